Source: an optimization exercise on an open RTL-to-GDS flow (aim: small area, a short achievable clock period and few clock cycles). Production flows keep margins and buffers that such runs may drop.
RTL that was checked went through simulation tests only; none was proved equivalent to the original.
Order is by start time. A run may have started before the one above it ended, and the first run may already hold edits.
The series may have gaps, and a smaller design here may also do less where the tests do not look.
Function not checked in runs 2 to 11, 13, 15, 16, 18 to 22, 26, 27, 29, 34, 46, 47, 50 and 51: the RTL went through the layout flow alone.
No activity file was given, so power comes from the tool's default toggle rates.

===== design/flow/config.mk =====
export PLATFORM = sky130hd
export DESIGN_NAME = simple_cpu
export DESIGN_NICKNAME = simple_cpu
export VERILOG_FILES = /design/flow/design.v
export SDC_FILE = /design/flow/constraint.sdc
export NUM_CORES = 8
export LEC_CHECK = 0
export CAP_MARGIN = 20
export CORE_MARGIN = 2
export CORE_UTILIZATION = 40
export SLEW_MARGIN = 20

===== design/flow/constraint.sdc =====
create_clock -name core_clock -period 10.0 [get_ports {clk}]
set_input_delay 2.0000 -clock core_clock [delete_from_list [all_inputs] [get_ports {clk}]]
set_output_delay 2.0000 -clock core_clock [all_outputs]
set_load 0.01 [all_outputs]

===== design/flow/design.v =====
module register_file (
  input         clk,
  input  [4:0]  raddr1,
  input  [4:0]  raddr2,
  input  [4:0]  waddr,
  input  [31:0] wdata,
  input         wen,
  output [31:0] rdata1,
  output [31:0] rdata2
);
  reg [31:0] regs [1:31];
  always @(posedge clk) begin
    if (wen && waddr != 5'd0) regs[waddr] <= wdata;
  end
  assign rdata1 = (raddr1 == 5'd0) ? 32'd0 : regs[raddr1];
  assign rdata2 = (raddr2 == 5'd0) ? 32'd0 : regs[raddr2];
endmodule
module simple_cpu
#(parameter DATA_WIDTH = 32)(
  input clk,
  input rstn,
  output [DATA_WIDTH-1:0] imem_addr,
  input  [DATA_WIDTH-1:0] imem_rdata,
  output [DATA_WIDTH-1:0] dmem_addr,
  output [DATA_WIDTH-1:0] dmem_wdata,
  output [3:0]            dmem_wstrb,
  output                  dmem_re,
  input  [DATA_WIDTH-1:0] dmem_rdata
);
reg [31:0] ir;       
reg [31:0] pc;       
wire [31:0] next_pc;
always @(posedge clk) begin
  if (!rstn) begin
    ir <= 32'd0;
    pc <= 32'hFFFF_FFFC;    
  end else begin
    ir <= imem_rdata;
    pc <= next_pc;
  end
end
assign imem_addr = next_pc;
wire [6:0] opcode = ir[6:0];
wire [4:0] rd     = ir[11:7];
wire [2:0] funct3 = ir[14:12];
wire [4:0] rs1    = ir[19:15];
wire [4:0] rs2    = ir[24:20];
wire       f7b5   = ir[30];
wire is_op     = (opcode == 7'b0110011);
wire is_opimm  = (opcode == 7'b0010011);
wire is_load   = (opcode == 7'b0000011);
wire is_store  = (opcode == 7'b0100011);
wire is_branch = (opcode == 7'b1100011);
wire is_jalr   = (opcode == 7'b1100111);
wire is_jal    = (opcode == 7'b1101111);
wire is_lui    = (opcode == 7'b0110111);
wire is_auipc  = (opcode == 7'b0010111);
wire [31:0] imm_i = {{20{ir[31]}}, ir[31:20]};
wire [31:0] imm_s = {{20{ir[31]}}, ir[31:25], ir[11:7]};
wire [31:0] imm_b = {{20{ir[31]}}, ir[7], ir[30:25], ir[11:8], 1'b0};
wire [31:0] imm_j = {{12{ir[31]}}, ir[19:12], ir[20], ir[30:21], 1'b0};
wire [31:0] imm_u = {ir[31:12], 12'b0};
wire [31:0] rv1, rv2;
wire [31:0] wb_data;
wire        wb_en = is_op | is_opimm | is_load | is_jalr | is_jal | is_lui | is_auipc;
register_file m_rf (
  .clk(clk),
  .raddr1(rs1), .raddr2(rs2),
  .waddr(rd), .wdata(wb_data), .wen(wb_en & rstn),
  .rdata1(rv1), .rdata2(rv2)
);
wire [31:0] pc_plus4 = pc + 32'd4;
wire [31:0] pc_imm   = pc + (is_jal ? imm_j : imm_b);
wire [31:0] agu      = rv1 + (is_store ? imm_s : imm_i);    
wire        br_eq  = (rv1 == rv2);
wire [32:0] br_sub = {1'b0, rv1} - {1'b0, rv2};
wire        br_ltu = br_sub[32];
wire        br_lt  = (rv1[31] ^ rv2[31]) ? rv1[31] : br_sub[32];
reg br_cond;
always @(*) begin
  case (funct3)
    3'b000:  br_cond = br_eq;
    3'b001:  br_cond = !br_eq;
    3'b100:  br_cond = br_lt;
    3'b101:  br_cond = !br_lt;
    3'b110:  br_cond = br_ltu;
    3'b111:  br_cond = !br_ltu;
    default: br_cond = 1'b0;
  endcase
end
wire take_imm = is_jal | (is_branch & br_cond);
assign next_pc = is_jalr ? agu : (take_imm ? pc_imm : pc_plus4);
wire [31:0] op_a = is_lui ? 32'd0 : (is_auipc ? pc : rv1);
wire [31:0] op_b = is_op ? rv2 : (is_lui | is_auipc) ? imm_u : imm_i;
wire        sub     = is_op & f7b5;
wire [32:0] sum     = {1'b0, op_a} + {1'b0, sub ? ~op_b : op_b} + {32'd0, sub};
wire [32:0] cmp     = {1'b0, op_a} - {1'b0, op_b};
wire        lt_u    = cmp[32];
wire        lt_s    = (op_a[31] ^ op_b[31]) ? op_a[31] : cmp[32];
wire [4:0]  shamt   = op_b[4:0];
wire [31:0] sra_out = $signed(op_a) >>> shamt;
reg [31:0] alu_out;
always @(*) begin
  if (is_lui | is_auipc) alu_out = sum[31:0];
  else if (is_op & f7b5 & (funct3 != 3'b000) & (funct3 != 3'b101)) alu_out = 32'd0;
  else begin
    case (funct3)
      3'b000: alu_out = sum[31:0];
      3'b001: alu_out = op_a << shamt;
      3'b010: alu_out = {31'd0, lt_s};
      3'b011: alu_out = {31'd0, lt_u};
      3'b100: alu_out = op_a ^ op_b;
      3'b101: alu_out = f7b5 ? sra_out : (op_a >> shamt);
      3'b110: alu_out = op_a | op_b;
      default: alu_out = op_a & op_b;
    endcase
  end
end
assign dmem_addr = agu;
assign dmem_re   = is_load;
reg [31:0] st_data;
reg [3:0]  st_strb;
always @(*) begin
  st_data = rv2;
  st_strb = 4'b0000;
  case (funct3[1:0])
    2'b00: begin st_data = {4{rv2[7:0]}};  st_strb = 4'b0001 << agu[1:0]; end
    2'b01: begin st_data = {2{rv2[15:0]}}; st_strb = agu[1] ? 4'b1100 : 4'b0011; end
    2'b10: begin st_data = rv2;            st_strb = 4'b1111; end
    default: ;
  endcase
end
assign dmem_wdata = st_data;
assign dmem_wstrb = (is_store & rstn) ? st_strb : 4'b0000;
wire [7:0]  ld_byte = agu[1] ? (agu[0] ? dmem_rdata[31:24] : dmem_rdata[23:16])
                             : (agu[0] ? dmem_rdata[15:8]  : dmem_rdata[7:0]);
wire [15:0] ld_half = agu[1] ? dmem_rdata[31:16] : dmem_rdata[15:0];
reg  [31:0] ld_data;
always @(*) begin
  case (funct3[1:0])
    2'b00:   ld_data = {{24{ld_byte[7]  & ~funct3[2]}}, ld_byte};
    2'b01:   ld_data = {{16{ld_half[15] & ~funct3[2]}}, ld_half};
    2'b10:   ld_data = dmem_rdata;
    default: ld_data = 32'd0;
  endcase
end
assign wb_data = is_load ? ld_data : (is_jal | is_jalr) ? pc_plus4 : alu_out;
endmodule

===== design/flow/run.sh =====
#!/bin/bash
# synth_recipe.tcl (not shown) runs the flow's synth.tcl, then flattens the netlist and writes it again
# the make line also repeats each setting of config.mk as NAME=value (left out here)
make -C /OpenROAD-flow-scripts/flow DESIGN_CONFIG=/design/flow/config.mk WORK_HOME=/design/flow/orfs CLKGATE_MAP_FILE= SYNTH_SCRIPT=/design/flow/synth_recipe.tcl finish

==> run summary, run 1 <==
Max Clock Skew 0.05411 ns; Initial Util 40.37%; reg2reg setup slack 1.92 ns; min-delay src pc[0]; Rel. slew slack 12.00%; grt ovf 0; status no timing/DRC/antenna violations; Cells after Synth 4739; fin worst setup slack 0.1855 ns; register area share after synthesis 49.10%; DRC 0; hold endpoint pc[0]; critical-path cell list or3b_2 > buf_4 > buf_4 > o221ai_1 > a211oi_1 > a31oi_1 > and2_1 > ha_1 > nand4_1 > or3_1 > nor3_1 > nand2_1 > nor4_1 > a21oi_1 > o21ai_0 > a41oi_1 > nand2_1 > buf_4 > mux2_2 > o21ai_0 > clkdlybuf4s50_1; Internal 8913 uW; Most used DFF post-synth edfxtp_1; Worst-path clk slew 0.06 ns; first-pass iteration count of the detailed router 8; pwr dens 184.2 mW/mm^2; Synth cell types 101; WL/cell 37.92 um; Pleak 0.02481 uW; vias in the first global route 46750; DRT iter0 DRCs 7283; Post-synth ARST share 0%; crit path capture type output pin; final hold vios 0; final worst-path cycle share 98.14%; DP Worst Slack 0.5644 ns; RR Endpoint m_rf.regs[21][28]; Setup CP Type register to output pin; CTS tree built; Arr. time, crit path 7.81 ns; power share of the sequential group 39.6%; Yosys reg bits 1056; Die Footprint 0.1614 sq mm; utilization after layout 46.26%; worst slew pin tran 1.306 ns; Cell Area, Synth 0.06328 sq mm; maxcap violations 0; Worst Path Max Fanout 24; routability cong. 1.113; Max stage delay cell, worst path or3b_2; Worst R2R Path Depth 21; sw frac 33.27%; power share of the clock group 31.7%; DIE HEIGHT 401.7 um; worst vdd ir 163.8 uV; Combinational Power Share 28.7%; CTS sink cnt 1056; Post-synth EDFFs 992; worst hold path depth 3; worst reg2reg startpoint ir[20]; final net count 5246; initial antenna violation count 9; CP required 8.00 ns; Routed Antenna Nets 0; layout cells sized above 1 22.84%; final setup fails 0; Fmax 101.9 MHz; GRT Resource Usage Total 32.66%; placed inst area 0.06856 sq mm; first-pass GRT wire length 370.4 mm; Worst-Skew Late Latency 0.77 ns; clk buf depth 3; synthesized net count 5029; clk root buf clkbuf_16; syn_area_per_cell 13.35 sq um; Hold-fix buffers, CTS 0; Largest stage delay, worst path 0.76 ns; Tmin final 9.814 ns; H-Tree Depth 3; worst min-delay path category register to register; FILL cells 13770; Port Buf Inserts 166; post-DP HPWL 188.1 mm; CP dominant cell by count buf_4; Die X 401.7 um; DR vias/cell 6.806; total core area 0.1568 sq mm; CP Launch Type register; total wire length 269.7 mm; Area growth syn-to-layout 14.60%; CTS buffer count 109; Final Non-Filler Cells 7114; I/O Pins 167; Max Slew Vio Count 0; Via Count 48420; most frequent cells in the layout edfxtp_1, mux4_2, a21oi_1; setup_tns 0 ns; design area 0.07252 sq mm; row cnt 145; dpl cells 6890; largest net degree at the start of global routing 62; Ys Warns 2; RSZ-0062 raised after global routing false; switching pwr 4444 uW; commonest non-fill, non-tap cell in the layout edfxtp_1
sequential cells by signal, summed over array words and instances, names as in the netlist:
| signal | flops |
|---|---|
| ir | 32 |
| pc | 32 |
| m_rf.regs | 992 |
cells by family (layout without fill, tap and decap cells):
group / after synthesis / in the layout / synth area share (%)
other: 0 / 7 / 0
multiplexers: 826 / 826 / 22.63
flip-flops: 1056 / 1056 / 49.10
AO/OA/AOI/OAI: 1180 / 1180 / 12.46
XOR/XNOR: 127 / 127 / 1.770
buffers and inverters: 466 / 776 / 3.306
AND/OR/NAND/NOR: 860 / 860 / 6.264
adder cells (fa/ha/maj): 224 / 224 / 4.465
power groups by stage:
stage / sequential [uW] / combinational [uW] / clock, uW
floorplan: 5290 / 2090 / 0
global route: 5290 / 3990 / 4440
global placement: 5390 / 3670 / 0
finish: 5300 / 3830 / 4230
CTS: 5290 / 3700 / 4280
detailed placement: 5390 / 3670 / 0
metrics by stage:
step                      power (uW)  hold WS [ns]
after floorplan                 7377        0.4838
after global placement          9058        0.6607
after detailed placement        9060        0.6653
after CTS                      13270        0.6746
after global routing           13720        0.7290
final                          13360        0.6856
worst max-delay path, delay by kind of cell, from the launching register on:
family | cells | cell delay (ns)
adder cells (fa/ha/maj) | 1 | 0.17
buffers and inverters | 4 | 1.51
flip-flops | 1 | 0.62
multiplexers | 1 | 0.40
AO/OA/AOI/OAI | 7 | 1.74
AND/OR/NAND/NOR | 8 | 2.58
final cells by class:
class | count | area (sq um) | area share (%)
Antenna cell | 7 | 17.52 | 0.02416
Clock buffer | 131 | 2838 | 3.913
Clock inverter | 73 | 879.6 | 1.213
Inverter | 126 | 474.2 | 0.6539
Multi-Input combinational cell | 3217 | 30600 | 42.20
Sequential cell | 1056 | 31100 | 42.89
Tap cell | 2058 | 2575 | 3.551
Timing Repair Buffer | 446 | 4028 | 5.554
what timing repair did:
action                     in CTS  in global routing
gates resized for setup         1                  3
setup endpoints to repair       7                 22
buffers inserted                8                  4
worst max path at each step:
stage,from,to,depth (start not counted)
after global placement,ir[18],imem_addr[28],20
after CTS,ir[20],imem_addr[28],20
after floorplan,ir[20],imem_addr[17],26
after detailed placement,ir[18],imem_addr[28],21
final,ir[16],imem_addr[29],21
after global routing,ir[16],imem_addr[28],21
routing by layer:
| layer | part of all wire, % | global-route usage (%) | wire (um) | vias to the layer above |
|---|---|---|---|---|
| li1 | - | - | - | 19520 |
| met1 | 36 | 41.31 | 97210 | 24550 |
| met5 | 0.016 | 0 | 44 | - |
| met3 | 11 | 7.245 | 30420 | 817 |
| met2 | 44 | 50.25 | 120000 | 3529 |
| met4 | 8.2 | 22.22 | 22070 | 6 |
cell usage after synthesis, types with 37 or more instances:
master	instances	area, sq um
a21o_1	74	555.5
ha_1	221	2765
edfxtp_1	992	29790
a221oi_1	48	420.4
and2_1	58	362.9
o21ai_0	178	890.9
mux2i_1	255	2552
dfxtp_1	64	1281
nand2_1	254	953.4
o211ai_1	45	337.8
mux2_2	98	1104
a211oi_1	62	465.5
a31oi_1	38	237.7
a21oi_1	322	1612
clkbuf_1	182	683.2
a22o_1	37	324.1
nor2_1	295	1107
a22oi_1	83	623.1
xnor2_1	92	805.8
buf_2	80	400.4
nor3_1	43	215.2
inv_1	117	439.2
o221ai_1	48	420.4
mux4_2	466	10500
nand3_1	54	270.3
Testbench counts, summed over its fixed seeds: cycles 1,946,880.
==> run 2: changes to the inputs <==
==> design/flow/design.v (replaced) <==
module register_file (
  input         clk,
  input  [4:0]  raddr1,
  input  [4:0]  raddr2,
  input  [4:0]  waddr,
  input  [31:0] wdata,
  input         wen,
  output [31:0] rdata1,
  output [31:0] rdata2
);
  reg [31:0] regs [1:31];
  always @(posedge clk) begin
    if (wen) regs[waddr] <= wdata;
  end
  assign rdata1 = (raddr1 == 5'd0) ? 32'd0 : regs[raddr1];
  assign rdata2 = (raddr2 == 5'd0) ? 32'd0 : regs[raddr2];
endmodule
module simple_cpu
#(parameter DATA_WIDTH = 32)(
  input clk,
  input rstn,
  output [DATA_WIDTH-1:0] imem_addr,
  input  [DATA_WIDTH-1:0] imem_rdata,
  output [DATA_WIDTH-1:0] dmem_addr,
  output [DATA_WIDTH-1:0] dmem_wdata,
  output [3:0]            dmem_wstrb,
  output                  dmem_re,
  input  [DATA_WIDTH-1:0] dmem_rdata
);
wire [31:0] f_inst = imem_rdata;
wire [6:0]  f_op   = f_inst[6:0];
wire [4:0]  f_rd   = f_inst[11:7];
wire [4:0]  f_rs1  = f_inst[19:15];
wire [4:0]  f_rs2  = f_inst[24:20];
wire f_is_op     = (f_op == 7'b0110011);
wire f_is_opimm  = (f_op == 7'b0010011);
wire f_is_load   = (f_op == 7'b0000011);
wire f_is_store  = (f_op == 7'b0100011);
wire f_is_branch = (f_op == 7'b1100011);
wire f_is_jalr   = (f_op == 7'b1100111);
wire f_is_jal    = (f_op == 7'b1101111);
wire f_is_lui    = (f_op == 7'b0110111);
wire f_is_auipc  = (f_op == 7'b0010111);
wire f_wr = (f_is_op | f_is_opimm | f_is_load | f_is_jalr | f_is_jal | f_is_lui | f_is_auipc)
            & (f_rd != 5'd0);
reg [31:0] f_imm;
always @(*) begin
  if (f_is_store)
    f_imm = {{20{f_inst[31]}}, f_inst[31:25], f_inst[11:7]};
  else if (f_is_branch)
    f_imm = {{20{f_inst[31]}}, f_inst[7], f_inst[30:25], f_inst[11:8], 1'b0};
  else if (f_is_jal)
    f_imm = {{12{f_inst[31]}}, f_inst[19:12], f_inst[20], f_inst[30:21], 1'b0};
  else if (f_is_lui | f_is_auipc)
    f_imm = {f_inst[31:12], 12'b0};
  else
    f_imm = {{20{f_inst[31]}}, f_inst[31:20]};
end
reg [31:0] pc;           
reg [31:0] imm;
reg [31:0] rv1, rv2;
reg [4:0]  rd;
reg [2:0]  funct3;
reg        f7b5;
reg        is_op, is_opimm, is_load, is_store, is_branch, is_jalr, is_jal, is_lui, is_auipc;
reg        wr;           
wire [31:0] wb_data;
wire [31:0] next_pc;
wire [31:0] rf_rd1, rf_rd2;
register_file m_rf (
  .clk(clk),
  .raddr1(f_rs1), .raddr2(f_rs2),
  .waddr(rd), .wdata(wb_data), .wen(wr),
  .rdata1(rf_rd1), .rdata2(rf_rd2)
);
wire [31:0] f_rv1 = (wr && rd == f_rs1) ? wb_data : rf_rd1;
wire [31:0] f_rv2 = (wr && rd == f_rs2) ? wb_data : rf_rd2;
always @(posedge clk) begin
  if (!rstn) begin
    pc        <= 32'hFFFF_FFFC;
    is_op     <= 1'b0;
    is_opimm  <= 1'b0;
    is_load   <= 1'b0;
    is_store  <= 1'b0;
    is_branch <= 1'b0;
    is_jalr   <= 1'b0;
    is_jal    <= 1'b0;
    is_lui    <= 1'b0;
    is_auipc  <= 1'b0;
    wr        <= 1'b0;
  end else begin
    pc        <= next_pc;
    is_op     <= f_is_op;
    is_opimm  <= f_is_opimm;
    is_load   <= f_is_load;
    is_store  <= f_is_store;
    is_branch <= f_is_branch;
    is_jalr   <= f_is_jalr;
    is_jal    <= f_is_jal;
    is_lui    <= f_is_lui;
    is_auipc  <= f_is_auipc;
    wr        <= f_wr;
  end
  imm    <= f_imm;
  rd     <= f_rd;
  funct3 <= f_inst[14:12];
  f7b5   <= f_inst[30];
  rv1    <= f_rv1;
  rv2    <= f_rv2;
end
assign imem_addr = next_pc;
wire [31:0] pc_plus4 = pc + 32'd4;
wire [31:0] pc_imm   = pc + imm;          
wire [31:0] agu      = rv1 + imm;         
wire        br_eq  = (rv1 == rv2);
wire [32:0] br_sub = {1'b0, rv1} - {1'b0, rv2};
wire        br_ltu = br_sub[32];
wire        br_lt  = (rv1[31] ^ rv2[31]) ? rv1[31] : br_sub[32];
reg br_cond;
always @(*) begin
  case (funct3)
    3'b000:  br_cond = br_eq;
    3'b001:  br_cond = !br_eq;
    3'b100:  br_cond = br_lt;
    3'b101:  br_cond = !br_lt;
    3'b110:  br_cond = br_ltu;
    3'b111:  br_cond = !br_ltu;
    default: br_cond = 1'b0;
  endcase
end
wire take_imm = is_jal | (is_branch & br_cond);
assign next_pc = is_jalr ? agu : (take_imm ? pc_imm : pc_plus4);
wire [31:0] op_b = is_op ? rv2 : imm;
wire        sub     = is_op & f7b5;
wire [31:0] sum     = rv1 + (sub ? ~op_b : op_b) + {31'd0, sub};
wire [32:0] cmp     = {1'b0, rv1} - {1'b0, op_b};
wire        lt_u    = cmp[32];
wire        lt_s    = (rv1[31] ^ op_b[31]) ? rv1[31] : cmp[32];
wire [4:0]  shamt   = op_b[4:0];
wire [31:0] sra_out = $signed(rv1) >>> shamt;
reg [31:0] alu_out;
always @(*) begin
  if (is_op & f7b5 & (funct3 != 3'b000) & (funct3 != 3'b101)) alu_out = 32'd0;
  else begin
    case (funct3)
      3'b000: alu_out = sum;
      3'b001: alu_out = rv1 << shamt;
      3'b010: alu_out = {31'd0, lt_s};
      3'b011: alu_out = {31'd0, lt_u};
      3'b100: alu_out = rv1 ^ op_b;
      3'b101: alu_out = f7b5 ? sra_out : (rv1 >> shamt);
      3'b110: alu_out = rv1 | op_b;
      default: alu_out = rv1 & op_b;
    endcase
  end
end
assign dmem_addr = agu;
assign dmem_re   = is_load;
reg [31:0] st_data;
reg [3:0]  st_strb;
always @(*) begin
  st_data = rv2;
  st_strb = 4'b0000;
  case (funct3[1:0])
    2'b00: begin st_data = {4{rv2[7:0]}};  st_strb = 4'b0001 << agu[1:0]; end
    2'b01: begin st_data = {2{rv2[15:0]}}; st_strb = agu[1] ? 4'b1100 : 4'b0011; end
    2'b10: begin st_data = rv2;            st_strb = 4'b1111; end
    default: ;
  endcase
end
assign dmem_wdata = st_data;
assign dmem_wstrb = is_store ? st_strb : 4'b0000;
wire [7:0]  ld_byte = agu[1] ? (agu[0] ? dmem_rdata[31:24] : dmem_rdata[23:16])
                             : (agu[0] ? dmem_rdata[15:8]  : dmem_rdata[7:0]);
wire [15:0] ld_half = agu[1] ? dmem_rdata[31:16] : dmem_rdata[15:0];
reg  [31:0] ld_data;
always @(*) begin
  case (funct3[1:0])
    2'b00:   ld_data = {{24{ld_byte[7]  & ~funct3[2]}}, ld_byte};
    2'b01:   ld_data = {{16{ld_half[15] & ~funct3[2]}}, ld_half};
    2'b10:   ld_data = dmem_rdata;
    default: ld_data = 32'd0;
  endcase
end
assign wb_data = is_load             ? ld_data  :
                 (is_jal | is_jalr)  ? pc_plus4 :
                 is_lui              ? imm      :
                 is_auipc            ? pc_imm   : alu_out;
endmodule
--- a/design/flow/config.mk
+++ b/design/flow/config.mk
@@ -8,4 +8,5 @@
 export CAP_MARGIN = 20
 export CORE_MARGIN = 2
 export CORE_UTILIZATION = 40
+export SETUP_SLACK_MARGIN = 5
 export SLEW_MARGIN = 20
==> run summary, run 2 <==
layout cells sized above 1 30.69% (+7.9 points); Worst-Skew Late Latency 0.79 ns (+0.02 ns); RSZ-0062 raised after global routing true; reg2reg setup slack 5.00 ns (+3.08 ns); Synth area leader edfxtp_1; final net count 5725 (+9.1%); Largest stage delay, worst path 0.48 ns (-0.28 ns); vias in the first global route 50590 (+8.2%); Worst-path clk slew 0.06 ns (about the same); maxcap violations 0 (unchanged); worst reg2reg startpoint rv2[1]; worst vdd ir 163.0 uV (-0.52%); WL/cell 38.04 um (+0.33%); CTS buffer count 120 (+10%); DR vias/cell 6.794 (-0.19%); Synth cell types 95 (-5.9%); Worst setup startpoint rv2[8]; CTS sink cnt 1138 (+7.8%); Initial Util 40.24% (-0.13 points); Ys Warns 2 (unchanged); status no timing/DRC/antenna violations; FILL cells 14690 (+6.7%); row cnt 151 (+4.1%); Synth top cells by count edfxtp_1, mux4_2, nor2_1, a21oi_1, mux2i_1; total power 14820 uW (+11%); DRC 0 (unchanged); Worst R2R Path Depth 13 (-38%); setup_tns 0 ns (unchanged); Max stage delay cell, worst path or3_4; register area share after synthesis 47.96% (-1.1 points); Pleak 0.02816 uW (+13%); placed inst area 0.07273 sq mm (+6.1%); Cells after Synth 5126 (+8.2%); post-DP HPWL 191.8 mm (+2.0%); Cell Area, Synth 0.06820 sq mm (+7.8%); Max Slew Vio Count 0 (unchanged); CTS tree built; Worst Path Max Fanout 6 (-75%); final setup fails 0 (unchanged); largest net degree at the start of global routing 129 (+110%); syn_area_per_cell 13.31 sq um (-0.36%); GRT Resource Usage Total 33.33% (+0.67 points); final worst-path cycle share 62.11% (-36 points); Die X 416.9 um (+3.8%); critical path buffer and inverter count 3 (-1); pwr dens 181.7 mW/mm^2 (-1.3%); first-pass GRT wire length 406.5 mm (+9.8%); worst min-delay path category register to register; Hold-fix buffers, CTS 0 (unchanged); grt ovf 0 (unchanged); clk root buf clkbuf_16; routability cong. 1.068 (-4.0%); worst hold path depth 2 (-1); Reg with most FFs m_rf.regs; Via Count 52690 (+8.8%); Setup CP Type register to output pin; Routed Antenna Nets 0 (unchanged); initial antenna violation count 7 (-2); hold endpoint pc[2]; ranking of synthesized cells by area edfxtp_1, mux4_2, mux2i_1, dfxtp_1, ha_1; Rel. slew slack 24.35% (+12 points); CP Launch Type register; clk buf depth 3 (unchanged); Arr. time, crit path 4.21 ns (-3.60 ns); max reg flops 992 (unchanged); min-delay src pc[2]; synthesized net count 5417 (+7.7%); CP required 8.00 ns (about the same); Max Clock Skew 0.08788 ns (+0.03377 ns); total core area 0.1695 sq mm (+8.1%); DRT iter0 DRCs 7735 (+6.2%); DIE HEIGHT 416.9 um (+3.8%); Die Footprint 0.1738 sq mm (+7.7%); most frequent cells in the layout edfxtp_1, mux4_2, nor2_1; H-Tree Depth 3 (unchanged); final hold vios 0 (unchanged); Yosys reg bits 1138 (+7.8%); Post-synth EDFFs 992 (unchanged); RR Endpoint m_rf.regs[29][15]; total wire length 295.0 mm (+9.4%); worst slew pin tran 1.125 ns (-0.1811 ns); area share of the largest cell type after synthesis 43.68% (-3.4 points); Tmin final 6.211 ns (-3.604 ns); Port Buf Inserts 166 (unchanged); most frequent cell after synthesis edfxtp_1; I/O Pins 167 (unchanged); design area 0.08156 sq mm (+12%); Most used DFF post-synth edfxtp_1; commonest non-fill, non-tap cell in the layout edfxtp_1; Top Family by Delay on Critical Path simple AND/OR/NAND/NOR gates; Fmax 161.0 MHz (+58%); first-pass iteration count of the detailed router 6 (-2); Post-synth ARST share 0% (unchanged); Area growth syn-to-layout 19.59%; crit path capture type output pin; critical-path cell list inv_4 > ha_4 > nand4_1 > or3_4 > nor4_4 > mux2i_2 > nand2_2 > o41a_4 > buf_12 > and2_4 > a22o_1 > a21o_1 > buf_2
## run 2: cell count changes in the layout (fill, tap and decap cells not counted), moves of 45 or more
cell	before	now
o22ai_1	18	63
a22oi_1	82	15
nor2_1	261	319
mux4_2	466	606
clkdlybuf4s50_1	165	94
mux2_2	98	14
buf_6	1	79
## run 2: cells by family after synthesis
group / count (synthesis) / share of synthesized area [%]
flip-flops: 1138 / 47.96
AO/OA/AOI/OAI: 1122 / 10.83
AND/OR/NAND/NOR: 1017 / 6.907
multiplexers: 939 / 25.05
buffers and inverters: 547 / 3.315
adder cells (fa/ha/maj): 225 / 4.161
XOR/XNOR: 138 / 1.772
## run 2: layer usage
layer | GRT usage, % | share of wire [%] | vias to the layer above | wire length, um
met3 | 8.787 | 11 | 867 | 33080
met5 | 0 | 0.015 | - | 43
met1 | 41.68 | 36 | 27030 | 105400
met4 | 20.58 | 7.8 | 6 | 23040
li1 | - | - | 21190 | -
met2 | 51.72 | 45 | 3593 | 133400
## run 2: stage by stage
step	setup slack (ns)	hold slack (ns)	utilization (%)	instances
final	3.789	0.7349	48.13	7755
after floorplan	4.992	0.6338	-	5126
after global placement	3.208	0.7626	42.91	7295
after detailed placement	3.212	0.7745	42.92	7295
after CTS	3.814	0.7316	47.47	7702
after global routing	3.751	0.7568	48.13	7754
## run 2: where the power goes
group          leakage, uW  switching [uW]  internal [uW]
Combinational       0.0161            2890           1890
Clock              0.00187            1970           2490
Sequential          0.0102             151           5420
## run 2: tightest hold or removal path: stages, from the launching register on
cell and delay, ns:
dfxtp_2 0.39, mux2i_4 0.18, or2_2 0.13
## run 2: layout make-up
class                   instances  area (sq um)  area share, %
diodes                          1         2.502       0.003068
clock buffers                 159          3199          3.923
clock inverters                65         696.9         0.8545
inverters                     172         703.2         0.8621
multi-input cells            3444         35750          43.83
flip-flops and latches       1138         32920          40.36
well taps                    2218          2775          3.403
repair buffers                549          5449          6.681
repair inverters                9         67.56        0.08284
## run 2: worst max path at each step
stage / cells after the start / slack [ns] / to
6_report: 13 / 3.79 / imem_addr[23]
4_1_cts: 13 / 3.81 / imem_addr[23]
2_1_floorplan: 12 / 4.99 / imem_addr[20]
3_3_place_gp: 11 / 3.21 / imem_addr[28]
3_5_place_dp: 11 / 3.21 / imem_addr[28]
5_1_grt: 13 / 3.75 / imem_addr[23]
## run 2: what timing repair did
action	CTS	global route
endpoints found under the setup margin	973	870
setup buffers	165	47
resized for setup	751	165
pin swaps	103	68
gates cloned	18	2
==> run 3: changes to the inputs <==
--- a/design/flow/config.mk
+++ b/design/flow/config.mk
@@ -8,5 +8,5 @@
 export CAP_MARGIN = 20
 export CORE_MARGIN = 2
 export CORE_UTILIZATION = 40
-export SETUP_SLACK_MARGIN = 5
+export SETUP_SLACK_MARGIN = 3
 export SLEW_MARGIN = 20
==> run summary, run 3 <==
max reg flops 992 (unchanged); most frequent cell after synthesis edfxtp_1; most frequent cells in the layout edfxtp_1, mux4_2, a21oi_1; Routed Antenna Nets 0 (unchanged); area share of the largest cell type after synthesis 43.68% (unchanged); Reg with most FFs m_rf.regs; vias in the first global route 49410 (-2.3%); Synth top cells by count edfxtp_1, mux4_2, nor2_1, a21oi_1, mux2i_1; Rel. slew slack 19.50% (-4.9 points); synthesized net count 5417 (unchanged); row cnt 151 (unchanged); clk root buf clkbuf_16; Via Count 51040 (-3.1%); dpl cells 7309 (+0.19%); CP required 8.00 ns (about the same); Max Clock Skew 0.08175 ns (-0.006123 ns); status no timing/DRC/antenna violations; setup_tns 0 ns (unchanged); Pleak 0.02653 uW (-5.8%); DIE HEIGHT 416.9 um (unchanged); Arr. time, crit path 5.02 ns (+0.81 ns); CTS tree built; Yosys reg bits 1138 (unchanged); first-pass GRT wire length 402.9 mm (-0.89%); Setup CP Type register to output pin; FILL cells 15000 (+2.1%); Hold-fix buffers, CTS 0 (unchanged); Post-synth EDFFs 992 (unchanged); Max Slew Vio Count 0 (unchanged); Ys Warns 2 (unchanged); Post-synth ARST share 0% (unchanged); Tmin final 7.019 ns (+0.8086 ns); commonest non-fill, non-tap cell in the layout edfxtp_1; CTS buffer count 121 (+0.83%); maxcap violations 0 (unchanged); CP Launch Type register; design area 0.07713 sq mm (-5.4%); DRT iter0 DRCs 7402 (-4.3%); Synth cell types 95 (unchanged); first-pass iteration count of the detailed router 6 (unchanged); post-DP HPWL 200.5 mm (+4.6%); ranking of synthesized cells by area edfxtp_1, mux4_2, mux2i_1, dfxtp_1, ha_1; final setup fails 0 (unchanged); clk buf depth 3 (unchanged); WL/cell 38.91 um (+2.3%); Synth area leader edfxtp_1; worst slew pin tran 1.203 ns (+0.07800 ns); GRT Resource Usage Total 33.21% (-0.12 points); Worst-Skew Late Latency 0.80 ns (about the same); Most used DFF post-synth edfxtp_1; worst vdd ir 154.3 uV (-5.3%); worst min-delay path category register to register; RSZ-0062 raised after global routing true; crit path capture type output pin; Worst Path Max Fanout 6 (unchanged); Final Non-Filler Cells 7550 (-2.6%); grt ovf 0 (unchanged); layout cells sized above 1 21.54% (-9.2 points); total core area 0.1695 sq mm (unchanged); register area share after synthesis 47.96% (unchanged); I/O Pins 167 (unchanged); Cells after Synth 5126 (unchanged); multi-input logic area 0.03378 sq mm (-5.5%); total wire length 293.8 mm (-0.42%); Seq. cell area 0.03274 sq mm (-0.52%); largest net degree at the start of global routing 82 (-36%); pwr dens 185.4 mW/mm^2 (+2.0%); Area growth syn-to-layout 13.09%; Die X 416.9 um (unchanged); final hold vios 0 (unchanged); final net count 5510 (-3.8%); final worst-path cycle share 70.19% (+8.1 points); placed inst area 0.07277 sq mm (about the same); routability cong. 1.058 (-0.91%); H-Tree Depth 3 (unchanged); Die Footprint 0.1738 sq mm (unchanged); CTS sink cnt 1138 (unchanged); Worst-path clk slew 0.07 ns (about the same); Port Buf Inserts 166 (unchanged); DP Worst Slack 3.147 ns (-0.06496 ns); syn_area_per_cell 13.31 sq um (unchanged); worst reg2reg startpoint is_op; fin worst setup slack 2.981 ns (-0.8086 ns); min-delay src wr; DRC 0 (unchanged); initial antenna violation count 10 (+3); Initial Util 40.24% (unchanged); DR vias/cell 6.761 (-0.49%); utilization after layout 45.51% (-2.6 points); Worst setup startpoint imm[14]; Cell Area, Synth 0.06820 sq mm (unchanged); Fmax 142.5 MHz (-12%)
-- run 3: cell count changes in the layout (fill, tap and decap cells not counted), moves of 24 or more --
cell,delta
dfxtp_4,-44
dfxtp_1,+49
buf_2,-24
buf_6,-77
ha_1,+38
clkdlybuf4s50_1,+62
buf_4,-101
ha_4,-36
buf_12,-41
-- run 3: cells by family after synthesis --
family | synth area share (%)
XOR/XNOR | 1.772
AND/OR/NAND/NOR | 6.907
AO/OA/AOI/OAI | 10.83
multiplexers | 25.05
adder cells (fa/ha/maj) | 4.161
flip-flops | 47.96
buffers and inverters | 3.315
-- run 3: per-layer routing --
| layer | GRT usage (%) | routed length (um) | part of all wire, % | vias to the layer above |
|---|---|---|---|---|
| met5 | 0 | 14 | 0.0048 | - |
| met4 | 20.07 | 21620 | 7.4 | 2 |
| met3 | 6.551 | 27350 | 9.3 | 704 |
| met2 | 52.18 | 134700 | 46 | 3232 |
| met1 | 42.61 | 110100 | 37 | 26370 |
| li1 | - | - | - | 20740 |
-- run 3: path summary, 6_finish.rpt --
check / endpoint / slack (ns) / depth (start not counted)
max reg2reg: m_rf.regs[5][26] / 3.76 / 10
min: rv1[23] / 0.75 / 2
max: imem_addr[17] / 2.98 / 10
min reg2reg: rv1[23] / 0.75 / 2
-- run 3: where the power goes --
part	total [uW]	internal [uW]	switching, uW
Clock	4700	2660	2040
Combinational	4000	1420	2580
Sequential	5600	5420	180
Total	14300	9500	4800
-- run 3: through the flow --
step	hold slack (ns)	power, uW
after floorplan	0.6338	7808
after global placement	0.7161	9530
after detailed placement	0.7320	9527
after CTS	0.7194	14210
after global routing	0.7609	14660
final	0.7527	14300
-- run 3: timing repair --
item,in CTS,in global routing
endpoints found under the setup margin,31,34
pin swaps,1,1
gates cloned,1,0
hold endpoints to repair,0,0
setup buffers,4,0
resized for setup,26,26
-- run 3: layout make-up --
cell class,instances,share of cell area (%)
Timing Repair Buffer,344,3.984
Tap cell,2218,3.598
Clock buffer,143,4.072
Clock inverter,86,1.228
Inverter,172,0.8436
Antenna cell,7,0.02271
Sequential cell,1138,42.45
Multi-Input combinational cell,3442,43.80
-- run 3: critical path, stage by stage, from the launching register on --
cell and delay, ns:
dfxtp_1 1.00, ha_1 0.41, inv_1 0.06, nor2_1 0.22
nand4_1 0.19, o21ai_1 0.73, a21boi_0 0.24, xnor2_1 0.43
a21oi_1 0.16, nor2_1 0.26, clkdlybuf4s50_1 0.58
==> run 4: changes to the inputs <==
--- a/design/flow/design.v
+++ b/design/flow/design.v
@@ -1,3 +1,37 @@
+module ks_adder #(
+  parameter W = 32
+)(
+  input  [W-1:0] a,
+  input  [W-1:0] b,
+  input          cin,
+  output [W-1:0] sum,
+  output         cout
+);
+  localparam L = $clog2(W);
+  wire [W-1:0] p0 = a ^ b;
+  wire [W-1:0] g0 = a & b;
+  wire [W-1:0] gl [0:L];
+  wire [W-1:0] pl [0:L];
+  assign gl[0] = {g0[W-1:1], g0[0] | (p0[0] & cin)};
+  assign pl[0] = p0;
+  genvar l, i;
+  generate
+    for (l = 0; l < L; l = l + 1) begin : lvl
+      for (i = 0; i < W; i = i + 1) begin : bit_
+        if (i >= (1 << l)) begin : node
+          assign gl[l+1][i] = gl[l][i] | (pl[l][i] & gl[l][i - (1 << l)]);
+          assign pl[l+1][i] = pl[l][i] & pl[l][i - (1 << l)];
+        end else begin : pass
+          assign gl[l+1][i] = gl[l][i];
+          assign pl[l+1][i] = pl[l][i];
+        end
+      end
+    end
+  endgenerate
+  wire [W:0] c = {gl[L], cin};
+  assign sum  = p0 ^ c[W-1:0];
+  assign cout = c[W];
+endmodule
 module register_file (
   input         clk,
   input  [4:0]  raddr1,
@@ -5,15 +39,22 @@
   input  [4:0]  waddr,
   input  [31:0] wdata,
   input         wen,
-  output [31:0] rdata1,
-  output [31:0] rdata2
+  output reg [31:0] rdata1,
+  output reg [31:0] rdata2
 );
   reg [31:0] regs [1:31];
   always @(posedge clk) begin
     if (wen) regs[waddr] <= wdata;
   end
-  assign rdata1 = (raddr1 == 5'd0) ? 32'd0 : regs[raddr1];
-  assign rdata2 = (raddr2 == 5'd0) ? 32'd0 : regs[raddr2];
+  integer i;
+  always @(*) begin
+    rdata1 = 32'd0;
+    rdata2 = 32'd0;
+    for (i = 1; i < 32; i = i + 1) begin
+      rdata1 = rdata1 | ({32{raddr1 == i}} & regs[i]);
+      rdata2 = rdata2 | ({32{raddr2 == i}} & regs[i]);
+    end
+  end
 endmodule
 module simple_cpu
 #(parameter DATA_WIDTH = 32)(
@@ -43,6 +84,14 @@
 wire f_is_auipc  = (f_op == 7'b0010111);
 wire f_wr = (f_is_op | f_is_opimm | f_is_load | f_is_jalr | f_is_jal | f_is_lui | f_is_auipc)
             & (f_rd != 5'd0);
+wire [2:0] f_f3 = f_inst[14:12];
+wire f_tk_always = f_is_jal | f_is_jalr;
+wire f_tk_eq  = f_is_branch & (f_f3 == 3'b000);
+wire f_tk_ne  = f_is_branch & (f_f3 == 3'b001);
+wire f_tk_lt  = f_is_branch & (f_f3 == 3'b100);
+wire f_tk_ge  = f_is_branch & (f_f3 == 3'b101);
+wire f_tk_ltu = f_is_branch & (f_f3 == 3'b110);
+wire f_tk_geu = f_is_branch & (f_f3 == 3'b111);
 reg [31:0] f_imm;
 always @(*) begin
   if (f_is_store)
@@ -64,6 +113,7 @@
 reg        f7b5;
 reg        is_op, is_opimm, is_load, is_store, is_branch, is_jalr, is_jal, is_lui, is_auipc;
 reg        wr;           
+reg        tk_always, tk_eq, tk_ne, tk_lt, tk_ge, tk_ltu, tk_geu;
 wire [31:0] wb_data;
 wire [31:0] next_pc;
 wire [31:0] rf_rd1, rf_rd2;
@@ -88,6 +138,13 @@
     is_lui    <= 1'b0;
     is_auipc  <= 1'b0;
     wr        <= 1'b0;
+    tk_always <= 1'b0;
+    tk_eq     <= 1'b0;
+    tk_ne     <= 1'b0;
+    tk_lt     <= 1'b0;
+    tk_ge     <= 1'b0;
+    tk_ltu    <= 1'b0;
+    tk_geu    <= 1'b0;
   end else begin
     pc        <= next_pc;
     is_op     <= f_is_op;
@@ -100,6 +157,13 @@
     is_lui    <= f_is_lui;
     is_auipc  <= f_is_auipc;
     wr        <= f_wr;
+    tk_always <= f_tk_always;
+    tk_eq     <= f_tk_eq;
+    tk_ne     <= f_tk_ne;
+    tk_lt     <= f_tk_lt;
+    tk_ge     <= f_tk_ge;
+    tk_ltu    <= f_tk_ltu;
+    tk_geu    <= f_tk_geu;
   end
   imm    <= f_imm;
   rd     <= f_rd;
@@ -111,44 +175,47 @@
 assign imem_addr = next_pc;
 wire [31:0] pc_plus4 = pc + 32'd4;
 wire [31:0] pc_imm   = pc + imm;          
-wire [31:0] agu      = rv1 + imm;         
-wire        br_eq  = (rv1 == rv2);
-wire [32:0] br_sub = {1'b0, rv1} - {1'b0, rv2};
-wire        br_ltu = br_sub[32];
-wire        br_lt  = (rv1[31] ^ rv2[31]) ? rv1[31] : br_sub[32];
-reg br_cond;
-always @(*) begin
-  case (funct3)
-    3'b000:  br_cond = br_eq;
-    3'b001:  br_cond = !br_eq;
-    3'b100:  br_cond = br_lt;
-    3'b101:  br_cond = !br_lt;
-    3'b110:  br_cond = br_ltu;
-    3'b111:  br_cond = !br_ltu;
-    default: br_cond = 1'b0;
-  endcase
-end
-wire take_imm = is_jal | (is_branch & br_cond);
-assign next_pc = is_jalr ? agu : (take_imm ? pc_imm : pc_plus4);
+wire [31:0] agu;                          
+wire        agu_co;
+ks_adder #(.W(32)) m_agu (.a(rv1), .b(imm), .cin(1'b0), .sum(agu), .cout(agu_co));
+wire [31:0] br_diff;
+wire        br_co;
+ks_adder #(.W(32)) m_cmp (.a(rv1), .b(~rv2), .cin(1'b1), .sum(br_diff), .cout(br_co));
+wire br_eq  = (rv1 == rv2);
+wire br_ltu = ~br_co;
+wire br_lt  = (rv1[31] ^ rv2[31]) ? rv1[31] : br_ltu;
+wire take = tk_always | (tk_eq & br_eq) | (tk_ne & ~br_eq) | (tk_lt & br_lt) |
+            (tk_ge & ~br_lt) | (tk_ltu & br_ltu) | (tk_geu & ~br_ltu);
+wire [31:0] target = is_jalr ? agu : pc_imm;
+assign next_pc = take ? target : pc_plus4;
 wire [31:0] op_b = is_op ? rv2 : imm;
-wire        sub     = is_op & f7b5;
-wire [31:0] sum     = rv1 + (sub ? ~op_b : op_b) + {31'd0, sub};
-wire [32:0] cmp     = {1'b0, rv1} - {1'b0, op_b};
-wire        lt_u    = cmp[32];
-wire        lt_s    = (rv1[31] ^ op_b[31]) ? rv1[31] : cmp[32];
+wire        sub     = (is_op & f7b5 & (funct3 == 3'b000)) | (funct3[2:1] == 2'b01);
+wire [32:0] sum     = {1'b0, rv1} + {1'b0, op_b ^ {32{sub}}} + {32'd0, sub};
+wire        lt_u    = ~sum[32];
+wire        lt_s    = (rv1[31] ^ op_b[31]) ? rv1[31] : sum[31];
 wire [4:0]  shamt   = op_b[4:0];
-wire [31:0] sra_out = $signed(rv1) >>> shamt;
+wire        sh_left = (funct3 == 3'b001);
+reg  [31:0] sh_in, sh_out;
+integer k;
+always @(*) begin
+  for (k = 0; k < 32; k = k + 1) sh_in[k] = sh_left ? rv1[31-k] : rv1[k];
+end
+wire [63:0] sh_ext = {{32{f7b5 & rv1[31] & ~sh_left}}, sh_in};
+wire [31:0] sh_r   = sh_ext >> shamt;
+always @(*) begin
+  for (k = 0; k < 32; k = k + 1) sh_out[k] = sh_left ? sh_r[31-k] : sh_r[k];
+end
 reg [31:0] alu_out;
 always @(*) begin
   if (is_op & f7b5 & (funct3 != 3'b000) & (funct3 != 3'b101)) alu_out = 32'd0;
   else begin
     case (funct3)
-      3'b000: alu_out = sum;
-      3'b001: alu_out = rv1 << shamt;
+      3'b000: alu_out = sum[31:0];
+      3'b001: alu_out = sh_out;
       3'b010: alu_out = {31'd0, lt_s};
       3'b011: alu_out = {31'd0, lt_u};
       3'b100: alu_out = rv1 ^ op_b;
-      3'b101: alu_out = f7b5 ? sra_out : (rv1 >> shamt);
+      3'b101: alu_out = sh_out;
       3'b110: alu_out = rv1 | op_b;
       default: alu_out = rv1 & op_b;
     endcase
--- a/design/flow/config.mk
+++ b/design/flow/config.mk
@@ -8,5 +8,5 @@
 export CAP_MARGIN = 20
 export CORE_MARGIN = 2
 export CORE_UTILIZATION = 40
-export SETUP_SLACK_MARGIN = 3
+export SETUP_SLACK_MARGIN = 5
 export SLEW_MARGIN = 20
==> run summary, run 4 <==
status no timing/DRC/antenna violations; register area share after synthesis 53.59% (+5.6 points); Ys Warns 3 (+1); Synth cell types 96 (+1.1%); GRT Resource Usage Total 44.30% (+11 points); Max stage delay cell, worst path dfxtp_2; Die Footprint 0.1563 sq mm (-10%); first-pass GRT wire length 476.7 mm (+18%); multi-input logic area 0.02931 sq mm (-13%); Die X 395.4 um (-5.2%); worst min-delay path category register to register; worst vdd ir 164.9 uV (+6.9%); Via Count 60100 (+18%); CTS sink cnt 1144 (+0.53%); Area growth syn-to-layout 20.75%; Yosys reg bits 1144 (+0.53%); Worst-path clk slew 0.06 ns (about the same); I/O Pins 167 (unchanged); DP Worst Slack 2.920 ns (-0.2273 ns); FILL cells 13830 (-7.9%); CP Launch Type register; vias in the first global route 55920 (+13%); Rel. slew slack 12.70% (-6.8 points); H-Tree Depth 3 (unchanged); Max Clock Skew 0.07699 ns (-0.004768 ns); Largest stage delay, worst path 0.57 ns (-0.43 ns); Pleak 0.02544 uW (-4.1%); largest net degree at the start of global routing 45 (-45%); DRT iter0 DRCs 12310 (+66%); critical path buffer and inverter count 4 (+2); XOR/XNOR share of the synthesized area 2.059% (+0.29 points); fin worst setup slack 3.796 ns (+0.8152 ns); DIE HEIGHT 395.4 um (-5.2%); Worst Path Max Fanout 7 (+1); utilization after layout 48.65% (+3.1 points); Initial Util 40.29% (+0.041 points); post-synthesis mux area share 2.377% (-23 points); maxcap violations 0 (unchanged); Most used DFF post-synth edfxtp_1; final net count 6112 (+11%); Max Slew Vio Count 0 (unchanged); row cnt 143 (-5.3%); Simple-Gate Fraction of Synth Area 11.90% (+5.0 points); Cells after Synth 5571 (+8.7%); Seq. cell area 0.03296 sq mm (+0.65%); final hold vios 0 (unchanged); ranking of synthesized cells by area edfxtp_1, a22oi_1, dfxtp_1, ha_1, nand2_1; Port Buf Inserts 166 (unchanged); CTS buffer count 116 (-4.1%); pwr dens 198.0 mW/mm^2 (+6.8%); WL/cell 45.26 um (+16%); most frequent cells in the layout edfxtp_1, a22oi_1, nand2_1; hold_ws 0.6258 ns (-0.1269 ns); total wire length 361.3 mm (+23%); Arr. time, crit path 4.20 ns (-0.82 ns); Setup CP Type register to output pin; total power 14650 uW (+2.4%); final worst-path cycle share 62.04% (-8.2 points); CP required 8.00 ns (about the same); DR vias/cell 7.527 (+11%); Tmin final 6.204 ns (-0.8152 ns); initial antenna violation count 20 (+10); layout cells sized above 1 18.90% (-2.6 points); clk buf depth 3 (unchanged); Top Family by Delay on Critical Path compound AO/OA/AOI/OAI gates; RSZ-0062 raised after global routing true; critical-path cell list ha_1 > and4_1 > a221oi_4 > nor2_4 > o41ai_4 > mux2i_4 > buf_6 > nand3_4 > buf_8 > buf_12 > mux2i_4 > buf_2; first-pass iteration count of the detailed router 14 (+8); largest family of logic cells by synthesized area compound AO/OA/AOI/OAI gates; synthesized net count 5830 (+7.6%); area share of the largest cell type after synthesis 48.62% (+4.9 points); most frequent cell after synthesis edfxtp_1; crit path capture type output pin; Post-synth ARST share 0% (unchanged); Post-synth EDFFs 992 (unchanged); Fmax 161.2 MHz (+13%); commonest non-fill, non-tap cell in the layout edfxtp_1; CTS tree built; Synth Area in Adders 3.978% (-0.18 points); final setup fails 0 (unchanged); Synth area leader edfxtp_1; Routed Antenna Nets 0 (unchanged); Cell Area, Synth 0.06127 sq mm (-10%); setup_tns 0 ns (unchanged); clk root buf clkbuf_16; routability cong. 1.095 (+3.5%); syn_area_per_cell 11.00 sq um (-17%); post-DP HPWL 218.6 mm (+9.0%); Worst-Skew Late Latency 0.81 ns (about the same); total core area 0.1521 sq mm (-10%); Synth top cells by count edfxtp_1, a22oi_1, nand2_1, nor2_1, clkbuf_1; DRC 0 (unchanged); Synth Area in Compound Gates 22.72% (+12 points); Reg with most FFs m_rf.regs; worst slew pin tran 1.296 ns (+0.09268 ns); max reg flops 992 (unchanged); CP dominant cell by count mux2i_4; grt ovf 0 (unchanged)
[run 4: cell count changes after synthesis, moves of 45 or more]
cell / change
nand2_1: +197
a21oi_1: -89
nand4_1: +85
nand3_1: +69
clkbuf_1: +62
a222oi_1: +62
nor2_1: -48
buf_2: -45
mux2i_1: -202
mux4_2: -601
a22oi_1: +839
[run 4: power by group]
group          internal [uW]  switching [uW]  leakage (uW)
clock network           2400            1970       0.00179
registers               5480             230        0.0103
logic                   1580            2990        0.0134
[run 4: cell type report]
cell class                 count  share of cell area [%]
antenna                        7                 0.02368
clock buffer                 148                   4.086
clock inverter                64                  0.9403
inverter                     148                  0.8050
multi-input combinational   3906                   39.62
sequential                  1144                   44.55
tap                         2030                   3.433
timing repair buffer         526                   6.437
timing repair inverter        11                  0.1082
[run 4: worst min-delay path, cell delays in order (launching register included)]
cell      delay, ns
edfxtp_1       0.35
a222oi_1       0.09
a22oi_1        0.13
[run 4: final timing paths]
kind	from	depth (start not counted)	slack, ns	to
worst max-delay path	rv1[15]	12	3.80	imem_addr[23]
worst min-delay path	m_rf.regs[24][13]	2	0.63	rv1[13]
worst max register to register	is_op	13	4.77	rv2[7]
worst min register to register	m_rf.regs[24][13]	2	0.63	rv1[13]
[run 4: per-stage QoR]
stage,cells,instance area (sq um)
finish,7984,73980
global route,7978,73970
CTS,7916,72770
detailed placement,7582,66360
global placement,7580,66320
floorplan,5571,61350
[run 4: cell families (layout without fill, tap and decap cells)]
family	after synthesis	after routing
xor+xnor	144	144
flops	1144	1144
fa+ha+maj	193	193
mux	135	135
simple gates	1490	1493
other cells	0	7
buf+inv	527	897
compound gates	1938	1941
[run 4: timing repair]
item | 4_1_cts | 5_1_grt
pin swaps | 80 | 66
resized for setup | 616 | 181
buffers inserted | 111 | 50
hold buffers | 0 | 0
gates cloned | 11 | 9
setup endpoints to repair | 1061 | 834
[run 4: metal layers]
layer	wire (um)	up-vias	part of all wire, %	track usage, %
met5	428	-	0.12	0.4002
met4	38150	28	11	35.06
met3	58880	1986	16	18.55
met2	145200	6473	40	63.43
met1	118700	28840	33	52.14
li1	-	22770	-	-
==> run 5: changes to the inputs <==
--- a/design/flow/config.mk
+++ b/design/flow/config.mk
@@ -8,5 +8,5 @@
 export CAP_MARGIN = 20
 export CORE_MARGIN = 2
 export CORE_UTILIZATION = 40
-export SETUP_SLACK_MARGIN = 5
+export SETUP_SLACK_MARGIN = 4
 export SLEW_MARGIN = 20
==> run summary, run 5 <==
status no timing/DRC/antenna violations; total wire length 359.1 mm (-0.61%); Worst R2R Path Depth 11 (-2); Tmin final 6.222 ns (+0.01764 ns); global routing usage on met3 16.86% (-1.7 points); clk buf depth 3 (unchanged); worst vdd ir 164.8 uV (about the same); fin worst setup slack 3.778 ns (-0.01764 ns); Routed Antenna Nets 0 (unchanged); Synth Area in Adders 3.978% (unchanged); sw frac 34.62% (-0.79 points); Cells after Synth 5571 (unchanged); FILL cells 13780 (-0.37%); largest family of logic cells by synthesized area compound AO/OA/AOI/OAI gates; DIE HEIGHT 395.4 um (unchanged); GR met1 Demand/Resource 53.06% (+0.92 points); final hold vios 0 (unchanged); ranking of synthesized cells by area edfxtp_1, a22oi_1, dfxtp_1, ha_1, nand2_1; critical-path cell list inv_1 > ha_2 > a21o_1 > a221o_1 > a221oi_4 > nor2_4 > o41ai_4 > mux2i_2 > buf_4 > nand3_4 > buf_12 > buf_16 > buf_8 > mux2i_4 > buf_2; Area growth syn-to-layout 17.95%; Worst-path clk slew 0.07 ns (about the same); commonest non-fill, non-tap cell in the layout edfxtp_1; Max stage delay cell, worst path a221oi_4; Synth cell types 96 (unchanged); WL/cell 45.52 um (+0.58%); GRT Resource Usage Total 44.20% (-0.10 points); DP Worst Slack 2.703 ns (-0.2170 ns); row cnt 143 (unchanged); XOR/XNOR share of the synthesized area 2.059% (unchanged); max reg flops 992 (unchanged); clk root buf clkbuf_16; Worst-Skew Late Latency 0.83 ns (+0.02 ns); worst min-delay path category register to register; reg2reg setup slack 4.03 ns (-0.74 ns); Yosys reg bits 1144 (unchanged); Largest stage delay, worst path 0.46 ns (-0.11 ns); CP required 8.00 ns (about the same); power share of the clock group 32.9% (+3.1 points); final net count 5997 (-1.9%); Max Slew Vio Count 0 (unchanged); RSZ-0062 raised after global routing true; Internal 9705 uW (+2.6%); final setup fails 0 (unchanged); maxcap violations 0 (unchanged); vias in the first global route 54760 (-2.1%); RR Endpoint m_rf.regs[20][21]; Arr. time, crit path 4.22 ns (+0.02 ns); Ys Warns 3 (unchanged); synthesized net count 5830 (unchanged); first-pass iteration count of the detailed router 12 (-2); routability cong. 1.078 (-1.6%); most frequent cells in the layout edfxtp_1, a22oi_1, nand2_1; post-synthesis mux area share 2.377% (unchanged); worst slew pin tran 1.313 ns (+0.01710 ns); largest net degree at the start of global routing 59 (+31%); met2 Track Usage GR 63.21% (-0.22 points); Rel. slew slack 12.26% (-0.43 points); total core area 0.1521 sq mm (unchanged); Combinational Power Share 28.6% (-2.6 points); Max Clock Skew 0.09469 ns (+0.01771 ns); Worst setup startpoint rv2[8]; area share of the largest cell type after synthesis 48.62% (unchanged); Hold-fix buffers, CTS 0 (unchanged); dpl cells 7578 (-0.053%); Die Footprint 0.1563 sq mm (unchanged); initial antenna violation count 18 (-10%); CTS buffer count 118 (+1.7%); Most used DFF post-synth edfxtp_1; layout cells sized above 1 14.81% (-4.1 points); CTS tree built; Initial Util 40.29% (unchanged); Reg with most FFs m_rf.regs; DR vias/cell 7.534 (about the same); Synth area leader edfxtp_1; Simple-Gate Fraction of Synth Area 11.90% (unchanged); power share of the sequential group 38.5% (-0.5 points); Final Non-Filler Cells 7889 (-1.2%); min-delay src m_rf.regs[29][6]; syn_area_per_cell 11.00 sq um (unchanged); Setup CP Type register to output pin; CTS sink cnt 1144 (unchanged); switching pwr 5139 uW (-0.94%); register area share after synthesis 53.59% (unchanged); crit path capture type output pin; first-pass GRT wire length 474.3 mm (-0.50%); Die X 395.4 um (unchanged); Post-synth ARST share 0% (unchanged); final worst-path cycle share 62.22% (+0.18 points); Port Buf Inserts 166 (unchanged); Synth Area in Compound Gates 22.72% (unchanged); Via Count 59430 (-1.1%); grt ovf 0 (unchanged); Most Crowded Layer GR met2; pwr dens 205.4 mW/mm^2 (+3.7%); Post-synth EDFFs 992 (unchanged); CP Launch Type register; DRC 0 (unchanged); Fmax 160.7 MHz (-0.28%); Worst Path Max Fanout 4 (-3); end of the critical path imem_addr[10]; worst reg2reg startpoint funct3[1]; total power 14840 uW (+1.3%); DRT iter0 DRCs 12160 (-1.2%); most frequent cell after synthesis edfxtp_1; post-DP HPWL 222.6 mm (+1.8%); worst hold path depth 2 (unchanged); Synth top cells by count edfxtp_1, a22oi_1, nand2_1, nor2_1, clkbuf_1; Pleak 0.02478 uW (-2.6%); H-Tree Depth 3 (unchanged); setup_tns 0 ns (unchanged); Cell Area, Synth 0.06127 sq mm (unchanged); I/O Pins 167 (unchanged); hold endpoint rv1[6]
[run 5: power by group through the flow]
| stage | Sequential (uW) | Combinational [uW] | Clock [uW] |
|---|---|---|---|
| 4_1_cts | 5700 | 3880 | 4870 |
| 2_1_floorplan | 5680 | 2050 | 0 |
| 5_1_grt | 5710 | 4360 | 5040 |
| 6_report | 5710 | 4250 | 4890 |
| 3_5_place_dp | 5800 | 3770 | 0 |
| 3_3_place_gp | 5800 | 3810 | 0 |
[run 5: logic make-up (layout without fill, tap and decap cells)]
logic type | after synthesis | count (layout)
AO/OA/AOI/OAI | 1938 | 1938
AND/OR/NAND/NOR | 1490 | 1491
flip-flops | 1144 | 1144
buffers and inverters | 527 | 796
adder cells (fa/ha/maj) | 193 | 193
XOR/XNOR | 144 | 144
multiplexers | 135 | 135
other | 0 | 18
[run 5: timing repair]
action / CTS / global route
gates cloned: 3 / 2
resized for setup: 318 / 105
buffers inserted: 44 / 18
pin swaps: 23 / 23
endpoints found under the setup margin: 501 / 450
[run 5: stage by stage]
| stage | util, % | hold WS [ns] | cell area (sq um) |
|---|---|---|---|
| floorplan | - | 0.5435 | 61270 |
| global placement | 43.58 | 0.6420 | 66270 |
| global route | 47.49 | 0.6653 | 72220 |
| detailed placement | 43.59 | 0.6433 | 66290 |
| finish | 47.52 | 0.6467 | 72270 |
| CTS | 47.03 | 0.6552 | 71530 |
[run 5: metal layers]
| metal | wire (um) | part of all wire (%) | up-vias |
|---|---|---|---|
| met5 | 252 | 0.070 | - |
| met4 | 37090 | 10 | 16 |
| met3 | 55320 | 15 | 1923 |
| met2 | 145800 | 41 | 6256 |
| met1 | 120600 | 34 | 28680 |
| li1 | - | - | 22560 |
[run 5: critical path, delay by kind of cell, from the launching register on]
| family | cells | cell delay, ns |
|---|---|---|
| buf+inv | 6 | 0.82 |
| simple gates | 2 | 0.16 |
| compound gates | 4 | 1.41 |
| flops | 1 | 0.35 |
| fa+ha+maj | 1 | 0.17 |
| mux | 2 | 0.49 |
[run 5: area by class of cell]
cell class,instances,area (sq um),share of cell area (%)
repair buffers,422,3739,5.173
flip-flops and latches,1144,32940,45.58
clock inverters,79,1162,1.608
clock buffers,144,3100,4.290
multi-input cells,3901,28150,38.95
inverters,148,570.5,0.7895
diodes,18,45.04,0.06233
repair inverters,3,22.52,0.03116
well taps,2030,2540,3.515
==> run 6: changes to the inputs <==
--- a/design/flow/config.mk
+++ b/design/flow/config.mk
@@ -7,6 +7,6 @@
 export LEC_CHECK = 0
 export CAP_MARGIN = 20
 export CORE_MARGIN = 2
-export CORE_UTILIZATION = 40
+export CORE_UTILIZATION = 50
 export SETUP_SLACK_MARGIN = 4
 export SLEW_MARGIN = 20
==> run summary, run 6 <==
status no timing/DRC/antenna violations; Final Non-Filler Cells 7471 (-5.3%); Hold-fix buffers, CTS 0 (unchanged); Largest stage delay, worst path 1.04 ns (+0.58 ns); CTS tree built; end of the critical path m_rf.regs[26][31]; final hold vios 0 (unchanged); dpl cells 7173 (-5.3%); Tmin final 6.162 ns (-0.05962 ns); Cells after Synth 5571 (unchanged); DP Worst Slack 2.925 ns (+0.2228 ns); total power 14160 uW (-4.6%); clk buf depth 3 (unchanged); utilization after layout 58.37% (+11 points); placed inst area 0.06576 sq mm (-0.80%); GRT Resource Usage Total 53.33% (+9.1 points); setup_tns 0 ns (unchanged); Port Buf Inserts 166 (unchanged); I/O Pins 167 (unchanged); Max Slew Vio Count 0 (unchanged); Area growth syn-to-layout 15.96%; pwr dens 199.3 mW/mm^2 (-3.0%); grt ovf 0 (unchanged); initial antenna violation count 29 (+11); worst min-delay path category register to register; crit path capture type register; hold_ws 0.6542 ns (+0.007521 ns); Cell Area, Synth 0.06127 sq mm (unchanged); layout cells sized above 1 14.29% (-0.52 points); Max stage delay cell, worst path a211oi_1; WL met3 57.99 mm (+4.8%); DIE HEIGHT 354.1 um (-10%); routability cong. 1.113 (+3.3%); row cnt 128 (-10%); Routed Antenna Nets 0 (unchanged); CTS buffer count 117 (-0.85%); CP required 10.28 ns (+2.28 ns); Post-synth ARST share 0% (unchanged); uppermost layer routed met5; critical-path cell list buf_4 > or3b_2 > a211oi_1 > nor2_1 > a221oi_2 > nand2_1 > o2111ai_1 > nor2_1 > nor3_2 > nand3_2; CP dominant cell by count nor2_1; H-Tree Depth 3 (unchanged); Rel. slew slack 7.965% (-4.3 points); Worst-Skew Late Latency 0.81 ns (-0.02 ns); Via Count 59870 (+0.74%); most frequent cell after synthesis edfxtp_1; Most used DFF post-synth edfxtp_1; most frequent cells in the layout edfxtp_1, a22oi_1, nand2_1; vias in the first global route 54660 (-0.18%); max reg flops 992 (unchanged); Synth cell types 96 (unchanged); largest net degree at the start of global routing 49 (-17%); DR vias/cell 8.014 (+6.4%); Worst setup startpoint funct3[0]; ranking of synthesized cells by area edfxtp_1, a22oi_1, dfxtp_1, ha_1, nand2_1; synthesized net count 5830 (unchanged); syn_area_per_cell 11.00 sq um (unchanged); total wire length 345.6 mm (-3.8%); Fmax 162.3 MHz (+0.97%); final net count 5989 (-0.13%); maxcap violations 0 (unchanged); Worst-path clk slew 0.07 ns (about the same); design area 0.07104 sq mm (-1.7%); Setup CP Type register to register; Initial Util 50.34% (+10 points); Die Footprint 0.1254 sq mm (-20%); Yosys reg bits 1144 (unchanged); total core area 0.1217 sq mm (-20%); reg2reg setup slack 3.84 ns (-0.19 ns); RSZ-0062 raised after global routing true; Max Clock Skew 0.1041 ns (+0.009428 ns); DRT iter0 DRCs 12830 (+5.5%); Synth area leader edfxtp_1; worst slew pin tran 1.366 ns (+0.05318 ns); DRC 0 (unchanged); final setup fails 0 (unchanged); metal2 WL 138.1 mm (-5.3%); worst reg2reg startpoint funct3[0]; Pleak 0.02447 uW (-1.2%); CTS sink cnt 1144 (unchanged); fin worst setup slack 3.838 ns (+0.05962 ns); routed metal-1 wire length 109.7 mm (-9.1%); Ys Warns 3 (unchanged); Worst Path Max Fanout 31 (+27); first-pass iteration count of the detailed router 14 (+2); register area share after synthesis 53.59% (unchanged); Post-synth EDFFs 992 (unchanged); commonest non-fill, non-tap cell in the layout edfxtp_1; WL/cell 46.26 um (+1.6%); post-DP HPWL 211.6 mm (-5.0%); Reg with most FFs m_rf.regs; final worst-path cycle share 61.62% (-0.60 points); CP Launch Type register; Die X 354.1 um (-10%); Synth top cells by count edfxtp_1, a22oi_1, nand2_1, nor2_1, clkbuf_1; Worst R2R Path Depth 10 (-1); worst vdd ir 209.0 uV (+27%); first-pass GRT wire length 459.4 mm (-3.1%); clk root buf clkbuf_16; Arr. time, crit path 6.44 ns (+2.22 ns); area share of the largest cell type after synthesis 48.62% (unchanged); RR Endpoint m_rf.regs[26][31]
run 6: cell count changes in the layout (fill, tap and decap cells not counted), moves of 4 or more:
cell       before  now
o21ai_1        16   12
buf_4         228  223
ha_4           11    7
bufinv_16      23   11
o21ai_0       170  179
dfxtp_4        18    9
clkinv_2       18   23
mux2i_1        85   89
ha_2            5    9
clkbuf_8        5    1
buf_2          21   33
buf_6          21    3
dfxtp_2        30   42
clkinv_1       22   28
run 6: cell type report:
class,instances,area (sq um)
Fill cell,10190,50670
Antenna cell,17,42.54
Inverter,148,570.5
Multi-Input combinational cell,3902,27990
Timing Repair Buffer,413,3622
Clock buffer,141,3028
Sequential cell,1144,32920
Timing Repair inverter,4,27.53
Clock inverter,77,808.3
Tap cell,1625,2033
run 6: logic make-up after synthesis:
family	Yosys count	share of synthesized area (%)
flip-flops	1144	53.59
buffers and inverters	527	3.380
AND/OR/NAND/NOR	1490	11.90
AO/OA/AOI/OAI	1938	22.72
adder cells (fa/ha/maj)	193	3.978
XOR/XNOR	144	2.059
multiplexers	135	2.377
run 6: layer usage:
layer	global-route usage [%]	vias up
met5	0.2642	-
met4	44.65	38
met3	23.94	2111
met2	75.21	6715
met1	61.98	28470
li1	-	22530
run 6: how the worst min path moves through the flow:
stage / slack (ns) / cells after the start / start / endpoint
after global placement: 0.60 / 2 / m_rf.regs[1][6] / rv1[6]
after detailed placement: 0.64 / 2 / m_rf.regs[24][13] / rv1[13]
final: 0.65 / 2 / m_rf.regs[29][6] / rv1[6]
after floorplan: 0.54 / 2 / m_rf.regs[26][28] / rv2[28]
after global routing: 0.73 / 2 / pc[0] / pc[0]
after CTS: 0.66 / 2 / m_rf.regs[29][6] / rv1[6]
run 6: repair_timing:
action | 4_1_cts | 5_1_grt
gates cloned | 5 | 4
gates resized for setup | 266 | 88
endpoints found under the setup margin | 424 | 467
setup buffers | 38 | 10
pin swaps | 21 | 14
run 6: power by group:
| part | internal, uW | leakage, uW | total (uW) | switching [uW] |
|---|---|---|---|---|
| Clock | 2450 | 0.00185 | 4460 | 2010 |
| Sequential | 5480 | 0.0103 | 5700 | 219 |
| Combinational | 1310 | 0.0124 | 4000 | 2690 |
| Total | 9240 | 0.0245 | 14200 | 4920 |
run 6: worst max-delay path: cells and delay by family, from the launching register on:
family / cells / cell delay [ns]
simple gates: 6 / 2.78
flops: 1 / 0.31
buf+inv: 1 / 0.32
compound gates: 3 / 2.19
==> run 7: changes to the inputs <==
--- a/design/flow/design.v
+++ b/design/flow/design.v
@@ -32,6 +32,33 @@
   assign sum  = p0 ^ c[W-1:0];
   assign cout = c[W];
 endmodule
+module lt_tree #(
+  parameter W = 32           
+)(
+  input  [W-1:0] lt_bit,     
+  input  [W-1:0] eq_bit,     
+  output         lt
+);
+  localparam L = $clog2(W);
+  wire [W-1:0] g [0:L];
+  wire [W-1:0] p [0:L];
+  assign g[0] = lt_bit;
+  assign p[0] = eq_bit;
+  genvar l, i;
+  generate
+    for (l = 0; l < L; l = l + 1) begin : lvl
+      for (i = 0; i < (W >> (l + 1)); i = i + 1) begin : node
+        assign g[l+1][i] = g[l][2*i+1] | (p[l][2*i+1] & g[l][2*i]);
+        assign p[l+1][i] = p[l][2*i+1] & p[l][2*i];
+      end
+      for (i = (W >> (l + 1)); i < W; i = i + 1) begin : unused
+        assign g[l+1][i] = 1'b0;
+        assign p[l+1][i] = 1'b0;
+      end
+    end
+  endgenerate
+  assign lt = g[L][0];
+endmodule
 module register_file (
   input         clk,
   input  [4:0]  raddr1,
@@ -108,6 +135,9 @@
 reg [31:0] pc;           
 reg [31:0] imm;
 reg [31:0] rv1, rv2;
+reg [31:0] c_eq;         
+reg [31:0] c_lt;         
+reg        c_ltu31;      
 reg [4:0]  rd;
 reg [2:0]  funct3;
 reg        f7b5;
@@ -117,14 +147,26 @@
 wire [31:0] wb_data;
 wire [31:0] next_pc;
 wire [31:0] rf_rd1, rf_rd2;
+reg  [31:0] w_data;
+reg  [4:0]  w_rd;
+reg         w_wr;
+always @(posedge clk) begin
+  w_data <= wb_data;
+  w_rd   <= rd;
+  w_wr   <= wr & rstn;
+end
 register_file m_rf (
   .clk(clk),
   .raddr1(f_rs1), .raddr2(f_rs2),
-  .waddr(rd), .wdata(wb_data), .wen(wr),
+  .waddr(w_rd), .wdata(w_data), .wen(w_wr),
   .rdata1(rf_rd1), .rdata2(rf_rd2)
 );
-wire [31:0] f_rv1 = (wr && rd == f_rs1) ? wb_data : rf_rd1;
-wire [31:0] f_rv2 = (wr && rd == f_rs2) ? wb_data : rf_rd2;
+wire x_hit1 = wr & (rd == f_rs1);
+wire x_hit2 = wr & (rd == f_rs2);
+wire w_hit1 = w_wr & (w_rd == f_rs1);
+wire w_hit2 = w_wr & (w_rd == f_rs2);
+wire [31:0] f_rv1 = x_hit1 ? wb_data : w_hit1 ? w_data : rf_rd1;
+wire [31:0] f_rv2 = x_hit2 ? wb_data : w_hit2 ? w_data : rf_rd2;
 always @(posedge clk) begin
   if (!rstn) begin
     pc        <= 32'hFFFF_FFFC;
@@ -171,6 +213,9 @@
   f7b5   <= f_inst[30];
   rv1    <= f_rv1;
   rv2    <= f_rv2;
+  c_eq    <= ~(f_rv1 ^ f_rv2);
+  c_lt    <= {f_rv1[31] & ~f_rv2[31], ~f_rv1[30:0] & f_rv2[30:0]};
+  c_ltu31 <= ~f_rv1[31] & f_rv2[31];
 end
 assign imem_addr = next_pc;
 wire [31:0] pc_plus4 = pc + 32'd4;
@@ -178,12 +223,11 @@
 wire [31:0] agu;                          
 wire        agu_co;
 ks_adder #(.W(32)) m_agu (.a(rv1), .b(imm), .cin(1'b0), .sum(agu), .cout(agu_co));
-wire [31:0] br_diff;
-wire        br_co;
-ks_adder #(.W(32)) m_cmp (.a(rv1), .b(~rv2), .cin(1'b1), .sum(br_diff), .cout(br_co));
-wire br_eq  = (rv1 == rv2);
-wire br_ltu = ~br_co;
-wire br_lt  = (rv1[31] ^ rv2[31]) ? rv1[31] : br_ltu;
+wire lt_low;
+lt_tree #(.W(32)) m_lt (.lt_bit({c_lt[30:0], 1'b0}), .eq_bit({c_eq[30:0], 1'b1}), .lt(lt_low));
+wire br_eq  = &c_eq;
+wire br_lt  = c_lt[31] | (c_eq[31] & lt_low);
+wire br_ltu = c_ltu31  | (c_eq[31] & lt_low);
 wire take = tk_always | (tk_eq & br_eq) | (tk_ne & ~br_eq) | (tk_lt & br_lt) |
             (tk_ge & ~br_lt) | (tk_ltu & br_ltu) | (tk_geu & ~br_ltu);
 wire [31:0] target = is_jalr ? agu : pc_imm;
--- a/design/flow/config.mk
+++ b/design/flow/config.mk
@@ -7,6 +7,6 @@
 export LEC_CHECK = 0
 export CAP_MARGIN = 20
 export CORE_MARGIN = 2
-export CORE_UTILIZATION = 50
+export CORE_UTILIZATION = 40
 export SETUP_SLACK_MARGIN = 4
 export SLEW_MARGIN = 20
==> run summary, run 7 <==
status no timing/DRC/antenna violations; WL/cell 42.89 um (-7.3%); most frequent cells in the layout edfxtp_1, a22oi_1, nand2_1; Area growth syn-to-layout 17.74%; CTS tree built; worst slew pin tran 1.274 ns (-0.09172 ns); register area share after synthesis 54.81% (+1.2 points); WL met3 55.68 mm (-4.0%); Max Slew Vio Count 0 (unchanged); largest net degree at the start of global routing 86 (+76%); total core area 0.1582 sq mm (+30%); final setup fails 0 (unchanged); clk buf depth 3 (unchanged); DR vias/cell 7.402 (-7.6%); Reg with most FFs m_rf.regs; synthesized net count 5925 (+1.6%); GRT Resource Usage Total 41.18% (-12 points); grt ovf 0 (unchanged); Final Non-Filler Cells 8059 (+7.9%); Max Clock Skew 0.03307 ns (-0.07105 ns); fin worst setup slack 3.891 ns (+0.05263 ns); Worst-path clk slew 0.06 ns (about the same); Synth Area in Compound Gates 21.99% (-0.73 points); area share of the largest cell type after synthesis 46.79% (-1.8 points); worst min-delay path category register to register; first-pass iteration count of the detailed router 13 (-1); Synth Area in Adders 3.848% (-0.13 points); pwr dens 208.9 mW/mm^2 (+4.8%); total power 15660 uW (+11%); RSZ-0062 raised after global routing true; routed metal-1 wire length 115.1 mm (+4.9%); Tmin final 6.109 ns (-0.05263 ns); final net count 6118 (+2.2%); Rel. slew slack 14.84% (+6.9 points); DP Worst Slack 3.359 ns (+0.4339 ns); Synth area leader edfxtp_1; Top Family by Delay on Critical Path compound AO/OA/AOI/OAI gates; uppermost layer routed met5; Routed Antenna Nets 0 (unchanged); Initial Util 40.24% (-10 points); CP dominant cell by count buf_4; largest family of logic cells by synthesized area compound AO/OA/AOI/OAI gates; Worst Path Max Fanout 38 (+23%); CP required 10.67 ns (+0.39 ns); DRT iter0 DRCs 12630 (-1.6%); Post-synth EDFFs 992 (unchanged); Die Footprint 0.1624 sq mm (+30%); H-Tree Depth 4 (+1); clk root buf clkbuf_16; Arr. time, crit path 6.78 ns (+0.34 ns); Pleak 0.02636 uW (+7.7%); Fmax 163.7 MHz (+0.86%); metal2 WL 139.2 mm (+0.80%); Port Buf Inserts 166 (unchanged); Ys Warns 4 (+1); post-synthesis mux area share 3.433% (+1.1 points); CTS buffer count 133 (+14%); first-pass GRT wire length 463.4 mm (+0.87%); I/O Pins 167 (unchanged); worst vdd ir 177.8 uV (-15%); Via Count 59660 (-0.36%); CP Launch Type register; dpl cells 7725 (+7.7%); Yosys reg bits 1247 (+9.0%); Hold-fix buffers, CTS 0 (unchanged); XOR/XNOR share of the synthesized area 2.146% (+0.088 points); routability cong. 1.117 (+0.33%); most frequent cell after synthesis edfxtp_1; Post-synth ARST share 0% (unchanged); Cells after Synth 5665 (+1.7%); Cell Area, Synth 0.06366 sq mm (+3.9%); final hold vios 0 (unchanged); Largest stage delay, worst path 0.56 ns (-0.48 ns); Simple-Gate Fraction of Synth Area 10.56% (-1.3 points); final worst-path cycle share 61.09% (-0.53 points); Synth cell types 98 (+2.1%); multi-input logic area 0.02847 sq mm (+1.7%); Setup CP Type register to register; layout cells sized above 1 14.85% (+0.56 points); Synth top cells by count edfxtp_1, a22oi_1, nand2_1, nor2_1, clkbuf_1; initial antenna violation count 25 (-14%); setup_tns 0 ns (unchanged); row cnt 146 (+14%); post-DP HPWL 214.1 mm (+1.2%); DIE HEIGHT 402.9 um (+14%); ranking of synthesized cells by area edfxtp_1, a22oi_1, dfxtp_1, ha_1, nand2_1; CTS sink cnt 1247 (+9.0%); Die X 402.9 um (+14%); Seq. cell area 0.03501 sq mm (+6.4%); critical-path cell list buf_4 > mux2i_4 > buf_4 > inv_4 > a211oi_1 > nor2_1 > a21oi_1 > a221oi_1 > buf_4 > o2111ai_1 > nand4_1 > a221o_1 > a31oi_2 > o21ai_0 > ha_1; max reg flops 992 (unchanged); Max stage delay cell, worst path a211oi_1; syn_area_per_cell 11.24 sq um (+2.2%); Worst-Skew Late Latency 0.79 ns (-0.02 ns); critical path buffer and inverter count 4 (+3); vias in the first global route 55640 (+1.8%); crit path capture type register; total wire length 345.6 mm (about the same); Most used DFF post-synth edfxtp_1; FILL cells 14380 (+41%); DRC 0 (unchanged); commonest non-fill, non-tap cell in the layout edfxtp_1; maxcap violations 0 (unchanged)
-- run 7: final timing paths --
path,startpoint,end,slack (ns),depth (start not counted)
max,is_op,c_eq[21],3.89,15
min,rd[0],w_rd[0],0.42,0
max reg2reg,is_op,c_eq[21],3.89,15
min reg2reg,rd[0],w_rd[0],0.42,0
-- run 7: where the power goes --
| part | internal, uW | total (uW) | switching (uW) | leakage [uW] |
|---|---|---|---|---|
| registers | 5990 | 6450 | 461 | 0.0111 |
| logic | 1530 | 4080 | 2560 | 0.0131 |
| clock network | 2900 | 5130 | 2230 | 0.00215 |
-- run 7: cell type report --
cell class	count	area share (%)
antenna	21	0.07011
clock buffer	172	4.816
clock inverter	71	1.130
inverter	130	0.6543
multi-input combinational	3902	37.98
sequential	1247	46.71
tap	2072	3.459
timing repair buffer	444	5.181
-- run 7: through the flow --
| stage | hold slack (ns) | instance area, sq um | utilization [%] |
|---|---|---|---|
| 2_1_floorplan | 0.3730 | 63660 | - |
| 3_3_place_gp | 0.4055 | 68820 | 43.50 |
| 3_5_place_dp | 0.4006 | 68820 | 43.51 |
| 4_1_cts | 0.4223 | 74220 | 46.92 |
| 5_1_grt | 0.4353 | 74910 | 47.35 |
| 6_report | 0.4226 | 74960 | 47.38 |
-- run 7: kinds of logic after synthesis --
kind of cell,Yosys count
AOI/OAI and AO/OA,1937
xor gates and xnor gates,156
adders and majority gates,194
buffers and inverters,518
DFF,1247
muxes,201
and+or+nand+nor,1412
-- run 7: repair_timing --
action | CTS | global route
setup buffers | 38 | 29
cloned | 2 | 0
pin swaps | 37 | 53
gates resized for setup | 212 | 119
setup endpoints to repair | 56 | 67
-- run 7: routing by layer --
metal  global-route usage, %  vias up
met2                   58.79     6205
met5                  0.2379        -
met1                   48.40    28610
met4                   31.34       37
met3                   18.38     1970
li1                        -    22830
==> run 8: changes to the inputs <==
==> design/flow/flow/run.sh (new file) <==
#!/bin/bash
# Own layout flow: the standard flow (standard.sh, standard synthesis and
# the standard floorplan, power grid, placement, CTS and routing), except that
# the ports are buffered with buf_2 cells instead of the slow delay cell that
# buffer_ports picks by default.
set -euo pipefail
export BUFFER_PORTS_ARGS="-buffer_cell sky130_fd_sc_hd__buf_2"
bash standard.sh > standard_flow.log 2>&1
==> design/flow/standard.sh (new file) <==
#!/bin/bash
# synth_recipe.tcl (not shown) runs the flow's synth.tcl, then flattens the netlist and writes it again
# the make line also repeats each setting of config.mk as NAME=value (left out here)
make -C /OpenROAD-flow-scripts/flow DESIGN_CONFIG=/design/flow/config.mk WORK_HOME=/design/flow/orfs CLKGATE_MAP_FILE= SYNTH_SCRIPT=/design/flow/synth_recipe.tcl "${@:-finish}"
removed: design/flow/run.sh
==> run summary, run 8 <==
metal2 WL 143.1 mm (+2.8%); syn_area_per_cell 11.24 sq um (unchanged); RSZ-0062 raised after global routing true; Internal 10320 uW (-0.94%); Worst Path Max Fanout 3 (-92%); pwr dens 210.7 mW/mm^2 (+0.89%); Routed Antenna Nets 0 (unchanged); first-pass GRT wire length 463.8 mm (about the same); DIE HEIGHT 402.9 um (unchanged); area share of the largest cell type after synthesis 46.79% (unchanged); switching pwr 5245 uW (about the same); I/O Pins 167 (unchanged); clk root buf clkbuf_16; total wire length 347.2 mm (+0.46%); Worst-path clk slew 0.08 ns (+0.02 ns); total core area 0.1582 sq mm (unchanged); register area share after synthesis 54.81% (unchanged); synthesized net count 5925 (unchanged); power share of the sequential group 41.5% (+0.3 points); layout cells sized above 1 16.79% (+1.9 points); crit path capture type output pin; sw frac 33.71% (+0.22 points); Reg with most FFs m_rf.regs; Max stage delay cell, worst path fa_2; status no timing/DRC/antenna violations; FILL cells 14410 (+0.19%); CTS tree built; routed metal-1 wire length 116.3 mm (+1.0%); Max Clock Skew 0.05924 ns (+0.02617 ns); initial antenna violation count 29 (+16%); Ys Warns 4 (unchanged); maxcap violations 0 (unchanged); H-Tree Depth 4 (unchanged); clk buf depth 3 (unchanged); Cells after Synth 5665 (unchanged); largest net degree at the start of global routing 82 (-4.7%); Combinational Power Share 24.6% (-1.5 points); most frequent cell after synthesis edfxtp_1; Die Footprint 0.1624 sq mm (unchanged); DR vias/cell 7.339 (-0.85%); Area growth syn-to-layout 15.99%; Arr. time, crit path 4.08 ns (-2.70 ns); power share of the clock group 33.9% (+1.2 points); post-DP HPWL 218.4 mm (+2.0%); utilization after layout 46.68% (-0.70 points); CTS sink cnt 1247 (unchanged); final worst-path cycle share 60.77% (-0.32 points); Setup CP Type register to output pin; Die X 402.9 um (unchanged); Post-synth ARST share 0% (unchanged); worst vdd ir 195.6 uV (+10%); WL/cell 43.19 um (+0.70%); Pleak 0.02620 uW (-0.62%); CP required 8.00 ns (-2.67 ns); Most used DFF post-synth edfxtp_1; Tmin final 6.077 ns (-0.03208 ns); GRT Resource Usage Total 41.33% (+0.15 points); Cell Area, Synth 0.06366 sq mm (unchanged); CP Launch Type register; Initial Util 40.24% (unchanged); grt ovf 0 (unchanged); Synth cell types 98 (unchanged); Largest stage delay, worst path 0.39 ns (-0.17 ns); Post-synth EDFFs 992 (unchanged); ranking of synthesized cells by area edfxtp_1, a22oi_1, dfxtp_1, ha_1, nand2_1; Yosys reg bits 1247 (unchanged); final setup fails 0 (unchanged); critical-path cell list ha_4 > fa_2 > a211oi_4 > o21ai_2 > a211o_4 > a21oi_4 > o21ai_4 > a21bo_4 > a311oi_4 > xnor2_2 > a21o_1 > o21a_1 > buf_2; final net count 6104 (-0.23%); Rel. slew slack 21.95% (+7.1 points); DRC 0 (unchanged); commonest non-fill, non-tap cell in the layout edfxtp_1; routability cong. 1.045 (-6.5%); uppermost layer routed met5; worst slew pin tran 1.168 ns (-0.1063 ns); first-pass iteration count of the detailed router 14 (+1); Synth area leader edfxtp_1; vias in the first global route 54950 (-1.2%); final hold vios 0 (unchanged); Port Buf Inserts 166 (unchanged); setup_tns 0 ns (unchanged); CTS buffer count 134 (+0.75%); Synth top cells by count edfxtp_1, a22oi_1, nand2_1, nor2_1, clkbuf_1; Top Family by Delay on Critical Path compound AO/OA/AOI/OAI gates; WL met3 52.62 mm (-5.5%); row cnt 146 (unchanged); Via Count 59010 (-1.1%); Worst-Skew Late Latency 0.81 ns (+0.02 ns); DRT iter0 DRCs 11330 (-10%); max reg flops 992 (unchanged); Max Slew Vio Count 0 (unchanged); most frequent cells in the layout edfxtp_1, a22oi_1, nand2_1; Fmax 164.5 MHz (+0.53%); worst min-delay path category register to register; critical path buffer and inverter count 1 (-3)
-- run 8: worst paths after layout --
kind	to	slack, ns	cells past startpoint	start
worst min-delay path	w_rd[1]	0.41	0	rd[1]
worst max register to register	c_eq[15]	3.95	16	is_op
worst max-delay path	imem_addr[30]	3.92	13	imm[0]
worst min register to register	w_rd[1]	0.41	0	rd[1]
-- run 8: final cells by class --
class                           count  area [sq um]  share of cell area [%]
Antenna cell                       13         32.53                 0.04405
Clock buffer                      178          3746                   5.073
Clock inverter                     69         919.6                   1.245
Inverter                          130         488.0                  0.6608
Multi-Input combinational cell   3901         28210                   38.21
Sequential cell                  1247         34980                   47.37
Tap cell                         2072          2592                   3.511
Timing Repair Buffer              430          2872                   3.889
-- run 8: metal layers --
metal	vias to the layer above	global-route usage, %
met2	6006	60.18
met5	-	0.4460
met1	28310	49.09
met3	1871	16.00
li1	22780	-
met4	34	31.58
-- run 8: cell families (layout without fill, tap and decap cells) --
| group | after synthesis | after routing | synth area share, % |
|---|---|---|---|
| other | 0 | 13 | 0 |
| DFF | 1247 | 1247 | 54.81 |
| muxes | 201 | 201 | 3.433 |
| adders and majority gates | 194 | 194 | 3.848 |
| AOI/OAI and AO/OA | 1937 | 1937 | 21.99 |
| and+or+nand+nor | 1412 | 1413 | 10.56 |
| xor gates and xnor gates | 156 | 156 | 2.146 |
| buffers and inverters | 518 | 807 | 3.217 |
-- run 8: repair_timing --
action                     in CTS  in global routing
setup endpoints to repair      51                 47
cloned                          1                  0
buffers inserted               43                 16
hold buffers                    0                  0
pin swaps                      32                 33
gates resized for setup       103                 71
-- run 8: power groups by stage --
stage	Combinational [uW]	Clock, uW	Sequential (uW)
3_5_place_dp	3370	0	6540
5_1_grt	3950	5480	6470
3_3_place_gp	3390	0	6530
6_report	3820	5280	6460
2_1_floorplan	1930	0	6320
4_1_cts	3530	5270	6430
-- run 8: per-stage QoR --
step / cells / worst slack (ns) / total power [uW] / cell area [sq um] / hold slack, ns
2_1_floorplan: 5665 / 4.749 / 8248 / 63660 / 0.3730
3_3_place_gp: 7720 / 3.479 / 9928 / 67920 / 0.4002
3_5_place_dp: 7720 / 3.510 / 9907 / 67920 / 0.3954
4_1_cts: 8011 / 3.914 / 15230 / 73350 / 0.4095
5_1_grt: 8027 / 3.860 / 15900 / 73810 / 0.4235
6_report: 8040 / 3.923 / 15560 / 73840 / 0.4128
==> run 9: changes to the inputs <==
==> design/flow/design.v: back to that of run 4 <==
==> design/flow/run.sh (new file) <==
#!/bin/bash
# synth_recipe.tcl (not shown) runs the flow's synth.tcl, then flattens the netlist and writes it again
# the make line also repeats each setting of config.mk as NAME=value (left out here)
make -C /OpenROAD-flow-scripts/flow DESIGN_CONFIG=/design/flow/config.mk WORK_HOME=/design/flow/orfs CLKGATE_MAP_FILE= SYNTH_SCRIPT=/design/flow/synth_recipe.tcl finish
--- a/design/flow/config.mk
+++ b/design/flow/config.mk
@@ -8,5 +8,6 @@
 export CAP_MARGIN = 20
 export CORE_MARGIN = 2
 export CORE_UTILIZATION = 40
+export CTS_BUF_LIST = sky130_fd_sc_hd__clkbuf_8
 export SETUP_SLACK_MARGIN = 4
 export SLEW_MARGIN = 20
removed: design/flow/flow/run.sh
removed: design/flow/standard.sh
==> run summary, run 9 <==
status no timing/DRC/antenna violations; Post-synth EDFFs 992 (unchanged); clk buf depth 3 (unchanged); CTS sink cnt 1144 (-8.3%); end of the critical path imem_addr[1]; min-delay src m_rf.regs[24][13]; worst slew pin tran 1.301 ns (+0.1327 ns); total power 14030 uW (-9.9%); maxcap violations 0 (unchanged); Synth Area in Adders 3.978% (+0.13 points); max reg flops 992 (unchanged); global routing usage on met3 17.21% (+1.2 points); Via Count 59920 (+1.5%); most frequent cells in the layout edfxtp_1, a22oi_1, nand2_1; RR Endpoint m_rf.regs[11][31]; clk root buf clkbuf_8; I/O Pins 167 (unchanged); register area share after synthesis 53.59% (-1.2 points); Synth Area in Compound Gates 22.72% (+0.73 points); Cells after Synth 5571 (-1.7%); Area growth syn-to-layout 16.81%; critical-path cell list ha_4 > a21o_1 > a221o_1 > a221oi_4 > nor2_4 > o41ai_4 > mux2i_2 > buf_4 > nand3_4 > buf_12 > buf_6 > mux2_4 > buf_6; vias in the first global route 55380 (+0.78%); first-pass iteration count of the detailed router 12 (-2); Synth cell types 96 (-2.0%); post-synthesis mux area share 2.377% (-1.1 points); Most Crowded Layer GR met2; grt ovf 0 (unchanged); layout cells sized above 1 15.74% (-1.1 points); DR vias/cell 7.493 (+2.1%); CTS buffer count 186 (+39%); largest net degree at the start of global routing 59 (-28%); utilization after layout 47.06% (+0.38 points); pwr dens 196.0 mW/mm^2 (-7.0%); ranking of synthesized cells by area edfxtp_1, a22oi_1, dfxtp_1, ha_1, nand2_1; DRT iter0 DRCs 11490 (+1.5%); final hold vios 0 (unchanged); DIE HEIGHT 395.4 um (-1.9%); RSZ-0062 raised after global routing true; Tmin final 6.380 ns (+0.3022 ns); Pleak 0.02477 uW (-5.4%); Post-synth ARST share 0% (unchanged); DRC 0 (unchanged); Simple-Gate Fraction of Synth Area 11.90% (+1.3 points); fin worst setup slack 3.621 ns (-0.3022 ns); worst vdd ir 154.3 uV (-21%); Worst Path Max Fanout 5 (+2); Setup CP Type register to output pin; area share of the largest cell type after synthesis 48.62% (+1.8 points); routability cong. 1.078 (+3.2%); largest family of logic cells by synthesized area compound AO/OA/AOI/OAI gates; CTS tree built; first-pass GRT wire length 477.5 mm (+2.9%); hold_ws 0.6413 ns (+0.2285 ns); GRT Resource Usage Total 44.54% (+3.2 points); Max Slew Vio Count 0 (unchanged); FILL cells 13980 (-3.0%); post-DP HPWL 222.6 mm (+1.9%); CP dominant cell by count buf_6; XOR/XNOR share of the synthesized area 2.059% (-0.088 points); met2 Track Usage GR 63.88% (+3.7 points); Worst R2R Path Depth 10 (-6); final net count 6063 (-0.67%); Yosys reg bits 1144 (-8.3%); crit path capture type output pin; Fmax 156.8 MHz (-4.7%); final worst-path cycle share 63.80% (+3.0 points); row cnt 143 (-2.1%); Worst setup startpoint rv1[9]; commonest non-fill, non-tap cell in the layout edfxtp_1; Ys Warns 3 (-1); Routed Antenna Nets 0 (unchanged); reg2reg setup slack 4.01 ns (+0.06 ns); Largest stage delay, worst path 0.46 ns (+0.07 ns); total core area 0.1521 sq mm (-3.9%); Rel. slew slack 13.07% (-8.9 points); Reg with most FFs m_rf.regs; syn_area_per_cell 11.00 sq um (-2.1%); Max stage delay cell, worst path a221oi_4; Cell Area, Synth 0.06127 sq mm (-3.8%); Arr. time, crit path 4.38 ns (+0.30 ns); Die X 395.4 um (-1.9%); Synth top cells by count edfxtp_1, a22oi_1, nand2_1, nor2_1, clkbuf_1; Port Buf Inserts 166 (unchanged); synthesized net count 5830 (-1.6%); setup_tns 0 ns (unchanged); CP Launch Type register; WL/cell 45.20 um (+4.7%); Most used DFF post-synth edfxtp_1; Initial Util 40.29% (+0.042 points); worst reg2reg startpoint funct3[1]; Synth area leader edfxtp_1; DP Worst Slack 2.703 ns (-0.8074 ns); worst min-delay path category register to register; CP required 8.00 ns (about the same); total wire length 361.4 mm (+4.1%); initial antenna violation count 20 (-31%); H-Tree Depth 4 (unchanged); final setup fails 0 (unchanged); Worst-path clk slew 0.06 ns (-0.02 ns); Worst-Skew Late Latency 1.01 ns (+0.20 ns); most frequent cell after synthesis edfxtp_1; Max Clock Skew 0.09690 ns (+0.03766 ns); Die Footprint 0.1563 sq mm (-3.7%); GR met1 Demand/Resource 53.03% (+3.9 points)
run 9: cell count changes in the layout (fill, tap and decap cells not counted), sizes merged, moves of 30 or more:
cell | before | now
clkdlybuf4s50 | 0 | 122
mux2i | 153 | 109
inv | 134 | 199
a22o | 63 | 33
a21oi | 216 | 251
clkinv | 44 | 83
dfxtp | 255 | 152
buf | 430 | 288
run 9: critical path, delay by kind of cell (launching register included):
kind / cells / cell delay, ns
compound gates: 4 / 1.37
fa+ha+maj: 1 / 0.24
buf+inv: 4 / 0.61
flops: 1 / 0.36
mux: 2 / 0.62
simple gates: 2 / 0.20
run 9: where the power goes:
group | leakage [uW] | internal, uW | switching [uW]
Sequential | 0.0103 | 5480 | 226
Clock | 0.00202 | 1980 | 2110
Combinational | 0.0125 | 1370 | 2850
Total | 0.0248 | 8840 | 5190
run 9: how the worst min path moves through the flow:
| stage | depth (start not counted) | endpoint | slack [ns] |
|---|---|---|---|
| CTS | 2 | rv1[13] | 0.66 |
| floorplan | 2 | rv2[28] | 0.54 |
| detailed placement | 2 | rv1[6] | 0.64 |
| finish | 2 | rv1[13] | 0.64 |
| global route | 2 | rv1[6] | 0.68 |
| global placement | 2 | rv1[13] | 0.64 |
run 9: cell families after synthesis:
kind of cell    Yosys count
buf+inv                 527
xor+xnor                144
mux                     135
flops                  1144
fa+ha+maj               193
simple gates           1490
compound gates         1938
run 9: stage by stage:
stage,cell area [sq um],instances
4_1_cts,70980,7965
2_1_floorplan,61270,5571
6_report,71570,7996
5_1_grt,71540,7984
3_3_place_gp,66270,7577
3_5_place_dp,66290,7578
run 9: layout make-up:
cell class	instances	area (sq um)	area share, %
flip-flops and latches	1144	32940	46.03
multi-input cells	3901	28180	39.38
repair buffers	419	3696	5.164
clock buffers	189	2601	3.635
well taps	2030	2540	3.549
clock inverters	148	969.7	1.355
inverters	148	574.3	0.8024
diodes	13	32.53	0.04545
repair inverters	4	30.03	0.04196
run 9: per-layer routing:
metal  part of all wire, %  vias up  wire [um]
met3                    15     1983      55430
li1                      -    22690          -
met1                    34    28810     121500
met4                    11       20      38110
met5                 0.080        -        290
met2                    40     6417     146100
run 9: what timing repair did:
| action | in CTS | in global routing |
|---|---|---|
| gates resized for setup | 362 | 89 |
| setup endpoints to repair | 522 | 545 |
| setup buffers | 46 | 12 |
| hold buffers | 0 | 0 |
| gates cloned | 4 | 2 |
| pin swaps | 30 | 23 |
==> run 10: changes to the inputs <==
==> design/flow/flow/run.sh (new file) <==
#!/bin/bash
# Own layout flow: the standard flow (standard.sh, standard synthesis and
# the standard floorplan, power grid, placement, CTS and routing), except that
# the ports are buffered with buf_2 cells instead of the slow delay cell that
# buffer_ports picks by default.
set -euo pipefail
export BUFFER_PORTS_ARGS="-buffer_cell sky130_fd_sc_hd__buf_2"
bash standard.sh > standard_flow.log 2>&1
==> design/flow/standard.sh (new file) <==
#!/bin/bash
# synth_recipe.tcl (not shown) runs the flow's synth.tcl, then flattens the netlist and writes it again
# the make line also repeats each setting of config.mk as NAME=value (left out here)
make -C /OpenROAD-flow-scripts/flow DESIGN_CONFIG=/design/flow/config.mk WORK_HOME=/design/flow/orfs CLKGATE_MAP_FILE= SYNTH_SCRIPT=/design/flow/synth_recipe.tcl "${@:-finish}"
==> design/flow/config.mk (replaced) <==
export PLATFORM = sky130hd
export DESIGN_NAME = simple_cpu
export DESIGN_NICKNAME = simple_cpu
export VERILOG_FILES = /design/flow/design.v
export SDC_FILE = /design/flow/constraint.sdc
export NUM_CORES = 8
export LEC_CHECK = 0
export CAP_MARGIN = 40
export CORE_MARGIN = 2
export CORE_UTILIZATION = 40
export SETUP_SLACK_MARGIN = 5
export SLEW_MARGIN = 60
removed: design/flow/run.sh
==> run summary, run 10 <==
power share of the clock group 31.4% (+2.2 points); DRC 0 (unchanged); Fmax 161.6 MHz (+3.1%); DRT iter0 DRCs 12130 (+5.6%); setup_tns 0 ns (unchanged); Synth area leader edfxtp_1; final setup fails 0 (unchanged); clk buf depth 3 (unchanged); clk root buf clkbuf_16; Post-synth ARST share 0% (unchanged); crit path capture type output pin; Die Footprint 0.1563 sq mm (unchanged); CTS tree built; Max stage delay cell, worst path a221oi_4; worst min-delay path category register to register; first-pass GRT wire length 477.3 mm (about the same); maxcap violations 0 (unchanged); Top Family by Delay on Critical Path compound AO/OA/AOI/OAI gates; grt ovf 0 (unchanged); FILL cells 13620 (-2.6%); power share of the sequential group 39.0% (-1.7 points); Cell Area, Synth 0.06127 sq mm (unchanged); Synth cell types 96 (unchanged); critical path buffer and inverter count 4 (unchanged); Cells after Synth 5571 (unchanged); Combinational Power Share 29.5% (-0.6 points); post-DP HPWL 226.9 mm (+1.9%); GRT Resource Usage Total 44.27% (-0.26 points); worst slew pin tran 0.7391 ns (-0.5617 ns); final worst-path cycle share 61.88% (-1.9 points); Worst-Skew Late Latency 0.81 ns (-0.20 ns); Port Buf Inserts 166 (unchanged); final hold vios 0 (unchanged); worst vdd ir 171.6 uV (+11%); CP required 8.00 ns (about the same); Max Slew Vio Count 0 (unchanged); placed inst area 0.06717 sq mm (+1.3%); total wire length 359.5 mm (-0.53%); reg2reg setup slack 5.06 ns (+1.05 ns); worst hold path depth 2 (unchanged); CP Launch Type register; syn_area_per_cell 11.00 sq um (unchanged); largest net degree at the start of global routing 44 (-25%); Hold-fix buffers, CTS 0 (unchanged); Pleak 0.02564 uW (+3.5%); Worst Path Max Fanout 6 (+1); most frequent cell after synthesis edfxtp_1; CTS buffer count 119 (-36%); Rel. slew slack 50.61% (+38 points); Routed Antenna Nets 0 (unchanged); CTS sink cnt 1144 (unchanged); Die X 395.4 um (unchanged); worst reg2reg startpoint imm[2]; pwr dens 198.7 mW/mm^2 (+1.4%); Via Count 60000 (+0.14%); DR vias/cell 7.516 (+0.30%); commonest non-fill, non-tap cell in the layout edfxtp_1; row cnt 143 (unchanged); total power 14710 uW (+4.9%); total core area 0.1521 sq mm (unchanged); area share of the largest cell type after synthesis 48.62% (unchanged); RR Endpoint m_rf.regs[7][8]; Setup CP Type register to output pin; ranking of synthesized cells by area edfxtp_1, a22oi_1, dfxtp_1, ha_1, nand2_1; WL/cell 45.03 um (-0.37%); sw frac 35.49% (-1.5 points); Largest stage delay, worst path 0.44 ns (-0.02 ns); Initial Util 40.29% (unchanged); register area share after synthesis 53.59% (unchanged); final net count 6098 (+0.58%); Tmin final 6.188 ns (-0.1917 ns); Worst path depth 14 (+1); RSZ-0062 raised after global routing true; status no timing/DRC/antenna violations; Internal 9489 uW (+7.4%); Worst R2R Path Depth 17 (+7); critical-path cell list inv_4 > ha_4 > a21o_1 > a221o_1 > a221oi_4 > nor2_2 > o41ai_2 > mux2i_2 > buf_4 > and3_4 > buf_12 > a211o_1 > o21ai_2 > buf_2; layout cells sized above 1 21.74% (+6.0 points); synthesized net count 5830 (unchanged); Worst setup startpoint rv2[9]; max reg flops 992 (unchanged); routability cong. 1.070 (-0.69%); end of the critical path imem_addr[31]; Max Clock Skew 0.08980 ns (-0.007105 ns); Ys Warns 3 (unchanged); I/O Pins 167 (unchanged); most frequent cells in the layout edfxtp_1, a22oi_1, nand2_1; vias in the first global route 55640 (+0.47%); Synth top cells by count edfxtp_1, a22oi_1, nand2_1, nor2_1, clkbuf_1; Worst-path clk slew 0.07 ns (about the same); Arr. time, crit path 4.19 ns (-0.19 ns); initial antenna violation count 22 (+10%); Post-synth EDFFs 992 (unchanged); Most used DFF post-synth edfxtp_1; Area growth syn-to-layout 20.82%; design area 0.07402 sq mm (+3.4%); switching pwr 5220 uW (+0.63%); DIE HEIGHT 395.4 um (unchanged); first-pass iteration count of the detailed router 11 (-1); Yosys reg bits 1144 (unchanged); H-Tree Depth 3 (-1); Reg with most FFs m_rf.regs
==> run 10: per-stage QoR <==
| step | hold slack, ns | worst slack, ns | util [%] | cells |
|---|---|---|---|---|
| after CTS | 0.6290 | 3.799 | 47.97 | 7933 |
| after detailed placement | 0.6211 | 3.857 | 44.16 | 7642 |
| after global routing | 0.6714 | 3.729 | 48.65 | 7972 |
| after floorplan | 0.5435 | 5.001 | - | 5571 |
| after global placement | 0.6093 | 3.267 | 43.09 | 7588 |
| final | 0.6332 | 3.812 | 48.67 | 7983 |
==> run 10: area by class of cell <==
| type | instances | area, sq um | area share, % |
|---|---|---|---|
| Antenna cell | 11 | 27.53 | 0.03719 |
| Clock buffer | 138 | 3132 | 4.231 |
| Sequential cell | 1144 | 32990 | 44.56 |
| Inverter | 148 | 573.1 | 0.7742 |
| Timing Repair Buffer | 525 | 4498 | 6.077 |
| Multi-Input combinational cell | 3901 | 29350 | 39.65 |
| Tap cell | 2030 | 2540 | 3.431 |
| Clock inverter | 86 | 917.1 | 1.239 |
==> run 10: cell families after synthesis <==
| family | after synthesis | synth area share [%] |
|---|---|---|
| DFF | 1144 | 53.59 |
| buffers and inverters | 527 | 3.380 |
| muxes | 135 | 2.377 |
| xor gates and xnor gates | 144 | 2.059 |
| AOI/OAI and AO/OA | 1938 | 22.72 |
| adders and majority gates | 193 | 3.978 |
| and+or+nand+nor | 1490 | 11.90 |
==> run 10: how the worst min path moves through the flow <==
stage	start	end	slack, ns
floorplan	m_rf.regs[26][28]	rv2[28]	0.54
global placement	m_rf.regs[6][13]	rv1[13]	0.61
detailed placement	m_rf.regs[24][13]	rv1[13]	0.62
CTS	m_rf.regs[6][13]	rv1[13]	0.63
global route	m_rf.regs[6][13]	rv1[13]	0.67
finish	m_rf.regs[6][13]	rv1[13]	0.63
==> run 10: power groups by stage <==
stage	sequential, uW	combinational (uW)	clock (uW)
6_report	5740	4340	4630
2_1_floorplan	5680	2050	0
4_1_cts	5720	4000	4630
3_3_place_gp	5840	3550	0
5_1_grt	5730	4470	4820
3_5_place_dp	5840	3650	0
==> run 10: per-layer routing <==
layer  wire [um]  vias up  GRT usage (%)
met5         416        -         0.3387
met4       37150       34          34.13
met1      120200    29100          52.81
li1            -    22750              -
met2      146000     6198          63.84
met3       55690     1923          17.41
==> run 10: what timing repair did <==
item | CTS | global route
gates cloned | 0 | 3
buffers inserted | 67 | 24
pin swaps | 55 | 37
resized for setup | 265 | 100
endpoints found under the setup margin | 777 | 682
==> run 11: changes to the inputs <==
==> design/flow/design.v: back to that of run 7 <==
--- a/design/flow/config.mk
+++ b/design/flow/config.mk
@@ -5,8 +5,8 @@
 export SDC_FILE = /design/flow/constraint.sdc
 export NUM_CORES = 8
 export LEC_CHECK = 0
-export CAP_MARGIN = 40
+export CAP_MARGIN = 20
 export CORE_MARGIN = 2
 export CORE_UTILIZATION = 40
 export SETUP_SLACK_MARGIN = 5
-export SLEW_MARGIN = 60
+export SLEW_MARGIN = 20
==> run summary, run 11 <==
Die Footprint 0.1624 sq mm (+3.9%); Via Count 59630 (-0.61%); worst vdd ir 205.4 uV (+20%); Port Buf Inserts 166 (unchanged); CP Launch Type register; commonest non-fill, non-tap cell in the layout edfxtp_1; synthesized net count 5925 (+1.6%); setup_tns 0 ns (unchanged); max reg flops 992 (unchanged); total core area 0.1582 sq mm (+4.0%); Yosys reg bits 1247 (+9.0%); metal2 WL 137.9 mm (-5.6%); worst reg2reg startpoint is_op; end of the critical path imem_addr[30]; Tmin final 6.069 ns (-0.1186 ns); RR Endpoint c_eq[4]; Initial Util 40.24% (-0.042 points); CTS tree built; grt ovf 0 (unchanged); Reg with most FFs m_rf.regs; WL met3 52.89 mm (-5.0%); most frequent cells in the layout edfxtp_1, a22oi_1, nand2_1; first-pass GRT wire length 452.3 mm (-5.2%); post-DP HPWL 203.9 mm (-10%); I/O Pins 167 (unchanged); Die X 402.9 um (+1.9%); routability cong. 1.063 (-0.71%); maxcap violations 0 (unchanged); Worst Path Max Fanout 3 (-3); Pleak 0.02679 uW (+4.5%); vias in the first global route 54620 (-1.8%); Synth area leader edfxtp_1; clk root buf clkbuf_16; register area share after synthesis 54.81% (+1.2 points); RSZ-0062 raised after global routing true; largest family of logic cells by synthesized area compound AO/OA/AOI/OAI gates; total wire length 339.1 mm (-5.7%); largest net degree at the start of global routing 69 (+57%); layout cells sized above 1 20.10% (-1.6 points); Final Non-Filler Cells 8113 (+1.6%); dpl cells 7700 (+0.76%); first-pass iteration count of the detailed router 13 (+2); Simple-Gate Fraction of Synth Area 10.56% (-1.3 points); most frequent cell after synthesis edfxtp_1; crit path capture type output pin; DP Worst Slack 3.523 ns (-0.3334 ns); CTS buffer count 132 (+11%); post-synthesis mux area share 3.433% (+1.1 points); DRT iter0 DRCs 11460 (-5.6%); Rel. slew slack 16.17% (-34 points); syn_area_per_cell 11.24 sq um (+2.2%); final hold vios 0 (unchanged); worst slew pin tran 1.244 ns (+0.5052 ns); Synth Area in Compound Gates 21.99% (-0.73 points); ranking of synthesized cells by area edfxtp_1, a22oi_1, dfxtp_1, ha_1, nand2_1; pwr dens 209.0 mW/mm^2 (+5.2%); H-Tree Depth 4 (+1); FILL cells 14260 (+4.7%); row cnt 146 (+2.1%); Post-synth ARST share 0% (unchanged); Most used DFF post-synth edfxtp_1; status no timing/DRC/antenna violations; Max Slew Vio Count 0 (unchanged); Ys Warns 4 (+1); Cells after Synth 5665 (+1.7%); DR vias/cell 7.350 (-2.2%); worst min-delay path category register to register; Worst-path clk slew 0.06 ns (about the same); final net count 6178 (+1.3%); reg2reg setup slack 4.97 ns (-0.09 ns); Synth Area in Adders 3.848% (-0.13 points); Max Clock Skew 0.05513 ns (-0.03467 ns); initial antenna violation count 19 (-14%); fin worst setup slack 3.931 ns (+0.1186 ns); CP required 8.00 ns (about the same); DIE HEIGHT 402.9 um (+1.9%); Hold-fix buffers, CTS 0 (unchanged); Worst R2R Path Depth 16 (-1); Setup CP Type register to output pin; Area growth syn-to-layout 18.86%; Worst setup startpoint imm[0]; Post-synth EDFFs 992 (unchanged); final worst-path cycle share 60.69% (-1.2 points); CTS sink cnt 1247 (+9.0%); clk buf depth 3 (unchanged); routed metal-1 wire length 113.9 mm (-5.2%); Fmax 164.8 MHz (+2.0%); DRC 0 (unchanged); area share of the largest cell type after synthesis 46.79% (-1.8 points); Routed Antenna Nets 0 (unchanged); GRT Resource Usage Total 40.11% (-4.2 points); Worst-Skew Late Latency 0.81 ns (about the same); final setup fails 0 (unchanged); uppermost layer routed met5; XOR/XNOR share of the synthesized area 2.146% (+0.088 points); Cell Area, Synth 0.06366 sq mm (+3.9%); Synth cell types 98 (+2.1%); Synth top cells by count edfxtp_1, a22oi_1, nand2_1, nor2_1, clkbuf_1; Arr. time, crit path 4.07 ns (-0.12 ns); WL/cell 41.79 um (-7.2%)
run 11: metrics by stage:
| step | util (%) | hold WS [ns] | total power, uW | cell area, sq um |
|---|---|---|---|---|
| global placement | 42.82 | 0.3972 | 9858 | 67740 |
| floorplan | - | 0.3730 | 8251 | 63680 |
| global route | 47.81 | 0.4176 | 16160 | 75630 |
| finish | 47.83 | 0.4143 | 15820 | 75670 |
| detailed placement | 42.82 | 0.3876 | 9846 | 67740 |
| CTS | 47.01 | 0.4070 | 15300 | 74360 |
run 11: layer usage:
metal / track usage [%] / vias to the layer above
met5: 0.7731 / -
met4: 30.41 / 24
met3: 15.30 / 1884
met2: 57.75 / 6218
met1: 48.43 / 28580
li1: - / 22920
run 11: layout make-up:
cell class,instances,area [sq um],share of cell area [%]
Antenna cell,16,40.04,0.05291
Timing Repair Buffer,502,3741,4.944
Clock inverter,64,808.3,1.068
Tap cell,2072,2592,3.426
Clock buffer,177,3603,4.762
Multi-Input combinational cell,3905,29340,38.77
Inverter,130,488.0,0.6449
Sequential cell,1247,35060,46.33
run 11: worst min-delay path by stage:
stage	from	end	slack, ns	cells after the start
6_report	rd[1]	w_rd[1]	0.41	0
5_1_grt	rd[4]	w_rd[4]	0.42	0
4_1_cts	rd[1]	w_rd[1]	0.41	0
3_5_place_dp	rd[1]	w_rd[1]	0.39	0
3_3_place_gp	rd[1]	w_rd[1]	0.40	0
2_1_floorplan	rd[1]	w_rd[1]	0.37	0
run 11: report_power, final:
| group | switching [uW] | internal (uW) |
|---|---|---|
| Combinational | 2670 | 1630 |
| Clock | 2230 | 2820 |
| Sequential | 478 | 5990 |
run 11: repair_timing:
action / 4_1_cts / 5_1_grt
cloned: 3 / 3
pin swaps: 83 / 88
setup endpoints to repair: 144 / 118
gates resized for setup: 322 / 151
buffers inserted: 91 / 57
run 11: logic make-up after synthesis:
group           Yosys count
fa+ha+maj               194
compound gates         1937
simple gates           1412
mux                     201
xor+xnor                156
flops                  1247
buf+inv                 518
run 11: critical path, cell delays in order, from the launching register on:
cell and delay [ns]:
dfxtp_4 0.39, ha_4 0.18, fa_2 0.37, a211oi_4 0.24, o21ai_2 0.12, a211o_4 0.42, a21oi_4 0.19, o21ai_2 0.08
a21bo_2 0.23, a311oi_2 0.32, xnor2_2 0.17, a21o_1 0.23, o21a_1 0.22, buf_2 0.14
--- run 12: outline of the changes from run 11 ---
design/flow/design.v: 300 -> 263 lines; modules unchanged: 2
  simple_cpu: edited, 215 -> 205 lines, not shown
  removed: lt_tree
removed: design/flow/flow/run.sh
removed: design/flow/standard.sh
==> design/flow/run.sh (new file) <==
#!/bin/bash
# synth_recipe.tcl (not shown) runs the flow's synth.tcl, then flattens the netlist and writes it again
# the make line also repeats each setting of config.mk as NAME=value (left out here)
make -C /OpenROAD-flow-scripts/flow DESIGN_CONFIG=/design/flow/config.mk WORK_HOME=/design/flow/orfs CLKGATE_MAP_FILE= SYNTH_SCRIPT=/design/flow/synth_recipe.tcl finish
--- a/design/flow/config.mk
+++ b/design/flow/config.mk
@@ -8,5 +8,5 @@
 export CAP_MARGIN = 20
 export CORE_MARGIN = 2
 export CORE_UTILIZATION = 40
-export SETUP_SLACK_MARGIN = 5
+export SETUP_SLACK_MARGIN = 4
 export SLEW_MARGIN = 20
==> run summary, run 12 <==
uppermost layer routed met5; routed metal-1 wire length 108.5 mm (-4.8%); DRC 0 (unchanged); Synth cell types 91 (-7.1%); Ys Warns 3 (-1); post-synthesis mux area share 4.163% (+0.73 points); first-pass GRT wire length 445.9 mm (-1.4%); H-Tree Depth 3 (-1); Rel. slew slack 16.64% (+0.47 points); GRT Resource Usage Total 42.16% (+2.0 points); Area growth syn-to-layout 17.81%; I/O Pins 167 (unchanged); Hold-fix buffers, CTS 0 (unchanged); total core area 0.1501 sq mm (-5.1%); Combinational Power Share 30.5% (+3.3 points); largest family of logic cells by synthesized area compound AO/OA/AOI/OAI gates; Port Buf Inserts 166 (unchanged); syn_area_per_cell 11.69 sq um (+4.0%); worst slew pin tran 1.241 ns (-0.003421 ns); WL/cell 44.76 um (+7.1%); power share of the sequential group 37.8% (-3.1 points); ranking of synthesized cells by area edfxtp_1, a22oi_1, dfxtp_1, a221oi_1, ha_1; crit path capture type register; final setup fails 0 (unchanged); Synth area leader edfxtp_1; DR vias/cell 7.586 (+3.2%); Most used DFF post-synth edfxtp_1; Synth Area in Compound Gates 22.25% (+0.26 points); Max Slew Vio Count 0 (unchanged); grt ovf 0 (unchanged); maxcap violations 0 (unchanged); Worst Path Max Fanout 51 (+48); XOR/XNOR share of the synthesized area 1.980% (-0.17 points); Initial Util 40.36% (+0.11 points); Post-synth ARST share 0% (unchanged); CTS buffer count 117 (-11%); post-DP HPWL 207.0 mm (+1.5%); switching pwr 5208 uW (-3.2%); Seq. cell area 0.03324 sq mm (-5.2%); Reg with most FFs m_rf.regs; setup_tns 0 ns (unchanged); Worst-path clk slew 0.06 ns (about the same); worst vdd ir 152.8 uV (-26%); Max Clock Skew 0.07545 ns (+0.02032 ns); layout cells sized above 1 16.70% (-3.4 points); status no timing/DRC/antenna violations; power share of the clock group 31.7% (-0.2 points); clk buf depth 3 (unchanged); WL met3 53.00 mm (+0.21%); routability cong. 1.096 (+3.2%); worst min-delay path category register to register; Die X 393.2 um (-2.4%); Internal 9643 uW (-7.6%); area share of the largest cell type after synthesis 49.16% (+2.4 points); final hold vios 0 (unchanged); FILL cells 13440 (-5.7%); most frequent cell after synthesis edfxtp_1; first-pass iteration count of the detailed router 12 (-1); Arr. time, crit path 6.56 ns (+2.49 ns); commonest non-fill, non-tap cell in the layout edfxtp_1; row cnt 142 (-2.7%); CTS tree built; clk root buf clkbuf_16; Worst-Skew Late Latency 0.79 ns (-0.02 ns); CP Launch Type register; largest net degree at the start of global routing 57 (-17%); dpl cells 7191 (-6.6%); pwr dens 208.1 mW/mm^2 (-0.47%); most frequent cells in the layout edfxtp_1, a22oi_1, nand2_1; register area share after synthesis 54.48% (-0.32 points); synthesized net count 5441 (-8.2%); Synth top cells by count edfxtp_1, a22oi_1, clkbuf_1, nand2_1, a221oi_1; initial antenna violation count 15 (-4); Die Footprint 0.1546 sq mm (-4.8%); Cell Area, Synth 0.06059 sq mm (-4.8%); total wire length 334.7 mm (-1.3%); Final Non-Filler Cells 7477 (-7.8%); Post-synth EDFFs 992 (unchanged); Via Count 56720 (-4.9%); Pleak 0.02444 uW (-8.8%); metal2 WL 135.6 mm (-1.7%); final worst-path cycle share 62.13% (+1.4 points); final net count 5614 (-9.1%); Simple-Gate Fraction of Synth Area 9.768% (-0.79 points); CTS sink cnt 1153 (-7.5%); sw frac 35.07% (+1.1 points); Fmax 161.0 MHz (-2.3%); DIE HEIGHT 393.2 um (-2.4%); RSZ-0062 raised after global routing true; Synth Area in Adders 4.023% (+0.17 points); DRT iter0 DRCs 11860 (+3.5%); utilization after layout 47.54% (-0.29 points); Tmin final 6.213 ns (+0.1433 ns); Routed Antenna Nets 0 (unchanged); multi-input logic area 0.02735 sq mm (-6.8%); Setup CP Type register to register; vias in the first global route 52670 (-3.6%); max reg flops 992 (unchanged); CP required 10.35 ns (+2.35 ns); Yosys reg bits 1153 (-7.5%); Cells after Synth 5182 (-8.5%)
[run 12: changes by cell type after synthesis, sizes merged, moves of 36 or more]
cell,previous run,this run
a221oi,73,277
a22o,63,254
a22oi,825,448
buf,104,68
dfxtp,255,161
nand2,469,301
nand3,141,182
nor2,332,248
o21ai,212,142
[run 12: area by class of cell]
type	count	share of cell area, %
sequential	1153	46.57
multi-input combinational	3515	38.31
timing repair buffer	425	5.126
clock buffer	138	4.212
tap	2016	3.534
clock inverter	82	1.467
inverter	142	0.7555
antenna	5	0.01753
timing repair inverter	1	0.01052
[run 12: path summary, 6_finish.rpt]
kind	slack, ns	cells after the start	start	endpoint
max	3.79	10	sh_l	m_rf.regs[28][2]
min	0.62	2	m_rf.regs[4][23]	xb[23]
max reg2reg	3.79	10	sh_l	m_rf.regs[28][2]
min reg2reg	0.62	2	m_rf.regs[4][23]	xb[23]
[run 12: what timing repair did]
item                                    CTS  global route
cloned                                    3             3
buffers inserted                         40            14
pin swaps                                35            15
endpoints found under the setup margin  117           290
gates resized for setup                 376            82
[run 12: worst max-delay path: stages, from the launching register on]
cell,delay (ns)
dfxtp_2,0.31
buf_4,0.60
mux2i_1,1.00
mux2i_1,0.50
mux2i_1,0.56
a21oi_1,0.14
a21oi_1,0.73
or4b_1,0.31
a41oi_1,0.12
a21oi_1,0.76
inv_1,0.67
[run 12: stage by stage]
step	total power, uW	worst slack (ns)	hold slack (ns)	area (sq um)
2_1_floorplan	7630	4.825	0.5332	60590
3_3_place_gp	9560	3.420	0.6173	65630
3_5_place_dp	9530	3.547	0.5985	65640
4_1_cts	14430	3.944	0.6170	70890
5_1_grt	15130	3.830	0.6795	71370
6_report	14850	3.787	0.6249	71380
[run 12: logic make-up after synthesis]
kind of cell | after synthesis
xor gates and xnor gates | 137
buffers and inverters | 514
and+or+nand+nor | 1193
muxes | 216
DFF | 1153
adders and majority gates | 193
AOI/OAI and AO/OA | 1776
[run 12: power by group through the flow]
stage	registers [uW]	clock network (uW)	logic, uW
2_1_floorplan	5530	0	2100
3_3_place_gp	5700	0	3870
3_5_place_dp	5690	0	3840
4_1_cts	5590	4690	4150
5_1_grt	5610	4880	4640
6_report	5620	4710	4530
[run 12: layer usage]
metal,global-route usage [%],up-vias
met2,60.49,5983
met4,35.11,22
met1,49.57,27360
met3,16.41,1952
met5,0.9569,-
li1,-,21400
Testbench counts for the RTL of run 12, summed over its fixed seeds: cycles 1,946,880.
==> run 13: changes to the inputs <==
--- a/design/flow/design.v
+++ b/design/flow/design.v
@@ -86,13 +86,6 @@
 wire f_is_auipc  = (f_op == 7'b0010111);
 wire f_wr = (f_is_op | f_is_opimm | f_is_load | f_is_jalr | f_is_jal | f_is_lui | f_is_auipc)
             & (f_rd != 5'd0);
-wire f_tk_always = f_is_jal | f_is_jalr;
-wire f_tk_eq  = f_is_branch & (f_f3 == 3'b000);
-wire f_tk_ne  = f_is_branch & (f_f3 == 3'b001);
-wire f_tk_lt  = f_is_branch & (f_f3 == 3'b100);
-wire f_tk_ge  = f_is_branch & (f_f3 == 3'b101);
-wire f_tk_ltu = f_is_branch & (f_f3 == 3'b110);
-wire f_tk_geu = f_is_branch & (f_f3 == 3'b111);
 wire f_alu    = f_is_opimm | (f_is_op & (~f_f7b5 | f_f3 == 3'b000 | f_f3 == 3'b101));
 wire f_r_add  = f_alu & (f_f3 == 3'b000);
 wire f_r_sh   = f_alu & (f_f3 == 3'b001 | f_f3 == 3'b101);
@@ -117,19 +110,20 @@
   else
     f_imm = {{20{f_inst[31]}}, f_inst[31:20]};
 end
-reg [31:0] pc;           
 reg [31:0] imm;
 reg [31:0] rv1, rv2;     
-reg [31:0] xa, xb;       
+reg [31:0] agu;          
+reg [31:0] tgt;          
+reg [31:0] pc4;          
+reg        take;         
 reg [4:0]  rd;
 reg [2:0]  funct3;
 reg        wr;           
 reg        is_op, is_load, is_store, is_jalr;
-reg        tk_always, tk_eq, tk_ne, tk_lt, tk_ge, tk_ltu, tk_geu;
 reg        r_add, r_sh, r_slt, r_sltu, r_xor, r_or, r_and, r_link, r_lui, r_auipc;
 reg        sub, sh_l, sh_a;
 wire [31:0] wb_data;
-wire [31:0] next_pc;
+wire [31:0] next_pc;     
 wire [31:0] rf_rd1, rf_rd2;
 register_file m_rf (
   .clk(clk),
@@ -139,36 +133,48 @@
 );
 wire [31:0] f_rv1 = (wr && rd == f_rs1) ? wb_data : rf_rd1;
 wire [31:0] f_rv2 = (wr && rd == f_rs2) ? wb_data : rf_rd2;
+wire [31:0] f_agu, f_tgt, f_diff;
+wire        f_agu_co, f_tgt_co, f_cmp_co;
+ks_adder #(.W(32)) m_agu (.a(f_rv1),   .b(f_imm), .cin(1'b0), .sum(f_agu), .cout(f_agu_co));
+ks_adder #(.W(32)) m_tgt (.a(next_pc), .b(f_imm), .cin(1'b0), .sum(f_tgt), .cout(f_tgt_co));
+ks_adder #(.W(32)) m_cmp (.a(f_rv1),   .b(~f_rv2), .cin(1'b1), .sum(f_diff), .cout(f_cmp_co));
+wire [31:0] f_pc4 = next_pc + 32'd4;
+wire f_eq  = (f_rv1 == f_rv2);
+wire f_ltu = ~f_cmp_co;
+wire f_lt  = (f_rv1[31] ^ f_rv2[31]) ? f_rv1[31] : f_ltu;
+reg f_cond;
+always @(*) begin
+  case (f_f3)
+    3'b000:  f_cond = f_eq;
+    3'b001:  f_cond = !f_eq;
+    3'b100:  f_cond = f_lt;
+    3'b101:  f_cond = !f_lt;
+    3'b110:  f_cond = f_ltu;
+    3'b111:  f_cond = !f_ltu;
+    default: f_cond = 1'b0;
+  endcase
+end
+wire f_take = f_is_jal | f_is_jalr | (f_is_branch & f_cond);
 always @(posedge clk) begin
   if (!rstn) begin
-    pc        <= 32'hFFFF_FFFC;
+    pc4       <= 32'd0;
+    take      <= 1'b0;
     wr        <= 1'b0;
     is_op     <= 1'b0;
     is_load   <= 1'b0;
     is_store  <= 1'b0;
     is_jalr   <= 1'b0;
-    tk_always <= 1'b0;
-    tk_eq     <= 1'b0;
-    tk_ne     <= 1'b0;
-    tk_lt     <= 1'b0;
-    tk_ge     <= 1'b0;
-    tk_ltu    <= 1'b0;
-    tk_geu    <= 1'b0;
   end else begin
-    pc        <= next_pc;
+    pc4       <= f_pc4;
+    take      <= f_take;
     wr        <= f_wr;
     is_op     <= f_is_op;
     is_load   <= f_is_load;
     is_store  <= f_is_store;
     is_jalr   <= f_is_jalr;
-    tk_always <= f_tk_always;
-    tk_eq     <= f_tk_eq;
-    tk_ne     <= f_tk_ne;
-    tk_lt     <= f_tk_lt;
-    tk_ge     <= f_tk_ge;
-    tk_ltu    <= f_tk_ltu;
-    tk_geu    <= f_tk_geu;
   end
+  agu     <= f_agu;
+  tgt     <= f_tgt;
   r_add   <= f_r_add;
   r_sh    <= f_r_sh;
   r_slt   <= f_r_slt;
@@ -187,25 +193,9 @@
   funct3  <= f_f3;
   rv1     <= f_rv1;
   rv2     <= f_rv2;
-  xa      <= f_rv1;
-  xb      <= f_rv2;
-end
+end
+assign next_pc   = take ? (is_jalr ? agu : tgt) : pc4;
 assign imem_addr = next_pc;
-wire [31:0] pc_plus4 = pc + 32'd4;
-wire [31:0] pc_imm   = pc + imm;          
-wire [31:0] agu;                          
-wire        agu_co;
-ks_adder #(.W(32)) m_agu (.a(xa), .b(imm), .cin(1'b0), .sum(agu), .cout(agu_co));
-wire [31:0] br_diff;
-wire        br_co;
-ks_adder #(.W(32)) m_cmp (.a(xa), .b(~xb), .cin(1'b1), .sum(br_diff), .cout(br_co));
-wire br_eq  = (xa == xb);
-wire br_ltu = ~br_co;
-wire br_lt  = (xa[31] ^ xb[31]) ? xa[31] : br_ltu;
-wire take = tk_always | (tk_eq & br_eq) | (tk_ne & ~br_eq) | (tk_lt & br_lt) |
-            (tk_ge & ~br_lt) | (tk_ltu & br_ltu) | (tk_geu & ~br_ltu);
-wire [31:0] target = is_jalr ? agu : pc_imm;
-assign next_pc = take ? target : pc_plus4;
 wire [31:0] op_b = is_op ? rv2 : imm;
 wire [32:0] sum  = {1'b0, rv1} + {1'b0, op_b ^ {32{sub}}} + {32'd0, sub};
 wire        lt_u = ~sum[32];
@@ -228,9 +218,9 @@
                     | ({32{r_xor}}   & (rv1 ^ op_b))
                     | ({32{r_or}}    & (rv1 | op_b))
                     | ({32{r_and}}   & (rv1 & op_b))
-                    | ({32{r_link}}  & pc_plus4)
+                    | ({32{r_link}}  & pc4)
                     | ({32{r_lui}}   & imm)
-                    | ({32{r_auipc}} & pc_imm);
+                    | ({32{r_auipc}} & tgt);
 assign dmem_addr = agu;
 assign dmem_re   = is_load;
 reg [31:0] st_data;
==> design/flow/flow/run.sh (new file) <==
#!/bin/bash
# Own layout flow: the standard flow (standard.sh, standard synthesis and
# the standard floorplan, power grid, placement, CTS and routing), except that
# the ports are buffered with buf_2 cells instead of the slow delay cell that
# buffer_ports picks by default.
set -euo pipefail
export BUFFER_PORTS_ARGS="-buffer_cell sky130_fd_sc_hd__buf_2"
bash standard.sh > standard_flow.log 2>&1
==> design/flow/standard.sh (new file) <==
#!/bin/bash
# synth_recipe.tcl (not shown) runs the flow's synth.tcl, then flattens the netlist and writes it again
# the make line also repeats each setting of config.mk as NAME=value (left out here)
make -C /OpenROAD-flow-scripts/flow DESIGN_CONFIG=/design/flow/config.mk WORK_HOME=/design/flow/orfs CLKGATE_MAP_FILE= SYNTH_SCRIPT=/design/flow/synth_recipe.tcl "${@:-finish}"
--- a/design/flow/config.mk
+++ b/design/flow/config.mk
@@ -8,5 +8,5 @@
 export CAP_MARGIN = 20
 export CORE_MARGIN = 2
 export CORE_UTILIZATION = 40
-export SETUP_SLACK_MARGIN = 4
+export SETUP_SLACK_MARGIN = 5
 export SLEW_MARGIN = 20
removed: design/flow/run.sh
==> run summary, run 13 <==
status no timing/DRC/antenna violations; RR Endpoint agu[31]; Pleak 0.02625 uW (+7.4%); Max stage delay cell, worst path nor3_2; Reg with most FFs m_rf.regs; switching pwr 3758 uW (-28%); final net count 5705 (+1.6%); CTS buffer count 133 (+14%); Post-synth EDFFs 992 (unchanged); Port Buf Inserts 166 (unchanged); RSZ-0062 raised after global routing true; vias in the first global route 51940 (-1.4%); grt ovf 0 (unchanged); Most used DFF post-synth edfxtp_1; GRT Resource Usage Total 41.94% (-0.22 points); Die X 391.6 um (-0.39%); Die Footprint 0.1534 sq mm (-0.79%); hold endpoint rv2[22]; CP Launch Type input port; area share of the largest cell type after synthesis 49.56% (+0.39 points); WL met3 56.35 mm (+6.3%); Post-synth ARST share 0% (unchanged); Synth top cells by count edfxtp_1, a22oi_1, a221oi_1, nor2_1, clkbuf_1; Worst-Skew Late Latency 0.82 ns (+0.03 ns); DIE HEIGHT 391.6 um (-0.39%); Combinational Power Share 16.9% (-14 points); register area share after synthesis 56.85% (+2.4 points); Hold-fix buffers, CTS 0 (unchanged); placed inst area 0.06489 sq mm (-1.1%); post-DP HPWL 198.7 mm (-4.0%); critical-path cell list buf_2 > or2_4 > nor2_4 > buf_4 > a22o_1 > a221oi_1 > nand4_1 > nor3_2 > nand2_1 > o21ai_0 > ha_1 > nand4_1 > nor4_1 > inv_1 > or3_4 > nor2_1 > o31ai_1 > nor4b_4 > xor2_1 > o211ai_1 > a311oi_1; sw frac 29.23% (-5.8 points); routability cong. 1.050 (-4.2%); pwr dens 172.8 mW/mm^2 (-17%); syn_area_per_cell 12.11 sq um (+3.5%); final hold vios 0 (unchanged); total power 12860 uW (-13%); total wire length 331.7 mm (-0.87%); WL/cell 43.76 um (-2.2%); commonest non-fill, non-tap cell in the layout edfxtp_1; row cnt 142 (unchanged); maxcap violations 0 (unchanged); DRT iter0 DRCs 11210 (-5.4%); Max Clock Skew 0.05744 ns (-0.01801 ns); Worst-path clk slew 0.06 ns (about the same); power share of the sequential group 45.1% (+7.3 points); synthesized net count 5224 (-4.0%); Synth cell types 85 (-6.6%); Routed Antenna Nets 0 (unchanged); Cell Area, Synth 0.06011 sq mm (-0.80%); worst vdd ir 136.5 uV (-11%); layout cells sized above 1 25.16% (+8.5 points); Max Slew Vio Count 0 (unchanged); CP required 10.72 ns (+0.37 ns); Largest stage delay, worst path 0.46 ns (-0.54 ns); global routing usage on met3 19.90% (+3.5 points); Synth area leader edfxtp_1; routed metal-1 wire length 108.1 mm (-0.38%); Worst Path Max Fanout 32 (-37%); Internal 9098 uW (-5.6%); Yosys reg bits 1211 (+5.0%); CTS tree built; DRC 0 (unchanged); min-delay src m_rf.regs[21][22]; reg2reg setup slack 3.88 ns (+0.09 ns); Cells after Synth 4965 (-4.2%); ranking of synthesized cells by area edfxtp_1, dfxtp_1, a22oi_1, a221oi_1, ha_1; clk buf depth 3 (unchanged); DR vias/cell 7.459 (-1.7%); Most Crowded Layer GR met2; Initial Util 40.18% (-0.18 points); setup_tns 0 ns (unchanged); first-pass GRT wire length 439.2 mm (-1.5%); worst min-delay path category register to register; design area 0.07439 sq mm (+4.2%); fin worst setup slack 3.751 ns (-0.03603 ns); Ys Warns 3 (unchanged); most frequent cell after synthesis edfxtp_1; CP dominant cell by count nand4_1; GR met1 Demand/Resource 49.08% (-0.50 points); most frequent cells in the layout edfxtp_1, buf_4, a22oi_1; final setup fails 0 (unchanged); worst hold path depth 3 (+1); I/O Pins 167 (unchanged); H-Tree Depth 4 (+1); DP Worst Slack 1.933 ns (-1.613 ns); Rel. slew slack 11.60% (-5.0 points); worst slew pin tran 1.316 ns (+0.07498 ns); final worst-path cycle share 62.49% (+0.36 points); Top Family by Delay on Critical Path simple AND/OR/NAND/NOR gates; Arr. time, crit path 6.97 ns (+0.41 ns); Fmax 160.0 MHz (-0.58%); total core area 0.1496 sq mm (-0.36%); crit path capture type register; first-pass iteration count of the detailed router 12 (unchanged); initial antenna violation count 31 (+16); worst reg2reg startpoint is_op; Worst R2R Path Depth 23 (+13); uppermost layer routed met5; met2 Track Usage GR 59.21% (-1.3 points); metal2 WL 133.0 mm (-1.9%); clk root buf clkbuf_16; Tmin final 6.249 ns (+0.03603 ns); CTS sink cnt 1211 (+5.0%); Via Count 56540 (-0.32%); FILL cells 13130 (-2.4%); Area growth syn-to-layout 23.77%; critical path buffer and inverter count 3 (+1); largest net degree at the start of global routing 59 (+3.5%); Setup CP Type input port to register; power share of the clock group 38.0% (+6.3 points); max reg flops 992 (unchanged)
run 13: cell count changes after synthesis, sizes merged, moves of 21 or more:
cell,before,now
nand2,301,221
clkbuf,304,272
o21a,26,67
nand3,182,153
a21oi,205,179
or2,30,9
a22oi,448,403
nor2,248,283
mux2,28,57
o21ai,142,167
dfxtp,161,219
run 13: metrics by stage:
| step | util (%) | hold slack [ns] | cells |
|---|---|---|---|
| 2_1_floorplan | - | 0.5735 | 4965 |
| 3_3_place_gp | 43.37 | 0.6331 | 6999 |
| 3_5_place_dp | 43.38 | 0.6290 | 7000 |
| 4_1_cts | 48.57 | 0.6405 | 7459 |
| 5_1_grt | 49.71 | 0.7019 | 7570 |
| 6_report | 49.73 | 0.6324 | 7580 |
run 13: area by class of cell:
cell class	count	area (sq um)	share of cell area, %
Timing Repair inverter	3	18.77	0.02523
Multi-Input combinational cell	3291	27420	36.86
Clock inverter	64	641.9	0.8628
Inverter	136	551.8	0.7417
Sequential cell	1211	34190	45.96
Timing Repair Buffer	670	5404	7.264
Clock buffer	170	3590	4.825
Tap cell	2016	2522	3.391
Antenna cell	19	47.55	0.06391
run 13: how the worst max path moves through the flow:
stage	from	endpoint	slack [ns]	cells past startpoint
after floorplan	is_op	agu[28]	3.90	30
after global placement	imem_rdata[16]	agu[31]	1.63	22
after detailed placement	imem_rdata[16]	agu[31]	1.93	20
after CTS	is_op	take	3.97	21
after global routing	is_op	agu[30]	3.69	28
final	imem_rdata[23]	take	3.75	21
run 13: tightest hold or removal path: stages, from the launching register on:
cell	delay, ns
edfxtp_1	0.36
nand2_1	0.06
nand2_1	0.07
o22a_1	0.14
run 13: cells by family after synthesis:
| group | share of synthesized area (%) |
|---|---|
| buf+inv | 3.100 |
| mux | 4.392 |
| compound gates | 21.27 |
| xor+xnor | 2.113 |
| simple gates | 8.214 |
| fa+ha+maj | 4.055 |
| flops | 56.85 |
run 13: what timing repair did:
action / 4_1_cts / 5_1_grt
endpoints found under the hold margin: 0 / 0
gates cloned: 21 / 2
pin swaps: 118 / 110
setup endpoints to repair: 478 / 54
gates resized for setup: 318 / 155
setup buffers: 204 / 95
run 13: power groups by stage:
stage	Sequential [uW]	Clock, uW	Combinational [uW]
3_5_place_dp	5870	0	1760
6_report	5800	4890	2170
2_1_floorplan	5730	0	1090
5_1_grt	5780	5090	2260
3_3_place_gp	5880	0	1760
4_1_cts	5770	4880	1970
==> run 14: changes to the inputs <==
==> design/flow/design.v: back to that of run 12 <==
==> run summary, run 14 <==
Max Clock Skew 0.09864 ns (+0.04120 ns); Non-CTS inverters 154 (+11%); Worst-Skew Late Latency 0.79 ns (-0.03 ns); maxcap violations 0 (unchanged); DIE HEIGHT 393.2 um (+0.40%); end of the critical path imem_addr[31]; register area share after synthesis 54.48% (-2.4 points); Tmin final 6.150 ns (-0.09820 ns); initial antenna violation count 14 (-55%); Hold-fix buffers, CTS 0 (unchanged); fin worst setup slack 3.850 ns (+0.09820 ns); Routed Antenna Nets 0 (unchanged); H-Tree Depth 3 (-1); RR Endpoint m_rf.regs[1][29]; CP Launch Type register; Reg with most FFs m_rf.regs; routability cong. 1.074 (+2.2%); Die X 393.2 um (+0.40%); CTS sink cnt 1153 (-4.8%); CTS buffer count 115 (-14%); Setup CP Type register to output pin; Post-synth EDFFs 992 (unchanged); syn_area_per_cell 11.69 sq um (-3.4%); final net count 5666 (-0.68%); Die Footprint 0.1546 sq mm (+0.79%); vias in the first global route 52730 (+1.5%); status no timing/DRC/antenna violations; worst min-delay path category register to register; Seq cells 1153 (-4.8%); Worst Path Max Fanout 5 (-84%); final setup fails 0 (unchanged); Via Count 56760 (+0.40%); Final non-clock buffer share 4.940% (-2.3 points); first-pass GRT wire length 444.5 mm (+1.2%); I/O Pins 167 (unchanged); synthesized net count 5441 (+4.2%); final hold vios 0 (unchanged); crit path capture type output pin; WL/cell 44.34 um (+1.3%); Largest stage delay, worst path 0.57 ns (+0.11 ns); setup_tns 0 ns (unchanged); worst slew pin tran 1.244 ns (-0.07190 ns); Clock buf/inv share 5.512% (-0.18 points); area share of the largest cell type after synthesis 49.16% (-0.39 points); max reg flops 992 (unchanged); row cnt 142 (unchanged); worst vdd ir 150.8 uV (+10%); first-pass iteration count of the detailed router 11 (-1); fraction of area in multi-input gates 38.86% (+2.0 points); Worst-path clk slew 0.06 ns (about the same); Synth area leader edfxtp_1; Synth top cells by count edfxtp_1, a22oi_1, clkbuf_1, nand2_1, a221oi_1; total wire length 334.0 mm (+0.69%); largest net degree at the start of global routing 57 (-3.4%); DP Worst Slack 3.382 ns (+1.449 ns); Largest cell class sequential cells; grt ovf 0 (unchanged); worst reg2reg startpoint is_op; Seq. cell area 0.03325 sq mm (-2.8%); Fmax 162.6 MHz (+1.6%); Worst setup startpoint xb[22]; total core area 0.1501 sq mm (+0.36%); Area growth syn-to-layout 18.73%; Cell Area, Synth 0.06059 sq mm (+0.80%); ranking of synthesized cells by area edfxtp_1, a22oi_1, dfxtp_1, a221oi_1, ha_1; most frequent cell after synthesis edfxtp_1; Rel. slew slack 17.07% (+5.5 points); clkbuf count 151 (-11%); post-DP HPWL 204.1 mm (+2.7%); Worst R2R Path Depth 13 (-43%); Most used DFF post-synth edfxtp_1; Port Buf Inserts 166 (unchanged); layout cells sized above 1 21.28% (-3.9 points); Synth cell types 91 (+7.1%); Yosys reg bits 1153 (-4.8%); clk buf depth 3 (unchanged); Arr. time, crit path 4.15 ns (-2.82 ns); Post-synth ARST share 0% (unchanged); GRT Resource Usage Total 42.01% (+0.071 points); commonest non-fill, non-tap cell in the layout edfxtp_1; bufs w/o clock 467 (-30%); FILL cells 13370 (+1.9%); tap cells 2016 (unchanged); Seq/total area 46.22% (+0.26 points); final worst-path cycle share 61.50% (-0.98 points); critical-path cell list inv_1 > ha_1 > nand4_1 > or4_4 > o31a_1 > a2111o_1 > and4b_2 > nor2_4 > buf_12 > bufbuf_16 > o211ai_1 > o21ai_2 > buf_2; CP required 8.00 ns (-2.72 ns); pwr dens 205.4 mW/mm^2 (+19%); RSZ-0062 raised after global routing true; DRC 0 (unchanged); # diodes 9 (-10); Initial Util 40.36% (+0.18 points); Max stage delay cell, worst path or4_4; CTS tree built; clk root buf clkbuf_16; hold_ws 0.6049 ns (-0.02752 ns); #MultiIn Comb 3516 (+6.8%); DR vias/cell 7.535 (+1.0%); Max Slew Vio Count 0 (unchanged); reg2reg setup slack 5.07 ns (+1.19 ns); multi-input logic area 0.02796 sq mm (+1.9%); most frequent cells in the layout edfxtp_1, a22oi_1, nand2_1; Cells after Synth 5182 (+4.4%); Pleak 0.02481 uW (-5.5%); Ys Warns 3 (unchanged); DRT iter0 DRCs 11530 (+2.8%)
run 14: cell count changes in the layout (fill, tap and decap cells not counted), sizes merged, moves of 25 or more:
cell    previous run  this run
buf              659       466
nand2            221       301
dfxtp            219       161
a22oi            403       448
o21a              68        26
nor2             288       248
mux2              57        28
nand3            153       182
clkbuf           178       151
o21ai            167       142
run 14: logic make-up after synthesis:
logic type / count (synthesis) / synth area share, %
muxes: 216 / 4.163
AOI/OAI and AO/OA: 1776 / 22.25
xor gates and xnor gates: 137 / 1.980
buffers and inverters: 514 / 3.329
DFF: 1153 / 54.48
and+or+nand+nor: 1193 / 9.768
adders and majority gates: 193 / 4.023
run 14: layer usage:
layer	vias up	global-route usage [%]	routed length [um]
met2	6053	59.69	133700
met4	16	33.11	34970
met1	27330	50.33	110000
met5	-	0.1276	216
li1	21500	-	-
met3	1859	16.95	55130
run 14: report_power, final:
| part | leakage (uW) | total [uW] | switching (uW) | internal [uW] |
|---|---|---|---|---|
| registers | 0.0106 | 5630 | 301 | 5330 |
| logic | 0.0123 | 4580 | 2870 | 1710 |
| clock network | 0.00191 | 4570 | 1990 | 2580 |
run 14: worst max-delay path: cells and delay by family (launching register included):
kind / cells / cell delay [ns]
buffers and inverters: 4 / 0.65
AOI/OAI and AO/OA: 4 / 0.87
and+or+nand+nor: 4 / 1.12
DFF: 1 / 0.40
adders and majority gates: 1 / 0.31
run 14: worst min-delay path by stage:
stage / depth (start not counted) / slack (ns) / start / end
4_1_cts: 2 / 0.61 / m_rf.regs[5][23] / xa[23]
3_5_place_dp: 2 / 0.59 / m_rf.regs[25][30] / xa[30]
2_1_floorplan: 2 / 0.54 / m_rf.regs[3][6] / xa[6]
6_report: 2 / 0.60 / m_rf.regs[5][23] / xa[23]
5_1_grt: 2 / 0.63 / m_rf.regs[14][31] / xb[31]
3_3_place_gp: 2 / 0.58 / m_rf.regs[25][30] / xa[30]
run 14: repair_timing:
item / 4_1_cts / 5_1_grt
buffers inserted: 89 / 21
pin swaps: 55 / 40
endpoints found under the setup margin: 1045 / 499
gates cloned: 14 / 5
gates resized for setup: 393 / 103
run 14: stage by stage:
step | utilization (%) | cells | cell area [sq um] | power [uW]
5_1_grt | 47.90 | 7524 | 71920 | 15080
2_1_floorplan | - | 5182 | 60650 | 7637
6_report | 47.92 | 7533 | 71940 | 14770
3_3_place_gp | 43.09 | 7176 | 64690 | 9252
3_5_place_dp | 43.10 | 7176 | 64710 | 9237
4_1_cts | 47.47 | 7497 | 71270 | 14370
Testbench counts for the RTL of run 14, summed over its fixed seeds: cycles 1,946,880.
==> run 15: changes to the inputs <==
--- a/design/flow/design.v
+++ b/design/flow/design.v
@@ -31,6 +31,33 @@
   wire [W:0] c = {gl[L], cin};
   assign sum  = p0 ^ c[W-1:0];
   assign cout = c[W];
+endmodule
+module lt_tree #(
+  parameter W = 32           
+)(
+  input  [W-1:0] lt_bit,     
+  input  [W-1:0] eq_bit,     
+  output         lt
+);
+  localparam L = $clog2(W);
+  wire [W-1:0] g [0:L];
+  wire [W-1:0] p [0:L];
+  assign g[0] = lt_bit;
+  assign p[0] = eq_bit;
+  genvar l, i;
+  generate
+    for (l = 0; l < L; l = l + 1) begin : lvl
+      for (i = 0; i < (W >> (l + 1)); i = i + 1) begin : node
+        assign g[l+1][i] = g[l][2*i+1] | (p[l][2*i+1] & g[l][2*i]);
+        assign p[l+1][i] = p[l][2*i+1] & p[l][2*i];
+      end
+      for (i = (W >> (l + 1)); i < W; i = i + 1) begin : unused
+        assign g[l+1][i] = 1'b0;
+        assign p[l+1][i] = 1'b0;
+      end
+    end
+  endgenerate
+  assign lt = g[L][0];
 endmodule
 module register_file (
   input         clk,
@@ -120,7 +147,10 @@
 reg [31:0] pc;           
 reg [31:0] imm;
 reg [31:0] rv1, rv2;     
-reg [31:0] xa, xb;       
+reg [31:0] xa;           
+reg [31:0] c_eq;         
+reg [31:0] c_lt;         
+reg        c_ltu31;      
 reg [4:0]  rd;
 reg [2:0]  funct3;
 reg        wr;           
@@ -188,7 +218,9 @@
   rv1     <= f_rv1;
   rv2     <= f_rv2;
   xa      <= f_rv1;
-  xb      <= f_rv2;
+  c_eq    <= ~(f_rv1 ^ f_rv2);
+  c_lt    <= {f_rv1[31] & ~f_rv2[31], ~f_rv1[30:0] & f_rv2[30:0]};
+  c_ltu31 <= ~f_rv1[31] & f_rv2[31];
 end
 assign imem_addr = next_pc;
 wire [31:0] pc_plus4 = pc + 32'd4;
@@ -196,12 +228,11 @@
 wire [31:0] agu;                          
 wire        agu_co;
 ks_adder #(.W(32)) m_agu (.a(xa), .b(imm), .cin(1'b0), .sum(agu), .cout(agu_co));
-wire [31:0] br_diff;
-wire        br_co;
-ks_adder #(.W(32)) m_cmp (.a(xa), .b(~xb), .cin(1'b1), .sum(br_diff), .cout(br_co));
-wire br_eq  = (xa == xb);
-wire br_ltu = ~br_co;
-wire br_lt  = (xa[31] ^ xb[31]) ? xa[31] : br_ltu;
+wire lt_low;
+lt_tree #(.W(32)) m_lt (.lt_bit({c_lt[30:0], 1'b0}), .eq_bit({c_eq[30:0], 1'b1}), .lt(lt_low));
+wire br_eq  = &c_eq;
+wire br_lt  = c_lt[31] | (c_eq[31] & lt_low);
+wire br_ltu = c_ltu31  | (c_eq[31] & lt_low);
 wire take = tk_always | (tk_eq & br_eq) | (tk_ne & ~br_eq) | (tk_lt & br_lt) |
             (tk_ge & ~br_lt) | (tk_ltu & br_ltu) | (tk_geu & ~br_ltu);
 wire [31:0] target = is_jalr ? agu : pc_imm;
==> run summary, run 15 <==
worst hold path depth 2 (unchanged); Post-synth ARST share 0% (unchanged); Yosys reg bits 1218 (+5.6%); largest net degree at the start of global routing 53 (-7.0%); CP required 10.69 ns (+2.69 ns); first-pass GRT wire length 460.0 mm (+3.5%); row cnt 144 (+1.4%); syn_area_per_cell 11.92 sq um (+2.0%); CTS tree built; Worst-path clk slew 0.07 ns (about the same); DP Worst Slack 3.430 ns (+0.04828 ns); I/O Pins 167 (unchanged); ranking of synthesized cells by area edfxtp_1, dfxtp_1, a221oi_1, a22oi_1, a22o_1; fin worst setup slack 4.091 ns (+0.2415 ns); Die Footprint 0.1581 sq mm (+2.2%); Max Clock Skew 0.05874 ns (-0.03990 ns); Pleak 0.02615 uW (+5.4%); Largest stage delay, worst path 0.52 ns (-0.05 ns); RSZ-0062 raised after global routing true; Worst Path Max Fanout 4 (-1); first-pass iteration count of the detailed router 12 (+1); total wire length 348.5 mm (+4.3%); Via Count 58370 (+2.8%); Synth cell types 93 (+2.2%); Synth top cells by count edfxtp_1, a22oi_1, a221oi_1, clkbuf_1, a22o_1; WL/cell 45.15 um (+1.8%); Area growth syn-to-layout 21.90%; Port Buf Inserts 166 (unchanged); Synth area leader edfxtp_1; CP Launch Type register; Die X 397.6 um (+1.1%); pwr dens 204.5 mW/mm^2 (-0.40%); commonest non-fill, non-tap cell in the layout edfxtp_1; worst vdd ir 205.4 uV (+36%); post-DP HPWL 210.0 mm (+2.9%); vias in the first global route 54380 (+3.1%); Initial Util 40.27% (-0.087 points); register area share after synthesis 55.38% (+0.89 points); max reg flops 992 (unchanged); met2 Track Usage GR 61.69% (+2.0 points); Reg with most FFs m_rf.regs; Routed Antenna Nets 0 (unchanged); DRC 0 (unchanged); Worst R2R Path Depth 34 (+21); crit path capture type register; maxcap violations 0 (unchanged); GR met1 Demand/Resource 48.51% (-1.8 points); routability cong. 1.085 (+1.0%); most frequent cells in the layout edfxtp_1, a22oi_1, buf_4; GRT Resource Usage Total 42.45% (+0.43 points); final net count 5808 (+2.5%); initial antenna violation count 21 (+7); Most Crowded Layer GR met2; Post-synth EDFFs 992 (unchanged); DRT iter0 DRCs 11760 (+2.0%); worst min-delay path category register to register; Fmax 169.2 MHz (+4.1%); status no timing/DRC/antenna violations; CTS sink cnt 1218 (+5.6%); DR vias/cell 7.564 (+0.38%); Most used DFF post-synth edfxtp_1; clk buf depth 3 (unchanged); final setup fails 0 (unchanged); setup_tns 0 ns (unchanged); CTS buffer count 131 (+14%); Max Slew Vio Count 0 (unchanged); Rel. slew slack 12.24% (-4.8 points); grt ovf 0 (unchanged); Max stage delay cell, worst path dfxtp_2; total core area 0.1539 sq mm (+2.5%); layout cells sized above 1 24.35% (+3.1 points); H-Tree Depth 4 (+1); synthesized net count 5458 (+0.31%); worst slew pin tran 1.312 ns (+0.06830 ns); area share of the largest cell type after synthesis 48.07% (-1.1 points); Cell Area, Synth 0.06196 sq mm (+2.3%); clk root buf clkbuf_16; most frequent cell after synthesis edfxtp_1; Worst-Skew Late Latency 0.82 ns (+0.03 ns); CP dominant cell by count buf_4; Cells after Synth 5198 (+0.31%); Tmin final 5.909 ns (-0.2415 ns); DIE HEIGHT 397.6 um (+1.1%); final worst-path cycle share 59.09% (-2.4 points); Ys Warns 4 (+1); final hold vios 0 (unchanged); Setup CP Type register to register; Arr. time, crit path 6.60 ns (+2.45 ns); global routing usage on met3 17.71% (+0.75 points)
run 15: cell types whose count changed in the layout (fill, tap and decap cells not counted), moves of 38 or more:
cell / previous run / this run
a22oi_1: 444 / 358
dfxtp_1: 75 / 156
buf_4: 268 / 336
a221oi_1: 272 / 325
nand2_1: 296 / 257
a22o_1: 253 / 291
run 15: metrics by stage:
stage / hold slack, ns / power, uW / utilization, % / std cells / area [sq um]
3_5_place_dp: 0.6387 / 9313 / 43.08 / 7244 / 66290
4_1_cts: 0.5930 / 14870 / 47.93 / 7612 / 73750
5_1_grt: 0.6593 / 15730 / 49.06 / 7701 / 75490
3_3_place_gp: 0.6330 / 9339 / 43.07 / 7241 / 66260
6_report: 0.6419 / 15450 / 49.09 / 7717 / 75530
2_1_floorplan: 0.5396 / 7758 / - / 5198 / 62010
run 15: metal layers:
metal  wire length (um)  vias to the layer above
met2             142900                     6045
met4              39260                       23
met3              53900                     2105
met5                298                        -
li1                   -                    21970
met1             112100                    28230
run 15: logic make-up (layout without fill, tap and decap cells):
logic type	after synthesis	in the layout	share of synthesized area (%)
fa+ha+maj	194	194	3.954
flops	1218	1218	55.38
xor+xnor	133	133	1.880
mux	220	220	4.184
compound gates	1815	1817	22.51
simple gates	1147	1150	9.113
buf+inv	471	923	2.986
other cells	0	18	0
run 15: where the power goes:
group          internal, uW  switching, uW
registers              5630            265
logic                  1610           2760
clock network          2940           2250
run 15: what timing repair did:
item / CTS / global route
setup endpoints to repair: 767 / 428
pin swaps: 86 / 85
resized for setup: 430 / 204
hold buffers: 0 / 0
cloned: 8 / 4
buffers inserted: 120 / 82
run 15: worst max-delay path: cells and delay by family (launching register included):
| family | cells | cell delay, ns |
|---|---|---|
| buf+inv | 24 | 3.07 |
| compound gates | 5 | 1.14 |
| simple gates | 3 | 0.55 |
| flops | 1 | 0.52 |
| fa+ha+maj | 1 | 0.38 |
| xor+xnor | 1 | 0.16 |
run 15: cell type report:
cell class / count / area [sq um]
inverters: 104 / 416.7
multi-input cells: 3514 / 28950
flip-flops and latches: 1218 / 34460
fillers: 13500 / 78330
repair inverters: 5 / 37.54
well taps: 2044 / 2557
clock inverters: 83 / 1074
diodes: 18 / 45.04
clock buffers: 157 / 3470
repair buffers: 574 / 4518
run 15: path summary, 6_finish.rpt:
kind	from	to	slack (ns)
hold reg to reg	pc[0]	pc[0]	0.64
setup reg to reg	imm[17]	pc[28]	4.09
setup / recovery	imm[17]	pc[28]	4.09
hold / removal	pc[0]	pc[0]	0.64
==> run 16: changes to the inputs <==
--- a/design/flow/design.v
+++ b/design/flow/design.v
@@ -113,7 +113,6 @@
 wire f_is_auipc  = (f_op == 7'b0010111);
 wire f_wr = (f_is_op | f_is_opimm | f_is_load | f_is_jalr | f_is_jal | f_is_lui | f_is_auipc)
             & (f_rd != 5'd0);
-wire f_tk_always = f_is_jal | f_is_jalr;
 wire f_tk_eq  = f_is_branch & (f_f3 == 3'b000);
 wire f_tk_ne  = f_is_branch & (f_f3 == 3'b001);
 wire f_tk_lt  = f_is_branch & (f_f3 == 3'b100);
@@ -144,10 +143,11 @@
   else
     f_imm = {{20{f_inst[31]}}, f_inst[31:20]};
 end
-reg [31:0] pc;           
 reg [31:0] imm;
 reg [31:0] rv1, rv2;     
-reg [31:0] xa;           
+reg [31:0] agu;          
+reg [31:0] tgt;          
+reg [31:0] pc4;          
 reg [31:0] c_eq;         
 reg [31:0] c_lt;         
 reg        c_ltu31;      
@@ -159,7 +159,7 @@
 reg        r_add, r_sh, r_slt, r_sltu, r_xor, r_or, r_and, r_link, r_lui, r_auipc;
 reg        sub, sh_l, sh_a;
 wire [31:0] wb_data;
-wire [31:0] next_pc;
+wire [31:0] next_pc;     
 wire [31:0] rf_rd1, rf_rd2;
 register_file m_rf (
   .clk(clk),
@@ -167,11 +167,17 @@
   .waddr(rd), .wdata(wb_data), .wen(wr),
   .rdata1(rf_rd1), .rdata2(rf_rd2)
 );
-wire [31:0] f_rv1 = (wr && rd == f_rs1) ? wb_data : rf_rd1;
-wire [31:0] f_rv2 = (wr && rd == f_rs2) ? wb_data : rf_rd2;
+wire f_hit1 = wr & (rd == f_rs1);
+wire f_hit2 = wr & (rd == f_rs2);
+wire [31:0] f_rv1 = f_hit1 ? wb_data : rf_rd1;
+wire [31:0] f_rv2 = f_hit2 ? wb_data : rf_rd2;
+wire f_stall = (f_is_load | f_is_store | f_is_jalr) & f_hit1;
+wire [31:0] f_agu = rf_rd1 + f_imm;       
+wire [31:0] f_tgt = next_pc + f_imm;
+wire [31:0] f_pc4 = next_pc + 32'd4;
 always @(posedge clk) begin
   if (!rstn) begin
-    pc        <= 32'hFFFF_FFFC;
+    pc4       <= 32'd0;
     wr        <= 1'b0;
     is_op     <= 1'b0;
     is_load   <= 1'b0;
@@ -184,31 +190,67 @@
     tk_ge     <= 1'b0;
     tk_ltu    <= 1'b0;
     tk_geu    <= 1'b0;
+    r_add     <= 1'b0;
+    r_sh      <= 1'b0;
+    r_slt     <= 1'b0;
+    r_sltu    <= 1'b0;
+    r_xor     <= 1'b0;
+    r_or      <= 1'b0;
+    r_and     <= 1'b0;
+    r_link    <= 1'b0;
+    r_lui     <= 1'b0;
+    r_auipc   <= 1'b0;
+  end else if (f_stall) begin
+    pc4       <= next_pc;
+    wr        <= 1'b0;
+    is_op     <= 1'b0;
+    is_load   <= 1'b0;
+    is_store  <= 1'b0;
+    is_jalr   <= 1'b0;
+    tk_always <= 1'b0;
+    tk_eq     <= 1'b0;
+    tk_ne     <= 1'b0;
+    tk_lt     <= 1'b0;
+    tk_ge     <= 1'b0;
+    tk_ltu    <= 1'b0;
+    tk_geu    <= 1'b0;
+    r_add     <= 1'b0;
+    r_sh      <= 1'b0;
+    r_slt     <= 1'b0;
+    r_sltu    <= 1'b0;
+    r_xor     <= 1'b0;
+    r_or      <= 1'b0;
+    r_and     <= 1'b0;
+    r_link    <= 1'b0;
+    r_lui     <= 1'b0;
+    r_auipc   <= 1'b0;
   end else begin
-    pc        <= next_pc;
+    pc4       <= f_pc4;
     wr        <= f_wr;
     is_op     <= f_is_op;
     is_load   <= f_is_load;
     is_store  <= f_is_store;
     is_jalr   <= f_is_jalr;
-    tk_always <= f_tk_always;
+    tk_always <= f_is_jal | f_is_jalr;
     tk_eq     <= f_tk_eq;
     tk_ne     <= f_tk_ne;
     tk_lt     <= f_tk_lt;
     tk_ge     <= f_tk_ge;
     tk_ltu    <= f_tk_ltu;
     tk_geu    <= f_tk_geu;
+    r_add     <= f_r_add;
+    r_sh      <= f_r_sh;
+    r_slt     <= f_r_slt;
+    r_sltu    <= f_r_sltu;
+    r_xor     <= f_r_xor;
+    r_or      <= f_r_or;
+    r_and     <= f_r_and;
+    r_link    <= f_is_jal | f_is_jalr;
+    r_lui     <= f_is_lui;
+    r_auipc   <= f_is_auipc;
   end
-  r_add   <= f_r_add;
-  r_sh    <= f_r_sh;
-  r_slt   <= f_r_slt;
-  r_sltu  <= f_r_sltu;
-  r_xor   <= f_r_xor;
-  r_or    <= f_r_or;
-  r_and   <= f_r_and;
-  r_link  <= f_is_jal | f_is_jalr;
-  r_lui   <= f_is_lui;
-  r_auipc <= f_is_auipc;
+  agu     <= f_agu;
+  tgt     <= f_tgt;
   sub     <= f_sub;
   sh_l    <= f_sh_l;
   sh_a    <= f_sh_a;
@@ -217,17 +259,10 @@
   funct3  <= f_f3;
   rv1     <= f_rv1;
   rv2     <= f_rv2;
-  xa      <= f_rv1;
   c_eq    <= ~(f_rv1 ^ f_rv2);
   c_lt    <= {f_rv1[31] & ~f_rv2[31], ~f_rv1[30:0] & f_rv2[30:0]};
   c_ltu31 <= ~f_rv1[31] & f_rv2[31];
 end
-assign imem_addr = next_pc;
-wire [31:0] pc_plus4 = pc + 32'd4;
-wire [31:0] pc_imm   = pc + imm;          
-wire [31:0] agu;                          
-wire        agu_co;
-ks_adder #(.W(32)) m_agu (.a(xa), .b(imm), .cin(1'b0), .sum(agu), .cout(agu_co));
 wire lt_low;
 lt_tree #(.W(32)) m_lt (.lt_bit({c_lt[30:0], 1'b0}), .eq_bit({c_eq[30:0], 1'b1}), .lt(lt_low));
 wire br_eq  = &c_eq;
@@ -235,8 +270,9 @@
 wire br_ltu = c_ltu31  | (c_eq[31] & lt_low);
 wire take = tk_always | (tk_eq & br_eq) | (tk_ne & ~br_eq) | (tk_lt & br_lt) |
             (tk_ge & ~br_lt) | (tk_ltu & br_ltu) | (tk_geu & ~br_ltu);
-wire [31:0] target = is_jalr ? agu : pc_imm;
-assign next_pc = take ? target : pc_plus4;
+wire [31:0] target = is_jalr ? agu : tgt;
+assign next_pc   = take ? target : pc4;
+assign imem_addr = next_pc;
 wire [31:0] op_b = is_op ? rv2 : imm;
 wire [32:0] sum  = {1'b0, rv1} + {1'b0, op_b ^ {32{sub}}} + {32'd0, sub};
 wire        lt_u = ~sum[32];
@@ -259,9 +295,9 @@
                     | ({32{r_xor}}   & (rv1 ^ op_b))
                     | ({32{r_or}}    & (rv1 | op_b))
                     | ({32{r_and}}   & (rv1 & op_b))
-                    | ({32{r_link}}  & pc_plus4)
+                    | ({32{r_link}}  & pc4)
                     | ({32{r_lui}}   & imm)
-                    | ({32{r_auipc}} & pc_imm);
+                    | ({32{r_auipc}} & tgt);
 assign dmem_addr = agu;
 assign dmem_re   = is_load;
 reg [31:0] st_data;
==> run summary, run 16 <==
routability cong. 1.060 (-2.3%); DRT iter0 DRCs 12880 (+9.6%); FILL cells 13520 (+0.13%); hold_ws 0.7384 ns (+0.09648 ns); switching pwr 4845 uW (-8.1%); commonest non-fill, non-tap cell in the layout edfxtp_1; power share of the clock group 34.0% (+0.5 points); final hold vios 0 (unchanged); worst slew pin tran 1.190 ns (-0.1226 ns); Combinational Power Share 24.1% (-4.2 points); first-pass GRT wire length 452.4 mm (-1.6%); Internal 10450 uW (+2.7%); most frequent cell after synthesis edfxtp_1; Pleak 0.02698 uW (+3.2%); final setup fails 0 (unchanged); total power 15290 uW (-1.0%); Synth top cells by count edfxtp_1, a22oi_1, nand2_1, dfxtp_1, nor2_1; register area share after synthesis 56.50% (+1.1 points); final worst-path cycle share 54.59% (-4.5 points); Final Non-Filler Cells 7953 (+3.1%); status no timing/DRC/antenna violations; maxcap violations 0 (unchanged); first-pass iteration count of the detailed router 13 (+1); DP Worst Slack 2.932 ns (-0.4985 ns); clk root buf clkbuf_16; Most used DFF post-synth edfxtp_1; Die X 400.7 um (+0.79%); total wire length 340.5 mm (-2.3%); pwr dens 197.4 mW/mm^2 (-3.5%); Initial Util 40.31% (about the same); crit path capture type output pin; syn_area_per_cell 11.81 sq um (-0.94%); fin worst setup slack 4.541 ns (+0.4496 ns); Arr. time, crit path 3.46 ns (-3.14 ns); CP Launch Type register; Ys Warns 3 (-1); vias in the first global route 54600 (+0.40%); Setup CP Type register to output pin; placed inst area 0.06789 sq mm (+2.4%); sw frac 31.68% (-2.4 points); Worst-Skew Late Latency 0.81 ns (about the same); Max stage delay cell, worst path dfxtp_4; Synth cell types 97 (+4.3%); Die Footprint 0.1606 sq mm (+1.6%); row cnt 145 (+0.69%); Top Family by Delay on Critical Path simple AND/OR/NAND/NOR gates; power share of the sequential group 41.9% (+3.8 points); Largest stage delay, worst path 0.37 ns (-0.15 ns); Max Clock Skew 0.06134 ns (+0.002602 ns); design area 0.07749 sq mm (+2.6%); GRT Resource Usage Total 40.61% (-1.8 points); Routed Antenna Nets 0 (unchanged); dpl cells 7418 (+2.4%); RSZ-0062 raised after global routing true; Reg with most FFs m_rf.regs; Seq. cell area 0.03559 sq mm (+3.3%); critical path buffer and inverter count 6 (-75%); ranking of synthesized cells by area edfxtp_1, a22oi_1, dfxtp_1, ha_1, nand2_1; Tmin final 5.459 ns (-0.4496 ns); CTS sink cnt 1281 (+5.2%); Max Slew Vio Count 0 (unchanged); worst min-delay path category register to register; max reg flops 992 (unchanged); area share of the largest cell type after synthesis 47.31% (-0.76 points); CP dominant cell by count buf_6; final net count 6037 (+3.9%); Via Count 58970 (+1.0%); Post-synth ARST share 0% (unchanged); initial antenna violation count 22 (+4.8%); Synth area leader edfxtp_1; WL/cell 42.81 um (-5.2%); grt ovf 0 (unchanged); Cell Area, Synth 0.06296 sq mm (+1.6%); largest net degree at the start of global routing 55 (+3.8%); DIE HEIGHT 400.7 um (+0.79%); total core area 0.1562 sq mm (+1.5%); Yosys reg bits 1281 (+5.2%); CP required 8.00 ns (-2.69 ns); CTS buffer count 135 (+3.1%); worst vdd ir 188.2 uV (-8.4%); most frequent cells in the layout edfxtp_1, a22oi_1, buf_4; Port Buf Inserts 166 (unchanged); Fmax 183.2 MHz (+8.2%); Area growth syn-to-layout 23.07%; critical-path cell list and4_4 > and2_4 > nand4_1 > buf_6 > mux2i_4 > buf_6 > nor4_4 > buf_6 > nor2_4 > buf_4 > buf_16 > a31oi_4 > buf_6; post-DP HPWL 207.1 mm (-1.4%); Worst-path clk slew 0.06 ns (about the same); Worst Path Max Fanout 7 (+3); Post-synth EDFFs 992 (unchanged); Rel. slew slack 20.03% (+7.8 points); DRC 0 (unchanged); H-Tree Depth 4 (unchanged); CTS tree built; setup_tns 0 ns (unchanged); Hold-fix buffers, CTS 0 (unchanged); layout cells sized above 1 23.36% (-0.99 points); utilization after layout 49.61% (+0.52 points); synthesized net count 5592 (+2.5%); I/O Pins 167 (unchanged); DR vias/cell 7.414 (-2.0%); multi-input logic area 0.02825 sq mm (-2.4%); clk buf depth 3 (unchanged); Cells after Synth 5332 (+2.6%)
[run 16: cells by family after synthesis]
group / after synthesis / share of synthesized area [%]
and+or+nand+nor: 1255 / 9.940
adders and majority gates: 194 / 3.891
muxes: 213 / 4.191
buffers and inverters: 474 / 2.951
DFF: 1281 / 56.50
AOI/OAI and AO/OA: 1794 / 20.84
xor gates and xnor gates: 121 / 1.683
[run 16: path summary, 6_finish.rpt]
path / depth (start not counted) / slack, ns / to / startpoint
setup reg to reg: 23 / 4.92 / tgt[29] / c_lt[21]
setup / recovery: 13 / 4.54 / imem_addr[14] / c_eq[14]
hold / removal: 3 / 0.74 / rv2[13] / m_rf.regs[30][13]
hold reg to reg: 3 / 0.74 / rv2[13] / m_rf.regs[30][13]
[run 16: layout make-up]
cell class	count	area share, %
antenna	9	0.02906
clock buffer	174	4.629
clock inverter	72	1.201
inverter	125	0.6346
multi-input combinational	3578	36.46
sequential	1281	45.93
tap	2058	3.323
timing repair buffer	652	7.754
timing repair inverter	4	0.03875
[run 16: repair_timing]
| action | in CTS | in global routing |
|---|---|---|
| gates cloned | 17 | 5 |
| setup buffers | 174 | 84 |
| pin swaps | 97 | 93 |
| setup endpoints to repair | 713 | 331 |
| resized for setup | 328 | 224 |
[run 16: worst reg2reg max path, stage by stage (launching register included)]
cell and delay (ns):
dfxtp_2 0.33, a211oi_2 0.21, o21ai_1 0.11, o221a_1 0.25, o31a_1 0.37, or4_4 0.57, buf_12 0.17, nand2_8 0.09
buf_12 0.17, nor2_4 0.05, a21oi_4 0.14, inv_2 0.07, buf_4 0.13, buf_6 0.11, ha_4 0.22, a21o_1 0.20
a221o_1 0.35, o21ba_4 0.22, nor3_4 0.25, nor4b_2 0.10, o21ai_2 0.28, a21oi_4 0.13, a2111o_1 0.39, o2111ai_1 0.09
[run 16: power by group through the flow]
stage          combinational [uW]  sequential [uW]  clock [uW]
3_5_place_dp                 2700             6460           0
6_report                     3680             6410        5200
4_1_cts                      3290             6360        5190
3_3_place_gp                 2680             6460           0
5_1_grt                      3840             6380        5400
2_1_floorplan                1760             6210           0
[run 16: per-layer routing]
metal	global-route usage [%]	up-vias	share of wire [%]
met3	17.81	2098	16
met1	47.05	28070	32
met5	1.695	-	0.19
met2	59.10	6458	41
li1	-	22320	-
met4	30.47	22	11
==> run 17: changes to the inputs <==
==> design/flow/design.v: back to that of run 12 <==
==> design/flow/flow/run.sh (replaced) <==
#!/bin/bash
# Own layout flow: the standard flow (standard.sh) with two changes:
# the ports are buffered with buf_2 cells instead of the slow delay cell that
# buffer_ports picks by default, and CTS inserts no dummy loads.
set -euo pipefail
export BUFFER_PORTS_ARGS="-buffer_cell sky130_fd_sc_hd__buf_2"
export CTS_ARGS="-sink_clustering_enable -repair_clock_nets -dont_use_dummy_load"
bash standard.sh > standard_flow.log 2>&1
==> run summary, run 17 <==
Reg with most FFs m_rf.regs; Initial Util 40.36% (+0.050 points); Cells after Synth 5182 (-2.8%); WL/cell 44.88 um (+4.8%); Setup CP Type register to output pin; H-Tree Depth 3 (-1); Synth Area in Adders 4.023% (+0.13 points); most frequent cell after synthesis edfxtp_1; initial antenna violation count 19 (-14%); Tmin final 6.162 ns (+0.7029 ns); min-delay src m_rf.regs[5][23]; first-pass GRT wire length 444.3 mm (-1.8%); worst vdd ir 145.2 uV (-23%); DR vias/cell 7.659 (+3.3%); Worst-Skew Late Latency 0.79 ns (-0.02 ns); Max Slew Vio Count 0 (unchanged); Internal 9053 uW (-13%); pwr dens 196.9 mW/mm^2 (-0.26%); Routed Antenna Nets 0 (unchanged); Clock group 3730 uW (-28%); total wire length 334.2 mm (-1.9%); P_comb 4620 uW (+26%); final setup fails 0 (unchanged); Synth area leader edfxtp_1; hold endpoint xa[23]; Rel. slew slack 14.43% (-5.6 points); Ys Warns 3 (unchanged); Synth cell types 91 (-6.2%); total core area 0.1501 sq mm (-3.9%); reg2reg setup slack 5.00 ns (+0.08 ns); Combinational Power Share 33.0% (+8.9 points); row cnt 142 (-2.1%); clk buf depth 3 (unchanged); DRT iter0 DRCs 12010 (-6.8%); Port Buf Inserts 166 (unchanged); Hold-fix buffers, CTS 0 (unchanged); Fmax 162.3 MHz (-11%); Pleak 0.02440 uW (-9.6%); dpl cells 7176 (-3.3%); maxcap violations 0 (unchanged); top power group sequential cells; crit path capture type output pin; Arr. time, crit path 4.16 ns (+0.70 ns); Worst-path clk slew 0.06 ns (about the same); worst reg2reg startpoint is_op; syn_area_per_cell 11.69 sq um (-0.98%); RR Endpoint m_rf.regs[18][5]; area share of the largest cell type after synthesis 49.16% (+1.9 points); CP Launch Type register; RSZ-0062 raised after global routing true; commonest non-fill, non-tap cell in the layout edfxtp_1; CP required 8.00 ns (about the same); grt ovf 0 (unchanged); DRC 0 (unchanged); power share of the clock group 26.7% (-7.3 points); Via Count 57030 (-3.3%); CTS tree built; Cell Area, Synth 0.06059 sq mm (-3.8%); Max Clock Skew 0.1526 ns (+0.09127 ns); Synth top cells by count edfxtp_1, a22oi_1, clkbuf_1, nand2_1, a221oi_1; vias in the first global route 52560 (-3.7%); Simple-Gate Fraction of Synth Area 9.768% (-0.17 points); most frequent cells in the layout edfxtp_1, a22oi_1, nand2_1; Die X 393.2 um (-1.9%); CTS buffer count 115 (-15%); worst slew pin tran 1.275 ns (+0.08535 ns); routed metal-1 wire length 109.8 mm (+0.12%); Sequential Power 5630 uW (-12%); layout cells sized above 1 20.65% (-2.7 points); CTS sink cnt 1153 (-10%); Worst Path Max Fanout 5 (-2); Post-synth ARST share 0% (unchanged); status no timing/DRC/antenna violations; synthesized net count 5441 (-2.7%); metal2 WL 134.6 mm (-3.0%); max reg flops 992 (unchanged); ranking of synthesized cells by area edfxtp_1, a22oi_1, dfxtp_1, a221oi_1, ha_1; power share of the sequential group 40.3% (-1.6 points); final worst-path cycle share 61.62% (+7.0 points); setup_tns 0 ns (unchanged); largest net degree at the start of global routing 57 (+3.6%); Area growth syn-to-layout 17.17%; worst min-delay path category register to register; switching pwr 4923 uW (+1.6%); uppermost layer routed met5; final hold vios 0 (unchanged); largest family of logic cells by synthesized area compound AO/OA/AOI/OAI gates; Worst R2R Path Depth 14 (-39%); post-DP HPWL 204.1 mm (-1.5%); Post-synth EDFFs 992 (unchanged); Most used DFF post-synth edfxtp_1; routability cong. 1.074 (+1.3%); WL met3 55.19 mm (-0.35%); sw frac 35.22% (+3.5 points); final net count 5681 (-5.9%); GRT Resource Usage Total 42.01% (+1.4 points); Synth Area in Compound Gates 22.25% (+1.4 points); XOR/XNOR share of the synthesized area 1.980% (+0.30 points); Die Footprint 0.1546 sq mm (-3.7%); register area share after synthesis 54.48% (-2.0 points); Yosys reg bits 1153 (-10%); I/O Pins 167 (unchanged); utilization after layout 47.29% (-2.3 points); first-pass iteration count of the detailed router 12 (-1); post-synthesis mux area share 4.163% (-0.028 points); DIE HEIGHT 393.2 um (-1.9%); Final Non-Filler Cells 7446 (-6.4%); clk root buf clkbuf_16; worst hold path depth 2 (-1)
-- run 17: cell count changes in the layout (fill, tap and decap cells not counted), sizes merged, moves of 63 or more --
cell,before,now
a221oi,66,277
dfxtp,289,161
nand3,106,182
clkbuf,179,116
a22o,50,254
buf,641,479
a22oi,858,448
-- run 17: area by class of cell --
type	instances	area (sq um)
tap	2016	2522
timing repair inverter	13	85.08
inverter	142	576.8
sequential	1153	33250
clock buffer	115	2878
multi-input combinational	3516	27970
timing repair buffer	481	3676
fill	13440	79140
antenna	10	25.02
-- run 17: what timing repair did --
action | in CTS | in global routing
buffers inserted | 89 | 35
setup endpoints to repair | 1002 | 552
pin swaps | 57 | 47
resized for setup | 390 | 102
hold endpoints to repair | 0 | 0
cloned | 14 | 6
-- run 17: worst max-delay path by stage --
stage,startpoint,end,slack [ns],depth (start not counted)
finish,xb[21],imem_addr[31],3.84,13
global route,xb[21],imem_addr[31],3.85,13
CTS,xb[26],imem_addr[30],3.96,13
detailed placement,is_op,m_rf.regs[14][30],3.38,15
global placement,dmem_rdata[31],m_rf.regs[14][30],3.35,9
floorplan,xa[30],imem_addr[30],5.00,10
-- run 17: kinds of logic (layout without fill, tap and decap cells) --
group                      after synthesis  in the layout
DFF                                   1153           1153
AOI/OAI and AO/OA                     1776           1777
muxes                                  216            216
and+or+nand+nor                       1193           1193
xor gates and xnor gates               137            137
adders and majority gates              193            193
buffers and inverters                  514            751
other                                    0             10
-- run 17: per-stage QoR --
stage                     hold slack, ns  instance area (sq um)  setup WS [ns]  total power (uW)
after global placement            0.5846                  64690          3.348              9252
final                             0.6043                  70990          3.838             13980
after global routing              0.6046                  70970          3.854             14260
after floorplan                   0.5435                  60650          5.001              7637
after CTS                         0.5857                  70210          3.955             13530
after detailed placement          0.5897                  64710          3.382              9237
-- run 17: routing by layer --
layer / vias to the layer above / global-route usage (%)
li1: 21440 / -
met2: 6236 / 60.18
met5: - / 0.1276
met3: 1894 / 16.64
met4: 20 / 32.02
met1: 27440 / 50.52
-- run 17: critical path, stage by stage, from the launching register on --
cell and delay, ns:
dfxtp_4 0.39, inv_1 0.09, ha_4 0.28, nand4_1 0.18, or4_4 0.58, o31a_1 0.30, a2111o_1 0.32, and4b_2 0.33
nor2_4 0.05, buf_12 0.15, bufbuf_16 0.28, o211ai_1 0.14, o21ai_2 0.15, buf_2 0.18
Testbench counts for the RTL of run 17, summed over its fixed seeds: cycles 1,946,880.
--- run 18: outline of the changes from run 17 ---
design/flow/design.v: 263 -> 344 lines; modules unchanged: 2
  lt_tree: new, 27 lines, not shown
  simple_cpu: edited, 205 -> 259 lines, shown in part
==> module simple_cpu, changes in run 18, first 30 of 207 lines <==
@@ -28,7 +28,6 @@
 wire f_is_auipc  = (f_op == 7'b0010111);
 wire f_wr = (f_is_op | f_is_opimm | f_is_load | f_is_jalr | f_is_jal | f_is_lui | f_is_auipc)
             & (f_rd != 5'd0);
-wire f_tk_always = f_is_jal | f_is_jalr;
 wire f_tk_eq  = f_is_branch & (f_f3 == 3'b000);
 wire f_tk_ne  = f_is_branch & (f_f3 == 3'b001);
 wire f_tk_lt  = f_is_branch & (f_f3 == 3'b100);
@@ -59,10 +58,16 @@
   else
     f_imm = {{20{f_inst[31]}}, f_inst[31:20]};
 end
-reg [31:0] pc;           
-reg [31:0] imm;
-reg [31:0] rv1, rv2;     
-reg [31:0] xa, xb;       
+reg [31:0] rv1;          
+reg [31:0] rv2;          
+reg [31:0] agu;          
+reg [31:0] tgt;          
+reg [31:0] pc4;          
+reg [7:0]  c_eq;         
+reg [7:0]  c_lt;         
+reg        c_eq31;       
+reg        c_lts31;      
+reg        c_ltu31;      
 reg [4:0]  rd;
 reg [2:0]  funct3;
 reg        wr;           
@@ -71,7 +76,7 @@
==> design/flow/flow/run.sh (replaced) <==
#!/bin/bash
# Own layout flow: the standard flow (standard.sh, standard synthesis and
# the standard floorplan, power grid, placement, CTS and routing), except that
# the ports are buffered with buf_2 cells instead of the slow delay cell that
# buffer_ports picks by default.
set -euo pipefail
export BUFFER_PORTS_ARGS="-buffer_cell sky130_fd_sc_hd__buf_2"
bash standard.sh > standard_flow.log 2>&1
==> run summary, run 18 <==
Reg with most FFs m_rf.regs; Tmin final 5.357 ns (-0.8056 ns); clk root buf clkbuf_16; Via Count 58840 (+3.2%); DR vias/cell 7.417 (-3.2%); final net count 6028 (+6.1%); total wire length 344.5 mm (+3.1%); Synth area leader edfxtp_1; P_comb 2110 uW (-54%); row cnt 144 (+1.4%); switching pwr 3787 uW (-23%); GRT Resource Usage Total 41.96% (-0.051 points); worst min-delay path category register to register; power share of the sequential group 44.8% (+4.5 points); CP Launch Type input port; Die Footprint 0.1584 sq mm (+2.5%); layout cells sized above 1 22.94% (+2.3 points); Max Slew Vio Count 0 (unchanged); CP required 10.70 ns (+2.70 ns); register area share after synthesis 54.73% (+0.25 points); first-pass iteration count of the detailed router 17 (+5); crit path capture type register; Post-synth EDFFs 992 (unchanged); syn_area_per_cell 11.54 sq um (-1.3%); FILL cells 13480 (+0.31%); total core area 0.1540 sq mm (+2.6%); largest net degree at the start of global routing 62 (+8.8%); Max Clock Skew 0.05484 ns (-0.09778 ns); synthesized net count 5642 (+3.7%); max reg flops 992 (unchanged); Worst setup startpoint imem_rdata[19]; most frequent cells in the layout edfxtp_1, a22oi_1, nand2_1; final worst-path cycle share 53.57% (-8.1 points); Setup CP Type input port to register; grt ovf 0 (unchanged); Die X 398.0 um (+1.2%); Worst Path Max Fanout 32 (+27); status no timing/DRC/antenna violations; Rel. slew slack 23.32% (+8.9 points); final hold vios 0 (unchanged); area share of the largest cell type after synthesis 47.96% (-1.2 points); Worst-path clk slew 0.06 ns (about the same); ranking of synthesized cells by area edfxtp_1, a22oi_1, dfxtp_1, ha_1, nand2_1; Hold-fix buffers, CTS 0 (unchanged); power share of the clock group 38.8% (+12 points); CTS tree built; vias in the first global route 54360 (+3.4%); DRT iter0 DRCs 11470 (-4.5%); Area growth syn-to-layout 22.18%; worst vdd ir 233.4 uV (+61%); worst reg2reg startpoint c_lt[4]; CTS buffer count 131 (+14%); Cell Area, Synth 0.06211 sq mm (+2.5%); H-Tree Depth 4 (+1); maxcap violations 0 (unchanged); I/O Pins 167 (unchanged); Synth top cells by count edfxtp_1, a22oi_1, nand2_1, nor2_1, clkbuf_1; most frequent cell after synthesis edfxtp_1; Clock group 4990 uW (+34%); commonest non-fill, non-tap cell in the layout edfxtp_1; DRC 0 (unchanged); setup_tns 0 ns (unchanged); Post-synth ARST share 0% (unchanged); routability cong. 1.032 (-3.9%); Pleak 0.02759 uW (+13%); Port Buf Inserts 166 (unchanged); top power group sequential cells; Arr. time, crit path 6.05 ns (+1.89 ns); first-pass GRT wire length 456.1 mm (+2.6%); dpl cells 7408 (+3.2%); Yosys reg bits 1202 (+4.2%); worst slew pin tran 1.143 ns (-0.1316 ns); Ys Warns 4 (+1); Routed Antenna Nets 0 (unchanged); final setup fails 0 (unchanged); initial antenna violation count 18 (-1); clk buf depth 3 (unchanged); post-DP HPWL 204.7 mm (+0.30%); Synth cell types 93 (+2.2%); Cells after Synth 5382 (+3.9%); DIE HEIGHT 398.0 um (+1.2%); Fmax 186.7 MHz (+15%); min-delay src pc4[1]; Worst R2R Path Depth 23 (+9); pwr dens 169.7 mW/mm^2 (-14%); sw frac 29.41% (-5.8 points); Internal 9089 uW (+0.39%); Worst-Skew Late Latency 0.83 ns (+0.04 ns); Sequential Power 5770 uW (+2%); RSZ-0062 raised after global routing true; worst hold path depth 2 (unchanged); Combinational Power Share 16.4% (-17 points); Initial Util 40.32% (-0.042 points); Final Non-Filler Cells 7932 (+6.5%); WL/cell 43.44 um (-3.2%); Most used DFF post-synth edfxtp_1; CTS sink cnt 1202 (+4.2%)
run 18: cell types whose count changed after synthesis, sizes merged, moves of 30 or more:
cell    change
a221oi    -161
a22o      -155
a22oi     +272
and3       +30
dfxtp      +49
mux2       +41
mux2i      -80
mux4       +30
nand2     +102
nand4      -30
nor2       +63
o21ai      +41
run 18: worst paths after layout:
| kind | to | slack (ns) |
|---|---|---|
| setup / recovery | agu[26] | 4.64 |
| hold / removal | pc4[1] | 0.73 |
| setup reg to reg | tgt[24] | 5.00 |
| hold reg to reg | pc4[1] | 0.73 |
run 18: layout make-up:
cell class              count  area, sq um  share of cell area, %
inverters                 140        531.8                 0.7008
flip-flops and latches   1202        34010                  44.82
repair buffers            617         5833                  7.687
clock inverters            75        825.8                  1.088
well taps                2044         2557                  3.370
diodes                     16        40.04                0.05276
repair inverters            1        7.507               0.009893
clock buffers             162         3520                  4.638
multi-input cells        3675        28550                  37.63
run 18: kinds of logic after synthesis:
logic type               synth area share [%]
AO/OA/AOI/OAI                           20.45
XOR/XNOR                                1.833
adder cells (fa/ha/maj)                 3.945
buffers and inverters                   3.231
flip-flops                              54.73
multiplexers                            4.613
AND/OR/NAND/NOR                         11.19
run 18: metrics by stage:
stage	util [%]	worst slack (ns)	power, uW	instance area (sq um)	hold WS [ns]
4_1_cts	48.17	4.770	12660	74200	0.7605
3_5_place_dp	43.17	2.730	7655	66500	0.7493
2_1_floorplan	-	4.359	6839	62660	0.6035
3_3_place_gp	43.17	2.734	7649	66500	0.7493
6_report	49.26	4.644	12880	75880	0.7341
5_1_grt	49.23	4.683	13150	75840	0.7242
run 18: critical path, stage by stage:
cell and delay (ns):
buf_12 0.11, nand3b_1 0.22, buf_6 0.16, nor2_4 0.03, buf_8 0.21, a22oi_1 0.30
nand4_1 0.13, or3_4 0.48, ha_4 0.23, inv_2 0.06, fa_2 0.23, nor2b_4 0.05
o2111ai_2 0.18, nand3_2 0.13, a311oi_4 0.30, o221ai_2 0.19, a311oi_2 0.35, o21ba_2 0.21
nor3_1 0.05, a311o_1 0.27
run 18: what timing repair did:
item | in CTS | in global routing
setup buffers | 181 | 68
resized for setup | 324 | 213
pin swaps | 90 | 79
endpoints found under the setup margin | 168 | 136
gates cloned | 13 | 9
run 18: routing by layer:
layer  vias to the layer above  routed length, um  track usage [%]
met1                     28360             113100            49.54
li1                      22230                  -                -
met5                         -                461            1.059
met4                        18              36290            32.42
met3                      1959              55570            18.11
met2                      6267             139100            59.77
==> run 19: changes to the inputs <==
==> design/flow/flow/run.sh (replaced) <==
#!/bin/bash
# Own layout flow: the standard flow (standard.sh) with two changes:
# the ports are buffered with buf_2 cells instead of the slow delay cell that
# buffer_ports picks by default, and CTS inserts no dummy loads and may use
# clkbuf_8 as well as clkbuf_16.
set -euo pipefail
export BUFFER_PORTS_ARGS="-buffer_cell sky130_fd_sc_hd__buf_2"
export CTS_ARGS="-sink_clustering_enable -repair_clock_nets -dont_use_dummy_load -buf_list {sky130_fd_sc_hd__clkbuf_8 sky130_fd_sc_hd__clkbuf_16}"
bash standard.sh > standard_flow.log 2>&1
==> run summary, run 19 <==
status no timing/DRC/antenna violations; Pleak 0.02732 uW (-0.97%); final setup fails 0 (unchanged); syn_area_per_cell 11.54 sq um (unchanged); Yosys reg bits 1202 (unchanged); Post-synth ARST share 0% (unchanged); layout cells sized above 1 22.61% (-0.33 points); H-Tree Depth 4 (unchanged); grt ovf 0 (unchanged); Cells after Synth 5382 (unchanged); DR vias/cell 7.528 (+1.5%); ranking of synthesized cells by area edfxtp_1, a22oi_1, dfxtp_1, ha_1, nand2_1; clk buf depth 3 (unchanged); CP required 10.64 ns (-0.06 ns); DRT iter0 DRCs 11660 (+1.7%); most frequent cells in the layout edfxtp_1, a22oi_1, nand2_1; crit path capture type register; Worst-path clk slew 0.06 ns (about the same); CTS buffer count 131 (unchanged); Most used DFF post-synth edfxtp_1; worst vdd ir 189.6 uV (-19%); Ys Warns 4 (unchanged); final net count 6057 (+0.48%); Initial Util 40.32% (unchanged); placed inst area 0.06650 sq mm (unchanged); WL/cell 44.04 um (+1.4%); Hold-fix buffers, CTS 0 (unchanged); Fmax 186.0 MHz (-0.34%); register area share after synthesis 54.73% (unchanged); design area 0.07524 sq mm (-0.85%); Final Non-Filler Cells 7868 (-0.81%); CTS sink cnt 1202 (unchanged); Reg with most FFs m_rf.regs; max reg flops 992 (unchanged); Synth cell types 93 (unchanged); area share of the largest cell type after synthesis 47.96% (unchanged); initial antenna violation count 17 (-1); Worst Path Max Fanout 8 (-75%); Die X 398.0 um (unchanged); DRC 0 (unchanged); Arr. time, crit path 6.02 ns (-0.03 ns); Max Slew Vio Count 0 (unchanged); maxcap violations 0 (unchanged); CP Launch Type input port; total wire length 346.5 mm (+0.58%); Die Footprint 0.1584 sq mm (unchanged); I/O Pins 167 (unchanged); Via Count 59230 (+0.68%); largest net degree at the start of global routing 62 (unchanged); Setup CP Type input port to register; FILL cells 13530 (+0.36%); Synth top cells by count edfxtp_1, a22oi_1, nand2_1, nor2_1, clkbuf_1; Rel. slew slack 20.81% (-2.5 points); clk root buf clkbuf_16; Synth area leader edfxtp_1; vias in the first global route 54060 (-0.56%); final hold vios 0 (unchanged); first-pass iteration count of the detailed router 14 (-3); worst slew pin tran 1.188 ns (+0.04446 ns); most frequent cell after synthesis edfxtp_1; Worst-Skew Late Latency 0.83 ns (about the same); routability cong. 1.032 (unchanged); dpl cells 7408 (unchanged); DIE HEIGHT 398.0 um (unchanged); setup_tns 0 ns (unchanged); GRT Resource Usage Total 42.16% (+0.21 points); Routed Antenna Nets 0 (unchanged); pwr dens 161.1 mW/mm^2 (-5.1%); CTS tree built; total core area 0.1540 sq mm (unchanged); Port Buf Inserts 166 (unchanged); synthesized net count 5642 (unchanged); worst min-delay path category register to register; first-pass GRT wire length 457.3 mm (+0.27%); Max Clock Skew 0.1122 ns (+0.05732 ns); Cell Area, Synth 0.06211 sq mm (unchanged); Post-synth EDFFs 992 (unchanged); final worst-path cycle share 53.75% (+0.18 points); post-DP HPWL 204.7 mm (unchanged); RSZ-0062 raised after global routing true; row cnt 144 (unchanged); commonest non-fill, non-tap cell in the layout edfxtp_1; Tmin final 5.375 ns (+0.01849 ns); Area growth syn-to-layout 21.15%
-- run 19: worst paths after layout --
check        slack [ns]      end  depth (start not counted)      startpoint
min                0.78   pc4[3]                          4          pc4[3]
max reg2reg        5.03  c_eq[7]                         13          rv2[2]
min reg2reg        0.78   pc4[3]                          4          pc4[3]
max                4.63  agu[30]                         21  imem_rdata[19]
-- run 19: repair_timing --
action / CTS / global route
buffers inserted: 169 / 105
gates cloned: 16 / 10
endpoints found under the hold margin: 0 / 0
pin swaps: 88 / 93
resized for setup: 321 / 234
endpoints found under the setup margin: 173 / 136
-- run 19: worst max-delay path, stage by stage --
cell	delay, ns
buf_12	0.09
nand3b_1	0.17
buf_12	0.15
buf_12	0.10
nor2_4	0.08
buf_12	0.17
a222oi_1	0.32
nand4_1	0.15
or3_4	0.51
ha_4	0.23
inv_2	0.07
fa_2	0.22
nor2b_2	0.06
o2111ai_2	0.18
nand3_2	0.13
a311oi_4	0.30
o221ai_2	0.19
a311oi_2	0.34
o21ai_1	0.14
mux2i_1	0.20
o2111ai_1	0.16
-- run 19: cells by family after synthesis --
group,synth area share (%)
flip-flops,54.73
AND/OR/NAND/NOR,11.19
XOR/XNOR,1.833
buffers and inverters,3.231
AO/OA/AOI/OAI,20.45
multiplexers,4.613
adder cells (fa/ha/maj),3.945
-- run 19: area by class of cell --
class	count	area, sq um	area share [%]
Clock buffer	131	3278	4.357
Multi-Input combinational cell	3675	28590	38.01
Sequential cell	1202	34010	45.21
Antenna cell	29	72.57	0.09645
Tap cell	2044	2557	3.399
Timing Repair inverter	1	7.507	0.009978
Timing Repair Buffer	646	6181	8.215
Inverter	140	534.3	0.7101
-- run 19: metrics by stage --
step                      hold slack [ns]  total power, uW  utilization (%)  setup WS, ns
final                              0.7816            12120            48.84         4.625
after global routing               0.8078            12360            48.80         4.629
after CTS                          0.7355            11880            47.47         4.718
after detailed placement           0.7493             7655            43.17         2.730
after global placement             0.7493             7649            43.17         2.734
after floorplan                    0.6035             6839                -         4.359
-- run 19: power by group --
part           internal [uW]  total, uW  switching (uW)
combinational            828       2140            1310
clock                   2290       4200            1910
sequential              5490       5780             291
-- run 19: layer usage --
metal	routed length (um)	up-vias	global-route usage, %
li1	-	22190	-
met1	113100	28490	49.58
met2	138300	6462	59.77
met3	56960	2080	18.63
met4	37840	16	33.02
met5	317	-	1.029
==> run 20: changes to the inputs <==
==> design/flow/flow/run.sh (replaced) <==
#!/bin/bash
# Own layout flow: the standard flow (standard.sh) with two changes:
# the ports are buffered with buf_2 cells instead of the slow delay cell that
# buffer_ports picks by default, and CTS inserts no dummy loads.
set -euo pipefail
export BUFFER_PORTS_ARGS="-buffer_cell sky130_fd_sc_hd__buf_2"
export CTS_ARGS="-sink_clustering_enable -repair_clock_nets -dont_use_dummy_load"
bash standard.sh > standard_flow.log 2>&1
==> run summary, run 20 <==
Yosys reg bits 1202 (unchanged); clk root buf clkbuf_16; hold endpoint pc4[3]; CTS sink cnt 1202 (unchanged); final hold vios 0 (unchanged); DR vias/cell 7.528 (unchanged); Reg with most FFs m_rf.regs; first-pass iteration count of the detailed router 14 (unchanged); most frequent cell after synthesis edfxtp_1; Largest stage delay, worst path 0.51 ns (about the same); CP dominant cell by count buf_12; utilization after layout 48.84% (unchanged); grt ovf 0 (unchanged); I/O Pins 167 (unchanged); Ys Warns 4 (unchanged); Synth area leader edfxtp_1; total power 12120 uW (unchanged); worst vdd ir 189.6 uV (unchanged); Port Buf Inserts 166 (unchanged); Worst Path Max Fanout 8 (unchanged); most frequent cells in the layout edfxtp_1, a22oi_1, nand2_1; Die X 398.0 um (unchanged); final setup fails 0 (unchanged); worst hold path depth 4 (unchanged); DRC 0 (unchanged); reg2reg setup slack 5.03 ns (about the same); setup_tns 0 ns (unchanged); Routed Antenna Nets 0 (unchanged); Worst-path clk slew 0.06 ns (about the same); Max Slew Vio Count 0 (unchanged); post-DP HPWL 204.7 mm (unchanged); synthesized net count 5642 (unchanged); Fmax 186.0 MHz (unchanged); register area share after synthesis 54.73% (unchanged); CTS buffer count 131 (unchanged); status no timing/DRC/antenna violations; area share of the largest cell type after synthesis 47.96% (unchanged); DRT iter0 DRCs 11660 (unchanged); Worst R2R Path Depth 13 (unchanged); worst min-delay path category register to register; commonest non-fill, non-tap cell in the layout edfxtp_1; Pleak 0.02732 uW (unchanged); H-Tree Depth 4 (unchanged); initial antenna violation count 17 (unchanged); WL/cell 44.04 um (unchanged); Worst-Skew Late Latency 0.83 ns (about the same); Most used DFF post-synth edfxtp_1; Synth top cells by count edfxtp_1, a22oi_1, nand2_1, nor2_1, clkbuf_1; CP Launch Type input port; ranking of synthesized cells by area edfxtp_1, a22oi_1, dfxtp_1, ha_1, nand2_1; Final Non-Filler Cells 7868 (unchanged); Max stage delay cell, worst path or3_4; Die Footprint 0.1584 sq mm (unchanged); Setup CP Type input port to register; min-delay src pc4[3]; CTS tree built; Post-synth EDFFs 992 (unchanged); CP required 10.64 ns (about the same); RSZ-0062 raised after global routing true; Synth cell types 93 (unchanged); total wire length 346.5 mm (unchanged); max reg flops 992 (unchanged); total core area 0.1540 sq mm (unchanged); vias in the first global route 54060 (unchanged); Cells after Synth 5382 (unchanged); DIE HEIGHT 398.0 um (unchanged); final worst-path cycle share 53.75% (unchanged); Area growth syn-to-layout 21.15% (unchanged); pwr dens 161.1 mW/mm^2 (unchanged); Cell Area, Synth 0.06211 sq mm (unchanged); Max Clock Skew 0.1122 ns (unchanged); worst slew pin tran 1.188 ns (unchanged); syn_area_per_cell 11.54 sq um (unchanged); Arr. time, crit path 6.02 ns (about the same); Initial Util 40.32% (unchanged); final net count 6057 (unchanged); GRT Resource Usage Total 42.16% (unchanged); worst reg2reg startpoint rv2[2]; layout cells sized above 1 22.61% (unchanged); row cnt 144 (unchanged); critical-path cell list buf_12 > nand3b_1 > buf_12 > buf_12 > nor2_4 > buf_12 > a222oi_1 > nand4_1 > or3_4 > ha_4 > inv_2 > fa_2 > nor2b_2 > o2111ai_2 > nand3_2 > a311oi_4 > o221ai_2 > a311oi_2 > o21ai_1 > mux2i_1 > o2111ai_1; Post-synth ARST share 0% (unchanged); Tmin final 5.375 ns (unchanged); Rel. slew slack 20.81% (unchanged); Via Count 59230 (unchanged); maxcap violations 0 (unchanged); RR Endpoint c_eq[7]; DP Worst Slack 2.730 ns (unchanged); largest net degree at the start of global routing 62 (unchanged); dpl cells 7408 (unchanged); crit path capture type register; routability cong. 1.032 (unchanged); clk buf depth 3 (unchanged); fin worst setup slack 4.625 ns (unchanged); first-pass GRT wire length 457.3 mm (unchanged)
[run 20: cell counts after synthesis]
Identical to the previous run, type by type.
[run 20: final cells by class]
cell class	count	area, sq um
Multi-Input combinational cell	3675	28590
Inverter	140	534.3
Sequential cell	1202	34010
Timing Repair inverter	1	7.507
Clock buffer	131	3278
Fill cell	13530	78810
Tap cell	2044	2557
Timing Repair Buffer	646	6181
Antenna cell	29	72.57
[run 20: cells by family (layout without fill, tap and decap cells)]
group / after synthesis / count (layout) / share of synthesized area [%]
AOI/OAI and AO/OA: 1733 / 1733 / 20.45
and+or+nand+nor: 1411 / 1411 / 11.19
DFF: 1202 / 1202 / 54.73
buffers and inverters: 505 / 918 / 3.231
muxes: 207 / 207 / 4.613
adders and majority gates: 194 / 194 / 3.945
xor gates and xnor gates: 130 / 130 / 1.833
other: 0 / 29 / 0
[run 20: how the worst max path moves through the flow]
stage / startpoint / end / slack (ns) / cells after the start
after floorplan: imem_rdata[17] / agu[26] / 4.36 / 20
after detailed placement: imem_rdata[15] / agu[26] / 2.73 / 18
after CTS: imem_rdata[15] / agu[26] / 4.72 / 20
after global routing: imem_rdata[19] / agu[29] / 4.63 / 19
after global placement: imem_rdata[15] / agu[26] / 2.73 / 18
final: imem_rdata[19] / agu[30] / 4.63 / 21
[run 20: power breakdown]
part | switching [uW] | internal, uW
combinational | 1310 | 828
clock | 1910 | 2290
sequential | 291 | 5490
total | 3510 | 8610
[run 20: layer usage]
| layer | share of wire [%] | up-vias | routed length (um) | track usage (%) |
|---|---|---|---|---|
| met4 | 11 | 16 | 37840 | 33.02 |
| met5 | 0.091 | - | 317 | 1.029 |
| met3 | 16 | 2080 | 56960 | 18.63 |
| met2 | 40 | 6462 | 138300 | 59.77 |
| met1 | 33 | 28490 | 113100 | 49.58 |
| li1 | - | 22190 | - | - |
[run 20: stage by stage]
stage               hold WS (ns)  instance area [sq um]
floorplan                 0.6035                  62660
global placement          0.7493                  66500
detailed placement        0.7493                  66500
CTS                       0.7355                  73130
global route              0.8078                  75170
finish                    0.7816                  75240
[run 20: timing repair]
item                       in CTS  in global routing
cloned                         16                 10
pin swaps                      88                 93
setup endpoints to repair     173                136
buffers inserted              169                105
gates resized for setup       321                234
hold buffers                    0                  0
[run 20: worst max-delay path, delay by kind of cell]
family	cells	cell delay [ns]
multiplexers	1	0.20
buffers and inverters	5	0.58
AO/OA/AOI/OAI	7	1.63
adder cells (fa/ha/maj)	2	0.45
AND/OR/NAND/NOR	6	1.10
==> run 21: changes to the inputs <==
--- a/design/flow/design.v
+++ b/design/flow/design.v
@@ -185,7 +185,14 @@
     assign f_geq[gi] = &f_beq[4*gi +: 4];
   end
 endgenerate
-wire [31:0] f_agu = rf_rd1 + f_imm;       
+wire [12:0] f_agu_lo  = {1'b0, rf_rd1[11:0]} + {1'b0, f_imm[11:0]};
+wire [19:0] f_hi_inc  = rf_rd1[31:12] + 20'd1;
+wire [19:0] f_hi_dec  = rf_rd1[31:12] - 20'd1;
+wire        f_agu_c   = f_agu_lo[12];
+wire        f_agu_s   = f_imm[11];
+wire [19:0] f_agu_hi  = (f_agu_c & ~f_agu_s) ? f_hi_inc :
+                        (~f_agu_c & f_agu_s) ? f_hi_dec : rf_rd1[31:12];
+wire [31:0] f_agu     = {f_agu_hi, f_agu_lo[11:0]};    
 wire [31:0] f_tgt = next_pc + f_imm;
 wire [31:0] f_pc4 = next_pc + 32'd4;
 always @(posedge clk) begin
==> run summary, run 21 <==
most frequent cells in the layout edfxtp_1, a22oi_1, nand2_1; final net count 6003 (-0.89%); WL/cell 44.22 um (+0.40%); Most used DFF post-synth edfxtp_1; routability cong. 1.024 (-0.78%); Synth cell types 106 (+14%); DR vias/cell 7.457 (-0.95%); Post-synth ARST share 0% (unchanged); Area growth syn-to-layout 20.58%; final setup fails 0 (unchanged); Post-synth EDFFs 992 (unchanged); XOR/XNOR share of the synthesized area 2.056% (+0.22 points); Simple-Gate Fraction of Synth Area 12.07% (+0.87 points); dpl cells 7352 (-0.76%); placed inst area 0.06569 sq mm (-1.2%); DRC 0 (unchanged); Synth area leader edfxtp_1; Port Buf Inserts 166 (unchanged); Worst-Skew Late Latency 0.81 ns (-0.02 ns); design area 0.07396 sq mm (-1.7%); Pleak 0.02785 uW (+1.9%); ranking of synthesized cells by area edfxtp_1, a22oi_1, dfxtp_1, ha_1, nand2_1; Tmin final 6.097 ns (+0.7225 ns); Worst setup startpoint imem_rdata[18]; DIE HEIGHT 395.6 um (-0.61%); synthesized net count 5575 (-1.2%); final hold vios 0 (unchanged); GRT Resource Usage Total 42.19% (about the same); maxcap violations 0 (unchanged); Cell Area, Synth 0.06134 sq mm (-1.2%); routed metal-1 wire length 115.0 mm (+1.6%); Worst-path clk slew 0.06 ns (about the same); Max Clock Skew 0.09753 ns (-0.01463 ns); Synth Area in Compound Gates 19.11% (-1.3 points); crit path capture type register; setup_tns 0 ns (unchanged); WL met3 55.15 mm (-3.2%); worst reg2reg startpoint c_eq[3]; Most Crowded Layer GR met2; CTS sink cnt 1202 (unchanged); worst vdd ir 184.2 uV (-2.8%); clk root buf clkbuf_16; Cells after Synth 5332 (-0.93%); Via Count 58170 (-1.8%); row cnt 143 (-0.69%); largest net degree at the start of global routing 54 (-13%); multi-input logic area 0.02756 sq mm (-3.6%); Max Slew Vio Count 0 (unchanged); Yosys reg bits 1202 (unchanged); RSZ-0062 raised after global routing true; clk buf depth 3 (unchanged); uppermost layer routed met5; vias in the first global route 53280 (-1.4%); initial antenna violation count 18 (+1); Ys Warns 4 (unchanged); CP Launch Type input port; area share of the largest cell type after synthesis 48.56% (+0.60 points); status no timing/DRC/antenna violations; total power 11900 uW (-1.8%); global routing usage on met3 18.51% (-0.12 points); I/O Pins 167 (unchanged); min-delay src pc4[11]; Arr. time, crit path 6.79 ns (+0.77 ns); Reg with most FFs m_rf.regs; met2 Track Usage GR 60.08% (+0.30 points); Seq. cell area 0.03401 sq mm (about the same); Worst Path Max Fanout 6 (-2); CTS buffer count 132 (+0.76%); total wire length 345.0 mm (-0.45%); Routed Antenna Nets 0 (unchanged); Initial Util 40.33% (about the same); CTS tree built; grt ovf 0 (unchanged); worst slew pin tran 1.376 ns (+0.1886 ns); max reg flops 992 (unchanged); metal2 WL 138.8 mm (+0.38%); Fmax 164.0 MHz (-12%); CP required 10.69 ns (+0.05 ns); largest family of logic cells by synthesized area compound AO/OA/AOI/OAI gates; DRT iter0 DRCs 12160 (+4.3%); post-DP HPWL 209.2 mm (+2.2%); first-pass iteration count of the detailed router 22 (+8); Rel. slew slack 8.142% (-13 points); H-Tree Depth 4 (unchanged); commonest non-fill, non-tap cell in the layout edfxtp_1; worst min-delay path category register to register; Synth Area in Adders 3.647% (-0.30 points); most frequent cell after synthesis edfxtp_1; Die X 395.6 um (-0.61%); layout cells sized above 1 23.29% (+0.68 points); GR met1 Demand/Resource 50.34% (+0.76 points); Setup CP Type input port to register; total core area 0.1521 sq mm (-1.3%); final worst-path cycle share 60.97% (+7.2 points); Final Non-Filler Cells 7801 (-0.85%); first-pass GRT wire length 453.0 mm (-0.94%); Die Footprint 0.1565 sq mm (-1.2%); register area share after synthesis 55.42% (+0.68 points); post-synthesis mux area share 4.125% (-0.49 points); syn_area_per_cell 11.50 sq um (-0.31%); FILL cells 13540 (+0.11%); Synth top cells by count edfxtp_1, a22oi_1, nand2_1, nor2_1, clkbuf_1; pwr dens 160.9 mW/mm^2 (about the same)
-- run 21: cell count changes after synthesis, moves of 21 or more --
cell,before,now
a22oi_1,719,770
and3_1,61,156
nand3_1,188,138
buf_2,25,50
a2111oi_0,7,28
nor2_1,311,340
a22o_1,99,46
clkbuf_1,287,247
a221oi_1,116,65
a21oi_1,199,168
-- run 21: final timing paths --
path                            cells past startpoint  endpoint  slack (ns)
worst min register to register                      3   pc4[12]        0.72
worst max-delay path                               22   agu[28]        3.90
worst min-delay path                                3   pc4[12]        0.72
worst max register to register                     30   tgt[31]        4.86
-- run 21: timing repair --
| item | 4_1_cts | 5_1_grt |
|---|---|---|
| setup endpoints to repair | 167 | 82 |
| buffers inserted | 190 | 89 |
| cloned | 20 | 3 |
| hold buffers | 0 | 0 |
| gates resized for setup | 298 | 216 |
| hold endpoints to repair | 0 | 0 |
| pin swaps | 78 | 91 |
-- run 21: logic make-up (layout without fill, tap and decap cells) --
logic type	after synthesis	after routing
other cells	0	13
compound gates	1603	1604
simple gates	1483	1488
flops	1202	1202
mux	192	192
buf+inv	531	951
xor+xnor	144	144
fa+ha+maj	177	177
-- run 21: metrics by stage --
stage                     setup WS [ns]  hold slack [ns]  util [%]
after floorplan                   3.660           0.5137         -
after global placement            2.202           0.6380     43.18
after detailed placement          2.131           0.6403     43.19
after CTS                         4.065           0.6890     47.47
after global routing              3.847           0.7394     48.62
final                             3.903           0.7197     48.63
-- run 21: final cells by class --
cell class                 instances  share of cell area (%)
timing repair inverter             1                0.006767
multi-input combinational       3605                   37.26
sequential                      1202                   45.98
clock buffer                     132                   4.466
antenna                           13                 0.04398
timing repair buffer             662                   7.998
tap                             2030                   3.434
inverter                         156                  0.8052
-- run 21: critical path, cell delays in order --
cell and delay (ns):
buf_16 0.12, and3b_2 0.26, buf_12 0.15, and2_4 0.21, buf_6 0.15, a222oi_1 0.35, nand4_1 0.15, or4_4 0.51
ha_4 0.20, inv_2 0.05, fa_2 0.23, nor2b_4 0.05, o31a_1 0.27, or4_4 0.52, a21oi_4 0.16, buf_12 0.14
nor3_4 0.06, buf_12 0.15, or4_4 0.44, or3_4 0.38, o21ai_2 0.06, xor2_1 0.14
-- run 21: power breakdown --
| group | switching (uW) | internal, uW |
|---|---|---|
| sequential | 248 | 5470 |
| combinational | 1240 | 733 |
| clock | 1900 | 2310 |
==> run 22: changes to the inputs <==
--- a/design/flow/design.v
+++ b/design/flow/design.v
@@ -59,6 +59,13 @@
   endgenerate
   assign lt = g[L][0];
 endmodule
+module add32 (
+  input  [31:0] a,
+  input  [31:0] b,
+  output [31:0] s
+);
+  assign s = a + b;
+endmodule
 module register_file (
   input         clk,
   input  [4:0]  raddr1,
@@ -185,15 +192,10 @@
     assign f_geq[gi] = &f_beq[4*gi +: 4];
   end
 endgenerate
-wire [12:0] f_agu_lo  = {1'b0, rf_rd1[11:0]} + {1'b0, f_imm[11:0]};
-wire [19:0] f_hi_inc  = rf_rd1[31:12] + 20'd1;
-wire [19:0] f_hi_dec  = rf_rd1[31:12] - 20'd1;
-wire        f_agu_c   = f_agu_lo[12];
-wire        f_agu_s   = f_imm[11];
-wire [19:0] f_agu_hi  = (f_agu_c & ~f_agu_s) ? f_hi_inc :
-                        (~f_agu_c & f_agu_s) ? f_hi_dec : rf_rd1[31:12];
-wire [31:0] f_agu     = {f_agu_hi, f_agu_lo[11:0]};    
-wire [31:0] f_tgt = next_pc + f_imm;
+wire [31:0] f_agu;                       
+wire [31:0] f_tgt;
+add32 m_agu (.a(rf_rd1),  .b(f_imm), .s(f_agu));
+add32 m_tgt (.a(next_pc), .b(f_imm), .s(f_tgt));
 wire [31:0] f_pc4 = next_pc + 32'd4;
 always @(posedge clk) begin
   if (!rstn) begin
--- a/design/flow/config.mk
+++ b/design/flow/config.mk
@@ -10,3 +10,4 @@
 export CORE_UTILIZATION = 40
 export SETUP_SLACK_MARGIN = 5
 export SLEW_MARGIN = 20
+export SYNTH_HIERARCHICAL = 1
==> run summary, run 22 <==
hold endpoint pc4[11]; initial antenna violation count 25 (+7); syn_area_per_cell 11.32 sq um (-1.6%); first-pass GRT wire length 465.5 mm (+2.8%); Ys Warns 10 (+6); DR vias/cell 7.405 (-0.70%); CTS buffer count 136 (+3.0%); commonest non-fill, non-tap cell in the layout edfxtp_1; Reg with most FFs m_rf.regs; RR Endpoint c_lt[3]; worst hold path depth 3 (unchanged); final net count 6345 (+5.7%); DRT iter0 DRCs 11750 (-3.3%); Routed Antenna Nets 0 (unchanged); grt ovf 0 (unchanged); pwr dens 161.1 mW/mm^2 (about the same); clk root buf clkbuf_16; synthesized net count 6024 (+8.1%); layout cells sized above 1 21.89% (-1.4 points); CTS sink cnt 1202 (unchanged); CP required 10.64 ns (-0.05 ns); total wire length 352.7 mm (+2.2%); Worst R2R Path Depth 11 (-63%); CTS tree built; Worst setup startpoint imem_rdata[19]; Cells after Synth 5761 (+8.0%); setup_tns 0 ns (unchanged); reg2reg setup slack 5.02 ns (+0.16 ns); Max Clock Skew 0.09883 ns (+0.001297 ns); Worst-Skew Late Latency 0.82 ns (about the same); status no timing/DRC/antenna violations; worst min-delay path category register to register; Die Footprint 0.1663 sq mm (+6.3%); maxcap violations 0 (unchanged); Pleak 0.02701 uW (-3.0%); final setup fails 0 (unchanged); Arr. time, crit path 6.02 ns (-0.77 ns); GRT Resource Usage Total 40.44% (-1.7 points); worst vdd ir 200.6 uV (+8.9%); H-Tree Depth 4 (unchanged); vias in the first global route 56210 (+5.5%); fin worst setup slack 4.622 ns (+0.7195 ns); worst slew pin tran 1.223 ns (-0.1533 ns); RSZ-0062 raised after global routing true; Setup CP Type input port to register; final hold vios 0 (unchanged); first-pass iteration count of the detailed router 10 (-55%); total power 12450 uW (+4.6%); final worst-path cycle share 53.78% (-7.2 points); max reg flops 992 (unchanged); WL/cell 42.55 um (-3.8%); CP Launch Type input port; DIE HEIGHT 407.8 um (+3.1%); crit path capture type register; Rel. slew slack 17.83% (+9.7 points); Tmin final 5.378 ns (-0.7195 ns); Hold-fix buffers, CTS 0 (unchanged); Via Count 61390 (+5.5%); Die X 407.8 um (+3.1%); Initial Util 40.16% (-0.18 points); I/O Pins 167 (unchanged); total core area 0.1624 sq mm (+6.8%); Max Slew Vio Count 0 (unchanged); Fmax 185.9 MHz (+13%); routability cong. 1.036 (+1.2%); Worst Path Max Fanout 8 (+2); DRC 0 (unchanged); DP Worst Slack 2.516 ns (+0.3853 ns); row cnt 148 (+3.5%); post-DP HPWL 221.6 mm (+5.9%); Worst-path clk slew 0.06 ns (about the same); Cell Area, Synth 0.06522 sq mm (+6.3%); worst reg2reg startpoint sh_l; Port Buf Inserts 166 (unchanged); largest net degree at the start of global routing 96 (+78%); Area growth syn-to-layout 18.56%; clk buf depth 3 (unchanged); most frequent cells in the layout edfxtp_1, a22oi_1, buf_4; min-delay src pc4[11]
[run 22: how the worst max path moves through the flow]
stage / endpoint / cells after the start
global route: agu[31] / 18
global placement: agu[26] / 16
floorplan: agu[31] / 15
finish: agu[31] / 15
CTS: agu[31] / 16
detailed placement: agu[26] / 16
[run 22: final cells by class]
class,instances,area (sq um)
inverter,128,491.7
timing repair buffer,613,5679
antenna,35,87.58
fill,14650,85080
multi-input combinational,3998,30900
clock buffer,136,3403
sequential,1202,34010
timing repair inverter,3,20.02
tap,2175,2721
[run 22: critical path, cell delays in order]
cell	delay, ns
buf_16	0.14
buf_16	0.14
and3b_2	0.26
buf_12	0.15
and2_4	0.28
buf_4	0.21
a222oi_1	0.33
and3_1	0.22
nand4_1	0.55
ha_1	0.64
nand3_1	0.17
nor2_1	0.07
a2111oi_2	0.33
o21ai_1	0.11
or3_1	0.38
[run 22: what timing repair did]
item | 4_1_cts | 5_1_grt
cloned | 23 | 8
resized for setup | 275 | 252
setup endpoints to repair | 285 | 104
pin swaps | 66 | 94
buffers inserted | 143 | 97
[run 22: stage by stage]
step | util [%] | instances | instance area, sq um | hold WS (ns)
floorplan | - | 5761 | 65740 | 0.6311
global placement | 42.48 | 7848 | 68990 | 0.6527
detailed placement | 42.49 | 7848 | 69000 | 0.6673
CTS | 46.35 | 8150 | 75270 | 0.6964
global route | 47.56 | 8258 | 77240 | 0.7891
finish | 47.61 | 8290 | 77320 | 0.7359
[run 22: per-layer routing]
layer	part of all wire, %	track usage [%]	routed length, um	vias to the layer above
met5	0.048	0	169	-
met4	9.8	30.27	34400	16
met3	15	15.24	53110	1759
met2	41	58.47	145300	6234
met1	34	48.93	119700	29950
li1	-	-	-	23430
[run 22: power breakdown]
| group | total [uW] | switching [uW] | leakage, uW | internal (uW) |
|---|---|---|---|---|
| sequential | 5730 | 258 | 0.0100 | 5470 |
| combinational | 2410 | 1500 | 0.0153 | 901 |
| clock | 4320 | 1940 | 0.00168 | 2370 |
==> run 23: changes to the inputs <==
--- a/design/flow/design.v
+++ b/design/flow/design.v
@@ -59,13 +59,6 @@
   endgenerate
   assign lt = g[L][0];
 endmodule
-module add32 (
-  input  [31:0] a,
-  input  [31:0] b,
-  output [31:0] s
-);
-  assign s = a + b;
-endmodule
 module register_file (
   input         clk,
   input  [4:0]  raddr1,
@@ -155,8 +148,8 @@
 reg [31:0] agu;          
 reg [31:0] tgt;          
 reg [31:0] pc4;          
-reg [7:0]  c_eq;         
-reg [7:0]  c_lt;         
+reg [3:0]  c_eq;         
+reg [3:0]  c_lt;         
 reg        c_eq31;       
 reg        c_lts31;      
 reg        c_ltu31;      
@@ -184,18 +177,16 @@
 wire f_stall = (f_is_load | f_is_store | f_is_jalr) & f_hit1;
 wire [31:0] f_beq = {~(f_rv1[30:0] ^ f_rv2[30:0]), 1'b1};
 wire [31:0] f_blt = {~f_rv1[30:0] & f_rv2[30:0], 1'b0};
-wire [7:0]  f_geq, f_glt;
+wire [3:0]  f_geq, f_glt;
 genvar gi;
 generate
-  for (gi = 0; gi < 8; gi = gi + 1) begin : cmp_grp
-    lt_tree #(.W(4)) m_glt (.lt_bit(f_blt[4*gi +: 4]), .eq_bit(f_beq[4*gi +: 4]), .lt(f_glt[gi]));
-    assign f_geq[gi] = &f_beq[4*gi +: 4];
+  for (gi = 0; gi < 4; gi = gi + 1) begin : cmp_grp
+    lt_tree #(.W(8)) m_glt (.lt_bit(f_blt[8*gi +: 8]), .eq_bit(f_beq[8*gi +: 8]), .lt(f_glt[gi]));
+    assign f_geq[gi] = &f_beq[8*gi +: 8];
   end
 endgenerate
-wire [31:0] f_agu;                       
-wire [31:0] f_tgt;
-add32 m_agu (.a(rf_rd1),  .b(f_imm), .s(f_agu));
-add32 m_tgt (.a(next_pc), .b(f_imm), .s(f_tgt));
+wire [31:0] f_agu = rf_rd1 + f_imm;       
+wire [31:0] f_tgt = next_pc + f_imm;
 wire [31:0] f_pc4 = next_pc + 32'd4;
 always @(posedge clk) begin
   if (!rstn) begin
@@ -287,7 +278,7 @@
   c_ltu31 <= ~f_rv1[31] & f_rv2[31];
 end
 wire lt_low;
-lt_tree #(.W(8)) m_lt (.lt_bit(c_lt), .eq_bit(c_eq), .lt(lt_low));
+lt_tree #(.W(4)) m_lt (.lt_bit(c_lt), .eq_bit(c_eq), .lt(lt_low));
 wire br_eq  = c_eq31 & (&c_eq);
 wire br_lt  = c_lts31 | (c_eq31 & lt_low);
 wire br_ltu = c_ltu31 | (c_eq31 & lt_low);
--- a/design/flow/config.mk
+++ b/design/flow/config.mk
@@ -10,4 +10,3 @@
 export CORE_UTILIZATION = 40
 export SETUP_SLACK_MARGIN = 5
 export SLEW_MARGIN = 20
-export SYNTH_HIERARCHICAL = 1
==> run summary, run 23 <==
Port Buf Inserts 166 (unchanged); DP Worst Slack 2.801 ns (+0.2850 ns); Combinational Power Share 16.9% (-2.4 points); reg2reg setup slack 5.05 ns (+0.03 ns); Reg with most FFs m_rf.regs; most frequent cells in the layout edfxtp_1, a22oi_1, nand2_1; final net count 5943 (-6.3%); setup_tns 0 ns (unchanged); Top Family by Delay on Critical Path simple AND/OR/NAND/NOR gates; Max Slew Vio Count 0 (unchanged); first-pass GRT wire length 439.8 mm (-5.5%); utilization after layout 48.18% (+0.56 points); Area growth syn-to-layout 19.68%; DRT iter0 DRCs 11490 (-2.2%); Post-synth EDFFs 992; CP Launch Type input port; Rel. slew slack 18.21% (+0.37 points); CTS tree built; routability cong. 1.046 (+0.96%); maxcap violations 0 (unchanged); Cells after Synth 5271 (-8.5%); Cell Area, Synth 0.06107 sq mm (-6.4%); largest net degree at the start of global routing 61 (-36%); post-DP HPWL 199.9 mm (-9.8%); final worst-path cycle share 52.90% (-0.87 points); Arr. time, crit path 5.98 ns (-0.04 ns); Via Count 57730 (-6.0%); initial antenna violation count 25 (unchanged); grt ovf 0 (unchanged); worst min-delay path category register to register; metal2 WL 132.8 mm (-8.6%); worst reg2reg startpoint rv2[1]; min-delay src pc4[18]; Die Footprint 0.1558 sq mm (-6.3%); most frequent cell after synthesis edfxtp_1; layout cells sized above 1 22.00% (+0.11 points); FILL cells 13550 (-7.5%); Worst-path clk slew 0.06 ns (about the same); pwr dens 162.6 mW/mm^2 (+0.96%); Internal 8510 uW (-2.7%); clk buf depth 3 (unchanged); total core area 0.1517 sq mm (-6.6%); clk root buf clkbuf_16; switching pwr 3377 uW (-8.8%); power share of the sequential group 47.9% (+1.9 points); worst hold path depth 2 (-1); Synth top cells by count edfxtp_1, a22oi_1, nand2_1, nor2_1, clkbuf_1; RSZ-0062 raised after global routing true; commonest non-fill, non-tap cell in the layout edfxtp_1; Pleak 0.02616 uW (-3.1%); total power 11890 uW (-4.6%); worst vdd ir 158.0 uV (-21%); CTS buffer count 132 (-2.9%); Tmin final 5.290 ns (-0.08746 ns); Most used DFF post-synth edfxtp_1; CTS sink cnt 1194 (-0.67%); total wire length 331.7 mm (-6.0%); vias in the first global route 53270 (-5.2%); synthesized net count 5531 (-8.2%); ranking of synthesized cells by area edfxtp_1, a22oi_1, dfxtp_1, ha_1, nand2_1; I/O Pins 167 (unchanged); area share of the largest cell type after synthesis 48.78%; final setup fails 0 (unchanged); WL/cell 42.93 um (+0.91%); first-pass iteration count of the detailed router 14 (+4); Die X 394.7 um (-3.2%); RR Endpoint c_lt[0]; postcts setup bufs 187 (+31%); DIE HEIGHT 394.7 um (-3.2%); DR vias/cell 7.473 (+0.93%); Ys Warns 4 (-6); register area share after synthesis 55.40%; power share of the clock group 35.2% (+0.5 points); DRC 0 (unchanged); routed metal-1 wire length 107.4 mm (-10%); Worst Path Max Fanout 12 (+4); Routed Antenna Nets 0 (unchanged); Worst-Skew Late Latency 0.82 ns (about the same); Worst setup startpoint imem_rdata[19]; syn_area_per_cell 11.59 sq um (+2.4%); row cnt 143 (-3.4%); final hold vios 0 (unchanged); sw frac 28.41% (-1.3 points); status no timing/DRC/antenna violations; Yosys reg bits 1194; H-Tree Depth 4 (unchanged); critical-path cell list buf_6 > nand3b_1 > buf_6 > buf_4 > nor2_4 > buf_4 > a22o_1 > a221oi_1 > nand3_1 > or4_1 > ha_1 > nand2_1 > nor2_1 > nand3_1 > o211a_4 > nor2b_2 > xnor2_1; Setup CP Type input port to register; uppermost layer routed met5; hold endpoint pc4[18]; crit path capture type register; hold_ws 0.7271 ns (-0.008773 ns); Fmax 189.0 MHz (+1.7%); Post-CTS Resized 267 (-2.9%); max reg flops 992 (unchanged); Largest stage delay, worst path 0.71 ns (+0.07 ns); Worst R2R Path Depth 21 (+10); Initial Util 40.25% (+0.095 points); Synth cell types 88; critical path buffer and inverter count 4 (unchanged); Max stage delay cell, worst path or4_1; Synth area leader edfxtp_1; worst slew pin tran 1.218 ns (-0.005564 ns); Max Clock Skew 0.1032 ns (+0.004396 ns); WL met3 54.23 mm (+2.1%); CP required 10.69 ns (+0.05 ns); Post-synth ARST share 0%; GRT Resource Usage Total 40.87% (+0.43 points); Hold-fix buffers, CTS 0 (unchanged); fin worst setup slack 4.710 ns (+0.08746 ns)
## run 23: worst reg2reg max path, stage by stage, from the launching register on
cell and delay, ns:
dfxtp_1 0.34, buf_8 0.25, xor2_1 0.23, inv_1 0.08, fa_1 0.42, nor2b_2 0.16
o31a_1 0.22, o21ai_1 0.20, a211oi_4 0.51, a2111oi_4 0.16, buf_4 0.19, buf_4 0.14
o31a_1 0.35, and3_1 0.24, o21bai_4 0.33, a21boi_0 0.25, ha_1 0.29, a21o_1 0.16
a21oi_1 0.14, nor2_1 0.05, nor2_1 0.08, nand2_1 0.06
## run 23: worst max path at each step
stage	endpoint	slack, ns	depth (start not counted)
floorplan	agu[28]	4.50	20
global placement	agu[30]	2.80	20
detailed placement	agu[30]	2.80	20
CTS	agu[29]	4.86	18
global route	agu[29]	4.66	18
finish	agu[27]	4.71	17
## run 23: per-layer routing
| metal | vias up | track usage, % |
|---|---|---|
| li1 | 21810 | - |
| met1 | 27670 | 47.46 |
| met2 | 6157 | 57.78 |
| met3 | 2058 | 18.46 |
| met4 | 38 | 33.41 |
| met5 | - | 0.1232 |
## run 23: power by group through the flow
stage          Combinational [uW]  Clock [uW]  Sequential [uW]
2_1_floorplan                1060           0             5640
3_3_place_gp                 1690           0             5770
3_5_place_dp                 1690           0             5770
4_1_cts                      1830        4170             5670
5_1_grt                      2090        4370             5680
6_report                     2000        4190             5690
## run 23: layout make-up
type | instances | area, sq um | area share (%)
inverters | 158 | 605.6 | 0.8285
repair buffers | 615 | 5146 | 7.041
well taps | 2030 | 2540 | 3.475
multi-input cells | 3581 | 27610 | 37.77
flip-flops and latches | 1194 | 33850 | 46.31
repair inverters | 1 | 5.005 | 0.006847
diodes | 14 | 35.03 | 0.04793
clock buffers | 132 | 3303 | 4.519
## run 23: through the flow
| step | std cells | instance area [sq um] |
|---|---|---|
| finish | 7725 | 73090 |
| global route | 7712 | 73060 |
| CTS | 7629 | 71800 |
| detailed placement | 7296 | 65480 |
| global placement | 7295 | 65450 |
| floorplan | 5271 | 61520 |
## run 23: cells by family after synthesis
| group | count (synthesis) | synth area share, % |
|---|---|---|
| AOI/OAI and AO/OA | 1733 | 20.66 |
| and+or+nand+nor | 1306 | 10.24 |
| DFF | 1194 | 55.40 |
| buffers and inverters | 505 | 3.204 |
| muxes | 208 | 4.614 |
| adders and majority gates | 194 | 4.011 |
| xor gates and xnor gates | 131 | 1.879 |
Testbench counts for the RTL of run 23, summed over its fixed seeds: cycles 1,992,704.
==> run 24: changes to the inputs <==
--- a/design/flow/config.mk
+++ b/design/flow/config.mk
@@ -5,6 +5,7 @@
 export SDC_FILE = /design/flow/constraint.sdc
 export NUM_CORES = 8
 export LEC_CHECK = 0
+export ABC_AREA = 1
 export CAP_MARGIN = 20
 export CORE_MARGIN = 2
 export CORE_UTILIZATION = 40
==> run summary, run 24 <==
status no timing/DRC/antenna violations; max reg flops 992 (unchanged); CTS sink cnt 1194 (unchanged); final hold vios 0 (unchanged); Worst Path Max Fanout 16 (+4); total core area 0.1580 sq mm (+4.1%); post-DP HPWL 238.6 mm (+19%); Cells after Synth 6940 (+32%); Yosys reg bits 1194 (unchanged); utilization after layout 48.58% (+0.40 points); clk root buf clkbuf_16; maxcap violations 0 (unchanged); worst min-delay path category register to register; Setup CP Type input port to register; Max Clock Skew 0.09671 ns (-0.006519 ns); clk buf depth 3 (unchanged); Reg with most FFs m_rf.regs; Port Buf Inserts 166 (unchanged); GR met1 Demand/Resource 47.36% (-0.11 points); global routing usage on met3 16.08% (-2.4 points); Rel. slew slack 18.19% (-0.023 points); CP required 10.67 ns (-0.02 ns); Via Count 62010 (+7.4%); first-pass iteration count of the detailed router 7 (-7); synthesized net count 7200 (+30%); DRT iter0 DRCs 10220 (-11%); largest net degree at the start of global routing 77 (+26%); Cell Area, Synth 0.06349 sq mm (+4.0%); Arr. time, crit path 5.92 ns (-0.06 ns); Most used DFF post-synth edfxtp_1; Post-synth ARST share 0% (unchanged); most frequent cell after synthesis nand2_1; Synth cell types 72 (-18%); multi-input logic area 0.02770 sq mm (+0.31%); Fmax 190.7 MHz (+0.91%); CP Launch Type input port; final worst-path cycle share 52.43% (-0.48 points); initial antenna violation count 23 (-8.0%); Die X 402.4 um (+1.9%); reg2reg setup slack 5.05 ns (about the same); Final Non-Filler Cells 9512 (+23%); first-pass GRT wire length 457.4 mm (+4.0%); H-Tree Depth 4 (unchanged); Worst-path clk slew 0.05 ns (about the same); layout cells sized above 1 17.14% (-4.9 points); Post-synth EDFFs 992 (unchanged); Worst-Skew Late Latency 0.81 ns (about the same); fin worst setup slack 4.757 ns (+0.04775 ns); final setup fails 0 (unchanged); commonest non-fill, non-tap cell in the layout nand2_1; Ys Warns 4 (unchanged); WL/cell 36.33 um (-15%); routability cong. 1.067 (+2.0%); row cnt 146 (+2.1%); CTS tree built; ranking of synthesized cells by area edfxtp_1, nand2_1, dfxtp_1, inv_1, ha_1; DIE HEIGHT 402.4 um (+1.9%); vias in the first global route 56680 (+6.4%); most frequent cells in the layout nand2_1, edfxtp_1, inv_1; Tmin final 5.243 ns (-0.04775 ns); CP dominant cell by count nand2_1; Synth area leader edfxtp_1; I/O Pins 167 (unchanged); worst vdd ir 186.4 uV (+18%); FILL cells 14770 (+9.1%); DRC 0 (unchanged); Pleak 0.03057 uW (+17%); Max Slew Vio Count 0 (unchanged); met2 Track Usage GR 60.34% (+2.6 points); Initial Util 40.18% (-0.071 points); Largest stage delay, worst path 0.94 ns (+0.23 ns); Seq. cell area 0.03385 sq mm (about the same); syn_area_per_cell 9.149 sq um (-21%); Die Footprint 0.1619 sq mm (+3.9%); CTS buffer count 136 (+3.0%); Most Crowded Layer GR met2; grt ovf 0 (unchanged); crit path capture type register; dpl cells 9076 (+24%); GRT Resource Usage Total 40.82% (-0.056 points); RSZ-0062 raised after global routing true; Routed Antenna Nets 0 (unchanged); final net count 7684 (+29%); DR vias/cell 6.519 (-13%); worst slew pin tran 1.218 ns (+0.0003487 ns); critical-path cell list buf_6 > inv_4 > nand2_8 > nor2_4 > nand2_4 > buf_4 > clkinvlp_4 > buf_6 > nand2_1 > o2111ai_1 > nor3_1 > nand4_1 > nand2_1 > nand2_1 > inv_1 > ha_1; Max stage delay cell, worst path nor3_1; Synth top cells by count nand2_1, edfxtp_1, inv_1, nand3_1, o21ai_0; DP Worst Slack 2.028 ns (-0.7729 ns); total wire length 345.6 mm (+4.2%); Hold-fix buffers, CTS 0 (unchanged); pwr dens 156.3 mW/mm^2 (-3.9%); setup_tns 0 ns (unchanged); Area growth syn-to-layout 20.90%; area share of the largest cell type after synthesis 46.92% (-1.9 points); register area share after synthesis 53.29% (-2.1 points)
-- run 24: cell count changes after synthesis, sizes merged, moves of 68 or more --
cell and delta:
a222oi -77, o22ai +218, o21ai +272, nand3 +238, mux2 -68, inv +718, nand2 +1306, a22oi -709
a221oi +70, mux2i -74, a22o -79, nor2 +72, clkbuf -109
-- run 24: through the flow --
stage / cell area [sq um] / hold slack (ns) / total power [uW]
3_5_place_dp: 67760 / 0.6160 / 7455
5_1_grt: 76720 / 0.6647 / 12250
6_report: 76760 / 0.6258 / 11990
4_1_cts: 74060 / 0.6226 / 11770
3_3_place_gp: 67600 / 0.6051 / 7446
2_1_floorplan: 63850 / 0.5319 / 6619
-- run 24: repair_timing --
action | CTS | global route
cloned | 6 | 8
endpoints found under the setup margin | 167 | 72
pin swaps | 70 | 94
resized for setup | 364 | 306
setup buffers | 145 | 117
-- run 24: worst paths after layout --
kind,startpoint,endpoint,depth (start not counted)
worst max-delay path,imem_rdata[18],c_eq31,16
worst min-delay path,pc4[0],pc4[0],3
worst max register to register,r_auipc,c_lt[2],13
worst min register to register,pc4[0],pc4[0],3
-- run 24: power by group --
group | switching (uW) | internal (uW)
clock network | 1940 | 2380
registers | 256 | 5450
logic | 1330 | 639
total | 3530 | 8470
-- run 24: cell type report --
| class | count | share of cell area (%) |
|---|---|---|
| multi-input combinational | 4577 | 36.08 |
| inverter | 882 | 4.802 |
| timing repair buffer | 632 | 7.146 |
| sequential | 1194 | 44.09 |
| timing repair inverter | 1 | 0.01141 |
| tap | 2072 | 3.377 |
| clock buffer | 136 | 4.434 |
| antenna | 18 | 0.05868 |
-- run 24: critical path, delay by kind of cell --
family,cells,cell delay [ns]
compound gates,1,0.11
buf+inv,6,0.83
fa+ha+maj,1,0.23
simple gates,8,2.71
-- run 24: metal layers --
layer	share of wire, %	routed length (um)	up-vias
met5	0.13	456	-
met4	9.8	33870	30
met3	14	48980	1526
met2	42	145700	5282
met1	34	116600	29630
li1	-	-	25540
-- run 24: kinds of logic (layout without fill, tap and decap cells) --
| group | Yosys count | count (layout) | synth area share (%) |
|---|---|---|---|
| simple gates | 2743 | 2748 | 18.36 |
| mux | 17 | 17 | 0.2917 |
| xor+xnor | 98 | 98 | 1.352 |
| fa+ha+maj | 194 | 194 | 3.859 |
| other cells | 0 | 18 | 0 |
| buf+inv | 1174 | 1651 | 7.220 |
| flops | 1194 | 1194 | 53.29 |
| compound gates | 1520 | 1520 | 15.63 |
==> run 25: changes to the inputs <==
==> design/flow/flow/run.sh (replaced) <==
#!/bin/bash
# Own layout flow: the standard flow (standard.sh) with two changes:
# the ports are buffered with buf_2 cells instead of the slow delay cell that
# buffer_ports picks by default, and CTS inserts no dummy loads and clusters up to 20 sinks per leaf buffer.
set -euo pipefail
export BUFFER_PORTS_ARGS="-buffer_cell sky130_fd_sc_hd__buf_2"
export CTS_ARGS="-sink_clustering_enable -repair_clock_nets -dont_use_dummy_load -sink_clustering_size 20 -sink_clustering_max_diameter 60"
bash standard.sh > standard_flow.log 2>&1
--- a/design/flow/config.mk
+++ b/design/flow/config.mk
@@ -5,7 +5,6 @@
 export SDC_FILE = /design/flow/constraint.sdc
 export NUM_CORES = 8
 export LEC_CHECK = 0
-export ABC_AREA = 1
 export CAP_MARGIN = 20
 export CORE_MARGIN = 2
 export CORE_UTILIZATION = 40
==> run summary, run 25 <==
CTS sink cnt 1194 (unchanged); reg2reg setup slack 5.10 ns (+0.05 ns); maxcap violations 0 (unchanged); dpl cells 7296 (-20%); clk root buf clkbuf_16; ranking of synthesized cells by area edfxtp_1, a22oi_1, dfxtp_1, ha_1, nand2_1; min-delay src pc4[10]; fin worst setup slack 4.643 ns (-0.1145 ns); most frequent cell after synthesis edfxtp_1; RR Endpoint c_lt[2]; worst min-delay path category register to register; Routed Antenna Nets 0 (unchanged); worst slew pin tran 1.201 ns (-0.01722 ns); global routing usage on met3 17.77% (+1.7 points); area share of the largest cell type after synthesis 48.78% (+1.9 points); synthesized net count 5531 (-23%); CP Launch Type input port; total wire length 332.3 mm (-3.9%); met2 Track Usage GR 57.51% (-2.8 points); Synth area leader edfxtp_1; WL/cell 42.89 um (+18%); status no timing/DRC/antenna violations; CP required 10.61 ns (-0.06 ns); total core area 0.1517 sq mm (-4.0%); pwr dens 154.1 mW/mm^2 (-1.4%); hold endpoint pc4[11]; syn_area_per_cell 11.59 sq um (+27%); Worst-Skew Late Latency 0.78 ns (-0.03 ns); GRT Resource Usage Total 40.46% (-0.35 points); H-Tree Depth 3 (-1); register area share after synthesis 55.40% (+2.1 points); Cells after Synth 5271 (-24%); total power 11270 uW (-6.0%); layout cells sized above 1 22.23% (+5.1 points); Reg with most FFs m_rf.regs; Post-synth ARST share 0% (unchanged); Die X 394.7 um (-1.9%); final net count 5962 (-22%); DIE HEIGHT 394.7 um (-1.9%); commonest non-fill, non-tap cell in the layout edfxtp_1; Pleak 0.02619 uW (-14%); CTS tree built; Cell Area, Synth 0.06107 sq mm (-3.8%); Worst Path Max Fanout 7 (-9); Area growth syn-to-layout 19.74%; Final Non-Filler Cells 7747 (-19%); Setup CP Type input port to register; final hold vios 0 (unchanged); setup_tns 0 ns (unchanged); DP Worst Slack 2.801 ns (+0.7729 ns); DR vias/cell 7.464 (+14%); CTS buffer count 103 (-24%); final setup fails 0 (unchanged); Worst-path clk slew 0.06 ns (about the same); final worst-path cycle share 53.57% (+1.1 points); grt ovf 0 (unchanged); Synth cell types 88 (+22%); GR met1 Demand/Resource 47.33% (about the same); first-pass GRT wire length 436.6 mm (-4.5%); crit path capture type register; Fmax 186.7 MHz (-2.1%); Port Buf Inserts 166 (unchanged); I/O Pins 167 (unchanged); worst vdd ir 152.0 uV (-18%); largest net degree at the start of global routing 61 (-21%); Ys Warns 4 (unchanged); most frequent cells in the layout edfxtp_1, a22oi_1, buf_4; Die Footprint 0.1558 sq mm (-3.8%); Synth top cells by count edfxtp_1, a22oi_1, nand2_1, nor2_1, clkbuf_1; Yosys reg bits 1194 (unchanged); Max Slew Vio Count 0 (unchanged); Rel. slew slack 19.34% (+1.2 points); DRT iter0 DRCs 11280 (+10%); Via Count 57820 (-6.8%); Tmin final 5.357 ns (+0.1145 ns); post-DP HPWL 199.9 mm (-16%); Post-synth EDFFs 992 (unchanged); initial antenna violation count 28 (+22%); DRC 0 (unchanged); RSZ-0062 raised after global routing true; row cnt 143 (-2.1%); Max Clock Skew 0.1345 ns (+0.03783 ns); worst reg2reg startpoint rv2[2]; Hold-fix buffers, CTS 0 (unchanged); hold_ws 0.7289 ns (+0.1031 ns); worst hold path depth 5 (+2); Initial Util 40.25% (+0.071 points); max reg flops 992 (unchanged); Arr. time, crit path 5.97 ns (+0.05 ns); Most used DFF post-synth edfxtp_1; Most Crowded Layer GR met2; first-pass iteration count of the detailed router 17 (+10); Worst R2R Path Depth 14 (+1); vias in the first global route 52550 (-7.3%); clk buf depth 3 (unchanged); routability cong. 1.046 (-2.0%)
==> run 25: power by group <==
group | internal [uW] | switching (uW)
combinational | 778 | 1250
clock | 1790 | 1760
sequential | 5440 | 257
==> run 25: worst max-delay path by stage <==
stage,startpoint,endpoint,slack (ns)
3_5_place_dp,imem_rdata[15],agu[30],2.80
5_1_grt,imem_rdata[18],agu[30],4.65
2_1_floorplan,imem_rdata[17],agu[28],4.50
4_1_cts,imem_rdata[18],agu[29],4.78
6_report,imem_rdata[18],agu[31],4.64
3_3_place_gp,imem_rdata[15],agu[30],2.80
==> run 25: per-layer routing <==
layer	routed length [um]	part of all wire, %
met5	323	0.097
met1	108700	33
met4	36210	11
met3	53530	16
met2	133500	40
==> run 25: layout make-up <==
| type | instances | area [sq um] |
|---|---|---|
| fill | 13540 | 78600 |
| timing repair buffer | 664 | 5826 |
| antenna | 17 | 42.54 |
| multi-input combinational | 3581 | 27690 |
| tap | 2030 | 2540 |
| clock buffer | 103 | 2577 |
| inverter | 158 | 596.8 |
| sequential | 1194 | 33850 |
==> run 25: critical path, cell delays in order <==
cell	delay (ns)
bufbuf_16	0.23
nor2_1	0.05
nand2_2	0.18
nor2_4	0.06
buf_12	0.16
buf_12	0.14
clkbuf_16	0.15
buf_4	0.18
a221oi_1	0.42
nand3_1	0.13
or4_4	0.63
ha_1	0.32
a21o_1	0.18
a21oi_1	0.27
or3b_2	0.47
o21ai_0	0.16
a31oi_4	0.05
xnor2_1	0.14
==> run 25: repair_timing <==
action / in CTS / in global routing
setup endpoints to repair: 264 / 62
pin swaps: 93 / 85
gates cloned: 13 / 9
buffers inserted: 168 / 140
gates resized for setup: 264 / 177
==> run 25: per-stage QoR <==
stage / cell area (sq um) / utilization [%]
5_1_grt: 73090 / 48.17
4_1_cts: 70880 / 46.71
6_report: 73130 / 48.20
2_1_floorplan: 61520 / -
3_3_place_gp: 65450 / 43.14
3_5_place_dp: 65480 / 43.16
==> run 25: cell families (layout without fill, tap and decap cells) <==
logic type	count (synthesis)	after routing	synth area share [%]
compound gates	1733	1736	20.66
xor+xnor	131	131	1.879
fa+ha+maj	194	194	4.011
buf+inv	505	925	3.204
flops	1194	1194	55.40
mux	208	208	4.614
other cells	0	17	0
simple gates	1306	1312	10.24
==> run 26: changes to the inputs <==
--- a/design/flow/design.v
+++ b/design/flow/design.v
@@ -145,7 +145,6 @@
 end
 reg [31:0] rv1;          
 reg [31:0] rv2;          
-reg [31:0] agu;          
 reg [31:0] tgt;          
 reg [31:0] pc4;          
 reg [3:0]  c_eq;         
@@ -174,7 +173,6 @@
 wire f_hit2 = wr & (rd == f_rs2);
 wire [31:0] f_rv1 = f_hit1 ? wb_data : rf_rd1;
 wire [31:0] f_rv2 = f_hit2 ? wb_data : rf_rd2;
-wire f_stall = (f_is_load | f_is_store | f_is_jalr) & f_hit1;
 wire [31:0] f_beq = {~(f_rv1[30:0] ^ f_rv2[30:0]), 1'b1};
 wire [31:0] f_blt = {~f_rv1[30:0] & f_rv2[30:0], 1'b0};
 wire [3:0]  f_geq, f_glt;
@@ -185,8 +183,8 @@
     assign f_geq[gi] = &f_beq[8*gi +: 8];
   end
 endgenerate
-wire [31:0] f_agu = rf_rd1 + f_imm;       
-wire [31:0] f_tgt = next_pc + f_imm;
+wire        f_mem = f_is_load | f_is_store | f_is_jalr;
+wire [31:0] f_tgt = (next_pc & {32{~f_mem}}) + f_imm;
 wire [31:0] f_pc4 = next_pc + 32'd4;
 always @(posedge clk) begin
   if (!rstn) begin
@@ -213,8 +211,8 @@
     r_link    <= 1'b0;
     r_lui     <= 1'b0;
     r_auipc   <= 1'b0;
-  end else if (f_stall) begin
-    pc4       <= next_pc;
+  end else if (is_jalr) begin
+    pc4       <= agu;
     wr        <= 1'b0;
     is_op     <= 1'b0;
     is_load   <= 1'b0;
@@ -244,7 +242,7 @@
     is_load   <= f_is_load;
     is_store  <= f_is_store;
     is_jalr   <= f_is_jalr;
-    tk_always <= f_is_jal | f_is_jalr;
+    tk_always <= f_is_jal;
     tk_eq     <= f_tk_eq;
     tk_ne     <= f_tk_ne;
     tk_lt     <= f_tk_lt;
@@ -262,7 +260,6 @@
     r_lui     <= f_is_lui;
     r_auipc   <= f_is_auipc;
   end
-  agu     <= f_agu;
   tgt     <= f_tgt;
   sub     <= f_sub;
   sh_l    <= f_sh_l;
@@ -284,8 +281,7 @@
 wire br_ltu = c_ltu31 | (c_eq31 & lt_low);
 wire take = tk_always | (tk_eq & br_eq) | (tk_ne & ~br_eq) | (tk_lt & br_lt) |
             (tk_ge & ~br_lt) | (tk_ltu & br_ltu) | (tk_geu & ~br_ltu);
-wire [31:0] target = is_jalr ? agu : tgt;
-assign next_pc   = take ? target : pc4;
+assign next_pc   = take ? tgt : pc4;
 assign imem_addr = next_pc;
 wire [31:0] op_b = rv2;
 wire [32:0] sum  = {1'b0, rv1} + {1'b0, op_b ^ {32{sub}}} + {32'd0, sub};
@@ -312,6 +308,7 @@
                     | ({32{r_link}}  & pc4)
                     | ({32{r_lui}}   & op_b)
                     | ({32{r_auipc}} & tgt);
+wire [31:0] agu = rv1 + tgt;              
 assign dmem_addr = agu;
 assign dmem_re   = is_load;
 reg [31:0] st_data;
==> design/flow/flow/run.sh (replaced) <==
#!/bin/bash
# Own layout flow: the standard flow (standard.sh) with two changes:
# the ports are buffered with buf_2 cells instead of the slow delay cell that
# buffer_ports picks by default, and CTS inserts no dummy loads.
set -euo pipefail
export BUFFER_PORTS_ARGS="-buffer_cell sky130_fd_sc_hd__buf_2"
export CTS_ARGS="-sink_clustering_enable -repair_clock_nets -dont_use_dummy_load"
bash standard.sh > standard_flow.log 2>&1
==> run summary, run 26 <==
status complete, but fails checks; Blocking Checks capacitance limit, slew limit; final worst-path cycle share 56.95% (+3.4 points); vias in the first global route 52980 (+0.82%); DRT iter0 DRCs 11610 (+3.0%); largest net degree at the start of global routing 63 (+3.3%); total core area 0.1500 sq mm (-1.2%); Max stage delay cell, worst path dfxtp_4; Rel. slew slack -54.12% (-73 points); Combinational Power Share 20.1% (+2.1 points); total wire length 328.3 mm (-1.2%); Via Count 56920 (-1.6%); Area growth syn-to-layout 19.76% (about the same); area share of the largest cell type after synthesis 49.22% (+0.45 points); clk buf depth 3 (unchanged); critical-path cell list ha_4 > fa_2 > a211oi_2 > o21ai_2 > a21oi_2 > buf_4 > buf_6 > buf_6 > o31ai_4 > o21ai_2 > o21a_1 > o21bai_2 > xor2_2 > buf_2; Max Clock Skew 0.1307 ns (-0.003862 ns); most frequent cells in the layout edfxtp_1, a22oi_1, nand2_1; Worst Path Max Fanout 3 (-4); pwr dens 160.6 mW/mm^2 (+4.2%); Fmax 175.6 MHz (-5.9%); postcts setup bufs 161 (-4.2%); Worst-Skew Late Latency 0.81 ns (+0.03 ns); RSZ-0062 raised after global routing true; Post-CTS Resized 308 (+17%); Tmin final 5.695 ns (+0.3374 ns); worst slew pin tran 2.298 ns (+1.097 ns); post-DP HPWL 198.6 mm (-0.66%); design area 0.07248 sq mm (-0.89%); synthesized net count 5444 (-1.6%); Pleak 0.02610 uW (-0.36%); Seq. cell area 0.03330 sq mm (-1.6%); DIE HEIGHT 393.0 um (-0.45%); Routed Antenna Nets 0 (unchanged); Ys Warns 4 (unchanged); first-pass iteration count of the detailed router 17 (unchanged); register area share after synthesis 54.88% (-0.52 points); FILL cells 13340 (-1.5%); Worst-path clk slew 0.06 ns (about the same); Top Family by Delay on Critical Path compound AO/OA/AOI/OAI gates; Initial Util 40.36% (+0.11 points); clk root buf clkbuf_16; WL/cell 43.21 um (+0.75%); final hold vios 0 (unchanged); Setup CP Type register to output pin; H-Tree Depth 3 (unchanged); layout cells sized above 1 22.87% (+0.65 points); critical path buffer and inverter count 4 (-1); GRT Resource Usage Total 41.13% (+0.67 points); Synth top cells by count edfxtp_1, a22oi_1, nand2_1, nor2_1, clkbuf_1; row cnt 142 (-0.70%); max reg flops 992 (unchanged); multi-input logic area 0.02784 sq mm (+0.56%); grt ovf 0 (unchanged); Cell Area, Synth 0.06052 sq mm (-0.91%); CP Launch Type register; most frequent cell after synthesis edfxtp_1; worst min-delay path category register to register; Most used DFF post-synth edfxtp_1; Die Footprint 0.1544 sq mm (-0.90%); CP required 8.00 ns (-2.61 ns); power share of the clock group 33.3% (+1.8 points); final net count 5836 (-2.1%); Post-synth ARST share 0% (unchanged); commonest non-fill, non-tap cell in the layout edfxtp_1; routability cong. 1.073 (+2.6%); power share of the sequential group 46.6% (-3.9 points); Post-synth EDFFs 992 (unchanged); I/O Pins 167 (unchanged); Arr. time, crit path 3.69 ns (-2.28 ns); CTS sink cnt 1163 (-2.6%); worst vdd ir 160.5 uV (+5.6%); Port Buf Inserts 166 (unchanged); Hold-fix buffers, CTS 0 (unchanged); CTS buffer count 120 (+17%); DR vias/cell 7.491 (+0.37%); total power 11640 uW (+3.2%); Synth cell types 91 (+3.4%); Cells after Synth 5184 (-1.7%); crit path capture type output pin; utilization after layout 48.33% (+0.14 points); Yosys reg bits 1163 (-2.6%); syn_area_per_cell 11.67 sq um (+0.76%); Synth area leader edfxtp_1; sw frac 29.11% (+0.16 points); initial antenna violation count 14 (-50%); Die X 393.0 um (-0.45%); setup_tns 0 ns (unchanged); first-pass GRT wire length 435.9 mm (-0.16%); final setup fails 0 (unchanged); Max Slew Vio Count 4 (+4); switching pwr 3388 uW (+3.8%); maxcap violations 1 (+1); DRC 0 (unchanged); CTS tree built; Reg with most FFs m_rf.regs; Internal 8249 uW (+3.0%); Largest stage delay, worst path 0.39 ns (-0.24 ns); ranking of synthesized cells by area edfxtp_1, a22oi_1, dfxtp_1, ha_1, a221oi_1; placed inst area 0.06489 sq mm (-0.91%)
-- run 26: changes by cell type in the layout (fill, tap and decap cells not counted), sizes merged, moves of 21 or more --
cell    change
a22oi     -117
nand3      -79
a22o       +71
a221oi     +66
a21oi      -51
buf        -36
nand4      +32
dfxtp      -31
a21o       +24
mux2       -23
or4        -21
-- run 26: metrics by stage --
stage / worst slack, ns / cells / hold slack, ns
global route: 4.264 / 7591 / 0.7313
CTS: 4.313 / 7492 / 0.7023
global placement: 3.420 / 7200 / 0.6641
detailed placement: 3.399 / 7200 / 0.6705
finish: 4.305 / 7598 / 0.7005
floorplan: 4.870 / 5184 / 0.5941
-- run 26: final timing paths --
kind,startpoint,endpoint,slack [ns],cells past startpoint
max,tgt[0],dmem_addr[20],4.31,14
min,m_rf.regs[23][30],rv1[30],0.70,3
max reg2reg,tgt[0],c_lt[1],5.02,14
min reg2reg,m_rf.regs[23][30],rv1[30],0.70,3
-- run 26: logic make-up after synthesis --
| family | synth area share, % |
|---|---|
| AO/OA/AOI/OAI | 21.31 |
| AND/OR/NAND/NOR | 9.738 |
| flip-flops | 54.88 |
| buffers and inverters | 3.409 |
| multiplexers | 4.633 |
| adder cells (fa/ha/maj) | 4.048 |
| XOR/XNOR | 1.983 |
-- run 26: cell type report --
class	count	area share (%)
antenna	8	0.02762
timing repair inverter	4	0.02762
clock buffer	120	4.143
inverter	176	0.9374
multi-input combinational	3497	38.42
sequential	1163	45.95
tap	2016	3.480
timing repair buffer	614	7.014
-- run 26: power by group through the flow --
stage / Sequential, uW / Clock (uW) / Combinational (uW)
after global placement: 5500 / 0 / 1850
after global routing: 5410 / 4040 / 2420
after floorplan: 5410 / 0 / 1120
after detailed placement: 5500 / 0 / 1850
after CTS: 5410 / 3870 / 2080
final: 5420 / 3880 / 2340
-- run 26: metal layers --
metal  part of all wire (%)  GRT usage, %  vias up
met5                   0.12         1.978        -
met4                     12         34.97       19
met3                     16         16.47     2074
met2                     40         58.04     6148
met1                     32         48.53    27210
li1                       -             -    21470
-- run 26: worst register-to-register path, cell delays in order, from the launching register on --
cell,delay [ns]
dfxtp_4,0.39
ha_4,0.20
fa_2,0.62
buf_6,0.21
inv_1,0.10
nor2_1,0.67
a22o_1,0.24
o21bai_1,0.19
o2111ai_1,0.25
a31oi_1,0.10
a22o_1,0.36
a22oi_1,0.87
ha_1,0.41
a21oi_1,0.15
o21ai_0,0.10
==> run 27: changes to the inputs <==
--- a/design/flow/design.v
+++ b/design/flow/design.v
@@ -59,29 +59,12 @@
   endgenerate
   assign lt = g[L][0];
 endmodule
-module register_file (
-  input         clk,
-  input  [4:0]  raddr1,
-  input  [4:0]  raddr2,
-  input  [4:0]  waddr,
-  input  [31:0] wdata,
-  input         wen,
-  output reg [31:0] rdata1,
-  output reg [31:0] rdata2
+module add32 (
+  input  [31:0] a,
+  input  [31:0] b,
+  output [31:0] s
 );
-  reg [31:0] regs [1:31];
-  always @(posedge clk) begin
-    if (wen) regs[waddr] <= wdata;
-  end
-  integer i;
-  always @(*) begin
-    rdata1 = 32'd0;
-    rdata2 = 32'd0;
-    for (i = 1; i < 32; i = i + 1) begin
-      rdata1 = rdata1 | ({32{raddr1 == i}} & regs[i]);
-      rdata2 = rdata2 | ({32{raddr2 == i}} & regs[i]);
-    end
-  end
+  assign s = a + b;
 endmodule
 module simple_cpu
 #(parameter DATA_WIDTH = 32)(
@@ -145,6 +128,7 @@
 end
 reg [31:0] rv1;          
 reg [31:0] rv2;          
+reg [31:0] agu;          
 reg [31:0] tgt;          
 reg [31:0] pc4;          
 reg [3:0]  c_eq;         
@@ -162,17 +146,28 @@
 wire [31:0] wb_data;
 wire [31:0] next_pc;     
 wire [31:0] rf_rd1, rf_rd2;
-register_file m_rf (
-  .clk(clk),
-  .raddr1(f_rs1), .raddr2(f_rs2),
-  .waddr(rd), .wdata(wb_data), .wen(wr),
-  .rdata1(rf_rd1), .rdata2(rf_rd2)
-);
+reg [31:0] regs [1:31];
+always @(posedge clk) begin
+  if (wr) regs[rd] <= wb_data;
+end
+reg [31:0] rf_rd1_r, rf_rd2_r;
+integer ri;
+always @(*) begin
+  rf_rd1_r = 32'd0;
+  rf_rd2_r = 32'd0;
+  for (ri = 1; ri < 32; ri = ri + 1) begin
+    rf_rd1_r = rf_rd1_r | ({32{f_rs1 == ri}} & regs[ri]);
+    rf_rd2_r = rf_rd2_r | ({32{f_rs2 == ri}} & regs[ri]);
+  end
+end
+assign rf_rd1 = rf_rd1_r;
+assign rf_rd2 = rf_rd2_r;
 wire f_use_rs2 = f_is_op | f_is_store | f_is_branch;
 wire f_hit1 = wr & (rd == f_rs1);
 wire f_hit2 = wr & (rd == f_rs2);
 wire [31:0] f_rv1 = f_hit1 ? wb_data : rf_rd1;
 wire [31:0] f_rv2 = f_hit2 ? wb_data : rf_rd2;
+wire f_stall = (f_is_load | f_is_store | f_is_jalr) & f_hit1;
 wire [31:0] f_beq = {~(f_rv1[30:0] ^ f_rv2[30:0]), 1'b1};
 wire [31:0] f_blt = {~f_rv1[30:0] & f_rv2[30:0], 1'b0};
 wire [3:0]  f_geq, f_glt;
@@ -183,8 +178,10 @@
     assign f_geq[gi] = &f_beq[8*gi +: 8];
   end
 endgenerate
-wire        f_mem = f_is_load | f_is_store | f_is_jalr;
-wire [31:0] f_tgt = (next_pc & {32{~f_mem}}) + f_imm;
+wire [31:0] f_agu;                       
+wire [31:0] f_tgt;
+add32 m_agu (.a(rf_rd1),  .b(f_imm), .s(f_agu));
+add32 m_tgt (.a(next_pc), .b(f_imm), .s(f_tgt));
 wire [31:0] f_pc4 = next_pc + 32'd4;
 always @(posedge clk) begin
   if (!rstn) begin
@@ -211,8 +208,8 @@
     r_link    <= 1'b0;
     r_lui     <= 1'b0;
     r_auipc   <= 1'b0;
-  end else if (is_jalr) begin
-    pc4       <= agu;
+  end else if (f_stall) begin
+    pc4       <= next_pc;
     wr        <= 1'b0;
     is_op     <= 1'b0;
     is_load   <= 1'b0;
@@ -242,7 +239,7 @@
     is_load   <= f_is_load;
     is_store  <= f_is_store;
     is_jalr   <= f_is_jalr;
-    tk_always <= f_is_jal;
+    tk_always <= f_is_jal | f_is_jalr;
     tk_eq     <= f_tk_eq;
     tk_ne     <= f_tk_ne;
     tk_lt     <= f_tk_lt;
@@ -260,6 +257,7 @@
     r_lui     <= f_is_lui;
     r_auipc   <= f_is_auipc;
   end
+  agu     <= f_agu;
   tgt     <= f_tgt;
   sub     <= f_sub;
   sh_l    <= f_sh_l;
@@ -281,7 +279,8 @@
 wire br_ltu = c_ltu31 | (c_eq31 & lt_low);
 wire take = tk_always | (tk_eq & br_eq) | (tk_ne & ~br_eq) | (tk_lt & br_lt) |
             (tk_ge & ~br_lt) | (tk_ltu & br_ltu) | (tk_geu & ~br_ltu);
-assign next_pc   = take ? tgt : pc4;
+wire [31:0] target = is_jalr ? agu : tgt;
+assign next_pc   = take ? target : pc4;
 assign imem_addr = next_pc;
 wire [31:0] op_b = rv2;
 wire [32:0] sum  = {1'b0, rv1} + {1'b0, op_b ^ {32{sub}}} + {32'd0, sub};
@@ -308,7 +307,6 @@
                     | ({32{r_link}}  & pc4)
                     | ({32{r_lui}}   & op_b)
                     | ({32{r_auipc}} & tgt);
-wire [31:0] agu = rv1 + tgt;              
 assign dmem_addr = agu;
 assign dmem_re   = is_load;
 reg [31:0] st_data;
--- a/design/flow/config.mk
+++ b/design/flow/config.mk
@@ -10,3 +10,5 @@
 export CORE_UTILIZATION = 40
 export SETUP_SLACK_MARGIN = 5
 export SLEW_MARGIN = 20
+export SYNTH_HIERARCHICAL = 1
+export SYNTH_MINIMUM_KEEP_SIZE = 50
==> run summary, run 27 <==
final net count 5948 (+1.9%); Arr. time, crit path 5.88 ns (+2.19 ns); hold endpoint pc4[31]; final hold vios 0 (unchanged); Max stage delay cell, worst path or3_4; RSZ-0062 raised after global routing true; register area share after synthesis 54.80% (-0.075 points); CTS sink cnt 1194 (+2.7%); Worst Path Max Fanout 32 (+29); worst reg2reg startpoint rv1[18]; commonest non-fill, non-tap cell in the layout edfxtp_1; area share of the largest cell type after synthesis 48.25% (-0.97 points); final setup fails 0 (unchanged); Fmax 190.6 MHz (+8.6%); largest family of logic cells by synthesized area compound AO/OA/AOI/OAI gates; Die X 396.9 um (+0.99%); layout cells sized above 1 21.93% (-0.94 points); Hold-fix buffers, CTS 0 (unchanged); worst min-delay path category register to register; CP required 10.64 ns (+2.64 ns); Cell Area, Synth 0.06173 sq mm (+2.0%); end of the critical path agu[31]; Synth Area in Adders 3.968% (-0.080 points); DRC 0 (unchanged); worst vdd ir 183.9 uV (+15%); first-pass GRT wire length 443.7 mm (+1.8%); Max Clock Skew 0.1326 ns (+0.001890 ns); Area growth syn-to-layout 19.93%; CTS buffer count 132 (+10%); Synth cell types 91 (unchanged); Worst R2R Path Depth 14 (unchanged); max reg flops 992 (unchanged); Synth area leader edfxtp_1; most frequent cell after synthesis edfxtp_1; Routed Antenna Nets 0 (unchanged); utilization after layout 48.17% (-0.16 points); Top Family by Delay on Critical Path compound AO/OA/AOI/OAI gates; Largest stage delay, worst path 0.52 ns (+0.13 ns); post-DP HPWL 199.8 mm (+0.61%); vias in the first global route 53210 (+0.42%); Post-synth EDFFs 992 (unchanged); setup_tns 0 ns (unchanged); grt ovf 0 (unchanged); synthesized net count 5591 (+2.7%); total wire length 337.9 mm (+2.9%); clk root buf clkbuf_16; Worst-Skew Late Latency 0.83 ns (+0.02 ns); status no timing/DRC/antenna violations; min-delay src pc4[31]; largest net degree at the start of global routing 64 (+1.6%); H-Tree Depth 4 (+1); GRT Resource Usage Total 40.89% (-0.24 points); final worst-path cycle share 52.46% (-4.5 points); Worst-path clk slew 0.05 ns (about the same); Simple-Gate Fraction of Synth Area 10.17% (+0.44 points); ranking of synthesized cells by area edfxtp_1, a22oi_1, dfxtp_1, ha_1, nand2_1; initial antenna violation count 19 (+5); Rel. slew slack 22.49% (+77 points); WL/cell 43.62 um (+0.96%); Setup CP Type input port to register; Worst path depth 18 (+4); DR vias/cell 7.551 (+0.80%); XOR/XNOR share of the synthesized area 1.944% (-0.039 points); I/O Pins 167 (unchanged); Die Footprint 0.1575 sq mm (+2.0%); pwr dens 163.2 mW/mm^2 (+1.6%); Synth Area in Compound Gates 21.69% (+0.38 points); Max Slew Vio Count 0 (-4); syn_area_per_cell 11.58 sq um (-0.81%); Pleak 0.02648 uW (+1.5%); Via Count 58480 (+2.7%); clk buf depth 3 (unchanged); CP Launch Type input port; Worst setup startpoint imem_rdata[19]; row cnt 144 (+1.4%); total core area 0.1537 sq mm (+2.5%); Reg with most FFs regs; Yosys reg bits 1194 (+2.7%); Most used DFF post-synth edfxtp_1; post-synthesis mux area share 4.252% (-0.38 points); CP dominant cell by count buf_12; worst slew pin tran 1.163 ns (-1.135 ns); critical path buffer and inverter count 4 (unchanged); Initial Util 40.17% (-0.19 points); reg2reg setup slack 5.03 ns (about the same); Port Buf Inserts 166 (unchanged); DIE HEIGHT 396.9 um (+0.99%); Post-synth ARST share 0% (unchanged); first-pass iteration count of the detailed router 14 (-3); Tmin final 5.246 ns (-0.4491 ns); worst hold path depth 4 (+1); maxcap violations 0 (-1); Cells after Synth 5331 (+2.8%); DRT iter0 DRCs 12950 (+11%); most frequent cells in the layout edfxtp_1, a22oi_1, nand2_1; RR Endpoint c_lt[1]; routability cong. 1.015 (-5.4%); CTS tree built; Synth top cells by count edfxtp_1, a22oi_1, nand2_1, clkbuf_1, nor2_1; Ys Warns 9 (+5); crit path capture type register; critical-path cell list buf_12 > nand2b_4 > buf_12 > buf_4 > nor2_4 > buf_12 > a22o_1 > a221oi_1 > nand3_1 > or3_4 > ha_4 > o211ai_1 > o21ai_2 > o21bai_4 > a22oi_4 > a311oi_4 > o311a_1 > or3_1
==> run 27: area by class of cell <==
type | instances | area (sq um)
Clock buffer | 132 | 3303
Timing Repair inverter | 1 | 5.005
Tap cell | 2044 | 2557
Fill cell | 13540 | 79650
Sequential cell | 1194 | 33850
Timing Repair Buffer | 583 | 5378
Antenna cell | 15 | 37.54
Multi-Input combinational cell | 3643 | 28390
Inverter | 133 | 515.5
==> run 27: power breakdown <==
| group | switching (uW) | leakage [uW] | internal [uW] |
|---|---|---|---|
| Clock | 1880 | 0.00163 | 2300 |
| Sequential | 237 | 0.0106 | 5440 |
| Combinational | 1390 | 0.0143 | 831 |
| Total | 3510 | 0.0265 | 8580 |
==> run 27: modules after synthesis, one instance, submodules excluded <==
| module | flops+latches | area (sq um) | copies in the design |
|---|---|---|---|
| simple_cpu | 1194 | 58250 | 1 |
| add32 | 0 | 1744 | 2 |
==> run 27: repair_timing <==
action | in CTS | in global routing
pin swaps | 74 | 60
buffers inserted | 124 | 107
setup endpoints to repair | 224 | 145
hold endpoints to repair | 0 | 0
cloned | 16 | 11
resized for setup | 254 | 204
==> run 27: kinds of logic after synthesis <==
group | count (synthesis)
and+or+nand+nor | 1299
muxes | 194
DFF | 1194
buffers and inverters | 501
xor gates and xnor gates | 137
AOI/OAI and AO/OA | 1812
adders and majority gates | 194
==> run 27: stage by stage <==
step           instances  cell area (sq um)  setup WS (ns)  total power (uW)  hold slack (ns)
2_1_floorplan       5331              62420          4.589              6813           0.5803
3_3_place_gp        7338              66090          2.813              7633           0.7559
3_5_place_dp        7339              66120          2.878              7634           0.7642
4_1_cts             7611              71900          4.905             11810           0.7421
5_1_grt             7733              74010          4.749             12310           0.7620
6_report            7745              74040          4.754             12080           0.7366
==> run 27: layer usage <==
layer | up-vias | wire length, um | GRT usage (%)
met4 | 22 | 36920 | 33.05
met5 | - | 365 | 0.5542
met3 | 2037 | 53840 | 17.35
met2 | 6223 | 135100 | 57.90
met1 | 28220 | 111700 | 48.20
li1 | 21990 | - | -
==> run 27: worst min-delay path, delay by kind of cell (launching register included) <==
kind	cells	cell delay [ns]
flops	1	0.30
xor+xnor	1	0.14
compound gates	1	0.08
simple gates	2	0.18
==> run 28: changes to the inputs <==
--- a/design/flow/design.v
+++ b/design/flow/design.v
@@ -59,12 +59,29 @@
   endgenerate
   assign lt = g[L][0];
 endmodule
-module add32 (
-  input  [31:0] a,
-  input  [31:0] b,
-  output [31:0] s
+module register_file (
+  input         clk,
+  input  [4:0]  raddr1,
+  input  [4:0]  raddr2,
+  input  [4:0]  waddr,
+  input  [31:0] wdata,
+  input         wen,
+  output reg [31:0] rdata1,
+  output reg [31:0] rdata2
 );
-  assign s = a + b;
+  reg [31:0] regs [1:31];
+  always @(posedge clk) begin
+    if (wen) regs[waddr] <= wdata;
+  end
+  integer i;
+  always @(*) begin
+    rdata1 = 32'd0;
+    rdata2 = 32'd0;
+    for (i = 1; i < 32; i = i + 1) begin
+      rdata1 = rdata1 | ({32{raddr1 == i}} & regs[i]);
+      rdata2 = rdata2 | ({32{raddr2 == i}} & regs[i]);
+    end
+  end
 endmodule
 module simple_cpu
 #(parameter DATA_WIDTH = 32)(
@@ -146,22 +163,12 @@
 wire [31:0] wb_data;
 wire [31:0] next_pc;     
 wire [31:0] rf_rd1, rf_rd2;
-reg [31:0] regs [1:31];
-always @(posedge clk) begin
-  if (wr) regs[rd] <= wb_data;
-end
-reg [31:0] rf_rd1_r, rf_rd2_r;
-integer ri;
-always @(*) begin
-  rf_rd1_r = 32'd0;
-  rf_rd2_r = 32'd0;
-  for (ri = 1; ri < 32; ri = ri + 1) begin
-    rf_rd1_r = rf_rd1_r | ({32{f_rs1 == ri}} & regs[ri]);
-    rf_rd2_r = rf_rd2_r | ({32{f_rs2 == ri}} & regs[ri]);
-  end
-end
-assign rf_rd1 = rf_rd1_r;
-assign rf_rd2 = rf_rd2_r;
+register_file m_rf (
+  .clk(clk),
+  .raddr1(f_rs1), .raddr2(f_rs2),
+  .waddr(rd), .wdata(wb_data), .wen(wr),
+  .rdata1(rf_rd1), .rdata2(rf_rd2)
+);
 wire f_use_rs2 = f_is_op | f_is_store | f_is_branch;
 wire f_hit1 = wr & (rd == f_rs1);
 wire f_hit2 = wr & (rd == f_rs2);
@@ -178,10 +185,8 @@
     assign f_geq[gi] = &f_beq[8*gi +: 8];
   end
 endgenerate
-wire [31:0] f_agu;                       
-wire [31:0] f_tgt;
-add32 m_agu (.a(rf_rd1),  .b(f_imm), .s(f_agu));
-add32 m_tgt (.a(next_pc), .b(f_imm), .s(f_tgt));
+wire [31:0] f_agu = rf_rd1 + f_imm;       
+wire [31:0] f_tgt = next_pc + f_imm;
 wire [31:0] f_pc4 = next_pc + 32'd4;
 always @(posedge clk) begin
   if (!rstn) begin
==> design/flow/flow/run.sh (replaced) <==
#!/bin/bash
# Own layout flow: the standard flow (standard.sh) with two changes:
# the ports are buffered with buf_2 cells instead of the slow delay cell that
# buffer_ports picks by default, and CTS inserts no dummy loads and builds the tree from clkbuf_8 cells, up to 12 sinks per leaf.
set -euo pipefail
export BUFFER_PORTS_ARGS="-buffer_cell sky130_fd_sc_hd__buf_2"
export CTS_ARGS="-sink_clustering_enable -repair_clock_nets -dont_use_dummy_load -sink_clustering_size 12 -sink_clustering_max_diameter 60 -buf_list sky130_fd_sc_hd__clkbuf_8"
bash standard.sh > standard_flow.log 2>&1
--- a/design/flow/config.mk
+++ b/design/flow/config.mk
@@ -8,7 +8,5 @@
 export CAP_MARGIN = 20
 export CORE_MARGIN = 2
 export CORE_UTILIZATION = 40
-export SETUP_SLACK_MARGIN = 5
+export SETUP_SLACK_MARGIN = 4.6
 export SLEW_MARGIN = 20
-export SYNTH_HIERARCHICAL = 1
-export SYNTH_MINIMUM_KEEP_SIZE = 50
==> run summary, run 28 <==
status no timing/DRC/antenna violations; syn_area_per_cell 11.59 sq um (about the same); post-DP HPWL 193.3 mm (-3.3%); Pleak 0.02410 uW (-9.0%); Rel. slew slack 20.80% (-1.7 points); CTS sink cnt 1194 (unchanged); DRT iter0 DRCs 11500 (-11%); Port Buf Inserts 166 (unchanged); design area 0.06855 sq mm (-7.4%); Tmin final 5.623 ns (+0.3777 ns); commonest non-fill, non-tap cell in the layout edfxtp_1; initial antenna violation count 21 (+2); setup_tns 0 ns (unchanged); final setup fails 0 (unchanged); worst vdd ir 110.6 uV (-40%); first-pass iteration count of the detailed router 15 (+1); Synth area leader edfxtp_1; total wire length 320.4 mm (-5.2%); maxcap violations 0 (unchanged); Initial Util 40.25% (+0.083 points); Routed Antenna Nets 0 (unchanged); Max stage delay cell, worst path buf_4; Final Non-Filler Cells 7530 (-2.8%); worst min-delay path category register to register; vias in the first global route 51780 (-2.7%); Top Family by Delay on Critical Path simple AND/OR/NAND/NOR gates; largest net degree at the start of global routing 62 (-3.1%); worst slew pin tran 1.188 ns (+0.02539 ns); RR Endpoint c_lt[3]; hold_ws 0.6626 ns (-0.07400 ns); Worst-Skew Late Latency 0.93 ns (+0.10 ns); FILL cells 13980 (+3.2%); Arr. time, crit path 6.36 ns (+0.48 ns); row cnt 143 (-0.69%); worst reg2reg startpoint rv2[7]; CTS buffer count 121 (-8.3%); CP required 10.73 ns (+0.09 ns); Die X 394.7 um (-0.53%); most frequent cells in the layout edfxtp_1, a22oi_1, nand2_1; multi-input logic area 0.02676 sq mm (-5.8%); RSZ-0062 raised after global routing true; clk root buf clkbuf_8; Reg with most FFs m_rf.regs; synthesized net count 5531 (-1.1%); Synth cell types 88 (-3.3%); Worst R2R Path Depth 16 (+2); final net count 5745 (-3.4%); Fmax 177.8 MHz (-6.7%); routability cong. 0.9985 (-1.6%); Yosys reg bits 1194 (unchanged); Worst Path Max Fanout 23 (-28%); GRT Resource Usage Total 39.58% (-1.3 points); Ys Warns 4 (-5); Hold-fix buffers, CTS 0 (unchanged); Via Count 56200 (-3.9%); Die Footprint 0.1558 sq mm (-1.1%); WL/cell 42.54 um (-2.5%); Largest stage delay, worst path 0.70 ns (+0.18 ns); Synth top cells by count edfxtp_1, a22oi_1, nand2_1, nor2_1, clkbuf_1; CTS tree built; register area share after synthesis 55.40% (+0.59 points); placed inst area 0.06531 sq mm (-1.2%); worst hold path depth 2 (-2); Post-synth EDFFs 992 (unchanged); critical-path cell list buf_2 > or3b_2 > nor2_4 > buf_4 > a22oi_1 > nand2_1 > nor4_1 > and3_1 > a21oi_1 > ha_1 > a21o_1 > a21o_1 > a21oi_1 > o21ai_0; Area growth syn-to-layout 12.24%; Most used DFF post-synth edfxtp_1; DIE HEIGHT 394.7 um (-0.53%); DRC 0 (unchanged); ranking of synthesized cells by area edfxtp_1, a22oi_1, dfxtp_1, ha_1, nand2_1; pwr dens 149.9 mW/mm^2 (-8.2%); CP Launch Type input port; final hold vios 0 (unchanged); most frequent cell after synthesis edfxtp_1; Worst-path clk slew 0.09 ns (+0.04 ns); final worst-path cycle share 56.23% (+3.8 points); grt ovf 0 (unchanged); min-delay src pc4[18]; DR vias/cell 7.464 (-1.2%); dpl cells 7284 (-0.75%); crit path capture type register; H-Tree Depth 3 (-1); Max Slew Vio Count 0 (unchanged); Cells after Synth 5271 (-1.1%); Max Clock Skew 0.1224 ns (-0.01020 ns); total core area 0.1517 sq mm (-1.3%); I/O Pins 167 (unchanged); hold endpoint pc4[18]; Post-synth ARST share 0% (unchanged); reg2reg setup slack 4.60 ns (-0.43 ns); Setup CP Type input port to register; Cell Area, Synth 0.06107 sq mm (-1.1%); critical path buffer and inverter count 2 (-2); layout cells sized above 1 17.33% (-4.6 points); max reg flops 992 (unchanged); clk buf depth 3 (unchanged); Worst setup startpoint imem_rdata[21]; Seq. cell area 0.03384 sq mm (about the same); first-pass GRT wire length 428.5 mm (-3.4%); area share of the largest cell type after synthesis 48.78% (+0.52 points); utilization after layout 45.18% (-3.0 points)
-- run 28: changes by cell type after synthesis, sizes merged, moves of 14 or more --
| cell | change |
|---|---|
| and2 | -36 |
| a21o | -32 |
| o21ai | -29 |
| mux2 | +14 |
| a21oi | +30 |
| nand2 | -19 |
| xnor2 | +17 |
| nor3 | +32 |
| buf | -14 |
| xor2 | -23 |
| inv | +22 |
| nor2 | +27 |
| a221oi | -19 |
-- run 28: through the flow --
| step | setup slack, ns | total power (uW) |
|---|---|---|
| 3_3_place_gp | 3.029 | 7468 |
| 2_1_floorplan | 4.494 | 6694 |
| 6_report | 4.377 | 10270 |
| 3_5_place_dp | 2.946 | 7473 |
| 5_1_grt | 4.485 | 10510 |
| 4_1_cts | 4.591 | 10130 |
-- run 28: cells by family (layout without fill, tap and decap cells) --
| logic type | Yosys count | count (layout) | synth area share [%] |
|---|---|---|---|
| buffers and inverters | 505 | 714 | 3.204 |
| muxes | 208 | 208 | 4.614 |
| and+or+nand+nor | 1306 | 1309 | 10.24 |
| adders and majority gates | 194 | 194 | 4.011 |
| other | 0 | 17 | 0 |
| DFF | 1194 | 1194 | 55.40 |
| xor gates and xnor gates | 131 | 131 | 1.879 |
| AOI/OAI and AO/OA | 1733 | 1733 | 20.66 |
-- run 28: report_power, final --
part	leakage [uW]	switching (uW)	internal [uW]	total [uW]
clock	0.000870	1680	1060	2740
sequential	0.0107	248	5430	5680
combinational	0.0126	1180	674	1850
-- run 28: final cells by class --
| type | instances | share of cell area, % |
|---|---|---|
| diodes | 17 | 0.06206 |
| clock buffers | 121 | 2.430 |
| inverters | 158 | 0.8652 |
| multi-input cells | 3575 | 39.03 |
| flip-flops and latches | 1194 | 49.37 |
| well taps | 2030 | 3.705 |
| repair buffers | 435 | 4.532 |
-- run 28: how the worst max path moves through the flow --
stage	slack, ns	endpoint	cells past startpoint
final	4.38	c_lt[3]	14
after global routing	4.48	agu[29]	18
after CTS	4.59	imem_addr[22]	9
after detailed placement	2.95	agu[30]	16
after global placement	3.03	agu[30]	16
after floorplan	4.49	agu[28]	20
-- run 28: what timing repair did --
action	4_1_cts	5_1_grt
pin swaps	33	22
endpoints found under the setup margin	101	49
cloned	3	0
gates resized for setup	77	73
buffers inserted	62	43
-- run 28: layer usage --
metal | share of wire, % | vias to the layer above | track usage, %
li1 | - | 21350 | -
met1 | 33 | 26930 | 48.07
met2 | 40 | 6049 | 56.64
met3 | 17 | 1855 | 16.33
met4 | 10 | 18 | 28.13
met5 | 0.074 | - | 0
Testbench counts for the RTL of run 28, summed over its fixed seeds: cycles 1,992,704.
==> run 29: changes to the inputs <==
--- a/design/flow/design.v
+++ b/design/flow/design.v
@@ -59,29 +59,12 @@
   endgenerate
   assign lt = g[L][0];
 endmodule
-module register_file (
-  input         clk,
-  input  [4:0]  raddr1,
-  input  [4:0]  raddr2,
-  input  [4:0]  waddr,
-  input  [31:0] wdata,
-  input         wen,
-  output reg [31:0] rdata1,
-  output reg [31:0] rdata2
+module add32 (
+  input  [31:0] a,
+  input  [31:0] b,
+  output [31:0] s
 );
-  reg [31:0] regs [1:31];
-  always @(posedge clk) begin
-    if (wen) regs[waddr] <= wdata;
-  end
-  integer i;
-  always @(*) begin
-    rdata1 = 32'd0;
-    rdata2 = 32'd0;
-    for (i = 1; i < 32; i = i + 1) begin
-      rdata1 = rdata1 | ({32{raddr1 == i}} & regs[i]);
-      rdata2 = rdata2 | ({32{raddr2 == i}} & regs[i]);
-    end
-  end
+  assign s = a + b;
 endmodule
 module simple_cpu
 #(parameter DATA_WIDTH = 32)(
@@ -163,12 +146,22 @@
 wire [31:0] wb_data;
 wire [31:0] next_pc;     
 wire [31:0] rf_rd1, rf_rd2;
-register_file m_rf (
-  .clk(clk),
-  .raddr1(f_rs1), .raddr2(f_rs2),
-  .waddr(rd), .wdata(wb_data), .wen(wr),
-  .rdata1(rf_rd1), .rdata2(rf_rd2)
-);
+reg [31:0] regs [1:31];
+always @(posedge clk) begin
+  if (wr) regs[rd] <= wb_data;
+end
+reg [31:0] rf_rd1_r, rf_rd2_r;
+integer ri;
+always @(*) begin
+  rf_rd1_r = 32'd0;
+  rf_rd2_r = 32'd0;
+  for (ri = 1; ri < 32; ri = ri + 1) begin
+    rf_rd1_r = rf_rd1_r | ({32{f_rs1 == ri}} & regs[ri]);
+    rf_rd2_r = rf_rd2_r | ({32{f_rs2 == ri}} & regs[ri]);
+  end
+end
+assign rf_rd1 = rf_rd1_r;
+assign rf_rd2 = rf_rd2_r;
 wire f_use_rs2 = f_is_op | f_is_store | f_is_branch;
 wire f_hit1 = wr & (rd == f_rs1);
 wire f_hit2 = wr & (rd == f_rs2);
@@ -185,8 +178,10 @@
     assign f_geq[gi] = &f_beq[8*gi +: 8];
   end
 endgenerate
-wire [31:0] f_agu = rf_rd1 + f_imm;       
-wire [31:0] f_tgt = next_pc + f_imm;
+wire [31:0] f_agu;                       
+wire [31:0] f_tgt;
+add32 m_agu (.a(rf_rd1),  .b(f_imm), .s(f_agu));
+add32 m_tgt (.a(next_pc), .b(f_imm), .s(f_tgt));
 wire [31:0] f_pc4 = next_pc + 32'd4;
 always @(posedge clk) begin
   if (!rstn) begin
--- a/design/flow/config.mk
+++ b/design/flow/config.mk
@@ -8,5 +8,7 @@
 export CAP_MARGIN = 20
 export CORE_MARGIN = 2
 export CORE_UTILIZATION = 40
-export SETUP_SLACK_MARGIN = 4.6
+export SETUP_SLACK_MARGIN = 5
 export SLEW_MARGIN = 20
+export SYNTH_HIERARCHICAL = 1
+export SYNTH_MINIMUM_KEEP_SIZE = 50
==> run summary, run 29 <==
commonest non-fill, non-tap cell in the layout edfxtp_1; WL/cell 43.23 um (+1.6%); final worst-path cycle share 51.76% (-4.5 points); Worst-path clk slew 0.08 ns (about the same); Post-synth EDFFs 992 (unchanged); Tmin final 5.176 ns (-0.4469 ns); row cnt 144 (+0.70%); GRT Resource Usage Total 40.52% (+0.94 points); RSZ-0062 raised after global routing true; Die X 396.9 um (+0.53%); worst vdd ir 102.6 uV (-7.3%); utilization after layout 47.37% (+2.2 points); Initial Util 40.17% (-0.083 points); I/O Pins 167 (unchanged); Worst-Skew Late Latency 0.98 ns (+0.05 ns); layout cells sized above 1 22.18% (+4.9 points); Cell Area, Synth 0.06173 sq mm (+1.1%); Ys Warns 9 (+5); Hold-fix buffers, CTS 0 (unchanged); Arr. time, crit path 3.18 ns (-3.18 ns); H-Tree Depth 4 (+1); CTS sink cnt 1194 (unchanged); Post-CTS Resized 296 (+280%); setup_tns 0 ns (unchanged); maxcap violations 0 (unchanged); max reg flops 992 (unchanged); Fmax 193.2 MHz (+8.6%); most frequent cell after synthesis edfxtp_1; FILL cells 13670 (-2.2%); worst min-delay path category register to register; final setup fails 0 (unchanged); status no timing/DRC/antenna violations; pwr dens 148.1 mW/mm^2 (-1.1%); Max Slew Vio Count 0 (unchanged); Rel. slew slack 12.33% (-8.5 points); DIE HEIGHT 396.9 um (+0.53%); synthesized net count 5591 (+1.1%); final hold vios 0 (unchanged); DR vias/cell 7.492 (+0.37%); register area share after synthesis 54.80% (-0.59 points); Worst Path Max Fanout 6 (-74%); largest net degree at the start of global routing 64 (+3.2%); Area growth syn-to-layout 17.94%; first-pass GRT wire length 440.6 mm (+2.8%); Synth area leader edfxtp_1; total core area 0.1537 sq mm (+1.3%); routability cong. 1.015 (+1.6%); total wire length 335.2 mm (+4.6%); DRT iter0 DRCs 12980 (+13%); Via Count 58090 (+3.4%); Reg with most FFs regs; Most used DFF post-synth edfxtp_1; most frequent cells in the layout edfxtp_1, a22oi_1, nand2_1; Cells after Synth 5331 (+1.1%); worst slew pin tran 1.315 ns (+0.1271 ns); CTS tree built; clk buf depth 3 (unchanged); Max stage delay cell, worst path dfxtp_2; Routed Antenna Nets 0 (unchanged); CTS buffer count 133 (+9.9%); CP dominant cell by count buf_6; vias in the first global route 53060 (+2.5%); CP required 8.00 ns (-2.73 ns); Post-synth ARST share 0% (unchanged); Yosys reg bits 1194 (unchanged); Synth top cells by count edfxtp_1, a22oi_1, nand2_1, clkbuf_1, nor2_1; final net count 5966 (+3.8%); Port Buf Inserts 166 (unchanged); DRC 0 (unchanged); Die Footprint 0.1575 sq mm (+1.1%); hold_ws 0.7216 ns (+0.05903 ns); Max Clock Skew 0.1564 ns (+0.03402 ns); critical-path cell list nand3_4 > buf_6 > o21a_1 > a2111oi_4 > buf_6 > nand3_4 > buf_6 > buf_16 > a21oi_4 > buf_6; post-DP HPWL 199.8 mm (+3.4%); Synth cell types 91 (+3.4%); postcts setup bufs 111 (+79%); initial antenna violation count 24 (+14%); Setup CP Type register to output pin; crit path capture type output pin; clk root buf clkbuf_8; first-pass iteration count of the detailed router 15 (unchanged); area share of the largest cell type after synthesis 48.25% (-0.52 points); grt ovf 0 (unchanged); ranking of synthesized cells by area edfxtp_1, a22oi_1, dfxtp_1, ha_1, nand2_1; Pleak 0.02590 uW (+7.5%); CP Launch Type register; Largest stage delay, worst path 0.37 ns (-0.33 ns); syn_area_per_cell 11.58 sq um (about the same)
run 29: cell types whose count changed after synthesis, sizes merged, moves of 19 or more:
cell | previous run | this run
nor2 | 291 | 264
inv | 155 | 133
a21o | 62 | 94
xor2 | 62 | 85
o21ai | 176 | 205
a221oi | 110 | 129
a21oi | 219 | 189
nor3 | 81 | 49
and2 | 11 | 47
nand2 | 391 | 410
run 29: critical path, delay by kind of cell, from the launching register on:
kind,cells,cell delay [ns]
buf+inv,5,0.84
simple gates,2,0.26
compound gates,3,0.76
flops,1,0.37
run 29: kinds of logic after synthesis:
logic type                 count (synthesis)  share of synthesized area (%)
AOI/OAI and AO/OA                       1812                          21.69
xor gates and xnor gates                 137                          1.944
adders and majority gates                194                          3.968
buffers and inverters                    501                          3.172
DFF                                     1194                          54.80
muxes                                    194                          4.252
and+or+nand+nor                         1299                          10.17
run 29: through the flow:
stage	power, uW	setup WS [ns]	std cells	instance area [sq um]
2_1_floorplan	6813	4.589	5331	62420
3_3_place_gp	7633	2.813	7338	66090
3_5_place_dp	7634	2.878	7339	66120
4_1_cts	10520	4.822	7598	70340
5_1_grt	11010	4.788	7751	72800
6_report	10790	4.824	7754	72810
run 29: where the power goes:
group | internal [uW] | leakage [uW] | switching [uW]
Clock | 1180 | 0.000956 | 1750
Sequential | 5430 | 0.0106 | 237
Combinational | 815 | 0.0144 | 1370
run 29: final cells by class:
| type | instances | area, sq um | area share, % |
|---|---|---|---|
| clock buffers | 133 | 1831 | 2.514 |
| well taps | 2044 | 2557 | 3.513 |
| repair inverters | 1 | 5.005 | 0.006874 |
| flip-flops and latches | 1194 | 33850 | 46.49 |
| multi-input cells | 3644 | 28480 | 39.12 |
| repair buffers | 599 | 5563 | 7.640 |
| diodes | 6 | 15.01 | 0.02062 |
| inverters | 133 | 509.2 | 0.6994 |
run 29: final timing paths:
path | start | to | slack, ns | cells after the start
worst max-delay path | c_eq[3] | imem_addr[0] | 4.82 | 10
worst min-delay path | pc4[1] | pc4[1] | 0.72 | 3
worst max register to register | rv2[10] | c_lt[2] | 4.97 | 17
worst min register to register | pc4[1] | pc4[1] | 0.72 | 3
run 29: modules after synthesis (local to each module, per instance):
module      cells  flops+latches
simple_cpu   4849           1194
add32         241              0
run 29: per-layer routing:
metal  wire length [um]  part of all wire [%]  global-route usage [%]
met5                818                  0.24                   2.032
met4              34890                    10                   31.23
met3              53520                    16                   16.41
met2             135800                    41                   58.17
met1             110200                    33                   48.06
==> run 30: changes to the inputs <==
--- a/design/flow/design.v
+++ b/design/flow/design.v
@@ -59,12 +59,29 @@
   endgenerate
   assign lt = g[L][0];
 endmodule
-module add32 (
-  input  [31:0] a,
-  input  [31:0] b,
-  output [31:0] s
+module register_file (
+  input         clk,
+  input  [4:0]  raddr1,
+  input  [4:0]  raddr2,
+  input  [4:0]  waddr,
+  input  [31:0] wdata,
+  input         wen,
+  output reg [31:0] rdata1,
+  output reg [31:0] rdata2
 );
-  assign s = a + b;
+  reg [31:0] regs [1:31];
+  always @(posedge clk) begin
+    if (wen) regs[waddr] <= wdata;
+  end
+  integer i;
+  always @(*) begin
+    rdata1 = 32'd0;
+    rdata2 = 32'd0;
+    for (i = 1; i < 32; i = i + 1) begin
+      rdata1 = rdata1 | ({32{raddr1 == i}} & regs[i]);
+      rdata2 = rdata2 | ({32{raddr2 == i}} & regs[i]);
+    end
+  end
 endmodule
 module simple_cpu
 #(parameter DATA_WIDTH = 32)(
@@ -146,22 +163,12 @@
 wire [31:0] wb_data;
 wire [31:0] next_pc;     
 wire [31:0] rf_rd1, rf_rd2;
-reg [31:0] regs [1:31];
-always @(posedge clk) begin
-  if (wr) regs[rd] <= wb_data;
-end
-reg [31:0] rf_rd1_r, rf_rd2_r;
-integer ri;
-always @(*) begin
-  rf_rd1_r = 32'd0;
-  rf_rd2_r = 32'd0;
-  for (ri = 1; ri < 32; ri = ri + 1) begin
-    rf_rd1_r = rf_rd1_r | ({32{f_rs1 == ri}} & regs[ri]);
-    rf_rd2_r = rf_rd2_r | ({32{f_rs2 == ri}} & regs[ri]);
-  end
-end
-assign rf_rd1 = rf_rd1_r;
-assign rf_rd2 = rf_rd2_r;
+register_file m_rf (
+  .clk(clk),
+  .raddr1(f_rs1), .raddr2(f_rs2),
+  .waddr(rd), .wdata(wb_data), .wen(wr),
+  .rdata1(rf_rd1), .rdata2(rf_rd2)
+);
 wire f_use_rs2 = f_is_op | f_is_store | f_is_branch;
 wire f_hit1 = wr & (rd == f_rs1);
 wire f_hit2 = wr & (rd == f_rs2);
@@ -178,10 +185,8 @@
     assign f_geq[gi] = &f_beq[8*gi +: 8];
   end
 endgenerate
-wire [31:0] f_agu;                       
-wire [31:0] f_tgt;
-add32 m_agu (.a(rf_rd1),  .b(f_imm), .s(f_agu));
-add32 m_tgt (.a(next_pc), .b(f_imm), .s(f_tgt));
+wire [31:0] f_agu = rf_rd1 + f_imm;       
+wire [31:0] f_tgt = next_pc + f_imm;
 wire [31:0] f_pc4 = next_pc + 32'd4;
 always @(posedge clk) begin
   if (!rstn) begin
--- a/design/flow/config.mk
+++ b/design/flow/config.mk
@@ -8,7 +8,6 @@
 export CAP_MARGIN = 20
 export CORE_MARGIN = 2
 export CORE_UTILIZATION = 40
+export PLACE_DENSITY = 0.65
 export SETUP_SLACK_MARGIN = 5
 export SLEW_MARGIN = 20
-export SYNTH_HIERARCHICAL = 1
-export SYNTH_MINIMUM_KEEP_SIZE = 50
==> run summary, run 30 <==
fin worst setup slack 4.775 ns (-0.04901 ns); CTS buffer count 131 (-1.5%); Synth cell types 88 (-3.3%); Cell Area, Synth 0.06107 sq mm (-1.1%); Max Slew Vio Count 0 (unchanged); CP Launch Type input port; Largest stage delay, worst path 0.49 ns (+0.12 ns); synthesized net count 5531 (-1.1%); worst slew pin tran 1.247 ns (-0.06806 ns); routability cong. 1.006 (-0.82%); Max Clock Skew 0.1202 ns (-0.03618 ns); DR vias/cell 7.524 (+0.43%); initial antenna violation count 22 (-8.3%); crit path capture type register; Internal 7346 uW (-1.1%); CP dominant cell by count buf_12; final worst-path cycle share 52.25% (+0.49 points); total wire length 330.8 mm (-1.3%); total core area 0.1517 sq mm (-1.3%); Ys Warns 4 (-5); Worst-path clk slew 0.08 ns (about the same); Most used DFF post-synth edfxtp_1; Reg with most FFs m_rf.regs; largest net degree at the start of global routing 61 (-4.7%); first-pass GRT wire length 436.6 mm (-0.91%); power share of the clock group 27.4% (+0.2 points); clk root buf clkbuf_8; CTS sink cnt 1194 (unchanged); critical-path cell list buf_12 > buf_2 > nand3b_1 > buf_12 > nor2_4 > buf_6 > buf_12 > buf_6 > a22oi_2 > nand3_1 > or4_4 > ha_4 > buf_4 > buf_4 > nor4_4 > a21bo_2 > a21oi_2 > or3_4 > a31oi_4 > o21ai_2 > a31oi_1 > xnor2_1; grt ovf 0 (unchanged); Top Family by Delay on Critical Path simple AND/OR/NAND/NOR gates; sw frac 30.48% (-0.67 points); critical path buffer and inverter count 8 (+3); Die Footprint 0.1558 sq mm (-1.1%); ranking of synthesized cells by area edfxtp_1, a22oi_1, dfxtp_1, ha_1, nand2_1; Max stage delay cell, worst path or4_4; Setup CP Type input port to register; first-pass iteration count of the detailed router 13 (-2); setup_tns 0 ns (unchanged); P_comb 1990 uW (-9.1%); final net count 5954 (-0.20%); Yosys reg bits 1194 (unchanged); Area growth syn-to-layout 18.31%; syn_area_per_cell 11.59 sq um (about the same); Post-CTS Resized 318 (+7.4%); top power group sequential cells; post-DP HPWL 193.9 mm (-3.0%); Fmax 191.4 MHz (-0.94%); Arr. time, crit path 6.02 ns (+2.84 ns); Clock group 2890 uW (-1%); maxcap violations 0 (unchanged); postcts setup bufs 188 (+69%); most frequent cell after synthesis edfxtp_1; row cnt 143 (-0.69%); Sequential Power 5680 uW (about the same); most frequent cells in the layout edfxtp_1, a22oi_1, nand2_1; power share of the sequential group 53.8% (+1.2 points); Cells after Synth 5271 (-1.1%); final hold vios 0 (unchanged); worst vdd ir 109.8 uV (+7.0%); Rel. slew slack 16.86% (+4.5 points); Combinational Power Share 18.9% (-1.4 points); Port Buf Inserts 166 (unchanged); Initial Util 40.25% (+0.083 points); layout cells sized above 1 22.14% (-0.041 points); Post-synth EDFFs 992 (unchanged); Pleak 0.02572 uW (-0.67%); I/O Pins 167 (unchanged); GRT Resource Usage Total 40.42% (-0.10 points); clk buf depth 3 (unchanged); switching pwr 3221 uW (-4.1%); DRC 0 (unchanged); register area share after synthesis 55.40% (+0.59 points); Hold-fix buffers, CTS 0 (unchanged); Post-synth ARST share 0% (unchanged); Synth top cells by count edfxtp_1, a22oi_1, nand2_1, nor2_1, clkbuf_1; RSZ-0062 raised after global routing true; Synth area leader edfxtp_1; H-Tree Depth 4 (unchanged); Tmin final 5.225 ns (+0.04901 ns); DP Worst Slack 2.850 ns (-0.02828 ns); final setup fails 0 (unchanged); worst min-delay path category register to register; DIE HEIGHT 394.7 um (-0.53%); area share of the largest cell type after synthesis 48.78% (+0.52 points); Worst Path Max Fanout 6 (unchanged); Die X 394.7 um (-0.53%); DRT iter0 DRCs 13160 (+1.3%); CP required 10.79 ns (+2.79 ns); CTS tree built; Routed Antenna Nets 0 (unchanged); WL/cell 42.75 um (-1.1%); status no timing/DRC/antenna violations; Worst-Skew Late Latency 0.94 ns (-0.04 ns); pwr dens 146.3 mW/mm^2 (-1.3%); commonest non-fill, non-tap cell in the layout edfxtp_1; Via Count 58220 (+0.22%); max reg flops 992 (unchanged); vias in the first global route 52930 (-0.25%)
==> run 30: changes by cell type after synthesis, moves of 24 or more <==
cell,before,now
and2_1,47,10
a21o_1,94,62
nor3_1,49,81
a21oi_1,189,219
nor2_1,264,291
inv_1,130,154
==> run 30: stage by stage <==
step	instances	hold WS (ns)	power (uW)	utilization, %	cell area [sq um]
2_1_floorplan	5271	0.5755	6701	-	61520
3_3_place_gp	7285	0.7063	7455	43.09	65390
3_5_place_dp	7287	0.7277	7461	43.13	65440
4_1_cts	7624	0.6506	10340	46.61	70720
5_1_grt	7724	0.6789	10800	47.60	72220
6_report	7738	0.6745	10570	47.62	72250
==> run 30: kinds of logic (layout without fill, tap and decap cells) <==
| group | Yosys count | in the layout | share of synthesized area (%) |
|---|---|---|---|
| buffers and inverters | 505 | 917 | 3.204 |
| adder cells (fa/ha/maj) | 194 | 194 | 4.011 |
| other | 0 | 16 | 0 |
| AO/OA/AOI/OAI | 1733 | 1735 | 20.66 |
| flip-flops | 1194 | 1194 | 55.40 |
| multiplexers | 208 | 208 | 4.614 |
| AND/OR/NAND/NOR | 1306 | 1313 | 10.24 |
| XOR/XNOR | 131 | 131 | 1.879 |
==> run 30: path summary, 6_finish.rpt <==
path,startpoint,end,depth (start not counted),slack [ns]
min,pc4[1],pc4[1],2,0.67
max,imem_rdata[17],agu[30],22,4.77
max reg2reg,c_eq[3],tgt[28],24,4.98
min reg2reg,pc4[1],pc4[1],2,0.67
==> run 30: routing by layer <==
layer,global-route usage [%],vias up,part of all wire [%]
met2,56.80,6613,40
met1,48.03,27710,32
met5,0.1539,-,0.13
met3,17.88,2086,17
met4,31.64,20,11
li1,-,21800,-
==> run 30: cell type report <==
type / count / area, sq um
diodes: 16 / 40.04
clock buffers: 131 / 1803
fillers: 13530 / 79470
inverters: 158 / 593.1
multi-input cells: 3581 / 27710
flip-flops and latches: 1194 / 33850
well taps: 2030 / 2540
repair buffers: 628 / 5718
==> run 30: worst register-to-register path, cell delays in order, from the launching register on <==
cell and delay [ns]:
dfxtp_4 0.39, nand3_4 0.12, o21a_1 0.24, a2111oi_4 0.42, buf_6 0.21, nand3_4 0.18
buf_4 0.21, buf_4 0.13, o21ai_4 0.15, inv_2 0.07, buf_4 0.13, buf_4 0.12
buf_4 0.12, buf_4 0.12, buf_4 0.12, ha_2 0.36, o21a_1 0.13, nor2_1 0.06
o41ai_2 0.31, o211ai_1 0.23, o211ai_1 0.30, nand2_1 0.14, or2_2 0.34, a311oi_2 0.22
xor2_1 0.17
Testbench counts for the RTL of run 30, summed over its fixed seeds: cycles 1,992,704.
==> run 31: changes to the inputs <==
--- a/design/flow/config.mk
+++ b/design/flow/config.mk
@@ -8,6 +8,5 @@
 export CAP_MARGIN = 20
 export CORE_MARGIN = 2
 export CORE_UTILIZATION = 40
-export PLACE_DENSITY = 0.65
 export SETUP_SLACK_MARGIN = 5
 export SLEW_MARGIN = 20
==> run summary, run 31 <==
Routed Antenna Nets 0 (unchanged); Synth Area in Compound Gates 20.66% (unchanged); final setup fails 0 (unchanged); Reg with most FFs m_rf.regs; max reg flops 992 (unchanged); Synth top cells by count edfxtp_1, a22oi_1, nand2_1, nor2_1, clkbuf_1; dpl cells 7296 (+0.12%); most frequent cell after synthesis edfxtp_1; CTS sink cnt 1194 (unchanged); Rel. slew slack 19.82% (+3.0 points); Cell Area, Synth 0.06107 sq mm (unchanged); worst hold path depth 2 (unchanged); Via Count 58060 (-0.27%); worst min-delay path category register to register; largest net degree at the start of global routing 61 (unchanged); min-delay src pc4[1]; hold endpoint pc4[1]; total core area 0.1517 sq mm (unchanged); first-pass iteration count of the detailed router 15 (+2); clk root buf clkbuf_8; status no timing/DRC/antenna violations; Max stage delay cell, worst path or3_1; Fmax 190.3 MHz (-0.57%); Ys Warns 4 (unchanged); Final Non-Filler Cells 7755 (+0.22%); register area share after synthesis 55.40% (unchanged); routability cong. 1.046 (+3.9%); Post-synth ARST share 0% (unchanged); reg2reg setup slack 5.08 ns (+0.10 ns); commonest non-fill, non-tap cell in the layout edfxtp_1; Port Buf Inserts 166 (unchanged); row cnt 143 (unchanged); layout cells sized above 1 22.48% (+0.34 points); CP Launch Type input port; Tmin final 5.256 ns (+0.03011 ns); initial antenna violation count 32 (+45%); CTS buffer count 130 (-0.76%); total wire length 333.8 mm (+0.91%); RR Endpoint c_lt[2]; Yosys reg bits 1194 (unchanged); Worst R2R Path Depth 14 (-42%); post-synthesis mux area share 4.614% (unchanged); Arr. time, crit path 6.03 ns (about the same); DIE HEIGHT 394.7 um (unchanged); Most used DFF post-synth edfxtp_1; Initial Util 40.25% (unchanged); Area growth syn-to-layout 18.09%; critical-path cell list buf_12 > buf_6 > nand3b_1 > buf_4 > buf_4 > nor2_4 > buf_4 > buf_12 > buf_4 > a22oi_1 > nand4_1 > or3_1 > ha_1 > a21oi_1 > or3b_2 > o21ai_0 > a31oi_2 > xnor2_1; XOR/XNOR share of the synthesized area 1.879% (unchanged); CP required 10.77 ns (-0.02 ns); WL/cell 43.05 um (+0.69%); vias in the first global route 53220 (+0.55%); Synth area leader edfxtp_1; largest family of logic cells by synthesized area compound AO/OA/AOI/OAI gates; Worst-path clk slew 0.09 ns (about the same); CTS tree built; final worst-path cycle share 52.56% (+0.30 points); maxcap violations 0 (unchanged); clk buf depth 3 (unchanged); setup_tns 0 ns (unchanged); worst slew pin tran 1.203 ns (-0.04431 ns); Worst Path Max Fanout 8 (+2); grt ovf 0 (unchanged); Synth Area in Adders 4.011% (unchanged); Die X 394.7 um (unchanged); worst reg2reg startpoint sh_l; DRT iter0 DRCs 11750 (-11%); Pleak 0.02570 uW (about the same); RSZ-0062 raised after global routing true; Die Footprint 0.1558 sq mm (unchanged); DR vias/cell 7.487 (-0.49%); synthesized net count 5531 (unchanged); syn_area_per_cell 11.59 sq um (unchanged); Hold-fix buffers, CTS 0 (unchanged); Post-synth EDFFs 992 (unchanged); area share of the largest cell type after synthesis 48.78% (unchanged); first-pass GRT wire length 442.2 mm (+1.3%); Worst-Skew Late Latency 0.95 ns (about the same); Largest stage delay, worst path 0.56 ns (+0.07 ns); Synth cell types 88 (unchanged); CP dominant cell by count buf_4; Setup CP Type input port to register; Simple-Gate Fraction of Synth Area 10.24% (unchanged); worst vdd ir 111.9 uV (+1.9%); I/O Pins 167 (unchanged); H-Tree Depth 4 (unchanged); utilization after layout 47.53% (-0.087 points); crit path capture type register; Max Clock Skew 0.1411 ns (+0.02093 ns); GRT Resource Usage Total 41.15% (+0.73 points); Max Slew Vio Count 0 (unchanged); final hold vios 0 (unchanged); final net count 5966 (+0.20%); Cells after Synth 5271 (unchanged); ranking of synthesized cells by area edfxtp_1, a22oi_1, dfxtp_1, ha_1, nand2_1; post-DP HPWL 199.9 mm (+3.1%); most frequent cells in the layout edfxtp_1, a22oi_1, nand2_1; DRC 0 (unchanged); pwr dens 146.3 mW/mm^2 (about the same)
[run 31: critical path, delay by kind of cell]
| kind | cells | cell delay (ns) |
|---|---|---|
| xor+xnor | 1 | 0.14 |
| buf+inv | 7 | 1.29 |
| fa+ha+maj | 1 | 0.39 |
| simple gates | 5 | 1.67 |
| compound gates | 4 | 0.51 |
[run 31: worst max-delay path by stage]
stage	start	endpoint	slack (ns)	cells past startpoint
final	imem_rdata[17]	agu[31]	4.74	18
after global routing	imem_rdata[18]	agu[28]	4.73	19
after CTS	c_eq[3]	imem_addr[6]	4.91	8
after detailed placement	imem_rdata[15]	agu[30]	2.80	20
after global placement	imem_rdata[15]	agu[30]	2.80	20
after floorplan	imem_rdata[17]	agu[28]	4.50	20
[run 31: area by class of cell]
cell class / count / area [sq um]
repair buffers: 639 / 5524
well taps: 2030 / 2540
diodes: 21 / 52.55
multi-input cells: 3582 / 27750
fillers: 13650 / 79610
repair inverters: 1 / 5.005
flip-flops and latches: 1194 / 33860
clock buffers: 130 / 1789
inverters: 158 / 601.8
[run 31: kinds of logic after synthesis]
| logic type | count (synthesis) |
|---|---|
| flops | 1194 |
| simple gates | 1306 |
| fa+ha+maj | 194 |
| xor+xnor | 131 |
| mux | 208 |
| buf+inv | 505 |
| compound gates | 1733 |
[run 31: through the flow]
step | power (uW) | setup WS, ns | cell area, sq um | hold WS (ns)
2_1_floorplan | 6701 | 4.501 | 61520 | 0.5755
3_3_place_gp | 7459 | 2.796 | 65450 | 0.7068
3_5_place_dp | 7465 | 2.801 | 65480 | 0.7118
4_1_cts | 10350 | 4.909 | 70670 | 0.7047
5_1_grt | 10800 | 4.731 | 72080 | 0.6887
6_report | 10550 | 4.744 | 72120 | 0.6705
[run 31: power breakdown]
group / internal, uW / total, uW / switching, uW
logic: 759 / 2000 / 1240
clock network: 1150 / 2870 / 1720
registers: 5430 / 5690 / 256
total: 7350 / 10600 / 3210
[run 31: layer usage]
metal | vias to the layer above | part of all wire (%) | track usage [%]
li1 | 21800 | - | -
met1 | 27780 | 32 | 48.02
met2 | 6322 | 40 | 57.73
met3 | 2127 | 17 | 18.91
met4 | 34 | 11 | 33.49
met5 | - | 0.13 | 0
[run 31: what timing repair did]
action                                  CTS  global route
pin swaps                                93            75
endpoints found under the setup margin  261            60
gates cloned                             17             2
setup buffers                           198            90
resized for setup                       317           143
==> run 32: changes to the inputs <==
--- a/design/flow/design.v
+++ b/design/flow/design.v
@@ -59,29 +59,23 @@
   endgenerate
   assign lt = g[L][0];
 endmodule
-module register_file (
-  input         clk,
-  input  [4:0]  raddr1,
-  input  [4:0]  raddr2,
-  input  [4:0]  waddr,
-  input  [31:0] wdata,
-  input         wen,
-  output reg [31:0] rdata1,
-  output reg [31:0] rdata2
+module add32 (
+  input  [31:0] a,
+  input  [31:0] b,
+  output [31:0] s
 );
-  reg [31:0] regs [1:31];
-  always @(posedge clk) begin
-    if (wen) regs[waddr] <= wdata;
-  end
-  integer i;
-  always @(*) begin
-    rdata1 = 32'd0;
-    rdata2 = 32'd0;
-    for (i = 1; i < 32; i = i + 1) begin
-      rdata1 = rdata1 | ({32{raddr1 == i}} & regs[i]);
-      rdata2 = rdata2 | ({32{raddr2 == i}} & regs[i]);
+  assign s = a + b;
+endmodule
+module rf_dec (
+  input  [4:0]  a,
+  output [31:1] y
+);
+  genvar i;
+  generate
+    for (i = 1; i < 32; i = i + 1) begin : line
+      assign y[i] = (a == i);
     end
-  end
+  endgenerate
 endmodule
 module simple_cpu
 #(parameter DATA_WIDTH = 32)(
@@ -163,12 +157,27 @@
 wire [31:0] wb_data;
 wire [31:0] next_pc;     
 wire [31:0] rf_rd1, rf_rd2;
-register_file m_rf (
-  .clk(clk),
-  .raddr1(f_rs1), .raddr2(f_rs2),
-  .waddr(rd), .wdata(wb_data), .wen(wr),
-  .rdata1(rf_rd1), .rdata2(rf_rd2)
-);
+reg [31:0] regs [1:31];
+always @(posedge clk) begin
+  if (wr) regs[rd] <= wb_data;
+end
+wire [31:1] sel1_lo, sel1_hi, sel2_lo, sel2_hi;
+rf_dec m_dec1_lo (.a(f_rs1), .y(sel1_lo));
+rf_dec m_dec1_hi (.a(f_rs1), .y(sel1_hi));
+rf_dec m_dec2_lo (.a(f_rs2), .y(sel2_lo));
+rf_dec m_dec2_hi (.a(f_rs2), .y(sel2_hi));
+reg [31:0] rf_rd1_r, rf_rd2_r;
+integer ri;
+always @(*) begin
+  rf_rd1_r = 32'd0;
+  rf_rd2_r = 32'd0;
+  for (ri = 1; ri < 32; ri = ri + 1) begin
+    rf_rd1_r = rf_rd1_r | {{16{sel1_hi[ri]}} & regs[ri][31:16], {16{sel1_lo[ri]}} & regs[ri][15:0]};
+    rf_rd2_r = rf_rd2_r | {{16{sel2_hi[ri]}} & regs[ri][31:16], {16{sel2_lo[ri]}} & regs[ri][15:0]};
+  end
+end
+assign rf_rd1 = rf_rd1_r;
+assign rf_rd2 = rf_rd2_r;
 wire f_use_rs2 = f_is_op | f_is_store | f_is_branch;
 wire f_hit1 = wr & (rd == f_rs1);
 wire f_hit2 = wr & (rd == f_rs2);
@@ -185,8 +194,10 @@
     assign f_geq[gi] = &f_beq[8*gi +: 8];
   end
 endgenerate
-wire [31:0] f_agu = rf_rd1 + f_imm;       
-wire [31:0] f_tgt = next_pc + f_imm;
+wire [31:0] f_agu;                       
+wire [31:0] f_tgt;
+add32 m_agu (.a(rf_rd1),  .b(f_imm), .s(f_agu));
+add32 m_tgt (.a(next_pc), .b(f_imm), .s(f_tgt));
 wire [31:0] f_pc4 = next_pc + 32'd4;
 always @(posedge clk) begin
   if (!rstn) begin
--- a/design/flow/config.mk
+++ b/design/flow/config.mk
@@ -10,3 +10,5 @@
 export CORE_UTILIZATION = 40
 export SETUP_SLACK_MARGIN = 5
 export SLEW_MARGIN = 20
+export SYNTH_HIERARCHICAL = 1
+export SYNTH_MINIMUM_KEEP_SIZE = 50
==> run summary, run 32 <==
Area growth syn-to-layout 13.07%; DRT iter0 DRCs 12310 (+4.8%); first-pass GRT wire length 433.0 mm (-2.1%); WL/cell 42.70 um (-0.80%); clk buf depth 3 (unchanged); Internal 7339 uW (about the same); sw frac 30.76% (+0.36 points); status no timing/DRC/antenna violations; reg2reg setup slack 4.95 ns (-0.13 ns); Initial Util 40.32% (+0.067 points); worst slew pin tran 1.224 ns (+0.02168 ns); GRT Resource Usage Total 39.47% (-1.7 points); row cnt 144 (+0.70%); commonest non-fill, non-tap cell in the layout edfxtp_1; most frequent cell after synthesis edfxtp_1; Worst Path Max Fanout 19 (+11); RSZ-0062 raised after global routing true; CP Launch Type input port; ranking of synthesized cells by area edfxtp_1, dfxtp_1, a22oi_1, ha_1, a221oi_1; Arr. time, crit path 6.08 ns (+0.05 ns); final hold vios 0 (unchanged); I/O Pins 167 (unchanged); H-Tree Depth 4 (unchanged); largest net degree at the start of global routing 55 (-9.8%); Cells after Synth 5385 (+2.2%); layout cells sized above 1 20.57% (-1.9 points); initial antenna violation count 10 (-69%); Worst setup startpoint imem_rdata[21]; total core area 0.1540 sq mm (+1.5%); max reg flops 992 (unchanged); DIE HEIGHT 398.1 um (+0.84%); worst min-delay path category register to register; utilization after layout 45.59% (-1.9 points); Worst path depth 13 (-5); worst vdd ir 79.65 uV (-29%); pwr dens 150.9 mW/mm^2 (+3.1%); Rel. slew slack 18.18% (-1.6 points); Fmax 188.8 MHz (-0.79%); placed inst area 0.06651 sq mm (+1.6%); metal2 WL 130.5 mm (-1.3%); WL met3 53.04 mm (-5.1%); setup_tns 0 ns (unchanged); total wire length 324.3 mm (-2.8%); Synth cell types 94 (+6.8%); area share of the largest cell type after synthesis 47.96% (-0.82 points); FILL cells 13930 (+2.1%); Worst-Skew Late Latency 0.95 ns (about the same); power share of the clock group 26.9% (-0.3 points); Post-synth ARST share 0% (unchanged); post-DP HPWL 205.2 mm (+2.7%); Max Slew Vio Count 0 (unchanged); first-pass iteration count of the detailed router 12 (-3); Post-CTS Resized 146 (-54%); most frequent cells in the layout edfxtp_1, a22oi_1, nand2_1; Port Buf Inserts 166 (unchanged); routability cong. 1.065 (+1.9%); design area 0.07023 sq mm (-2.6%); grt ovf 0 (unchanged); DRC 0 (unchanged); Synth top cells by count edfxtp_1, a22oi_1, clkbuf_1, nor2_1, nand2_1; Max stage delay cell, worst path nor2_4; Ys Warns 9 (+5); multi-input logic area 0.02809 sq mm (+1.2%); Worst-path clk slew 0.06 ns (-0.03 ns); Seq. cell area 0.03385 sq mm (about the same); Combinational Power Share 19.3% (+0.4 points); Routed Antenna Nets 0 (unchanged); register area share after synthesis 54.47% (-0.93 points); power share of the sequential group 53.8% (about the same); Hold-fix buffers, CTS 0 (unchanged); Most used DFF post-synth edfxtp_1; switching pwr 3261 uW (+1.6%); worst reg2reg startpoint sh_l; postcts setup bufs 26 (-87%); clk root buf clkbuf_8; Via Count 56710 (-2.3%); Yosys reg bits 1194 (unchanged); Synth area leader edfxtp_1; synthesized net count 5645 (+2.1%); Worst R2R Path Depth 13 (-1); Setup CP Type input port to register; critical path buffer and inverter count 1 (-6); Top Family by Delay on Critical Path simple AND/OR/NAND/NOR gates; routed metal-1 wire length 108.8 mm (+0.78%); Cell Area, Synth 0.06211 sq mm (+1.7%); Largest stage delay, worst path 1.01 ns (+0.45 ns); crit path capture type register; final setup fails 0 (unchanged); Die Footprint 0.1584 sq mm (+1.7%); Reg with most FFs regs; CP required 10.79 ns (+0.02 ns); Max Clock Skew 0.1263 ns (-0.01482 ns); CTS tree built; syn_area_per_cell 11.53 sq um (-0.45%); final worst-path cycle share 52.97% (+0.42 points); Die X 398.1 um (+0.84%); end of the critical path c_lt[3]; critical-path cell list buf_2 > nand3b_1 > nor2_4 > a22o_1 > a221oi_1 > nand4_1 > nor3_1 > a221oi_1 > ha_1 > a21o_1 > a21o_1 > a21oi_1 > o21ai_0; Post-synth EDFFs 992 (unchanged); final net count 5803 (-2.7%); vias in the first global route 52920 (-0.57%); DR vias/cell 7.467 (-0.27%); maxcap violations 0 (unchanged); CTS buffer count 130 (unchanged); uppermost layer routed met5; Tmin final 5.297 ns (+0.04166 ns); CTS sink cnt 1194 (unchanged); RR Endpoint c_lt[3]; Pleak 0.02430 uW (-5.5%)
-- run 32: changes by cell type after synthesis, sizes merged, moves of 35 or more --
cell,change
nand2,-101
clkbuf,+98
a22oi,-210
nand4,+35
a221oi,+125
a22o,+113
nor2,+53
-- run 32: cell type report --
cell class	instances	share of cell area (%)
well taps	2044	3.642
repair inverters	1	0.01069
diodes	10	0.03563
multi-input cells	3625	40.00
flip-flops and latches	1194	48.20
repair buffers	456	4.828
clock buffers	130	2.548
inverters	135	0.7323
-- run 32: logic make-up (layout without fill, tap and decap cells) --
group | count (synthesis) | count (layout) | share of synthesized area [%]
compound gates | 1813 | 1813 | 21.81
simple gates | 1315 | 1316 | 10.46
flops | 1194 | 1194 | 54.47
buf+inv | 567 | 722 | 3.614
fa+ha+maj | 194 | 194 | 3.944
mux | 159 | 159 | 3.691
xor+xnor | 143 | 143 | 2.016
other cells | 0 | 10 | 0
-- run 32: modules after synthesis, one instance, submodules excluded --
| module | cell area [sq um] | cells | copies in the design | flops+latches |
|---|---|---|---|---|
| simple_cpu | 57750 | 4719 | 1 | 1194 |
| add32 | 1744 | 241 | 2 | 0 |
| rf_dec | 217.7 | 46 | 4 | 0 |
-- run 32: how the worst min path moves through the flow --
stage / slack (ns) / endpoint / depth (start not counted) / start
finish: 0.63 / pc4[28] / 3 / pc4[28]
global route: 0.67 / pc4[28] / 3 / pc4[28]
CTS: 0.63 / pc4[28] / 3 / pc4[28]
detailed placement: 0.60 / pc4[28] / 3 / pc4[28]
global placement: 0.60 / pc4[28] / 3 / pc4[28]
floorplan: 0.53 / pc4[31] / 3 / pc4[31]
-- run 32: power groups by stage --
stage                     sequential [uW]  combinational (uW)  clock [uW]
after floorplan                      5640                1150           0
after global placement               5790                1820           0
after detailed placement             5790                1820           0
after CTS                            5680                1880        2860
after global routing                 5680                2140        3010
final                                5710                2040        2850
-- run 32: per-stage QoR --
stage | instances | setup WS (ns) | total power (uW) | hold WS, ns
CTS | 7530 | 4.782 | 10420 | 0.6283
detailed placement | 7371 | 3.432 | 7612 | 0.6036
floorplan | 5385 | 4.734 | 6787 | 0.5285
finish | 7595 | 4.703 | 10600 | 0.6342
global placement | 7370 | 3.513 | 7608 | 0.5951
global route | 7586 | 4.801 | 10830 | 0.6712
-- run 32: layer usage --
layer	track usage (%)	vias to the layer above
li1	-	21730
met1	47.37	27280
met2	56.32	5893
met3	16.81	1786
met4	28.98	20
met5	0	-
Testbench counts for the RTL of run 32, summed over its fixed seeds: cycles 1,992,704.
==> run 33: changes to the inputs <==
--- a/design/flow/config.mk
+++ b/design/flow/config.mk
@@ -9,6 +9,6 @@
 export CORE_MARGIN = 2
 export CORE_UTILIZATION = 40
 export SETUP_SLACK_MARGIN = 5
-export SLEW_MARGIN = 20
+export SLEW_MARGIN = 50
 export SYNTH_HIERARCHICAL = 1
 export SYNTH_MINIMUM_KEEP_SIZE = 50
==> run summary, run 33 <==
metal2 WL 130.4 mm (about the same); Tmin final 5.122 ns (-0.1755 ns); Routed Antenna Nets 0 (unchanged); Initial Util 40.32% (unchanged); Die Footprint 0.1584 sq mm (unchanged); sw frac 30.67% (-0.093 points); switching pwr 3257 uW (-0.11%); Synth area leader edfxtp_1; maxcap violations 0 (unchanged); reg2reg setup slack 5.03 ns (+0.08 ns); synthesized net count 5645 (unchanged); multi-input logic area 0.02825 sq mm (+0.57%); total wire length 324.2 mm (about the same); Most used DFF post-synth edfxtp_1; worst min-delay path category register to register; area share of the largest cell type after synthesis 47.96% (unchanged); routability cong. 1.065 (unchanged); GRT Resource Usage Total 39.54% (+0.067 points); grt ovf 0 (unchanged); final hold vios 0 (unchanged); syn_area_per_cell 11.53 sq um (unchanged); Seq. cell area 0.03385 sq mm (about the same); WL/cell 42.55 um (-0.36%); largest net degree at the start of global routing 55 (unchanged); hold_ws 0.6022 ns (-0.03202 ns); Post-synth EDFFs 992 (unchanged); most frequent cell after synthesis edfxtp_1; utilization after layout 46.10% (+0.51 points); Die X 398.1 um (unchanged); DP Worst Slack 3.456 ns (+0.02402 ns); Combinational Power Share 19.5% (+0.2 points); crit path capture type register; worst slew pin tran 0.9322 ns (-0.2923 ns); Synth cell types 94 (unchanged); FILL cells 13960 (+0.19%); DR vias/cell 7.486 (+0.26%); Area growth syn-to-layout 14.34%; I/O Pins 167 (unchanged); first-pass GRT wire length 433.2 mm (about the same); Largest stage delay, worst path 0.86 ns (-0.15 ns); Max stage delay cell, worst path nor2_2; Max Slew Vio Count 0 (unchanged); initial antenna violation count 20 (+10); routed metal-1 wire length 107.0 mm (-1.7%); Setup CP Type input port to register; register area share after synthesis 54.47% (unchanged); row cnt 144 (unchanged); CP required 10.79 ns (about the same); Pleak 0.02462 uW (+1.4%); max reg flops 992 (unchanged); status no timing/DRC/antenna violations; CTS tree built; commonest non-fill, non-tap cell in the layout edfxtp_1; Cell Area, Synth 0.06211 sq mm (unchanged); Worst-Skew Late Latency 0.94 ns (about the same); clk buf depth 3 (unchanged); uppermost layer routed met5; power share of the clock group 26.8% (about the same); Arr. time, crit path 5.91 ns (-0.17 ns); fin worst setup slack 4.878 ns (+0.1755 ns); final worst-path cycle share 51.22% (-1.8 points); Fmax 195.2 MHz (+3.4%); Worst-path clk slew 0.09 ns (+0.03 ns); post-DP HPWL 210.8 mm (+2.7%); CTS sink cnt 1194 (unchanged); final setup fails 0 (unchanged); clk root buf clkbuf_8; largest family of logic cells by synthesized area compound AO/OA/AOI/OAI gates; total core area 0.1540 sq mm (unchanged); critical-path cell list buf_2 > nand2_1 > nor2_2 > buf_4 > a221oi_1 > nand4_1 > o32ai_1 > a31oi_1 > ha_1 > a21o_1 > a21oi_1 > nor2_1 > nor2_1 > nand2_1; Ys Warns 9 (unchanged); power share of the sequential group 53.7% (about the same); Hold-fix buffers, CTS 0 (unchanged); Synth Area in Compound Gates 21.81% (unchanged); Worst Path Max Fanout 11 (-8); CTS buffer count 131 (+0.77%); Reg with most FFs regs; Port Buf Inserts 166 (unchanged); layout cells sized above 1 21.27% (+0.69 points); H-Tree Depth 4 (unchanged); setup_tns 0 ns (unchanged); Rel. slew slack 37.79% (+20 points); DRC 0 (unchanged); WL met3 53.62 mm (+1.1%); Final Non-Filler Cells 7619 (+0.32%); Max Clock Skew 0.1223 ns (-0.004008 ns); RSZ-0062 raised after global routing true; first-pass iteration count of the detailed router 14 (+2); vias in the first global route 52900 (-0.038%); most frequent cells in the layout edfxtp_1, a22oi_1, nand2_1; CP Launch Type input port; Synth Area in Adders 3.944% (unchanged); DRT iter0 DRCs 13010 (+5.7%); Yosys reg bits 1194 (unchanged); Simple-Gate Fraction of Synth Area 10.46% (unchanged); final net count 5829 (+0.45%); DIE HEIGHT 398.1 um (unchanged); worst vdd ir 107.2 uV (+35%); ranking of synthesized cells by area edfxtp_1, dfxtp_1, a22oi_1, ha_1, a221oi_1; Via Count 57040 (+0.58%); post-synthesis mux area share 3.690% (unchanged); Internal 7363 uW (+0.32%); Cells after Synth 5385 (unchanged); dpl cells 7414 (+0.58%); XOR/XNOR share of the synthesized area 2.016% (unchanged); Synth top cells by count edfxtp_1, a22oi_1, clkbuf_1, nor2_1, nand2_1; Post-synth ARST share 0% (unchanged); pwr dens 149.5 mW/mm^2 (-0.93%)
==> run 33: area by class of cell <==
| type | count | share of cell area (%) |
|---|---|---|
| Inverter | 135 | 0.7153 |
| Clock buffer | 131 | 2.539 |
| Multi-Input combinational cell | 3624 | 39.78 |
| Timing Repair Buffer | 483 | 5.664 |
| Tap cell | 2044 | 3.601 |
| Sequential cell | 1194 | 47.67 |
| Antenna cell | 8 | 0.02819 |
==> run 33: path summary, 6_finish.rpt <==
check / from / endpoint / cells past startpoint
min reg2reg: pc4[28] / pc4[28] / 3
max reg2reg: rv2[2] / c_lt[3] / 13
max: imem_rdata[24] / c_lt[0] / 14
min: pc4[28] / pc4[28] / 3
==> run 33: cells by family after synthesis <==
family	Yosys count
buf+inv	567
simple gates	1315
mux	159
xor+xnor	143
flops	1194
compound gates	1813
fa+ha+maj	194
==> run 33: Yosys stat by module (local to each module, per instance) <==
module | flip-flops and latches | cells | cell area (sq um)
simple_cpu | 1194 | 4719 | 57750
rf_dec | 0 | 46 | 217.7
add32 | 0 | 241 | 1744
==> run 33: layer usage <==
metal	GRT usage, %	up-vias
li1	-	21800
met5	0	-
met4	29.43	22
met2	56.43	6091
met3	16.61	1820
met1	47.43	27310
==> run 33: power groups by stage <==
stage	logic (uW)	clock network (uW)	registers, uW
after floorplan	1150	0	5640
after detailed placement	1840	0	5790
final	2070	2840	5710
after CTS	1900	2850	5680
after global placement	1820	0	5790
after global routing	2160	3030	5680
==> run 33: repair_timing <==
action                     CTS  global route
pin swaps                   14            47
cloned                       1             4
buffers inserted            20            40
resized for setup          134           136
setup endpoints to repair  122            50
==> run 33: metrics by stage <==
stage	cell area, sq um	power [uW]
after CTS	69890	10430
after global routing	71010	10870
after floorplan	62890	6787
final	71020	10620
after global placement	66500	7608
after detailed placement	67380	7629
==> run 33: critical path, delay by kind of cell <==
kind | cells | cell delay, ns
AND/OR/NAND/NOR | 6 | 1.78
AO/OA/AOI/OAI | 5 | 0.95
adder cells (fa/ha/maj) | 1 | 0.32
buffers and inverters | 2 | 0.83
==> run 34: changes to the inputs <==
--- a/design/flow/design.v
+++ b/design/flow/design.v
@@ -66,17 +66,6 @@
 );
   assign s = a + b;
 endmodule
-module rf_dec (
-  input  [4:0]  a,
-  output [31:1] y
-);
-  genvar i;
-  generate
-    for (i = 1; i < 32; i = i + 1) begin : line
-      assign y[i] = (a == i);
-    end
-  endgenerate
-endmodule
 module simple_cpu
 #(parameter DATA_WIDTH = 32)(
   input clk,
@@ -161,19 +150,14 @@
 always @(posedge clk) begin
   if (wr) regs[rd] <= wb_data;
 end
-wire [31:1] sel1_lo, sel1_hi, sel2_lo, sel2_hi;
-rf_dec m_dec1_lo (.a(f_rs1), .y(sel1_lo));
-rf_dec m_dec1_hi (.a(f_rs1), .y(sel1_hi));
-rf_dec m_dec2_lo (.a(f_rs2), .y(sel2_lo));
-rf_dec m_dec2_hi (.a(f_rs2), .y(sel2_hi));
 reg [31:0] rf_rd1_r, rf_rd2_r;
 integer ri;
 always @(*) begin
   rf_rd1_r = 32'd0;
   rf_rd2_r = 32'd0;
   for (ri = 1; ri < 32; ri = ri + 1) begin
-    rf_rd1_r = rf_rd1_r | {{16{sel1_hi[ri]}} & regs[ri][31:16], {16{sel1_lo[ri]}} & regs[ri][15:0]};
-    rf_rd2_r = rf_rd2_r | {{16{sel2_hi[ri]}} & regs[ri][31:16], {16{sel2_lo[ri]}} & regs[ri][15:0]};
+    rf_rd1_r = rf_rd1_r | ({32{f_rs1 == ri}} & regs[ri]);
+    rf_rd2_r = rf_rd2_r | ({32{f_rs2 == ri}} & regs[ri]);
   end
 end
 assign rf_rd1 = rf_rd1_r;
--- a/design/flow/config.mk
+++ b/design/flow/config.mk
@@ -12,3 +12,4 @@
 export SLEW_MARGIN = 50
 export SYNTH_HIERARCHICAL = 1
 export SYNTH_MINIMUM_KEEP_SIZE = 50
+export TNS_END_PERCENT = 20
==> run summary, run 34 <==
largest net degree at the start of global routing 58 (+5.5%); Cells after Synth 5331 (-1.0%); Worst-Skew Late Latency 0.95 ns (about the same); synthesized net count 5591 (-0.96%); initial antenna violation count 19 (-5.0%); CTS buffer count 130 (-0.76%); maxcap violations 0 (unchanged); GRT Resource Usage Total 40.57% (+1.0 points); Initial Util 40.17% (-0.15 points); first-pass iteration count of the detailed router 11 (-3); Area growth syn-to-layout 16.23%; first-pass GRT wire length 441.6 mm (+1.9%); Synth cell types 91 (-3.2%); worst slew pin tran 1.025 ns (+0.09238 ns); most frequent cells in the layout edfxtp_1, a22oi_1, nand2_1; hold endpoint pc4[9]; final worst-path cycle share 51.48% (+0.27 points); DRC 0 (unchanged); Pleak 0.02537 uW (+3.0%); dpl cells 7365 (-0.66%); Ys Warns 9 (unchanged); pwr dens 149.5 mW/mm^2 (about the same); Reg with most FFs regs; DR vias/cell 7.523 (+0.49%); crit path capture type register; row cnt 144 (unchanged); setup_tns 0 ns (unchanged); Synth top cells by count edfxtp_1, a22oi_1, nand2_1, clkbuf_1, nor2_1; CP required 10.76 ns (-0.03 ns); grt ovf 0 (unchanged); WL/cell 43.84 um (+3.0%); commonest non-fill, non-tap cell in the layout edfxtp_1; max reg flops 992 (unchanged); worst min-delay path category register to register; total core area 0.1537 sq mm (-0.23%); final net count 5884 (+0.94%); Routed Antenna Nets 0 (unchanged); Worst Path Max Fanout 20 (+9); Fmax 194.2 MHz (-0.52%); Cell Area, Synth 0.06173 sq mm (-0.61%); total power 10730 uW (+1.0%); H-Tree Depth 4 (unchanged); Synth area leader edfxtp_1; status no timing/DRC/antenna violations; final setup fails 0 (unchanged); CTS sink cnt 1194 (unchanged); reg2reg setup slack 5.03 ns (about the same); ranking of synthesized cells by area edfxtp_1, a22oi_1, dfxtp_1, ha_1, nand2_1; Yosys reg bits 1194 (unchanged); routability cong. 1.021 (-4.2%); DRT iter0 DRCs 13110 (+0.76%); clk buf depth 3 (unchanged); Port Buf Inserts 166 (unchanged); register area share after synthesis 54.80% (+0.33 points); CTS tree built; Worst R2R Path Depth 14 (+1); DIE HEIGHT 396.9 um (-0.30%); Setup CP Type input port to register; most frequent cell after synthesis edfxtp_1; vias in the first global route 52770 (-0.23%); Arr. time, crit path 5.91 ns (about the same); total wire length 336.7 mm (+3.9%); min-delay src pc4[9]; Tmin final 5.148 ns (+0.02669 ns); Most used DFF post-synth edfxtp_1; area share of the largest cell type after synthesis 48.25% (+0.29 points); RSZ-0062 raised after global routing true; Worst-path clk slew 0.08 ns (about the same); Rel. slew slack 31.21% (-6.6 points); layout cells sized above 1 20.81% (-0.46 points); worst reg2reg startpoint rv1[14]; Max Clock Skew 0.1279 ns (+0.005530 ns); clk root buf clkbuf_8; Via Count 57770 (+1.3%); worst vdd ir 135.2 uV (+26%); Post-synth ARST share 0% (unchanged); Final Non-Filler Cells 7679 (+0.79%); Die Footprint 0.1575 sq mm (-0.60%); Post-synth EDFFs 992 (unchanged); final hold vios 0 (unchanged); post-DP HPWL 205.7 mm (-2.4%); syn_area_per_cell 11.58 sq um (+0.40%); Max Slew Vio Count 0 (unchanged); RR Endpoint c_lt[1]; I/O Pins 167 (unchanged); Worst setup startpoint imem_rdata[20]; CP Launch Type input port; Die X 396.9 um (-0.30%); worst hold path depth 4 (+1)
-- run 34: critical path, cell delays in order --
cell and delay [ns]:
clkbuf_4 0.25, xnor2_1 0.88, nand3_4 0.64, buf_4 0.48
nand3_1 0.14, nor4_1 0.06, nand2_1 0.23, o21a_1 0.28
ha_1 0.28, a21o_1 0.18, a21o_1 0.17, a21oi_1 0.13
o21ai_0 0.08
-- run 34: how the worst max path moves through the flow --
stage	endpoint	slack (ns)	cells past startpoint
floorplan	agu[31]	4.58	16
global placement	agu[31]	3.08	16
detailed placement	agu[31]	3.19	16
CTS	c_lt[3]	4.88	14
global route	agu[31]	4.91	15
finish	c_lt[1]	4.85	13
-- run 34: cell type report --
cell class	count	area (sq um)
Antenna cell	13	32.53
Clock buffer	130	1789
Fill cell	13840	81930
Inverter	133	506.7
Multi-Input combinational cell	3643	28210
Sequential cell	1194	33860
Tap cell	2044	2557
Timing Repair Buffer	522	4798
-- run 34: stage by stage --
stage          utilization [%]  setup WS, ns  hold WS (ns)  area [sq um]
3_5_place_dp             43.44         3.194        0.7745         66760
4_1_cts                  45.24         4.879        0.7406         69530
5_1_grt                  46.67         4.908        0.7780         71730
3_3_place_gp             42.98         3.085        0.7655         66050
2_1_floorplan                -         4.582        0.5803         62360
6_report                 46.69         4.852        0.7565         71760
-- run 34: per-module statistics from Yosys (local to each module, per instance) --
module	cells	cell area, sq um	flip-flops and latches	copies in the design
add32	241	1744	0	2
simple_cpu	4849	58250	1194	1
-- run 34: cells by family after synthesis --
logic type | share of synthesized area (%)
fa+ha+maj | 3.968
flops | 54.80
simple gates | 10.17
buf+inv | 3.172
mux | 4.252
compound gates | 21.69
xor+xnor | 1.944
-- run 34: per-layer routing --
| layer | up-vias | part of all wire, % | wire length [um] | global-route usage (%) |
|---|---|---|---|---|
| met5 | - | 0.12 | 406 | 0.9236 |
| met4 | 26 | 10 | 34350 | 29.40 |
| met3 | 1952 | 16 | 54120 | 17.33 |
| met2 | 6255 | 40 | 135300 | 58.00 |
| met1 | 27710 | 33 | 112500 | 48.59 |
| li1 | 21820 | - | - | - |
-- run 34: timing repair --
action	in CTS	in global routing
pin swaps	28	90
gates cloned	6	14
setup endpoints to repair	72	76
resized for setup	143	217
hold buffers	0	0
setup buffers	48	101
-- run 34: power breakdown --
part / total [uW] / switching, uW / internal, uW / leakage [uW]
clock: 2870 / 1720 / 1150 / 0.000935
combinational: 2100 / 1310 / 788 / 0.0139
sequential: 5750 / 321 / 5430 / 0.0106
==> run 35: changes to the inputs <==
--- a/design/flow/design.v
+++ b/design/flow/design.v
@@ -66,6 +66,17 @@
 );
   assign s = a + b;
 endmodule
+module rf_dec (
+  input  [4:0]  a,
+  output [31:1] y
+);
+  genvar i;
+  generate
+    for (i = 1; i < 32; i = i + 1) begin : line
+      assign y[i] = (a == i);
+    end
+  endgenerate
+endmodule
 module simple_cpu
 #(parameter DATA_WIDTH = 32)(
   input clk,
@@ -150,14 +161,19 @@
 always @(posedge clk) begin
   if (wr) regs[rd] <= wb_data;
 end
+wire [31:1] sel1_lo, sel1_hi, sel2_lo, sel2_hi;
+rf_dec m_dec1_lo (.a(f_rs1), .y(sel1_lo));
+rf_dec m_dec1_hi (.a(f_rs1), .y(sel1_hi));
+rf_dec m_dec2_lo (.a(f_rs2), .y(sel2_lo));
+rf_dec m_dec2_hi (.a(f_rs2), .y(sel2_hi));
 reg [31:0] rf_rd1_r, rf_rd2_r;
 integer ri;
 always @(*) begin
   rf_rd1_r = 32'd0;
   rf_rd2_r = 32'd0;
   for (ri = 1; ri < 32; ri = ri + 1) begin
-    rf_rd1_r = rf_rd1_r | ({32{f_rs1 == ri}} & regs[ri]);
-    rf_rd2_r = rf_rd2_r | ({32{f_rs2 == ri}} & regs[ri]);
+    rf_rd1_r = rf_rd1_r | {{16{sel1_hi[ri]}} & regs[ri][31:16], {16{sel1_lo[ri]}} & regs[ri][15:0]};
+    rf_rd2_r = rf_rd2_r | {{16{sel2_hi[ri]}} & regs[ri][31:16], {16{sel2_lo[ri]}} & regs[ri][15:0]};
   end
 end
 assign rf_rd1 = rf_rd1_r;
--- a/design/flow/config.mk
+++ b/design/flow/config.mk
@@ -12,4 +12,4 @@
 export SLEW_MARGIN = 50
 export SYNTH_HIERARCHICAL = 1
 export SYNTH_MINIMUM_KEEP_SIZE = 50
-export TNS_END_PERCENT = 20
+export TNS_END_PERCENT = 5
==> run summary, run 35 <==
final hold vios 0 (unchanged); Via Count 57100 (-1.2%); most frequent cell after synthesis edfxtp_1; I/O Pins 167 (unchanged); Die Footprint 0.1584 sq mm (+0.60%); DIE HEIGHT 398.1 um (+0.30%); Synth cell types 94 (+3.3%); Rel. slew slack 38.58% (+7.4 points); Initial Util 40.32% (+0.15 points); grt ovf 0 (unchanged); Arr. time, crit path 6.02 ns (+0.11 ns); CTS tree built; worst min-delay path category register to register; Worst-path clk slew 0.08 ns (about the same); hold endpoint pc4[28]; DRC 0 (unchanged); routability cong. 1.104 (+8.2%); Cell Area, Synth 0.06211 sq mm (+0.61%); first-pass GRT wire length 434.5 mm (-1.6%); commonest non-fill, non-tap cell in the layout edfxtp_1; setup_tns 0 ns (unchanged); H-Tree Depth 4 (unchanged); ranking of synthesized cells by area edfxtp_1, dfxtp_1, a22oi_1, ha_1, a221oi_1; FILL cells 13950 (+0.83%); Worst Path Max Fanout 11 (-45%); Cells after Synth 5385 (+1.0%); Setup CP Type input port to register; RSZ-0062 raised after global routing true; Tmin final 5.213 ns (+0.06436 ns); Post-synth ARST share 0% (unchanged); Worst R2R Path Depth 16 (+2); Synth top cells by count edfxtp_1, a22oi_1, clkbuf_1, nor2_1, nand2_1; Reg with most FFs regs; final worst-path cycle share 52.13% (+0.64 points); min-delay src pc4[28]; fin worst setup slack 4.787 ns (-0.06436 ns); final setup fails 0 (unchanged); clk buf depth 3 (unchanged); Yosys reg bits 1194 (unchanged); Max Clock Skew 0.1271 ns (-0.0007120 ns); dpl cells 7419 (+0.73%); design area 0.07034 sq mm (-2.0%); DP Worst Slack 3.311 ns (+0.1174 ns); worst hold path depth 3 (-1); Pleak 0.02441 uW (-3.8%); Synth area leader edfxtp_1; largest net degree at the start of global routing 50 (-14%); clk root buf clkbuf_8; CP Launch Type input port; area share of the largest cell type after synthesis 47.96% (-0.29 points); total wire length 323.7 mm (-3.8%); Max Slew Vio Count 0 (unchanged); vias in the first global route 53210 (+0.83%); register area share after synthesis 54.47% (-0.33 points); DR vias/cell 7.507 (-0.21%); Die X 398.1 um (+0.30%); Ys Warns 9 (unchanged); Port Buf Inserts 166 (unchanged); utilization after layout 45.66% (-1.0 points); Area growth syn-to-layout 13.25%; CTS buffer count 135 (+3.8%); maxcap violations 0 (unchanged); worst slew pin tran 0.9203 ns (-0.1043 ns); most frequent cells in the layout edfxtp_1, a22oi_1, nand2_1; Routed Antenna Nets 0 (unchanged); CTS sink cnt 1194 (unchanged); max reg flops 992 (unchanged); hold_ws 0.6134 ns (-0.1431 ns); placed inst area 0.06726 sq mm (+0.74%); total power 10630 uW (-0.88%); total core area 0.1540 sq mm (+0.23%); reg2reg setup slack 4.92 ns (-0.11 ns); RR Endpoint c_lt[3]; DRT iter0 DRCs 12050 (-8.1%); worst reg2reg startpoint sub; crit path capture type register; layout cells sized above 1 20.34% (-0.47 points); row cnt 144 (unchanged); GRT Resource Usage Total 39.63% (-0.94 points); Most used DFF post-synth edfxtp_1; Worst-Skew Late Latency 0.96 ns (about the same); first-pass iteration count of the detailed router 13 (+2); worst vdd ir 116.1 uV (-14%); status no timing/DRC/antenna violations; final net count 5812 (-1.2%); post-DP HPWL 210.9 mm (+2.5%); pwr dens 151.1 mW/mm^2 (+1.1%); Final Non-Filler Cells 7606 (-0.95%); Fmax 191.8 MHz (-1.2%); CP required 10.80 ns (+0.04 ns); initial antenna violation count 15 (-4); Post-synth EDFFs 992 (unchanged); synthesized net count 5645 (+0.97%); WL/cell 42.56 um (-2.9%); syn_area_per_cell 11.53 sq um (-0.40%)
## run 35: cell types whose count changed after synthesis, moves of 19 or more
| cell | delta |
|---|---|
| nand3_1 | +29 |
| nor2_1 | +80 |
| nand2_1 | -120 |
| nand4_1 | +23 |
| o21a_1 | -21 |
| mux2_2 | -19 |
| buf_1 | -37 |
| a22oi_1 | -220 |
| a21oi_1 | +36 |
| clkbuf_1 | +91 |
| nor4_1 | -30 |
| a221oi_1 | +105 |
| a22o_1 | +100 |
## run 35: area by class of cell
class	count	area (sq um)	share of cell area, %
Sequential cell	1194	33850	48.12
Multi-Input combinational cell	3624	27880	39.63
Timing Repair Buffer	462	3662	5.206
Tap cell	2044	2557	3.636
Clock buffer	135	1858	2.641
Inverter	135	506.7	0.7204
Antenna cell	12	30.03	0.04269
## run 35: report_power, final
part | internal (uW) | switching (uW)
registers | 5430 | 278
clock network | 1200 | 1730
logic | 733 | 1270
## run 35: worst max-delay path: stages
cell and delay [ns]:
buf_2 0.36, nand2b_1 0.52, nor2_2 0.28, buf_4 0.32, a22o_1 0.24, a221oi_1 0.24
nand4_1 0.13, nor3_1 0.74, a21oi_1 0.29, ha_1 0.36, a21o_1 0.16, a21o_1 0.17
a21oi_1 0.12, o21ai_0 0.08
## run 35: per-layer routing
layer / global-route usage (%) / wire length [um]
met1: 47.04 / 107500
met2: 56.34 / 130400
met3: 17.46 / 53080
met4: 29.62 / 32400
met5: 1.211 / 358
## run 35: cell families after synthesis
logic type / after synthesis / synth area share [%]
mux: 159 / 3.691
compound gates: 1813 / 21.81
xor+xnor: 143 / 2.016
simple gates: 1315 / 10.46
flops: 1194 / 54.47
buf+inv: 567 / 3.614
fa+ha+maj: 194 / 3.944
## run 35: worst max path at each step
stage                          to  cells after the start      startpoint  slack (ns)
after floorplan           agu[31]                     16  imem_rdata[19]        4.73
after global placement    agu[26]                     16  imem_rdata[18]        3.33
after global routing      agu[31]                     19  imem_rdata[18]        4.83
final                     c_lt[1]                     14  imem_rdata[23]        4.79
after CTS                 c_lt[2]                     18          rv2[5]        4.91
after detailed placement  agu[26]                     16  imem_rdata[19]        3.31
## run 35: what timing repair did
action	CTS	global route
hold buffers	0	0
setup endpoints to repair	96	73
buffers inserted	16	19
pin swaps	9	22
gates resized for setup	112	79
cloned	2	0
## run 35: Yosys stat by module, one instance, submodules excluded
module	copies in the design	cells inside	cell area, sq um
simple_cpu	1	4719	57750
add32	2	241	1744
rf_dec	4	46	217.7
Testbench counts for the RTL of run 35, summed over its fixed seeds: cycles 1,992,704.
==> run 36: changes to the inputs <==
--- a/design/flow/config.mk
+++ b/design/flow/config.mk
@@ -9,7 +9,7 @@
 export CORE_MARGIN = 2
 export CORE_UTILIZATION = 40
 export SETUP_SLACK_MARGIN = 5
-export SLEW_MARGIN = 50
+export SLEW_MARGIN = 70
 export SYNTH_HIERARCHICAL = 1
 export SYNTH_MINIMUM_KEEP_SIZE = 50
-export TNS_END_PERCENT = 5
+export TNS_END_PERCENT = 20
==> run summary, run 36 <==
power share of the sequential group 54.3% (+0.6 points); DR vias/cell 7.427 (-1.1%); first-pass GRT wire length 432.9 mm (-0.37%); register area share after synthesis 54.47% (unchanged); CTS tree built; most frequent cells in the layout edfxtp_1, a22oi_1, nand2_1; Worst R2R Path Depth 19 (+3); H-Tree Depth 3 (-1); Post-synth ARST share 0% (unchanged); worst slew pin tran 0.5265 ns (-0.3938 ns); min-delay src pc4[28]; worst hold path depth 3 (unchanged); Die Footprint 0.1584 sq mm (unchanged); row cnt 144 (unchanged); Via Count 57120 (+0.046%); CTS sink cnt 1194 (unchanged); final setup fails 0 (unchanged); Routed Antenna Nets 0 (unchanged); Worst-Skew Late Latency 0.96 ns (about the same); Synth top cells by count edfxtp_1, a22oi_1, clkbuf_1, nor2_1, nand2_1; Yosys reg bits 1194 (unchanged); Cell Area, Synth 0.06211 sq mm (unchanged); critical path buffer and inverter count 2 (unchanged); Top Family by Delay on Critical Path compound AO/OA/AOI/OAI gates; critical-path cell list buf_6 > or2_4 > nor2_2 > buf_6 > a222oi_1 > nand3_1 > or4_4 > ha_4 > o211ai_1 > o21ai_2 > o21bai_4 > a22oi_4 > a311oi_4 > o311a_1 > or3_1; post-DP HPWL 218.2 mm (+3.5%); clk buf depth 3 (unchanged); setup_tns 0 ns (unchanged); CP Launch Type input port; Area growth syn-to-layout 16.40%; worst min-delay path category register to register; Pleak 0.02504 uW (+2.6%); crit path capture type register; Max Slew Vio Count 0 (unchanged); Initial Util 40.32% (unchanged); commonest non-fill, non-tap cell in the layout edfxtp_1; max reg flops 992 (unchanged); DRT iter0 DRCs 12310 (+2.1%); Synth cell types 94 (unchanged); Ys Warns 9 (unchanged); CP required 10.78 ns (-0.02 ns); worst reg2reg startpoint sub; switching pwr 3254 uW (-0.62%); Internal 7258 uW (-1.3%); sw frac 30.96% (+0.16 points); DRC 0 (unchanged); Max stage delay cell, worst path or4_4; Rel. slew slack 64.86% (+26 points); clk root buf clkbuf_8; GRT Resource Usage Total 39.29% (-0.34 points); syn_area_per_cell 11.53 sq um (unchanged); DIE HEIGHT 398.1 um (unchanged); Synth area leader edfxtp_1; largest net degree at the start of global routing 55 (+10%); routability cong. 1.081 (-2.1%); Largest stage delay, worst path 0.59 ns (-0.15 ns); Post-synth EDFFs 992 (unchanged); grt ovf 0 (unchanged); RR Endpoint c_lt[2]; multi-input logic area 0.02884 sq mm (+3.4%); Hold-fix buffers, CTS 0 (unchanged); initial antenna violation count 17 (+2); Die X 398.1 um (unchanged); I/O Pins 167 (unchanged); Most used DFF post-synth edfxtp_1; reg2reg setup slack 5.00 ns (+0.08 ns); FILL cells 13790 (-1.2%); most frequent cell after synthesis edfxtp_1; vias in the first global route 53240 (+0.049%); pwr dens 145.4 mW/mm^2 (-3.8%); final net count 5901 (+1.5%); maxcap violations 0 (unchanged); Combinational Power Share 19.9% (+1.1 points); Cells after Synth 5385 (unchanged); power share of the clock group 25.8% (-1.7 points); total wire length 322.1 mm (-0.52%); Max Clock Skew 0.1443 ns (+0.01711 ns); Worst-path clk slew 0.09 ns (about the same); Reg with most FFs regs; status no timing/DRC/antenna violations; Setup CP Type input port to register; Seq. cell area 0.03390 sq mm (+0.14%); WL/cell 41.88 um (-1.6%); final hold vios 0 (unchanged); Arr. time, crit path 5.90 ns (-0.12 ns); synthesized net count 5645 (unchanged); area share of the largest cell type after synthesis 47.96% (unchanged); total power 10510 uW (-1.1%); hold endpoint pc4[28]; ranking of synthesized cells by area edfxtp_1, dfxtp_1, a22oi_1, ha_1, a221oi_1; Fmax 195.6 MHz (+2.0%); Tmin final 5.113 ns (-0.09992 ns); Worst Path Max Fanout 16 (+5); first-pass iteration count of the detailed router 11 (-2); final worst-path cycle share 51.13% (-1.0 points); hold_ws 0.6046 ns (-0.008872 ns); CTS buffer count 119 (-12%); CP dominant cell by count buf_6; worst vdd ir 110.0 uV (-5.2%); Port Buf Inserts 166 (unchanged); layout cells sized above 1 23.92% (+3.6 points); total core area 0.1540 sq mm (unchanged); RSZ-0062 raised after global routing true
[run 36: cell counts after synthesis]
No cell type changed its count.
[run 36: logic make-up (layout without fill, tap and decap cells)]
family                     after synthesis  after routing  share of synthesized area [%]
AOI/OAI and AO/OA                     1813           1813                          21.81
xor gates and xnor gates               143            143                          2.016
adders and majority gates              194            194                          3.944
buffers and inverters                  567            821                          3.614
DFF                                   1194           1194                          54.47
muxes                                  159            159                          3.691
other                                    0              8                              0
and+or+nand+nor                       1315           1315                          10.46
[run 36: final cells by class]
type,instances,area share [%]
antenna,8,0.02769
clock buffer,119,2.265
inverter,135,0.7234
tap,2044,3.537
sequential,1194,46.88
multi-input combinational,3624,39.89
timing repair buffer,567,6.677
[run 36: power groups by stage]
stage	clock, uW	sequential, uW	combinational (uW)
after floorplan	0	5640	1140
after global placement	0	5790	1810
after detailed placement	0	5790	1880
after CTS	2710	5680	1930
after global routing	2880	5690	2190
final	2710	5700	2090
[run 36: per-module statistics from Yosys, one instance, submodules excluded]
module | cell area (sq um) | copies in the design | cells inside | flops+latches
add32 | 1744 | 2 | 241 | 0
rf_dec | 217.7 | 4 | 46 | 0
simple_cpu | 57750 | 1 | 4719 | 1194
[run 36: stage by stage]
step	setup slack (ns)	cells	util, %	cell area [sq um]
after detailed placement	3.469	7517	44.81	69030
final	4.887	7691	46.93	72300
after global routing	4.849	7686	46.92	72280
after floorplan	4.734	5385	-	62750
after CTS	4.975	7647	46.21	71180
after global placement	3.440	7384	43.16	66490
[run 36: worst max path at each step]
stage,end,cells past startpoint,from,slack [ns]
final,agu[31],15,imem_rdata[19],4.89
after floorplan,agu[31],16,imem_rdata[19],4.73
after detailed placement,agu[31],17,imem_rdata[17],3.47
after CTS,imem_addr[2],8,c_eq[2],4.98
after global placement,agu[31],17,imem_rdata[18],3.44
after global routing,agu[26],16,imem_rdata[16],4.85
[run 36: layer usage]
layer / part of all wire (%) / global-route usage (%) / wire (um)
met5: 0.088 / 0.4843 / 282
met4: 9.7 / 29.37 / 31280
met1: 33 / 47.00 / 107900
met3: 16 / 16.31 / 51290
met2: 41 / 56.26 / 131300
[run 36: repair_timing]
action | in CTS | in global routing
setup endpoints to repair | 54 | 54
cloned | 1 | 0
pin swaps | 11 | 34
resized for setup | 96 | 102
setup buffers | 10 | 15
[run 36: worst min-delay path, delay by kind of cell, from the launching register on]
kind	cells	cell delay, ns
and+or+nand+nor	1	0.06
DFF	1	0.35
muxes	1	0.06
AOI/OAI and AO/OA	1	0.08
==> run 37: changes to the inputs <==
--- a/design/flow/config.mk
+++ b/design/flow/config.mk
@@ -5,11 +5,11 @@
 export SDC_FILE = /design/flow/constraint.sdc
 export NUM_CORES = 8
 export LEC_CHECK = 0
-export CAP_MARGIN = 20
+export CAP_MARGIN = 50
 export CORE_MARGIN = 2
 export CORE_UTILIZATION = 40
 export SETUP_SLACK_MARGIN = 5
-export SLEW_MARGIN = 70
+export SLEW_MARGIN = 50
 export SYNTH_HIERARCHICAL = 1
 export SYNTH_MINIMUM_KEEP_SIZE = 50
 export TNS_END_PERCENT = 20
==> run summary, run 37 <==
CTS sink cnt 1194 (unchanged); status no timing/DRC/antenna violations; Top Family by Delay on Critical Path compound AO/OA/AOI/OAI gates; Combinational Power Share 19.5% (-0.4 points); post-synthesis mux area share 3.690% (unchanged); Rel. slew slack 42.24% (-23 points); Fmax 193.8 MHz (-0.92%); total power 10470 uW (-0.43%); Setup CP Type input port to register; max reg flops 992 (unchanged); critical-path cell list buf_8 > nand3b_1 > buf_4 > nor2_2 > buf_6 > a22o_1 > a221oi_1 > nand3_1 > or4_4 > ha_4 > o21a_2 > o211ai_1 > o21bai_4 > a22oi_4 > a311oi_4 > o311a_1 > or3_1; multi-input logic area 0.02811 sq mm (-2.5%); setup_tns 0 ns (unchanged); routability cong. 1.081 (unchanged); Cell Area, Synth 0.06211 sq mm (unchanged); register area share after synthesis 54.47% (unchanged); XOR/XNOR share of the synthesized area 2.016% (unchanged); WL/cell 42.32 um (+1.1%); Via Count 57120 (-0.0070%); DIE HEIGHT 398.1 um (unchanged); placed inst area 0.06709 sq mm (-2.8%); crit path capture type register; sw frac 30.82% (-0.14 points); Worst-Skew Late Latency 0.91 ns (-0.05 ns); reg2reg setup slack 5.08 ns (+0.08 ns); ranking of synthesized cells by area edfxtp_1, dfxtp_1, a22oi_1, ha_1, a221oi_1; Synth Area in Compound Gates 21.81% (unchanged); row cnt 144 (unchanged); worst min-delay path category register to register; Most used DFF post-synth edfxtp_1; design area 0.07037 sq mm (-2.7%); Synth Area in Adders 3.944% (unchanged); final hold vios 0 (unchanged); Yosys reg bits 1194 (unchanged); final net count 5805 (-1.6%); Max Clock Skew 0.1111 ns (-0.03313 ns); total core area 0.1540 sq mm (unchanged); Routed Antenna Nets 0 (unchanged); DRT iter0 DRCs 11940 (-3.0%); commonest non-fill, non-tap cell in the layout edfxtp_1; CP Launch Type input port; Max Slew Vio Count 0 (unchanged); Synth cell types 94 (unchanged); Worst-path clk slew 0.08 ns (about the same); I/O Pins 167 (unchanged); Tmin final 5.160 ns (+0.04736 ns); Internal 7241 uW (-0.23%); Worst Path Max Fanout 18 (+2); largest net degree at the start of global routing 55 (unchanged); Seq. cell area 0.03385 sq mm (-0.14%); CTS tree built; switching pwr 3226 uW (-0.87%); RSZ-0062 raised after global routing true; final worst-path cycle share 51.60% (+0.47 points); Port Buf Inserts 166 (unchanged); Arr. time, crit path 5.90 ns (about the same); initial antenna violation count 24 (+7); hold_ws 0.6163 ns (+0.01170 ns); Ys Warns 9 (unchanged); area share of the largest cell type after synthesis 47.96% (unchanged); Synth top cells by count edfxtp_1, a22oi_1, clkbuf_1, nor2_1, nand2_1; Final Non-Filler Cells 7594 (-1.3%); DRC 0 (unchanged); H-Tree Depth 3 (unchanged); Synth area leader edfxtp_1; Largest stage delay, worst path 0.62 ns (+0.03 ns); Area growth syn-to-layout 13.29%; most frequent cells in the layout edfxtp_1, a22oi_1, nand2_1; most frequent cell after synthesis edfxtp_1; power share of the clock group 26.0% (+0.2 points); first-pass iteration count of the detailed router 11 (unchanged); Pleak 0.02436 uW (-2.7%); grt ovf 0 (unchanged); CTS buffer count 120 (+0.84%); Post-synth EDFFs 992 (unchanged); Reg with most FFs regs; layout cells sized above 1 20.71% (-3.2 points); largest family of logic cells by synthesized area compound AO/OA/AOI/OAI gates; worst slew pin tran 0.8652 ns (+0.3387 ns); maxcap violations 0 (unchanged); post-DP HPWL 210.0 mm (-3.8%); power share of the sequential group 54.5% (+0.2 points); clk root buf clkbuf_8; Initial Util 40.32% (unchanged); CP required 10.74 ns (-0.04 ns); critical path buffer and inverter count 3 (+1); Post-synth ARST share 0% (unchanged); worst vdd ir 124.5 uV (+13%); FILL cells 13980 (+1.4%); DR vias/cell 7.521 (+1.3%); dpl cells 7408 (-1.5%); synthesized net count 5645 (unchanged); Hold-fix buffers, CTS 0 (unchanged); pwr dens 148.8 mW/mm^2 (+2.3%); vias in the first global route 52650 (-1.1%); first-pass GRT wire length 430.8 mm (-0.49%); Cells after Synth 5385 (unchanged); Max stage delay cell, worst path or4_4; syn_area_per_cell 11.53 sq um (unchanged); Die X 398.1 um (unchanged); total wire length 321.4 mm (-0.21%); Simple-Gate Fraction of Synth Area 10.46% (unchanged); final setup fails 0 (unchanged); GRT Resource Usage Total 39.17% (-0.12 points); clk buf depth 3 (unchanged); Die Footprint 0.1584 sq mm (unchanged)
==> run 37: cell count changes in the layout (fill, tap and decap cells not counted), sizes merged <==
cell           change
clkdlybuf4s25      -1
clkdlybuf4s15      -3
buf               -91
diode              -1
clkbuf             -1
inv                +6
clkinv             -6
==> run 37: cells by family (layout without fill, tap and decap cells) <==
family	Yosys count	count (layout)
compound gates	1813	1813
fa+ha+maj	194	194
xor+xnor	143	143
flops	1194	1194
simple gates	1315	1315
other cells	0	7
buf+inv	567	725
mux	159	159
==> run 37: per-module statistics from Yosys (local to each module, per instance) <==
module | cells | copies in the design | flip-flops and latches | area [sq um]
add32 | 241 | 2 | 0 | 1744
simple_cpu | 4719 | 1 | 1194 | 57750
rf_dec | 46 | 4 | 0 | 217.7
==> run 37: worst reg2reg max path: stages (launching register included) <==
cell      delay (ns)
dfxtp_2         0.54
buf_8           0.37
mux4_2          0.62
mux2_2          0.33
o311ai_1        0.61
o21ai_0         0.31
or3_1           0.44
o31ai_4         0.38
buf_4           0.19
a21oi_2         0.07
ha_1            0.34
a21o_1          0.17
a21o_1          0.17
a21oi_1         0.16
o21ai_0         0.10
==> run 37: final cells by class <==
class	count	area share, %
diodes	7	0.02489
clock buffers	120	2.347
inverters	135	0.7201
multi-input cells	3624	39.94
flip-flops and latches	1194	48.10
well taps	2044	3.634
repair buffers	470	5.228
==> run 37: power by group through the flow <==
stage	registers (uW)	clock network, uW	logic [uW]
after floorplan	5640	0	1140
after global placement	5790	0	1810
after detailed placement	5790	0	1830
after CTS	5670	2720	1890
after global routing	5680	2880	2140
final	5700	2720	2050
==> run 37: timing repair <==
action / CTS / global route
gates resized for setup: 139 / 100
gates cloned: 1 / 2
setup buffers: 16 / 37
pin swaps: 13 / 30
setup endpoints to repair: 60 / 56
==> run 37: final timing paths <==
kind                        from      end  cells past startpoint
setup reg to reg          rv2[0]  c_lt[3]                     14
hold / removal           pc4[31]  pc4[31]                      3
setup / recovery  imem_rdata[15]  agu[31]                     17
hold reg to reg          pc4[31]  pc4[31]                      3
==> run 37: per-layer routing <==
metal	vias up	track usage [%]	wire (um)
met1	27510	47.78	107500
met4	30	29.44	32320
met5	-	0.4237	380
li1	21730	-	-
met3	1759	15.01	51740
met2	6087	55.90	129400
==> run 37: per-stage QoR <==
step | utilization, % | worst slack (ns)
after floorplan | - | 4.734
after global placement | 43.16 | 3.440
after detailed placement | 43.55 | 3.412
after CTS | 45.07 | 4.936
after global routing | 45.67 | 4.812
final | 45.68 | 4.840
==> run 38: changes to the inputs <==
--- a/design/flow/config.mk
+++ b/design/flow/config.mk
@@ -5,7 +5,7 @@
 export SDC_FILE = /design/flow/constraint.sdc
 export NUM_CORES = 8
 export LEC_CHECK = 0
-export CAP_MARGIN = 50
+export CAP_MARGIN = 20
 export CORE_MARGIN = 2
 export CORE_UTILIZATION = 40
 export SETUP_SLACK_MARGIN = 5
==> run summary, run 38 <==
final hold vios 0 (unchanged); setup_tns 0 ns (unchanged); clk buf depth 3 (unchanged); RSZ-0062 raised after global routing true; area share of the largest cell type after synthesis 47.96% (unchanged); Tmin final 5.185 ns (+0.02469 ns); max reg flops 992 (unchanged); largest net degree at the start of global routing 55 (unchanged); CP Launch Type input port; crit path capture type register; routability cong. 1.081 (unchanged); grt ovf 0 (unchanged); final net count 5805 (unchanged); register area share after synthesis 54.47% (unchanged); hold_ws 0.6163 ns (-0.00001900 ns); GRT Resource Usage Total 39.17% (unchanged); Synth cell types 94 (unchanged); Via Count 56960 (-0.27%); H-Tree Depth 3 (unchanged); Worst-path clk slew 0.07 ns (about the same); Die Footprint 0.1584 sq mm (unchanged); Most used DFF post-synth edfxtp_1; pwr dens 148.7 mW/mm^2 (about the same); final setup fails 0 (unchanged); reg2reg setup slack 5.05 ns (-0.03 ns); initial antenna violation count 24 (unchanged); clk root buf clkbuf_8; min-delay src pc4[31]; worst reg2reg startpoint rv2[0]; final worst-path cycle share 51.85% (+0.25 points); DIE HEIGHT 398.1 um (unchanged); worst min-delay path category register to register; total wire length 321.3 mm (about the same); ranking of synthesized cells by area edfxtp_1, dfxtp_1, a22oi_1, ha_1, a221oi_1; Initial Util 40.32% (unchanged); Worst-Skew Late Latency 0.92 ns (about the same); Arr. time, crit path 5.93 ns (+0.03 ns); commonest non-fill, non-tap cell in the layout edfxtp_1; worst vdd ir 125.8 uV (+1.0%); CP required 10.74 ns (about the same); first-pass iteration count of the detailed router 17 (+6); maxcap violations 0 (unchanged); Yosys reg bits 1194 (unchanged); Rel. slew slack 42.94% (+0.70 points); Ys Warns 9 (unchanged); Cell Area, Synth 0.06211 sq mm (unchanged); DR vias/cell 7.500 (-0.28%); CTS sink cnt 1194 (unchanged); vias in the first global route 52650 (unchanged); status no timing/DRC/antenna violations; worst hold path depth 3 (unchanged); Worst Path Max Fanout 18 (unchanged); Cells after Synth 5385 (unchanged); DRC 0 (unchanged); FILL cells 13980 (+0.0072%); DRT iter0 DRCs 12390 (+3.7%); CTS buffer count 120 (unchanged); synthesized net count 5645 (unchanged); I/O Pins 167 (unchanged); total core area 0.1540 sq mm (unchanged); layout cells sized above 1 20.71% (unchanged); Max Clock Skew 0.1180 ns (+0.006888 ns); Area growth syn-to-layout 13.30% (about the same); hold endpoint pc4[31]; Setup CP Type input port to register; CTS tree built; worst slew pin tran 0.8550 ns (-0.01024 ns); most frequent cells in the layout edfxtp_1, a22oi_1, nand2_1; Post-synth ARST share 0% (unchanged); Post-synth EDFFs 992 (unchanged); RR Endpoint c_lt[3]; Port Buf Inserts 166 (unchanged); Synth area leader edfxtp_1; WL/cell 42.30 um (about the same); Synth top cells by count edfxtp_1, a22oi_1, clkbuf_1, nor2_1, nand2_1; most frequent cell after synthesis edfxtp_1; syn_area_per_cell 11.53 sq um (unchanged); row cnt 144 (unchanged); Routed Antenna Nets 0 (unchanged); Reg with most FFs regs; Die X 398.1 um (unchanged); Worst R2R Path Depth 14 (unchanged); Fmax 192.9 MHz (-0.48%); post-DP HPWL 210.0 mm (unchanged); Pleak 0.02436 uW (unchanged); Max Slew Vio Count 0 (unchanged); first-pass GRT wire length 430.8 mm (unchanged)
[run 38: cell type report]
type	count	area [sq um]	area share (%)
sequential	1194	33850	48.10
multi-input combinational	3624	28110	39.94
antenna	8	20.02	0.02845
timing repair buffer	470	3679	5.228
inverter	135	506.7	0.7201
clock buffer	120	1652	2.347
tap	2044	2557	3.634
[run 38: per-stage QoR]
step | instance area [sq um] | util (%) | instances | total power [uW] | worst slack [ns]
final | 70370 | 45.68 | 7595 | 10460 | 4.815
after global placement | 66490 | 43.16 | 7384 | 7599 | 3.440
after CTS | 69420 | 45.07 | 7545 | 10290 | 4.936
after floorplan | 62750 | - | 5385 | 6779 | 4.734
after detailed placement | 67090 | 43.55 | 7408 | 7616 | 3.412
after global routing | 70350 | 45.67 | 7589 | 10700 | 4.812
[run 38: where the power goes]
group	internal [uW]	switching [uW]	total, uW
sequential	5430	273	5700
clock	1050	1670	2720
combinational	761	1280	2050
[run 38: what timing repair did]
item,4_1_cts,5_1_grt
pin swaps,13,30
setup endpoints to repair,60,56
cloned,1,2
buffers inserted,16,37
hold buffers,0,0
gates resized for setup,139,100
[run 38: kinds of logic after synthesis]
logic type	synth area share, %
xor gates and xnor gates	2.016
adders and majority gates	3.944
and+or+nand+nor	10.46
muxes	3.691
DFF	54.47
buffers and inverters	3.614
AOI/OAI and AO/OA	21.81
[run 38: how the worst max path moves through the flow]
stage,startpoint,end,slack (ns),cells past startpoint
finish,imem_rdata[15],agu[31],4.82,16
global route,imem_rdata[15],agu[31],4.81,17
CTS,imem_rdata[23],c_lt[2],4.94,15
detailed placement,imem_rdata[18],agu[31],3.41,16
global placement,imem_rdata[18],agu[31],3.44,17
floorplan,imem_rdata[19],agu[31],4.73,16
[run 38: Yosys stat by module (local to each module, per instance)]
module | cells | area [sq um] | copies in the design
simple_cpu | 4719 | 57750 | 1
rf_dec | 46 | 217.7 | 4
add32 | 241 | 1744 | 2
[run 38: per-layer routing]
layer / vias up / GRT usage (%) / part of all wire (%)
li1: 21750 / - / -
met1: 27420 / 47.78 / 33
met2: 5998 / 55.90 / 40
met3: 1760 / 15.01 / 16
met4: 32 / 29.44 / 10
met5: - / 0.4237 / 0.12
[run 38: critical path, stage by stage]
cell      delay (ns)
buf_8           0.16
nand3b_1        0.21
buf_4           0.16
nor2_2          0.05
buf_6           0.18
a222oi_1        0.39
nand3_1         0.13
or4_4           0.59
ha_4            0.30
o211ai_1        0.11
o21ai_2         0.33
o21bai_4        0.16
a22oi_4         0.27
a311oi_4        0.17
o311a_1         0.31
or3_1           0.34
==> run 39: changes to the inputs <==
--- a/design/flow/config.mk
+++ b/design/flow/config.mk
@@ -7,7 +7,7 @@
 export LEC_CHECK = 0
 export CAP_MARGIN = 20
 export CORE_MARGIN = 2
-export CORE_UTILIZATION = 40
+export CORE_UTILIZATION = 33
 export SETUP_SLACK_MARGIN = 5
 export SLEW_MARGIN = 50
 export SYNTH_HIERARCHICAL = 1
==> run summary, run 39 <==
RR Endpoint c_lt[3]; Arr. time, crit path 6.11 ns (+0.18 ns); Port Buf Inserts 166 (unchanged); Initial Util 33.14% (-7.2 points); first-pass iteration count of the detailed router 14 (-3); CTS sink cnt 1194 (unchanged); max reg flops 992 (unchanged); DR vias/cell 7.033 (-6.2%); Rel. slew slack 39.68% (-3.3 points); switching pwr 3273 uW (+1.6%); Worst Path Max Fanout 10 (-8); sw frac 30.82% (about the same); Worst-Skew Late Latency 0.96 ns (+0.04 ns); Post-CTS Resized 162 (+17%); final net count 5840 (+0.60%); Worst-path clk slew 0.08 ns (about the same); worst min-delay path category register to register; first-pass GRT wire length 442.6 mm (+2.8%); final hold vios 0 (unchanged); layout cells sized above 1 20.96% (+0.25 points); grt ovf 0 (unchanged); DRC 0 (unchanged); FILL cells 17950 (+28%); CP dominant cell by count buf_4; CP Launch Type input port; Reg with most FFs regs; total wire length 331.1 mm (+3.1%); reg2reg setup slack 4.86 ns (-0.19 ns); maxcap violations 0 (unchanged); WL/cell 40.97 um (-3.1%); Max Slew Vio Count 0 (unchanged); DIE HEIGHT 437.8 um (+10%); Pleak 0.02467 uW (+1.3%); CTS buffer count 131 (+9.2%); Fmax 188.5 MHz (-2.3%); clk buf depth 3 (unchanged); largest net degree at the start of global routing 55 (unchanged); Internal 7347 uW (+1.5%); synthesized net count 5645 (unchanged); Yosys reg bits 1194 (unchanged); worst vdd ir 141.4 uV (+12%); most frequent cells in the layout edfxtp_1, a22oi_1, nand2_1; Combinational Power Share 19.3% (-0.2 points); syn_area_per_cell 11.53 sq um (unchanged); Tmin final 5.305 ns (+0.1201 ns); final worst-path cycle share 53.05% (+1.2 points); H-Tree Depth 4 (+1); DRT iter0 DRCs 11390 (-8.1%); Final Non-Filler Cells 8082 (+6.4%); ranking of synthesized cells by area edfxtp_1, dfxtp_1, a22oi_1, ha_1, a221oi_1; Cells after Synth 5385 (unchanged); Max Clock Skew 0.1371 ns (+0.01913 ns); Setup CP Type input port to register; Sequential Power 5680 uW (about the same); top power group sequential cells; Worst R2R Path Depth 14 (unchanged); Clock group 2890 uW (+6%); design area 0.07162 sq mm (+1.8%); vias in the first global route 53030 (+0.72%); area share of the largest cell type after synthesis 47.96% (unchanged); postcts setup bufs 43 (+27); RSZ-0062 raised after global routing true; critical-path cell list buf_8 > or2_4 > nor2_2 > buf_4 > a221oi_1 > nand4_1 > nor3_4 > buf_4 > inv_1 > ha_4 > o21a_4 > o211ai_1 > o21bai_4 > a22oi_4 > a311oi_4 > o311a_1 > or3_1; status no timing/DRC/antenna violations; Largest stage delay, worst path 0.66 ns (+0.07 ns); Hold-fix buffers, CTS 0 (unchanged); Routed Antenna Nets 0 (unchanged); total power 10620 uW (+1.5%); Area growth syn-to-layout 15.31%; dpl cells 7866 (+6.2%); I/O Pins 167 (unchanged); Post-synth ARST share 0% (unchanged); most frequent cell after synthesis edfxtp_1; routability cong. 1.033 (-4.5%); final setup fails 0 (unchanged); register area share after synthesis 54.47% (unchanged); post-DP HPWL 217.0 mm (+3.4%); commonest non-fill, non-tap cell in the layout edfxtp_1; total core area 0.1874 sq mm (+22%); Max stage delay cell, worst path nor2_2; setup_tns 0 ns (unchanged); power share of the sequential group 53.5% (-1.0 points); Cell Area, Synth 0.06211 sq mm (unchanged); worst hold path depth 3 (unchanged); hold endpoint pc4[0]; Synth cell types 94 (unchanged); min-delay src pc4[0]; Die Footprint 0.1917 sq mm (+21%); worst reg2reg startpoint rv2[0]; GRT Resource Usage Total 33.18% (-6.0 points); P_comb 2050 uW (about the same); Most used DFF post-synth edfxtp_1; initial antenna violation count 10 (-58%); Post-synth EDFFs 992 (unchanged); CTS tree built; Die X 437.8 um (+10%); Synth area leader edfxtp_1; clk root buf clkbuf_8; placed inst area 0.06800 sq mm (+1.4%); row cnt 159 (+10%); pwr dens 148.3 mW/mm^2 (-0.28%); CP required 10.80 ns (+0.06 ns); Ys Warns 9 (unchanged); Via Count 56840 (-0.22%); crit path capture type register; worst slew pin tran 0.9039 ns (+0.04889 ns); power share of the clock group 27.2% (+1.2 points); Synth top cells by count edfxtp_1, a22oi_1, clkbuf_1, nor2_1, nand2_1
run 39: cell types whose count changed in the layout (fill, tap and decap cells not counted), moves of 4 or more:
cell / change
buf_12: +6
buf_16: +6
buf_2: -10
buf_4: +11
buf_8: +10
clkbuf_8: +11
dfxtp_1: +4
dfxtp_2: -5
nor2_1: +5
nor2_2: -18
nor2_4: +13
run 39: kinds of logic (layout without fill, tap and decap cells):
logic type	count (synthesis)	count (layout)	share of synthesized area [%]
adders and majority gates	194	194	3.944
AOI/OAI and AO/OA	1813	1813	21.81
DFF	1194	1194	54.47
and+or+nand+nor	1315	1315	10.46
xor gates and xnor gates	143	143	2.016
muxes	159	159	3.691
buffers and inverters	567	760	3.614
other	0	9	0
run 39: final cells by class:
class | count | area [sq um] | share of cell area (%)
Sequential cell | 1194 | 33850 | 47.26
Clock buffer | 131 | 1803 | 2.518
Tap cell | 2495 | 3122 | 4.359
Antenna cell | 9 | 22.52 | 0.03145
Multi-Input combinational cell | 3624 | 28160 | 39.32
Inverter | 135 | 511.7 | 0.7145
Timing Repair Buffer | 494 | 4150 | 5.795
run 39: worst max path at each step:
stage                              start  endpoint  slack (ns)  cells past startpoint
final                     imem_rdata[19]   agu[31]        4.70                     17
after global routing              rv2[4]   c_lt[2]        4.77                     17
after CTS                           sh_l   c_lt[2]        4.85                     15
after detailed placement  imem_rdata[15]   agu[31]        3.35                     17
after global placement    imem_rdata[18]   agu[31]        3.36                     16
after floorplan           imem_rdata[19]   agu[31]        4.73                     16
run 39: modules after synthesis (local to each module, per instance):
module	area [sq um]	cells inside	flops+latches
simple_cpu	57750	4719	1194
add32	1744	241	0
rf_dec	217.7	46	0
run 39: routing by layer:
layer	track usage, %	vias up	routed length (um)
met5	0.07444	-	208
met3	13.88	1688	51530
met4	22.55	14	29760
li1	-	21790	-
met2	48.50	5687	136800
met1	39.63	27660	112800
run 39: through the flow:
stage | setup WS, ns | utilization (%) | hold slack [ns]
after global placement | 3.357 | 35.78 | 0.5936
after CTS | 4.853 | 37.84 | 0.6062
after floorplan | 4.734 | - | 0.5285
after detailed placement | 3.355 | 36.29 | 0.6169
final | 4.695 | 38.22 | 0.6674
after global routing | 4.773 | 38.21 | 0.7136
run 39: worst max-delay path, delay by kind of cell:
family | cells | cell delay, ns
AOI/OAI and AO/OA | 7 | 1.36
buffers and inverters | 4 | 0.94
adders and majority gates | 1 | 0.21
and+or+nand+nor | 5 | 1.54
==> run 40: changes to the inputs <==
--- a/design/flow/config.mk
+++ b/design/flow/config.mk
@@ -7,7 +7,7 @@
 export LEC_CHECK = 0
 export CAP_MARGIN = 20
 export CORE_MARGIN = 2
-export CORE_UTILIZATION = 33
+export CORE_UTILIZATION = 53
 export SETUP_SLACK_MARGIN = 5
 export SLEW_MARGIN = 50
 export SYNTH_HIERARCHICAL = 1
==> run summary, run 40 <==
status no timing/DRC/antenna violations; Seq. cell area 0.03384 sq mm (about the same); Yosys reg bits 1194 (unchanged); Post-synth EDFFs 992 (unchanged); first-pass GRT wire length 422.6 mm (-4.5%); DRC 0 (unchanged); Reg with most FFs regs; most frequent cell after synthesis edfxtp_1; post-DP HPWL 201.5 mm (-7.1%); final hold vios 0 (unchanged); CTS tree built; Rel. slew slack 38.72% (-0.95 points); Top Family by Delay on Critical Path simple AND/OR/NAND/NOR gates; pwr dens 150.6 mW/mm^2 (+1.6%); final worst-path cycle share 52.07% (-0.98 points); clk buf depth 3 (unchanged); Post-synth ARST share 0% (unchanged); Synth cell types 94 (unchanged); layout cells sized above 1 21.03% (+0.070 points); CP Launch Type input port; Area growth syn-to-layout 12.96%; Most used DFF post-synth edfxtp_1; vias in the first global route 52550 (-0.90%); Die Footprint 0.1199 sq mm (-37%); area share of the largest cell type after synthesis 47.96% (unchanged); fraction of area in multi-input gates 40.06% (+0.74 points); Routed Antenna Nets 0 (unchanged); tap cells 1524 (-39%); Cell Area, Synth 0.06211 sq mm (unchanged); worst min-delay path category register to register; clkbuf count 131 (unchanged); Port Buf Inserts 166 (unchanged); Initial Util 53.45% (+20 points); grt ovf 0 (unchanged); Tmin final 5.207 ns (-0.09830 ns); DR vias/cell 8.115 (+15%); Die X 346.3 um (-21%); DRT iter0 DRCs 13230 (+16%); Max Clock Skew 0.1616 ns (+0.02448 ns); max reg flops 992 (unchanged); FILL cells 9300 (-48%); Cells after Synth 5385 (unchanged); final setup fails 0 (unchanged); bufs w/o clock 484 (-2.0%); Worst-path clk slew 0.06 ns (-0.02 ns); total wire length 314.8 mm (-4.9%); multi-input logic area 0.02811 sq mm (-0.20%); I/O Pins 167 (unchanged); DIE HEIGHT 346.3 um (-21%); critical path buffer and inverter count 2 (-2); CP required 10.74 ns (-0.06 ns); GRT Resource Usage Total 50.90% (+18 points); Worst Path Max Fanout 19 (+9); Via Count 57650 (+1.4%); Arr. time, crit path 5.95 ns (-0.16 ns); WL/cell 44.32 um (+8.2%); CTS buffer count 131 (unchanged); Final non-clock buffer share 5.648% (-0.15 points); Synth area leader edfxtp_1; critical-path cell list buf_2 > or3b_4 > nor2_2 > buf_4 > a221oi_1 > nand4_1 > nor3_1 > a221oi_1 > ha_1 > a21o_1 > a21o_1 > a21oi_1 > o21ai_0; Max stage delay cell, worst path nor2_2; largest net degree at the start of global routing 55 (unchanged); routability cong. 1.100 (+6.5%); Worst-Skew Late Latency 0.92 ns (-0.04 ns); Fmax 192.1 MHz (+1.9%); H-Tree Depth 4 (unchanged); register area share after synthesis 54.47% (unchanged); setup_tns 0 ns (unchanged); Synth top cells by count edfxtp_1, a22oi_1, clkbuf_1, nor2_1, nand2_1; Largest cell class sequential cells; CTS sink cnt 1194 (unchanged); Hold-fix buffers, CTS 0 (unchanged); total core area 0.1162 sq mm (-38%); Clock buf/inv share 2.570% (+0.052 points); crit path capture type register; final net count 5831 (-0.15%); Max Slew Vio Count 0 (unchanged); Largest stage delay, worst path 0.66 ns (about the same); initial antenna violation count 15 (+5); clk root buf clkbuf_8; Pleak 0.02456 uW (-0.45%); Ys Warns 9 (unchanged); maxcap violations 0 (unchanged); syn_area_per_cell 11.53 sq um (unchanged); worst vdd ir 135.8 uV (-3.9%); Seq cells 1194 (unchanged); Setup CP Type input port to register; first-pass iteration count of the detailed router 17 (+3); worst slew pin tran 0.9121 ns (+0.008219 ns); most frequent cells in the layout edfxtp_1, a22oi_1, nand2_1; RSZ-0062 raised after global routing true; row cnt 125 (-21%); Seq/total area 48.24% (+0.98 points); commonest non-fill, non-tap cell in the layout edfxtp_1; # diodes 11 (+2); dpl cells 6894 (-12%); Non-CTS inverters 135 (unchanged); #MultiIn Comb 3625 (+0.028%); Final Non-Filler Cells 7104 (-12%); synthesized net count 5645 (unchanged); ranking of synthesized cells by area edfxtp_1, dfxtp_1, a22oi_1, ha_1, a221oi_1
==> run 40: kinds of logic after synthesis <==
kind of cell	after synthesis	synth area share (%)
multiplexers	159	3.691
flip-flops	1194	54.47
AO/OA/AOI/OAI	1813	21.81
buffers and inverters	567	3.614
AND/OR/NAND/NOR	1315	10.46
XOR/XNOR	143	2.016
adder cells (fa/ha/maj)	194	3.944
==> run 40: stage by stage <==
step | util, % | total power [uW] | area, sq um | hold WS (ns) | setup WS (ns)
finish | 60.37 | 10570 | 70160 | 0.6470 | 4.793
global route | 60.35 | 10800 | 70130 | 0.7086 | 4.866
CTS | 59.42 | 10340 | 69050 | 0.6521 | 4.937
detailed placement | 57.36 | 7578 | 66660 | 0.6626 | 3.442
global placement | 56.66 | 7556 | 65840 | 0.6696 | 3.473
floorplan | - | 6779 | 62750 | 0.5285 | 4.734
==> run 40: routing by layer <==
layer | track usage (%) | vias up | share of wire [%]
li1 | - | 21780 | -
met4 | 36.91 | 32 | 9.9
met3 | 25.69 | 1920 | 18
met2 | 70.65 | 6521 | 40
met1 | 60.46 | 27390 | 32
met5 | 1.961 | - | 0.18
==> run 40: worst paths after layout <==
| kind | slack (ns) | end | from | cells after the start |
|---|---|---|---|---|
| min | 0.65 | pc4[28] | pc4[28] | 3 |
| min reg2reg | 0.65 | pc4[28] | pc4[28] | 3 |
| max | 4.79 | c_lt[3] | imem_rdata[22] | 13 |
| max reg2reg | 4.98 | c_lt[3] | sh_l | 13 |
==> run 40: what timing repair did <==
| action | CTS | global route |
|---|---|---|
| pin swaps | 11 | 44 |
| cloned | 1 | 0 |
| buffers inserted | 24 | 40 |
| gates resized for setup | 107 | 137 |
| setup endpoints to repair | 95 | 93 |
==> run 40: Yosys stat by module (local to each module, per instance) <==
module	cells	times used	flops+latches	area (sq um)
simple_cpu	4719	1	1194	57750
rf_dec	46	4	0	217.7
add32	241	2	0	1744
==> run 40: worst min-delay path, stage by stage, from the launching register on <==
cell and delay [ns]:
dfxtp_1 0.39, a21oi_2 0.09, nand2_1 0.07, mux2i_1 0.05
==> run 40: where the power goes <==
| part | total (uW) | internal, uW | switching [uW] | leakage, uW |
|---|---|---|---|---|
| registers | 5690 | 5430 | 261 | 0.0105 |
| clock network | 2840 | 1160 | 1680 | 0.000942 |
| logic | 2040 | 766 | 1270 | 0.0131 |
| total | 10600 | 7360 | 3210 | 0.0246 |
==> run 41: changes to the inputs <==
--- a/design/flow/config.mk
+++ b/design/flow/config.mk
@@ -7,7 +7,8 @@
 export LEC_CHECK = 0
 export CAP_MARGIN = 20
 export CORE_MARGIN = 2
-export CORE_UTILIZATION = 53
+export CORE_UTILIZATION = 47
+export PLACE_DENSITY = 0.7
 export SETUP_SLACK_MARGIN = 5
 export SLEW_MARGIN = 50
 export SYNTH_HIERARCHICAL = 1
==> run summary, run 41 <==
status no timing/DRC/antenna violations; dpl cells 7121 (+3.3%); maxcap violations 0 (unchanged); Port Buf Inserts 166 (unchanged); design area 0.07020 sq mm (about the same); routability cong. 1.053 (-4.2%); vias in the first global route 52520 (-0.072%); clk root buf clkbuf_8; Cell Area, Synth 0.06211 sq mm (unchanged); most frequent cells in the layout edfxtp_1, a22oi_1, nand2_1; Worst-path clk slew 0.08 ns (+0.02 ns); Initial Util 47.31% (-6.1 points); Synth area leader edfxtp_1; FILL cells 11030 (+19%); RSZ-0062 raised after global routing true; register area share after synthesis 54.47% (unchanged); initial antenna violation count 17 (+2); Post-synth ARST share 0% (unchanged); grt ovf 0 (unchanged); synthesized net count 5645 (unchanged); H-Tree Depth 4 (unchanged); total power 10560 uW (about the same); Arr. time, crit path 5.87 ns (-0.08 ns); XOR/XNOR share of the synthesized area 2.016% (unchanged); Final Non-Filler Cells 7332 (+3.2%); Rel. slew slack 38.97% (+0.24 points); first-pass GRT wire length 420.4 mm (-0.51%); syn_area_per_cell 11.53 sq um (unchanged); GRT Resource Usage Total 44.70% (-6.2 points); DR vias/cell 7.769 (-4.3%); final hold vios 0 (unchanged); CTS buffer count 132 (+0.76%); worst vdd ir 129.7 uV (-4.5%); post-synthesis mux area share 3.690% (unchanged); Die X 367.5 um (+6.1%); Routed Antenna Nets 0 (unchanged); Ys Warns 9 (unchanged); Setup CP Type input port to register; total core area 0.1313 sq mm (+13%); Worst Path Max Fanout 19 (unchanged); Synth top cells by count edfxtp_1, a22oi_1, clkbuf_1, nor2_1, nand2_1; Most used DFF post-synth edfxtp_1; setup_tns 0 ns (unchanged); fin worst setup slack 4.897 ns (+0.1032 ns); Cells after Synth 5385 (unchanged); DRC 0 (unchanged); largest family of logic cells by synthesized area compound AO/OA/AOI/OAI gates; Synth Area in Compound Gates 21.81% (unchanged); Pleak 0.02452 uW (-0.16%); DIE HEIGHT 367.5 um (+6.1%); most frequent cell after synthesis edfxtp_1; row cnt 133 (+6.4%); CP Launch Type input port; worst slew pin tran 0.9145 ns (+0.002382 ns); hold_ws 0.6669 ns (+0.01992 ns); CTS tree built; total wire length 313.0 mm (-0.57%); placed inst area 0.06661 sq mm (about the same); utilization after layout 53.46% (-6.9 points); Reg with most FFs regs; worst min-delay path category register to register; Max Clock Skew 0.1206 ns (-0.04099 ns); commonest non-fill, non-tap cell in the layout edfxtp_1; CP required 10.77 ns (+0.03 ns); ranking of synthesized cells by area edfxtp_1, dfxtp_1, a22oi_1, ha_1, a221oi_1; Simple-Gate Fraction of Synth Area 10.46% (unchanged); CTS sink cnt 1194 (unchanged); WL/cell 42.69 um (-3.7%); Fmax 195.9 MHz (+2.0%); Worst-Skew Late Latency 0.95 ns (+0.03 ns); clk buf depth 3 (unchanged); Max Slew Vio Count 0 (unchanged); area share of the largest cell type after synthesis 47.96% (unchanged); final net count 5830 (-0.017%); Post-synth EDFFs 992 (unchanged); Synth Area in Adders 3.944% (unchanged); layout cells sized above 1 20.55% (-0.48 points); pwr dens 150.5 mW/mm^2 (-0.11%); I/O Pins 167 (unchanged); max reg flops 992 (unchanged); largest net degree at the start of global routing 55 (unchanged); first-pass iteration count of the detailed router 13 (-4); DP Worst Slack 3.536 ns (+0.09424 ns); Yosys reg bits 1194 (unchanged); Tmin final 5.103 ns (-0.1032 ns); final setup fails 0 (unchanged); Via Count 56960 (-1.2%); post-DP HPWL 201.2 mm (-0.19%); crit path capture type register; Die Footprint 0.1351 sq mm (+13%); DRT iter0 DRCs 12930 (-2.3%); Area growth syn-to-layout 13.02% (about the same); Synth cell types 94 (unchanged); final worst-path cycle share 51.03% (-1.0 points); Hold-fix buffers, CTS 0 (unchanged)
==> run 41: cell counts after synthesis <==
Identical to the previous run, type by type.
==> run 41: metal layers <==
| metal | track usage, % | part of all wire, % | vias to the layer above |
|---|---|---|---|
| met2 | 62.96 | 40 | 6175 |
| met1 | 54.05 | 33 | 27100 |
| met3 | 19.78 | 17 | 1861 |
| met5 | 1.068 | 0.16 | - |
| met4 | 32.37 | 9.9 | 38 |
| li1 | - | - | 21780 |
==> run 41: what timing repair did <==
item | in CTS | in global routing
pin swaps | 13 | 50
buffers inserted | 16 | 49
endpoints found under the setup margin | 123 | 55
gates cloned | 1 | 2
resized for setup | 103 | 160
==> run 41: Yosys stat by module (local to each module, per instance) <==
module | flops+latches | cell area, sq um
simple_cpu | 1194 | 57750
add32 | 0 | 1744
rf_dec | 0 | 217.7
==> run 41: cell families (layout without fill, tap and decap cells) <==
family          Yosys count  in the layout
buf+inv                 567            749
mux                     159            159
xor+xnor                143            143
compound gates         1813           1813
simple gates           1315           1316
other cells               0              9
flops                  1194           1194
fa+ha+maj               194            194
==> run 41: final timing paths <==
path,cells after the start,slack [ns],from,end
hold / removal,3,0.67,pc4[28],pc4[28]
setup reg to reg,14,5.06,rv1[18],c_lt[2]
setup / recovery,14,4.90,imem_rdata[22],c_lt[0]
hold reg to reg,3,0.67,pc4[28],pc4[28]
==> run 41: area by class of cell <==
| type | instances | area, sq um | area share (%) |
|---|---|---|---|
| Sequential cell | 1194 | 33850 | 48.22 |
| Timing Repair Buffer | 482 | 3842 | 5.474 |
| Tap cell | 1755 | 2196 | 3.128 |
| Clock buffer | 132 | 1817 | 2.588 |
| Antenna cell | 9 | 22.52 | 0.03208 |
| Inverter | 135 | 508.0 | 0.7237 |
| Multi-Input combinational cell | 3625 | 27970 | 39.84 |
==> run 41: report_power, final <==
group | switching [uW] | internal (uW) | total [uW]
clock network | 1680 | 1170 | 2860
logic | 1270 | 752 | 2020
registers | 254 | 5430 | 5680
==> run 41: critical path: stages <==
cell and delay [ns]:
buf_2 0.48, or3b_4 0.51, nor2_4 0.52, buf_4 0.39
a222oi_1 0.14, nand4_1 0.31, o32ai_1 0.15, a31oi_2 0.46
ha_1 0.35, a21o_1 0.18, a21oi_1 0.15, nor2_1 0.06
nor2_1 0.08, nand2_1 0.06
==> run 42: changes to the inputs <==
==> design/flow/flow/run.sh (replaced) <==
#!/bin/bash
# Own layout flow: the standard flow (standard.sh) with three changes:
# the ports are buffered with buf_2 cells instead of the slow delay cell that
# buffer_ports picks by default; CTS inserts no dummy loads and builds the tree
# from clkbuf_8 cells, up to 12 sinks per leaf; and repair_design (before
# placement resizing and before global routing) also splits high-fanout nets.
set -euo pipefail
here=$(pwd)
export BUFFER_PORTS_ARGS="-buffer_cell sky130_fd_sc_hd__buf_2"
export CTS_ARGS="-sink_clustering_enable -repair_clock_nets -dont_use_dummy_load -sink_clustering_size 12 -sink_clustering_max_diameter 60 -buf_list sky130_fd_sc_hd__clkbuf_8"
export PRE_RESIZE_TCL="$here/flow/max_fanout.tcl"
export PRE_GLOBAL_ROUTE_TCL="$here/flow/max_fanout.tcl"
bash standard.sh > standard_flow.log 2>&1
==> design/flow/flow/max_fanout.tcl (new file) <==
# Ask repair_design to split nets with more than 12 loads.
set_max_fanout 12 [current_design]
--- a/design/flow/config.mk
+++ b/design/flow/config.mk
@@ -8,7 +8,6 @@
 export CAP_MARGIN = 20
 export CORE_MARGIN = 2
 export CORE_UTILIZATION = 47
-export PLACE_DENSITY = 0.7
 export SETUP_SLACK_MARGIN = 5
 export SLEW_MARGIN = 50
 export SYNTH_HIERARCHICAL = 1
==> run summary, run 42 <==
register area share after synthesis 54.47% (unchanged); Setup CP Type input port to register; switching pwr 3325 uW (+3.5%); Max Clock Skew 0.1176 ns (-0.003084 ns); DRC 0 (unchanged); worst reg2reg startpoint r_or; CTS tree built; ranking of synthesized cells by area edfxtp_1, dfxtp_1, a22oi_1, ha_1, a221oi_1; Routed Antenna Nets 0 (unchanged); Worst Path Max Fanout 12 (-7); layout cells sized above 1 25.50% (+4.9 points); Internal 7429 uW (+1.1%); min-delay src pc4[28]; Area growth syn-to-layout 19.09%; design area 0.07397 sq mm (+5.4%); most frequent cell after synthesis edfxtp_1; Most used DFF post-synth edfxtp_1; power share of the sequential group 53.0% (-0.8 points); pwr dens 145.4 mW/mm^2 (-3.4%); worst slew pin tran 0.9212 ns (+0.006671 ns); Initial Util 47.31% (unchanged); DRT iter0 DRCs 13710 (+6.0%); Cells after Synth 5385 (unchanged); Die X 367.5 um (unchanged); Via Count 60520 (+6.3%); WL/cell 44.71 um (+4.7%); power share of the clock group 26.8% (-0.2 points); sw frac 30.92% (+0.51 points); clk root buf clkbuf_8; H-Tree Depth 4 (unchanged); Rel. slew slack 38.52% (-0.45 points); dpl cells 7483 (+5.1%); initial antenna violation count 34 (+17); syn_area_per_cell 11.53 sq um (unchanged); Arr. time, crit path 6.17 ns (+0.30 ns); max reg flops 992 (unchanged); final setup fails 0 (unchanged); Pleak 0.02687 uW (+9.6%); Post-synth EDFFs 992 (unchanged); final worst-path cycle share 53.79% (+2.8 points); most frequent cells in the layout edfxtp_1, a22oi_1, buf_4; Ys Warns 9 (unchanged); DR vias/cell 7.816 (+0.61%); Yosys reg bits 1194 (unchanged); maxcap violations 0 (unchanged); area share of the largest cell type after synthesis 47.96% (unchanged); Final Non-Filler Cells 7744 (+5.6%); largest net degree at the start of global routing 17 (-69%); final hold vios 0 (unchanged); total core area 0.1313 sq mm (unchanged); FILL cells 10990 (-0.42%); Die Footprint 0.1351 sq mm (unchanged); Port Buf Inserts 166 (unchanged); Tmin final 5.379 ns (+0.2755 ns); Synth top cells by count edfxtp_1, a22oi_1, clkbuf_1, nor2_1, nand2_1; setup_tns 0 ns (unchanged); Synth cell types 94 (unchanged); Worst-Skew Late Latency 0.92 ns (-0.03 ns); clk buf depth 3 (unchanged); DIE HEIGHT 367.5 um (unchanged); status no timing/DRC/antenna violations; CTS sink cnt 1194 (unchanged); Combinational Power Share 20.3% (+1.1 points); GRT Resource Usage Total 49.51% (+4.8 points); first-pass GRT wire length 460.1 mm (+9.4%); Reg with most FFs regs; first-pass iteration count of the detailed router 17 (+4); Worst-path clk slew 0.08 ns (about the same); utilization after layout 56.34% (+2.9 points); Fmax 185.9 MHz (-5.1%); row cnt 133 (unchanged); Max Slew Vio Count 0 (unchanged); worst min-delay path category register to register; RSZ-0062 raised after global routing true; final net count 6220 (+6.7%); total power 10750 uW (+1.8%); post-DP HPWL 245.0 mm (+22%); Post-synth ARST share 0% (unchanged); placed inst area 0.06936 sq mm (+4.1%); CTS buffer count 132 (unchanged); commonest non-fill, non-tap cell in the layout edfxtp_1; CP required 10.79 ns (+0.02 ns); total wire length 346.2 mm (+11%); I/O Pins 167 (unchanged); worst vdd ir 143.0 uV (+10%); Synth area leader edfxtp_1; Cell Area, Synth 0.06211 sq mm (unchanged); vias in the first global route 55370 (+5.4%); CP Launch Type input port; grt ovf 0 (unchanged); routability cong. 1.062 (+0.79%); crit path capture type register; synthesized net count 5645 (unchanged); Worst setup startpoint imem_rdata[16]
## run 42: per-stage QoR
step	hold slack, ns	setup WS [ns]
2_1_floorplan	0.5285	4.734
3_3_place_gp	0.6235	3.545
3_5_place_dp	0.6311	-0.2084
4_1_cts	0.6481	4.734
5_1_grt	0.6875	4.574
6_report	0.6509	4.621
## run 42: worst paths after layout
path / cells past startpoint / endpoint / slack [ns]
setup / recovery: 18 / agu[31] / 4.62
hold / removal: 3 / pc4[28] / 0.65
hold reg to reg: 3 / pc4[28] / 0.65
setup reg to reg: 13 / regs[28][14] / 4.76
## run 42: what timing repair did
action,CTS,global route
gates cloned,0,8
pin swaps,24,92
endpoints found under the setup margin,1218,553
gates resized for setup,710,328
buffers inserted,20,67
hold buffers,0,0
## run 42: per-module statistics from Yosys (local to each module, per instance)
module,cells inside,times used,cell area (sq um)
add32,241,2,1744
rf_dec,46,4,217.7
simple_cpu,4719,1,57750
## run 42: layout make-up
cell class	count	area, sq um	area share (%)
Antenna cell	31	77.57	0.1049
Clock buffer	132	1817	2.456
Inverter	135	510.5	0.6902
Multi-Input combinational cell	3624	28570	38.62
Sequential cell	1194	33840	45.75
Tap cell	1755	2196	2.969
Timing Repair Buffer	873	6957	9.405
## run 42: worst max-delay path: stages
cell,delay [ns]
buf_6,0.10
buf_12,0.14
clkbuf_16,0.16
or3b_4,0.28
nor2_2,0.04
buf_4,0.18
buf_6,0.19
a22oi_1,0.31
nand4_1,0.15
or4_4,0.61
ha_4,0.33
and3_4,0.18
o211ai_1,0.08
o21bai_4,0.21
a22oi_4,0.28
a311oi_4,0.18
o311a_1,0.35
or3_1,0.35
## run 42: cell families after synthesis
kind of cell,after synthesis,share of synthesized area [%]
xor+xnor,143,2.016
simple gates,1315,10.46
buf+inv,567,3.614
mux,159,3.691
compound gates,1813,21.81
flops,1194,54.47
fa+ha+maj,194,3.944
## run 42: power by group through the flow
stage          combinational [uW]  sequential [uW]  clock, uW
2_1_floorplan                1140             5640          0
3_3_place_gp                 1810             5780          0
3_5_place_dp                 1880             5780          0
4_1_cts                      1950             5670       2870
5_1_grt                      2260             5680       3040
6_report                     2180             5700       2880
## run 42: routing by layer
metal,vias to the layer above,global-route usage [%],share of wire (%)
met2,6712,67.52,39
li1,22660,-,-
met5,-,2.350,0.23
met4,34,40.88,11
met3,2292,26.27,17
met1,28820,56.79,32
==> run 43: changes to the inputs <==
--- a/design/flow/design.v
+++ b/design/flow/design.v
@@ -1,37 +1,3 @@
-module ks_adder #(
-  parameter W = 32
-)(
-  input  [W-1:0] a,
-  input  [W-1:0] b,
-  input          cin,
-  output [W-1:0] sum,
-  output         cout
-);
-  localparam L = $clog2(W);
-  wire [W-1:0] p0 = a ^ b;
-  wire [W-1:0] g0 = a & b;
-  wire [W-1:0] gl [0:L];
-  wire [W-1:0] pl [0:L];
-  assign gl[0] = {g0[W-1:1], g0[0] | (p0[0] & cin)};
-  assign pl[0] = p0;
-  genvar l, i;
-  generate
-    for (l = 0; l < L; l = l + 1) begin : lvl
-      for (i = 0; i < W; i = i + 1) begin : bit_
-        if (i >= (1 << l)) begin : node
-          assign gl[l+1][i] = gl[l][i] | (pl[l][i] & gl[l][i - (1 << l)]);
-          assign pl[l+1][i] = pl[l][i] & pl[l][i - (1 << l)];
-        end else begin : pass
-          assign gl[l+1][i] = gl[l][i];
-          assign pl[l+1][i] = pl[l][i];
-        end
-      end
-    end
-  endgenerate
-  wire [W:0] c = {gl[L], cin};
-  assign sum  = p0 ^ c[W-1:0];
-  assign cout = c[W];
-endmodule
 module lt_tree #(
   parameter W = 32           
 )(
==> design/flow/flow/run.sh (replaced) <==
#!/bin/bash
# Own layout flow: the standard flow (standard.sh) with two changes:
# the ports are buffered with buf_2 cells instead of the slow delay cell that
# buffer_ports picks by default, and CTS inserts no dummy loads and builds the tree from clkbuf_8 cells, up to 12 sinks per leaf.
set -euo pipefail
export BUFFER_PORTS_ARGS="-buffer_cell sky130_fd_sc_hd__buf_2"
export CTS_ARGS="-sink_clustering_enable -repair_clock_nets -dont_use_dummy_load -sink_clustering_size 12 -sink_clustering_max_diameter 60 -buf_list sky130_fd_sc_hd__clkbuf_8"
bash standard.sh > standard_flow.log 2>&1
removed: design/flow/flow/max_fanout.tcl
==> run summary, run 43 <==
worst vdd ir 145.1 uV (+1.5%); register area share after synthesis 54.47% (unchanged); DRC 0 (unchanged); CTS tree built; clk root buf clkbuf_8; most frequent cells in the layout edfxtp_1, a22oi_1, nand2_1; Synth area leader edfxtp_1; Max stage delay cell, worst path nor2_2; critical-path cell list buf_2 > or3b_4 > nor2_2 > buf_4 > a221oi_1 > nand4_1 > nor3_1 > a221oi_1 > ha_1 > a21o_1 > a21o_1 > a21oi_1 > o21ai_0; commonest non-fill, non-tap cell in the layout edfxtp_1; Largest stage delay, worst path 0.75 ns (+0.14 ns); Synth top cells by count edfxtp_1, a22oi_1, clkbuf_1, nor2_1, nand2_1; Initial Util 47.31% (unchanged); Reg with most FFs regs; largest family of logic cells by synthesized area compound AO/OA/AOI/OAI gates; row cnt 133 (unchanged); Hold-fix buffers, CTS 0 (unchanged); Pleak 0.02443 uW (-9.1%); setup_tns 0 ns (unchanged); first-pass iteration count of the detailed router 11 (-6); Setup CP Type input port to register; CTS sink cnt 1194 (unchanged); largest net degree at the start of global routing 55 (+38); I/O Pins 167 (unchanged); Worst-path clk slew 0.07 ns (about the same); area share of the largest cell type after synthesis 47.96% (unchanged); Max Clock Skew 0.08254 ns (-0.03502 ns); GRT Resource Usage Total 46.08% (-3.4 points); final worst-path cycle share 52.24% (-1.5 points); maxcap violations 0 (unchanged); Synth cell types 94 (unchanged); most frequent cell after synthesis edfxtp_1; synthesized net count 5645 (unchanged); syn_area_per_cell 11.53 sq um (unchanged); Most used DFF post-synth edfxtp_1; DR vias/cell 7.800 (-0.20%); DRT iter0 DRCs 12250 (-11%); grt ovf 0 (unchanged); Worst Path Max Fanout 19 (+7); max reg flops 992 (unchanged); clk buf depth 3 (unchanged); first-pass GRT wire length 431.0 mm (-6.3%); final net count 5817 (-6.5%); worst slew pin tran 0.9762 ns (+0.05506 ns); total power 10620 uW (-1.3%); Via Count 57130 (-5.6%); total wire length 321.0 mm (-7.3%); Simple-Gate Fraction of Synth Area 10.46% (unchanged); crit path capture type register; Synth Area in Adders 3.944% (unchanged); status no timing/DRC/antenna violations; initial antenna violation count 15 (-56%); Synth Area in Compound Gates 21.81% (unchanged); Max Slew Vio Count 0 (unchanged); routability cong. 1.063 (about the same); worst min-delay path category register to register; WL/cell 43.82 um (-2.0%); Worst-Skew Late Latency 0.94 ns (+0.02 ns); Cell Area, Synth 0.06211 sq mm (unchanged); CP Launch Type input port; pwr dens 151.2 mW/mm^2 (+4.0%); Ys Warns 9 (unchanged); H-Tree Depth 4 (unchanged); total core area 0.1313 sq mm (unchanged); final setup fails 0 (unchanged); Post-synth ARST share 0% (unchanged); Port Buf Inserts 166 (unchanged); Die Footprint 0.1351 sq mm (unchanged); CTS buffer count 135 (+2.3%); Die X 367.5 um (unchanged); Arr. time, crit path 5.99 ns (-0.18 ns); final hold vios 0 (unchanged); post-DP HPWL 205.8 mm (-16%); ranking of synthesized cells by area edfxtp_1, dfxtp_1, a22oi_1, ha_1, a221oi_1; vias in the first global route 52200 (-5.7%); XOR/XNOR share of the synthesized area 2.016% (unchanged); Rel. slew slack 34.85% (-3.7 points); Tmin final 5.224 ns (-0.1547 ns); RSZ-0062 raised after global routing true; Post-synth EDFFs 992 (unchanged); Cells after Synth 5385 (unchanged); Routed Antenna Nets 0 (unchanged); post-synthesis mux area share 3.690% (unchanged); CP required 10.77 ns (-0.02 ns); DIE HEIGHT 367.5 um (unchanged); Fmax 191.4 MHz (+3.0%); layout cells sized above 1 20.70% (-4.8 points); Yosys reg bits 1194 (unchanged); Area growth syn-to-layout 13.03%
## run 43: final cells by class
class	instances	area (sq um)
antenna	15	37.54
clock buffer	135	1858
fill	11260	61090
inverter	135	508.0
multi-input combinational	3624	28000
sequential	1194	33850
tap	1755	2196
timing repair buffer	467	3752
## run 43: critical path: cells and delay by family
| kind | cells | cell delay, ns |
|---|---|---|
| AOI/OAI and AO/OA | 6 | 1.24 |
| adders and majority gates | 1 | 0.37 |
| buffers and inverters | 2 | 0.84 |
| and+or+nand+nor | 4 | 1.51 |
## run 43: report_power, final
part	internal, uW	total, uW	switching, uW
Sequential	5430	5680	256
Combinational	751	2040	1290
Clock	1200	2890	1700
Total	7370	10600	3240
## run 43: metrics by stage
stage / cells / hold WS, ns / instance area (sq um) / worst slack (ns) / utilization (%)
3_5_place_dp: 7127 / 0.6211 / 66980 / 3.358 / 51.02
5_1_grt: 7314 / 0.6930 / 70180 / 4.784 / 53.45
2_1_floorplan: 5385 / 0.5285 / 62750 / 4.734 / -
4_1_cts: 7279 / 0.6177 / 69330 / 4.819 / 52.80
6_report: 7325 / 0.6149 / 70200 / 4.776 / 53.47
3_3_place_gp: 7089 / 0.6228 / 66150 / 3.457 / 50.38
## run 43: final timing paths
check,from,endpoint,slack [ns],cells past startpoint
worst max-delay path,imem_rdata[21],c_lt[3],4.78,13
worst min-delay path,pc4[28],pc4[28],0.61,3
worst max register to register,rv2[0],c_lt[0],4.98,15
worst min register to register,pc4[28],pc4[28],0.61,3
## run 43: logic make-up (layout without fill, tap and decap cells)
family / Yosys count / in the layout
AOI/OAI and AO/OA: 1813 / 1813
xor gates and xnor gates: 143 / 143
adders and majority gates: 194 / 194
buffers and inverters: 567 / 737
DFF: 1194 / 1194
muxes: 159 / 159
other: 0 / 15
and+or+nand+nor: 1315 / 1315
## run 43: layer usage
layer  up-vias  global-route usage [%]  share of wire (%)
met1     27450                   56.43                 34
met2      6140                   64.80                 40
met4        20                   31.27                9.4
met5         -                   2.066               0.24
li1      21740                       -                  -
met3      1788                   20.57                 16
## run 43: timing repair
action	in CTS	in global routing
gates cloned	1	0
pin swaps	6	29
gates resized for setup	86	124
setup endpoints to repair	91	87
buffers inserted	16	28
## run 43: per-module statistics from Yosys, one instance, submodules excluded
| module | copies in the design | area [sq um] |
|---|---|---|
| add32 | 2 | 1744 |
| rf_dec | 4 | 217.7 |
| simple_cpu | 1 | 57750 |
Testbench counts for the RTL of run 43, summed over its fixed seeds: cycles 1,992,704.
==> run 44: changes to the inputs <==
--- a/design/flow/design.v
+++ b/design/flow/design.v
@@ -1,3 +1,37 @@
+module ks_adder #(
+  parameter W = 32
+)(
+  input  [W-1:0] a,
+  input  [W-1:0] b,
+  input          cin,
+  output [W-1:0] sum,
+  output         cout
+);
+  localparam L = $clog2(W);
+  wire [W-1:0] p0 = a ^ b;
+  wire [W-1:0] g0 = a & b;
+  wire [W-1:0] gl [0:L];
+  wire [W-1:0] pl [0:L];
+  assign gl[0] = {g0[W-1:1], g0[0] | (p0[0] & cin)};
+  assign pl[0] = p0;
+  genvar l, i;
+  generate
+    for (l = 0; l < L; l = l + 1) begin : lvl
+      for (i = 0; i < W; i = i + 1) begin : bit_
+        if (i >= (1 << l)) begin : node
+          assign gl[l+1][i] = gl[l][i] | (pl[l][i] & gl[l][i - (1 << l)]);
+          assign pl[l+1][i] = pl[l][i] & pl[l][i - (1 << l)];
+        end else begin : pass
+          assign gl[l+1][i] = gl[l][i];
+          assign pl[l+1][i] = pl[l][i];
+        end
+      end
+    end
+  endgenerate
+  wire [W:0] c = {gl[L], cin};
+  assign sum  = p0 ^ c[W-1:0];
+  assign cout = c[W];
+endmodule
 module lt_tree #(
   parameter W = 32           
 )(
==> design/flow/flow/run.sh (replaced) <==
#!/bin/bash
# Own layout flow: the standard flow (standard.sh) with two changes:
# the input ports are buffered with buf_8 cells and the output ports with
# buf_2 cells, instead of the slow delay cell that buffer_ports picks by
# default; and CTS inserts no dummy loads and builds the tree from clkbuf_8
# cells, up to 12 sinks per leaf.
set -euo pipefail
here=$(pwd)
export BUFFER_PORTS_ARGS="-inputs -buffer_cell sky130_fd_sc_hd__buf_8"
export POST_GLOBAL_PLACE_TCL="$here/flow/out_buf.tcl"
export CTS_ARGS="-sink_clustering_enable -repair_clock_nets -dont_use_dummy_load -sink_clustering_size 12 -sink_clustering_max_diameter 60 -buf_list sky130_fd_sc_hd__clkbuf_8"
bash standard.sh > standard_flow.log 2>&1
==> design/flow/flow/out_buf.tcl (new file) <==
# Buffer the output ports (the inputs were buffered by the standard step).
buffer_ports -outputs -buffer_cell sky130_fd_sc_hd__buf_2
==> run summary, run 44 <==
status no timing/DRC/antenna violations; Synth top cells by count edfxtp_1, a22oi_1, clkbuf_1, nor2_1, nand2_1; DR vias/cell 7.766 (-0.43%); Combinational Power Share 19.3% (about the same); Port Buf Inserts 166 (unchanged); most frequent cell after synthesis edfxtp_1; Tmin final 5.089 ns (-0.1354 ns); maxcap violations 0 (unchanged); Hold-fix buffers, CTS 0 (unchanged); worst vdd ir 109.5 uV (-24%); final net count 5797 (-0.34%); power share of the sequential group 53.7% (+0.2 points); Internal 7393 uW (+0.25%); fin worst setup slack 4.911 ns (+0.1354 ns); syn_area_per_cell 11.53 sq um (unchanged); DRC 0 (unchanged); first-pass iteration count of the detailed router 15 (+4); worst hold path depth 3 (unchanged); CTS tree built; final worst-path cycle share 50.89% (-1.4 points); Die X 367.5 um (unchanged); CP required 10.76 ns (about the same); total wire length 321.6 mm (+0.20%); largest net degree at the start of global routing 55 (unchanged); GRT Resource Usage Total 46.10% (about the same); Routed Antenna Nets 0 (unchanged); crit path capture type register; total core area 0.1313 sq mm (unchanged); Worst R2R Path Depth 13 (-2); clk root buf clkbuf_8; ranking of synthesized cells by area edfxtp_1, dfxtp_1, a22oi_1, ha_1, a221oi_1; hold_ws 0.6562 ns (+0.04122 ns); switching pwr 3238 uW (-0.11%); Max Clock Skew 0.1685 ns (+0.08595 ns); DRT iter0 DRCs 12200 (-0.40%); Worst-Skew Late Latency 0.95 ns (about the same); power share of the clock group 27.0% (-0.2 points); register area share after synthesis 54.47% (unchanged); Cell Area, Synth 0.06211 sq mm (unchanged); Cells after Synth 5385 (unchanged); DP Worst Slack 3.479 ns (+0.1207 ns); Die Footprint 0.1351 sq mm (unchanged); Arr. time, crit path 5.85 ns (-0.14 ns); Post-synth ARST share 0% (unchanged); worst min-delay path category register to register; pwr dens 150.0 mW/mm^2 (-0.82%); Initial Util 47.31% (unchanged); CP Launch Type input port; CTS buffer count 133 (-1.5%); Synth cell types 94 (unchanged); Seq. cell area 0.03385 sq mm (about the same); post-DP HPWL 210.3 mm (+2.2%); FILL cells 11150 (-0.99%); setup_tns 0 ns (unchanged); WL/cell 44.08 um (+0.60%); DIE HEIGHT 367.5 um (unchanged); area share of the largest cell type after synthesis 47.96% (unchanged); row cnt 133 (unchanged); Post-synth EDFFs 992 (unchanged); H-Tree Depth 4 (unchanged); Reg with most FFs regs; final setup fails 0 (unchanged); grt ovf 0 (unchanged); CTS sink cnt 1194 (unchanged); utilization after layout 53.99% (+0.52 points); placed inst area 0.06755 sq mm (+0.85%); total power 10630 uW (+0.14%); Via Count 56660 (-0.83%); initial antenna violation count 9 (-6); max reg flops 992 (unchanged); multi-input logic area 0.02811 sq mm (+0.39%); Ys Warns 9 (unchanged); final hold vios 0 (unchanged); commonest non-fill, non-tap cell in the layout edfxtp_1; Worst-path clk slew 0.07 ns (about the same); I/O Pins 167 (unchanged); Yosys reg bits 1194 (unchanged); Fmax 196.5 MHz (+2.7%); Area growth syn-to-layout 14.12%; vias in the first global route 52320 (+0.24%); synthesized net count 5645 (unchanged); Pleak 0.02464 uW (+0.85%); Rel. slew slack 42.49% (+7.6 points); layout cells sized above 1 20.34% (-0.36 points); Synth area leader edfxtp_1; Setup CP Type input port to register; design area 0.07088 sq mm (+0.97%); clk buf depth 3 (unchanged); Worst Path Max Fanout 16 (-3); sw frac 30.45% (-0.076 points); RSZ-0062 raised after global routing true; Final Non-Filler Cells 7296 (-0.40%); Max Slew Vio Count 0 (unchanged); worst slew pin tran 0.8618 ns (-0.1145 ns); dpl cells 7117 (-0.14%); Most used DFF post-synth edfxtp_1; first-pass GRT wire length 430.1 mm (-0.21%); most frequent cells in the layout edfxtp_1, a22oi_1, nand2_1
[run 44: final cells by class]
| cell class | instances | share of cell area, % |
|---|---|---|
| clock buffer | 133 | 2.582 |
| multi-input combinational | 3624 | 39.66 |
| timing repair buffer | 449 | 6.175 |
| sequential | 1194 | 47.75 |
| inverter | 135 | 0.7149 |
| antenna | 6 | 0.02118 |
| tap | 1755 | 3.098 |
[run 44: timing repair]
item	in CTS	in global routing
pin swaps	7	45
buffers inserted	12	23
gates resized for setup	94	151
cloned	1	1
endpoints found under the setup margin	90	55
[run 44: cell families after synthesis]
group,share of synthesized area (%)
AO/OA/AOI/OAI,21.81
XOR/XNOR,2.016
adder cells (fa/ha/maj),3.944
buffers and inverters,3.614
flip-flops,54.47
multiplexers,3.691
AND/OR/NAND/NOR,10.46
[run 44: metal layers]
layer	part of all wire, %	vias up	track usage, %
li1	-	21720	-
met1	34	27370	57.10
met2	40	5854	65.38
met3	16	1698	19.19
met4	9.2	12	31.11
met5	0.13	-	0.3561
[run 44: per-module statistics from Yosys (local to each module, per instance)]
| module | cells inside | flip-flops and latches | cell area [sq um] | copies in the design |
|---|---|---|---|---|
| rf_dec | 46 | 0 | 217.7 | 4 |
| simple_cpu | 4719 | 1194 | 57750 | 1 |
| add32 | 241 | 0 | 1744 | 2 |
[run 44: worst max-delay path, stage by stage]
cell and delay (ns):
buf_12 0.13, nand2b_4 0.20, buf_4 0.16, nor2_2 0.04
buf_4 0.25, a22o_1 0.28, a221oi_1 0.24, nand3_1 0.11
or4_4 0.61, ha_2 0.39, a21oi_2 0.22, o21ai_0 0.14
a22o_1 0.25, a311oi_4 0.39, nor4_1 0.10, or3_1 0.32
[run 44: path summary, 6_finish.rpt]
kind | end | from | slack [ns]
setup / recovery | agu[31] | imem_rdata[18] | 4.91
hold / removal | pc4[28] | pc4[28] | 0.66
setup reg to reg | c_lt[3] | rv1[31] | 5.07
hold reg to reg | pc4[28] | pc4[28] | 0.66
[run 44: power groups by stage]
| stage | clock (uW) | sequential [uW] | combinational (uW) |
|---|---|---|---|
| 2_1_floorplan | 0 | 5640 | 1140 |
| 6_report | 2880 | 5710 | 2050 |
| 4_1_cts | 2870 | 5680 | 1880 |
| 3_5_place_dp | 0 | 5790 | 1840 |
| 3_3_place_gp | 0 | 5830 | 1740 |
| 5_1_grt | 3060 | 5690 | 2150 |
Testbench counts for the RTL of run 44, summed over its fixed seeds: cycles 1,992,704.
==> run 45: changes to the inputs <==
==> design/flow/flow/run.sh (replaced) <==
#!/bin/bash
# Own layout flow: the standard flow (standard.sh) with two changes:
# the ports are buffered with buf_2 cells instead of the slow delay cell that
# buffer_ports picks by default, and CTS inserts no dummy loads and builds the tree from clkbuf_8 cells, up to 12 sinks per leaf.
set -euo pipefail
export BUFFER_PORTS_ARGS="-buffer_cell sky130_fd_sc_hd__buf_2"
export CTS_ARGS="-sink_clustering_enable -repair_clock_nets -dont_use_dummy_load -sink_clustering_size 12 -sink_clustering_max_diameter 60 -buf_list sky130_fd_sc_hd__clkbuf_8"
bash standard.sh > standard_flow.log 2>&1
removed: design/flow/flow/out_buf.tcl
==> run summary, run 45 <==
routability cong. 1.062; Worst R2R Path Depth 16 (+3); total power 10580 uW (-0.44%); Reg with most FFs regs; first-pass GRT wire length 428.7 mm (-0.32%); Final Non-Filler Cells 7298 (+0.027%); Area growth syn-to-layout 12.85%; Ys Warns 9 (unchanged); Synth top cells by count edfxtp_1, a22oi_1, clkbuf_1, nor2_1, nand2_1; CP required 10.81 ns (+0.05 ns); Synth cell types 94 (unchanged); critical-path cell list buf_8 > or3b_4 > nor2_2 > buf_4 > a22o_1 > a221oi_1 > nand3_1 > or4_4 > ha_4 > and3_1 > o211ai_1 > o21bai_4 > a22oi_4 > a311oi_4 > o311a_1 > or3_1; I/O Pins 167 (unchanged); grt ovf 0 (unchanged); Seq. cell area 0.03384 sq mm (about the same); worst reg2reg startpoint rv2[0]; crit path capture type register; post-DP HPWL 210.0 mm (-0.12%); multi-input logic area 0.02801 sq mm (-0.36%); placed inst area 0.06703 sq mm (-0.78%); setup_tns 0 ns (unchanged); CTS sink cnt 1194 (unchanged); reg2reg setup slack 5.02 ns (-0.05 ns); hold endpoint pc4[28]; fin worst setup slack 4.906 ns (-0.005650 ns); worst hold path depth 3 (unchanged); RR Endpoint c_lt[3]; Cell Area, Synth 0.06211 sq mm (unchanged); Largest stage delay, worst path 0.60 ns (about the same); maxcap violations 0 (unchanged); RSZ-0062 raised after global routing true; Routed Antenna Nets 0 (unchanged); DIE HEIGHT 367.5 um (unchanged); Setup CP Type input port to register; Die Footprint 0.1351 sq mm (unchanged); status no timing/DRC/antenna violations; Max Slew Vio Count 0 (unchanged); WL/cell 43.74 um (-0.78%); Tmin final 5.095 ns (+0.005650 ns); vias in the first global route 52400 (+0.15%); DRT iter0 DRCs 12660 (+3.8%); design area 0.07009 sq mm (-1.1%); FILL cells 11250 (+0.90%); final worst-path cycle share 50.94% (+0.056 points); GRT Resource Usage Total 45.88% (-0.22 points); max reg flops 992 (unchanged); Most used DFF post-synth edfxtp_1; worst vdd ir 126.7 uV (+16%); Worst Path Max Fanout 18 (+2); commonest non-fill, non-tap cell in the layout edfxtp_1; DP Worst Slack 3.464 ns (-0.01459 ns); utilization after layout 53.38% (-0.60 points); Worst setup startpoint imem_rdata[17]; Via Count 56630 (-0.053%); Worst-path clk slew 0.09 ns (+0.02 ns); register area share after synthesis 54.47% (unchanged); Worst-Skew Late Latency 0.97 ns (+0.02 ns); most frequent cells in the layout edfxtp_1, a22oi_1, nand2_1; most frequent cell after synthesis edfxtp_1; layout cells sized above 1 20.38% (+0.032 points); H-Tree Depth 4 (unchanged); DR vias/cell 7.760 (about the same); dpl cells 7126 (+0.13%); largest net degree at the start of global routing 55 (unchanged); row cnt 133 (unchanged); pwr dens 151.0 mW/mm^2 (+0.68%); Max Clock Skew 0.1083 ns (-0.06020 ns); synthesized net count 5645 (unchanged); Die X 367.5 um (unchanged); min-delay src pc4[28]; Arr. time, crit path 5.90 ns (+0.05 ns); worst min-delay path category register to register; CP Launch Type input port; clk buf depth 3 (unchanged); syn_area_per_cell 11.53 sq um (unchanged); critical path buffer and inverter count 2 (-1); Post-synth EDFFs 992 (unchanged); CTS buffer count 133 (unchanged); hold_ws 0.6600 ns (+0.003873 ns); Max stage delay cell, worst path or4_4; CTS tree built; clk root buf clkbuf_8; DRC 0 (unchanged); ranking of synthesized cells by area edfxtp_1, dfxtp_1, a22oi_1, ha_1, a221oi_1; worst slew pin tran 0.8770 ns (+0.01528 ns); Cells after Synth 5385 (unchanged); Pleak 0.02440 uW (-0.96%); Top Family by Delay on Critical Path simple AND/OR/NAND/NOR gates; total wire length 319.2 mm (-0.75%); Yosys reg bits 1194 (unchanged); Fmax 196.3 MHz (-0.11%); final hold vios 0 (unchanged); Rel. slew slack 41.47% (-1.0 points); Port Buf Inserts 166 (unchanged); Synth area leader edfxtp_1; area share of the largest cell type after synthesis 47.96% (unchanged); Post-synth ARST share 0% (unchanged); final setup fails 0 (unchanged); Initial Util 47.31% (unchanged); total core area 0.1313 sq mm (unchanged); initial antenna violation count 13 (+4); final net count 5798 (+0.017%); first-pass iteration count of the detailed router 14 (-1)
==> run 45: cell types whose count changed in the layout (fill, tap and decap cells not counted), moves of 4 or more <==
cell / change
o21ai_1: -9
o21ai_0: +9
o21ai_2: +4
buf_4: +14
a211oi_2: +4
nor2_2: +11
buf_12: -15
nor2_1: -8
buf_6: -13
buf_8: -49
o21ai_4: -4
buf_2: +60
==> run 45: cells by family (layout without fill, tap and decap cells) <==
logic type | Yosys count | count (layout) | synth area share, %
DFF | 1194 | 1194 | 54.47
adders and majority gates | 194 | 194 | 3.944
buffers and inverters | 567 | 718 | 3.614
muxes | 159 | 159 | 3.691
other | 0 | 7 | 0
AOI/OAI and AO/OA | 1813 | 1813 | 21.81
xor gates and xnor gates | 143 | 143 | 2.016
and+or+nand+nor | 1315 | 1315 | 10.46
==> run 45: how the worst max path moves through the flow <==
stage	end	slack, ns	cells after the start
6_report	agu[31]	4.91	16
5_1_grt	agu[31]	4.87	17
4_1_cts	agu[31]	4.88	17
3_5_place_dp	agu[31]	3.46	15
3_3_place_gp	agu[31]	3.54	16
2_1_floorplan	agu[31]	4.73	16
==> run 45: metal layers <==
layer / GRT usage (%) / up-vias / routed length [um]
met5: 0.1425 / - / 357
met4: 32.12 / 22 / 30600
met3: 19.52 / 1738 / 51190
met2: 65.08 / 5824 / 128500
met1: 56.09 / 27320 / 108600
li1: - / 21720 / -
==> run 45: what timing repair did <==
item / CTS / global route
setup endpoints to repair: 61 / 90
buffers inserted: 11 / 16
hold buffers: 0 / 0
gates cloned: 1 / 1
resized for setup: 80 / 129
pin swaps: 8 / 37
endpoints found under the hold margin: 0 / 0
==> run 45: area by class of cell <==
class / instances / share of cell area (%)
Antenna cell: 7 / 0.02499
Clock buffer: 133 / 2.612
Inverter: 135 / 0.7230
Multi-Input combinational cell: 3624 / 39.96
Sequential cell: 1194 / 48.28
Tap cell: 1755 / 3.133
Timing Repair Buffer: 450 / 5.264
==> run 45: where the power goes <==
group          switching, uW  internal (uW)  total (uW)  leakage, uW
sequential               264           5430        5690       0.0105
combinational           1260            746        2000       0.0129
clock                   1710           1180        2890     0.000956
==> run 45: modules after synthesis, one instance, submodules excluded <==
| module | area, sq um | cells inside |
|---|---|---|
| rf_dec | 217.7 | 46 |
| add32 | 1744 | 241 |
| simple_cpu | 57750 | 4719 |
==> run 45: tightest hold or removal path, delay by kind of cell (launching register included) <==
family,cells,cell delay [ns]
DFF,1,0.36
AOI/OAI and AO/OA,1,0.12
and+or+nand+nor,1,0.08
muxes,1,0.06
==> run 46: changes to the inputs <==
--- a/design/flow/design.v
+++ b/design/flow/design.v
@@ -161,20 +161,25 @@
 always @(posedge clk) begin
   if (wr) regs[rd] <= wb_data;
 end
-wire [31:1] sel1_lo, sel1_hi, sel2_lo, sel2_hi;
-rf_dec m_dec1_lo (.a(f_rs1), .y(sel1_lo));
-rf_dec m_dec1_hi (.a(f_rs1), .y(sel1_hi));
-rf_dec m_dec2_lo (.a(f_rs2), .y(sel2_lo));
-rf_dec m_dec2_hi (.a(f_rs2), .y(sel2_hi));
+wire [31:1] sel1 [0:3];
+wire [31:1] sel2 [0:3];
+genvar di;
+generate
+  for (di = 0; di < 4; di = di + 1) begin : rf_decs
+    rf_dec m_dec1 (.a(f_rs1), .y(sel1[di]));
+    rf_dec m_dec2 (.a(f_rs2), .y(sel2[di]));
+  end
+endgenerate
 reg [31:0] rf_rd1_r, rf_rd2_r;
-integer ri;
+integer ri, bi;
 always @(*) begin
   rf_rd1_r = 32'd0;
   rf_rd2_r = 32'd0;
-  for (ri = 1; ri < 32; ri = ri + 1) begin
-    rf_rd1_r = rf_rd1_r | {{16{sel1_hi[ri]}} & regs[ri][31:16], {16{sel1_lo[ri]}} & regs[ri][15:0]};
-    rf_rd2_r = rf_rd2_r | {{16{sel2_hi[ri]}} & regs[ri][31:16], {16{sel2_lo[ri]}} & regs[ri][15:0]};
-  end
+  for (ri = 1; ri < 32; ri = ri + 1)
+    for (bi = 0; bi < 4; bi = bi + 1) begin
+      rf_rd1_r[8*bi +: 8] = rf_rd1_r[8*bi +: 8] | ({8{sel1[bi][ri]}} & regs[ri][8*bi +: 8]);
+      rf_rd2_r[8*bi +: 8] = rf_rd2_r[8*bi +: 8] | ({8{sel2[bi][ri]}} & regs[ri][8*bi +: 8]);
+    end
 end
 assign rf_rd1 = rf_rd1_r;
 assign rf_rd2 = rf_rd2_r;
--- a/design/flow/config.mk
+++ b/design/flow/config.mk
@@ -7,7 +7,7 @@
 export LEC_CHECK = 0
 export CAP_MARGIN = 20
 export CORE_MARGIN = 2
-export CORE_UTILIZATION = 47
+export CORE_UTILIZATION = 40
 export SETUP_SLACK_MARGIN = 5
 export SLEW_MARGIN = 50
 export SYNTH_HIERARCHICAL = 1
==> run summary, run 46 <==
design area 0.07295 sq mm (+4.1%); worst min-delay path category register to register; clk buf depth 3 (unchanged); H-Tree Depth 4 (unchanged); CP Launch Type input port; final worst-path cycle share 51.21% (+0.27 points); pwr dens 147.8 mW/mm^2 (-2.1%); GRT Resource Usage Total 40.53% (-5.3 points); total wire length 343.7 mm (+7.7%); area share of the largest cell type after synthesis 47.10% (-0.86 points); CP dominant cell by count a21oi_1; CP required 10.72 ns (-0.09 ns); Worst-path clk slew 0.09 ns (about the same); Synth cell types 93 (-1.1%); Routed Antenna Nets 0 (unchanged); DR vias/cell 7.490 (-3.5%); Max Clock Skew 0.1106 ns (+0.002264 ns); commonest non-fill, non-tap cell in the layout edfxtp_1; final setup fails 0 (unchanged); worst hold path depth 4 (+1); status no timing/DRC/antenna violations; met2 Track Usage GR 56.06% (-9.0 points); CTS sink cnt 1194 (unchanged); first-pass GRT wire length 453.8 mm (+5.8%); synthesized net count 5818 (+3.1%); critical path buffer and inverter count 2 (unchanged); Worst R2R Path Depth 15 (-1); RSZ-0062 raised after global routing true; Max Slew Vio Count 0 (unchanged); Most used DFF post-synth edfxtp_1; register area share after synthesis 53.50% (-0.97 points); clk root buf clkbuf_8; post-DP HPWL 237.8 mm (+13%); max reg flops 992 (unchanged); DRC 0 (unchanged); Max stage delay cell, worst path o21ai_2; syn_area_per_cell 11.38 sq um (-1.4%); Cell Area, Synth 0.06324 sq mm (+1.8%); Worst-Skew Late Latency 0.98 ns (about the same); grt ovf 0 (unchanged); DIE HEIGHT 401.6 um (+9.3%); Post-synth ARST share 0% (unchanged); setup_tns 0 ns (unchanged); CTS tree built; largest net degree at the start of global routing 53 (-3.6%); Rel. slew slack 36.44% (-5.0 points); Arr. time, crit path 5.84 ns (-0.06 ns); FILL cells 14180 (+26%); worst vdd ir 127.9 uV (+0.97%); Ys Warns 9 (unchanged); I/O Pins 167 (unchanged); Fmax 195.3 MHz (-0.52%); Setup CP Type input port to register; most frequent cell after synthesis edfxtp_1; Via Count 59430 (+4.9%); routability cong. 1.068 (+0.55%); final hold vios 0 (unchanged); global routing usage on met3 16.61% (-2.9 points); Initial Util 40.39% (-6.9 points); Tmin final 5.121 ns (+0.02657 ns); CTS buffer count 137 (+3.0%); Synth top cells by count edfxtp_1, a22oi_1, nor2_1, clkbuf_1, nand2_1; ranking of synthesized cells by area edfxtp_1, dfxtp_1, a22oi_1, ha_1, a221oi_1; Top Family by Delay on Critical Path compound AO/OA/AOI/OAI gates; crit path capture type register; Die Footprint 0.1613 sq mm (+19%); row cnt 145 (+9.0%); Area growth syn-to-layout 15.35%; vias in the first global route 54050 (+3.1%); total core area 0.1566 sq mm (+19%); Reg with most FFs regs; placed inst area 0.06908 sq mm (+3.1%); worst slew pin tran 0.9523 ns (+0.07526 ns); Port Buf Inserts 166 (unchanged); Largest stage delay, worst path 0.60 ns (about the same); DRT iter0 DRCs 13200 (+4.2%); Worst Path Max Fanout 14 (-4); Worst path depth 13 (-3); Synth area leader edfxtp_1; Cells after Synth 5558 (+3.2%); maxcap violations 0 (unchanged); Most Crowded Layer GR met2; first-pass iteration count of the detailed router 12 (-2); Pleak 0.02540 uW (+4.1%); Hold-fix buffers, CTS 0 (unchanged); most frequent cells in the layout edfxtp_1, a22oi_1, buf_4; initial antenna violation count 27 (+14); Post-synth EDFFs 992 (unchanged); critical-path cell list buf_2 > mux4_2 > nor2_1 > a2111oi_2 > buf_4 > a21oi_1 > o211a_1 > o311ai_1 > o21ai_2 > a21oi_1 > ha_1 > a21oi_1 > o21ai_0; WL/cell 43.31 um (-0.98%); final net count 6130 (+5.7%); GR met1 Demand/Resource 52.96% (-3.1 points); layout cells sized above 1 21.51% (+1.1 points); Yosys reg bits 1194 (unchanged); Die X 401.6 um (+9.3%)
run 46: cell count changes in the layout (fill, tap and decap cells not counted), moves of 26 or more:
cell / before / now
buf_4: 193 / 373
mux2i_1: 63 / 95
nand2_1: 281 / 250
nor2_1: 182 / 348
nor2_2: 100 / 47
o21a_1: 22 / 48
o21ai_0: 160 / 134
run 46: layer usage:
metal | vias up | routed length, um
met3 | 1720 | 56410
li1 | 22660 | -
met5 | - | 578
met4 | 34 | 28470
met1 | 28750 | 123900
met2 | 6271 | 134300
run 46: where the power goes:
group / internal [uW] / switching (uW)
Combinational: 789 / 1340
Sequential: 5430 / 282
Clock: 1210 / 1730
run 46: timing repair:
item	in CTS	in global routing
endpoints found under the setup margin	112	94
gates resized for setup	135	146
setup buffers	16	50
hold endpoints to repair	0	0
pin swaps	12	46
gates cloned	1	7
run 46: logic make-up after synthesis:
kind of cell | share of synthesized area, %
AOI/OAI and AO/OA | 21.56
buffers and inverters | 3.640
adders and majority gates | 3.874
DFF | 53.50
muxes | 4.299
xor gates and xnor gates | 1.884
and+or+nand+nor | 11.25
run 46: cell type report:
cell class                      count  area [sq um]  share of cell area (%)
Timing Repair Buffer              619          5032                   6.899
Antenna cell                        9         22.52                 0.03087
Clock buffer                      137          1886                   2.585
Multi-Input combinational cell   3776         29040                   39.82
Inverter                          142         533.0                  0.7307
Sequential cell                  1194         33850                   46.41
Tap cell                         2058          2575                   3.530
run 46: stage by stage:
step                      hold slack, ns  setup slack (ns)  power (uW)  utilization [%]  instances
final                             0.7184             4.879       10780            46.59       7935
after global routing              0.7950             4.917       11020            46.58       7930
after CTS                         0.7084             4.868       10570            45.74       7868
after detailed placement          0.7016             3.314        7685            44.12       7714
after global placement            0.6986             3.118        7665            43.44       7660
after floorplan                   0.6436             4.765        6809                -       5558
run 46: final timing paths:
| kind | to | slack (ns) | start |
|---|---|---|---|
| max | c_lt[2] | 4.88 | dmem_rdata[7] |
| min | pc4[6] | 0.72 | pc4[5] |
| max reg2reg | c_lt[2] | 4.96 | rv2[0] |
| min reg2reg | pc4[6] | 0.72 | pc4[5] |
run 46: tightest hold or removal path: stages (launching register included):
cell and delay (ns):
dfxtp_1 0.37, nand2_1 0.08, a211oi_1 0.08, xnor2_1 0.13
nor2b_1 0.04
run 46: modules after synthesis, one instance, submodules excluded:
module / cell area (sq um) / cells inside
add32: 1744 / 241
simple_cpu: 58010 / 4708
rf_dec: 217.7 / 46
==> run 47: changes to the inputs <==
--- a/design/flow/config.mk
+++ b/design/flow/config.mk
@@ -7,7 +7,7 @@
 export LEC_CHECK = 0
 export CAP_MARGIN = 20
 export CORE_MARGIN = 2
-export CORE_UTILIZATION = 40
+export CORE_UTILIZATION = 47
 export SETUP_SLACK_MARGIN = 5
 export SLEW_MARGIN = 50
 export SYNTH_HIERARCHICAL = 1
==> run summary, run 47 <==
final hold vios 0 (unchanged); Die X 370.8 um (-7.7%); Max Slew Vio Count 0 (unchanged); Port Buf Inserts 166 (unchanged); max reg flops 992 (unchanged); most frequent cells in the layout edfxtp_1, a22oi_1, nor2_1, buf_4, nand2_1; DP Worst Slack 3.351 ns (+0.03662 ns); status no timing/DRC/antenna violations; reg2reg setup slack 4.89 ns (-0.07 ns); Worst-path clk slew 0.08 ns (about the same); Area growth syn-to-layout 13.28%; layout cells sized above 1 20.73% (-0.78 points); RSZ-0062 raised after global routing true; largest net degree at the start of global routing 63 (+19%); clk root buf clkbuf_8; Worst-Skew Late Latency 0.93 ns (-0.05 ns); Hold-fix buffers, CTS 0 (unchanged); area share of the largest cell type after synthesis 47.10% (unchanged); post-DP HPWL 228.1 mm (-4.1%); FILL cells 11590 (-18%); WL/cell 43.60 um (+0.67%); Worst Path Max Fanout 36 (+22); DRC 0 (unchanged); multi-input logic area 0.02912 sq mm (+0.27%); worst min-delay path category register to register; crit path capture type register; hold_ws 0.7866 ns (+0.06827 ns); Post-synth EDFFs 992 (unchanged); first-pass iteration count of the detailed router 14 (+2); CTS tree built; Cell Area, Synth 0.06324 sq mm (unchanged); syn_area_per_cell 11.38 sq um (unchanged); final setup fails 0 (unchanged); Yosys reg bits 1194 (unchanged); routability cong. 1.116 (+4.5%); DIE HEIGHT 370.8 um (-7.7%); Synth cell types 93 (unchanged); Seq. cell area 0.03385 sq mm (unchanged); final worst-path cycle share 51.12% (-0.086 points); DR vias/cell 7.764 (+3.7%); DRT iter0 DRCs 12890 (-2.3%); grt ovf 0 (unchanged); total core area 0.1335 sq mm (-15%); Synth area leader edfxtp_1; final net count 6027 (-1.7%); Max Clock Skew 0.1135 ns (+0.002970 ns); Routed Antenna Nets 0 (unchanged); pwr dens 149.1 mW/mm^2 (+0.90%); total wire length 328.9 mm (-4.3%); min-delay src pc4[17]; GRT Resource Usage Total 46.28% (+5.8 points); first-pass GRT wire length 438.3 mm (-3.4%); worst slew pin tran 0.9721 ns (+0.01978 ns); CP required 10.76 ns (+0.04 ns); H-Tree Depth 4 (unchanged); Final Non-Filler Cells 7543 (-4.9%); CP Launch Type register; Reg with most FFs regs; commonest non-fill, non-tap cell in the layout edfxtp_1; most frequent cell after synthesis edfxtp_1; Worst setup startpoint sh_l; Most used DFF post-synth edfxtp_1; Tmin final 5.112 ns (-0.008580 ns); maxcap violations 0 (unchanged); worst vdd ir 122.7 uV (-4.1%); Pleak 0.02481 uW (-2.3%); setup_tns 0 ns (unchanged); Initial Util 47.39% (+7.0 points); synthesized net count 5818 (unchanged); register area share after synthesis 53.50% (unchanged); CTS buffer count 135 (-1.5%); CTS sink cnt 1194 (unchanged); dpl cells 7345 (-4.8%); Ys Warns 9 (unchanged); Post-synth ARST share 0% (unchanged); Via Count 58560 (-1.5%); Cells after Synth 5558 (unchanged); clk buf depth 3 (unchanged); Synth top cells by count edfxtp_1, a22oi_1, nor2_1, clkbuf_1, nand2_1; worst reg2reg startpoint sh_l; Setup CP Type register to register; ranking of synthesized cells by area edfxtp_1, dfxtp_1, a22oi_1, ha_1, a221oi_1; Die Footprint 0.1375 sq mm (-15%); Fmax 195.6 MHz (+0.17%); row cnt 134 (-7.6%); Arr. time, crit path 5.87 ns (+0.03 ns); I/O Pins 167 (unchanged); fin worst setup slack 4.888 ns (+0.008580 ns); Rel. slew slack 34.96% (-1.5 points); initial antenna violation count 9 (-67%); vias in the first global route 53840 (-0.38%)
==> run 47: cell counts after synthesis <==
No cell type changed its count.
==> run 47: power breakdown <==
part | total, uW | switching, uW | internal, uW
Sequential | 5690 | 268 | 5430
Clock | 2880 | 1680 | 1200
Combinational | 2110 | 1340 | 776
==> run 47: logic make-up (layout without fill, tap and decap cells) <==
group,count (synthesis),after routing,share of synthesized area [%]
AO/OA/AOI/OAI,1814,1814,21.56
AND/OR/NAND/NOR,1426,1427,11.25
flip-flops,1194,1194,53.50
buffers and inverters,589,795,3.640
multiplexers,205,205,4.299
adder cells (fa/ha/maj),194,194,3.874
XOR/XNOR,136,136,1.884
other,0,10,0
==> run 47: metal layers <==
layer / share of wire (%) / track usage, % / up-vias
met4: 11 / 36.29 / 10
met5: 0.041 / 0 / -
met3: 15 / 17.15 / 2033
met2: 40 / 66.73 / 6104
li1: - / - / 22470
met1: 34 / 55.83 / 27940
==> run 47: modules after synthesis (local to each module, per instance) <==
module,flops+latches,copies in the design,cells
add32,0,2,241
rf_dec,0,8,46
simple_cpu,1194,1,4708
==> run 47: repair_timing <==
action,in CTS,in global routing
cloned,1,2
resized for setup,79,137
endpoints found under the setup margin,79,72
setup buffers,8,37
pin swaps,5,25
==> run 47: worst max-delay path, stage by stage, from the launching register on <==
cell	delay (ns)
dfxtp_4	0.59
buf_8	0.35
mux4_2	0.59
mux2_2	0.31
mux2i_1	0.42
o22ai_1	0.22
o21ai_1	0.38
nand4_1	0.25
o31a_1	0.31
buf_4	0.24
o21a_1	0.31
ha_1	0.33
a21o_1	0.16
a21o_1	0.16
a21oi_1	0.13
o21ai_0	0.16
==> run 47: cell type report <==
class	count	share of cell area [%]
multi-input combinational	3776	40.65
sequential	1194	47.26
timing repair buffer	518	5.627
antenna	10	0.03493
tap	1768	3.088
clock buffer	135	2.594
inverter	142	0.7475
==> run 47: path summary, 6_finish.rpt <==
kind | cells after the start | to
max | 15 | c_lt[2]
min | 4 | pc4[17]
max reg2reg | 15 | c_lt[2]
min reg2reg | 4 | pc4[17]
==> run 47: through the flow <==
stage               power [uW]  cell area, sq um  utilization (%)
CTS                      10480             70510            52.83
detailed placement        7674             68280            51.16
finish                   10680             71640            53.68
global placement          7649             67140            50.31
floorplan                 6809             63680                -
global route             10950             71620            53.67
==> run 48: changes to the inputs <==
--- a/design/flow/design.v
+++ b/design/flow/design.v
@@ -161,25 +161,20 @@
 always @(posedge clk) begin
   if (wr) regs[rd] <= wb_data;
 end
-wire [31:1] sel1 [0:3];
-wire [31:1] sel2 [0:3];
-genvar di;
-generate
-  for (di = 0; di < 4; di = di + 1) begin : rf_decs
-    rf_dec m_dec1 (.a(f_rs1), .y(sel1[di]));
-    rf_dec m_dec2 (.a(f_rs2), .y(sel2[di]));
-  end
-endgenerate
+wire [31:1] sel1_lo, sel1_hi, sel2_lo, sel2_hi;
+rf_dec m_dec1_lo (.a(f_rs1), .y(sel1_lo));
+rf_dec m_dec1_hi (.a(f_rs1), .y(sel1_hi));
+rf_dec m_dec2_lo (.a(f_rs2), .y(sel2_lo));
+rf_dec m_dec2_hi (.a(f_rs2), .y(sel2_hi));
 reg [31:0] rf_rd1_r, rf_rd2_r;
-integer ri, bi;
+integer ri;
 always @(*) begin
   rf_rd1_r = 32'd0;
   rf_rd2_r = 32'd0;
-  for (ri = 1; ri < 32; ri = ri + 1)
-    for (bi = 0; bi < 4; bi = bi + 1) begin
-      rf_rd1_r[8*bi +: 8] = rf_rd1_r[8*bi +: 8] | ({8{sel1[bi][ri]}} & regs[ri][8*bi +: 8]);
-      rf_rd2_r[8*bi +: 8] = rf_rd2_r[8*bi +: 8] | ({8{sel2[bi][ri]}} & regs[ri][8*bi +: 8]);
-    end
+  for (ri = 1; ri < 32; ri = ri + 1) begin
+    rf_rd1_r = rf_rd1_r | {{16{sel1_hi[ri]}} & regs[ri][31:16], {16{sel1_lo[ri]}} & regs[ri][15:0]};
+    rf_rd2_r = rf_rd2_r | {{16{sel2_hi[ri]}} & regs[ri][31:16], {16{sel2_lo[ri]}} & regs[ri][15:0]};
+  end
 end
 assign rf_rd1 = rf_rd1_r;
 assign rf_rd2 = rf_rd2_r;
--- a/design/flow/config.mk
+++ b/design/flow/config.mk
@@ -7,7 +7,7 @@
 export LEC_CHECK = 0
 export CAP_MARGIN = 20
 export CORE_MARGIN = 2
-export CORE_UTILIZATION = 47
+export CORE_UTILIZATION = 50
 export SETUP_SLACK_MARGIN = 5
 export SLEW_MARGIN = 50
 export SYNTH_HIERARCHICAL = 1
==> run summary, run 48 <==
status no timing/DRC/antenna violations; CP Launch Type input port; Fmax 193.9 MHz (-0.88%); utilization after layout 56.75% (+3.1 points); Setup CP Type input port to register; final net count 5815 (-3.5%); Max Clock Skew 0.1447 ns (+0.03120 ns); largest family of logic cells by synthesized area compound AO/OA/AOI/OAI gates; Synth Area in Compound Gates 21.81% (+0.25 points); synthesized net count 5645 (-3.0%); design area 0.07007 sq mm (-2.2%); routability cong. 1.040 (-6.8%); worst reg2reg startpoint sh_l; worst slew pin tran 0.8198 ns (-0.1523 ns); Largest stage delay, worst path 0.55 ns (-0.04 ns); Post-synth EDFFs 992 (unchanged); Simple-Gate Fraction of Synth Area 10.46% (-0.79 points); Die X 356.5 um (-3.9%); total core area 0.1235 sq mm (-7.5%); Reg with most FFs regs; Most used DFF post-synth edfxtp_1; Synth top cells by count edfxtp_1, a22oi_1, clkbuf_1, nor2_1, nand2_1; Combinational Power Share 19.1% (-0.7 points); RR Endpoint c_lt[3]; Ys Warns 9 (unchanged); Yosys reg bits 1194 (unchanged); Hold-fix buffers, CTS 0 (unchanged); Internal 7372 uW (-0.36%); CTS tree built; clk root buf clkbuf_8; XOR/XNOR share of the synthesized area 2.016% (+0.13 points); Synth Area in Adders 3.944% (+0.070 points); first-pass iteration count of the detailed router 14 (unchanged); Pleak 0.02444 uW (-1.5%); Worst R2R Path Depth 13 (-2); clk buf depth 3 (unchanged); final setup fails 0 (unchanged); maxcap violations 0 (unchanged); DRT iter0 DRCs 12040 (-6.6%); Port Buf Inserts 166 (unchanged); Sequential Power 5690 uW (about the same); vias in the first global route 52500 (-2.5%); CTS sink cnt 1194 (unchanged); total wire length 320.8 mm (-2.4%); WL met3 54.25 mm (+11%); Synth cell types 94 (+1.1%); DIE HEIGHT 356.5 um (-3.9%); fin worst setup slack 4.842 ns (-0.04553 ns); Rel. slew slack 45.35% (+10 points); post-synthesis mux area share 3.690% (-0.61 points); CTS buffer count 134 (-0.74%); Seq. cell area 0.03385 sq mm (about the same); uppermost layer routed met5; DR vias/cell 7.910 (+1.9%); FILL cells 10320 (-11%); register area share after synthesis 54.47% (+0.97 points); WL/cell 44.54 um (+2.2%); Die Footprint 0.1271 sq mm (-7.6%); final hold vios 0 (unchanged); max reg flops 992 (unchanged); end of the critical path agu[31]; critical path buffer and inverter count 5 (+3); critical-path cell list buf_8 > nand3b_1 > buf_4 > nor2_2 > buf_4 > a221oi_1 > nand4_1 > nor3_4 > buf_12 > inv_2 > ha_4 > o21a_1 > o211ai_1 > o21bai_4 > a22oi_4 > a311oi_4 > o311a_1 > or3_1; Arr. time, crit path 5.95 ns (+0.08 ns); commonest non-fill, non-tap cell in the layout edfxtp_1; Worst-path clk slew 0.09 ns (about the same); top power group sequential cells; reg2reg setup slack 5.16 ns (+0.27 ns); Cells after Synth 5385 (-3.1%); Initial Util 50.30% (+2.9 points); row cnt 129 (-3.7%); RSZ-0062 raised after global routing true; most frequent cells in the layout edfxtp_1, a22oi_1, nand2_1; Worst Path Max Fanout 18 (-50%); grt ovf 0 (unchanged); Worst path depth 18 (+3); GRT Resource Usage Total 49.18% (+2.9 points); final worst-path cycle share 51.58% (+0.46 points); initial antenna violation count 19 (+10); Routed Antenna Nets 0 (unchanged); CP dominant cell by count buf_4; pwr dens 151.5 mW/mm^2 (+1.6%); Worst-Skew Late Latency 0.94 ns (about the same); Clock group 2890 uW (about the same); largest net degree at the start of global routing 55 (-13%); dpl cells 7005 (-4.6%); Max stage delay cell, worst path nor2_2; first-pass GRT wire length 428.9 mm (-2.1%); Post-synth ARST share 0% (unchanged); power share of the sequential group 53.6% (+0.3 points); ranking of synthesized cells by area edfxtp_1, dfxtp_1, a22oi_1, ha_1, a221oi_1; Cell Area, Synth 0.06211 sq mm (-1.8%); power share of the clock group 27.3% (+0.4 points); DRC 0 (unchanged); Via Count 56980 (-2.7%); worst min-delay path category register to register; routed metal-1 wire length 107.1 mm (-3.0%); CP required 10.79 ns (+0.03 ns); post-DP HPWL 207.6 mm (-9.0%); most frequent cell after synthesis edfxtp_1; area share of the largest cell type after synthesis 47.96% (+0.86 points); placed inst area 0.06689 sq mm (-2.0%); metal2 WL 129.4 mm (-2.5%); layout cells sized above 1 20.69% (-0.037 points); P_comb 2030 uW (-4%); Synth area leader edfxtp_1; Area growth syn-to-layout 12.81%; switching pwr 3244 uW (-1.2%); sw frac 30.56% (-0.19 points); multi-input logic area 0.02807 sq mm (-3.6%); worst vdd ir 135.1 uV (+10%); Tmin final 5.158 ns (+0.04553 ns); syn_area_per_cell 11.53 sq um (+1.4%); DP Worst Slack 3.210 ns (-0.1410 ns); crit path capture type register; Top Family by Delay on Critical Path simple AND/OR/NAND/NOR gates; H-Tree Depth 4 (unchanged); I/O Pins 167 (unchanged); Worst setup startpoint imem_rdata[16]; Final Non-Filler Cells 7203 (-4.5%); setup_tns 0 ns (unchanged); Max Slew Vio Count 0 (unchanged)
## run 48: cell count changes after synthesis, sizes merged, moves of 11 or more
cell / previous run / this run
a21oi: 212 / 227
and3: 32 / 18
mux2: 60 / 46
mux2i: 100 / 64
nand2: 258 / 290
nand3b: 46 / 28
nor2: 442 / 344
o21a: 48 / 23
or2: 20 / 31
or3b: 28 / 15
## run 48: logic make-up (layout without fill, tap and decap cells)
| group | after synthesis | in the layout |
|---|---|---|
| mux | 159 | 159 |
| flops | 1194 | 1194 |
| fa+ha+maj | 194 | 194 |
| xor+xnor | 143 | 143 |
| other cells | 0 | 13 |
| simple gates | 1315 | 1315 |
| compound gates | 1813 | 1813 |
| buf+inv | 567 | 735 |
## run 48: worst min-delay path by stage
stage,startpoint,endpoint,cells after the start
2_1_floorplan,pc4[31],pc4[31],3
5_1_grt,pc4[28],pc4[28],3
3_5_place_dp,pc4[28],pc4[28],3
6_report,pc4[28],pc4[28],3
3_3_place_gp,pc4[28],pc4[28],3
4_1_cts,pc4[28],pc4[28],3
## run 48: timing repair
action	in CTS	in global routing
pin swaps	11	29
buffers inserted	22	27
setup endpoints to repair	93	89
endpoints found under the hold margin	0	0
cloned	1	0
gates resized for setup	89	113
## run 48: layout make-up
class                      count  area share (%)
tap                         1637           2.923
timing repair buffer         466           5.311
sequential                  1194           48.31
inverter                     135          0.7232
clock buffer                 134           2.632
multi-input combinational   3624           40.06
antenna                       13         0.04643
## run 48: worst reg2reg max path, stage by stage (launching register included)
cell	delay [ns]
dfxtp_2	0.33
buf_12	0.17
inv_1	0.58
mux4_2	0.50
mux4_2	0.52
a21o_1	0.27
o221ai_1	0.60
nor3b_1	0.17
o21ai_2	0.40
nand2_1	0.41
a21o_1	0.29
ha_1	0.30
a21oi_1	0.12
o21ai_0	0.09
## run 48: through the flow
stage	power, uW	hold WS [ns]
after CTS	10430	0.6508
after floorplan	6779	0.5285
final	10620	0.6615
after global placement	7584	0.6351
after global routing	10860	0.6912
after detailed placement	7607	0.6298
## run 48: per-module statistics from Yosys (local to each module, per instance)
module | cell area (sq um) | cells | flip-flops and latches | copies in the design
rf_dec | 217.7 | 46 | 0 | 4
simple_cpu | 57750 | 4719 | 1194 | 1
add32 | 1744 | 241 | 0 | 2
## run 48: per-layer routing
layer	track usage, %	vias up
met1	59.41	27340
met3	23.60	1771
li1	-	21770
met4	33.30	32
met5	1.407	-
met2	69.16	6067
Testbench counts for the RTL of run 48, summed over its fixed seeds: cycles 1,992,704.
==> run 49: changes to the inputs <==
--- a/design/flow/config.mk
+++ b/design/flow/config.mk
@@ -7,7 +7,7 @@
 export LEC_CHECK = 0
 export CAP_MARGIN = 20
 export CORE_MARGIN = 2
-export CORE_UTILIZATION = 50
+export CORE_UTILIZATION = 44
 export SETUP_SLACK_MARGIN = 5
 export SLEW_MARGIN = 50
 export SYNTH_HIERARCHICAL = 1
==> run summary, run 49 <==
Post-synth EDFFs 992 (unchanged); Via Count 57060 (+0.14%); largest family of logic cells by synthesized area compound AO/OA/AOI/OAI gates; design area 0.07019 sq mm (+0.18%); CP required 10.79 ns (about the same); global routing usage on met3 17.78% (-5.8 points); maxcap violations 0 (unchanged); layout cells sized above 1 20.44% (-0.25 points); utilization after layout 50.18% (-6.6 points); area share of the largest cell type after synthesis 47.96% (unchanged); commonest non-fill, non-tap cell in the layout edfxtp_1; pwr dens 150.9 mW/mm^2 (-0.40%); GRT Resource Usage Total 43.49% (-5.7 points); final setup fails 0 (unchanged); Setup CP Type input port to register; post-synthesis mux area share 3.690% (unchanged); final hold vios 0 (unchanged); most frequent cells in the layout edfxtp_1, a22oi_1, nand2_1; Tmin final 5.153 ns (-0.005350 ns); routability cong. 1.044 (+0.37%); RSZ-0062 raised after global routing true; initial antenna violation count 17 (-2); status no timing/DRC/antenna violations; WL/cell 43.88 um (-1.5%); GR met1 Demand/Resource 53.15% (-6.3 points); Yosys reg bits 1194 (unchanged); crit path capture type register; Worst-path clk slew 0.09 ns (about the same); clk buf depth 3 (unchanged); Routed Antenna Nets 0 (unchanged); placed inst area 0.06708 sq mm (+0.29%); grt ovf 0 (unchanged); Cell Area, Synth 0.06211 sq mm (unchanged); Arr. time, crit path 5.95 ns (about the same); DIE HEIGHT 379.7 um (+6.5%); CTS tree built; WL met3 51.01 mm (-6.0%); Reg with most FFs regs; CTS sink cnt 1194 (unchanged); Synth top cells by count edfxtp_1, a22oi_1, clkbuf_1, nor2_1, nand2_1; routed metal-1 wire length 111.1 mm (+3.7%); Simple-Gate Fraction of Synth Area 10.46% (unchanged); H-Tree Depth 4 (unchanged); final worst-path cycle share 51.53% (-0.054 points); first-pass GRT wire length 436.0 mm (+1.7%); Fmax 194.1 MHz (+0.10%); most frequent cell after synthesis edfxtp_1; XOR/XNOR share of the synthesized area 2.016% (unchanged); Area growth syn-to-layout 13.01%; Pleak 0.02435 uW (-0.37%); CTS buffer count 134 (unchanged); vias in the first global route 52790 (+0.56%); Most Crowded Layer GR met2; worst vdd ir 106.9 uV (-21%); DRC 0 (unchanged); total power 10590 uW (-0.22%); total core area 0.1399 sq mm (+13%); Die X 379.7 um (+6.5%); Max Slew Vio Count 0 (unchanged); Rel. slew slack 41.26% (-4.1 points); DRT iter0 DRCs 11770 (-2.3%); Port Buf Inserts 166 (unchanged); dpl cells 7244 (+3.4%); ranking of synthesized cells by area edfxtp_1, dfxtp_1, a22oi_1, ha_1, a221oi_1; worst min-delay path category register to register; max reg flops 992 (unchanged); Synth Area in Adders 3.944% (unchanged); Worst-Skew Late Latency 0.95 ns (about the same); Synth Area in Compound Gates 21.81% (unchanged); Cells after Synth 5385 (unchanged); Die Footprint 0.1442 sq mm (+13%); Initial Util 44.40% (-5.9 points); metal2 WL 132.3 mm (+2.2%); Synth area leader edfxtp_1; total wire length 325.8 mm (+1.5%); Post-synth ARST share 0% (unchanged); FILL cells 12400 (+20%); CP Launch Type input port; worst slew pin tran 0.8802 ns (+0.06039 ns); Max Clock Skew 0.1277 ns (-0.01704 ns); met2 Track Usage GR 62.18% (-7.0 points); Final Non-Filler Cells 7424 (+3.1%); setup_tns 0 ns (unchanged); synthesized net count 5645 (unchanged); final net count 5799 (-0.28%); first-pass iteration count of the detailed router 11 (-3); Ys Warns 9 (unchanged); Synth cell types 94 (unchanged); Hold-fix buffers, CTS 0 (unchanged); syn_area_per_cell 11.53 sq um (unchanged); DR vias/cell 7.685 (-2.8%); I/O Pins 167 (unchanged); uppermost layer routed met5; Worst Path Max Fanout 18 (unchanged); Most used DFF post-synth edfxtp_1; largest net degree at the start of global routing 50 (-9.1%); register area share after synthesis 54.47% (unchanged); post-DP HPWL 214.6 mm (+3.4%); clk root buf clkbuf_8; row cnt 137 (+6.2%)
[run 49: cell types whose count changed in the layout (fill, tap and decap cells not counted), sizes merged]
cell           delta
clkinv            +1
diode             -2
clkinvlp          +2
inv               -3
clkdlybuf4s18     -1
clkbuf            -2
buf              -13
[run 49: metrics by stage]
stage	setup slack, ns	hold WS (ns)
after global routing	4.822	0.6625
final	4.847	0.6514
after global placement	3.342	0.6042
after floorplan	4.734	0.5285
after detailed placement	3.393	0.6173
after CTS	4.766	0.6277
[run 49: Yosys stat by module, one instance, submodules excluded]
module      cell area [sq um]  cells inside
rf_dec                  217.7            46
simple_cpu              57750          4719
add32                    1744           241
[run 49: what timing repair did]
item / 4_1_cts / 5_1_grt
pin swaps: 4 / 32
cloned: 1 / 0
setup endpoints to repair: 91 / 101
buffers inserted: 9 / 22
gates resized for setup: 72 / 138
[run 49: power by group]
part | internal (uW) | switching (uW) | total [uW] | leakage [uW]
logic | 745 | 1290 | 2030 | 0.0128
clock network | 1190 | 1690 | 2880 | 0.000964
registers | 5430 | 255 | 5680 | 0.0105
[run 49: path summary, 6_finish.rpt]
kind,startpoint,end,slack (ns),cells past startpoint
setup / recovery,imem_rdata[17],agu[31],4.85,18
setup reg to reg,rv2[2],c_lt[3],5.06,15
hold / removal,pc4[28],pc4[28],0.65,3
hold reg to reg,pc4[28],pc4[28],0.65,3
[run 49: kinds of logic (layout without fill, tap and decap cells)]
logic type | count (synthesis) | count (layout)
DFF | 1194 | 1194
xor gates and xnor gates | 143 | 143
and+or+nand+nor | 1315 | 1315
adders and majority gates | 194 | 194
AOI/OAI and AO/OA | 1813 | 1813
other | 0 | 11
muxes | 159 | 159
buffers and inverters | 567 | 719
[run 49: cell type report]
cell class                 count  area [sq um]  share of cell area [%]
sequential                  1194         33850                   48.22
multi-input combinational   3624         28060                   39.98
timing repair buffer         450          3547                   5.053
tap                         1876          2347                   3.344
clock buffer                 134          1844                   2.627
inverter                     135         515.5                  0.7344
antenna                       11         27.53                 0.03921
[run 49: worst max-delay path: stages]
cell and delay [ns]:
buf_6 0.18, nand3b_1 0.28, buf_4 0.17, nor2_2 0.03, buf_4 0.26, a221oi_2 0.36
nand4_1 0.19, nor3_4 0.19, buf_4 0.21, inv_1 0.15, ha_4 0.32, o21a_4 0.15
o211ai_1 0.08, o21bai_4 0.22, a22oi_4 0.26, a311oi_4 0.17, o311a_1 0.31, or3_1 0.36
==> run 50: changes to the inputs <==
--- a/design/flow/design.v
+++ b/design/flow/design.v
@@ -140,7 +140,6 @@
 reg [31:0] rv1;          
 reg [31:0] rv2;          
 reg [31:0] agu;          
-reg [31:0] tgt;          
 reg [31:0] pc4;          
 reg [3:0]  c_eq;         
 reg [3:0]  c_lt;         
@@ -178,7 +177,8 @@
 end
 assign rf_rd1 = rf_rd1_r;
 assign rf_rd2 = rf_rd2_r;
-wire f_use_rs2 = f_is_op | f_is_store | f_is_branch;
+wire f_use_rs2 = f_is_op | f_is_store;
+wire f_use_tgt = f_is_branch | f_is_jal | f_is_auipc;
 wire f_hit1 = wr & (rd == f_rs1);
 wire f_hit2 = wr & (rd == f_rs2);
 wire [31:0] f_rv1 = f_hit1 ? wb_data : rf_rd1;
@@ -274,14 +274,13 @@
     r_auipc   <= f_is_auipc;
   end
   agu     <= f_agu;
-  tgt     <= f_tgt;
   sub     <= f_sub;
   sh_l    <= f_sh_l;
   sh_a    <= f_sh_a;
   rd      <= f_rd;
   funct3  <= f_f3;
   rv1     <= f_rv1;
-  rv2     <= f_use_rs2 ? f_rv2 : f_imm;
+  rv2     <= f_use_rs2 ? f_rv2 : f_use_tgt ? f_tgt : f_imm;
   c_eq    <= f_geq;
   c_lt    <= f_glt;
   c_eq31  <= ~(f_rv1[31] ^ f_rv2[31]);
@@ -295,7 +294,7 @@
 wire br_ltu = c_ltu31 | (c_eq31 & lt_low);
 wire take = tk_always | (tk_eq & br_eq) | (tk_ne & ~br_eq) | (tk_lt & br_lt) |
             (tk_ge & ~br_lt) | (tk_ltu & br_ltu) | (tk_geu & ~br_ltu);
-wire [31:0] target = is_jalr ? agu : tgt;
+wire [31:0] target = is_jalr ? agu : rv2;
 assign next_pc   = take ? target : pc4;
 assign imem_addr = next_pc;
 wire [31:0] op_b = rv2;
@@ -322,7 +321,7 @@
                     | ({32{r_and}}   & (rv1 & op_b))
                     | ({32{r_link}}  & pc4)
                     | ({32{r_lui}}   & op_b)
-                    | ({32{r_auipc}} & tgt);
+                    | ({32{r_auipc}} & rv2);
 assign dmem_addr = agu;
 assign dmem_re   = is_load;
 reg [31:0] st_data;
--- a/design/flow/config.mk
+++ b/design/flow/config.mk
@@ -7,7 +7,7 @@
 export LEC_CHECK = 0
 export CAP_MARGIN = 20
 export CORE_MARGIN = 2
-export CORE_UTILIZATION = 44
+export CORE_UTILIZATION = 40
 export SETUP_SLACK_MARGIN = 5
 export SLEW_MARGIN = 50
 export SYNTH_HIERARCHICAL = 1
==> run summary, run 50 <==
Largest cell class sequential cells; I/O Pins 167 (unchanged); grt ovf 0 (unchanged); #MultiIn Comb 3585 (-1.1%); Routed Antenna Nets 0 (unchanged); Seq. cell area 0.03321 sq mm (-1.9%); Area growth syn-to-layout 16.32%; RR Endpoint c_lt[1]; post-DP HPWL 225.0 mm (+4.8%); Die X 396.3 um (+4.4%); tap cells 2030 (+8.2%); Setup CP Type input port to register; worst vdd ir 151.1 uV (+41%); Max Slew Vio Count 0 (unchanged); status no timing/DRC/antenna violations; total core area 0.1524 sq mm (+9.0%); Combinational Power Share 20.1% (+0.9 points); clk buf depth 3 (unchanged); Port Buf Inserts 166 (unchanged); reg2reg setup slack 4.94 ns (-0.12 ns); routability cong. 1.036 (-0.81%); Worst-Skew Late Latency 0.97 ns (+0.02 ns); Cell Area, Synth 0.06155 sq mm (-0.90%); worst hold path depth 4 (+1); area share of the largest cell type after synthesis 48.40% (+0.43 points); CTS tree built; final worst-path cycle share 51.29% (-0.23 points); setup_tns 0 ns (unchanged); Worst Path Max Fanout 18 (unchanged); Max Clock Skew 0.1169 ns (-0.01076 ns); clk root buf clkbuf_8; Synth top cells by count edfxtp_1, a22oi_1, clkbuf_1, nor2_1, nand2_1; maxcap violations 0 (unchanged); Non-CTS inverters 144 (+6.7%); final hold vios 0 (unchanged); Internal 7275 uW (-1.2%); Most used DFF post-synth edfxtp_1; Ys Warns 9 (unchanged); total wire length 332.1 mm (+1.9%); CP required 10.77 ns (-0.02 ns); first-pass GRT wire length 441.6 mm (+1.3%); Yosys reg bits 1162 (-2.7%); clkbuf count 134 (unchanged); total power 10570 uW (-0.19%); synthesized net count 5586 (-1.0%); pwr dens 147.7 mW/mm^2 (-2.1%); Via Count 56160 (-1.6%); Final non-clock buffer share 6.606% (+1.6 points); Seq cells 1162 (-2.7%); ranking of synthesized cells by area edfxtp_1, a22oi_1, dfxtp_1, ha_1, a221oi_1; Arr. time, crit path 5.90 ns (-0.05 ns); Clock buf/inv share 2.576% (-0.052 points); RSZ-0062 raised after global routing true; Post-synth ARST share 0% (unchanged); layout cells sized above 1 22.70% (+2.3 points); WL/cell 43.69 um (-0.44%); Pleak 0.02485 uW (+2.1%); P_comb 2120 uW (+4%); multi-input logic area 0.02871 sq mm (+2.3%); DIE HEIGHT 396.3 um (+4.4%); most frequent cells in the layout edfxtp_1, a22oi_1, nand2_1; Seq/total area 46.39% (-1.8 points); FILL cells 13790 (+11%); Worst R2R Path Depth 14 (-1); largest net degree at the start of global routing 55 (+10%); Worst-path clk slew 0.07 ns (-0.02 ns); register area share after synthesis 53.92% (-0.55 points); DR vias/cell 7.389 (-3.9%); row cnt 143 (+4.4%); vias in the first global route 52790 (-0.0057%); sw frac 31.19% (+0.68 points); fraction of area in multi-input gates 40.09% (+0.11 points); Sequential Power 5570 uW (-2%); CTS buffer count 134 (unchanged); DRC 0 (unchanged); max reg flops 992 (unchanged); Post-synth EDFFs 992 (unchanged); final net count 5825 (+0.45%); bufs w/o clock 538 (+20%); syn_area_per_cell 11.56 sq um (+0.20%); Tmin final 5.129 ns (-0.02319 ns); Synth cell types 99 (+5.3%); H-Tree Depth 4 (unchanged); Clock group 2880 uW (about the same); final setup fails 0 (unchanged); worst min-delay path category register to register; worst reg2reg startpoint sub; first-pass iteration count of the detailed router 14 (+3); initial antenna violation count 12 (-5); worst slew pin tran 0.8840 ns (+0.003810 ns); Worst setup startpoint imem_rdata[16]; Fmax 195.0 MHz (+0.45%); switching pwr 3298 uW (+2.0%); Hold-fix buffers, CTS 0 (unchanged); top power group sequential cells; DRT iter0 DRCs 10520 (-11%); Die Footprint 0.1570 sq mm (+8.9%); Cells after Synth 5326 (-1.1%); Reg with most FFs regs; most frequent cell after synthesis edfxtp_1; power share of the clock group 27.2% (about the same); power share of the sequential group 52.7% (-0.9 points); CP Launch Type input port; # diodes 8 (-3); Initial Util 40.38% (-4.0 points); Synth area leader edfxtp_1; crit path capture type register; CTS sink cnt 1162 (-2.7%); end of the critical path agu[31]; Rel. slew slack 41.07% (-0.19 points); commonest non-fill, non-tap cell in the layout edfxtp_1; GRT Resource Usage Total 40.79% (-2.7 points)
-- run 50: changes by cell type after synthesis, sizes merged, moves of 15 or more --
cell,change
mux2i,+56
a21oi,-51
a22oi,+34
dfxtp,-32
a22o,-29
o21a,+21
nand2,-20
a221oi,-15
nor3,-15
-- run 50: through the flow --
stage / worst slack [ns] / cell area [sq um] / instances / utilization, % / hold WS (ns)
after global placement: 3.328 / 66070 / 7293 / 43.34 / 0.7405
after global routing: 4.835 / 71580 / 7595 / 46.96 / 0.8064
after floorplan: 4.677 / 62140 / 5326 / - / 0.6506
after CTS: 4.872 / 70410 / 7556 / 46.19 / 0.7556
final: 4.871 / 71600 / 7601 / 46.97 / 0.7543
after detailed placement: 3.284 / 67570 / 7377 / 44.33 / 0.7444
-- run 50: repair_timing --
| item | CTS | global route |
|---|---|---|
| resized for setup | 148 | 178 |
| endpoints found under the setup margin | 87 | 69 |
| buffers inserted | 41 | 36 |
| cloned | 4 | 1 |
| pin swaps | 28 | 53 |
-- run 50: routing by layer --
| metal | vias to the layer above | share of wire (%) | track usage, % |
|---|---|---|---|
| li1 | 21740 | - | - |
| met1 | 27440 | 35 | 49.36 |
| met2 | 5465 | 42 | 59.90 |
| met3 | 1508 | 14 | 15.11 |
| met4 | 8 | 9.2 | 29.01 |
| met5 | - | 0.038 | 0 |
-- run 50: critical path, cell delays in order --
cell,delay (ns)
buf_8,0.14
nand3b_1,0.21
buf_4,0.17
nor2_4,0.10
buf_12,0.19
a222oi_1,0.32
nand3_1,0.20
or4_4,0.57
ha_4,0.31
o211ai_1,0.10
o21ai_2,0.28
o21bai_4,0.15
a22oi_4,0.27
a311oi_4,0.17
o311a_1,0.32
or3_1,0.35
-- run 50: logic make-up after synthesis --
group / Yosys count / share of synthesized area (%)
xor gates and xnor gates: 136 / 1.935
AOI/OAI and AO/OA: 1775 / 21.72
muxes: 205 / 4.442
adders and majority gates: 194 / 3.980
and+or+nand+nor: 1274 / 10.31
buffers and inverters: 580 / 3.687
DFF: 1162 / 53.92
-- run 50: how the worst min path moves through the flow --
stage                 start      end  slack, ns
finish              pc4[17]  pc4[18]       0.75
global route         pc4[6]   pc4[7]       0.81
CTS                 pc4[17]  pc4[18]       0.76
detailed placement  pc4[17]  pc4[18]       0.74
global placement    pc4[17]  pc4[18]       0.74
floorplan           pc4[15]  pc4[15]       0.65
-- run 50: Yosys stat by module, one instance, submodules excluded --
module,copies in the design,flops+latches
rf_dec,4,0
simple_cpu,1,1162
add32,2,0
==> run 51: changes to the inputs <==
--- a/design/flow/config.mk
+++ b/design/flow/config.mk
@@ -7,7 +7,7 @@
 export LEC_CHECK = 0
 export CAP_MARGIN = 20
 export CORE_MARGIN = 2
-export CORE_UTILIZATION = 40
+export CORE_UTILIZATION = 47
 export SETUP_SLACK_MARGIN = 5
 export SLEW_MARGIN = 50
 export SYNTH_HIERARCHICAL = 1
==> run summary, run 51 <==
status no timing/DRC/antenna violations; grt ovf 0 (unchanged); Rel. slew slack 43.76% (+2.7 points); post-DP HPWL 208.5 mm (-7.3%); most frequent cell after synthesis edfxtp_1; max reg flops 992 (unchanged); Arr. time, crit path 3.16 ns (-2.74 ns); final net count 5798 (-0.46%); Cell Area, Synth 0.06155 sq mm (unchanged); Worst R2R Path Depth 19 (+5); Max Clock Skew 0.1083 ns (-0.008635 ns); met2 Track Usage GR 65.85% (+6.0 points); Die Footprint 0.1339 sq mm (-15%); critical-path cell list buf_4 > nand2b_2 > a21oi_1 > nor3_1 > buf_2; Worst Path Max Fanout 21 (+3); CTS tree built; Internal 7241 uW (-0.46%); Worst-Skew Late Latency 0.95 ns (-0.02 ns); RSZ-0062 raised after global routing true; Initial Util 47.42% (+7.0 points); worst vdd ir 138.9 uV (-8.1%); Most used DFF post-synth edfxtp_1; Yosys reg bits 1162 (unchanged); clk buf depth 3 (unchanged); crit path capture type output pin; first-pass GRT wire length 428.0 mm (-3.1%); pwr dens 148.8 mW/mm^2 (+0.78%); Post-synth EDFFs 992 (unchanged); RR Endpoint c_lt[0]; Worst-path clk slew 0.06 ns (about the same); Port Buf Inserts 166 (unchanged); initial antenna violation count 16 (+4); final worst-path cycle share 51.62% (+0.32 points); Routed Antenna Nets 0 (unchanged); Synth top cells by count edfxtp_1, a22oi_1, clkbuf_1, nor2_1, nand2_1; total power 10480 uW (-0.92%); sw frac 30.88% (-0.32 points); DRC 0 (unchanged); WL/cell 43.77 um (+0.19%); clk root buf clkbuf_8; DR vias/cell 7.793 (+5.5%); Final Non-Filler Cells 7289 (-4.1%); synthesized net count 5586 (unchanged); worst reg2reg startpoint sub; design area 0.07040 sq mm (-1.7%); Area growth syn-to-layout 14.37%; Synth cell types 99 (unchanged); total wire length 319.0 mm (-3.9%); largest net degree at the start of global routing 57 (+3.6%); Hold-fix buffers, CTS 0 (unchanged); Tmin final 5.162 ns (+0.03231 ns); Most Crowded Layer GR met2; I/O Pins 167 (unchanged); maxcap violations 0 (unchanged); Synth area leader edfxtp_1; CTS sink cnt 1162 (unchanged); register area share after synthesis 53.92% (unchanged); Largest stage delay, worst path 0.64 ns (+0.07 ns); final hold vios 0 (unchanged); Via Count 56810 (+1.1%); setup_tns 0 ns (unchanged); DRT iter0 DRCs 12040 (+15%); row cnt 132 (-7.7%); DIE HEIGHT 365.9 um (-7.7%); Ys Warns 9 (unchanged); Die X 365.9 um (-7.7%); ranking of synthesized cells by area edfxtp_1, a22oi_1, dfxtp_1, ha_1, a221oi_1; Reg with most FFs regs; H-Tree Depth 4 (unchanged); power share of the sequential group 52.4% (-0.3 points); first-pass iteration count of the detailed router 11 (-3); Cells after Synth 5326 (unchanged); commonest non-fill, non-tap cell in the layout edfxtp_1; reg2reg setup slack 5.11 ns (+0.17 ns); layout cells sized above 1 21.68% (-1.0 points); syn_area_per_cell 11.56 sq um (unchanged); GRT Resource Usage Total 45.91% (+5.1 points); Post-synth ARST share 0% (unchanged); power share of the clock group 27.0% (-0.2 points); GR met1 Demand/Resource 55.71% (+6.4 points); Max stage delay cell, worst path nor3_1; CP Launch Type register; Max Slew Vio Count 0 (unchanged); area share of the largest cell type after synthesis 48.40% (unchanged); global routing usage on met3 19.18% (+4.1 points); worst hold path depth 4 (unchanged); CTS buffer count 131 (-2.2%); Setup CP Type register to output pin; CP required 8.00 ns (-2.77 ns); vias in the first global route 52010 (-1.5%); Fmax 193.7 MHz (-0.63%); min-delay src pc4[17]; hold endpoint pc4[18]; Pleak 0.02459 uW (-1.1%); total core area 0.1298 sq mm (-15%); final setup fails 0 (unchanged); FILL cells 11140 (-19%); Combinational Power Share 20.6% (+0.5 points); most frequent cells in the layout edfxtp_1, a22oi_1, nand2_1; placed inst area 0.06677 sq mm (-1.2%); dpl cells 7070 (-4.2%); worst slew pin tran 0.8428 ns (-0.04124 ns); routability cong. 1.042 (+0.65%); switching pwr 3235 uW (-1.9%); worst min-delay path category register to register
run 51: modules after synthesis (local to each module, per instance):
module | copies in the design | area [sq um] | flops+latches
add32 | 2 | 1744 | 0
rf_dec | 4 | 217.7 | 0
simple_cpu | 1 | 57190 | 1162
run 51: power by group through the flow:
stage | registers (uW) | clock network, uW | logic, uW
after global placement | 5580 | 0 | 1920
after CTS | 5470 | 2810 | 2000
after global routing | 5480 | 2990 | 2240
after detailed placement | 5580 | 0 | 1940
after floorplan | 5490 | 0 | 1180
final | 5490 | 2830 | 2150
run 51: cell type report:
class / instances / area, sq um / share of cell area, %
clock buffer: 131 / 1803 / 2.561
sequential: 1162 / 33200 / 47.17
timing repair buffer: 515 / 4345 / 6.173
antenna: 11 / 27.53 / 0.03910
tap: 1742 / 2180 / 3.096
multi-input combinational: 3584 / 28290 / 40.19
inverter: 144 / 544.3 / 0.7732
run 51: how the worst max path moves through the flow:
stage	start	to	slack, ns	cells past startpoint
after floorplan	imem_rdata[16]	agu[31]	4.68	15
after global placement	imem_rdata[1]	rv2[30]	3.03	16
after detailed placement	imem_rdata[1]	rv2[30]	3.23	17
after CTS	imem_rdata[1]	rv2[30]	4.80	16
after global routing	imem_rdata[6]	rv2[30]	4.82	17
final	funct3[0]	dmem_wstrb[0]	4.84	5
run 51: critical path, delay by kind of cell, from the launching register on:
family / cells / cell delay, ns
flip-flops: 1 / 0.30
buffers and inverters: 2 / 0.63
AND/OR/NAND/NOR: 2 / 1.04
AO/OA/AOI/OAI: 1 / 0.30
run 51: what timing repair did:
action | in CTS | in global routing
gates resized for setup | 120 | 132
pin swaps | 26 | 43
setup endpoints to repair | 80 | 75
cloned | 0 | 4
buffers inserted | 34 | 36
run 51: logic make-up after synthesis:
family	Yosys count	synth area share, %
fa+ha+maj	194	3.980
xor+xnor	136	1.935
flops	1162	53.92
buf+inv	580	3.687
simple gates	1274	10.31
mux	205	4.442
compound gates	1775	21.72
run 51: metal layers:
layer | up-vias | part of all wire (%)
li1 | 21660 | -
met2 | 6088 | 41
met4 | 10 | 9.7
met1 | 27180 | 34
met3 | 1871 | 16
met5 | - | 0.023
run 51: metrics by stage:
stage               setup WS, ns  hold WS (ns)  utilization, %
floorplan                  4.677        0.6506               -
global placement           3.031        0.7108           50.63
detailed placement         3.231        0.7091           51.43
CTS                        4.802        0.7118           53.42
global route               4.820        0.7759           54.21
finish                     4.838        0.7049           54.23
==> run 52: changes to the inputs <==
--- a/design/flow/design.v
+++ b/design/flow/design.v
@@ -140,6 +140,7 @@
 reg [31:0] rv1;          
 reg [31:0] rv2;          
 reg [31:0] agu;          
+reg [31:0] tgt;          
 reg [31:0] pc4;          
 reg [3:0]  c_eq;         
 reg [3:0]  c_lt;         
@@ -177,8 +178,7 @@
 end
 assign rf_rd1 = rf_rd1_r;
 assign rf_rd2 = rf_rd2_r;
-wire f_use_rs2 = f_is_op | f_is_store;
-wire f_use_tgt = f_is_branch | f_is_jal | f_is_auipc;
+wire f_use_rs2 = f_is_op | f_is_store | f_is_branch;
 wire f_hit1 = wr & (rd == f_rs1);
 wire f_hit2 = wr & (rd == f_rs2);
 wire [31:0] f_rv1 = f_hit1 ? wb_data : rf_rd1;
@@ -274,13 +274,14 @@
     r_auipc   <= f_is_auipc;
   end
   agu     <= f_agu;
+  tgt     <= f_tgt;
   sub     <= f_sub;
   sh_l    <= f_sh_l;
   sh_a    <= f_sh_a;
   rd      <= f_rd;
   funct3  <= f_f3;
   rv1     <= f_rv1;
-  rv2     <= f_use_rs2 ? f_rv2 : f_use_tgt ? f_tgt : f_imm;
+  rv2     <= f_use_rs2 ? f_rv2 : f_imm;
   c_eq    <= f_geq;
   c_lt    <= f_glt;
   c_eq31  <= ~(f_rv1[31] ^ f_rv2[31]);
@@ -294,7 +295,7 @@
 wire br_ltu = c_ltu31 | (c_eq31 & lt_low);
 wire take = tk_always | (tk_eq & br_eq) | (tk_ne & ~br_eq) | (tk_lt & br_lt) |
             (tk_ge & ~br_lt) | (tk_ltu & br_ltu) | (tk_geu & ~br_ltu);
-wire [31:0] target = is_jalr ? agu : rv2;
+wire [31:0] target = is_jalr ? agu : tgt;
 assign next_pc   = take ? target : pc4;
 assign imem_addr = next_pc;
 wire [31:0] op_b = rv2;
@@ -321,7 +322,7 @@
                     | ({32{r_and}}   & (rv1 & op_b))
                     | ({32{r_link}}  & pc4)
                     | ({32{r_lui}}   & op_b)
-                    | ({32{r_auipc}} & rv2);
+                    | ({32{r_auipc}} & tgt);
 assign dmem_addr = agu;
 assign dmem_re   = is_load;
 reg [31:0] st_data;
--- a/design/flow/config.mk
+++ b/design/flow/config.mk
@@ -12,4 +12,4 @@
 export SLEW_MARGIN = 50
 export SYNTH_HIERARCHICAL = 1
 export SYNTH_MINIMUM_KEEP_SIZE = 50
-export TNS_END_PERCENT = 20
+export TNS_END_PERCENT = 0
==> run summary, run 52 <==
Pleak 0.02437 uW (-0.91%); first-pass iteration count of the detailed router 14 (+3); Arr. time, crit path 5.96 ns (+2.80 ns); Cell Area, Synth 0.06211 sq mm (+0.91%); Largest stage delay, worst path 0.66 ns (+0.02 ns); Post-synth ARST share 0% (unchanged); I/O Pins 167 (unchanged); Final Non-Filler Cells 7310 (+0.29%); Worst setup startpoint imem_rdata[19]; Area growth syn-to-layout 12.59%; status no timing/DRC/antenna violations; initial antenna violation count 13 (-3); area share of the largest cell type after synthesis 47.96% (-0.43 points); clk root buf clkbuf_8; max reg flops 992 (unchanged); row cnt 133 (+0.76%); GRT Resource Usage Total 46.50% (+0.59 points); Synth area leader edfxtp_1; worst reg2reg startpoint sub; Worst-path clk slew 0.08 ns (+0.02 ns); DRC 0 (unchanged); most frequent cell after synthesis edfxtp_1; worst min-delay path category register to register; worst vdd ir 112.5 uV (-19%); Worst R2R Path Depth 15 (-4); Max stage delay cell, worst path or4_4; vias in the first global route 52320 (+0.59%); commonest non-fill, non-tap cell in the layout edfxtp_1; WL/cell 44.24 um (+1.1%); syn_area_per_cell 11.53 sq um (-0.20%); Die X 367.5 um (+0.45%); final net count 5808 (+0.17%); synthesized net count 5645 (+1.1%); largest net degree at the start of global routing 55 (-3.5%); Most used DFF post-synth edfxtp_1; Port Buf Inserts 166 (unchanged); CTS sink cnt 1194 (+2.8%); Yosys reg bits 1194 (+2.8%); FILL cells 11300 (+1.4%); maxcap violations 0 (unchanged); worst slew pin tran 0.8890 ns (+0.04627 ns); grt ovf 0 (unchanged); worst hold path depth 3 (-1); DP Worst Slack 3.326 ns (+0.09561 ns); design area 0.06993 sq mm (-0.66%); Routed Antenna Nets 0 (unchanged); hold endpoint pc4[28]; Worst Path Max Fanout 16 (-24%); Die Footprint 0.1351 sq mm (+0.90%); Worst-Skew Late Latency 0.96 ns (about the same); Synth cell types 94 (-5.1%); reg2reg setup slack 4.97 ns (-0.14 ns); placed inst area 0.06680 sq mm (about the same); Ys Warns 9 (unchanged); dpl cells 7123 (+0.75%); fin worst setup slack 4.841 ns (+0.002370 ns); setup_tns 0 ns (unchanged); RR Endpoint c_lt[3]; DRT iter0 DRCs 12770 (+6.0%); total core area 0.1313 sq mm (+1.1%); CTS tree built; Setup CP Type input port to register; Max Slew Vio Count 0 (unchanged); RSZ-0062 raised after global routing true; Post-synth EDFFs 992 (unchanged); CP required 10.80 ns (+2.80 ns); Tmin final 5.159 ns (-0.002370 ns); Reg with most FFs regs; Hold-fix buffers, CTS 0 (unchanged); Rel. slew slack 40.67% (-3.1 points); utilization after layout 53.26% (-0.97 points); layout cells sized above 1 20.54% (-1.1 points); final worst-path cycle share 51.59% (about the same); final hold vios 0 (unchanged); total wire length 323.4 mm (+1.4%); pwr dens 151.7 mW/mm^2 (+1.9%); DIE HEIGHT 367.5 um (+0.45%); hold_ws 0.6181 ns (-0.08677 ns); Fmax 193.8 MHz (about the same); post-DP HPWL 208.8 mm (+0.13%); DR vias/cell 7.783 (-0.14%); final setup fails 0 (unchanged); crit path capture type register; routability cong. 1.064 (+2.1%); register area share after synthesis 54.47% (+0.55 points); most frequent cells in the layout edfxtp_1, a22oi_1, nand2_1; Cells after Synth 5385 (+1.1%); Synth top cells by count edfxtp_1, a22oi_1, clkbuf_1, nor2_1, nand2_1; total power 10610 uW (+1.3%); ranking of synthesized cells by area edfxtp_1, dfxtp_1, a22oi_1, ha_1, a221oi_1; Initial Util 47.31% (-0.11 points); CTS buffer count 135 (+3.1%); Max Clock Skew 0.1252 ns (+0.01693 ns); first-pass GRT wire length 434.0 mm (+1.4%); critical-path cell list buf_8 > or2_4 > nor2_2 > buf_4 > a222oi_1 > nand3_1 > or4_4 > ha_4 > o211ai_1 > o21ai_2 > o21bai_4 > a22oi_4 > a311oi_4 > o311a_1 > or3_1; CP Launch Type input port; Via Count 56890 (+0.15%); H-Tree Depth 4 (unchanged); min-delay src pc4[28]; clk buf depth 3 (unchanged)
==> run 52: cell count changes after synthesis, moves of 20 or more <==
cell,previous run,this run
nand2_1,270,290
mux2i_1,119,64
o21ai_0,149,189
a22oi_1,549,515
o21ai_1,41,4
o21a_1,44,23
dfxtp_1,170,202
a22o_1,184,213
a21oi_1,173,225
==> run 52: cell type report <==
type | count | area, sq um | area share, %
flip-flops and latches | 1194 | 33840 | 48.40
diodes | 9 | 22.52 | 0.03221
repair buffers | 457 | 3595 | 5.140
inverters | 135 | 508.0 | 0.7264
well taps | 1755 | 2196 | 3.140
multi-input cells | 3625 | 27910 | 39.91
clock buffers | 135 | 1858 | 2.657
==> run 52: modules after synthesis, one instance, submodules excluded <==
module      cell area [sq um]  copies in the design  cells inside  flip-flops and latches
simple_cpu              57750                     1          4719                    1194
add32                    1744                     2           241                       0
rf_dec                  217.7                     4            46                       0
==> run 52: how the worst max path moves through the flow <==
| stage | slack, ns | cells past startpoint | endpoint |
|---|---|---|---|
| after floorplan | 4.73 | 16 | agu[31] |
| after global placement | 3.33 | 15 | agu[31] |
| after global routing | 4.84 | 16 | agu[26] |
| after CTS | 4.91 | 17 | c_lt[3] |
| after detailed placement | 3.33 | 17 | agu[31] |
| final | 4.84 | 15 | agu[31] |
==> run 52: report_power, final <==
| part | leakage, uW | switching, uW | internal (uW) |
|---|---|---|---|
| clock network | 0.000971 | 1700 | 1200 |
| registers | 0.0105 | 250 | 5430 |
| logic | 0.0129 | 1300 | 743 |
==> run 52: repair_timing <==
item	4_1_cts	5_1_grt
buffers inserted	15	24
gates cloned	1	0
endpoints found under the setup margin	98	74
pin swaps	10	33
endpoints found under the hold margin	0	0
resized for setup	109	107
==> run 52: worst max-delay path: cells and delay by family <==
kind,cells,cell delay [ns]
buf+inv,2,0.44
fa+ha+maj,1,0.33
compound gates,7,1.70
simple gates,5,1.43
==> run 52: cell families (layout without fill, tap and decap cells) <==
group	after synthesis	in the layout	share of synthesized area (%)
AO/OA/AOI/OAI	1813	1813	21.81
flip-flops	1194	1194	54.47
adder cells (fa/ha/maj)	194	194	3.944
buffers and inverters	567	727	3.614
other	0	9	0
multiplexers	159	159	3.691
XOR/XNOR	143	143	2.016
AND/OR/NAND/NOR	1315	1316	10.46
==> run 52: per-layer routing <==
layer	track usage [%]	part of all wire, %
met5	0.3917	0.049
met4	31.38	9.0
met3	19.36	16
met2	65.59	40
met1	57.92	35
Testbench counts for the RTL of run 52, summed over its fixed seeds: cycles 1,992,704.

==> afterwards: timing with drivers on the ports <==
Ports are ideal in the flow. The routed layouts listed here were re-timed in OpenROAD.
Step 1 (the two cells are an assumption about what drives the block):
set clk [get_ports {clk}]
set_driving_cell -lib_cell sky130_fd_sc_hd__clkbuf_16 $clk
set_driving_cell -lib_cell sky130_fd_sc_hd__buf_2 [delete_from_list [all_inputs] $clk]
Step 2 adds t to the input delays and takes it off the output delays; t is the mean of the earliest and latest rising clock arrival at the registers after step 1. Input paths then give back, and output paths get back, about the clock's delay inside the block.
Slacks: ideal ports / drivers / drivers and shift; pairs: ideal ports / drivers.
| run | t (ns) | setup slack, ns | worst setup path at the end | worst slew at a driven data input, ns | cell pins on the clock port's net |
|---|---|---|---|---|---|
| run 1 | 0.832 | 0.186 / 0.095 / 0.927 | register to output | 0.09 | 1 |
| run 2 | 0.823 | 3.789 / 3.712 / 4.228 | input to register | 0.06 | 1 |
| run 3 | 0.833 | 2.981 / 2.905 / 3.281 | input to register | 0.13 | 1 |
| run 4 | 0.847 | 3.796 / 3.716 / 4.045 | input to register | 0.06 | 1 |
| run 5 | 0.867 | 3.778 / 3.690 / 3.578 | input to register | 0.06 | 1 |
| run 6 | 0.841 | 3.838 / 3.771 / 3.511 | input to register | 0.07 | 1 |
| run 7 | 0.852 | 3.891 / 3.852 / 3.095 | input to register | 0.15 | 1 |
| run 8 | 0.869 | 3.923 / 3.837 / 3.469 | input to register | 0.17 | 1 |
| run 9 | 1.038 | 3.620 / 3.544 / 3.533 | input to register | 0.05 | 1 |
| run 10 | 0.847 | 3.812 / 3.734 / 4.463 | input to register | 0.07 | 1 |
| run 11 | 0.867 | 3.931 / 3.848 / 4.012 | input to register | 0.15 | 1 |
| run 12 | 0.833 | 3.787 / 3.787 / 3.301 | input to register | 0.14 | 1 |
| run 13 | 0.866 | 3.751 / 3.754 / 2.888 | input to register | 0.14 | 1 |
| run 14 | 0.820 | 3.850 / 3.765 / 4.142 | input to register | 0.13 | 1 |
| run 15 | 0.864 | 4.091 / 4.056 / 3.980 | input to register | 0.08 | 1 |
| run 16 | 0.865 | 4.541 / 4.460 / 3.753 | input to register | 0.19 | 1 |
| run 17 | 0.798 | 3.838 / 3.757 / 4.124 | input to register | 0.13 | 1 |
| run 18 | 0.881 | 4.643 / 4.540 / 3.659 | input to register | 0.24 | 1 |
| run 19 | 0.852 | 4.625 / 4.478 / 3.626 | input to register | 0.24 | 1 |
| run 20 | 0.852 | 4.625 / 4.478 / 3.626 | input to register | 0.24 | 1 |
| run 21 | 0.840 | 3.903 / 3.726 / 2.886 | input to register | 0.29 | 1 |
| run 22 | 0.852 | 4.622 / 4.402 / 3.551 | input to register | 0.46 | 1 |
| run 23 | 0.843 | 4.710 / 4.637 / 3.794 | input to register | 0.19 | 1 |
| run 24 | 0.845 | 4.757 / 4.570 / 3.726 | input to register | 0.29 | 1 |
| run 25 | 0.797 | 4.643 / 4.599 / 3.801 | input to register | 0.16 | 1 |
| run 26 | 0.820 | 4.305 / 4.228 / 4.054 | input to register | 0.10 | 1 |
| run 27 | 0.846 | 4.754 / 4.750 / 3.904 | input to register | 0.18 | 1 |
| run 28 | 0.958 | 4.377 / 4.445 / 3.486 | input to register | 0.10 | 1 |
| run 29 | 0.974 | 4.824 / 4.750 / 3.848 | input to register | 0.16 | 1 |
| run 30 | 0.952 | 4.775 / 4.792 / 3.851 | input to register | 0.12 | 1 |
| run 31 | 0.964 | 4.744 / 4.780 / 3.815 | input to register | 0.16 | 1 |
| run 32 | 0.966 | 4.703 / 4.650 / 3.684 | input to register | 0.14 | 1 |
| run 33 | 0.965 | 4.878 / 4.863 / 3.898 | input to register | 0.13 | 1 |
| run 34 | 0.964 | 4.852 / 4.748 / 3.785 | input to register | 0.24 | 1 |
| run 35 | 0.988 | 4.787 / 4.752 / 3.764 | input to register | 0.15 | 1 |
| run 36 | 0.968 | 4.887 / 4.854 / 3.885 | input to register | 0.15 | 1 |
| run 37 | 0.934 | 4.840 / 4.697 / 3.762 | input to register | 0.26 | 1 |
| run 38 | 0.938 | 4.815 / 4.685 / 3.747 | input to register | 0.28 | 1 |
| run 39 | 0.974 | 4.695 / 4.714 / 3.740 | input to register | 0.19 | 1 |
| run 40 | 0.911 | 4.793 / 4.659 / 3.748 | input to register | 0.20 | 1 |
| run 41 | 0.960 | 4.897 / 4.882 / 3.921 | input to register | 0.16 | 1 |
| run 42 | 0.941 | 4.621 / 4.622 / 3.681 | input to register | 0.15 | 1 |
| run 43 | 0.990 | 4.776 / 4.670 / 3.680 | input to register | 0.20 | 1 |
| run 44 | 0.936 | 4.911 / 4.828 / 3.891 | input to register | 0.16 | 1 |
| run 45 | 0.986 | 4.906 / 4.874 / 3.890 | input to register | 0.14 | 1 |
| run 46 | 0.998 | 4.879 / 4.759 / 3.762 | input to register | 0.31 | 1 |
| run 47 | 0.951 | 4.888 / 4.806 / 3.855 | input to register | 0.28 | 1 |
| run 48 | 0.942 | 4.842 / 4.827 / 3.885 | input to register | 0.17 | 1 |
| run 49 | 0.944 | 4.847 / 4.784 / 3.839 | input to register | 0.15 | 1 |
| run 50 | 0.964 | 4.871 / 4.701 / 3.737 | input to register | 0.29 | 1 |
| run 51 | 0.975 | 4.838 / 4.643 / 3.668 | input to register | 0.36 | 1 |
| run 52 | 0.980 | 4.841 / 4.780 / 3.799 | input to register | 0.14 | 1 |
For run 51, which loses most, drivers alone change the setup slack by -0.195 ns; drivers and shift together by -1.170 ns.
